Context: an optimization exercise on an open-source flow, tuned for small area. The choices shown serve that exercise and are no tape-out recipe. Only simulation tests tie the RTL to the original design; equivalence was not proved. Runs are listed by start time; runs that overlapped did not see each other's results, and the first one shown may already differ from the original design. Not every run is shown, and edits may drop behaviour that the tests do not exercise. Power is estimated from default activity; no workload was simulated.

### config.mk
export PLATFORM = sky130hd
export DESIGN_NAME = map
export DESIGN_NICKNAME = map
export VERILOG_FILES = /design/flow/design.v
export SDC_FILE = /design/flow/constraint.sdc
export NUM_CORES = 4
export LEC_CHECK = 0
export CAP_MARGIN = 20
export CORE_MARGIN = 2
export CORE_UTILIZATION = 40
export SLEW_MARGIN = 20
### constraint.sdc
create_clock -name core_clock -period 12.0 [get_ports {CLOCK}]
set_input_delay 2.4000 -clock core_clock [delete_from_list [all_inputs] [get_ports {CLOCK}]]
set_output_delay 2.4000 -clock core_clock [all_outputs]
set_load 0.01 [all_outputs]
### design.v
`timescale 1ns / 1ps
module anode_control(input [1:0] counter, output reg [3:0] anode);
    always @ (counter) begin
        case (counter) 
            0: 
                anode = 4'b1110;
            1: 
                anode = 4'b1101;
            2: 
                anode = 4'b1011;
            default:
                anode = 4'b1111;
        endcase
    end
endmodule
`timescale 1ns / 1ps
module seg_disp( input [3:0] one, ten, hun, input [1:0] counter, output reg [3:0] digit);
    always @ (*) begin
        case (counter) 
            0: 
                digit = one;
            1: 
                digit = ten;
            2: 
                digit = hun;
            default:
                digit = 0;
        endcase
    end
endmodule
`timescale 1ns / 1ps
module refresh_counter(input CLOCK, input rst, input tick, output reg [1:0] counter);
    always @ (posedge CLOCK) begin
        if (rst) counter <= 0;
        else if (!tick) counter <= counter;
        else if (counter == 2) counter <= 0;
        else counter <= counter + 1;
    end
endmodule
`timescale 1ns / 1ps
module disp_dist( input clk50, input rst, input tick, input [13:0] distance, output reg [7:0] seg_map, output wire [3:0] an_map);
    wire [1:0] counter;
    wire [3:0] one, ten, hun, digit;
    refresh_counter fa01 (clk50, rst, tick, counter);
    anode_control fa02 (counter, an_map);
    seg_disp fa03 (one, ten, hun, counter, digit);
    assign one = distance % 10;
    assign ten = (distance/10) % 10;
    assign hun = (distance/100) % 10;
    always @ (digit) begin
        case (digit)
            0: begin
                seg_map <= 8'b11000000;
            end
            1: begin
                seg_map <= 8'b11111001;
            end
            2: begin
                seg_map <= 8'b10100100;
            end
            3: begin
                seg_map <= 8'b10110000;
            end
            4: begin
                seg_map <= 8'b10011001;
            end
            5: begin
                seg_map <= 8'b10010010;
            end
            6: begin
                seg_map <= 8'b10000010;
            end
            7: begin
                seg_map <= 8'b11111000;
            end
            8: begin;
                seg_map <= 8'b10000000;
            end
            9: begin
                seg_map <= 8'b10010000;
            end
            default: begin
                seg_map <= 8'b11000000;
            end
        endcase
    end
endmodule
`timescale 1ns / 1ps
module sqrt
    #(parameter N = 14)
    (   input Clock,   
        input rst,     
        input [6:0] set_x1, set_y1, set_x2, set_y2,
        output reg done,      
        output reg [N/2-1:0] sq_root   
    );
    reg [6:0] x, y;
    reg [N-1:0] num_in;
    reg [N-1:0] a;    
    reg [N/2+1:0] left,right;      
    reg signed [N/2+1:0] r;
    reg [N/2-1:0] q;     
    integer i;    
    always @(posedge Clock) 
    begin
        if (rst || !(set_x1 && set_y1 && set_x2 && set_y2)) begin    
            done <= 0;
            sq_root <= 0;
            i = 0;
            a = 0;
            left = 0;
            right = 0;
            r = 0;
            q = 0;
        end    
        else begin
            x = (set_x1 > set_x2) ? set_x1 - set_x2 : set_x2 - set_x1;
            y = (set_y1 > set_y2) ? set_y1 - set_y2 : set_y2 - set_y1;
            num_in = x*x + y*y;
            if(i == 0) begin  
                a = num_in;
                done <= 0;     
                i = i+1;    
            end
            else if(i < N/2) begin  
                i = i+1;  
            end
            right = {q,r[N/2+1],1'b1};
            left = {r[N/2-1:0], a[N-1:N-2]};
            a = {a[N-3:0], 2'b0};   
            if ( r[N/2+1] == 1)     
                r = left + right;
            else
                r = left - right;
            q = {q[N/2-2:0], ~r[N/2+1]};
            if(i == N/2) begin     
                done <= 1;     
                i = 0;  
                sq_root <= q;    
                left = 0;
                right = 0;
                r = 0;
                q = 0;
            end
        end    
    end
endmodule
`timescale 1ns / 1ps
module boundary_r( input clk50, input rst, input tick, input [6:0] x, y, output reg map);
    parameter [31:0] a = 4; 
    always @ (posedge clk50) begin
        if (rst) map <= 0;
        else if (tick)
        map <= (y==a && (x>= 45 && x<=53)) || (y==a+1 && (x>= 44 && x<=54)) || (y==a+2 && (x>= 41 && x<=55)) || (y==a+3 && (x>= 41 && x<=55)) || (y==a+4 && ((x>= 28 && x<=31)||(x>=39 && x<=57)))
            || (y==a+5 && ((x>= 28 && x<=31)||(x>= 39 && x<=57))) || (y==a+6 && ((x>= 25 && x<=32)||(x>= 39 && x<=58))) || (y==a+7 && ((x>= 24 && x<=32)||(x>= 37 && x<=58))) || (y==a+8 && (x>= 23 && x<=57))
            || (y==a+9 && ((x>= 21 && x<=57)||(x>=60 && x<=63))) 
            || (y==a+10 && ((x>= 19 && x<=55)||(x>= 59 && x<=63)||(x>= 72 && x<=76))) 
            || (y==a+11 && ((x>= 19 && x<=55)||(x>= 59 && x<=63)||(x==65)||(x>= 72 && x<=76))) 
            || (y==a+12 && ((x>= 19 && x<=53)||(x>= 57 && x<=65)||(x>=67 && x<=68)||(x>= 73 && x<=81)))                
            || (y==a+13 && ((x>= 19 && x<=51)||(x>= 56 && x<=65)||(x>=67 && x<=68)||(x>= 77 && x<=83))) 
            || (y==a+14 && ((x>= 18 && x<=51)||(x>= 53 && x<=69)||(x>= 78 && x<=81)))
            || (y==a+15 && ((x>= 18 && x<=49)||(x>= 53 && x<=69)||(x>= 78 && x<=81))) || (y==a+16 && (x>= 17 && x<=72)) || (y==a+17 && ((x>= 17 && x<=73)||(x>=83 && x<=85))) || (y==a+18 && ((x>= 17 && x<=73)||(x>=83 && x<=85))) 
            || (y==a+19 && ((x>= 17 && x<=75)||(x>=82 && x<=89))) || (y==a+20 && ((x>= 16 && x<=77)||(x>=80 && x<=88))) || (y==a+21 && (x>= 16 && x<=89)) || (y==a+22 && (x>= 16 && x<=89)) || (y==a+23 && (x>= 13 && x<=88)) 
            || (y==a+24 && (x>= 13 && x<=88)) || (y==a+25 && (x>= 12 && x<=89)) || (y==a+26 && (x>= 12 && x<=89)) || (y==a+27 && (x>= 11 && x<=89)) || (y==a+28 && (x>= 11 && x<=89)) || (y==a+29 && (x>= 11 && x<=89)) || (y==a+30 && (x>= 11 && x<=88)) || (y==a+31 && (x>= 10 && x<=88)) || (y==a+32 && (x>= 10 && x<=88)) || (y==a+33 && (x>= 10 && x<=87)) || (y==a+34 && (x>= 10 && x<=87)) || (y==a+35 && (x>= 10 && x<=90)) 
            || (y==a+36 && (x>= 9 && x<=91)) || (y==a+37 && ((x>= 9 && x<=10)||(x>=13 && x<=77))) || (y==a+38 && ((x>= 9 && x<=10)||(x>=16 && x<=24)||(x>=30 && x<=71))) || (y==a+39 && ((x>= 8 && x<=11)||(x>=16 && x<=18)||(x>=34 && x<=67))) || (y==a+40 && ((x>= 8 && x<=11)||(x>=16 && x<=18)||(x>=34 && x<=67))) || (y==a+41 && ((x>= 8 && x<=12)||(x>=16 && x<=18)||(x>=27 && x<=29)||(x>=37 && x<=65))) || (y==a+42 && ((x>= 8 && x<=12)||(x>=24 && x<=29)||(x>=39 && x<=63))) 
            || (y==a+43 && ((x>= 9 && x<=12)||(x>=24 && x<=30)||(x>=35 && x<=38)||(x>=40 && x<=60))) || (y==a+44 && ((x>= 9 && x<=12)||(x>=24 && x<=30)||(x>=35 && x<=38)||(x>=40 && x<=60))) || (y==a+45 && ((x>= 19 && x<=20)||(x>=23 && x<=33)||(x>=36 && x<=39)||(x>=42 && x<=59))) || (y==a+46 && ((x>= 18 && x<=21)||(x>=23 && x<=29)||(x==32)||(x>=37 && x<=39)||(x>=45 && x<=58))) || (y==a+47 && ((x>= 18 && x<=21)||(x>=23 && x<=29)||(x==32)||(x>=37 && x<=39)||(x>=45 && x<=58))) 
            || (y==a+48 && ((x>= 17 && x<=26)||(x>=28 && x<=30)||(x>=46 && x<=54))) || (y==a+49 && ((x>= 16 && x<=24)||(x>=49 && x<=50))) || (y==a+50 && ((x>= 17 && x<=22)||(x>=24 && x<=26)||(x>=47 && x<=50)||(x>=52 && x<=54))) || (y==a+51 && ((x>= 17 && x<=21)||(x>=48 && x<=55))) || (y==a+52 && ((x>= 18 && x<=20)||(x>=51 && x<=54)))
            || (y==a+53 && ((x>= 18 && x<=20)||(x>=51 && x<=54))) || (y==a+54 && ((x>= 18 && x<=20)||(x==52))) || (y==a+55 && ((x>= 18 && x<=20)||(x==52)));
    end
endmodule
`timescale 1ns / 1ps
module boundary_l( input clk50, input rst, input tick, input [6:0] x, y, output reg map);
    parameter [31:0] a = 4; 
    always @ (posedge clk50) begin
        if (rst) map <= 0;
        else if (tick)
        map <= (y==a && (x>= 45 && x<=53)) || (y==a+1 && (x>= 44 && x<=54)) || (y==a+2 && (x>= 41 && x<=55)) || (y==a+3 && (x>= 41 && x<=55)) || (y==a+4 && ((x>= 28 && x<=31)||(x>=39 && x<=57)))
            || (y==a+5 && ((x>= 28 && x<=31)||(x>= 39 && x<=57))) || (y==a+6 && ((x>= 25 && x<=32)||(x>= 39 && x<=58))) || (y==a+7 && ((x>= 24 && x<=32)||(x>= 37 && x<=58))) || (y==a+8 && (x>= 23 && x<=57))
            || (y==a+9 && ((x>= 21 && x<=57)||(x>=60 && x<=63))) 
            || (y==a+10 && ((x>= 19 && x<=55)||(x>= 59 && x<=63)||(x>= 72 && x<=76))) 
            || (y==a+11 && ((x>= 19 && x<=55)||(x>= 59 && x<=63)||(x==65)||(x>= 72 && x<=76))) 
            || (y==a+12 && ((x>= 19 && x<=53)||(x>= 57 && x<=65)||(x>=67 && x<=68)||(x>= 73 && x<=81)))                
            || (y==a+13 && ((x>= 19 && x<=51)||(x>= 56 && x<=65)||(x>=67 && x<=68)||(x>= 77 && x<=83))) 
            || (y==a+14 && ((x>= 18 && x<=51)||(x>= 53 && x<=69)||(x>= 78 && x<=81)))
            || (y==a+15 && ((x>= 18 && x<=49)||(x>= 53 && x<=69)||(x>= 78 && x<=81))) || (y==a+16 && (x>= 17 && x<=72)) || (y==a+17 && ((x>= 17 && x<=73)||(x>=83 && x<=85))) || (y==a+18 && ((x>= 17 && x<=73)||(x>=83 && x<=85))) 
            || (y==a+19 && ((x>= 17 && x<=75)||(x>=82 && x<=89))) || (y==a+20 && ((x>= 16 && x<=77)||(x>=80 && x<=88))) || (y==a+21 && (x>= 16 && x<=89)) || (y==a+22 && (x>= 16 && x<=89)) || (y==a+23 && (x>= 13 && x<=88)) 
            || (y==a+24 && (x>= 13 && x<=88)) || (y==a+25 && (x>= 12 && x<=89)) || (y==a+26 && (x>= 12 && x<=89)) || (y==a+27 && (x>= 11 && x<=89)) || (y==a+28 && (x>= 11 && x<=89)) || (y==a+29 && (x>= 11 && x<=89)) || (y==a+30 && (x>= 11 && x<=88)) || (y==a+31 && (x>= 10 && x<=88)) || (y==a+32 && (x>= 10 && x<=88)) || (y==a+33 && (x>= 10 && x<=87)) || (y==a+34 && (x>= 10 && x<=87)) || (y==a+35 && (x>= 10 && x<=90)) 
            || (y==a+36 && (x>= 9 && x<=91)) || (y==a+37 && ((x>= 9 && x<=10)||(x>=13 && x<=77))) || (y==a+38 && ((x>= 9 && x<=10)||(x>=16 && x<=24)||(x>=30 && x<=71))) || (y==a+39 && ((x>= 8 && x<=11)||(x>=16 && x<=18)||(x>=34 && x<=67))) || (y==a+40 && ((x>= 8 && x<=11)||(x>=16 && x<=18)||(x>=34 && x<=67))) || (y==a+41 && ((x>= 8 && x<=12)||(x>=16 && x<=18)||(x>=27 && x<=29)||(x>=37 && x<=65))) || (y==a+42 && ((x>= 8 && x<=12)||(x>=24 && x<=29)||(x>=39 && x<=63))) 
            || (y==a+43 && ((x>= 9 && x<=12)||(x>=24 && x<=30)||(x>=35 && x<=38)||(x>=40 && x<=60))) || (y==a+44 && ((x>= 9 && x<=12)||(x>=24 && x<=30)||(x>=35 && x<=38)||(x>=40 && x<=60))) || (y==a+45 && ((x>= 19 && x<=20)||(x>=23 && x<=33)||(x>=36 && x<=39)||(x>=42 && x<=59))) || (y==a+46 && ((x>= 18 && x<=21)||(x>=23 && x<=29)||(x==32)||(x>=37 && x<=39)||(x>=45 && x<=58))) || (y==a+47 && ((x>= 18 && x<=21)||(x>=23 && x<=29)||(x==32)||(x>=37 && x<=39)||(x>=45 && x<=58))) 
            || (y==a+48 && ((x>= 17 && x<=26)||(x>=28 && x<=30)||(x>=46 && x<=54))) || (y==a+49 && ((x>= 16 && x<=24)||(x>=49 && x<=50))) || (y==a+50 && ((x>= 17 && x<=22)||(x>=24 && x<=26)||(x>=47 && x<=50)||(x>=52 && x<=54))) || (y==a+51 && ((x>= 17 && x<=21)||(x>=48 && x<=55))) || (y==a+52 && ((x>= 18 && x<=20)||(x>=51 && x<=54)))
            || (y==a+53 && ((x>= 18 && x<=20)||(x>=51 && x<=54))) || (y==a+54 && ((x>= 18 && x<=20)||(x==52))) || (y==a+55 && ((x>= 18 && x<=20)||(x==52)));
    end
endmodule
`timescale 1ns / 1ps
module boundary_u( input clk50, input rst, input tick, input [6:0] x, y, output reg map);
    parameter [31:0] a = 4; 
    always @ (posedge clk50) begin
        if (rst) map <= 0;
        else if (tick)
        map <= (y==a && (x>= 45 && x<=53)) || (y==a+1 && (x>= 44 && x<=54)) || (y==a+2 && (x>= 41 && x<=55)) || (y==a+3 && (x>= 41 && x<=55)) || (y==a+4 && ((x>= 28 && x<=31)||(x>=39 && x<=57)))
            || (y==a+5 && ((x>= 28 && x<=31)||(x>= 39 && x<=57))) || (y==a+6 && ((x>= 25 && x<=32)||(x>= 39 && x<=58))) || (y==a+7 && ((x>= 24 && x<=32)||(x>= 37 && x<=58))) || (y==a+8 && (x>= 23 && x<=57))
            || (y==a+9 && ((x>= 21 && x<=57)||(x>=60 && x<=63))) 
            || (y==a+10 && ((x>= 19 && x<=55)||(x>= 59 && x<=63)||(x>= 72 && x<=76))) 
            || (y==a+11 && ((x>= 19 && x<=55)||(x>= 59 && x<=63)||(x==65)||(x>= 72 && x<=76))) 
            || (y==a+12 && ((x>= 19 && x<=53)||(x>= 57 && x<=65)||(x>=67 && x<=68)||(x>= 73 && x<=81)))                
            || (y==a+13 && ((x>= 19 && x<=51)||(x>= 56 && x<=65)||(x>=67 && x<=68)||(x>= 77 && x<=83))) 
            || (y==a+14 && ((x>= 18 && x<=51)||(x>= 53 && x<=69)||(x>= 78 && x<=81)))
            || (y==a+15 && ((x>= 18 && x<=49)||(x>= 53 && x<=69)||(x>= 78 && x<=81))) || (y==a+16 && (x>= 17 && x<=72)) || (y==a+17 && ((x>= 17 && x<=73)||(x>=83 && x<=85))) || (y==a+18 && ((x>= 17 && x<=73)||(x>=83 && x<=85))) 
            || (y==a+19 && ((x>= 17 && x<=75)||(x>=82 && x<=89))) || (y==a+20 && ((x>= 16 && x<=77)||(x>=80 && x<=88))) || (y==a+21 && (x>= 16 && x<=89)) || (y==a+22 && (x>= 16 && x<=89)) || (y==a+23 && (x>= 13 && x<=88)) 
            || (y==a+24 && (x>= 13 && x<=88)) || (y==a+25 && (x>= 12 && x<=89)) || (y==a+26 && (x>= 12 && x<=89)) || (y==a+27 && (x>= 11 && x<=89)) || (y==a+28 && (x>= 11 && x<=89)) || (y==a+29 && (x>= 11 && x<=89)) || (y==a+30 && (x>= 11 && x<=88)) || (y==a+31 && (x>= 10 && x<=88)) || (y==a+32 && (x>= 10 && x<=88)) || (y==a+33 && (x>= 10 && x<=87)) || (y==a+34 && (x>= 10 && x<=87)) || (y==a+35 && (x>= 10 && x<=90)) 
            || (y==a+36 && (x>= 9 && x<=91)) || (y==a+37 && ((x>= 9 && x<=10)||(x>=13 && x<=77))) || (y==a+38 && ((x>= 9 && x<=10)||(x>=16 && x<=24)||(x>=30 && x<=71))) || (y==a+39 && ((x>= 8 && x<=11)||(x>=16 && x<=18)||(x>=34 && x<=67))) || (y==a+40 && ((x>= 8 && x<=11)||(x>=16 && x<=18)||(x>=34 && x<=67))) || (y==a+41 && ((x>= 8 && x<=12)||(x>=16 && x<=18)||(x>=27 && x<=29)||(x>=37 && x<=65))) || (y==a+42 && ((x>= 8 && x<=12)||(x>=24 && x<=29)||(x>=39 && x<=63))) 
            || (y==a+43 && ((x>= 9 && x<=12)||(x>=24 && x<=30)||(x>=35 && x<=38)||(x>=40 && x<=60))) || (y==a+44 && ((x>= 9 && x<=12)||(x>=24 && x<=30)||(x>=35 && x<=38)||(x>=40 && x<=60))) || (y==a+45 && ((x>= 19 && x<=20)||(x>=23 && x<=33)||(x>=36 && x<=39)||(x>=42 && x<=59))) || (y==a+46 && ((x>= 18 && x<=21)||(x>=23 && x<=29)||(x==32)||(x>=37 && x<=39)||(x>=45 && x<=58))) || (y==a+47 && ((x>= 18 && x<=21)||(x>=23 && x<=29)||(x==32)||(x>=37 && x<=39)||(x>=45 && x<=58))) 
            || (y==a+48 && ((x>= 17 && x<=26)||(x>=28 && x<=30)||(x>=46 && x<=54))) || (y==a+49 && ((x>= 16 && x<=24)||(x>=49 && x<=50))) || (y==a+50 && ((x>= 17 && x<=22)||(x>=24 && x<=26)||(x>=47 && x<=50)||(x>=52 && x<=54))) || (y==a+51 && ((x>= 17 && x<=21)||(x>=48 && x<=55))) || (y==a+52 && ((x>= 18 && x<=20)||(x>=51 && x<=54)))
            || (y==a+53 && ((x>= 18 && x<=20)||(x>=51 && x<=54))) || (y==a+54 && ((x>= 18 && x<=20)||(x==52))) || (y==a+55 && ((x>= 18 && x<=20)||(x==52)));
    end
endmodule
`timescale 1ns / 1ps
module boundary_d( input clk50, input rst, input tick, input [6:0] x, y, output reg map);
    parameter [31:0] a = 4; 
    always @ (posedge clk50) begin
        if (rst) map <= 0;
        else if (tick)
        map <= (y==a && (x>= 45 && x<=53)) || (y==a+1 && (x>= 44 && x<=54)) || (y==a+2 && (x>= 41 && x<=55)) || (y==a+3 && (x>= 41 && x<=55)) || (y==a+4 && ((x>= 28 && x<=31)||(x>=39 && x<=57)))
            || (y==a+5 && ((x>= 28 && x<=31)||(x>= 39 && x<=57))) || (y==a+6 && ((x>= 25 && x<=32)||(x>= 39 && x<=58))) || (y==a+7 && ((x>= 24 && x<=32)||(x>= 37 && x<=58))) || (y==a+8 && (x>= 23 && x<=57))
            || (y==a+9 && ((x>= 21 && x<=57)||(x>=60 && x<=63))) 
            || (y==a+10 && ((x>= 19 && x<=55)||(x>= 59 && x<=63)||(x>= 72 && x<=76))) 
            || (y==a+11 && ((x>= 19 && x<=55)||(x>= 59 && x<=63)||(x==65)||(x>= 72 && x<=76))) 
            || (y==a+12 && ((x>= 19 && x<=53)||(x>= 57 && x<=65)||(x>=67 && x<=68)||(x>= 73 && x<=81)))                
            || (y==a+13 && ((x>= 19 && x<=51)||(x>= 56 && x<=65)||(x>=67 && x<=68)||(x>= 77 && x<=83))) 
            || (y==a+14 && ((x>= 18 && x<=51)||(x>= 53 && x<=69)||(x>= 78 && x<=81)))
            || (y==a+15 && ((x>= 18 && x<=49)||(x>= 53 && x<=69)||(x>= 78 && x<=81))) || (y==a+16 && (x>= 17 && x<=72)) || (y==a+17 && ((x>= 17 && x<=73)||(x>=83 && x<=85))) || (y==a+18 && ((x>= 17 && x<=73)||(x>=83 && x<=85))) 
            || (y==a+19 && ((x>= 17 && x<=75)||(x>=82 && x<=89))) || (y==a+20 && ((x>= 16 && x<=77)||(x>=80 && x<=88))) || (y==a+21 && (x>= 16 && x<=89)) || (y==a+22 && (x>= 16 && x<=89)) || (y==a+23 && (x>= 13 && x<=88)) 
            || (y==a+24 && (x>= 13 && x<=88)) || (y==a+25 && (x>= 12 && x<=89)) || (y==a+26 && (x>= 12 && x<=89)) || (y==a+27 && (x>= 11 && x<=89)) || (y==a+28 && (x>= 11 && x<=89)) || (y==a+29 && (x>= 11 && x<=89)) || (y==a+30 && (x>= 11 && x<=88)) || (y==a+31 && (x>= 10 && x<=88)) || (y==a+32 && (x>= 10 && x<=88)) || (y==a+33 && (x>= 10 && x<=87)) || (y==a+34 && (x>= 10 && x<=87)) || (y==a+35 && (x>= 10 && x<=90)) 
            || (y==a+36 && (x>= 9 && x<=91)) || (y==a+37 && ((x>= 9 && x<=10)||(x>=13 && x<=77))) || (y==a+38 && ((x>= 9 && x<=10)||(x>=16 && x<=24)||(x>=30 && x<=71))) || (y==a+39 && ((x>= 8 && x<=11)||(x>=16 && x<=18)||(x>=34 && x<=67))) || (y==a+40 && ((x>= 8 && x<=11)||(x>=16 && x<=18)||(x>=34 && x<=67))) || (y==a+41 && ((x>= 8 && x<=12)||(x>=16 && x<=18)||(x>=27 && x<=29)||(x>=37 && x<=65))) || (y==a+42 && ((x>= 8 && x<=12)||(x>=24 && x<=29)||(x>=39 && x<=63))) 
            || (y==a+43 && ((x>= 9 && x<=12)||(x>=24 && x<=30)||(x>=35 && x<=38)||(x>=40 && x<=60))) || (y==a+44 && ((x>= 9 && x<=12)||(x>=24 && x<=30)||(x>=35 && x<=38)||(x>=40 && x<=60))) || (y==a+45 && ((x>= 19 && x<=20)||(x>=23 && x<=33)||(x>=36 && x<=39)||(x>=42 && x<=59))) || (y==a+46 && ((x>= 18 && x<=21)||(x>=23 && x<=29)||(x==32)||(x>=37 && x<=39)||(x>=45 && x<=58))) || (y==a+47 && ((x>= 18 && x<=21)||(x>=23 && x<=29)||(x==32)||(x>=37 && x<=39)||(x>=45 && x<=58))) 
            || (y==a+48 && ((x>= 17 && x<=26)||(x>=28 && x<=30)||(x>=46 && x<=54))) || (y==a+49 && ((x>= 16 && x<=24)||(x>=49 && x<=50))) || (y==a+50 && ((x>= 17 && x<=22)||(x>=24 && x<=26)||(x>=47 && x<=50)||(x>=52 && x<=54))) || (y==a+51 && ((x>= 17 && x<=21)||(x>=48 && x<=55))) || (y==a+52 && ((x>= 18 && x<=20)||(x>=51 && x<=54)))
            || (y==a+53 && ((x>= 18 && x<=20)||(x>=51 && x<=54))) || (y==a+54 && ((x>= 18 && x<=20)||(x==52))) || (y==a+55 && ((x>= 18 && x<=20)||(x==52)));
    end
endmodule
`timescale 1ns / 1ps
module boundary_r2( input clk50, input rst, input tick, input [6:0] x, y, output reg map);
    parameter [31:0] a = 4; 
    always @ (posedge clk50) begin
        if (rst) map <= 0;
        else if (tick)
        map <= (y==a && (x>= 45 && x<=53)) || (y==a+1 && (x>= 44 && x<=54)) || (y==a+2 && (x>= 41 && x<=55)) || (y==a+3 && (x>= 41 && x<=55)) || (y==a+4 && ((x>= 28 && x<=31)||(x>=39 && x<=57)))
            || (y==a+5 && ((x>= 28 && x<=31)||(x>= 39 && x<=57))) || (y==a+6 && ((x>= 25 && x<=32)||(x>= 39 && x<=58))) || (y==a+7 && ((x>= 24 && x<=32)||(x>= 37 && x<=58))) || (y==a+8 && (x>= 23 && x<=57))
            || (y==a+9 && ((x>= 21 && x<=57)||(x>=60 && x<=63))) 
            || (y==a+10 && ((x>= 19 && x<=55)||(x>= 59 && x<=63)||(x>= 72 && x<=76))) 
            || (y==a+11 && ((x>= 19 && x<=55)||(x>= 59 && x<=63)||(x==65)||(x>= 72 && x<=76))) 
            || (y==a+12 && ((x>= 19 && x<=53)||(x>= 57 && x<=65)||(x>=67 && x<=68)||(x>= 73 && x<=81)))                
            || (y==a+13 && ((x>= 19 && x<=51)||(x>= 56 && x<=65)||(x>=67 && x<=68)||(x>= 77 && x<=83))) 
            || (y==a+14 && ((x>= 18 && x<=51)||(x>= 53 && x<=69)||(x>= 78 && x<=81)))
            || (y==a+15 && ((x>= 18 && x<=49)||(x>= 53 && x<=69)||(x>= 78 && x<=81))) || (y==a+16 && (x>= 17 && x<=72)) || (y==a+17 && ((x>= 17 && x<=73)||(x>=83 && x<=85))) || (y==a+18 && ((x>= 17 && x<=73)||(x>=83 && x<=85))) 
            || (y==a+19 && ((x>= 17 && x<=75)||(x>=82 && x<=89))) || (y==a+20 && ((x>= 16 && x<=77)||(x>=80 && x<=88))) || (y==a+21 && (x>= 16 && x<=89)) || (y==a+22 && (x>= 16 && x<=89)) || (y==a+23 && (x>= 13 && x<=88)) 
            || (y==a+24 && (x>= 13 && x<=88)) || (y==a+25 && (x>= 12 && x<=89)) || (y==a+26 && (x>= 12 && x<=89)) || (y==a+27 && (x>= 11 && x<=89)) || (y==a+28 && (x>= 11 && x<=89)) || (y==a+29 && (x>= 11 && x<=89)) || (y==a+30 && (x>= 11 && x<=88)) || (y==a+31 && (x>= 10 && x<=88)) || (y==a+32 && (x>= 10 && x<=88)) || (y==a+33 && (x>= 10 && x<=87)) || (y==a+34 && (x>= 10 && x<=87)) || (y==a+35 && (x>= 10 && x<=90)) 
            || (y==a+36 && (x>= 9 && x<=91)) || (y==a+37 && ((x>= 9 && x<=10)||(x>=13 && x<=77))) || (y==a+38 && ((x>= 9 && x<=10)||(x>=16 && x<=24)||(x>=30 && x<=71))) || (y==a+39 && ((x>= 8 && x<=11)||(x>=16 && x<=18)||(x>=34 && x<=67))) || (y==a+40 && ((x>= 8 && x<=11)||(x>=16 && x<=18)||(x>=34 && x<=67))) || (y==a+41 && ((x>= 8 && x<=12)||(x>=16 && x<=18)||(x>=27 && x<=29)||(x>=37 && x<=65))) || (y==a+42 && ((x>= 8 && x<=12)||(x>=24 && x<=29)||(x>=39 && x<=63))) 
            || (y==a+43 && ((x>= 9 && x<=12)||(x>=24 && x<=30)||(x>=35 && x<=38)||(x>=40 && x<=60))) || (y==a+44 && ((x>= 9 && x<=12)||(x>=24 && x<=30)||(x>=35 && x<=38)||(x>=40 && x<=60))) || (y==a+45 && ((x>= 19 && x<=20)||(x>=23 && x<=33)||(x>=36 && x<=39)||(x>=42 && x<=59))) || (y==a+46 && ((x>= 18 && x<=21)||(x>=23 && x<=29)||(x==32)||(x>=37 && x<=39)||(x>=45 && x<=58))) || (y==a+47 && ((x>= 18 && x<=21)||(x>=23 && x<=29)||(x==32)||(x>=37 && x<=39)||(x>=45 && x<=58))) 
            || (y==a+48 && ((x>= 17 && x<=26)||(x>=28 && x<=30)||(x>=46 && x<=54))) || (y==a+49 && ((x>= 16 && x<=24)||(x>=49 && x<=50))) || (y==a+50 && ((x>= 17 && x<=22)||(x>=24 && x<=26)||(x>=47 && x<=50)||(x>=52 && x<=54))) || (y==a+51 && ((x>= 17 && x<=21)||(x>=48 && x<=55))) || (y==a+52 && ((x>= 18 && x<=20)||(x>=51 && x<=54)))
            || (y==a+53 && ((x>= 18 && x<=20)||(x>=51 && x<=54))) || (y==a+54 && ((x>= 18 && x<=20)||(x==52))) || (y==a+55 && ((x>= 18 && x<=20)||(x==52)));
    end
endmodule
`timescale 1ns / 1ps
module boundary_l2( input clk50, input rst, input tick, input [6:0] x, y, output reg map);
    parameter [31:0] a = 4; 
    always @ (posedge clk50) begin
        if (rst) map <= 0;
        else if (tick)
        map <= (y==a && (x>= 45 && x<=53)) || (y==a+1 && (x>= 44 && x<=54)) || (y==a+2 && (x>= 41 && x<=55)) || (y==a+3 && (x>= 41 && x<=55)) || (y==a+4 && ((x>= 28 && x<=31)||(x>=39 && x<=57)))
            || (y==a+5 && ((x>= 28 && x<=31)||(x>= 39 && x<=57))) || (y==a+6 && ((x>= 25 && x<=32)||(x>= 39 && x<=58))) || (y==a+7 && ((x>= 24 && x<=32)||(x>= 37 && x<=58))) || (y==a+8 && (x>= 23 && x<=57))
            || (y==a+9 && ((x>= 21 && x<=57)||(x>=60 && x<=63))) 
            || (y==a+10 && ((x>= 19 && x<=55)||(x>= 59 && x<=63)||(x>= 72 && x<=76))) 
            || (y==a+11 && ((x>= 19 && x<=55)||(x>= 59 && x<=63)||(x==65)||(x>= 72 && x<=76))) 
            || (y==a+12 && ((x>= 19 && x<=53)||(x>= 57 && x<=65)||(x>=67 && x<=68)||(x>= 73 && x<=81)))                
            || (y==a+13 && ((x>= 19 && x<=51)||(x>= 56 && x<=65)||(x>=67 && x<=68)||(x>= 77 && x<=83))) 
            || (y==a+14 && ((x>= 18 && x<=51)||(x>= 53 && x<=69)||(x>= 78 && x<=81)))
            || (y==a+15 && ((x>= 18 && x<=49)||(x>= 53 && x<=69)||(x>= 78 && x<=81))) || (y==a+16 && (x>= 17 && x<=72)) || (y==a+17 && ((x>= 17 && x<=73)||(x>=83 && x<=85))) || (y==a+18 && ((x>= 17 && x<=73)||(x>=83 && x<=85))) 
            || (y==a+19 && ((x>= 17 && x<=75)||(x>=82 && x<=89))) || (y==a+20 && ((x>= 16 && x<=77)||(x>=80 && x<=88))) || (y==a+21 && (x>= 16 && x<=89)) || (y==a+22 && (x>= 16 && x<=89)) || (y==a+23 && (x>= 13 && x<=88)) 
            || (y==a+24 && (x>= 13 && x<=88)) || (y==a+25 && (x>= 12 && x<=89)) || (y==a+26 && (x>= 12 && x<=89)) || (y==a+27 && (x>= 11 && x<=89)) || (y==a+28 && (x>= 11 && x<=89)) || (y==a+29 && (x>= 11 && x<=89)) || (y==a+30 && (x>= 11 && x<=88)) || (y==a+31 && (x>= 10 && x<=88)) || (y==a+32 && (x>= 10 && x<=88)) || (y==a+33 && (x>= 10 && x<=87)) || (y==a+34 && (x>= 10 && x<=87)) || (y==a+35 && (x>= 10 && x<=90)) 
            || (y==a+36 && (x>= 9 && x<=91)) || (y==a+37 && ((x>= 9 && x<=10)||(x>=13 && x<=77))) || (y==a+38 && ((x>= 9 && x<=10)||(x>=16 && x<=24)||(x>=30 && x<=71))) || (y==a+39 && ((x>= 8 && x<=11)||(x>=16 && x<=18)||(x>=34 && x<=67))) || (y==a+40 && ((x>= 8 && x<=11)||(x>=16 && x<=18)||(x>=34 && x<=67))) || (y==a+41 && ((x>= 8 && x<=12)||(x>=16 && x<=18)||(x>=27 && x<=29)||(x>=37 && x<=65))) || (y==a+42 && ((x>= 8 && x<=12)||(x>=24 && x<=29)||(x>=39 && x<=63))) 
            || (y==a+43 && ((x>= 9 && x<=12)||(x>=24 && x<=30)||(x>=35 && x<=38)||(x>=40 && x<=60))) || (y==a+44 && ((x>= 9 && x<=12)||(x>=24 && x<=30)||(x>=35 && x<=38)||(x>=40 && x<=60))) || (y==a+45 && ((x>= 19 && x<=20)||(x>=23 && x<=33)||(x>=36 && x<=39)||(x>=42 && x<=59))) || (y==a+46 && ((x>= 18 && x<=21)||(x>=23 && x<=29)||(x==32)||(x>=37 && x<=39)||(x>=45 && x<=58))) || (y==a+47 && ((x>= 18 && x<=21)||(x>=23 && x<=29)||(x==32)||(x>=37 && x<=39)||(x>=45 && x<=58))) 
            || (y==a+48 && ((x>= 17 && x<=26)||(x>=28 && x<=30)||(x>=46 && x<=54))) || (y==a+49 && ((x>= 16 && x<=24)||(x>=49 && x<=50))) || (y==a+50 && ((x>= 17 && x<=22)||(x>=24 && x<=26)||(x>=47 && x<=50)||(x>=52 && x<=54))) || (y==a+51 && ((x>= 17 && x<=21)||(x>=48 && x<=55))) || (y==a+52 && ((x>= 18 && x<=20)||(x>=51 && x<=54)))
            || (y==a+53 && ((x>= 18 && x<=20)||(x>=51 && x<=54))) || (y==a+54 && ((x>= 18 && x<=20)||(x==52))) || (y==a+55 && ((x>= 18 && x<=20)||(x==52)));
    end
endmodule
`timescale 1ns / 1ps
module boundary_u2( input clk50, input rst, input tick, input [6:0] x, y, output reg map);
    parameter [31:0] a = 4; 
    always @ (posedge clk50) begin
        if (rst) map <= 0;
        else if (tick)
        map <= (y==a && (x>= 45 && x<=53)) || (y==a+1 && (x>= 44 && x<=54)) || (y==a+2 && (x>= 41 && x<=55)) || (y==a+3 && (x>= 41 && x<=55)) || (y==a+4 && ((x>= 28 && x<=31)||(x>=39 && x<=57)))
            || (y==a+5 && ((x>= 28 && x<=31)||(x>= 39 && x<=57))) || (y==a+6 && ((x>= 25 && x<=32)||(x>= 39 && x<=58))) || (y==a+7 && ((x>= 24 && x<=32)||(x>= 37 && x<=58))) || (y==a+8 && (x>= 23 && x<=57))
            || (y==a+9 && ((x>= 21 && x<=57)||(x>=60 && x<=63))) 
            || (y==a+10 && ((x>= 19 && x<=55)||(x>= 59 && x<=63)||(x>= 72 && x<=76))) 
            || (y==a+11 && ((x>= 19 && x<=55)||(x>= 59 && x<=63)||(x==65)||(x>= 72 && x<=76))) 
            || (y==a+12 && ((x>= 19 && x<=53)||(x>= 57 && x<=65)||(x>=67 && x<=68)||(x>= 73 && x<=81)))                
            || (y==a+13 && ((x>= 19 && x<=51)||(x>= 56 && x<=65)||(x>=67 && x<=68)||(x>= 77 && x<=83))) 
            || (y==a+14 && ((x>= 18 && x<=51)||(x>= 53 && x<=69)||(x>= 78 && x<=81)))
            || (y==a+15 && ((x>= 18 && x<=49)||(x>= 53 && x<=69)||(x>= 78 && x<=81))) || (y==a+16 && (x>= 17 && x<=72)) || (y==a+17 && ((x>= 17 && x<=73)||(x>=83 && x<=85))) || (y==a+18 && ((x>= 17 && x<=73)||(x>=83 && x<=85))) 
            || (y==a+19 && ((x>= 17 && x<=75)||(x>=82 && x<=89))) || (y==a+20 && ((x>= 16 && x<=77)||(x>=80 && x<=88))) || (y==a+21 && (x>= 16 && x<=89)) || (y==a+22 && (x>= 16 && x<=89)) || (y==a+23 && (x>= 13 && x<=88)) 
            || (y==a+24 && (x>= 13 && x<=88)) || (y==a+25 && (x>= 12 && x<=89)) || (y==a+26 && (x>= 12 && x<=89)) || (y==a+27 && (x>= 11 && x<=89)) || (y==a+28 && (x>= 11 && x<=89)) || (y==a+29 && (x>= 11 && x<=89)) || (y==a+30 && (x>= 11 && x<=88)) || (y==a+31 && (x>= 10 && x<=88)) || (y==a+32 && (x>= 10 && x<=88)) || (y==a+33 && (x>= 10 && x<=87)) || (y==a+34 && (x>= 10 && x<=87)) || (y==a+35 && (x>= 10 && x<=90)) 
            || (y==a+36 && (x>= 9 && x<=91)) || (y==a+37 && ((x>= 9 && x<=10)||(x>=13 && x<=77))) || (y==a+38 && ((x>= 9 && x<=10)||(x>=16 && x<=24)||(x>=30 && x<=71))) || (y==a+39 && ((x>= 8 && x<=11)||(x>=16 && x<=18)||(x>=34 && x<=67))) || (y==a+40 && ((x>= 8 && x<=11)||(x>=16 && x<=18)||(x>=34 && x<=67))) || (y==a+41 && ((x>= 8 && x<=12)||(x>=16 && x<=18)||(x>=27 && x<=29)||(x>=37 && x<=65))) || (y==a+42 && ((x>= 8 && x<=12)||(x>=24 && x<=29)||(x>=39 && x<=63))) 
            || (y==a+43 && ((x>= 9 && x<=12)||(x>=24 && x<=30)||(x>=35 && x<=38)||(x>=40 && x<=60))) || (y==a+44 && ((x>= 9 && x<=12)||(x>=24 && x<=30)||(x>=35 && x<=38)||(x>=40 && x<=60))) || (y==a+45 && ((x>= 19 && x<=20)||(x>=23 && x<=33)||(x>=36 && x<=39)||(x>=42 && x<=59))) || (y==a+46 && ((x>= 18 && x<=21)||(x>=23 && x<=29)||(x==32)||(x>=37 && x<=39)||(x>=45 && x<=58))) || (y==a+47 && ((x>= 18 && x<=21)||(x>=23 && x<=29)||(x==32)||(x>=37 && x<=39)||(x>=45 && x<=58))) 
            || (y==a+48 && ((x>= 17 && x<=26)||(x>=28 && x<=30)||(x>=46 && x<=54))) || (y==a+49 && ((x>= 16 && x<=24)||(x>=49 && x<=50))) || (y==a+50 && ((x>= 17 && x<=22)||(x>=24 && x<=26)||(x>=47 && x<=50)||(x>=52 && x<=54))) || (y==a+51 && ((x>= 17 && x<=21)||(x>=48 && x<=55))) || (y==a+52 && ((x>= 18 && x<=20)||(x>=51 && x<=54)))
            || (y==a+53 && ((x>= 18 && x<=20)||(x>=51 && x<=54))) || (y==a+54 && ((x>= 18 && x<=20)||(x==52))) || (y==a+55 && ((x>= 18 && x<=20)||(x==52)));
    end
endmodule
`timescale 1ns / 1ps
module boundary_d2( input clk50, input rst, input tick, input [6:0] x, y, output reg map);
    parameter [31:0] a = 4; 
    always @ (posedge clk50) begin
        if (rst) map <= 0;
        else if (tick)
        map <= (y==a && (x>= 45 && x<=53)) || (y==a+1 && (x>= 44 && x<=54)) || (y==a+2 && (x>= 41 && x<=55)) || (y==a+3 && (x>= 41 && x<=55)) || (y==a+4 && ((x>= 28 && x<=31)||(x>=39 && x<=57)))
            || (y==a+5 && ((x>= 28 && x<=31)||(x>= 39 && x<=57))) || (y==a+6 && ((x>= 25 && x<=32)||(x>= 39 && x<=58))) || (y==a+7 && ((x>= 24 && x<=32)||(x>= 37 && x<=58))) || (y==a+8 && (x>= 23 && x<=57))
            || (y==a+9 && ((x>= 21 && x<=57)||(x>=60 && x<=63))) 
            || (y==a+10 && ((x>= 19 && x<=55)||(x>= 59 && x<=63)||(x>= 72 && x<=76))) 
            || (y==a+11 && ((x>= 19 && x<=55)||(x>= 59 && x<=63)||(x==65)||(x>= 72 && x<=76))) 
            || (y==a+12 && ((x>= 19 && x<=53)||(x>= 57 && x<=65)||(x>=67 && x<=68)||(x>= 73 && x<=81)))                
            || (y==a+13 && ((x>= 19 && x<=51)||(x>= 56 && x<=65)||(x>=67 && x<=68)||(x>= 77 && x<=83))) 
            || (y==a+14 && ((x>= 18 && x<=51)||(x>= 53 && x<=69)||(x>= 78 && x<=81)))
            || (y==a+15 && ((x>= 18 && x<=49)||(x>= 53 && x<=69)||(x>= 78 && x<=81))) || (y==a+16 && (x>= 17 && x<=72)) || (y==a+17 && ((x>= 17 && x<=73)||(x>=83 && x<=85))) || (y==a+18 && ((x>= 17 && x<=73)||(x>=83 && x<=85))) 
            || (y==a+19 && ((x>= 17 && x<=75)||(x>=82 && x<=89))) || (y==a+20 && ((x>= 16 && x<=77)||(x>=80 && x<=88))) || (y==a+21 && (x>= 16 && x<=89)) || (y==a+22 && (x>= 16 && x<=89)) || (y==a+23 && (x>= 13 && x<=88)) 
            || (y==a+24 && (x>= 13 && x<=88)) || (y==a+25 && (x>= 12 && x<=89)) || (y==a+26 && (x>= 12 && x<=89)) || (y==a+27 && (x>= 11 && x<=89)) || (y==a+28 && (x>= 11 && x<=89)) || (y==a+29 && (x>= 11 && x<=89)) || (y==a+30 && (x>= 11 && x<=88)) || (y==a+31 && (x>= 10 && x<=88)) || (y==a+32 && (x>= 10 && x<=88)) || (y==a+33 && (x>= 10 && x<=87)) || (y==a+34 && (x>= 10 && x<=87)) || (y==a+35 && (x>= 10 && x<=90)) 
            || (y==a+36 && (x>= 9 && x<=91)) || (y==a+37 && ((x>= 9 && x<=10)||(x>=13 && x<=77))) || (y==a+38 && ((x>= 9 && x<=10)||(x>=16 && x<=24)||(x>=30 && x<=71))) || (y==a+39 && ((x>= 8 && x<=11)||(x>=16 && x<=18)||(x>=34 && x<=67))) || (y==a+40 && ((x>= 8 && x<=11)||(x>=16 && x<=18)||(x>=34 && x<=67))) || (y==a+41 && ((x>= 8 && x<=12)||(x>=16 && x<=18)||(x>=27 && x<=29)||(x>=37 && x<=65))) || (y==a+42 && ((x>= 8 && x<=12)||(x>=24 && x<=29)||(x>=39 && x<=63))) 
            || (y==a+43 && ((x>= 9 && x<=12)||(x>=24 && x<=30)||(x>=35 && x<=38)||(x>=40 && x<=60))) || (y==a+44 && ((x>= 9 && x<=12)||(x>=24 && x<=30)||(x>=35 && x<=38)||(x>=40 && x<=60))) || (y==a+45 && ((x>= 19 && x<=20)||(x>=23 && x<=33)||(x>=36 && x<=39)||(x>=42 && x<=59))) || (y==a+46 && ((x>= 18 && x<=21)||(x>=23 && x<=29)||(x==32)||(x>=37 && x<=39)||(x>=45 && x<=58))) || (y==a+47 && ((x>= 18 && x<=21)||(x>=23 && x<=29)||(x==32)||(x>=37 && x<=39)||(x>=45 && x<=58))) 
            || (y==a+48 && ((x>= 17 && x<=26)||(x>=28 && x<=30)||(x>=46 && x<=54))) || (y==a+49 && ((x>= 16 && x<=24)||(x>=49 && x<=50))) || (y==a+50 && ((x>= 17 && x<=22)||(x>=24 && x<=26)||(x>=47 && x<=50)||(x>=52 && x<=54))) || (y==a+51 && ((x>= 17 && x<=21)||(x>=48 && x<=55))) || (y==a+52 && ((x>= 18 && x<=20)||(x>=51 && x<=54)))
            || (y==a+53 && ((x>= 18 && x<=20)||(x>=51 && x<=54))) || (y==a+54 && ((x>= 18 && x<=20)||(x==52))) || (y==a+55 && ((x>= 18 && x<=20)||(x==52)));
    end
endmodule
`timescale 1ns / 1ps 
module map(input CLOCK, input rst, input tick, input pbu, pbu_ndb, pbd, pbd_ndb, pbl, pbl_ndb, pbr, pbr_ndb, pbc, SW0, SW1, SW14, input [2:0] layer, input [31:0] x, y, output reg [15:0] oled_data, output reg [7:0] seg_map, output reg [3:0] an_map); 
    parameter [6:0] b = 6;
    parameter [31:0] a = 4; 
    reg [6:0] x_ini;  
    reg [6:0] y_ini;  
    reg [6:0] x_ini2;  
    reg [6:0] y_ini2;  
    reg [6:0] set_x1;
    reg [6:0] set_y1;
    reg [6:0] set_x2;
    reg [6:0] set_y2;
    reg [2:0] cursor_state;
    reg [31:0] COUNT;
    reg [6:0] n_x_ini, n_y_ini, n_x_ini2, n_y_ini2, n_set_x1, n_set_y1, n_set_x2, n_set_y2;
    reg [2:0] n_cursor_state;
    wire sg_flag, map1, map2, cursor1, cursor2, pos1, pos2, distance_get, vert, vert2, done_sqrt, up, down, left, right, up2, down2, left2, right2;
    wire [6:0] borderx, bordery;
    wire [15:0] map [3:0];
    wire [13:0] distance;
    wire [6:0] x1, x2, y1, y2;
    wire [7:0] seg;
    wire [3:0] an;
    assign x1 = set_x1;
    assign x2 = set_x2;
    assign y1 = set_y1;
    assign y2 = set_y2;
    sqrt fa06 ( .Clock(CLOCK), .rst(rst), .set_x1(x1), .set_y1(y1), .set_x2(x2), .set_y2(y2), .done(done_sqrt), .sq_root(distance[6:0]));
    assign distance[13:7] = 7'd0;  
    boundary_r fa07 (.clk50(CLOCK), .rst(rst), .tick(tick), .x(x_ini+1), .y(y_ini), .map(right));
    boundary_l fa08 (.clk50(CLOCK), .rst(rst), .tick(tick), .x(x_ini-1), .y(y_ini), .map(left));
    boundary_u fa09 (.clk50(CLOCK), .rst(rst), .tick(tick), .x(x_ini), .y(y_ini-1), .map(up));
    boundary_d fa10 (.clk50(CLOCK), .rst(rst), .tick(tick), .x(x_ini), .y(y_ini+1), .map(down));
    boundary_r2 fa11 (.clk50(CLOCK), .rst(rst), .tick(tick), .x(x_ini2+1), .y(y_ini2), .map(right2));
    boundary_l2 fa12 (.clk50(CLOCK), .rst(rst), .tick(tick), .x(x_ini2-1), .y(y_ini2), .map(left2));
    boundary_u2 fa13 (.clk50(CLOCK), .rst(rst), .tick(tick), .x(x_ini2), .y(y_ini2-1), .map(up2));
    boundary_d2 fa14 (.clk50(CLOCK), .rst(rst), .tick(tick), .x(x_ini2), .y(y_ini2+1), .map(down2));
    disp_dist fa15 ( .clk50(CLOCK), .rst(rst), .tick(tick), .distance(distance/2), .seg_map(seg), .an_map(an));
    assign map1 = (y==a && (x>= 45 && x<=53)) || (y==a+1 && (x>= 44 && x<=54)) || (y==a+2 && (x>= 41 && x<=55)) || (y==a+3 && (x>= 41 && x<=55)) || (y==a+4 && ((x>= 28 && x<=31)||(x>=39 && x<=57)))
                || (y==a+5 && ((x>= 28 && x<=31)||(x>= 39 && x<=57))) || (y==a+6 && ((x>= 25 && x<=32)||(x>= 39 && x<=58))) || (y==a+7 && ((x>= 24 && x<=32)||(x>= 37 && x<=58))) || (y==a+8 && (x>= 23 && x<=57))
                || (y==a+9 && ((x>= 21 && x<=57)||(x>=60 && x<=63))) 
                || (y==a+10 && ((x>= 19 && x<=55)||(x>= 59 && x<=63)||(x>= 72 && x<=76))) 
                || (y==a+11 && ((x>= 19 && x<=55)||(x>= 59 && x<=63)||(x==65)||(x>= 72 && x<=76))) 
                || (y==a+12 && ((x>= 19 && x<=53)||(x>= 57 && x<=65)||(x>=67 && x<=68)||(x>= 73 && x<=81)))                
                || (y==a+13 && ((x>= 19 && x<=51)||(x>= 56 && x<=65)||(x>=67 && x<=68)||(x>= 77 && x<=83))) 
                || (y==a+14 && ((x>= 18 && x<=51)||(x>= 53 && x<=69)||(x>= 78 && x<=81)))
                || (y==a+15 && ((x>= 18 && x<=49)||(x>= 53 && x<=69)||(x>= 78 && x<=81))) || (y==a+16 && (x>= 17 && x<=72)) || (y==a+17 && ((x>= 17 && x<=73)||(x>=83 && x<=85))) || (y==a+18 && ((x>= 17 && x<=73)||(x>=83 && x<=85))) 
                || (y==a+19 && ((x>= 17 && x<=75)||(x>=82 && x<=89))) || (y==a+20 && ((x>= 16 && x<=77)||(x>=80 && x<=88))) || (y==a+21 && (x>= 16 && x<=89)) || (y==a+22 && (x>= 16 && x<=89)) || (y==a+23 && (x>= 13 && x<=88)) 
                || (y==a+24 && (x>= 13 && x<=88)) || (y==a+25 && (x>= 12 && x<=89)) || (y==a+26 && (x>= 12 && x<=89)) || (y==a+27 && (x>= 11 && x<=89));
     assign map2 = (y==a+28 && (x>= 11 && x<=89)) || (y==a+29 && (x>= 11 && x<=89)) || (y==a+30 && (x>= 11 && x<=88)) || (y==a+31 && (x>= 10 && x<=88)) || (y==a+32 && (x>= 10 && x<=88)) || (y==a+33 && (x>= 10 && x<=87)) || (y==a+34 && (x>= 10 && x<=87)) || (y==a+35 && (x>= 10 && x<=90)) 
                || (y==a+36 && (x>= 9 && x<=91)) || (y==a+37 && ((x>= 9 && x<=10)||(x>=13 && x<=77))) || (y==a+38 && ((x>= 9 && x<=10)||(x>=16 && x<=24)||(x>=30 && x<=71))) || (y==a+39 && ((x>= 8 && x<=11)||(x>=16 && x<=18)||(x>=34 && x<=67))) || (y==a+40 && ((x>= 8 && x<=11)||(x>=16 && x<=18)||(x>=34 && x<=67))) || (y==a+41 && ((x>= 8 && x<=12)||(x>=16 && x<=18)||(x>=27 && x<=29)||(x>=37 && x<=65))) || (y==a+42 && ((x>= 8 && x<=12)||(x>=24 && x<=29)||(x>=39 && x<=63))) 
                || (y==a+43 && ((x>= 9 && x<=12)||(x>=24 && x<=30)||(x>=35 && x<=38)||(x>=40 && x<=60))) || (y==a+44 && ((x>= 9 && x<=12)||(x>=24 && x<=30)||(x>=35 && x<=38)||(x>=40 && x<=60))) || (y==a+45 && ((x>= 19 && x<=20)||(x>=23 && x<=33)||(x>=36 && x<=39)||(x>=42 && x<=59))) || (y==a+46 && ((x>= 18 && x<=21)||(x>=23 && x<=29)||(x==32)||(x>=37 && x<=39)||(x>=45 && x<=58))) || (y==a+47 && ((x>= 18 && x<=21)||(x>=23 && x<=29)||(x==32)||(x>=37 && x<=39)||(x>=45 && x<=58))) 
                || (y==a+48 && ((x>= 17 && x<=26)||(x>=28 && x<=30)||(x>=46 && x<=54))) || (y==a+49 && ((x>= 16 && x<=24)||(x>=49 && x<=50))) || (y==a+50 && ((x>= 17 && x<=22)||(x>=24 && x<=26)||(x>=47 && x<=50)||(x>=52 && x<=54))) || (y==a+51 && ((x>= 17 && x<=21)||(x>=48 && x<=55))) || (y==a+52 && ((x>= 18 && x<=20)||(x>=51 && x<=54)))
                || (y==a+53 && ((x>= 18 && x<=20)||(x>=51 && x<=54))) || (y==a+54 && ((x>= 18 && x<=20)||(x==52))) || (y==a+55 && ((x>= 18 && x<=20)||(x==52)));
    assign sg_flag = (x == 27 && ( y >= 19 && y <= 22)) || (x == 28 && ( y >= 18 && y <= 23)) || (x == 29 && ( y == 17 || y == 18 || y == 23 || y == 24)) || (x == 30 && ( y == 17 || y == 24)) || (x == 31 && ( y == 17 || y == 24))
                     || (x == 32 && y == 20) || (x == 33 && y == 22) || (x == 34 && y == 18) || (x == 35 && y == 22) || (x == 36 && y == 20);
      assign vert = y >= 14 && y <= 20;
      assign vert2 = y >= 32 && y <= 38;
      assign distance_get = (x == b && vert) || (x == b+1 && ( y == 14 || y == 20)) || (x == b+2 && ( y == 14 || y == 20)) || (x == b+3 && ( y == 14 || y == 20)) || (x == b+4 && ( y >= 15 && y <= 19)) 
                            || (x == b+6 && vert) 
                            || (x == b+8 && ( y == 15 || y == 16 || y == 19)) || (x == b+9 && ( y == 14 || y == 20 || y == 17)) || (x == b+10 && ( y == 14 || y == 20 || y == 17)) || (x == b+11 && ( y == 14 || y == 20 || y == 17)) || (x == b+12 && ( y == 15 || y == 19 || y == 18)) 
                            || (x == b+14 && y == 14) || (x == b+15 && y == 14)|| (x == b+16 && vert)  || (x == b+17 && y == 14) || (x == b+18 && y == 14) 
                            || (x == b+20 && ( y >= 16 && y <= 20)) || (x == b+21 && ( y == 15 || y == 18)) || (x == b+22 && ( y == 14 || y == 18)) || (x == b+23 && ( y == 15 || y == 18)) || (x == b+24 && ( y >= 16 && y <= 20)) 
                            || (x == b+26 && vert) || (x == b+27 && y == 16) || (x == b+28 && y == 17) || (x == b+29 && y == 18) || (x == b+30 && vert)
                            || (x == b+32 && ( y >= 15 && y <= 19)) || (x == b+33 && ( y == 14 || y == 20)) || (x == b+34 && ( y == 14 || y == 20)) || (x == b+35 && ( y == 14 || y == 20)) || (x == b+36 && ( y == 15 || y == 19)) 
                            || (x == b+38 && vert) || (x == b+39 && ( y == 14 || y == 20 || y == 17)) || (x == b+40 && ( y == 14 || y == 20 || y == 17)) || (x == b+41 && ( y == 14 || y == 20)) || (x == b+42 && ( y == 14 || y == 20)) 
                            || (x == b+49 && ( y >= 16 && y <= 20)) || (x == b+50 && ( y == 15 || y == 18)) || (x == b+51 && ( y == 14 || y == 18)) || (x == b+52 && ( y == 15 || y == 18)) || (x == b+53 && ( y >= 16 && y <= 20)) 
                            || (x == b+55 && ( y >= 15 && y <= 19)) || (x == b+56 && ( y == 14 || y == 20)) || (x == b+57 && ( y == 14 || y == 20 || y == 18)) || (x == b+58 && ( y == 14 || y == 20 || y == 19)) || (x == b+59 && ( y >= 15 && y <= 19))
                            || (x == b+61 && ( y >= 14 && y <= 19)) || (x == b+62 && y == 20) || (x == b+63 && y == 20) || (x == b+64 && y == 20) || (x == b+65 && ( y >= 14 && y <= 19))
                            || (x == b+67 && vert) || (x == b+69 && vert) || (x == b+70 && ( y == 14 || y == 17)) || (x == b+71 && ( y == 14 || y == 18 || y == 17)) || (x == b+72 && ( y == 14 || y == 19 || y == 17)) || (x == b+73 && ( y == 15 || y == 20 || y == 16))
                            || (x == b+75 && vert) || (x == b+76 && ( y == 14 || y == 20 || y == 17)) || (x == b+77 && ( y == 14 || y == 20 || y == 17)) || (x == b+78 && ( y == 14 || y == 20)) || (x == b+79 && ( y == 14 || y == 20)) 
                            || (x == b+81 && vert) || (x == b+82 && ( y == 14 || y == 20)) || (x == b+83 && ( y == 14 || y == 20)) || (x == b+84 && ( y == 14 || y == 20)) || (x == b+85 && ( y >= 15 && y <= 19)) 
                            || ((x >= 6 && x <= 91) && y ==22)
                            || (x == a && y == 35) || (x == a+1 && (y >= 34 && y <= 36)) || (x == a+2 && (y >= 33 && y <= 37)) || (x == a+3 && (y >= 32 && y <= 38)) || (x == a+4 && (y >= 31 && y <= 39)) || (x == a+5 && (y >= 30 && y <= 40)) || ((x >= a+6 && x <= a+18) && (y >= 34 && y <= 36))
                            || (x == a+21 && vert2) || (x == a+22 && ( y == 32 || y == 38)) || (x == a+23 && ( y == 32 || y == 38)) || (x == a+24 && ( y == 32 || y == 38)) || (x == a+25 && ( y >= 33 && y <= 37)) 
                            || (x == a+27 && vert2) 
                            || (x== a+29 && (y ==33 || y == 34 || y ==37)) || (x==a+30 && (y ==32 || y == 35 || y ==38)) || (x==a+31 && (y ==32 || y == 35 || y ==38)) || (x==a+32 && (y ==32 || y == 35 || y ==38)) || (x==a+33 && (y ==33 || y == 36 || y ==37)) 
                            || (x==a+35 && y ==32) || (x==36 && y ==32) || (x==a+37 && vert2) || (x==38 && y ==32) || (x==a+39 && y ==32)
                            || (x == a+41 && (y >= 34 && y <= 38)) || (x== a+42 && (y ==33 || y == 36)) || (x== a+43 && (y ==32 || y == 36)) || (x== a+44 && (y ==33 || y == 36)) || (x == a+45 && (y >= 34 && y <= 38))
                            || (x == a+47 && vert2) || (x== a+48 && y ==34) || (x== a+49 && y ==35) || (x== a+50 && y ==36) || (x == a+51 && vert2)
                            || (x == a+53 && (y >= 33 && y <= 37)) || (x== a+54 && (y ==32 || y == 38)) || (x== a+55 && (y ==32 || y == 38)) || (x== a+56 && (y ==32 || y == 38)) || (x== a+57 && (y ==33 || y == 37))
                            || (x == a+59 && vert2) || (x== a+60 && (y ==32 || y == 35 || y ==38)) || (x== a+61 && (y ==32 || y == 35 || y ==38)) || (x== a+62 && (y ==32 || y ==38)) || (x== a+63 && (y ==32 || y ==38))
                            || (x == a+68 && vert2) 
                            || (x == a+70 && vert2) || (x== a+71 && y ==34) || (x== a+72 && y ==35) || (x== a+73 && y ==36) || (x == a+74 && vert2)
                            || (x == a+79 && vert2) || (x== a+80 && y ==35) || (x== a+81 && y ==35) || (x== a+82 && (y ==34 || y==36))|| (x== a+83 && (y ==32 || y==33 || y ==37 || y==38))
                            || (x == a+85 && vert2) || (x== a+86 && y ==33) || (x== a+87 && y ==34) || (x== a+88 && y ==33) || (x == a+89 && vert2);
      assign cursor1 = (x == x_ini && (y >= y_ini - 1 && y<= y_ini + 1)) || (y == y_ini && (x== x_ini - 1 || x== x_ini + 1));
      assign cursor2 = (x == x_ini2 && (y >= y_ini2 - 1 && y<= y_ini2 + 1)) || (y == y_ini2 && (x== x_ini2 - 1 || x== x_ini2 + 1));
      always @ (posedge CLOCK) begin  
        if (rst) begin
          set_x1 <= 0;
          set_y1 <= 0;
          set_x2 <= 0;
          set_y2 <= 0;
          x_ini <= 45;
          y_ini <= 30;
          x_ini2 <= 45;
          y_ini2 <= 30;
          cursor_state <= 0;
          COUNT <= 0;
          an_map <= 0;
          seg_map <= 0;
        end
        else if (tick) begin
          n_set_x1 = set_x1;
          n_set_y1 = set_y1;
          n_set_x2 = set_x2;
          n_set_y2 = set_y2;
          n_x_ini2 = x_ini2;
          n_y_ini2 = y_ini2;
          n_x_ini = x_ini;
          n_y_ini = y_ini;
          n_cursor_state = cursor_state;
        if (SW14) begin
          n_set_x1 = 0;
          n_set_y1 = 0;
          n_set_x2 = 0;
          n_set_y2 = 0;
          n_x_ini = 45; 
          n_y_ini = 30; 
          n_x_ini2 = 45; 
          n_y_ini2 = 30;
          n_cursor_state = 0;
        end
        if (SW0 && layer == 1) begin
            case (n_cursor_state)
                0: begin
                  an_map <= 4'b1111;
                  seg_map <= 8'b11111111;
                  if ( pbd_ndb && layer == 1 && down) begin  
                    COUNT <= COUNT + 1;
                    if (COUNT > 20) begin
                     n_y_ini = n_y_ini + 1;
                     n_x_ini = n_x_ini;
                     COUNT <= 0;
                  end
                  end 
                  else if (pbl_ndb && layer == 1 && left) begin  
                  COUNT <= COUNT + 1;
                  if (COUNT > 20) begin
                     n_x_ini = n_x_ini - 1;
                     n_y_ini = n_y_ini;
                     COUNT <= 0;
                   end
                  end else if (pbr_ndb && layer == 1 && right) begin  
                  COUNT <= COUNT + 1;
                  if (COUNT > 20) begin
                     n_x_ini = n_x_ini + 1;
                     n_y_ini = n_y_ini;
                     COUNT <= 0;
                  end
                  end else if (pbu_ndb && layer == 1 && up) begin  
                      COUNT <= COUNT + 1;
                      if (COUNT > 20) begin
                         n_y_ini = n_y_ini - 1;
                         n_x_ini = n_x_ini;
                         COUNT <= 0;
                      end
                  end
                  else if (pbc && layer == 1) begin     
                        n_set_y1 = n_y_ini;
                        n_set_x1 = n_x_ini;
                        n_cursor_state = 1;
                   end
                  else begin
                      n_y_ini = n_y_ini;
                      n_x_ini = n_x_ini;
                 end
             end
             1: begin 
                 if (pbd_ndb && layer == 1 && down2) begin  
                 COUNT <= COUNT + 1;
                 if (COUNT > 20) begin
                      n_y_ini2 = n_y_ini2 + 1;
                      n_x_ini2 = n_x_ini2;
                      COUNT <= 0;
                 end
                   end 
                   else if (pbl_ndb && layer == 1 && left2) begin  
                   COUNT <= COUNT + 1;
                   if (COUNT > 20) begin
                      n_x_ini2 = n_x_ini2 - 1;
                      n_y_ini2 = n_y_ini2;
                      COUNT <= 0;
                   end
                   end else if (pbr_ndb && layer == 1 && right2) begin  
                   COUNT <= COUNT + 1;
                   if (COUNT > 20) begin
                      n_x_ini2 = n_x_ini2 + 1;
                      n_y_ini2 = n_y_ini2;
                      COUNT <= 0;  
                   end
                   end else if (pbu_ndb && layer == 1 && up2) begin  
                   COUNT <= COUNT + 1;
                   if (COUNT > 20) begin
                      n_y_ini2 = n_y_ini2 - 1;
                      n_x_ini2 = n_x_ini2;
                      COUNT <= 0;
                   end
                   end
                   else if (pbc && layer == 1) begin
                       n_set_y2 = n_y_ini2;
                       n_set_x2 = n_x_ini2;
                       n_cursor_state = 2;
                   end
                   else begin
                       n_y_ini2 = n_y_ini2;
                       n_x_ini2 = n_x_ini2;
                  end
             end
             2: begin
                 if (layer == 1 && pbc) begin
                     n_cursor_state = 3;
                 end
             end
             3: begin
                 if (layer == 1 && pbc) begin
                   n_cursor_state = 0;
                   n_set_x1 = 0;
                   n_set_y1 = 0;
                   n_set_x2 = 0;
                   n_set_y2 = 0;
                   n_x_ini = 45; 
                   n_y_ini = 30; 
                   n_x_ini2 = 45; 
                   n_y_ini2 = 30;
                 end
                 else if (done_sqrt && layer == 1) begin
                    an_map <= an;
                    seg_map <= seg;
                  end
             end
            endcase
        end
        else begin 
        case (n_cursor_state)
            0: begin
              an_map <= 4'b1111;
              seg_map <= 8'b11111111;
              if (pbd && layer == 1 && down) begin  
                 n_y_ini = n_y_ini + 1;
                 n_x_ini = n_x_ini;
              end 
              else if (pbl && layer == 1 && left) begin  
                 n_x_ini = n_x_ini - 1;
                 n_y_ini = n_y_ini;
              end else if (pbr && layer == 1 && right) begin  
                 n_x_ini = n_x_ini + 1;
                 n_y_ini = n_y_ini;
              end else if (pbu && layer == 1 && up) begin  
                 n_y_ini = n_y_ini - 1;
                 n_x_ini = n_x_ini;
              end
              else if (pbc && layer == 1) begin
                    n_set_y1 = n_y_ini;
                    n_set_x1 = n_x_ini;
                    n_cursor_state = 1;
               end
              else begin
                  n_y_ini = n_y_ini;
                  n_x_ini = n_x_ini;
             end
         end
         1: begin 
             if (pbd && layer == 1 && down2) begin  
                  n_y_ini2 = n_y_ini2 + 1;
                  n_x_ini2 = n_x_ini2;
               end 
               else if (pbl && layer == 1 && left2) begin  
                  n_x_ini2 = n_x_ini2 - 1;
                  n_y_ini2 = n_y_ini2;
               end else if (pbr && layer == 1 && right2) begin  
                  n_x_ini2 = n_x_ini2 + 1;
                  n_y_ini2 = n_y_ini2;
               end else if (pbu && layer == 1 && up2) begin  
                  n_y_ini2 = n_y_ini2 - 1;
                  n_x_ini2 = n_x_ini2;
               end
               else if (pbc && layer == 1) begin
                   n_set_y2 = n_y_ini2;
                   n_set_x2 = n_x_ini2;
                   n_cursor_state = 2;
               end
               else begin
                   n_y_ini2 = n_y_ini2;
                   n_x_ini2 = n_x_ini2;
              end
         end
         2: begin
             if (layer == 1 && pbc) begin
                 n_cursor_state = 3;
             end
         end
         3: begin
             if (layer == 1 && pbc) begin
                n_cursor_state = 0;
                n_set_x1 = 0;
                n_set_y1 = 0;
                n_set_x2 = 0;
                n_set_y2 = 0;
                n_x_ini = 45; 
                n_y_ini = 30; 
                n_x_ini2 = 45; 
                n_y_ini2 = 30;
             end
             else if (done_sqrt && layer == 1) begin
                    an_map <= an;
                    seg_map <= seg;
             end
         end
        endcase
        end
          set_x1 <= n_set_x1;
          set_y1 <= n_set_y1;
          set_x2 <= n_set_x2;
          set_y2 <= n_set_y2;
          x_ini2 <= n_x_ini2;
          y_ini2 <= n_y_ini2;
          x_ini <= n_x_ini;
          y_ini <= n_y_ini;
          cursor_state <= n_cursor_state;
        end
      end
     assign pos1 = (x == set_x1 && (y >= set_y1 - 1 && y <= set_y1 + 1)) || (y == set_y1 && (x== set_x1 - 1 || x== set_x1 + 1));
     assign pos2 = (x == set_x2 && (y >= set_y2 - 1 && y<= set_y2 + 1)) || (y == set_y2 && (x== set_x2 - 1 || x== set_x2 + 1));
     assign map[0] = (map1 || map2) && ~cursor1;
     assign map[1] = (map1 || map2) && ~cursor2 && ~pos1;
     assign map[2] = (map1 || map2) && ~pos2 && ~pos1;
     assign map[3] = distance_get;  
    always @ (posedge CLOCK) begin
        if (rst) begin
            oled_data <= 0;
        end
        else if(SW1 && layer == 1) begin
           oled_data <= (map1 && ~sg_flag) ? 16'b1111100000000000 : (map2 || sg_flag) ? 16'b1111111111111111 : 0;
        end
        else if (SW14 && layer == 1) begin
            oled_data <= map[0] ? 16'b11111_000000_00000 : cursor1 ? 16'b11111_111111_00000 : 0;  
        end
        else begin
            oled_data <= map[cursor_state] ? 16'b11111_000000_00000 : (cursor_state == 0 && cursor1) ? 16'b11111_111111_00000   
            : (cursor_state == 1 && cursor2) ? 16'b11111_111111_00000 : (cursor_state == 1 && pos1) ? 16'b00000_111111_00000  
            : (cursor_state == 2 && (pos1 || pos2)) ? 16'b00000_111111_00000 : 0;  
        end
    end
endmodule
### run.sh
#!/bin/bash
# synth_recipe.tcl (not shown) runs the flow's synth.tcl, then flattens the netlist and writes it again
# the make line also repeats each setting of config.mk as NAME=value (left out here)
make -C /OpenROAD-flow-scripts/flow DESIGN_CONFIG=/design/flow/config.mk WORK_HOME=/design/flow/orfs CLKGATE_MAP_FILE= SYNTH_SCRIPT=/design/flow/synth_recipe.tcl finish
==> impl_metrics.ini, run 1 <==
[status]
run_status = complete, no violations

[yosys]
synth_most_common_cell = nor2_1
yosysWarnings = 23
synth-seq-area-share_pct = 9.77
synth.avg_cell_area_sq_um = 6.57
synthArstFlopShare_pct = 0
synth-seq-cells = 181
ys.flop_type = dfxtp_1
synth_common_cells = nor2_1, nand2_1, o21ai_0
synth_top_family_by_area = compound AO/OA/AOI/OAI gates
synth_xor_area_share_pct = 6.36
synth_compound_area_share_pct = 32.0
synthMuxAreaShare_pct = 1.53
synth_cells = 5640
synth_cell_type_count = 121
synth_area_sq_um = 37100
synth_top_area_cell = ha_1
synth_fp_nets = 6093
yosys.area_share.simple_pct = 29.6
synth_edf_count = 0
synth_area_leaders = ha_1, dfxtp_1, nor2_1, o21ai_0, a21oi_1
yosysTopAreaCellShare_pct = 10.7
synthAdderAreaFrac_pct = 13.7

[power_and_ir_drop]
powerDensity_nw_per_um2 = 50.5
p_total_mw = 2.00
ir_drop_v = 0.000122
leakagePower_nw = 15.1

[finish]
final_layout_size_suffix_gt1_share_pct = 5.66
nNetsFinal = 5931
areaGrowthSynthToFinish_pct = 7.03

[global_route]
grt_max_degree = 55
grt_pass1_wl_um = 253000
grt_overflow = 0
use_met1_pct = 47.0
use_met2_pct = 50.0
met3_usage_pct = 6.44
antenna_found_initial = 4
busiest_layer = met2
grt_pass1_vias = 41522
grt_usage_pct = 33.6

[clock_network]
numCtsBuffers = 17
cts_resized = 0
cts_tree = yes
clk_pin_slew_ns = 0.08
hold_buffers = 0
cts_setup_buffers = 0
clock-root-buffer = clkbuf_16
insertion_delay_ns = 0.51
cts.path.max_buffers = 2
ctsHtreeMaxLevel = 4
numClockSinks = 181

[placement]
post-place-ws_ns = 1.93
gp_congestion = 1.01
io_buffers = 109
dp_hpwl_um = 121000

[critical_path]
worst-endpoint-required_ns = 12.39
slowest_stage = xor2_1
worst_setup_path_start_kind = register
crit_top_cell = fa_1
cp.arrival_ns = 10.48
path_class = register to register
path_max_fanout = 11
end_kind = register
cpPeakStageDelay_ns = 0.67

[timing]
finalHoldViolCount = 0
clock_skew_ns = 0.0197
setup_tns_ns = 0
finalCritPeriodShare_pct = 84.1
finalSetupViolCount = 0
tightest_slew_ns = 1.19
fin_ws_ns = 1.91
slew_headroom_pct = 19.8
maxSlewViolCount = 0
rsz0062_at_grt = no
finalCriticalPeriod_ns = 10.09
max_freq_mhz = 99.1

[worst_hold_path]
hold_path.class = register to register

[floorplan]
start_util_pct = 40.4
core-area_sq_um = 91800
die_area_sq_um = 95100
die_height_um = 308
ios = 110
die_x_um = 308
rows = 111

[job]
maxCapViolCount = 0

[routing]
dr.pass1.iters = 9
drt_iter0_drc = 7201
post_drt_wl_per_cell_um = 24.7
vias = 45575
drc_errors = 0
wl_um = 166000
ant_nets = 0
viasPerCell = 6.76
[sequential cells by signal (all words and copies together), names as in the netlist, 8 cells and up]
signal / flops
COUNT: 32
fa06.a: 12
fa06.i: 32
fa06.r: 8
seg_map: 8
[cells by family (layout without fill, tap and decap cells)]
kind of cell	after synthesis	after routing
xor+xnor	265	265
fa+ha+maj	374	374
mux	54	54
simple gates	2293	2293
buf+inv	639	490
flops	181	181
other cells	1	4
compound gates	1833	1833
[power by group]
part / leakage [nW] / switching [mW] / internal (mW) / total (mW)
clock network: 0.292 / 0.299 / 0.302 / 0.601
registers: 1.47 / 0.0126 / 0.609 / 0.622
logic: 13.3 / 0.510 / 0.271 / 0.781
total: 15.1 / 0.821 / 1.18 / 2.00
[routing by layer]
| layer | part of all wire [%] | vias to the layer above |
|---|---|---|
| li1 | - | 20527 |
| met1 | 42 | 21138 |
| met2 | 41 | 3282 |
| met5 | 0.0078 | - |
| met4 | 4.8 | 2 |
| met3 | 12 | 626 |
[metrics by stage]
| step | instances | cell area [sq um] | util [%] | hold slack (ns) |
|---|---|---|---|---|
| after floorplan | 5640 | 37100 | - | 0.432 |
| after global placement | 6701 | 39000 | 42.5 | 0.444 |
| after detailed placement | 6702 | 39100 | 42.5 | 0.458 |
| after CTS | 6734 | 39700 | 43.2 | 0.470 |
| after global routing | 6735 | 39700 | 43.2 | 0.500 |
| final | 6737 | 39700 | 43.2 | 0.460 |
[critical path: cells and delay by family (launching register included)]
kind | cells | cell delay [ns]
multiplexers | 1 | 0.15
buffers and inverters | 2 | 0.21
adder cells (fa/ha/maj) | 9 | 3.95
flip-flops | 1 | 0.59
XOR/XNOR | 4 | 1.37
AO/OA/AOI/OAI | 13 | 2.45
AND/OR/NAND/NOR | 7 | 1.26
[layout make-up]
cell class              count  area (sq um)
flip-flops and latches    181          3630
diodes                      3          7.51
clock inverters            13           159
inverters                 214           803
well taps                1243          1560
multi-input cells        4820         31100
clock buffers              19           443
repair buffers            244          2040
fillers                  9684         52100
[cell usage in the layout, fill, tap and decap left out, drive strengths merged, types with 47 or more instances in the layout]
cell type        n
a211oi          63
a21o            80
a21oi          456
a22oi           59
a31oi          105
and3            74
buf            148
clkdlybuf4s50   96
dfxtp          181
fa              55
ha             316
inv            209
nand2          586
nand2b          63
nand3          253
nand4          117
nor2           648
nor2b           60
nor3           204
nor4            86
o211ai          61
o21ai          470
o22ai           80
or3             47
xnor2          166
xor2            98
[final timing paths]
kind         slack (ns)   endpoint  startpoint  cells past startpoint
max reg2reg        1.91  fa06.r[8]   set_y2[2]                     36
min reg2reg        0.46  fa06.a[9]   fa06.a[7]                      2
min                0.46  fa06.a[9]   fa06.a[7]                      2
max                1.91  fa06.r[8]   set_y2[2]                     36
==> run 2: changes to the inputs <==
==> design.v (replaced) <==
module map(input CLOCK, input rst, input tick, input pbu, pbu_ndb, pbd, pbd_ndb, pbl, pbl_ndb, pbr, pbr_ndb, pbc, SW0, SW1, SW14, input [2:0] layer, input [31:0] x, y, output reg [15:0] oled_data, output reg [7:0] seg_map, output reg [3:0] an_map);
    function mapf;
        input [6:0] fx;
        input [5:0] fy;
        begin
            case (fy)
            4: mapf = (fx >= 45 && fx <= 53);
            5: mapf = (fx >= 44 && fx <= 54);
            6: mapf = (fx >= 41 && fx <= 55);
            7: mapf = (fx >= 41 && fx <= 55);
            8: mapf = (fx >= 28 && fx <= 31) || (fx >= 39 && fx <= 57);
            9: mapf = (fx >= 28 && fx <= 31) || (fx >= 39 && fx <= 57);
            10: mapf = (fx >= 25 && fx <= 32) || (fx >= 39 && fx <= 58);
            11: mapf = (fx >= 24 && fx <= 32) || (fx >= 37 && fx <= 58);
            12: mapf = (fx >= 23 && fx <= 57);
            13: mapf = (fx >= 21 && fx <= 57) || (fx >= 60 && fx <= 63);
            14: mapf = (fx >= 19 && fx <= 55) || (fx >= 59 && fx <= 63) || (fx >= 72 && fx <= 76);
            15: mapf = (fx >= 19 && fx <= 55) || (fx >= 59 && fx <= 63) || fx == 65 || (fx >= 72 && fx <= 76);
            16: mapf = (fx >= 19 && fx <= 53) || (fx >= 57 && fx <= 65) || (fx >= 67 && fx <= 68) || (fx >= 73 && fx <= 81);
            17: mapf = (fx >= 19 && fx <= 51) || (fx >= 56 && fx <= 65) || (fx >= 67 && fx <= 68) || (fx >= 77 && fx <= 83);
            18: mapf = (fx >= 18 && fx <= 51) || (fx >= 53 && fx <= 69) || (fx >= 78 && fx <= 81);
            19: mapf = (fx >= 18 && fx <= 49) || (fx >= 53 && fx <= 69) || (fx >= 78 && fx <= 81);
            20: mapf = (fx >= 17 && fx <= 72);
            21: mapf = (fx >= 17 && fx <= 73) || (fx >= 83 && fx <= 85);
            22: mapf = (fx >= 17 && fx <= 73) || (fx >= 83 && fx <= 85);
            23: mapf = (fx >= 17 && fx <= 75) || (fx >= 82 && fx <= 89);
            24: mapf = (fx >= 16 && fx <= 77) || (fx >= 80 && fx <= 88);
            25: mapf = (fx >= 16 && fx <= 89);
            26: mapf = (fx >= 16 && fx <= 89);
            27: mapf = (fx >= 13 && fx <= 88);
            28: mapf = (fx >= 13 && fx <= 88);
            29: mapf = (fx >= 12 && fx <= 89);
            30: mapf = (fx >= 12 && fx <= 89);
            31: mapf = (fx >= 11 && fx <= 89);
            32: mapf = (fx >= 11 && fx <= 89);
            33: mapf = (fx >= 11 && fx <= 89);
            34: mapf = (fx >= 11 && fx <= 88);
            35: mapf = (fx >= 10 && fx <= 88);
            36: mapf = (fx >= 10 && fx <= 88);
            37: mapf = (fx >= 10 && fx <= 87);
            38: mapf = (fx >= 10 && fx <= 87);
            39: mapf = (fx >= 10 && fx <= 90);
            40: mapf = (fx >= 9 && fx <= 91);
            41: mapf = (fx >= 9 && fx <= 10) || (fx >= 13 && fx <= 77);
            42: mapf = (fx >= 9 && fx <= 10) || (fx >= 16 && fx <= 24) || (fx >= 30 && fx <= 71);
            43: mapf = (fx >= 8 && fx <= 11) || (fx >= 16 && fx <= 18) || (fx >= 34 && fx <= 67);
            44: mapf = (fx >= 8 && fx <= 11) || (fx >= 16 && fx <= 18) || (fx >= 34 && fx <= 67);
            45: mapf = (fx >= 8 && fx <= 12) || (fx >= 16 && fx <= 18) || (fx >= 27 && fx <= 29) || (fx >= 37 && fx <= 65);
            46: mapf = (fx >= 8 && fx <= 12) || (fx >= 24 && fx <= 29) || (fx >= 39 && fx <= 63);
            47: mapf = (fx >= 9 && fx <= 12) || (fx >= 24 && fx <= 30) || (fx >= 35 && fx <= 38) || (fx >= 40 && fx <= 60);
            48: mapf = (fx >= 9 && fx <= 12) || (fx >= 24 && fx <= 30) || (fx >= 35 && fx <= 38) || (fx >= 40 && fx <= 60);
            49: mapf = (fx >= 19 && fx <= 20) || (fx >= 23 && fx <= 33) || (fx >= 36 && fx <= 39) || (fx >= 42 && fx <= 59);
            50: mapf = (fx >= 18 && fx <= 21) || (fx >= 23 && fx <= 29) || fx == 32 || (fx >= 37 && fx <= 39) || (fx >= 45 && fx <= 58);
            51: mapf = (fx >= 18 && fx <= 21) || (fx >= 23 && fx <= 29) || fx == 32 || (fx >= 37 && fx <= 39) || (fx >= 45 && fx <= 58);
            52: mapf = (fx >= 17 && fx <= 26) || (fx >= 28 && fx <= 30) || (fx >= 46 && fx <= 54);
            53: mapf = (fx >= 16 && fx <= 24) || (fx >= 49 && fx <= 50);
            54: mapf = (fx >= 17 && fx <= 22) || (fx >= 24 && fx <= 26) || (fx >= 47 && fx <= 50) || (fx >= 52 && fx <= 54);
            55: mapf = (fx >= 17 && fx <= 21) || (fx >= 48 && fx <= 55);
            56: mapf = (fx >= 18 && fx <= 20) || (fx >= 51 && fx <= 54);
            57: mapf = (fx >= 18 && fx <= 20) || (fx >= 51 && fx <= 54);
            58: mapf = (fx >= 18 && fx <= 20) || fx == 52;
            59: mapf = (fx >= 18 && fx <= 20) || fx == 52;
            default: mapf = 1'b0;
            endcase
        end
    endfunction
    function sgf;
        input [6:0] fx;
        input [5:0] fy;
        begin
            case (fy)
            17: sgf = (fx >= 29 && fx <= 31);
            18: sgf = (fx >= 28 && fx <= 29) || fx == 34;
            19: sgf = (fx >= 27 && fx <= 28);
            20: sgf = (fx >= 27 && fx <= 28) || fx == 32 || fx == 36;
            21: sgf = (fx >= 27 && fx <= 28);
            22: sgf = (fx >= 27 && fx <= 28) || fx == 33 || fx == 35;
            23: sgf = (fx >= 28 && fx <= 29);
            24: sgf = (fx >= 29 && fx <= 31);
            default: sgf = 1'b0;
            endcase
        end
    endfunction
    function dgf;
        input [6:0] fx;
        input [5:0] fy;
        begin
            case (fy)
            14: dgf = (fx >= 6 && fx <= 9) || fx == 12 || (fx >= 15 && fx <= 17) || (fx >= 20 && fx <= 24) || fx == 28 || fx == 32 || fx == 36 || (fx >= 39 && fx <= 41) || (fx >= 44 && fx <= 48) || fx == 57 || (fx >= 62 && fx <= 64) || fx == 67 || fx == 71 || fx == 73 || (fx >= 75 && fx <= 78) || (fx >= 81 && fx <= 85) || (fx >= 87 && fx <= 90);
            15: dgf = fx == 6 || fx == 10 || fx == 12 || fx == 14 || fx == 18 || fx == 22 || fx == 27 || fx == 29 || fx == 32 || fx == 36 || fx == 38 || fx == 42 || fx == 44 || fx == 56 || fx == 58 || fx == 61 || fx == 65 || fx == 67 || fx == 71 || fx == 73 || fx == 75 || fx == 79 || fx == 81 || fx == 87 || fx == 91;
            16: dgf = fx == 6 || fx == 10 || fx == 12 || fx == 14 || fx == 22 || fx == 26 || fx == 30 || (fx >= 32 && fx <= 33) || fx == 36 || fx == 38 || fx == 44 || fx == 55 || fx == 59 || fx == 61 || fx == 65 || fx == 67 || fx == 71 || fx == 73 || fx == 75 || fx == 79 || fx == 81 || fx == 87 || fx == 91;
            17: dgf = fx == 6 || fx == 10 || fx == 12 || (fx >= 15 && fx <= 17) || fx == 22 || fx == 26 || fx == 30 || fx == 32 || fx == 34 || fx == 36 || fx == 38 || (fx >= 44 && fx <= 46) || fx == 55 || fx == 59 || fx == 61 || fx == 65 || fx == 67 || fx == 71 || fx == 73 || (fx >= 75 && fx <= 78) || (fx >= 81 && fx <= 83) || fx == 87 || fx == 91;
            18: dgf = fx == 6 || fx == 10 || fx == 12 || fx == 18 || fx == 22 || (fx >= 26 && fx <= 30) || fx == 32 || (fx >= 35 && fx <= 36) || fx == 38 || fx == 44 || (fx >= 55 && fx <= 59) || fx == 61 || fx == 63 || fx == 65 || fx == 67 || fx == 71 || fx == 73 || fx == 75 || fx == 77 || fx == 81 || fx == 87 || fx == 91;
            19: dgf = fx == 6 || fx == 10 || fx == 12 || fx == 14 || fx == 18 || fx == 22 || fx == 26 || fx == 30 || fx == 32 || fx == 36 || fx == 38 || fx == 42 || fx == 44 || fx == 55 || fx == 59 || fx == 61 || (fx >= 64 && fx <= 65) || fx == 67 || fx == 71 || fx == 73 || fx == 75 || fx == 78 || fx == 81 || fx == 87 || fx == 91;
            20: dgf = (fx >= 6 && fx <= 9) || fx == 12 || (fx >= 15 && fx <= 17) || fx == 22 || fx == 26 || fx == 30 || fx == 32 || fx == 36 || (fx >= 39 && fx <= 41) || (fx >= 44 && fx <= 48) || fx == 55 || fx == 59 || (fx >= 62 && fx <= 64) || (fx >= 68 && fx <= 70) || fx == 73 || fx == 75 || fx == 79 || (fx >= 81 && fx <= 85) || (fx >= 87 && fx <= 90);
            22: dgf = (fx >= 6 && fx <= 91);
            30: dgf = fx == 9;
            31: dgf = (fx >= 8 && fx <= 9);
            32: dgf = (fx >= 7 && fx <= 9) || (fx >= 25 && fx <= 28) || fx == 31 || (fx >= 34 && fx <= 36) || (fx >= 38 && fx <= 39) || fx == 41 || fx == 43 || fx == 47 || fx == 51 || fx == 55 || (fx >= 58 && fx <= 60) || (fx >= 63 && fx <= 67) || fx == 72 || fx == 74 || fx == 78 || fx == 83 || fx == 87 || fx == 89 || fx == 93;
            33: dgf = (fx >= 6 && fx <= 9) || fx == 25 || fx == 29 || fx == 31 || fx == 33 || fx == 37 || fx == 41 || fx == 46 || fx == 48 || fx == 51 || fx == 55 || fx == 57 || fx == 61 || fx == 63 || fx == 72 || fx == 74 || fx == 78 || fx == 83 || fx == 87 || (fx >= 89 && fx <= 90) || (fx >= 92 && fx <= 93);
            34: dgf = (fx >= 5 && fx <= 22) || fx == 25 || fx == 29 || fx == 31 || fx == 33 || fx == 41 || fx == 45 || fx == 49 || (fx >= 51 && fx <= 52) || fx == 55 || fx == 57 || fx == 63 || fx == 72 || (fx >= 74 && fx <= 75) || fx == 78 || fx == 83 || fx == 86 || fx == 89 || fx == 91 || fx == 93;
            35: dgf = (fx >= 4 && fx <= 22) || fx == 25 || fx == 29 || fx == 31 || (fx >= 34 && fx <= 36) || fx == 41 || fx == 45 || fx == 49 || fx == 51 || fx == 53 || fx == 55 || fx == 57 || (fx >= 63 && fx <= 65) || fx == 72 || fx == 74 || fx == 76 || fx == 78 || (fx >= 83 && fx <= 85) || fx == 89 || fx == 93;
            36: dgf = (fx >= 5 && fx <= 22) || fx == 25 || fx == 29 || fx == 31 || fx == 37 || fx == 41 || (fx >= 45 && fx <= 49) || fx == 51 || (fx >= 54 && fx <= 55) || fx == 57 || fx == 63 || fx == 72 || fx == 74 || (fx >= 77 && fx <= 78) || fx == 83 || fx == 86 || fx == 89 || fx == 93;
            37: dgf = (fx >= 6 && fx <= 9) || fx == 25 || fx == 29 || fx == 31 || fx == 33 || fx == 37 || fx == 41 || fx == 45 || fx == 49 || fx == 51 || fx == 55 || fx == 57 || fx == 61 || fx == 63 || fx == 72 || fx == 74 || fx == 78 || fx == 83 || fx == 87 || fx == 89 || fx == 93;
            38: dgf = (fx >= 7 && fx <= 9) || (fx >= 25 && fx <= 28) || fx == 31 || (fx >= 34 && fx <= 36) || fx == 41 || fx == 45 || fx == 49 || fx == 51 || fx == 55 || (fx >= 58 && fx <= 60) || (fx >= 63 && fx <= 67) || fx == 72 || fx == 74 || fx == 78 || fx == 83 || fx == 87 || fx == 89 || fx == 93;
            39: dgf = (fx >= 8 && fx <= 9);
            40: dgf = fx == 9;
            default: dgf = 1'b0;
            endcase
        end
    endfunction
    reg [6:0] x1, x2;
    reg [5:0] y1, y2;
    reg [1:0] cs;
    reg [4:0] cnt;
    reg [1:0] rc;
    reg [3:0] lk1, lk2;      
    reg [12:0] nsq;          
    wire L1 = (layer == 3'd1);
    wire [1:0] ncs = SW14 ? 2'd0 : cs;
    wire sel2 = (cs == 2'd1);
    wire [6:0] qx = sel2 ? x2 : x1;
    wire [5:0] qy = sel2 ? y2 : y1;
    wire [3:0] lk = {mapf(qx, qy + 6'd1), mapf(qx - 7'd1, qy), mapf(qx + 7'd1, qy), mapf(qx, qy - 6'd1)};
    wire home1 = (x1 == 7'd45) & (y1 == 6'd30);
    wire [3:0] lkc = ncs[0] ? lk2 : lk1;
    wire mode0 = SW0 & L1;
    wire bd = mode0 ? pbd_ndb : pbd;
    wire bl = mode0 ? pbl_ndb : pbl;
    wire br = mode0 ? pbr_ndb : pbr;
    wire bu = mode0 ? pbu_ndb : pbu;
    wire md = bd & L1 & lkc[3];
    wire ml = ~md & bl & L1 & lkc[2];
    wire mr = ~md & ~ml & br & L1 & lkc[1];
    wire mu = ~md & ~ml & ~mr & bu & L1 & lkc[0];
    wire any = md | ml | mr | mu;
    wire cen = ~any & pbc & L1;
    wire step = any & (~mode0 | (cnt > 5'd20));
    wire [6:0] dx = (step & mr) ? 7'd1 : (step & ml) ? 7'h7f : 7'd0;
    wire [5:0] dy = (step & md) ? 6'd1 : (step & mu) ? 6'h3f : 6'd0;
    wire [6:0] bx1 = SW14 ? 7'd45 : x1;
    wire [5:0] by1 = SW14 ? 6'd30 : y1;
    wire [6:0] bx2 = SW14 ? 7'd45 : x2;
    wire [5:0] by2 = SW14 ? 6'd30 : y2;
    wire [7:0] ddx = {1'b0, bx1} - {1'b0, bx2};
    wire [7:0] ddy = {2'b0, by1} - {2'b0, by2};
    wire [7:0] dd = (md | mu) ? ddy : ddx;
    wire neg = ncs[0] ^ (ml | mu);
    wire [7:0] sd = neg ? -dd : dd;
    wire [12:0] nbase = SW14 ? 13'd0 : nsq;
    wire [12:0] nmove = nbase + {{4{sd[7]}}, sd, 1'b1};
    wire act = cs[1];
    reg [2:0] ph;
    reg [6:0] r;
    reg [5:0] q;
    reg [1:0] nb;
    always @(*) begin
        case (ph)
            3'd1: nb = nsq[11:10];
            3'd2: nb = nsq[9:8];
            3'd3: nb = nsq[7:6];
            3'd4: nb = nsq[5:4];
            3'd5: nb = nsq[3:2];
            default: nb = {1'b0, nsq[12]};
        endcase
    end
    wire first = (ph == 3'd0) | (ph == 3'd7);
    wire [6:0] r0 = first ? 7'd0 : r;
    wire [5:0] q0 = first ? 6'd0 : q;
    wire [8:0] rr = {r0, nb};
    wire [8:0] tr = rr - {1'b0, q0, 2'b01};
    wire done = (ph == 3'd7);
    always @(posedge CLOCK) begin
        if (rst | ~act) ph <= 3'd0;
        else ph <= (ph == 3'd7) ? 3'd1 : ph + 3'd1;
        if (ph != 3'd6) begin
            if (~tr[8]) begin r <= tr[6:0]; q <= {q0[4:0], 1'b1}; end
            else begin r <= rr[6:0]; q <= {q0[4:0], 1'b0}; end
        end
    end
    wire [3:0] ones = q % 10;
    wire [3:0] tens = q / 10;
    wire [3:0] digit = (rc == 2'd0) ? ones : (rc == 2'd1) ? tens : 4'd0;
    reg [6:0] seg7;
    always @(*) begin
        case (digit)
            4'd1: seg7 = 7'b1111001;
            4'd2: seg7 = 7'b0100100;
            4'd3: seg7 = 7'b0110000;
            4'd4: seg7 = 7'b0011001;
            4'd5: seg7 = 7'b0010010;
            4'd6: seg7 = 7'b0000010;
            4'd7: seg7 = 7'b1111000;
            4'd8: seg7 = 7'b0000000;
            4'd9: seg7 = 7'b0010000;
            default: seg7 = 7'b1000000;
        endcase
    end
    wire [3:0] anc = (rc == 2'd0) ? 4'b1110 : (rc == 2'd1) ? 4'b1101 : (rc == 2'd2) ? 4'b1011 : 4'b1111;
    always @(posedge CLOCK) begin
        if (rst) begin
            x1 <= 7'd45; y1 <= 6'd30; x2 <= 7'd45; y2 <= 6'd30;
            lk1 <= 4'd0; lk2 <= 4'd0; nsq <= 13'd0;
            cs <= 2'd0; cnt <= 5'd0; rc <= 2'd0;
            an_map <= 4'd0; seg_map <= 8'd0;
        end else if (tick) begin
            lk1 <= sel2 ? (home1 ? 4'b1111 : lk1) : lk;
            lk2 <= sel2 ? lk : (cs == 2'd0) ? 4'b1111 : lk2;
            rc <= (rc == 2'd2) ? 2'd0 : rc + 2'd1;
            x1 <= bx1; y1 <= by1; x2 <= bx2; y2 <= by2;
            nsq <= nbase;
            cs <= ncs;
            if (mode0 & any & ~ncs[1]) cnt <= (cnt > 5'd20) ? 5'd0 : cnt + 5'd1;
            case (ncs)
                2'd0: begin
                    an_map <= 4'b1111; seg_map <= 8'hff;
                    x1 <= bx1 + dx; y1 <= by1 + dy;
                    if (step) nsq <= nmove;
                    if (cen) cs <= 2'd1;
                end
                2'd1: begin
                    x2 <= bx2 + dx; y2 <= by2 + dy;
                    if (step) nsq <= nmove;
                    if (cen) cs <= 2'd2;
                end
                2'd2: if (L1 & pbc) cs <= 2'd3;
                2'd3: begin
                    if (L1 & pbc) begin
                        cs <= 2'd0;
                        x1 <= 7'd45; y1 <= 6'd30; x2 <= 7'd45; y2 <= 6'd30;
                        nsq <= 13'd0;
                    end else if (done & L1) begin
                        an_map <= anc; seg_map <= {1'b1, seg7};
                    end
                end
            endcase
        end
    end
    wire [6:0] xx = x[6:0];
    wire [5:0] yy = y[5:0];
    wire m = mapf(xx, yy);
    wire sg = sgf(xx, yy);
    wire dg = dgf(xx, yy);
    wire [6:0] ex1 = xx - x1, ex2 = xx - x2;
    wire [5:0] ey1 = yy - y1, ey2 = yy - y2;
    wire c1 = (ex1 == 7'd0 && (ey1 == 6'd0 || ey1 == 6'd1 || ey1 == 6'h3f)) || (ey1 == 6'd0 && (ex1 == 7'd1 || ex1 == 7'h7f));
    wire c2 = (ex2 == 7'd0 && (ey2 == 6'd0 || ey2 == 6'd1 || ey2 == 6'h3f)) || (ey2 == 6'd0 && (ex2 == 7'd1 || ex2 == 7'h7f));
    wire SW1L = SW1 & L1;
    wire SW14L = SW14 & L1;
    wire wht = sg | (m & yy[5]);
    reg cr, cg;
    always @(*) begin
        if (SW1L) begin cr = m | sg; cg = wht; end
        else if (SW14L) begin cr = m | c1; cg = c1; end
        else case (cs)
            2'd0: begin cr = m | c1; cg = c1; end
            2'd1: begin cr = (m & ~c1) | c2; cg = c1 | c2; end
            2'd2: begin cr = m & ~c1 & ~c2; cg = c1 | c2; end
            default: begin cr = dg; cg = 1'b0; end
        endcase
    end
    reg oR, oG, oB;
    always @(posedge CLOCK) begin
        if (rst) begin oR <= 1'b0; oG <= 1'b0; oB <= 1'b0; end
        else begin oR <= cr; oG <= cg; oB <= SW1L & wht; end
    end
    always @(*) oled_data = {{5{oR}}, {6{oG}}, {5{oB}}};
endmodule
==> run 2 against run 1 <==
Net effect:
- register-to-register slack improved by 1.7 ns
- largest power group unchanged
- via count decreased by 44%
- synthesized cell count decreased by 48%
- fmax is 20% higher
- highest routed layer unchanged
- critical path type unchanged
- routed wire length is 39% lower
- clock power decreased by 48%
- largest cell class unchanged
- final area fell by 48%
- hold slack better by 0.034 ns
- core utilization decreased by 0.40 points
==> impl_metrics.ini, run 2 <==
[routing]
post_drt_wl_per_cell_um = 29.2
drc_errors = 0
ant_nets = 0
viasPerCell = 7.33
dr.pass1.iters = 7
vias = 25588
drt_iter0_drc = 4409
wl_um = 102000

[yosys]
synth_top_area_cell = dfxtp_1
ys.flop_type = dfxtp_1
synth_area_sq_um = 19600
synth_edf_count = 13
synth_area_leaders = dfxtp_1, ha_1, a21oi_1, nand2_1, o21ai_0
synth_most_common_cell = nand2_1
synth-seq-area-share_pct = 9.47
synth_cells = 2958
synth_cell_type_count = 110
yosysWarnings = 1
synth-seq-cells = 86
synth.avg_cell_area_sq_um = 6.61
synthArstFlopShare_pct = 0
synth_fp_nets = 3154
synth_common_cells = nand2_1, nor2_1, a21oi_1
yosysTopAreaCellShare_pct = 7.47

[critical_path]
path_class = register to register
cpPeakStageDelay_ns = 0.83
timing.rr.start = cs[1]
path_delay_family = compound AO/OA/AOI/OAI gates
path_max_fanout = 61
worst-endpoint-required_ns = 12.24
worst_setup_path_start_kind = register
end_kind = register
cp.arrival_ns = 8.63
crit_chain = inv_1 -> ha_4 -> buf_4 -> mux2i_4 -> buf_4 -> inv_2 -> ha_1 -> clkinv_1 -> o41ai_1 -> o32a_1 -> buf_4 -> nand3_1 -> o221ai_1 -> a32oi_1 -> a2111oi_0 -> nand4_1 -> nor4_1 -> o2111a_1 -> a21oi_1
critPathBufInv = 6
cp-startpoint = cs[1]
crit_top_cell = buf_4
slowest_stage = o41ai_1

[finish]
layout_common_cells = nand2_1, nor2_1, a21oi_1
nNetsFinal = 3060
largest_register = nsq
final_layout_size_suffix_gt1_share_pct = 6.97
design_area_sq_um = 20800
n_fill_cell = 5118
areaGrowthSynthToFinish_pct = 6.34
final_cells = 3492
final_common_cell = nand2_1
largest_register_ffs = 13

[clock_network]
cts_tree = yes
numClockSinks = 86
numCtsBuffers = 9
clk_pin_slew_ns = 0.06
cts_setup_buffers = 0
ctsHtreeMaxLevel = 3
insertion_delay_ns = 0.36
clock-root-buffer = clkbuf_16
cts_resized = 0
hold_buffers = 0
cts.path.max_buffers = 2

[floorplan]
start_util_pct = 40.3
rows = 81
die_x_um = 225
core-area_sq_um = 48500
die_height_um = 225
ios = 110
die_area_sq_um = 50700

[timing]
setup_tns_ns = 0
tightest_slew_ns = 1.24
rsz0062_at_grt = no
finalCriticalPeriod_ns = 8.40
whs_ns = 0.494
fin_ws_ns = 3.60
finalSetupViolCount = 0
finalCritPeriodShare_pct = 70.0
maxSlewViolCount = 0
finalHoldViolCount = 0
max_freq_mhz = 119
clock_skew_ns = 0.0127
slew_headroom_pct = 17.5

[placement]
dpl_cell_area_sq_um = 20400
gp_congestion = 1.06
io_buffers = 58
post-place-ws_ns = 4.11
dpl.cell_count = 3475
dp_hpwl_um = 75600

[worst_hold_path]
hold_start = seg_map[0]
hold_path.class = register to register

[global_route]
grt_pass1_vias = 23568
grt_max_degree = 79
antenna_found_initial = 2
grt_usage_pct = 38.5
grt_pass1_wl_um = 150000
grt_overflow = 0

[power_and_ir_drop]
leakagePower_nw = 7.81
powerDensity_nw_per_um2 = 74.5
ir_drop_v = 0.000126

[job]
maxCapViolCount = 0

[status]
run_status = complete, no violations
## run 2: logic make-up after synthesis
group / Yosys count / share of synthesized area (%)
flops: 86 / 9.47
compound gates: 1119 / 39.0
simple gates: 1153 / 29.2
buf+inv: 348 / 7.49
fa+ha+maj: 115 / 7.77
mux: 45 / 2.66
xor+xnor: 92 / 4.38
## run 2: cell type report
| class | instances | area [sq um] | area share [%] |
|---|---|---|---|
| Clock inverter | 3 | 47.5 | 0.229 |
| Inverter | 110 | 413 | 1.99 |
| Clock buffer | 13 | 282 | 1.35 |
| Timing Repair Buffer | 133 | 1100 | 5.28 |
| Multi-Input combinational cell | 2524 | 16300 | 78.5 |
| Antenna cell | 1 | 2.50 | 0.0120 |
| Sequential cell | 86 | 1850 | 8.91 |
| Tap cell | 622 | 778 | 3.74 |
## run 2: worst paths after layout
path / cells past startpoint / slack [ns] / endpoint
max reg2reg: 19 / 3.60 / lk2[1]
min reg2reg: 2 / 0.49 / seg_map[0]
min: 2 / 0.49 / seg_map[0]
max: 19 / 3.60 / lk2[1]
## run 2: layer usage
layer	GRT usage, %	part of all wire (%)	up-vias	wire (um)
met5	0	0.012	-	12
met4	15.0	4.6	2	4730
met3	11.4	14	420	14400
met2	57.3	41	2033	42000
met1	52.0	40	12120	40800
li1	-	-	11013	-
## run 2: worst register-to-register path: stages, from the launching register on
cell and delay [ns]:
dfxtp_1 0.38, inv_1 0.30, ha_4 0.67, buf_4 0.62
mux2i_4 0.11, buf_4 0.24, inv_2 0.29, ha_1 0.79
clkinv_1 0.64, o41ai_1 0.83, o32a_1 0.24, buf_4 0.27
nand3_1 0.48, o221ai_1 0.36, a32oi_1 0.10, a2111oi_0 0.83
nand4_1 0.19, nor4_1 0.29, o2111a_1 0.49, a21oi_1 0.13
## run 2: per-stage QoR
stage | util (%) | power, mW
6_report | 42.8 | 1.55
5_1_grt | 42.8 | 1.60
4_1_cts | 42.8 | 1.50
3_5_place_dp | 42.1 | 1.19
3_3_place_gp | 42.1 | 1.19
2_1_floorplan | - | 0.898
## run 2: power by group
part	switching (mW)	internal [mW]
Combinational	0.626	0.276
Clock	0.125	0.187
Sequential	0.0269	0.309
==> run 3: changes to the inputs <==
--- a/design.v
+++ b/design.v
@@ -1,4 +1,126 @@
-module map(input CLOCK, input rst, input tick, input pbu, pbu_ndb, pbd, pbd_ndb, pbl, pbl_ndb, pbr, pbr_ndb, pbc, SW0, SW1, SW14, input [2:0] layer, input [31:0] x, y, output reg [15:0] oled_data, output reg [7:0] seg_map, output reg [3:0] an_map);
+module map_pixel(input [6:0] xx, input [5:0] yy, output m, output sg, output dg);
+    function mapf;
+        input [6:0] fx;
+        input [5:0] fy;
+        begin
+            case (fy)
+            4: mapf = (fx >= 45 && fx <= 53);
+            5: mapf = (fx >= 44 && fx <= 54);
+            6: mapf = (fx >= 41 && fx <= 55);
+            7: mapf = (fx >= 41 && fx <= 55);
+            8: mapf = (fx >= 28 && fx <= 31) || (fx >= 39 && fx <= 57);
+            9: mapf = (fx >= 28 && fx <= 31) || (fx >= 39 && fx <= 57);
+            10: mapf = (fx >= 25 && fx <= 32) || (fx >= 39 && fx <= 58);
+            11: mapf = (fx >= 24 && fx <= 32) || (fx >= 37 && fx <= 58);
+            12: mapf = (fx >= 23 && fx <= 57);
+            13: mapf = (fx >= 21 && fx <= 57) || (fx >= 60 && fx <= 63);
+            14: mapf = (fx >= 19 && fx <= 55) || (fx >= 59 && fx <= 63) || (fx >= 72 && fx <= 76);
+            15: mapf = (fx >= 19 && fx <= 55) || (fx >= 59 && fx <= 63) || fx == 65 || (fx >= 72 && fx <= 76);
+            16: mapf = (fx >= 19 && fx <= 53) || (fx >= 57 && fx <= 65) || (fx >= 67 && fx <= 68) || (fx >= 73 && fx <= 81);
+            17: mapf = (fx >= 19 && fx <= 51) || (fx >= 56 && fx <= 65) || (fx >= 67 && fx <= 68) || (fx >= 77 && fx <= 83);
+            18: mapf = (fx >= 18 && fx <= 51) || (fx >= 53 && fx <= 69) || (fx >= 78 && fx <= 81);
+            19: mapf = (fx >= 18 && fx <= 49) || (fx >= 53 && fx <= 69) || (fx >= 78 && fx <= 81);
+            20: mapf = (fx >= 17 && fx <= 72);
+            21: mapf = (fx >= 17 && fx <= 73) || (fx >= 83 && fx <= 85);
+            22: mapf = (fx >= 17 && fx <= 73) || (fx >= 83 && fx <= 85);
+            23: mapf = (fx >= 17 && fx <= 75) || (fx >= 82 && fx <= 89);
+            24: mapf = (fx >= 16 && fx <= 77) || (fx >= 80 && fx <= 88);
+            25: mapf = (fx >= 16 && fx <= 89);
+            26: mapf = (fx >= 16 && fx <= 89);
+            27: mapf = (fx >= 13 && fx <= 88);
+            28: mapf = (fx >= 13 && fx <= 88);
+            29: mapf = (fx >= 12 && fx <= 89);
+            30: mapf = (fx >= 12 && fx <= 89);
+            31: mapf = (fx >= 11 && fx <= 89);
+            32: mapf = (fx >= 11 && fx <= 89);
+            33: mapf = (fx >= 11 && fx <= 89);
+            34: mapf = (fx >= 11 && fx <= 88);
+            35: mapf = (fx >= 10 && fx <= 88);
+            36: mapf = (fx >= 10 && fx <= 88);
+            37: mapf = (fx >= 10 && fx <= 87);
+            38: mapf = (fx >= 10 && fx <= 87);
+            39: mapf = (fx >= 10 && fx <= 90);
+            40: mapf = (fx >= 9 && fx <= 91);
+            41: mapf = (fx >= 9 && fx <= 10) || (fx >= 13 && fx <= 77);
+            42: mapf = (fx >= 9 && fx <= 10) || (fx >= 16 && fx <= 24) || (fx >= 30 && fx <= 71);
+            43: mapf = (fx >= 8 && fx <= 11) || (fx >= 16 && fx <= 18) || (fx >= 34 && fx <= 67);
+            44: mapf = (fx >= 8 && fx <= 11) || (fx >= 16 && fx <= 18) || (fx >= 34 && fx <= 67);
+            45: mapf = (fx >= 8 && fx <= 12) || (fx >= 16 && fx <= 18) || (fx >= 27 && fx <= 29) || (fx >= 37 && fx <= 65);
+            46: mapf = (fx >= 8 && fx <= 12) || (fx >= 24 && fx <= 29) || (fx >= 39 && fx <= 63);
+            47: mapf = (fx >= 9 && fx <= 12) || (fx >= 24 && fx <= 30) || (fx >= 35 && fx <= 38) || (fx >= 40 && fx <= 60);
+            48: mapf = (fx >= 9 && fx <= 12) || (fx >= 24 && fx <= 30) || (fx >= 35 && fx <= 38) || (fx >= 40 && fx <= 60);
+            49: mapf = (fx >= 19 && fx <= 20) || (fx >= 23 && fx <= 33) || (fx >= 36 && fx <= 39) || (fx >= 42 && fx <= 59);
+            50: mapf = (fx >= 18 && fx <= 21) || (fx >= 23 && fx <= 29) || fx == 32 || (fx >= 37 && fx <= 39) || (fx >= 45 && fx <= 58);
+            51: mapf = (fx >= 18 && fx <= 21) || (fx >= 23 && fx <= 29) || fx == 32 || (fx >= 37 && fx <= 39) || (fx >= 45 && fx <= 58);
+            52: mapf = (fx >= 17 && fx <= 26) || (fx >= 28 && fx <= 30) || (fx >= 46 && fx <= 54);
+            53: mapf = (fx >= 16 && fx <= 24) || (fx >= 49 && fx <= 50);
+            54: mapf = (fx >= 17 && fx <= 22) || (fx >= 24 && fx <= 26) || (fx >= 47 && fx <= 50) || (fx >= 52 && fx <= 54);
+            55: mapf = (fx >= 17 && fx <= 21) || (fx >= 48 && fx <= 55);
+            56: mapf = (fx >= 18 && fx <= 20) || (fx >= 51 && fx <= 54);
+            57: mapf = (fx >= 18 && fx <= 20) || (fx >= 51 && fx <= 54);
+            58: mapf = (fx >= 18 && fx <= 20) || fx == 52;
+            59: mapf = (fx >= 18 && fx <= 20) || fx == 52;
+            default: mapf = 1'b0;
+            endcase
+        end
+    endfunction
+    function sgf;
+        input [6:0] fx;
+        input [5:0] fy;
+        begin
+            case (fy)
+            17: sgf = (fx >= 29 && fx <= 31);
+            18: sgf = (fx >= 28 && fx <= 29) || fx == 34;
+            19: sgf = (fx >= 27 && fx <= 28);
+            20: sgf = (fx >= 27 && fx <= 28) || fx == 32 || fx == 36;
+            21: sgf = (fx >= 27 && fx <= 28);
+            22: sgf = (fx >= 27 && fx <= 28) || fx == 33 || fx == 35;
+            23: sgf = (fx >= 28 && fx <= 29);
+            24: sgf = (fx >= 29 && fx <= 31);
+            default: sgf = 1'b0;
+            endcase
+        end
+    endfunction
+    function dgf;
+        input [6:0] fx;
+        input [5:0] fy;
+        begin
+            case (fy)
+            14: dgf = (fx >= 6 && fx <= 9) || fx == 12 || (fx >= 15 && fx <= 17) || (fx >= 20 && fx <= 24) || fx == 28 || fx == 32 || fx == 36 || (fx >= 39 && fx <= 41) || (fx >= 44 && fx <= 48) || fx == 57 || (fx >= 62 && fx <= 64) || fx == 67 || fx == 71 || fx == 73 || (fx >= 75 && fx <= 78) || (fx >= 81 && fx <= 85) || (fx >= 87 && fx <= 90);
+            15: dgf = fx == 6 || fx == 10 || fx == 12 || fx == 14 || fx == 18 || fx == 22 || fx == 27 || fx == 29 || fx == 32 || fx == 36 || fx == 38 || fx == 42 || fx == 44 || fx == 56 || fx == 58 || fx == 61 || fx == 65 || fx == 67 || fx == 71 || fx == 73 || fx == 75 || fx == 79 || fx == 81 || fx == 87 || fx == 91;
+            16: dgf = fx == 6 || fx == 10 || fx == 12 || fx == 14 || fx == 22 || fx == 26 || fx == 30 || (fx >= 32 && fx <= 33) || fx == 36 || fx == 38 || fx == 44 || fx == 55 || fx == 59 || fx == 61 || fx == 65 || fx == 67 || fx == 71 || fx == 73 || fx == 75 || fx == 79 || fx == 81 || fx == 87 || fx == 91;
+            17: dgf = fx == 6 || fx == 10 || fx == 12 || (fx >= 15 && fx <= 17) || fx == 22 || fx == 26 || fx == 30 || fx == 32 || fx == 34 || fx == 36 || fx == 38 || (fx >= 44 && fx <= 46) || fx == 55 || fx == 59 || fx == 61 || fx == 65 || fx == 67 || fx == 71 || fx == 73 || (fx >= 75 && fx <= 78) || (fx >= 81 && fx <= 83) || fx == 87 || fx == 91;
+            18: dgf = fx == 6 || fx == 10 || fx == 12 || fx == 18 || fx == 22 || (fx >= 26 && fx <= 30) || fx == 32 || (fx >= 35 && fx <= 36) || fx == 38 || fx == 44 || (fx >= 55 && fx <= 59) || fx == 61 || fx == 63 || fx == 65 || fx == 67 || fx == 71 || fx == 73 || fx == 75 || fx == 77 || fx == 81 || fx == 87 || fx == 91;
+            19: dgf = fx == 6 || fx == 10 || fx == 12 || fx == 14 || fx == 18 || fx == 22 || fx == 26 || fx == 30 || fx == 32 || fx == 36 || fx == 38 || fx == 42 || fx == 44 || fx == 55 || fx == 59 || fx == 61 || (fx >= 64 && fx <= 65) || fx == 67 || fx == 71 || fx == 73 || fx == 75 || fx == 78 || fx == 81 || fx == 87 || fx == 91;
+            20: dgf = (fx >= 6 && fx <= 9) || fx == 12 || (fx >= 15 && fx <= 17) || fx == 22 || fx == 26 || fx == 30 || fx == 32 || fx == 36 || (fx >= 39 && fx <= 41) || (fx >= 44 && fx <= 48) || fx == 55 || fx == 59 || (fx >= 62 && fx <= 64) || (fx >= 68 && fx <= 70) || fx == 73 || fx == 75 || fx == 79 || (fx >= 81 && fx <= 85) || (fx >= 87 && fx <= 90);
+            22: dgf = (fx >= 6 && fx <= 91);
+            30: dgf = fx == 9;
+            31: dgf = (fx >= 8 && fx <= 9);
+            32: dgf = (fx >= 7 && fx <= 9) || (fx >= 25 && fx <= 28) || fx == 31 || (fx >= 34 && fx <= 36) || (fx >= 38 && fx <= 39) || fx == 41 || fx == 43 || fx == 47 || fx == 51 || fx == 55 || (fx >= 58 && fx <= 60) || (fx >= 63 && fx <= 67) || fx == 72 || fx == 74 || fx == 78 || fx == 83 || fx == 87 || fx == 89 || fx == 93;
+            33: dgf = (fx >= 6 && fx <= 9) || fx == 25 || fx == 29 || fx == 31 || fx == 33 || fx == 37 || fx == 41 || fx == 46 || fx == 48 || fx == 51 || fx == 55 || fx == 57 || fx == 61 || fx == 63 || fx == 72 || fx == 74 || fx == 78 || fx == 83 || fx == 87 || (fx >= 89 && fx <= 90) || (fx >= 92 && fx <= 93);
+            34: dgf = (fx >= 5 && fx <= 22) || fx == 25 || fx == 29 || fx == 31 || fx == 33 || fx == 41 || fx == 45 || fx == 49 || (fx >= 51 && fx <= 52) || fx == 55 || fx == 57 || fx == 63 || fx == 72 || (fx >= 74 && fx <= 75) || fx == 78 || fx == 83 || fx == 86 || fx == 89 || fx == 91 || fx == 93;
+            35: dgf = (fx >= 4 && fx <= 22) || fx == 25 || fx == 29 || fx == 31 || (fx >= 34 && fx <= 36) || fx == 41 || fx == 45 || fx == 49 || fx == 51 || fx == 53 || fx == 55 || fx == 57 || (fx >= 63 && fx <= 65) || fx == 72 || fx == 74 || fx == 76 || fx == 78 || (fx >= 83 && fx <= 85) || fx == 89 || fx == 93;
+            36: dgf = (fx >= 5 && fx <= 22) || fx == 25 || fx == 29 || fx == 31 || fx == 37 || fx == 41 || (fx >= 45 && fx <= 49) || fx == 51 || (fx >= 54 && fx <= 55) || fx == 57 || fx == 63 || fx == 72 || fx == 74 || (fx >= 77 && fx <= 78) || fx == 83 || fx == 86 || fx == 89 || fx == 93;
+            37: dgf = (fx >= 6 && fx <= 9) || fx == 25 || fx == 29 || fx == 31 || fx == 33 || fx == 37 || fx == 41 || fx == 45 || fx == 49 || fx == 51 || fx == 55 || fx == 57 || fx == 61 || fx == 63 || fx == 72 || fx == 74 || fx == 78 || fx == 83 || fx == 87 || fx == 89 || fx == 93;
+            38: dgf = (fx >= 7 && fx <= 9) || (fx >= 25 && fx <= 28) || fx == 31 || (fx >= 34 && fx <= 36) || fx == 41 || fx == 45 || fx == 49 || fx == 51 || fx == 55 || (fx >= 58 && fx <= 60) || (fx >= 63 && fx <= 67) || fx == 72 || fx == 74 || fx == 78 || fx == 83 || fx == 87 || fx == 89 || fx == 93;
+            39: dgf = (fx >= 8 && fx <= 9);
+            40: dgf = fx == 9;
+            default: dgf = 1'b0;
+            endcase
+        end
+    endfunction
+    assign m = mapf(xx, yy);
+    assign sg = sgf(xx, yy);
+    assign dg = dgf(xx, yy);
+endmodule
+module map_cross(input [6:0] xx, input [5:0] yy, input [6:0] cx, input [5:0] cy, output c);
+    wire [6:0] ex = xx - cx;
+    wire [5:0] ey = yy - cy;
+    wire ex0 = (ex == 7'd0);
+    wire ey0 = (ey == 6'd0);
+    assign c = (ex0 & (ey0 | (ey == 6'd1) | (ey == 6'h3f))) | (ey0 & ((ex == 7'd1) | (ex == 7'h7f)));
+endmodule
+module map_lookup(input [6:0] qx, input [5:0] qy, output [3:0] lk);
     function mapf;
         input [6:0] fx;
         input [5:0] fy;
@@ -109,48 +231,99 @@
             endcase
         end
     endfunction
-    reg [6:0] x1, x2;
+    assign lk = {mapf(qx, qy + 6'd1), mapf(qx - 7'd1, qy), mapf(qx + 7'd1, qy), mapf(qx, qy - 6'd1)};
+endmodule
+module map(input CLOCK, input rst, input tick, input pbu, pbu_ndb, pbd, pbd_ndb, pbl, pbl_ndb, pbr, pbr_ndb, pbc, SW0, SW1, SW14, input [2:0] layer, input [31:0] x, y, output reg [15:0] oled_data, output reg [7:0] seg_map, output reg [3:0] an_map);
+    reg [6:0] x1, x2;        
     reg [5:0] y1, y2;
-    reg [1:0] cs;
-    reg [4:0] cnt;
-    reg [1:0] rc;
+    reg [1:0] cs;            
+    reg [4:0] cnt;           
+    reg [1:0] rc;            
     reg [3:0] lk1, lk2;      
     reg [12:0] nsq;          
+    reg [2:0] dm;            
     wire L1 = (layer == 3'd1);
-    wire [1:0] ncs = SW14 ? 2'd0 : cs;
-    wire sel2 = (cs == 2'd1);
+    wire sw = SW14;
+    wire [1:0] ncs = sw ? 2'd0 : cs;
+    wire sel2 = ~cs[1] & cs[0];
     wire [6:0] qx = sel2 ? x2 : x1;
     wire [5:0] qy = sel2 ? y2 : y1;
-    wire [3:0] lk = {mapf(qx, qy + 6'd1), mapf(qx - 7'd1, qy), mapf(qx + 7'd1, qy), mapf(qx, qy - 6'd1)};
+    wire [3:0] lk;
+    map_lookup u_lk (.qx(qx), .qy(qy), .lk(lk));
     wire home1 = (x1 == 7'd45) & (y1 == 6'd30);
     wire [3:0] lkc = ncs[0] ? lk2 : lk1;
     wire mode0 = SW0 & L1;
-    wire bd = mode0 ? pbd_ndb : pbd;
-    wire bl = mode0 ? pbl_ndb : pbl;
-    wire br = mode0 ? pbr_ndb : pbr;
-    wire bu = mode0 ? pbu_ndb : pbu;
-    wire md = bd & L1 & lkc[3];
-    wire ml = ~md & bl & L1 & lkc[2];
-    wire mr = ~md & ~ml & br & L1 & lkc[1];
-    wire mu = ~md & ~ml & ~mr & bu & L1 & lkc[0];
+    wire bd = L1 & (mode0 ? pbd_ndb : pbd);
+    wire bl = L1 & (mode0 ? pbl_ndb : pbl);
+    wire br = L1 & (mode0 ? pbr_ndb : pbr);
+    wire bu = L1 & (mode0 ? pbu_ndb : pbu);
+    wire md = bd & lkc[3];
+    wire ml = ~md & bl & lkc[2];
+    wire mr = ~md & ~ml & br & lkc[1];
+    wire mu = ~md & ~ml & ~mr & bu & lkc[0];
     wire any = md | ml | mr | mu;
     wire cen = ~any & pbc & L1;
-    wire step = any & (~mode0 | (cnt > 5'd20));
-    wire [6:0] dx = (step & mr) ? 7'd1 : (step & ml) ? 7'h7f : 7'd0;
-    wire [5:0] dy = (step & md) ? 6'd1 : (step & mu) ? 6'h3f : 6'd0;
-    wire [6:0] bx1 = SW14 ? 7'd45 : x1;
-    wire [5:0] by1 = SW14 ? 6'd30 : y1;
-    wire [6:0] bx2 = SW14 ? 7'd45 : x2;
-    wire [5:0] by2 = SW14 ? 6'd30 : y2;
-    wire [7:0] ddx = {1'b0, bx1} - {1'b0, bx2};
-    wire [7:0] ddy = {2'b0, by1} - {2'b0, by2};
-    wire [7:0] dd = (md | mu) ? ddy : ddx;
-    wire neg = ncs[0] ^ (ml | mu);
-    wire [7:0] sd = neg ? -dd : dd;
-    wire [12:0] nbase = SW14 ? 13'd0 : nsq;
+    wire cfull = cnt[4] & cnt[2] & cnt[0];           
+    wire step = any & (~mode0 | cfull) & ~ncs[1];
+    wire stx = step & (ml | mr);
+    wire sty = step & (md | mu);
+    wire dn = ml | mu;                               
+    wire clr = ncs[1] & ncs[0] & L1 & pbc;           
+    wire [6:0] bx1 = sw ? 7'd45 : x1;
+    wire [5:0] by1 = sw ? 6'd30 : y1;
+    wire [6:0] bx2 = sw ? 7'd45 : x2;
+    wire [5:0] by2 = sw ? 6'd30 : y2;
+    wire [6:0] mvx = ncs[0] ? bx2 : bx1;
+    wire [5:0] mvy = ncs[0] ? by2 : by1;
+    wire [6:0] mvc = sty ? {1'b0, mvy} : mvx;
+    reg [6:0] stp;
+    reg cy;
+    integer k;
+    always @(*) begin
+        cy = 1'b1;
+        for (k = 0; k < 7; k = k + 1) begin
+            stp[k] = mvc[k] ^ cy;
+            cy = cy & (mvc[k] ^ dn);
+        end
+    end
+    wire neg = ncs[0] ^ dn;
+    wire [6:0] c1s = sty ? {1'b0, by1} : bx1;
+    wire [6:0] c2s = sty ? {1'b0, by2} : bx2;
+    wire [6:0] opa = neg ? c2s : c1s;
+    wire [6:0] opb = neg ? c1s : c2s;
+    wire [7:0] sd = {1'b0, opa} - {1'b0, opb};
+    wire [12:0] nbase = sw ? 13'd0 : nsq;
     wire [12:0] nmove = nbase + {{4{sd[7]}}, sd, 1'b1};
+    always @(posedge CLOCK) begin
+        if (rst) begin
+            x1 <= 7'd45; y1 <= 6'd30; x2 <= 7'd45; y2 <= 6'd30;
+            lk1 <= 4'd0; lk2 <= 4'd0; nsq <= 13'd0;
+            cs <= 2'd0; cnt <= 5'd0; rc <= 2'd0;
+        end else if (tick) begin
+            lk1 <= sel2 ? (home1 ? 4'b1111 : lk1) : lk;
+            lk2 <= sel2 ? lk : (cs == 2'd0) ? 4'b1111 : lk2;
+            rc <= rc[1] ? 2'd0 : {rc[0], ~rc[0]};
+            if (mode0 & any & ~ncs[1]) cnt <= cfull ? 5'd0 : cnt + 5'd1;
+            if (clr) begin
+                x1 <= 7'd45; y1 <= 6'd30; x2 <= 7'd45; y2 <= 6'd30;
+            end else begin
+                x1 <= (stx & ~ncs[0]) ? stp : bx1;
+                y1 <= (sty & ~ncs[0]) ? stp[5:0] : by1;
+                x2 <= (stx & ncs[0]) ? stp : bx2;
+                y2 <= (sty & ncs[0]) ? stp[5:0] : by2;
+            end
+            nsq <= clr ? 13'd0 : step ? nmove : nbase;
+            case (ncs)
+                2'd0: cs <= cen ? 2'd1 : 2'd0;
+                2'd1: cs <= cen ? 2'd2 : 2'd1;
+                2'd2: cs <= (L1 & pbc) ? 2'd3 : 2'd2;
+                2'd3: cs <= clr ? 2'd0 : 2'd3;
+            endcase
+        end
+    end
     wire act = cs[1];
     reg [2:0] ph;
+    reg fin;
     reg [6:0] r;
     reg [5:0] q;
     reg [1:0] nb;
@@ -164,23 +337,35 @@
             default: nb = {1'b0, nsq[12]};
         endcase
     end
-    wire first = (ph == 3'd0) | (ph == 3'd7);
+    wire first = (ph == 3'd0);
     wire [6:0] r0 = first ? 7'd0 : r;
     wire [5:0] q0 = first ? 6'd0 : q;
     wire [8:0] rr = {r0, nb};
     wire [8:0] tr = rr - {1'b0, q0, 2'b01};
     wire done = (ph == 3'd7);
     always @(posedge CLOCK) begin
-        if (rst | ~act) ph <= 3'd0;
-        else ph <= (ph == 3'd7) ? 3'd1 : ph + 3'd1;
-        if (ph != 3'd6) begin
-            if (~tr[8]) begin r <= tr[6:0]; q <= {q0[4:0], 1'b1}; end
-            else begin r <= rr[6:0]; q <= {q0[4:0], 1'b0}; end
+        if (rst | ~act) begin
+            ph <= 3'd0;
+            fin <= 1'b0;
+        end else begin
+            ph <= done ? 3'd1 : ph + 3'd1;
+            if (ph == 3'd6) fin <= 1'b1;
+        end
+        if (act & ~fin & (ph != 3'd6)) begin
+            r <= tr[8] ? rr[6:0] : tr[6:0];
+            q <= {q0[4:0], ~tr[8]};
+        end
+    end
+    always @(posedge CLOCK) begin
+        if (rst) dm <= 3'b000;
+        else if (tick) begin
+            if (ncs == 2'd0) dm <= 3'b001;
+            else if ((ncs == 2'd3) & ~clr & done & L1) dm <= {1'b1, rc};
         end
     end
     wire [3:0] ones = q % 10;
     wire [3:0] tens = q / 10;
-    wire [3:0] digit = (rc == 2'd0) ? ones : (rc == 2'd1) ? tens : 4'd0;
+    wire [3:0] digit = dm[0] ? tens : dm[1] ? 4'd0 : ones;
     reg [6:0] seg7;
     always @(*) begin
         case (digit)
@@ -195,56 +380,21 @@
             4'd9: seg7 = 7'b0010000;
             default: seg7 = 7'b1000000;
         endcase
-    end
-    wire [3:0] anc = (rc == 2'd0) ? 4'b1110 : (rc == 2'd1) ? 4'b1101 : (rc == 2'd2) ? 4'b1011 : 4'b1111;
-    always @(posedge CLOCK) begin
-        if (rst) begin
-            x1 <= 7'd45; y1 <= 6'd30; x2 <= 7'd45; y2 <= 6'd30;
-            lk1 <= 4'd0; lk2 <= 4'd0; nsq <= 13'd0;
-            cs <= 2'd0; cnt <= 5'd0; rc <= 2'd0;
-            an_map <= 4'd0; seg_map <= 8'd0;
-        end else if (tick) begin
-            lk1 <= sel2 ? (home1 ? 4'b1111 : lk1) : lk;
-            lk2 <= sel2 ? lk : (cs == 2'd0) ? 4'b1111 : lk2;
-            rc <= (rc == 2'd2) ? 2'd0 : rc + 2'd1;
-            x1 <= bx1; y1 <= by1; x2 <= bx2; y2 <= by2;
-            nsq <= nbase;
-            cs <= ncs;
-            if (mode0 & any & ~ncs[1]) cnt <= (cnt > 5'd20) ? 5'd0 : cnt + 5'd1;
-            case (ncs)
-                2'd0: begin
-                    an_map <= 4'b1111; seg_map <= 8'hff;
-                    x1 <= bx1 + dx; y1 <= by1 + dy;
-                    if (step) nsq <= nmove;
-                    if (cen) cs <= 2'd1;
-                end
-                2'd1: begin
-                    x2 <= bx2 + dx; y2 <= by2 + dy;
-                    if (step) nsq <= nmove;
-                    if (cen) cs <= 2'd2;
-                end
-                2'd2: if (L1 & pbc) cs <= 2'd3;
-                2'd3: begin
-                    if (L1 & pbc) begin
-                        cs <= 2'd0;
-                        x1 <= 7'd45; y1 <= 6'd30; x2 <= 7'd45; y2 <= 6'd30;
-                        nsq <= 13'd0;
-                    end else if (done & L1) begin
-                        an_map <= anc; seg_map <= {1'b1, seg7};
-                    end
-                end
-            endcase
+        if (dm[2]) begin
+            seg_map = {1'b1, seg7};
+            an_map = dm[1] ? 4'b1011 : dm[0] ? 4'b1101 : 4'b1110;
+        end else begin
+            seg_map = {8{dm[0]}};
+            an_map = {4{dm[0]}};
         end
     end
     wire [6:0] xx = x[6:0];
     wire [5:0] yy = y[5:0];
-    wire m = mapf(xx, yy);
-    wire sg = sgf(xx, yy);
-    wire dg = dgf(xx, yy);
-    wire [6:0] ex1 = xx - x1, ex2 = xx - x2;
-    wire [5:0] ey1 = yy - y1, ey2 = yy - y2;
-    wire c1 = (ex1 == 7'd0 && (ey1 == 6'd0 || ey1 == 6'd1 || ey1 == 6'h3f)) || (ey1 == 6'd0 && (ex1 == 7'd1 || ex1 == 7'h7f));
-    wire c2 = (ex2 == 7'd0 && (ey2 == 6'd0 || ey2 == 6'd1 || ey2 == 6'h3f)) || (ey2 == 6'd0 && (ex2 == 7'd1 || ex2 == 7'h7f));
+    wire m, sg, dg;
+    map_pixel u_px (.xx(xx), .yy(yy), .m(m), .sg(sg), .dg(dg));
+    wire c1, c2;
+    map_cross u_c1 (.xx(xx), .yy(yy), .cx(x1), .cy(y1), .c(c1));
+    map_cross u_c2 (.xx(xx), .yy(yy), .cx(x2), .cy(y2), .c(c2));
     wire SW1L = SW1 & L1;
     wire SW14L = SW14 & L1;
     wire wht = sg | (m & yy[5]);
==> flow/run.sh (new file) <==
#!/bin/bash
# Standard layout, except that synthesis maps the logic with an area-oriented
# ABC script (see my_synth.tcl). Each tool's output goes to its own log here.
set -euo pipefail
W=$(pwd)
export MY_ABC_SCRIPT=$W/flow/area.abc
sed "s#SYNTH_SCRIPT=[^ ]*#SYNTH_SCRIPT=$W/flow/my_synth.tcl#" standard.sh > standard_area.sh
bash standard_area.sh > flow_make.log 2>&1
==> flow/area.abc (new file) <==
strash
dch -f
map -a
strash
dch -f
map -a
strash
dch -f
map -a
topo
==> flow/my_synth.tcl (new file) <==
# The standard flow's synthesis script, with only the ABC mapping script replaced by an
# area-oriented one (flow/area.abc); everything else is unchanged.
proc abc {args} {
  set i [lsearch -exact $args -script]
  if {$i >= 0} { lset args [expr {$i + 1}] $::env(MY_ABC_SCRIPT) }
  yosys abc {*}$args
}
source [file join [file dirname $::env(FLOW_CONFIG)] synth_recipe.tcl]
==> standard.sh (new file) <==
#!/bin/bash
# synth_recipe.tcl (not shown) runs the flow's synth.tcl, then flattens the netlist and writes it again
# the make line also repeats each setting of config.mk as NAME=value (left out here)
make -C /OpenROAD-flow-scripts/flow DESIGN_CONFIG=/design/flow/config.mk WORK_HOME=/design/flow/orfs CLKGATE_MAP_FILE= SYNTH_SCRIPT=/design/flow/synth_recipe.tcl "${@:-finish}"
--- a/config.mk
+++ b/config.mk
@@ -5,6 +5,7 @@
 export SDC_FILE = /design/flow/constraint.sdc
 export NUM_CORES = 4
 export LEC_CHECK = 0
+export ABC_AREA = 1
 export CAP_MARGIN = 20
 export CORE_MARGIN = 2
 export CORE_UTILIZATION = 40
removed: run.sh
==> run 3 against run 2 <==
Net effect:
- still clean
- sequential power decreased by 14%
- clock skew increased by 0.0098 ns
- non-clock buffer count decreased by 46
- cell count decreased by 2.5%
- critical path type is now input pin to register
- largest power group unchanged
- highest routed layer is now met4
==> impl_metrics.ini, run 3 <==
[timing]
fin_ws_ns = 2.15
finalSetupViolCount = 0
finalCritPeriodShare_pct = 82.1
finalCriticalPeriod_ns = 9.85
clock_skew_ns = 0.0224
slew_headroom_pct = 12.2
maxSlewViolCount = 0
whs_ns = 0.463
rsz0062_at_grt = no
tightest_slew_ns = 1.28
finalHoldViolCount = 0
max_freq_mhz = 102
setup_tns_ns = 0

[global_route]
antenna_found_initial = 0
grt_overflow = 0
grt_pass1_wl_um = 118000
grt_max_degree = 43
grt_pass1_vias = 19844
grt_usage_pct = 39.3

[routing]
drt_iter0_drc = 3525
vias = 21807
drc_errors = 0
ant_nets = 0
post_drt_wl_per_cell_um = 23.1
wl_um = 78600
dr.pass1.iters = 9
viasPerCell = 6.41

[floorplan]
core-area_sq_um = 37500
die_area_sq_um = 39400
ios = 110
die_height_um = 198
die_x_um = 198
rows = 71
start_util_pct = 40.3

[clock_network]
hold_buffers = 0
numCtsBuffers = 9
clock-root-buffer = clkbuf_16
cts.path.max_buffers = 2
numClockSinks = 79
insertion_delay_ns = 0.37
clk_pin_slew_ns = 0.08
ctsHtreeMaxLevel = 3
cts_tree = yes
cts_resized = 0
cts_setup_buffers = 0

[power_and_ir_drop]
ir_drop_v = 0.000134
leakagePower_nw = 5.94
powerDensity_nw_per_um2 = 77.9

[placement]
io_buffers = 58
post-place-ws_ns = 1.85
gp_congestion = 1.12
dp_hpwl_um = 63000
dpl.cell_count = 3383

[yosys]
synth-seq-area-share_pct = 11.3
synth.avg_cell_area_sq_um = 5.40
synth_area_leaders = nor2_1, clkinv_1, a21oi_1, o21ai_0, dfxtp_1
synth_common_cells = nor2_1, clkinv_1, nand2_1
synth_area_sq_um = 15100
yosysWarnings = 3
synthArstFlopShare_pct = 0
synth_edf_count = 13
yosysTopAreaCellShare_pct = 16.6
synth_cells = 2802
synth_fp_nets = 2961
ys.flop_type = dfxtp_1
synth_most_common_cell = nor2_1
synth_cell_type_count = 51
synth_top_area_cell = nor2_1
synth-seq-cells = 79

[finish]
nNetsFinal = 3042
regArea_sq_um = 1710
areaGrowthSynthToFinish_pct = 10.9
n_fill_cell = 4147
largest_register_ffs = 13
multi_input_area_sq_um = 11400
final_common_cell = nor2_1
final_layout_size_suffix_gt1_share_pct = 2.18
layout_common_cells = nor2_1, clkinv_1, nand2_1
largest_register = nsq
final_cells = 3403
fin_util_pct = 44.7

[critical_path]
end_kind = register
path_class = input pin to register
cpPeakStageDelay_ns = 0.68
path_delay_family = compound AO/OA/AOI/OAI gates
worst_setup_path_start_kind = input pin
critPathBufInv = 9
worst-endpoint-required_ns = 12.24
cp.arrival_ns = 10.09
slowest_stage = nor2_1
path_max_fanout = 37
crit_top_cell = nand2_1

[worst_hold_path]
hold_path.class = register to register

[job]
maxCapViolCount = 0

[status]
run_status = complete, no violations
run 3: per-stage QoR:
step	instance area, sq um	power, mW
2_1_floorplan	15100	0.709
3_3_place_gp	16400	0.943
3_5_place_dp	16400	0.940
4_1_cts	16800	1.27
5_1_grt	16800	1.36
6_report	16800	1.31
run 3: power by group:
part	leakage (nW)	switching [mW]	internal, mW
combinational	5.11	0.497	0.193
sequential	0.663	0.00938	0.279
clock	0.164	0.140	0.188
run 3: worst paths after layout:
| check | from | endpoint | slack (ns) | depth (start not counted) |
|---|---|---|---|---|
| hold / removal | nsq[0] | nsq[0] | 0.46 | 2 |
| hold reg to reg | nsq[0] | nsq[0] | 0.46 | 2 |
| setup reg to reg | cs[0] | nsq[12] | 3.53 | 41 |
| setup / recovery | SW14 | nsq[12] | 2.15 | 42 |
run 3: kinds of logic (layout without fill, tap and decap cells):
logic type               Yosys count  after routing  synth area share (%)
AND/OR/NAND/NOR                 1240           1240                  33.2
AO/OA/AOI/OAI                    831            831                  32.5
buffers and inverters            526            612                  13.5
flip-flops                        79             79                  11.3
adder cells (fa/ha/maj)           77             77                  6.67
XOR/XNOR                          48             48                  2.78
multiplexers                       1              1                0.0662
other                              0              4                     0
run 3: area by class of cell:
class                      count  share of cell area [%]
multi-input combinational   2197                    67.8
clock inverter                 7                   0.649
inverter                     509                    11.4
antenna                        4                  0.0597
clock buffer                   9                    1.34
tap                          511                    3.81
timing repair buffer          87                    4.72
sequential                    79                    10.2
run 3: per-layer routing:
layer  global-route usage (%)  share of wire, %
met1                     50.8                39
met2                     57.7                40
met5                        0                 0
met4                     19.8               6.2
met3                     13.6                15
run 3: worst min-delay path, delay by kind of cell (launching register included):
kind / cells / cell delay, ns
AOI/OAI and AO/OA: 1 / 0.05
DFF: 1 / 0.31
and+or+nand+nor: 1 / 0.06
==> run 4: changes to the inputs <==
--- a/design.v
+++ b/design.v
@@ -121,117 +121,267 @@
     assign c = (ex0 & (ey0 | (ey == 6'd1) | (ey == 6'h3f))) | (ey0 & ((ex == 7'd1) | (ex == 7'h7f)));
 endmodule
 module map_lookup(input [6:0] qx, input [5:0] qy, output [3:0] lk);
-    function mapf;
+    function fD;
         input [6:0] fx;
         input [5:0] fy;
         begin
             case (fy)
-            4: mapf = (fx >= 45 && fx <= 53);
-            5: mapf = (fx >= 44 && fx <= 54);
-            6: mapf = (fx >= 41 && fx <= 55);
-            7: mapf = (fx >= 41 && fx <= 55);
-            8: mapf = (fx >= 28 && fx <= 31) || (fx >= 39 && fx <= 57);
-            9: mapf = (fx >= 28 && fx <= 31) || (fx >= 39 && fx <= 57);
-            10: mapf = (fx >= 25 && fx <= 32) || (fx >= 39 && fx <= 58);
-            11: mapf = (fx >= 24 && fx <= 32) || (fx >= 37 && fx <= 58);
-            12: mapf = (fx >= 23 && fx <= 57);
-            13: mapf = (fx >= 21 && fx <= 57) || (fx >= 60 && fx <= 63);
-            14: mapf = (fx >= 19 && fx <= 55) || (fx >= 59 && fx <= 63) || (fx >= 72 && fx <= 76);
-            15: mapf = (fx >= 19 && fx <= 55) || (fx >= 59 && fx <= 63) || fx == 65 || (fx >= 72 && fx <= 76);
-            16: mapf = (fx >= 19 && fx <= 53) || (fx >= 57 && fx <= 65) || (fx >= 67 && fx <= 68) || (fx >= 73 && fx <= 81);
-            17: mapf = (fx >= 19 && fx <= 51) || (fx >= 56 && fx <= 65) || (fx >= 67 && fx <= 68) || (fx >= 77 && fx <= 83);
-            18: mapf = (fx >= 18 && fx <= 51) || (fx >= 53 && fx <= 69) || (fx >= 78 && fx <= 81);
-            19: mapf = (fx >= 18 && fx <= 49) || (fx >= 53 && fx <= 69) || (fx >= 78 && fx <= 81);
-            20: mapf = (fx >= 17 && fx <= 72);
-            21: mapf = (fx >= 17 && fx <= 73) || (fx >= 83 && fx <= 85);
-            22: mapf = (fx >= 17 && fx <= 73) || (fx >= 83 && fx <= 85);
-            23: mapf = (fx >= 17 && fx <= 75) || (fx >= 82 && fx <= 89);
-            24: mapf = (fx >= 16 && fx <= 77) || (fx >= 80 && fx <= 88);
-            25: mapf = (fx >= 16 && fx <= 89);
-            26: mapf = (fx >= 16 && fx <= 89);
-            27: mapf = (fx >= 13 && fx <= 88);
-            28: mapf = (fx >= 13 && fx <= 88);
-            29: mapf = (fx >= 12 && fx <= 89);
-            30: mapf = (fx >= 12 && fx <= 89);
-            31: mapf = (fx >= 11 && fx <= 89);
-            32: mapf = (fx >= 11 && fx <= 89);
-            33: mapf = (fx >= 11 && fx <= 89);
-            34: mapf = (fx >= 11 && fx <= 88);
-            35: mapf = (fx >= 10 && fx <= 88);
-            36: mapf = (fx >= 10 && fx <= 88);
-            37: mapf = (fx >= 10 && fx <= 87);
-            38: mapf = (fx >= 10 && fx <= 87);
-            39: mapf = (fx >= 10 && fx <= 90);
-            40: mapf = (fx >= 9 && fx <= 91);
-            41: mapf = (fx >= 9 && fx <= 10) || (fx >= 13 && fx <= 77);
-            42: mapf = (fx >= 9 && fx <= 10) || (fx >= 16 && fx <= 24) || (fx >= 30 && fx <= 71);
-            43: mapf = (fx >= 8 && fx <= 11) || (fx >= 16 && fx <= 18) || (fx >= 34 && fx <= 67);
-            44: mapf = (fx >= 8 && fx <= 11) || (fx >= 16 && fx <= 18) || (fx >= 34 && fx <= 67);
-            45: mapf = (fx >= 8 && fx <= 12) || (fx >= 16 && fx <= 18) || (fx >= 27 && fx <= 29) || (fx >= 37 && fx <= 65);
-            46: mapf = (fx >= 8 && fx <= 12) || (fx >= 24 && fx <= 29) || (fx >= 39 && fx <= 63);
-            47: mapf = (fx >= 9 && fx <= 12) || (fx >= 24 && fx <= 30) || (fx >= 35 && fx <= 38) || (fx >= 40 && fx <= 60);
-            48: mapf = (fx >= 9 && fx <= 12) || (fx >= 24 && fx <= 30) || (fx >= 35 && fx <= 38) || (fx >= 40 && fx <= 60);
-            49: mapf = (fx >= 19 && fx <= 20) || (fx >= 23 && fx <= 33) || (fx >= 36 && fx <= 39) || (fx >= 42 && fx <= 59);
-            50: mapf = (fx >= 18 && fx <= 21) || (fx >= 23 && fx <= 29) || fx == 32 || (fx >= 37 && fx <= 39) || (fx >= 45 && fx <= 58);
-            51: mapf = (fx >= 18 && fx <= 21) || (fx >= 23 && fx <= 29) || fx == 32 || (fx >= 37 && fx <= 39) || (fx >= 45 && fx <= 58);
-            52: mapf = (fx >= 17 && fx <= 26) || (fx >= 28 && fx <= 30) || (fx >= 46 && fx <= 54);
-            53: mapf = (fx >= 16 && fx <= 24) || (fx >= 49 && fx <= 50);
-            54: mapf = (fx >= 17 && fx <= 22) || (fx >= 24 && fx <= 26) || (fx >= 47 && fx <= 50) || (fx >= 52 && fx <= 54);
-            55: mapf = (fx >= 17 && fx <= 21) || (fx >= 48 && fx <= 55);
-            56: mapf = (fx >= 18 && fx <= 20) || (fx >= 51 && fx <= 54);
-            57: mapf = (fx >= 18 && fx <= 20) || (fx >= 51 && fx <= 54);
-            58: mapf = (fx >= 18 && fx <= 20) || fx == 52;
-            59: mapf = (fx >= 18 && fx <= 20) || fx == 52;
-            default: mapf = 1'b0;
+            3: fD = (fx >= 45 && fx <= 53);
+            4: fD = (fx >= 44 && fx <= 54);
+            5: fD = (fx >= 41 && fx <= 55);
+            6: fD = (fx >= 41 && fx <= 55);
+            7: fD = (fx >= 28 && fx <= 57);
+            8: fD = (fx >= 28 && fx <= 31) || (fx >= 39 && fx <= 57);
+            9: fD = (fx >= 25 && fx <= 32) || (fx >= 39 && fx <= 58);
+            10: fD = (fx >= 24 && fx <= 32) || (fx >= 37 && fx <= 58);
+            11: fD = (fx >= 23 && fx <= 57);
+            12: fD = (fx >= 21 && fx <= 57) || (fx >= 60 && fx <= 63);
+            13: fD = (fx >= 19 && fx <= 55) || (fx >= 59 && fx <= 63);
+            14: fD = (fx >= 19 && fx <= 55) || (fx >= 59 && fx <= 63) || fx == 65;
+            15: fD = (fx >= 19 && fx <= 53) || (fx >= 57 && fx <= 65) || (fx >= 67 && fx <= 68);
+            16: fD = (fx >= 19 && fx <= 51) || (fx >= 56 && fx <= 65) || (fx >= 67 && fx <= 68);
+            17: fD = (fx >= 18 && fx <= 51) || (fx >= 53 && fx <= 69);
+            18: fD = (fx >= 18 && fx <= 49) || (fx >= 53 && fx <= 69);
+            19: fD = (fx >= 17 && fx <= 72);
+            20: fD = (fx >= 17 && fx <= 85);
+            21: fD = (fx >= 17 && fx <= 73) || (fx >= 83 && fx <= 85);
+            22: fD = (fx >= 17 && fx <= 89);
+            23: fD = (fx >= 16 && fx <= 88);
+            24: fD = (fx >= 16 && fx <= 89);
+            25: fD = (fx >= 16 && fx <= 89);
+            26: fD = (fx >= 13 && fx <= 88);
+            27: fD = (fx >= 13 && fx <= 88);
+            28: fD = (fx >= 12 && fx <= 89);
+            29: fD = (fx >= 12 && fx <= 89);
+            30: fD = (fx >= 11 && fx <= 89);
+            31: fD = (fx >= 11 && fx <= 89);
+            32: fD = (fx >= 11 && fx <= 89);
+            33: fD = (fx >= 11 && fx <= 88);
+            34: fD = (fx >= 10 && fx <= 88);
+            35: fD = (fx >= 10 && fx <= 88);
+            36: fD = (fx >= 10 && fx <= 87);
+            37: fD = (fx >= 10 && fx <= 87);
+            38: fD = (fx >= 10 && fx <= 90);
+            39: fD = (fx >= 9 && fx <= 91);
+            40: fD = (fx >= 9 && fx <= 10) || (fx >= 13 && fx <= 77);
+            41: fD = (fx >= 9 && fx <= 10) || (fx >= 16 && fx <= 24) || (fx >= 30 && fx <= 71);
+            42: fD = (fx >= 8 && fx <= 11) || (fx >= 16 && fx <= 18) || (fx >= 34 && fx <= 67);
+            43: fD = (fx >= 8 && fx <= 11) || (fx >= 16 && fx <= 18) || (fx >= 34 && fx <= 67);
+            44: fD = (fx >= 8 && fx <= 12) || (fx >= 16 && fx <= 18) || (fx >= 37 && fx <= 65);
+            45: fD = (fx >= 8 && fx <= 12) || (fx >= 39 && fx <= 63);
+            46: fD = (fx >= 9 && fx <= 12) || (fx >= 35 && fx <= 38) || (fx >= 40 && fx <= 60);
+            47: fD = (fx >= 9 && fx <= 12) || (fx >= 35 && fx <= 38) || (fx >= 40 && fx <= 60);
+            48: fD = (fx >= 36 && fx <= 39) || (fx >= 42 && fx <= 59);
+            49: fD = (fx >= 37 && fx <= 39) || (fx >= 45 && fx <= 58);
+            50: fD = (fx >= 37 && fx <= 39) || (fx >= 45 && fx <= 58);
+            51: fD = (fx >= 46 && fx <= 54);
+            52: fD = (fx >= 49 && fx <= 50);
+            53: fD = (fx >= 47 && fx <= 50) || (fx >= 52 && fx <= 54);
+            54: fD = (fx >= 48 && fx <= 55);
+            55: fD = (fx >= 51 && fx <= 54);
+            56: fD = (fx >= 51 && fx <= 54);
+            57: fD = fx == 52;
+            58: fD = fx == 52;
+            default: fD = 1'b0;
             endcase
         end
     endfunction
-    function sgf;
+    function fL;
         input [6:0] fx;
         input [5:0] fy;
         begin
             case (fy)
-            17: sgf = (fx >= 29 && fx <= 31);
-            18: sgf = (fx >= 28 && fx <= 29) || fx == 34;
-            19: sgf = (fx >= 27 && fx <= 28);
-            20: sgf = (fx >= 27 && fx <= 28) || fx == 32 || fx == 36;
-            21: sgf = (fx >= 27 && fx <= 28);
-            22: sgf = (fx >= 27 && fx <= 28) || fx == 33 || fx == 35;
-            23: sgf = (fx >= 28 && fx <= 29);
-            24: sgf = (fx >= 29 && fx <= 31);
-            default: sgf = 1'b0;
+            4: fL = (fx >= 46 && fx <= 54);
+            5: fL = (fx >= 45 && fx <= 55);
+            6: fL = (fx >= 42 && fx <= 56);
+            7: fL = (fx >= 42 && fx <= 56);
+            8: fL = (fx >= 29 && fx <= 32) || (fx >= 40 && fx <= 58);
+            9: fL = (fx >= 29 && fx <= 32) || (fx >= 40 && fx <= 58);
+            10: fL = (fx >= 26 && fx <= 33) || (fx >= 40 && fx <= 59);
+            11: fL = (fx >= 25 && fx <= 33) || (fx >= 38 && fx <= 59);
+            12: fL = (fx >= 24 && fx <= 58);
+            13: fL = (fx >= 22 && fx <= 58) || (fx >= 61 && fx <= 64);
+            14: fL = (fx >= 20 && fx <= 56) || (fx >= 60 && fx <= 64);
+            15: fL = (fx >= 20 && fx <= 56) || (fx >= 60 && fx <= 64) || fx == 66;
+            16: fL = (fx >= 20 && fx <= 54) || (fx >= 58 && fx <= 66) || (fx >= 68 && fx <= 69);
+            17: fL = (fx >= 20 && fx <= 52) || (fx >= 57 && fx <= 66) || (fx >= 68 && fx <= 69);
+            18: fL = (fx >= 19 && fx <= 52) || (fx >= 54 && fx <= 70);
+            19: fL = (fx >= 19 && fx <= 50) || (fx >= 54 && fx <= 70);
+            20: fL = (fx >= 18 && fx <= 73);
+            21: fL = (fx >= 18 && fx <= 74) || (fx >= 84 && fx <= 86);
+            22: fL = (fx >= 18 && fx <= 74) || (fx >= 84 && fx <= 86);
+            23: fL = (fx >= 18 && fx <= 76) || (fx >= 83 && fx <= 90);
+            24: fL = (fx >= 17 && fx <= 78) || (fx >= 81 && fx <= 89);
+            25: fL = (fx >= 17 && fx <= 90);
+            26: fL = (fx >= 17 && fx <= 90);
+            27: fL = (fx >= 14 && fx <= 89);
+            28: fL = (fx >= 14 && fx <= 89);
+            29: fL = (fx >= 13 && fx <= 90);
+            30: fL = (fx >= 13 && fx <= 90);
+            31: fL = (fx >= 12 && fx <= 90);
+            32: fL = (fx >= 12 && fx <= 90);
+            33: fL = (fx >= 12 && fx <= 90);
+            34: fL = (fx >= 12 && fx <= 89);
+            35: fL = (fx >= 11 && fx <= 89);
+            36: fL = (fx >= 11 && fx <= 89);
+            37: fL = (fx >= 11 && fx <= 88);
+            38: fL = (fx >= 11 && fx <= 88);
+            39: fL = (fx >= 11 && fx <= 91);
+            40: fL = (fx >= 10 && fx <= 92);
+            41: fL = (fx >= 10 && fx <= 11) || (fx >= 14 && fx <= 78);
+            42: fL = (fx >= 10 && fx <= 11) || (fx >= 17 && fx <= 25) || (fx >= 31 && fx <= 72);
+            43: fL = (fx >= 9 && fx <= 12) || (fx >= 17 && fx <= 19) || (fx >= 35 && fx <= 68);
+            44: fL = (fx >= 9 && fx <= 12) || (fx >= 17 && fx <= 19) || (fx >= 35 && fx <= 68);
+            45: fL = (fx >= 9 && fx <= 13) || (fx >= 17 && fx <= 19) || (fx >= 38 && fx <= 66);
+            46: fL = (fx >= 9 && fx <= 13) || (fx >= 40 && fx <= 64);
+            47: fL = (fx >= 10 && fx <= 13) || (fx >= 36 && fx <= 39) || (fx >= 41 && fx <= 61);
+            48: fL = (fx >= 10 && fx <= 13) || (fx >= 36 && fx <= 39) || (fx >= 41 && fx <= 61);
+            49: fL = (fx >= 37 && fx <= 40) || (fx >= 43 && fx <= 60);
+            50: fL = (fx >= 38 && fx <= 40) || (fx >= 46 && fx <= 59);
+            51: fL = (fx >= 38 && fx <= 40) || (fx >= 46 && fx <= 59);
+            52: fL = (fx >= 47 && fx <= 55);
+            53: fL = (fx >= 50 && fx <= 51);
+            54: fL = (fx >= 48 && fx <= 51) || (fx >= 53 && fx <= 55);
+            55: fL = (fx >= 49 && fx <= 56);
+            56: fL = (fx >= 52 && fx <= 55);
+            57: fL = (fx >= 52 && fx <= 55);
+            58: fL = fx == 53;
+            59: fL = fx == 53;
+            default: fL = 1'b0;
             endcase
         end
     endfunction
-    function dgf;
+    function fR;
         input [6:0] fx;
         input [5:0] fy;
         begin
             case (fy)
-            14: dgf = (fx >= 6 && fx <= 9) || fx == 12 || (fx >= 15 && fx <= 17) || (fx >= 20 && fx <= 24) || fx == 28 || fx == 32 || fx == 36 || (fx >= 39 && fx <= 41) || (fx >= 44 && fx <= 48) || fx == 57 || (fx >= 62 && fx <= 64) || fx == 67 || fx == 71 || fx == 73 || (fx >= 75 && fx <= 78) || (fx >= 81 && fx <= 85) || (fx >= 87 && fx <= 90);
-            15: dgf = fx == 6 || fx == 10 || fx == 12 || fx == 14 || fx == 18 || fx == 22 || fx == 27 || fx == 29 || fx == 32 || fx == 36 || fx == 38 || fx == 42 || fx == 44 || fx == 56 || fx == 58 || fx == 61 || fx == 65 || fx == 67 || fx == 71 || fx == 73 || fx == 75 || fx == 79 || fx == 81 || fx == 87 || fx == 91;
-            16: dgf = fx == 6 || fx == 10 || fx == 12 || fx == 14 || fx == 22 || fx == 26 || fx == 30 || (fx >= 32 && fx <= 33) || fx == 36 || fx == 38 || fx == 44 || fx == 55 || fx == 59 || fx == 61 || fx == 65 || fx == 67 || fx == 71 || fx == 73 || fx == 75 || fx == 79 || fx == 81 || fx == 87 || fx == 91;
-            17: dgf = fx == 6 || fx == 10 || fx == 12 || (fx >= 15 && fx <= 17) || fx == 22 || fx == 26 || fx == 30 || fx == 32 || fx == 34 || fx == 36 || fx == 38 || (fx >= 44 && fx <= 46) || fx == 55 || fx == 59 || fx == 61 || fx == 65 || fx == 67 || fx == 71 || fx == 73 || (fx >= 75 && fx <= 78) || (fx >= 81 && fx <= 83) || fx == 87 || fx == 91;
-            18: dgf = fx == 6 || fx == 10 || fx == 12 || fx == 18 || fx == 22 || (fx >= 26 && fx <= 30) || fx == 32 || (fx >= 35 && fx <= 36) || fx == 38 || fx == 44 || (fx >= 55 && fx <= 59) || fx == 61 || fx == 63 || fx == 65 || fx == 67 || fx == 71 || fx == 73 || fx == 75 || fx == 77 || fx == 81 || fx == 87 || fx == 91;
-            19: dgf = fx == 6 || fx == 10 || fx == 12 || fx == 14 || fx == 18 || fx == 22 || fx == 26 || fx == 30 || fx == 32 || fx == 36 || fx == 38 || fx == 42 || fx == 44 || fx == 55 || fx == 59 || fx == 61 || (fx >= 64 && fx <= 65) || fx == 67 || fx == 71 || fx == 73 || fx == 75 || fx == 78 || fx == 81 || fx == 87 || fx == 91;
-            20: dgf = (fx >= 6 && fx <= 9) || fx == 12 || (fx >= 15 && fx <= 17) || fx == 22 || fx == 26 || fx == 30 || fx == 32 || fx == 36 || (fx >= 39 && fx <= 41) || (fx >= 44 && fx <= 48) || fx == 55 || fx == 59 || (fx >= 62 && fx <= 64) || (fx >= 68 && fx <= 70) || fx == 73 || fx == 75 || fx == 79 || (fx >= 81 && fx <= 85) || (fx >= 87 && fx <= 90);
-            22: dgf = (fx >= 6 && fx <= 91);
-            30: dgf = fx == 9;
-            31: dgf = (fx >= 8 && fx <= 9);
-            32: dgf = (fx >= 7 && fx <= 9) || (fx >= 25 && fx <= 28) || fx == 31 || (fx >= 34 && fx <= 36) || (fx >= 38 && fx <= 39) || fx == 41 || fx == 43 || fx == 47 || fx == 51 || fx == 55 || (fx >= 58 && fx <= 60) || (fx >= 63 && fx <= 67) || fx == 72 || fx == 74 || fx == 78 || fx == 83 || fx == 87 || fx == 89 || fx == 93;
-            33: dgf = (fx >= 6 && fx <= 9) || fx == 25 || fx == 29 || fx == 31 || fx == 33 || fx == 37 || fx == 41 || fx == 46 || fx == 48 || fx == 51 || fx == 55 || fx == 57 || fx == 61 || fx == 63 || fx == 72 || fx == 74 || fx == 78 || fx == 83 || fx == 87 || (fx >= 89 && fx <= 90) || (fx >= 92 && fx <= 93);
-            34: dgf = (fx >= 5 && fx <= 22) || fx == 25 || fx == 29 || fx == 31 || fx == 33 || fx == 41 || fx == 45 || fx == 49 || (fx >= 51 && fx <= 52) || fx == 55 || fx == 57 || fx == 63 || fx == 72 || (fx >= 74 && fx <= 75) || fx == 78 || fx == 83 || fx == 86 || fx == 89 || fx == 91 || fx == 93;
-            35: dgf = (fx >= 4 && fx <= 22) || fx == 25 || fx == 29 || fx == 31 || (fx >= 34 && fx <= 36) || fx == 41 || fx == 45 || fx == 49 || fx == 51 || fx == 53 || fx == 55 || fx == 57 || (fx >= 63 && fx <= 65) || fx == 72 || fx == 74 || fx == 76 || fx == 78 || (fx >= 83 && fx <= 85) || fx == 89 || fx == 93;
-            36: dgf = (fx >= 5 && fx <= 22) || fx == 25 || fx == 29 || fx == 31 || fx == 37 || fx == 41 || (fx >= 45 && fx <= 49) || fx == 51 || (fx >= 54 && fx <= 55) || fx == 57 || fx == 63 || fx == 72 || fx == 74 || (fx >= 77 && fx <= 78) || fx == 83 || fx == 86 || fx == 89 || fx == 93;
-            37: dgf = (fx >= 6 && fx <= 9) || fx == 25 || fx == 29 || fx == 31 || fx == 33 || fx == 37 || fx == 41 || fx == 45 || fx == 49 || fx == 51 || fx == 55 || fx == 57 || fx == 61 || fx == 63 || fx == 72 || fx == 74 || fx == 78 || fx == 83 || fx == 87 || fx == 89 || fx == 93;
-            38: dgf = (fx >= 7 && fx <= 9) || (fx >= 25 && fx <= 28) || fx == 31 || (fx >= 34 && fx <= 36) || fx == 41 || fx == 45 || fx == 49 || fx == 51 || fx == 55 || (fx >= 58 && fx <= 60) || (fx >= 63 && fx <= 67) || fx == 72 || fx == 74 || fx == 78 || fx == 83 || fx == 87 || fx == 89 || fx == 93;
-            39: dgf = (fx >= 8 && fx <= 9);
-            40: dgf = fx == 9;
-            default: dgf = 1'b0;
+            4: fR = (fx >= 44 && fx <= 52);
+            5: fR = (fx >= 43 && fx <= 53);
+            6: fR = (fx >= 40 && fx <= 54);
+            7: fR = (fx >= 40 && fx <= 54);
+            8: fR = (fx >= 27 && fx <= 30) || (fx >= 38 && fx <= 56);
+            9: fR = (fx >= 27 && fx <= 30) || (fx >= 38 && fx <= 56);
+            10: fR = (fx >= 24 && fx <= 31) || (fx >= 38 && fx <= 57);
+            11: fR = (fx >= 23 && fx <= 31) || (fx >= 36 && fx <= 57);
+            12: fR = (fx >= 22 && fx <= 56);
+            13: fR = (fx >= 20 && fx <= 56) || (fx >= 59 && fx <= 62);
+            14: fR = (fx >= 18 && fx <= 54) || (fx >= 58 && fx <= 62);
+            15: fR = (fx >= 18 && fx <= 54) || (fx >= 58 && fx <= 62) || fx == 64;
+            16: fR = (fx >= 18 && fx <= 52) || (fx >= 56 && fx <= 64) || (fx >= 66 && fx <= 67);
+            17: fR = (fx >= 18 && fx <= 50) || (fx >= 55 && fx <= 64) || (fx >= 66 && fx <= 67);
+            18: fR = (fx >= 17 && fx <= 50) || (fx >= 52 && fx <= 68);
+            19: fR = (fx >= 17 && fx <= 48) || (fx >= 52 && fx <= 68);
+            20: fR = (fx >= 16 && fx <= 71);
+            21: fR = (fx >= 16 && fx <= 72) || (fx >= 82 && fx <= 84);
+            22: fR = (fx >= 16 && fx <= 72) || (fx >= 82 && fx <= 84);
+            23: fR = (fx >= 16 && fx <= 74) || (fx >= 81 && fx <= 88);
+            24: fR = (fx >= 15 && fx <= 76) || (fx >= 79 && fx <= 87);
+            25: fR = (fx >= 15 && fx <= 88);
+            26: fR = (fx >= 15 && fx <= 88);
+            27: fR = (fx >= 12 && fx <= 87);
+            28: fR = (fx >= 12 && fx <= 87);
+            29: fR = (fx >= 11 && fx <= 88);
+            30: fR = (fx >= 11 && fx <= 88);
+            31: fR = (fx >= 10 && fx <= 88);
+            32: fR = (fx >= 10 && fx <= 88);
+            33: fR = (fx >= 10 && fx <= 88);
+            34: fR = (fx >= 10 && fx <= 87);
+            35: fR = (fx >= 9 && fx <= 87);
+            36: fR = (fx >= 9 && fx <= 87);
+            37: fR = (fx >= 9 && fx <= 86);
+            38: fR = (fx >= 9 && fx <= 86);
+            39: fR = (fx >= 9 && fx <= 89);
+            40: fR = (fx >= 8 && fx <= 90);
+            41: fR = (fx >= 8 && fx <= 9) || (fx >= 12 && fx <= 76);
+            42: fR = (fx >= 8 && fx <= 9) || (fx >= 15 && fx <= 23) || (fx >= 29 && fx <= 70);
+            43: fR = (fx >= 7 && fx <= 10) || (fx >= 15 && fx <= 17) || (fx >= 33 && fx <= 66);
+            44: fR = (fx >= 7 && fx <= 10) || (fx >= 15 && fx <= 17) || (fx >= 33 && fx <= 66);
+            45: fR = (fx >= 7 && fx <= 11) || (fx >= 15 && fx <= 17) || (fx >= 36 && fx <= 64);
+            46: fR = (fx >= 7 && fx <= 11) || (fx >= 38 && fx <= 62);
+            47: fR = (fx >= 8 && fx <= 11) || (fx >= 34 && fx <= 37) || (fx >= 39 && fx <= 59);
+            48: fR = (fx >= 8 && fx <= 11) || (fx >= 34 && fx <= 37) || (fx >= 39 && fx <= 59);
+            49: fR = (fx >= 35 && fx <= 38) || (fx >= 41 && fx <= 58);
+            50: fR = (fx >= 36 && fx <= 38) || (fx >= 44 && fx <= 57);
+            51: fR = (fx >= 36 && fx <= 38) || (fx >= 44 && fx <= 57);
+            52: fR = (fx >= 45 && fx <= 53);
+            53: fR = (fx >= 48 && fx <= 49);
+            54: fR = (fx >= 46 && fx <= 49) || (fx >= 51 && fx <= 53);
+            55: fR = (fx >= 47 && fx <= 54);
+            56: fR = (fx >= 50 && fx <= 53);
+            57: fR = (fx >= 50 && fx <= 53);
+            58: fR = fx == 51;
+            59: fR = fx == 51;
+            default: fR = 1'b0;
             endcase
         end
     endfunction
-    assign lk = {mapf(qx, qy + 6'd1), mapf(qx - 7'd1, qy), mapf(qx + 7'd1, qy), mapf(qx, qy - 6'd1)};
+    function fU;
+        input [6:0] fx;
+        input [5:0] fy;
+        begin
+            case (fy)
+            5: fU = (fx >= 45 && fx <= 53);
+            6: fU = (fx >= 44 && fx <= 54);
+            7: fU = (fx >= 41 && fx <= 55);
+            8: fU = (fx >= 41 && fx <= 55);
+            9: fU = (fx >= 28 && fx <= 31) || (fx >= 39 && fx <= 57);
+            10: fU = (fx >= 28 && fx <= 31) || (fx >= 39 && fx <= 57);
+            11: fU = (fx >= 25 && fx <= 32) || (fx >= 39 && fx <= 58);
+            12: fU = (fx >= 24 && fx <= 32) || (fx >= 37 && fx <= 58);
+            13: fU = (fx >= 23 && fx <= 57);
+            14: fU = (fx >= 21 && fx <= 57) || (fx >= 60 && fx <= 63);
+            15: fU = (fx >= 19 && fx <= 55) || (fx >= 59 && fx <= 63);
+            16: fU = (fx >= 19 && fx <= 55) || (fx >= 59 && fx <= 63) || fx == 65;
+            17: fU = (fx >= 19 && fx <= 53) || (fx >= 57 && fx <= 65) || (fx >= 67 && fx <= 68);
+            18: fU = (fx >= 19 && fx <= 51) || (fx >= 56 && fx <= 65) || (fx >= 67 && fx <= 68);
+            19: fU = (fx >= 18 && fx <= 51) || (fx >= 53 && fx <= 69);
+            20: fU = (fx >= 18 && fx <= 49) || (fx >= 53 && fx <= 69);
+            21: fU = (fx >= 17 && fx <= 72);
+            22: fU = (fx >= 17 && fx <= 73) || (fx >= 83 && fx <= 85);
+            23: fU = (fx >= 17 && fx <= 73) || (fx >= 83 && fx <= 85);
+            24: fU = (fx >= 17 && fx <= 75) || (fx >= 82 && fx <= 89);
+            25: fU = (fx >= 16 && fx <= 77) || (fx >= 80 && fx <= 88);
+            26: fU = (fx >= 16 && fx <= 89);
+            27: fU = (fx >= 16 && fx <= 89);
+            28: fU = (fx >= 13 && fx <= 88);
+            29: fU = (fx >= 13 && fx <= 88);
+            30: fU = (fx >= 12 && fx <= 89);
+            31: fU = (fx >= 12 && fx <= 89);
+            32: fU = (fx >= 11 && fx <= 89);
+            33: fU = (fx >= 11 && fx <= 89);
+            34: fU = (fx >= 11 && fx <= 89);
+            35: fU = (fx >= 11 && fx <= 88);
+            36: fU = (fx >= 10 && fx <= 88);
+            37: fU = (fx >= 10 && fx <= 88);
+            38: fU = (fx >= 10 && fx <= 87);
+            39: fU = (fx >= 10 && fx <= 87);
+            40: fU = (fx >= 10 && fx <= 90);
+            41: fU = (fx >= 9 && fx <= 91);
+            42: fU = (fx >= 9 && fx <= 10) || (fx >= 13 && fx <= 77);
+            43: fU = (fx >= 9 && fx <= 10) || (fx >= 16 && fx <= 71);
+            44: fU = (fx >= 8 && fx <= 11) || (fx >= 16 && fx <= 18) || (fx >= 34 && fx <= 67);
+            45: fU = (fx >= 8 && fx <= 11) || (fx >= 16 && fx <= 18) || (fx >= 34 && fx <= 67);
+            46: fU = (fx >= 8 && fx <= 12) || (fx >= 16 && fx <= 18) || (fx >= 37 && fx <= 65);
+            47: fU = (fx >= 8 && fx <= 12) || (fx >= 39 && fx <= 63);
+            48: fU = (fx >= 9 && fx <= 12) || (fx >= 35 && fx <= 38) || (fx >= 40 && fx <= 60);
+            49: fU = (fx >= 9 && fx <= 38) || (fx >= 40 && fx <= 60);
+            50: fU = (fx >= 36 && fx <= 39) || (fx >= 42 && fx <= 59);
+            51: fU = (fx >= 37 && fx <= 39) || (fx >= 45 && fx <= 58);
+            52: fU = (fx >= 37 && fx <= 58);
+            53: fU = (fx >= 46 && fx <= 54);
+            54: fU = (fx >= 49 && fx <= 50);
+            55: fU = (fx >= 47 && fx <= 50) || (fx >= 52 && fx <= 54);
+            56: fU = (fx >= 48 && fx <= 55);
+            57: fU = (fx >= 51 && fx <= 54);
+            58: fU = (fx >= 51 && fx <= 54);
+            59: fU = fx == 52;
+            60: fU = fx == 52;
+            default: fU = 1'b0;
+            endcase
+        end
+    endfunction
+    assign lk = {fD(qx,qy), fL(qx,qy), fR(qx,qy), fU(qx,qy)};
 endmodule
 module map(input CLOCK, input rst, input tick, input pbu, pbu_ndb, pbd, pbd_ndb, pbl, pbl_ndb, pbr, pbr_ndb, pbc, SW0, SW1, SW14, input [2:0] layer, input [31:0] x, y, output reg [15:0] oled_data, output reg [7:0] seg_map, output reg [3:0] an_map);
     reg [6:0] x1, x2;        
==> flow/run.sh (replaced) <==
#!/bin/bash
# Standard layout, except that:
# * synthesis leaves adders to ABC and maps the logic with an area-oriented
#   ABC script (flow/area.abc,
#   see flow/my_synth.tcl); registers are mapped exactly as in the standard flow;
# * each port gets the smallest buffer (buf_1) instead of the default choice.
# Each tool's output goes to its own log in this folder.
set -euo pipefail
W=$(pwd)
export MY_ABC_SCRIPT=$W/flow/area.abc
export BUFFER_PORTS_ARGS="-buffer_cell sky130_fd_sc_hd__buf_1"
sed "s#SYNTH_SCRIPT=[^ ]*#SYNTH_SCRIPT=$W/flow/my_synth.tcl BUFFER_PORTS_ARGS='-buffer_cell sky130_fd_sc_hd__buf_1'#" standard.sh > standard_area.sh
bash standard_area.sh > flow_make.log 2>&1
==> flow/area.abc (replaced) <==
strash
&get -n
&deepsyn -T 300
&put
dch -f
map -a
strash
&get -n
&deepsyn -T 300
&put
dch -f
map -a
strash
dch -f
map -a
topo
==> flow/my_synth.tcl (replaced) <==
# The standard flow's synthesis script (synth_recipe.tcl, sourced unchanged below) with two
# changes to how the combinational logic is mapped; registers are mapped exactly
# as in the standard flow:
# * adders are left to ABC instead of being extracted into full/half-adder cells;
# * ABC runs an area-oriented script (flow/area.abc) instead of the default one.
proc extract_fa {args} { puts "extract_fa skipped: adders are left to ABC" }
proc abc {args} {
  set i [lsearch -exact $args -script]
  if {$i >= 0} { lset args [expr {$i + 1}] $::env(MY_ABC_SCRIPT) }
  yosys abc {*}$args
}
source [file join [file dirname $::env(FLOW_CONFIG)] synth_recipe.tcl]
--- a/config.mk
+++ b/config.mk
@@ -9,4 +9,5 @@
 export CAP_MARGIN = 20
 export CORE_MARGIN = 2
 export CORE_UTILIZATION = 40
+export CTS_BUF_LIST = sky130_fd_sc_hd__clkbuf_8
 export SLEW_MARGIN = 20
==> run 4 against run 3 <==
Net effect:
- clock skew fell by 0.0041 ns
- sequential share of layout area is 5.8 points higher
- fmax rose by 19%
- register-to-register slack gained 1.9 ns
- still clean on timing, DRC and antenna
==> impl_metrics.ini, run 4 <==
[finish]
regArea_sq_um = 1710
layout_common_cells = nor2_1, clkinv_1, nand2_1
areaGrowthSynthToFinish_pct = 10.1
final_common_cell = nor2_1
final_layout_size_suffix_gt1_share_pct = 3.65
largest_register_ffs = 13
n_fill_cell = 2679
final_cells = 2185
n_antenna_cell = 0
multi_input_area_sq_um = 6790
largest_register = nsq
fin_util_pct = 44.5
nNetsFinal = 1938

[critical_path]
critPathCapture = nsq[12]
worst-path-stages = 39
crit_top_cell = nor2_1
path_max_fanout = 19
path_delay_family = simple AND/OR/NAND/NOR gates
worst-endpoint-required_ns = 12.31
reg2reg_to = nsq[12]
worst_setup_path_start_kind = input pin
ff2ff_setup_slack_ns = 5.38
slowest_stage = clkinv_1
cpPeakStageDelay_ns = 0.49
cp-startpoint = SW14
path_class = input pin to register
critPathBufInv = 6
reg2regPathDepth = 37
timing.rr.start = cs[0]
cp.arrival_ns = 8.61
end_kind = register

[floorplan]
die_height_um = 160
rows = 57
core-area_sq_um = 24100
die_area_sq_um = 25600
ios = 110
die_x_um = 160
start_util_pct = 40.4

[global_route]
grt_overflow = 0
grt_usage_pct = 39.1
antenna_found_initial = 0
grt_pass1_vias = 13016
grt_max_degree = 29
grt_pass1_wl_um = 76800

[clock_network]
clock-root-buffer = clkbuf_8
ctsHtreeMaxLevel = 3
numCtsBuffers = 9
clk_pin_slew_ns = 0.08
cts_setup_buffers = 0
cts_tree = yes
cts.path.max_buffers = 2
numClockSinks = 79
insertion_delay_ns = 0.39
cts_resized = 0
hold_buffers = 0

[yosys]
synth_most_common_cell = nor2_1
synth.avg_cell_area_sq_um = 5.52
synth_fp_nets = 1845
synth_cells = 1763
synthArstFlopShare_pct = 0
synth_edf_count = 13
yosysTopAreaCellShare_pct = 14.6
synth_cell_type_count = 45
ys.flop_type = dfxtp_1
yosysWarnings = 3
synth_top_area_cell = nor2_1
synth_common_cells = nor2_1, clkinv_1, nand2_1
synth-seq-cells = 79
synth_area_leaders = nor2_1, dfxtp_1, clkinv_1, nand2_1, o21ai_0
synth-seq-area-share_pct = 17.6
synth_area_sq_um = 9740

[timing]
finalSetupViolCount = 0
slew_headroom_pct = 24.2
max_freq_mhz = 121
rsz0062_at_grt = no
tightest_slew_ns = 1.13
finalCritPeriodShare_pct = 69.1
clock_skew_ns = 0.0183
finalHoldViolCount = 0
setup_tns_ns = 0
maxSlewViolCount = 0
finalCriticalPeriod_ns = 8.30

[status]
run_status = complete, no violations

[placement]
gp_congestion = 1.05
dp_hpwl_um = 39400
io_buffers = 58
dpl.cell_count = 2168

[routing]
wl_um = 51400
post_drt_wl_per_cell_um = 23.5
vias = 14105
viasPerCell = 6.46
drc_errors = 0
ant_nets = 0
dr.pass1.iters = 9
drt_iter0_drc = 1891

[job]
maxCapViolCount = 0

[power_and_ir_drop]
ir_drop_v = 0.0000619
p_total_uw = 685
powerDensity_nw_per_um2 = 63.9
leakagePower_nw = 3.74

[worst_hold_path]
hold_path.class = register to register
## run 4: routing by layer
| layer | up-vias | global-route usage (%) | part of all wire [%] |
|---|---|---|---|
| met5 | - | 0 | 0 |
| met4 | 0 | 26.1 | 8.3 |
| met3 | 342 | 9.22 | 13 |
| met2 | 1219 | 62.1 | 43 |
| met1 | 6253 | 47.1 | 36 |
| li1 | 6291 | - | - |
## run 4: kinds of logic (layout without fill, tap and decap cells)
family / count (synthesis) / count (layout) / share of synthesized area [%]
AO/OA/AOI/OAI: 522 / 522 / 32.2
XOR/XNOR: 35 / 35 / 3.15
buffers and inverters: 313 / 411 / 12.7
flip-flops: 79 / 79 / 17.6
multiplexers: 1 / 1 / 0.103
AND/OR/NAND/NOR: 813 / 813 / 34.2
## run 4: final cells by class
| cell class | instances | area share (%) |
|---|---|---|
| Multi-Input combinational cell | 1371 | 63.3 |
| Tap cell | 324 | 3.78 |
| Sequential cell | 79 | 16.0 |
| Clock inverter | 6 | 0.350 |
| Timing Repair Buffer | 99 | 4.90 |
| Clock buffer | 10 | 1.28 |
| Inverter | 296 | 10.4 |
## run 4: stage by stage
stage                     setup WS, ns  hold WS [ns]  instance area [sq um]
after detailed placement          3.47         0.441                  10500
final                             3.70         0.450                  10700
after floorplan                   4.20         0.416                   9740
after global placement            3.66         0.436                  10500
after CTS                         3.85         0.450                  10700
after global routing              2.76         0.481                  10700
## run 4: where the power goes
part,total [mW],switching [mW],internal (mW)
Combinational,0.221,0.162,0.0596
Sequential,0.276,0.00382,0.272
Clock,0.188,0.108,0.0797
## run 4: how the worst min path moves through the flow
stage / startpoint / end / cells after the start
after global placement: nsq[12] / nsq[12] / 1
final: nsq[12] / nsq[12] / 1
after detailed placement: nsq[12] / nsq[12] / 1
after floorplan: nsq[12] / nsq[12] / 1
after CTS: nsq[12] / nsq[12] / 1
after global routing: nsq[5] / nsq[5] / 1
## run 4: worst register-to-register path: cells and delay by family (launching register included)
kind                   cells  cell delay [ns]
AOI/OAI and AO/OA          9             2.08
buffers and inverters      6             1.12
DFF                        1             0.39
and+or+nand+nor           22             2.96
==> run 5: changes to the inputs <==
--- a/config.mk
+++ b/config.mk
@@ -9,5 +9,4 @@
 export CAP_MARGIN = 20
 export CORE_MARGIN = 2
 export CORE_UTILIZATION = 40
-export CTS_BUF_LIST = sky130_fd_sc_hd__clkbuf_8
 export SLEW_MARGIN = 20
==> run 5 against run 4 <==
Net effect:
- global-route usage grew 0.079 points
- die area unchanged
- sequential power is essentially flat
- fmax is 0.66% lower
- clock power up 38%
- total power grew 11%
- still clean
- routed wire length is 0.18% lower
- sequential cell count is the same
==> impl_metrics.ini, run 5 <==
[status]
run_status = complete, no violations

[timing]
finalSetupViolCount = 0
slew_headroom_pct = 27.2
tightest_slew_ns = 1.09
max_freq_mhz = 120
finalCriticalPeriod_ns = 8.35
setup_tns_ns = 0
clock_skew_ns = 0.0119
rsz0062_at_grt = no
finalHoldViolCount = 0
finalCritPeriodShare_pct = 69.6
maxSlewViolCount = 0

[clock_network]
cts_tree = yes
ctsHtreeMaxLevel = 3
insertion_delay_ns = 0.35
clock-root-buffer = clkbuf_16
hold_buffers = 0
cts.path.max_buffers = 2
cts_setup_buffers = 0
clk_pin_slew_ns = 0.06
numClockSinks = 79
cts_resized = 0
numCtsBuffers = 9

[finish]
areaGrowthSynthToFinish_pct = 11.0
final_layout_size_suffix_gt1_share_pct = 3.60
fin_util_pct = 44.9
nNetsFinal = 1937
multi_input_area_sq_um = 6790
largest_register_ffs = 13
n_antenna_cell = 0
layout_common_cells = nor2_1, clkinv_1, nand2_1
regArea_sq_um = 1710
largest_register = nsq
final_common_cell = nor2_1
n_fill_cell = 2659

[yosys]
synth_edf_count = 13
synth_xor_area_share_pct = 3.15
synth_common_cells = nor2_1, clkinv_1, nand2_1
synth_area_leaders = nor2_1, dfxtp_1, clkinv_1, nand2_1, o21ai_0
synth.avg_cell_area_sq_um = 5.52
ys.flop_type = dfxtp_1
synthArstFlopShare_pct = 0
yosysTopAreaCellShare_pct = 14.6
synth_area_sq_um = 9740
synth_cells = 1763
synth_fp_nets = 1845
yosysWarnings = 3
synth_compound_area_share_pct = 32.2
synth-seq-area-share_pct = 17.6
synth_most_common_cell = nor2_1
synth_cell_type_count = 45
synth_top_family_by_area = simple AND/OR/NAND/NOR gates
synth-seq-cells = 79
synthAdderAreaFrac_pct = 0
synth_top_area_cell = nor2_1
yosys.area_share.simple_pct = 34.2
synthMuxAreaShare_pct = 0.103

[critical_path]
path_class = input pin to register
path_max_fanout = 19
path_delay_family = simple AND/OR/NAND/NOR gates
end_kind = register
slowest_stage = clkinv_1
critPathBufInv = 7
worst-path-stages = 39
reg2regPathDepth = 38
worst_setup_path_start_kind = input pin
worst-endpoint-required_ns = 12.28
cpPeakStageDelay_ns = 0.50
cp.arrival_ns = 8.63

[job]
maxCapViolCount = 0

[floorplan]
die_x_um = 160
core-area_sq_um = 24100
ios = 110
start_util_pct = 40.4
rows = 57
die_area_sq_um = 25600
die_height_um = 160

[power_and_ir_drop]
powerDensity_nw_per_um2 = 70.0
ir_drop_v = 0.0000575
leakagePower_nw = 3.78

[global_route]
grt_usage_pct = 39.2
grt_pass1_wl_um = 77000
grt_pass1_vias = 13072
antenna_found_initial = 0
grt_overflow = 0
grt_max_degree = 29

[worst_hold_path]
whs_path_depth = 1
hold_path.class = register to register

[routing]
wl_um = 51300
vias = 14042
drc_errors = 0
viasPerCell = 6.43
drt_iter0_drc = 1847
ant_nets = 0
post_drt_wl_per_cell_um = 23.5
dr.pass1.iters = 6

[placement]
gp_congestion = 1.05
dp_hpwl_um = 39400
io_buffers = 58
## run 5: cell types whose count changed in the layout (fill, tap and decap cells not counted), sizes merged
| cell | before | now |
|---|---|---|
| clkbuf | 10 | 11 |
| buf | 99 | 98 |
| inv | 1 | 0 |
## run 5: worst register-to-register path, delay by kind of cell (launching register included)
family	cells	cell delay [ns]
AND/OR/NAND/NOR	20	2.96
AO/OA/AOI/OAI	10	1.70
buffers and inverters	7	1.34
flip-flops	1	0.37
XOR/XNOR	1	0.18
## run 5: area by class of cell
type	count	area share, %
inverter	296	10.3
tap	324	3.75
timing repair buffer	98	4.79
multi-input combinational	1371	62.8
sequential	79	15.8
clock inverter	5	0.312
clock buffer	11	2.25
## run 5: kinds of logic after synthesis
kind of cell / Yosys count
xor+xnor: 35
mux: 1
compound gates: 522
simple gates: 813
buf+inv: 313
flops: 79
## run 5: through the flow
step / cells / area (sq um) / setup WS [ns] / hold WS [ns] / total power, mW
after floorplan: 1763 / 9740 / 4.20 / 0.416 / 0.410
after global placement: 2168 / 10500 / 3.66 / 0.436 / 0.493
after detailed placement: 2168 / 10500 / 3.47 / 0.441 / 0.488
after CTS: 2184 / 10800 / 3.79 / 0.446 / 0.744
after global routing: 2184 / 10800 / 2.71 / 0.477 / 0.782
final: 2184 / 10800 / 3.65 / 0.446 / 0.757
## run 5: power by group
group	total (mW)	leakage (nW)	internal [mW]	switching [mW]
Combinational	0.221	2.99	0.0596	0.161
Clock	0.260	0.132	0.145	0.115
Sequential	0.276	0.653	0.272	0.00380
## run 5: final timing paths
| path | from | endpoint | slack, ns |
|---|---|---|---|
| max | SW14 | nsq[12] | 3.65 |
| min | nsq[12] | nsq[12] | 0.45 |
| max reg2reg | cs[0] | nsq[12] | 5.36 |
| min reg2reg | nsq[12] | nsq[12] | 0.45 |
## run 5: layer usage
layer / up-vias / global-route usage (%) / routed length, um
met5: - / 0 / 0
met3: 345 / 9.32 / 6850
met2: 1230 / 62.6 / 22200
li1: 6303 / - / -
met4: 0 / 25.3 / 4150
met1: 6164 / 47.2 / 18100
==> run 6: changes to the inputs <==
==> design.v (replaced) <==
module map_pixel(input [6:0] xx, input [5:0] yy, output m, output sg, output dg);
    wire new_n100;
    wire new_n101;
    wire new_n102;
    wire new_n103;
    wire new_n104;
    wire new_n105;
    wire new_n106;
    wire new_n107;
    wire new_n108;
    wire new_n109;
    wire new_n110;
    wire new_n111;
    wire new_n112;
    wire new_n113;
    wire new_n114;
    wire new_n115;
    wire new_n116;
    wire new_n117;
    wire new_n118;
    wire new_n119;
    wire new_n120;
    wire new_n121;
    wire new_n122;
    wire new_n123;
    wire new_n124;
    wire new_n125;
    wire new_n126;
    wire new_n127;
    wire new_n128;
    wire new_n129;
    wire new_n130;
    wire new_n131;
    wire new_n132;
    wire new_n133;
    wire new_n134;
    wire new_n135;
    wire new_n136;
    wire new_n137;
    wire new_n138;
    wire new_n139;
    wire new_n140;
    wire new_n141;
    wire new_n142;
    wire new_n143;
    wire new_n144;
    wire new_n145;
    wire new_n146;
    wire new_n147;
    wire new_n148;
    wire new_n149;
    wire new_n150;
    wire new_n151;
    wire new_n152;
    wire new_n153;
    wire new_n154;
    wire new_n155;
    wire new_n156;
    wire new_n157;
    wire new_n158;
    wire new_n159;
    wire new_n160;
    wire new_n161;
    wire new_n162;
    wire new_n163;
    wire new_n164;
    wire new_n165;
    wire new_n166;
    wire new_n167;
    wire new_n168;
    wire new_n169;
    wire new_n17;
    wire new_n170;
    wire new_n171;
    wire new_n172;
    wire new_n173;
    wire new_n174;
    wire new_n175;
    wire new_n176;
    wire new_n177;
    wire new_n178;
    wire new_n179;
    wire new_n18;
    wire new_n180;
    wire new_n181;
    wire new_n182;
    wire new_n183;
    wire new_n184;
    wire new_n185;
    wire new_n186;
    wire new_n187;
    wire new_n188;
    wire new_n189;
    wire new_n19;
    wire new_n190;
    wire new_n191;
    wire new_n192;
    wire new_n193;
    wire new_n194;
    wire new_n195;
    wire new_n196;
    wire new_n197;
    wire new_n198;
    wire new_n199;
    wire new_n20;
    wire new_n200;
    wire new_n201;
    wire new_n202;
    wire new_n203;
    wire new_n204;
    wire new_n205;
    wire new_n206;
    wire new_n207;
    wire new_n208;
    wire new_n209;
    wire new_n21;
    wire new_n210;
    wire new_n211;
    wire new_n212;
    wire new_n213;
    wire new_n214;
    wire new_n215;
    wire new_n216;
    wire new_n217;
    wire new_n218;
    wire new_n219;
    wire new_n22;
    wire new_n220;
    wire new_n221;
    wire new_n222;
    wire new_n223;
    wire new_n224;
    wire new_n225;
    wire new_n226;
    wire new_n227;
    wire new_n228;
    wire new_n229;
    wire new_n23;
    wire new_n230;
    wire new_n231;
    wire new_n232;
    wire new_n233;
    wire new_n234;
    wire new_n235;
    wire new_n236;
    wire new_n237;
    wire new_n238;
    wire new_n239;
    wire new_n24;
    wire new_n240;
    wire new_n241;
    wire new_n242;
    wire new_n243;
    wire new_n244;
    wire new_n245;
    wire new_n246;
    wire new_n247;
    wire new_n248;
    wire new_n249;
    wire new_n25;
    wire new_n250;
    wire new_n251;
    wire new_n252;
    wire new_n253;
    wire new_n254;
    wire new_n255;
    wire new_n256;
    wire new_n257;
    wire new_n258;
    wire new_n259;
    wire new_n26;
    wire new_n260;
    wire new_n261;
    wire new_n262;
    wire new_n263;
    wire new_n264;
    wire new_n265;
    wire new_n266;
    wire new_n267;
    wire new_n268;
    wire new_n269;
    wire new_n27;
    wire new_n270;
    wire new_n271;
    wire new_n272;
    wire new_n273;
    wire new_n274;
    wire new_n276;
    wire new_n277;
    wire new_n278;
    wire new_n279;
    wire new_n28;
    wire new_n280;
    wire new_n281;
    wire new_n282;
    wire new_n283;
    wire new_n285;
    wire new_n286;
    wire new_n287;
    wire new_n288;
    wire new_n289;
    wire new_n29;
    wire new_n290;
    wire new_n291;
    wire new_n292;
    wire new_n293;
    wire new_n294;
    wire new_n295;
    wire new_n296;
    wire new_n297;
    wire new_n298;
    wire new_n299;
    wire new_n30;
    wire new_n300;
    wire new_n301;
    wire new_n302;
    wire new_n303;
    wire new_n304;
    wire new_n305;
    wire new_n306;
    wire new_n307;
    wire new_n308;
    wire new_n309;
    wire new_n31;
    wire new_n310;
    wire new_n311;
    wire new_n312;
    wire new_n313;
    wire new_n314;
    wire new_n315;
    wire new_n316;
    wire new_n317;
    wire new_n318;
    wire new_n319;
    wire new_n32;
    wire new_n320;
    wire new_n321;
    wire new_n322;
    wire new_n323;
    wire new_n324;
    wire new_n325;
    wire new_n326;
    wire new_n327;
    wire new_n328;
    wire new_n329;
    wire new_n33;
    wire new_n330;
    wire new_n331;
    wire new_n332;
    wire new_n333;
    wire new_n334;
    wire new_n335;
    wire new_n336;
    wire new_n337;
    wire new_n338;
    wire new_n339;
    wire new_n34;
    wire new_n340;
    wire new_n341;
    wire new_n342;
    wire new_n343;
    wire new_n344;
    wire new_n345;
    wire new_n346;
    wire new_n347;
    wire new_n348;
    wire new_n349;
    wire new_n35;
    wire new_n350;
    wire new_n351;
    wire new_n352;
    wire new_n353;
    wire new_n354;
    wire new_n355;
    wire new_n356;
    wire new_n357;
    wire new_n358;
    wire new_n359;
    wire new_n36;
    wire new_n360;
    wire new_n361;
    wire new_n362;
    wire new_n363;
    wire new_n364;
    wire new_n365;
    wire new_n366;
    wire new_n367;
    wire new_n368;
    wire new_n369;
    wire new_n37;
    wire new_n370;
    wire new_n371;
    wire new_n372;
    wire new_n373;
    wire new_n374;
    wire new_n375;
    wire new_n376;
    wire new_n377;
    wire new_n378;
    wire new_n379;
    wire new_n38;
    wire new_n380;
    wire new_n381;
    wire new_n382;
    wire new_n383;
    wire new_n384;
    wire new_n385;
    wire new_n39;
    wire new_n40;
    wire new_n41;
    wire new_n42;
    wire new_n43;
    wire new_n44;
    wire new_n45;
    wire new_n46;
    wire new_n47;
    wire new_n48;
    wire new_n49;
    wire new_n50;
    wire new_n51;
    wire new_n52;
    wire new_n53;
    wire new_n54;
    wire new_n55;
    wire new_n56;
    wire new_n57;
    wire new_n58;
    wire new_n59;
    wire new_n60;
    wire new_n61;
    wire new_n62;
    wire new_n63;
    wire new_n64;
    wire new_n65;
    wire new_n66;
    wire new_n67;
    wire new_n68;
    wire new_n69;
    wire new_n70;
    wire new_n71;
    wire new_n72;
    wire new_n73;
    wire new_n74;
    wire new_n75;
    wire new_n76;
    wire new_n77;
    wire new_n78;
    wire new_n79;
    wire new_n80;
    wire new_n81;
    wire new_n82;
    wire new_n83;
    wire new_n84;
    wire new_n85;
    wire new_n86;
    wire new_n87;
    wire new_n88;
    wire new_n89;
    wire new_n90;
    wire new_n91;
    wire new_n92;
    wire new_n93;
    wire new_n94;
    wire new_n95;
    wire new_n96;
    wire new_n97;
    wire new_n98;
    wire new_n99;
    assign new_n17 = (~yy[2]);
    assign new_n18 = (~yy[0]&~new_n17);
    assign new_n19 = (~xx[0]&~xx[1]);
    assign new_n20 = (~new_n19);
    assign new_n21 = (~new_n20) | (~yy[1]);
    assign new_n22 = (~yy[3]);
    assign new_n23 = (~new_n22) | (~xx[1]);
    assign new_n24 = (~xx[3]);
    assign new_n25 = (~xx[4]);
    assign new_n26 = (~new_n24&~new_n25);
    assign new_n27 = (~new_n26) | (~xx[6]);
    assign new_n28 = (~new_n21&~new_n27) | (~new_n23&~new_n27);
    assign new_n29 = (~yy[0]&~yy[1]);
    assign new_n30 = (~new_n29);
    assign new_n31 = (~yy[2]&~new_n30) | (~yy[3]);
    assign new_n32 = (~yy[4]);
    assign new_n33 = (~yy[1]);
    assign new_n34 = (~new_n33&~new_n22);
    assign new_n35 = (~yy[5]&~new_n17&~new_n32);
    assign new_n36 = (~new_n31&~new_n34) | (~new_n31&~new_n35) | (~new_n32&~new_n34) | (~yy[5]&~new_n34) | (~new_n32&~new_n35) | (~yy[5]&~new_n35);
    assign new_n37 = (~xx[4]&~xx[5]);
    assign new_n38 = (~new_n37);
    assign new_n39 = (~xx[6]&~new_n38);
    assign new_n40 = (~new_n39);
    assign new_n41 = (~xx[0]);
    assign new_n42 = (~xx[1]);
    assign new_n43 = (~new_n41&~new_n42);
    assign new_n44 = (~xx[2]&~new_n43);
    assign new_n45 = (~new_n44);
    assign new_n46 = (~new_n40&~new_n45) | (~new_n17&~new_n45);
    assign new_n47 = (~new_n18&~new_n28&~new_n36&~new_n46);
    assign new_n48 = (~xx[2]&~new_n20);
    assign new_n49 = (~xx[6]&~new_n24);
    assign new_n50 = (~new_n49);
    assign new_n51 = (~xx[3]&~xx[5]);
    assign new_n52 = (~new_n51);
    assign new_n53 = (~xx[6]);
    assign new_n54 = (~xx[1]&~xx[2]);
    assign new_n55 = (~xx[2]);
    assign new_n56 = (~new_n55&~new_n19);
    assign new_n57 = (~new_n43);
    assign new_n58 = (~new_n55&~new_n57);
    assign new_n59 = (~new_n58);
    assign new_n60 = (~xx[3]&~xx[4]);
    assign new_n61 = (~new_n60);
    assign new_n62 = (~new_n59&~new_n61) | (~new_n45&~new_n61);
    assign new_n63 = (~new_n37&~new_n62) | (~new_n56&~new_n62);
    assign new_n64 = (~new_n54&~new_n63);
    assign new_n65 = (~new_n53&~new_n64) | (~new_n44&~new_n64);
    assign new_n66 = (~xx[2]&~new_n24);
    assign new_n67 = (~new_n42&~new_n55);
    assign new_n68 = (~xx[6]&~new_n67);
    assign new_n69 = (~new_n54);
    assign new_n70 = (~new_n69) | (~xx[4]);
    assign new_n71 = (~yy[2]&~yy[3]&~new_n30&~new_n26);
    assign new_n72 = (~new_n68&~new_n70) | (~new_n71);
    assign new_n73 = (~yy[0]);
    assign new_n74 = (~yy[1]&~yy[2]);
    assign new_n75 = (~new_n74);
    assign new_n76 = (~new_n73&~new_n75);
    assign new_n77 = (~xx[2]&~xx[3]);
    assign new_n78 = (~new_n77);
    assign new_n79 = (~new_n61) | (~new_n78);
    assign new_n80 = (~xx[5]&~xx[6]);
    assign new_n81 = (~new_n76&~new_n80) | (~new_n79&~new_n80);
    assign new_n82 = (~xx[6]&~new_n72) | (~xx[6]&~new_n81) | (~new_n19&~new_n72) | (~new_n66&~new_n72) | (~new_n19&~new_n81) | (~new_n66&~new_n81);
    assign new_n83 = (~new_n26);
    assign new_n84 = (~xx[5]);
    assign new_n85 = (~new_n55&~new_n84);
    assign new_n86 = (~new_n85);
    assign new_n87 = (~new_n83&~new_n86) | (~new_n76);
    assign new_n88 = (~new_n87&~new_n65);
    assign new_n89 = (~new_n82&~new_n88) | (~new_n52&~new_n65);
    assign new_n90 = (~new_n48&~new_n50) | (~new_n89);
    assign new_n91 = (~new_n90) | (~new_n40);
    assign new_n92 = (~yy[2]&~new_n33);
    assign new_n93 = (~new_n92);
    assign new_n94 = (~xx[4]&~xx[6]);
    assign new_n95 = (~new_n94);
    assign new_n96 = (~new_n56);
    assign new_n97 = (~new_n67);
    assign new_n98 = (~xx[3]&~new_n97);
    assign new_n99 = (~new_n54&~new_n67);
    assign new_n100 = (~xx[6]&~new_n25);
    assign new_n101 = (~new_n100);
    assign new_n102 = (~xx[3]&~new_n101);
    assign new_n103 = (~new_n102);
    assign new_n104 = (~new_n95&~new_n96&~new_n98) | (~new_n99&~new_n103);
    assign new_n105 = (~xx[5]&~new_n43);
    assign new_n106 = (~new_n37&~new_n105);
    assign new_n107 = (~new_n57) | (~xx[3]);
    assign new_n108 = (~new_n25&~new_n106) | (~new_n25&~new_n107) | (~new_n105&~new_n106) | (~new_n105&~new_n107);
    assign new_n109 = (new_n104&new_n108);
    assign new_n110 = (~new_n109);
    assign new_n111 = (~new_n25&~new_n84);
    assign new_n112 = (~new_n48) | (~new_n24);
    assign new_n113 = (~xx[6]&~new_n84);
    assign new_n114 = (~new_n113);
    assign new_n115 = (~new_n112&~new_n114) | (~new_n96&~new_n114);
    assign new_n116 = (~new_n26&~new_n115) | (~new_n68&~new_n115);
    assign new_n117 = (~new_n45&~new_n116) | (~new_n111&~new_n116);
    assign new_n118 = (~new_n110&~new_n117) | (~new_n102&~new_n117);
    assign new_n119 = (~new_n93&~new_n118);
    assign new_n120 = (~xx[3]&~new_n19);
    assign new_n121 = (~new_n84&~new_n120) | (~new_n19&~new_n120);
    assign new_n122 = (~yy[0]&~new_n121) | (~new_n52&~new_n121);
    assign new_n123 = (~new_n24&~new_n67);
    assign new_n124 = (~new_n123&~new_n98);
    assign new_n125 = (~new_n53&~new_n124);
    assign new_n126 = (~new_n116);
    assign new_n127 = (~new_n70&~new_n126);
    assign new_n128 = (~new_n69) | (~new_n24);
    assign new_n129 = (~new_n54) | (~xx[3]);
    assign new_n130 = (~new_n128) | (~new_n129);
    assign new_n131 = (~yy[0]) | (~yy[2]);
    assign new_n132 = (~new_n131&~new_n33);
    assign new_n133 = (~new_n130) | (~new_n132);
    assign new_n134 = (~yy[1]&~new_n73);
    assign new_n135 = (~yy[0]&~new_n33);
    assign new_n136 = (~new_n134&~new_n135);
    assign new_n137 = (~xx[1]&~new_n136) | (~new_n20);
    assign new_n138 = (~new_n83&~new_n137) | (~yy[3]);
    assign new_n139 = (~new_n73&~new_n33);
    assign new_n140 = (~yy[2]&~new_n139);
    assign new_n141 = (~new_n96&~new_n140);
    assign new_n142 = (~new_n24&~new_n97);
    assign new_n143 = (~new_n17&~new_n136);
    assign new_n144 = (~new_n143);
    assign new_n145 = (~new_n55&~new_n144) | (~new_n49&~new_n142);
    assign new_n146 = (~new_n141&~new_n145) | (new_n133&new_n138);
    assign new_n147 = (~new_n80&~new_n93&~new_n125&~new_n127) | (~new_n146);
    assign new_n148 = (~new_n119&~new_n147) | (~new_n122&~new_n147);
    assign new_n149 = (~new_n91&~new_n32&~yy[5]) | (~new_n148&~new_n32&~yy[5]);
    assign new_n150 = (~new_n55&~new_n83);
    assign new_n151 = (~xx[5]&~new_n150);
    assign new_n152 = (~new_n52&~new_n95);
    assign new_n153 = (~new_n152);
    assign new_n154 = (~new_n53&~new_n151) | (~new_n153);
    assign new_n155 = (~new_n154);
    assign new_n156 = (~new_n47&~new_n149) | (~new_n155);
    assign new_n157 = (~new_n24&~new_n95);
    assign new_n158 = (~new_n20&~new_n30) | (~xx[5]) | (~new_n157);
    assign new_n159 = (~new_n55&~new_n158) | (~new_n21&~new_n158);
    assign new_n160 = (~new_n41&~new_n97) | (~yy[0]&~new_n97);
    assign new_n161 = (~xx[3]&~new_n25);
    assign new_n162 = (~new_n113) | (~new_n161);
    assign new_n163 = (~new_n160&~new_n162) | (~new_n33&~new_n162);
    assign new_n164 = (~new_n159&~new_n163) | (~yy[2]);
    assign new_n165 = (~yy[5]);
    assign new_n166 = (~new_n164) | (~new_n165);
    assign new_n167 = (~new_n122);
    assign new_n168 = (~new_n119) | (~new_n167);
    assign new_n169 = (~new_n53&~new_n38);
    assign new_n170 = (~new_n169);
    assign new_n171 = (~xx[1]&~new_n41);
    assign new_n172 = (~new_n171);
    assign new_n173 = (~xx[2]&~new_n172);
    assign new_n174 = (~xx[3]&~new_n173) | (~xx[3]&~yy[0]) | (~new_n96&~new_n173) | (~new_n96&~yy[0]);
    assign new_n175 = (~new_n170&~new_n174) | (~new_n44&~new_n101);
    assign new_n176 = (~new_n84&~yy[2]) | (~new_n150);
    assign new_n177 = (~new_n33&~new_n17);
    assign new_n178 = (~new_n177);
    assign new_n179 = (~new_n18&~new_n176) | (~new_n178);
    assign new_n180 = (~new_n175) | (~new_n179);
    assign new_n181 = (~new_n59&~new_n114) | (~new_n60&~new_n114);
    assign new_n182 = (~yy[1]&~new_n69) | (~new_n26);
    assign new_n183 = (~new_n181) | (~new_n182);
    assign new_n184 = (~yy[0]&~new_n43) | (~new_n56);
    assign new_n185 = (~new_n184) | (~new_n51);
    assign new_n186 = (~xx[6]&~new_n37);
    assign new_n187 = (~new_n17&~new_n111);
    assign new_n188 = (~new_n185) | (~new_n186) | (~new_n187);
    assign new_n189 = (~new_n168&~new_n22) | (~new_n180&~new_n22) | (~new_n183&~new_n22) | (~new_n188&~new_n22);
    assign new_n190 = (~yy[4]&~new_n22);
    assign new_n191 = (~new_n190);
    assign new_n192 = (~new_n140);
    assign new_n193 = (~new_n25&~new_n171&~new_n99);
    assign new_n194 = (~new_n24&~new_n33&~new_n193);
    assign new_n195 = (~new_n142);
    assign new_n196 = (~new_n195&~new_n186) | (~new_n169&~new_n186);
    assign new_n197 = (~new_n192) | (~new_n178);
    assign new_n198 = (~new_n57) | (~new_n20);
    assign new_n199 = (~new_n197&~xx[2]) | (~new_n198&~xx[2]);
    assign new_n200 = (~new_n135&~new_n132) | (~new_n17&~new_n132);
    assign new_n201 = (~new_n200) | (~new_n56);
    assign new_n202 = (~new_n144&~new_n141) | (~new_n201&~new_n141);
    assign new_n203 = (~new_n199&~new_n202) | (~new_n157);
    assign new_n204 = (new_n192&new_n203) | (new_n194&new_n203) | (new_n196&new_n203);
    assign new_n205 = (~new_n204);
    assign new_n206 = (~xx[2]&~new_n42);
    assign new_n207 = (~yy[1]&~new_n43&~new_n86);
    assign new_n208 = (~new_n41&~yy[1]) | (~new_n206);
    assign new_n209 = (~new_n208);
    assign new_n210 = (~new_n96) | (~new_n69);
    assign new_n211 = (~new_n209&~new_n210);
    assign new_n212 = (~new_n84&~new_n207&~new_n211) | (~new_n206&~new_n207&~new_n211);
    assign new_n213 = (~yy[2]&~new_n103&~new_n212);
    assign new_n214 = (~yy[3]) | (~yy[4]);
    assign new_n215 = (~xx[6]&~new_n51&~new_n37);
    assign new_n216 = (~new_n84) | (~xx[0]);
    assign new_n217 = (~new_n216&~new_n101) | (~new_n54&~new_n101);
    assign new_n218 = (~new_n215&~new_n217);
    assign new_n219 = (~new_n161&~new_n57) | (~new_n55&~new_n33);
    assign new_n220 = (~new_n57&~new_n211) | (~new_n161);
    assign new_n221 = (xx[5]&new_n220) | (new_n219&new_n220);
    assign new_n222 = (~xx[0]&~new_n33);
    assign new_n223 = (~xx[4]&~new_n222);
    assign new_n224 = (~new_n142) | (~new_n223);
    assign new_n225 = (~new_n221) | (~new_n224);
    assign new_n226 = (~new_n54&~xx[1]) | (~new_n54&~new_n77) | (~xx[3]&~xx[1]) | (~xx[3]&~new_n77);
    assign new_n227 = (~new_n52&~new_n198) | (~xx[4]&~new_n226);
    assign new_n228 = (~new_n87&~new_n227);
    assign new_n229 = (~new_n225&~new_n228) | (~new_n18&~new_n228);
    assign new_n230 = (~new_n99) | (~new_n161);
    assign new_n231 = (~new_n44) | (~new_n26);
    assign new_n232 = (~xx[5]&~new_n53);
    assign new_n233 = (~new_n232);
    assign new_n234 = (~new_n230&~new_n233) | (~new_n231&~new_n233);
    assign new_n235 = (~new_n234);
    assign new_n236 = (~new_n19&~new_n27) | (~new_n155);
    assign new_n237 = (~new_n140&~new_n236) | (~new_n178&~new_n235);
    assign new_n238 = (~new_n27&~new_n136);
    assign new_n239 = (~new_n69&~new_n40);
    assign new_n240 = (~yy[4]&~new_n238&~new_n239);
    assign new_n241 = (~new_n237&~yy[3]) | (~new_n240&~yy[3]);
    assign new_n242 = (~new_n50&~new_n48);
    assign new_n243 = (~new_n42&~xx[5]) | (~xx[2]&~xx[5]);
    assign new_n244 = (~new_n173);
    assign new_n245 = (~new_n33&~new_n243) | (~new_n244);
    assign new_n246 = (~new_n84&~new_n245&~new_n209) | (~new_n84&~new_n24&~new_n209) | (~new_n33&~new_n245&~new_n209) | (~new_n33&~new_n24&~new_n209);
    assign new_n247 = (~new_n242&~new_n131&~new_n101&~new_n246);
    assign new_n248 = (~new_n247&~new_n119);
    assign new_n249 = (~new_n218&~new_n229) | (~new_n241) | (~new_n248);
    assign new_n250 = (~new_n213&~new_n214) | (~new_n191&~new_n205) | (~new_n249);
    assign new_n251 = (~new_n178&~new_n181);
    assign new_n252 = (~new_n33&~new_n131&~new_n54) | (~xx[4]&~new_n131&~new_n54);
    assign new_n253 = (~new_n24&~new_n114) | (~new_n54&~new_n114);
    assign new_n254 = (~new_n45&~new_n103) | (~new_n78&~new_n170);
    assign new_n255 = (~new_n253&~new_n254);
    assign new_n256 = (~new_n45&~new_n251) | (~new_n45&~new_n26) | (~new_n134&~new_n251) | (~new_n134&~new_n26);
    assign new_n257 = (~new_n251&~new_n252&~new_n255) | (~new_n116&~new_n256);
    assign new_n258 = (~new_n257) | (~new_n32);
    assign new_n259 = (~new_n29&~new_n34);
    assign new_n260 = (~new_n83&~new_n96&~new_n105);
    assign new_n261 = (~new_n259&~new_n260);
    assign new_n262 = (~yy[3]&~new_n32);
    assign new_n263 = (~new_n262&~new_n132);
    assign new_n264 = (~new_n191&~new_n263) | (~yy[2]&~new_n263);
    assign new_n265 = (~new_n242&~new_n215) | (~new_n261) | (~new_n264) | (~new_n63);
    assign new_n266 = (~new_n250) | (~yy[5]) | (~new_n258) | (~new_n265);
    assign new_n267 = (~new_n166&~new_n189) | (~new_n266);
    assign new_n268 = (~xx[5]&~new_n44);
    assign new_n269 = (~new_n268) | (~new_n161) | (~new_n99);
    assign new_n270 = (~new_n55&~new_n24) | (~new_n169);
    assign new_n271 = (~new_n29&~new_n269) | (~new_n270);
    assign new_n272 = (~new_n24&~new_n139&~new_n137) | (~new_n271);
    assign new_n273 = (~new_n272) | (~new_n218);
    assign new_n274 = (~new_n273) | (~new_n35);
    assign m = (~new_n156) | (~new_n267) | (~new_n274);
    assign new_n276 = (~yy[3]&~new_n76) | (~new_n56);
    assign new_n277 = (~new_n201) | (~new_n75);
    assign new_n278 = (~new_n19&~new_n177);
    assign new_n279 = (~new_n42&~yy[2]&~new_n45) | (~new_n222&~new_n278);
    assign new_n280 = (~yy[0]&~new_n61);
    assign new_n281 = (~new_n279) | (~new_n280);
    assign new_n282 = (~new_n42&~new_n200) | (~new_n268);
    assign new_n283 = (~new_n31) | (~yy[4]) | (~new_n165) | (~new_n215);
    assign sg = (~new_n276&~new_n281&~new_n283) | (~new_n276&~new_n282&~new_n283) | (~new_n277&~new_n281&~new_n283) | (~new_n277&~new_n282&~new_n283);
    assign new_n285 = (~new_n42&~new_n25) | (~new_n24&~new_n25);
    assign new_n286 = (~xx[2]&~new_n41);
    assign new_n287 = (~new_n286);
    assign new_n288 = (~new_n285&~new_n233&~new_n287);
    assign new_n289 = (~xx[2]&~new_n139) | (~new_n24&~new_n139);
    assign new_n290 = (~new_n41) | (~xx[3]);
    assign new_n291 = (~new_n61&~new_n56) | (~new_n25&~new_n290) | (~new_n53);
    assign new_n292 = (~new_n124) | (~new_n22) | (~new_n128) | (~new_n169);
    assign new_n293 = (~new_n42&~new_n291) | (~new_n292);
    assign new_n294 = (~new_n84&~new_n66) | (~new_n293);
    assign new_n295 = (~xx[1]&~new_n114) | (~new_n33&~new_n114);
    assign new_n296 = (~new_n33&~new_n43) | (~new_n55) | (~new_n280) | (~new_n295);
    assign new_n297 = (~xx[0]&~xx[5]) | (xx[0]&xx[5]);
    assign new_n298 = (~new_n297) | (~xx[1]) | (~new_n100);
    assign new_n299 = (~yy[3]&~new_n298&~new_n260);
    assign new_n300 = (~new_n195&~new_n261);
    assign new_n301 = (~new_n61&~new_n114);
    assign new_n302 = (~new_n24&~new_n40);
    assign new_n303 = (~new_n301&~new_n302) | (~new_n41);
    assign new_n304 = (~new_n233&~new_n57);
    assign new_n305 = (~new_n304);
    assign new_n306 = (~new_n172&~new_n83) | (~xx[4]&~new_n20);
    assign new_n307 = (~new_n306) | (~new_n113);
    assign new_n308 = (~new_n303) | (~new_n305) | (~new_n307);
    assign new_n309 = (~new_n308);
    assign new_n310 = (~new_n300&~new_n309);
    assign new_n311 = (~new_n299&~new_n310) | (~new_n226);
    assign new_n312 = (~xx[0]&~new_n289&~new_n294) | (~new_n296) | (~new_n311);
    assign new_n313 = (~new_n288&~new_n312);
    assign new_n314 = (~new_n22&~new_n297);
    assign new_n315 = (~new_n221) | (~new_n86) | (~new_n126);
    assign new_n316 = (~new_n286&~new_n298);
    assign new_n317 = (~new_n60&~new_n43);
    assign new_n318 = (~new_n317);
    assign new_n319 = (~new_n41&~new_n55&~new_n170&~new_n318);
    assign new_n320 = (~new_n316&~new_n319) | (~new_n73);
    assign new_n321 = (~new_n315) | (~new_n320);
    assign new_n322 = (~new_n135&~new_n314) | (~new_n321);
    assign new_n323 = (~xx[2]&~new_n304) | (~xx[2]&~new_n24) | (~new_n169&~new_n304) | (~new_n317&~new_n304) | (~new_n169&~new_n24) | (~new_n317&~new_n24);
    assign new_n324 = (~new_n110) | (~new_n323);
    assign new_n325 = (~new_n309&~new_n78) | (~new_n235&~new_n78);
    assign new_n326 = (~new_n324&~new_n325) | (~new_n134);
    assign new_n327 = (~new_n313) | (~new_n322) | (~new_n326);
    assign new_n328 = (~new_n114&~new_n195);
    assign new_n329 = (~new_n61&~new_n234&~new_n328&~new_n109) | (~new_n288&~new_n234&~new_n328&~new_n109);
    assign new_n330 = (~new_n55&~xx[6]&~new_n52);
    assign new_n331 = (~new_n80&~new_n330) | (~new_n19&~new_n330);
    assign new_n332 = (~new_n32&~new_n154) | (~new_n331&~new_n154);
    assign new_n333 = (~new_n50&~new_n244);
    assign new_n334 = (~new_n333) | (~xx[5]);
    assign new_n335 = (~new_n334) | (~new_n323);
    assign new_n336 = (~new_n77&~new_n298) | (~new_n33);
    assign new_n337 = (~new_n55&~new_n53&~new_n317&~new_n62);
    assign new_n338 = (~new_n336&~new_n337) | (~new_n332&~new_n335);
    assign new_n339 = (~new_n254&~new_n308) | (~new_n19);
    assign new_n340 = (~new_n95&~new_n77&~new_n99);
    assign new_n341 = (~new_n309) | (~new_n340);
    assign new_n342 = (~new_n177&~new_n18) | (~new_n177&~new_n262) | (~new_n190&~new_n18) | (~new_n73&~new_n18) | (~new_n190&~new_n262) | (~new_n73&~new_n262);
    assign new_n343 = (~new_n329&~new_n342) | (~new_n338&~new_n342) | (~new_n339&~new_n342) | (~new_n341&~new_n342);
    assign new_n344 = (~new_n327&~new_n343) | (~new_n264&~new_n343);
    assign new_n345 = (~yy[3]&~new_n132);
    assign new_n346 = (~xx[0]&~new_n333) | (~xx[2]&~new_n333) | (~new_n53&~new_n333) | (~new_n26&~new_n333);
    assign new_n347 = (~new_n61&~new_n114&~new_n210) | (~new_n306&~new_n346);
    assign new_n348 = (~new_n75&~new_n347) | (~new_n178&~new_n347);
    assign new_n349 = (~new_n318) | (~xx[1]) | (~new_n17) | (~new_n113);
    assign new_n350 = (~new_n78&~new_n170);
    assign new_n351 = (~xx[3]&~new_n350) | (~new_n96&~new_n350) | (~new_n217&~new_n350);
    assign new_n352 = (~new_n348) | (~new_n73) | (~new_n349) | (~new_n351);
    assign new_n353 = (~new_n301) | (~new_n171);
    assign new_n354 = (~new_n346) | (~new_n134) | (~new_n353);
    assign new_n355 = (~new_n161);
    assign new_n356 = (~new_n290&~new_n38);
    assign new_n357 = (~new_n356);
    assign new_n358 = (~new_n53&~new_n357) | (~new_n153);
    assign new_n359 = (~new_n41&~new_n162);
    assign new_n360 = (~new_n358&~new_n359) | (~new_n185&~new_n359);
    assign new_n361 = (~new_n42&~new_n360) | (~new_n355&~new_n305);
    assign new_n362 = (~new_n352&~new_n361) | (~new_n354&~new_n361);
    assign new_n363 = (~new_n17&~new_n319) | (~new_n353);
    assign new_n364 = (~new_n66&~new_n363) | (~new_n304&~new_n363);
    assign new_n365 = (~new_n104&~new_n364);
    assign new_n366 = (~xx[0]&~new_n55);
    assign new_n367 = (~new_n286&~new_n366) | (~xx[4]) | (~new_n51);
    assign new_n368 = (~new_n346&~new_n42) | (~new_n357&~new_n42) | (~new_n367&~new_n42);
    assign new_n369 = (~new_n365&~yy[0]&~new_n213&~new_n368) | (~yy[1]&~yy[0]&~new_n213&~new_n368);
    assign new_n370 = (~yy[1]&~new_n365) | (~new_n369);
    assign new_n371 = (~xx[6]&~new_n52);
    assign new_n372 = (~new_n139&~new_n371) | (~new_n360);
    assign new_n373 = (~new_n372&~new_n347);
    assign new_n374 = (~new_n330&~new_n350) | (~new_n42);
    assign new_n375 = (~new_n373) | (~new_n269) | (~new_n374);
    assign new_n376 = (~new_n361);
    assign new_n377 = (~new_n376&~new_n291) | (~new_n106&~new_n291) | (~new_n244&~new_n291);
    assign new_n378 = (~new_n370&~new_n377) | (~new_n375&~new_n377);
    assign new_n379 = (~new_n172&~new_n205) | (~xx[0]&~new_n87);
    assign new_n380 = (~new_n128&~new_n97) | (~new_n128&~new_n232) | (~new_n113&~new_n97) | (~new_n113&~new_n232);
    assign new_n381 = (~new_n104&~new_n236);
    assign new_n382 = (~new_n380&~new_n381);
    assign new_n383 = (~new_n22&~new_n379) | (~new_n22&~new_n382) | (~new_n54&~new_n379) | (~new_n356&~new_n379) | (~new_n54&~new_n382) | (~new_n356&~new_n382);
    assign new_n384 = (~new_n362&~new_n378) | (~new_n383);
    assign new_n385 = (~new_n239&~new_n345) | (~new_n384);
    assign dg = (~new_n36&~new_n385) | (~yy[5]&~new_n344);
endmodule
module map_cross(input [6:0] xx, input [5:0] yy, input [6:0] cx, input [5:0] cy, output c);
    wire new_n100;
    wire new_n101;
    wire new_n102;
    wire new_n103;
    wire new_n104;
    wire new_n105;
    wire new_n106;
    wire new_n28;
    wire new_n29;
    wire new_n30;
    wire new_n31;
    wire new_n32;
    wire new_n33;
    wire new_n34;
    wire new_n35;
    wire new_n36;
    wire new_n37;
    wire new_n38;
    wire new_n39;
    wire new_n40;
    wire new_n41;
    wire new_n42;
    wire new_n43;
    wire new_n44;
    wire new_n45;
    wire new_n46;
    wire new_n47;
    wire new_n48;
    wire new_n49;
    wire new_n50;
    wire new_n51;
    wire new_n52;
    wire new_n53;
    wire new_n54;
    wire new_n55;
    wire new_n56;
    wire new_n57;
    wire new_n58;
    wire new_n59;
    wire new_n60;
    wire new_n61;
    wire new_n62;
    wire new_n63;
    wire new_n64;
    wire new_n65;
    wire new_n66;
    wire new_n67;
    wire new_n68;
    wire new_n69;
    wire new_n70;
    wire new_n71;
    wire new_n72;
    wire new_n73;
    wire new_n74;
    wire new_n75;
    wire new_n76;
    wire new_n77;
    wire new_n78;
    wire new_n79;
    wire new_n80;
    wire new_n81;
    wire new_n82;
    wire new_n83;
    wire new_n84;
    wire new_n85;
    wire new_n86;
    wire new_n87;
    wire new_n88;
    wire new_n89;
    wire new_n90;
    wire new_n91;
    wire new_n92;
    wire new_n93;
    wire new_n94;
    wire new_n95;
    wire new_n96;
    wire new_n97;
    wire new_n98;
    wire new_n99;
    assign new_n28 = (~cx[1]);
    assign new_n29 = (~xx[1]&~new_n28);
    assign new_n30 = (~xx[1]);
    assign new_n31 = (~cx[1]&~new_n30);
    assign new_n32 = (~new_n29&~new_n31);
    assign new_n33 = (~new_n32);
    assign new_n34 = (~cx[0]);
    assign new_n35 = (~new_n34) | (~xx[0]);
    assign new_n36 = (~new_n35);
    assign new_n37 = (~xx[0]&~new_n34&~new_n33);
    assign new_n38 = (~new_n33&~new_n37) | (~new_n36&~new_n37);
    assign new_n39 = (xx[6]&~cx[6]) | (~xx[6]&cx[6]);
    assign new_n40 = (xx[5]&~cx[5]) | (~xx[5]&cx[5]);
    assign new_n41 = (~xx[4]);
    assign new_n42 = (xx[4]&~cx[4]) | (~xx[4]&cx[4]);
    assign new_n43 = (~xx[3]);
    assign new_n44 = (xx[3]&~cx[3]) | (~xx[3]&cx[3]);
    assign new_n45 = (~xx[2]);
    assign new_n46 = (~xx[2]&~cx[2]) | (xx[2]&cx[2]);
    assign new_n47 = (~new_n46);
    assign new_n48 = (~new_n29&~new_n37);
    assign new_n49 = (~new_n47&~new_n48);
    assign new_n50 = (~new_n45&~new_n49) | (~cx[2]&~new_n49);
    assign new_n51 = (~new_n44&~new_n50);
    assign new_n52 = (~new_n43&~new_n51) | (~cx[3]&~new_n51);
    assign new_n53 = (~new_n42&~new_n52);
    assign new_n54 = (~new_n41&~new_n53) | (~cx[4]&~new_n53);
    assign new_n55 = (~xx[5]);
    assign new_n56 = (~new_n55) | (~cx[5]);
    assign new_n57 = (~new_n40&~new_n54) | (~new_n56);
    assign new_n58 = (~new_n39&~new_n57) | (new_n39&new_n57);
    assign new_n59 = (new_n40&~new_n54) | (~new_n40&new_n54);
    assign new_n60 = (new_n44&~new_n50) | (~new_n44&new_n50);
    assign new_n61 = (~new_n60);
    assign new_n62 = (~new_n29&~new_n46&~new_n37);
    assign new_n63 = (~new_n62&~new_n49);
    assign new_n64 = (~new_n63);
    assign new_n65 = (new_n42&~new_n52) | (~new_n42&new_n52);
    assign new_n66 = (~new_n65);
    assign new_n67 = (~new_n61&~new_n64&~new_n66);
    assign new_n68 = (~new_n58) | (~new_n59) | (~new_n67);
    assign new_n69 = (~xx[0]&~new_n34);
    assign new_n70 = (yy[0]&~cy[0]) | (~yy[0]&cy[0]);
    assign new_n71 = (~new_n69&~new_n36) | (~new_n70);
    assign new_n72 = (~yy[4]&~cy[4]) | (yy[4]&cy[4]);
    assign new_n73 = (~cy[3]);
    assign new_n74 = (~cy[0]);
    assign new_n75 = (~yy[0]&~new_n74);
    assign new_n76 = (~cy[1]);
    assign new_n77 = (~new_n76) | (~yy[1]);
    assign new_n78 = (~yy[1]&~new_n76);
    assign new_n79 = (~new_n75&~new_n78) | (~new_n77&~new_n78);
    assign new_n80 = (~new_n79);
    assign new_n81 = (~new_n80) | (~cy[2]);
    assign new_n82 = (~cy[2]&~new_n80);
    assign new_n83 = (~new_n81&~new_n82) | (~yy[2]&~new_n82);
    assign new_n84 = (~yy[3]&~cy[3]) | (yy[3]&cy[3]);
    assign new_n85 = (~new_n83) | (~new_n84);
    assign new_n86 = (~yy[3]&~new_n73) | (~new_n85);
    assign new_n87 = (new_n72&~new_n86) | (~new_n72&new_n86);
    assign new_n88 = (new_n84&~new_n83) | (~new_n84&new_n83);
    assign new_n89 = (~yy[2]&~new_n81) | (~new_n83);
    assign new_n90 = (~new_n82) | (~yy[2]);
    assign new_n91 = (~new_n89) | (~new_n90);
    assign new_n92 = (~new_n78);
    assign new_n93 = (~new_n92) | (~new_n77);
    assign new_n94 = (new_n75&~new_n93) | (~new_n75&new_n93);
    assign new_n95 = (~new_n91) | (~new_n70) | (~new_n94);
    assign new_n96 = (~yy[5]&~cy[5]) | (yy[5]&cy[5]);
    assign new_n97 = (~yy[4]);
    assign new_n98 = (new_n97&new_n86) | (new_n97&cy[4]) | (new_n86&cy[4]);
    assign new_n99 = (new_n96&~new_n98) | (~new_n96&new_n98);
    assign new_n100 = (~new_n94&~new_n91);
    assign new_n101 = (~new_n99) | (~new_n87) | (~new_n88) | (~new_n100);
    assign new_n102 = (~new_n87&~new_n88&~new_n95&~new_n99) | (~new_n101);
    assign new_n103 = (~new_n69&~new_n32&~new_n36) | (~new_n71) | (~new_n102);
    assign new_n104 = (~new_n66) | (~new_n61) | (~new_n64);
    assign new_n105 = (~new_n59&~new_n104&~new_n58);
    assign new_n106 = (~new_n38&~new_n105);
    assign c = (~new_n38&~new_n103&~new_n106) | (~new_n68&~new_n103&~new_n106);
endmodule
module map_lookup(input [6:0] qx, input [5:0] qy, output [3:0] lk);
    wire new_n100;
    wire new_n101;
    wire new_n102;
    wire new_n103;
    wire new_n104;
    wire new_n105;
    wire new_n106;
    wire new_n107;
    wire new_n108;
    wire new_n109;
    wire new_n110;
    wire new_n111;
    wire new_n112;
    wire new_n113;
    wire new_n114;
    wire new_n115;
    wire new_n116;
    wire new_n117;
    wire new_n118;
    wire new_n119;
    wire new_n120;
    wire new_n121;
    wire new_n122;
    wire new_n123;
    wire new_n124;
    wire new_n125;
    wire new_n126;
    wire new_n127;
    wire new_n128;
    wire new_n129;
    wire new_n130;
    wire new_n131;
    wire new_n132;
    wire new_n133;
    wire new_n134;
    wire new_n135;
    wire new_n136;
    wire new_n137;
    wire new_n138;
    wire new_n139;
    wire new_n140;
    wire new_n141;
    wire new_n142;
    wire new_n143;
    wire new_n144;
    wire new_n145;
    wire new_n146;
    wire new_n147;
    wire new_n148;
    wire new_n149;
    wire new_n150;
    wire new_n151;
    wire new_n152;
    wire new_n153;
    wire new_n154;
    wire new_n155;
    wire new_n156;
    wire new_n157;
    wire new_n158;
    wire new_n159;
    wire new_n160;
    wire new_n161;
    wire new_n162;
    wire new_n163;
    wire new_n164;
    wire new_n165;
    wire new_n166;
    wire new_n167;
    wire new_n168;
    wire new_n169;
    wire new_n170;
    wire new_n171;
    wire new_n172;
    wire new_n173;
    wire new_n174;
    wire new_n175;
    wire new_n176;
    wire new_n177;
    wire new_n178;
    wire new_n179;
    wire new_n18;
    wire new_n180;
    wire new_n181;
    wire new_n182;
    wire new_n183;
    wire new_n184;
    wire new_n185;
    wire new_n186;
    wire new_n187;
    wire new_n188;
    wire new_n189;
    wire new_n19;
    wire new_n190;
    wire new_n191;
    wire new_n192;
    wire new_n193;
    wire new_n194;
    wire new_n195;
    wire new_n196;
    wire new_n197;
    wire new_n198;
    wire new_n199;
    wire new_n20;
    wire new_n200;
    wire new_n201;
    wire new_n202;
    wire new_n203;
    wire new_n204;
    wire new_n205;
    wire new_n206;
    wire new_n207;
    wire new_n208;
    wire new_n209;
    wire new_n21;
    wire new_n210;
    wire new_n211;
    wire new_n212;
    wire new_n213;
    wire new_n214;
    wire new_n215;
    wire new_n216;
    wire new_n217;
    wire new_n218;
    wire new_n219;
    wire new_n22;
    wire new_n220;
    wire new_n221;
    wire new_n222;
    wire new_n223;
    wire new_n224;
    wire new_n225;
    wire new_n226;
    wire new_n227;
    wire new_n228;
    wire new_n229;
    wire new_n23;
    wire new_n230;
    wire new_n231;
    wire new_n232;
    wire new_n233;
    wire new_n234;
    wire new_n235;
    wire new_n236;
    wire new_n237;
    wire new_n238;
    wire new_n239;
    wire new_n24;
    wire new_n240;
    wire new_n241;
    wire new_n242;
    wire new_n243;
    wire new_n244;
    wire new_n245;
    wire new_n246;
    wire new_n247;
    wire new_n248;
    wire new_n249;
    wire new_n25;
    wire new_n250;
    wire new_n251;
    wire new_n252;
    wire new_n253;
    wire new_n254;
    wire new_n255;
    wire new_n256;
    wire new_n257;
    wire new_n258;
    wire new_n259;
    wire new_n26;
    wire new_n260;
    wire new_n261;
    wire new_n262;
    wire new_n263;
    wire new_n264;
    wire new_n265;
    wire new_n266;
    wire new_n267;
    wire new_n268;
    wire new_n269;
    wire new_n27;
    wire new_n270;
    wire new_n271;
    wire new_n272;
    wire new_n273;
    wire new_n274;
    wire new_n275;
    wire new_n276;
    wire new_n277;
    wire new_n278;
    wire new_n279;
    wire new_n28;
    wire new_n280;
    wire new_n281;
    wire new_n282;
    wire new_n283;
    wire new_n284;
    wire new_n285;
    wire new_n286;
    wire new_n287;
    wire new_n288;
    wire new_n289;
    wire new_n29;
    wire new_n290;
    wire new_n291;
    wire new_n292;
    wire new_n293;
    wire new_n294;
    wire new_n295;
    wire new_n296;
    wire new_n297;
    wire new_n298;
    wire new_n299;
    wire new_n30;
    wire new_n300;
    wire new_n301;
    wire new_n302;
    wire new_n303;
    wire new_n304;
    wire new_n305;
    wire new_n307;
    wire new_n308;
    wire new_n309;
    wire new_n31;
    wire new_n310;
    wire new_n311;
    wire new_n312;
    wire new_n313;
    wire new_n314;
    wire new_n315;
    wire new_n316;
    wire new_n317;
    wire new_n318;
    wire new_n319;
    wire new_n32;
    wire new_n320;
    wire new_n321;
    wire new_n322;
    wire new_n323;
    wire new_n324;
    wire new_n325;
    wire new_n326;
    wire new_n327;
    wire new_n328;
    wire new_n329;
    wire new_n33;
    wire new_n330;
    wire new_n331;
    wire new_n332;
    wire new_n333;
    wire new_n334;
    wire new_n335;
    wire new_n336;
    wire new_n337;
    wire new_n338;
    wire new_n339;
    wire new_n34;
    wire new_n340;
    wire new_n341;
    wire new_n342;
    wire new_n343;
    wire new_n344;
    wire new_n345;
    wire new_n346;
    wire new_n347;
    wire new_n348;
    wire new_n349;
    wire new_n35;
    wire new_n350;
    wire new_n351;
    wire new_n352;
    wire new_n353;
    wire new_n354;
    wire new_n355;
    wire new_n356;
    wire new_n357;
    wire new_n358;
    wire new_n359;
    wire new_n36;
    wire new_n360;
    wire new_n361;
    wire new_n362;
    wire new_n363;
    wire new_n364;
    wire new_n365;
    wire new_n366;
    wire new_n367;
    wire new_n368;
    wire new_n369;
    wire new_n37;
    wire new_n370;
    wire new_n371;
    wire new_n372;
    wire new_n373;
    wire new_n374;
    wire new_n375;
    wire new_n376;
    wire new_n377;
    wire new_n378;
    wire new_n379;
    wire new_n38;
    wire new_n380;
    wire new_n381;
    wire new_n382;
    wire new_n383;
    wire new_n384;
    wire new_n385;
    wire new_n386;
    wire new_n387;
    wire new_n388;
    wire new_n389;
    wire new_n39;
    wire new_n390;
    wire new_n391;
    wire new_n392;
    wire new_n393;
    wire new_n394;
    wire new_n395;
    wire new_n396;
    wire new_n397;
    wire new_n399;
    wire new_n40;
    wire new_n400;
    wire new_n401;
    wire new_n402;
    wire new_n403;
    wire new_n404;
    wire new_n405;
    wire new_n406;
    wire new_n407;
    wire new_n408;
    wire new_n409;
    wire new_n41;
    wire new_n410;
    wire new_n411;
    wire new_n412;
    wire new_n413;
    wire new_n414;
    wire new_n415;
    wire new_n416;
    wire new_n417;
    wire new_n418;
    wire new_n419;
    wire new_n42;
    wire new_n420;
    wire new_n421;
    wire new_n422;
    wire new_n423;
    wire new_n424;
    wire new_n425;
    wire new_n426;
    wire new_n427;
    wire new_n428;
    wire new_n429;
    wire new_n43;
    wire new_n430;
    wire new_n431;
    wire new_n432;
    wire new_n433;
    wire new_n434;
    wire new_n435;
    wire new_n436;
    wire new_n437;
    wire new_n438;
    wire new_n439;
    wire new_n44;
    wire new_n440;
    wire new_n441;
    wire new_n442;
    wire new_n443;
    wire new_n444;
    wire new_n445;
    wire new_n446;
    wire new_n447;
    wire new_n448;
    wire new_n449;
    wire new_n45;
    wire new_n450;
    wire new_n451;
    wire new_n452;
    wire new_n453;
    wire new_n454;
    wire new_n455;
    wire new_n456;
    wire new_n457;
    wire new_n458;
    wire new_n459;
    wire new_n46;
    wire new_n460;
    wire new_n461;
    wire new_n462;
    wire new_n463;
    wire new_n464;
    wire new_n465;
    wire new_n466;
    wire new_n467;
    wire new_n468;
    wire new_n47;
    wire new_n470;
    wire new_n471;
    wire new_n472;
    wire new_n473;
    wire new_n474;
    wire new_n475;
    wire new_n476;
    wire new_n477;
    wire new_n478;
    wire new_n479;
    wire new_n48;
    wire new_n480;
    wire new_n481;
    wire new_n482;
    wire new_n483;
    wire new_n484;
    wire new_n485;
    wire new_n486;
    wire new_n487;
    wire new_n488;
    wire new_n489;
    wire new_n49;
    wire new_n490;
    wire new_n491;
    wire new_n492;
    wire new_n493;
    wire new_n494;
    wire new_n495;
    wire new_n50;
    wire new_n51;
    wire new_n52;
    wire new_n53;
    wire new_n54;
    wire new_n55;
    wire new_n56;
    wire new_n57;
    wire new_n58;
    wire new_n59;
    wire new_n60;
    wire new_n61;
    wire new_n62;
    wire new_n63;
    wire new_n64;
    wire new_n65;
    wire new_n66;
    wire new_n67;
    wire new_n68;
    wire new_n69;
    wire new_n70;
    wire new_n71;
    wire new_n72;
    wire new_n73;
    wire new_n74;
    wire new_n75;
    wire new_n76;
    wire new_n77;
    wire new_n78;
    wire new_n79;
    wire new_n80;
    wire new_n81;
    wire new_n82;
    wire new_n83;
    wire new_n84;
    wire new_n85;
    wire new_n86;
    wire new_n87;
    wire new_n88;
    wire new_n89;
    wire new_n90;
    wire new_n91;
    wire new_n92;
    wire new_n93;
    wire new_n94;
    wire new_n95;
    wire new_n96;
    wire new_n97;
    wire new_n98;
    wire new_n99;
    assign new_n18 = (~qy[3]);
    assign new_n19 = (~qy[5]);
    assign new_n20 = (~qy[4]&~new_n19);
    assign new_n21 = (~new_n20);
    assign new_n22 = (~new_n18&~new_n21);
    assign new_n23 = (~new_n22);
    assign new_n24 = (~qx[1]&~qx[2]);
    assign new_n25 = (~qx[1]);
    assign new_n26 = (~qx[2]);
    assign new_n27 = (~new_n25&~new_n26);
    assign new_n28 = (~new_n24&~new_n27);
    assign new_n29 = (~qx[3]);
    assign new_n30 = (~qx[5]);
    assign new_n31 = (~qx[6]&~new_n30);
    assign new_n32 = (~qx[4]&~qx[6]);
    assign new_n33 = (~new_n32);
    assign new_n34 = (~qx[2]&~new_n29);
    assign new_n35 = (~new_n34);
    assign new_n36 = (~new_n33&~new_n35);
    assign new_n37 = (~new_n28&~new_n36) | (~new_n29&~new_n36) | (~new_n31&~new_n36);
    assign new_n38 = (~qx[2]&~qx[3]);
    assign new_n39 = (~new_n38);
    assign new_n40 = (~qx[6]);
    assign new_n41 = (~qx[4]&~qx[5]);
    assign new_n42 = (~new_n41);
    assign new_n43 = (~new_n40&~new_n42);
    assign new_n44 = (~new_n43);
    assign new_n45 = (~new_n39&~new_n44);
    assign new_n46 = (~new_n45);
    assign new_n47 = (~qx[0]);
    assign new_n48 = (~new_n47&~new_n25);
    assign new_n49 = (~new_n39&~new_n48);
    assign new_n50 = (~qx[4]);
    assign new_n51 = (~qx[6]&~new_n50);
    assign new_n52 = (~new_n49) | (~new_n51);
    assign new_n53 = (~new_n31);
    assign new_n54 = (~new_n53&~new_n49);
    assign new_n55 = (~new_n54);
    assign new_n56 = (~new_n46&~new_n23) | (~new_n52&~new_n23) | (~new_n55&~new_n23);
    assign new_n57 = (~new_n56);
    assign new_n58 = (~new_n50&~new_n30);
    assign new_n59 = (~qx[2]&~new_n48);
    assign new_n60 = (~new_n29&~new_n59);
    assign new_n61 = (~new_n41&~new_n58) | (~new_n60);
    assign new_n62 = (~qx[3]&~qx[5]);
    assign new_n63 = (~new_n62);
    assign new_n64 = (~qx[0]&~qx[1]);
    assign new_n65 = (~new_n26&~new_n64);
    assign new_n66 = (~new_n64);
    assign new_n67 = (~qx[2]&~new_n66);
    assign new_n68 = (~new_n65&~new_n67);
    assign new_n69 = (~new_n68);
    assign new_n70 = (~new_n61&~qy[0]) | (~new_n61&~new_n69) | (~new_n63&~qy[0]) | (~new_n63&~new_n69);
    assign new_n71 = (~qx[6]&~new_n41);
    assign new_n72 = (~qx[1]&~new_n63) | (~new_n71);
    assign new_n73 = (~new_n46) | (~new_n72);
    assign new_n74 = (~qy[5]&~new_n18);
    assign new_n75 = (~new_n73) | (~new_n74);
    assign new_n76 = (~new_n70&~new_n75);
    assign new_n77 = (~qx[3]&~new_n69);
    assign new_n78 = (~qy[0]&~new_n77);
    assign new_n79 = (~new_n76) | (~new_n78);
    assign new_n80 = (~new_n26&~new_n29);
    assign new_n81 = (~new_n33&~new_n80);
    assign new_n82 = (~new_n29&~new_n33);
    assign new_n83 = (~new_n82);
    assign new_n84 = (~new_n65&~new_n83);
    assign new_n85 = (~new_n81&~new_n84);
    assign new_n86 = (~qy[4]);
    assign new_n87 = (~qy[5]&~new_n86);
    assign new_n88 = (~new_n87);
    assign new_n89 = (~new_n18&~new_n88);
    assign new_n90 = (~new_n89);
    assign new_n91 = (~new_n29&~new_n50);
    assign new_n92 = (~new_n91);
    assign new_n93 = (~new_n92&~new_n67);
    assign new_n94 = (~qx[5]&~new_n93);
    assign new_n95 = (~new_n94);
    assign new_n96 = (~new_n90&~new_n95);
    assign new_n97 = (~new_n25&~new_n29);
    assign new_n98 = (~new_n81);
    assign new_n99 = (~qx[5]&~new_n98);
    assign new_n100 = (~new_n99);
    assign new_n101 = (~new_n97&~new_n100);
    assign new_n102 = (~new_n95&~new_n101);
    assign new_n103 = (~qy[3]&~new_n19);
    assign new_n104 = (~new_n103);
    assign new_n105 = (~qy[4]&~new_n104);
    assign new_n106 = (~new_n71&~new_n102) | (~new_n105);
    assign new_n107 = (~new_n106);
    assign new_n108 = (~new_n85&~new_n107) | (~new_n96&~new_n107);
    assign new_n109 = (~new_n23&~new_n37) | (~new_n57) | (~new_n79) | (~new_n108);
    assign new_n110 = (~new_n65);
    assign new_n111 = (~new_n92&~new_n59);
    assign new_n112 = (~new_n50&~new_n111) | (~new_n110&~new_n111);
    assign new_n113 = (~new_n112) | (~new_n31) | (~new_n103);
    assign new_n114 = (~qy[2]);
    assign new_n115 = (~qy[1]&~new_n114);
    assign new_n116 = (~new_n113) | (~new_n115);
    assign new_n117 = (~new_n80&~new_n33) | (~qy[2]&~new_n33);
    assign new_n118 = (~new_n29&~new_n24);
    assign new_n119 = (~qx[5]&~new_n118);
    assign new_n120 = (~new_n40&~new_n41&~new_n119);
    assign new_n121 = (~new_n18&~new_n117&~new_n120);
    assign new_n122 = (~qx[2]&~new_n47);
    assign new_n123 = (~new_n122);
    assign new_n124 = (~qx[3]&~new_n44);
    assign new_n125 = (~new_n124);
    assign new_n126 = (~new_n66&~new_n125) | (~new_n123&~new_n125);
    assign new_n127 = (~new_n59);
    assign new_n128 = (~new_n71);
    assign new_n129 = (~new_n30&~new_n92);
    assign new_n130 = (~new_n26&~new_n128&~new_n129) | (~new_n62&~new_n128&~new_n129);
    assign new_n131 = (~new_n51&~new_n130) | (~new_n127&~new_n130);
    assign new_n132 = (~new_n131) | (~new_n53);
    assign new_n133 = (~new_n126&~new_n132);
    assign new_n134 = (~qx[2]&~new_n133) | (~new_n29&~new_n133) | (~new_n58&~new_n133);
    assign new_n135 = (~new_n121&~new_n134) | (~new_n87);
    assign new_n136 = (~new_n48);
    assign new_n137 = (~qy[3]&~new_n114);
    assign new_n138 = (~new_n137);
    assign new_n139 = (~qx[3]&~qx[4]);
    assign new_n140 = (~new_n30&~new_n139);
    assign new_n141 = (~new_n140);
    assign new_n142 = (~new_n118&~new_n128) | (~new_n58&~new_n128);
    assign new_n143 = (~new_n142);
    assign new_n144 = (~new_n141&~new_n143);
    assign new_n145 = (~new_n144);
    assign new_n146 = (~new_n138&~new_n145);
    assign new_n147 = (~new_n29&~new_n67);
    assign new_n148 = (~new_n147);
    assign new_n149 = (~new_n39&~new_n66);
    assign new_n150 = (~new_n149);
    assign new_n151 = (~new_n148&~new_n43) | (~new_n51&~new_n43) | (~new_n150&~new_n43);
    assign new_n152 = (~new_n39&~new_n151);
    assign new_n153 = (~new_n28);
    assign new_n154 = (~qx[2]&~qx[4]);
    assign new_n155 = (~new_n47&~new_n154) | (~new_n50&~new_n154);
    assign new_n156 = (~new_n153&~new_n155) | (~new_n56);
    assign new_n157 = (~qy[2]&~new_n53&~new_n104);
    assign new_n158 = (~new_n97);
    assign new_n159 = (~qx[4]&~new_n158) | (~qx[4]&~new_n154) | (~new_n80&~new_n158) | (~new_n80&~new_n154);
    assign new_n160 = (~new_n27);
    assign new_n161 = (~new_n160&~new_n40) | (~new_n41&~new_n40);
    assign new_n162 = (~new_n22) | (~new_n114);
    assign new_n163 = (~new_n161&~new_n162);
    assign new_n164 = (~new_n157&~new_n85) | (~new_n157&~new_n163) | (~new_n159&~new_n85) | (~new_n159&~new_n163);
    assign new_n165 = (~new_n156) | (~new_n164);
    assign new_n166 = (~qy[0]);
    assign new_n167 = (~new_n136&~new_n165) | (~new_n136&~new_n166) | (~new_n146&~new_n165) | (~new_n152&~new_n165) | (~new_n146&~new_n166) | (~new_n152&~new_n166);
    assign new_n168 = (~new_n135) | (~new_n167);
    assign new_n169 = (~new_n114&~new_n18);
    assign new_n170 = (~new_n169);
    assign new_n171 = (~new_n21&~new_n170);
    assign new_n172 = (~new_n171);
    assign new_n173 = (~new_n26&~new_n136);
    assign new_n174 = (~new_n173);
    assign new_n175 = (~new_n174&~new_n53) | (~new_n139&~new_n53);
    assign new_n176 = (~new_n84&~new_n175);
    assign new_n177 = (~new_n74);
    assign new_n178 = (~qy[2]&~new_n177);
    assign new_n179 = (~new_n178);
    assign new_n180 = (~qx[3]&~new_n48);
    assign new_n181 = (~new_n38&~new_n80&~new_n180);
    assign new_n182 = (~new_n60);
    assign new_n183 = (~new_n49);
    assign new_n184 = (~new_n44&~new_n183) | (~new_n53&~new_n149);
    assign new_n185 = (~new_n184);
    assign new_n186 = (~new_n181&~new_n185) | (~new_n150&~new_n185) | (~new_n182&~new_n185);
    assign new_n187 = (~qx[6]&~new_n94&~new_n179&~new_n186);
    assign new_n188 = (~new_n80);
    assign new_n189 = (~new_n136&~new_n188);
    assign new_n190 = (~new_n180&~new_n189);
    assign new_n191 = (~new_n146);
    assign new_n192 = (~new_n190&~new_n191);
    assign new_n193 = (~new_n187&~new_n192) | (~qy[0]);
    assign new_n194 = (new_n172&new_n193) | (new_n176&new_n193);
    assign new_n195 = (~qy[1]);
    assign new_n196 = (~qy[2]&~new_n113);
    assign new_n197 = (new_n37) | (~new_n66) | (~new_n136);
    assign new_n198 = (~new_n71&~new_n124);
    assign new_n199 = (~new_n197&~new_n162) | (~new_n198&~new_n162);
    assign new_n200 = (~new_n195&~new_n196&~new_n199);
    assign new_n201 = (~new_n194) | (~new_n200);
    assign new_n202 = (~new_n60&~new_n100);
    assign new_n203 = (~new_n120&~new_n202);
    assign new_n204 = (~new_n30&~new_n203) | (~new_n66&~new_n203) | (~new_n34&~new_n203);
    assign new_n205 = (~new_n204);
    assign new_n206 = (~new_n180) | (~qx[2]);
    assign new_n207 = (~new_n69&~new_n55) | (~new_n69&~new_n83) | (~new_n206&~new_n55) | (~new_n206&~new_n83);
    assign new_n208 = (~new_n144&~new_n207);
    assign new_n209 = (~new_n208);
    assign new_n210 = (~new_n86&~new_n104);
    assign new_n211 = (~new_n205&~new_n209) | (~new_n205&~new_n210) | (~qy[0]&~new_n209) | (~new_n22&~new_n209) | (~qy[0]&~new_n210) | (~new_n22&~new_n210);
    assign new_n212 = (~qy[1]&~qy[2]);
    assign new_n213 = (~new_n211) | (~new_n212);
    assign new_n214 = (~new_n168&~new_n201) | (~new_n109&~new_n116) | (~new_n213);
    assign new_n215 = (~new_n149&~new_n151);
    assign new_n216 = (~new_n51) | (~qx[0]);
    assign new_n217 = (~new_n26) | (~qx[1]);
    assign new_n218 = (~new_n217&~new_n83) | (~new_n28&~new_n216) | (~new_n53);
    assign new_n219 = (~new_n215&~new_n218) | (~new_n148&~new_n218);
    assign new_n220 = (~qx[3]&~new_n59);
    assign new_n221 = (~new_n220);
    assign new_n222 = (~new_n50&~new_n27);
    assign new_n223 = (~new_n222) | (~new_n30);
    assign new_n224 = (~new_n118&~new_n151) | (~new_n221&~new_n223);
    assign new_n225 = (~new_n224) | (~new_n87);
    assign new_n226 = (~qy[0]&~qy[1]);
    assign new_n227 = (~new_n114&~new_n226);
    assign new_n228 = (~new_n227);
    assign new_n229 = (~new_n219&~new_n225&~new_n228) | (~new_n195&~new_n225&~new_n228);
    assign new_n230 = (~new_n29&~new_n160);
    assign new_n231 = (~new_n32&~new_n230);
    assign new_n232 = (~new_n166&~new_n195);
    assign new_n233 = (~new_n232);
    assign new_n234 = (~new_n114&~new_n233);
    assign new_n235 = (~new_n234&~new_n178) | (~new_n18&~new_n178) | (~new_n19&~new_n178);
    assign new_n236 = (~new_n80&~new_n175);
    assign new_n237 = (~new_n143&~new_n235&~new_n236);
    assign new_n238 = (~new_n96&~new_n237) | (~new_n231&~new_n237);
    assign new_n239 = (~new_n59&~new_n173);
    assign new_n240 = (~new_n239);
    assign new_n241 = (~new_n50&~new_n240);
    assign new_n242 = (~new_n139);
    assign new_n243 = (~new_n242&~new_n67);
    assign new_n244 = (~qy[2]&~new_n243&~new_n111);
    assign new_n245 = (~new_n241) | (~new_n244);
    assign new_n246 = (~qy[5]&~new_n114);
    assign new_n247 = (~new_n246);
    assign new_n248 = (~new_n245) | (~new_n247);
    assign new_n249 = (~new_n63&~new_n173) | (~qy[3]) | (~new_n142) | (~new_n248);
    assign new_n250 = (~new_n226&~new_n232);
    assign new_n251 = (~new_n250);
    assign new_n252 = (~new_n238&~new_n251) | (~new_n249&~new_n251);
    assign new_n253 = (~new_n114&~new_n106) | (~new_n202&~new_n106);
    assign new_n254 = (~new_n40&~new_n114&~new_n92) | (~new_n253);
    assign new_n255 = (~new_n50&~qy[1]&~new_n222) | (~new_n65&~qy[1]&~new_n222);
    assign new_n256 = (~new_n166&~new_n247&~new_n255);
    assign new_n257 = (~new_n226);
    assign new_n258 = (~qy[2]&~new_n257);
    assign new_n259 = (~qx[2]&~new_n258) | (~new_n64&~new_n258);
    assign new_n260 = (~new_n50&~new_n18&~new_n259);
    assign new_n261 = (~new_n66&~new_n35);
    assign new_n262 = (~new_n91&~new_n261&~new_n145);
    assign new_n263 = (~new_n74&~new_n256&~new_n260) | (~new_n262);
    assign new_n264 = (~qx[1]&~new_n125);
    assign new_n265 = (~new_n264);
    assign new_n266 = (~new_n123&~new_n265) | (~new_n131);
    assign new_n267 = (~new_n97) | (~qx[5]);
    assign new_n268 = (~new_n267&~new_n65) | (~new_n63&~new_n65);
    assign new_n269 = (~new_n50&~new_n166) | (~new_n268);
    assign new_n270 = (~new_n195&~new_n114);
    assign new_n271 = (~new_n270);
    assign new_n272 = (~new_n177&~new_n271);
    assign new_n273 = (~qy[2]&~new_n232);
    assign new_n274 = (~new_n273);
    assign new_n275 = (~new_n105);
    assign new_n276 = (~new_n234);
    assign new_n277 = (~new_n90&~new_n276) | (~new_n274&~new_n275);
    assign new_n278 = (~new_n277) | (~new_n100);
    assign new_n279 = (~new_n120&~new_n278);
    assign new_n280 = (~new_n266&~new_n279) | (~new_n269&~new_n279) | (~new_n272&~new_n279);
    assign new_n281 = (~new_n247&~new_n181&~new_n145);
    assign new_n282 = (~new_n258);
    assign new_n283 = (~new_n282&~new_n23&~new_n101);
    assign new_n284 = (~qx[5]&~new_n111) | (~qx[6]);
    assign new_n285 = (~new_n281&~new_n283) | (~new_n281&~new_n284) | (~qy[1]&~new_n283) | (~qy[1]&~new_n284);
    assign new_n286 = (~new_n254) | (~new_n263) | (~new_n280) | (~new_n285);
    assign new_n287 = (~new_n229&~new_n252&~new_n286);
    assign new_n288 = (~new_n58);
    assign new_n289 = (~new_n29&~new_n288&~new_n147) | (~new_n160&~new_n288&~new_n147);
    assign new_n290 = (~new_n166&~new_n274&~new_n289&~new_n133);
    assign new_n291 = (~new_n32&~new_n120);
    assign new_n292 = (~new_n24);
    assign new_n293 = (~qx[3]&~new_n292);
    assign new_n294 = (~new_n18&~new_n80);
    assign new_n295 = (~new_n294);
    assign new_n296 = (~new_n151&~new_n295) | (~new_n293&~new_n295);
    assign new_n297 = (~new_n291&~new_n266) | (~new_n296&~new_n266);
    assign new_n298 = (~new_n71&~new_n73) | (~new_n292&~new_n73);
    assign new_n299 = (~new_n77) | (~qx[4]) | (~new_n292);
    assign new_n300 = (~new_n64) | (~new_n154) | (~qx[6]);
    assign new_n301 = (~new_n299&~new_n30) | (~new_n300&~new_n30);
    assign new_n302 = (~new_n298&~new_n301) | (~new_n265);
    assign new_n303 = (~new_n302);
    assign new_n304 = (~new_n273&~new_n303) | (~new_n282&~new_n297);
    assign new_n305 = (~new_n290&~new_n304) | (~new_n87);
    assign lk[0] = (~new_n214) | (~new_n287) | (~new_n305);
    assign new_n307 = (~new_n299) | (~new_n300);
    assign new_n308 = (~new_n307) | (~new_n30) | (~new_n250);
    assign new_n309 = (~new_n308) | (~new_n198);
    assign new_n310 = (~new_n288&~new_n123) | (~new_n42&~new_n123);
    assign new_n311 = (~qx[2]) | (~qy[0]);
    assign new_n312 = (~new_n160) | (~new_n62) | (~new_n311);
    assign new_n313 = (~new_n312) | (~new_n115);
    assign new_n314 = (~new_n241);
    assign new_n315 = (~qy[2]&~new_n195);
    assign new_n316 = (~new_n315);
    assign new_n317 = (~new_n29&~new_n316) | (~new_n311&~new_n316);
    assign new_n318 = (~new_n314) | (~new_n317);
    assign new_n319 = (~new_n310&~new_n313) | (~new_n318);
    assign new_n320 = (~new_n157&~new_n319) | (~new_n157&~new_n74) | (~new_n98&~new_n319) | (~new_n98&~new_n74);
    assign new_n321 = (~new_n143&~new_n320) | (~new_n114&~new_n88);
    assign new_n322 = (~new_n195&~new_n88);
    assign new_n323 = (~qy[0]&~new_n48);
    assign new_n324 = (~new_n323&~new_n133);
    assign new_n325 = (~new_n324) | (~new_n152);
    assign new_n326 = (~new_n126&~new_n132&~new_n152) | (~new_n322) | (~new_n325);
    assign new_n327 = (~new_n275&~new_n204);
    assign new_n328 = (~new_n50&~new_n40&~new_n180&~new_n234);
    assign new_n329 = (~qx[3]&~new_n227) | (~new_n328);
    assign new_n330 = (~new_n212&~new_n120);
    assign new_n331 = (~new_n327) | (~new_n329) | (~new_n330);
    assign new_n332 = (~new_n29&~new_n65);
    assign new_n333 = (~new_n42&~new_n173);
    assign new_n334 = (~new_n333);
    assign new_n335 = (~new_n41&~new_n332) | (~new_n334);
    assign new_n336 = (~qy[0]&~new_n335);
    assign new_n337 = (~new_n255) | (~new_n43);
    assign new_n338 = (~new_n323) | (~qx[2]);
    assign new_n339 = (~new_n338) | (~new_n82) | (~new_n217);
    assign new_n340 = (~new_n198&~new_n336) | (~new_n273) | (~new_n337) | (~new_n339);
    assign new_n341 = (new_n48&new_n32) | (new_n51&new_n293) | (new_n36);
    assign new_n342 = (~new_n341) | (~new_n240);
    assign new_n343 = (~new_n342) | (~new_n274) | (~new_n185);
    assign new_n344 = (~new_n227&~new_n23);
    assign new_n345 = (~new_n340) | (~new_n343) | (~new_n344);
    assign new_n346 = (~new_n326) | (~new_n331) | (~new_n285) | (~new_n345);
    assign new_n347 = (~new_n25&~qy[1]&~new_n88) | (~qx[6]&~qy[1]&~new_n88);
    assign new_n348 = (~qy[0]&~new_n299);
    assign new_n349 = (~new_n166&~new_n241);
    assign new_n350 = (~new_n288&~new_n221&~new_n348&~new_n349);
    assign new_n351 = (~new_n281&~new_n347) | (new_n350);
    assign new_n352 = (~new_n40&~new_n66) | (~new_n273) | (~new_n136) | (~new_n295);
    assign new_n353 = (~new_n352) | (~new_n30) | (~new_n87) | (~new_n98);
    assign new_n354 = (~new_n351&~new_n298) | (~new_n353&~new_n298);
    assign new_n355 = (~new_n341&~new_n31) | (~new_n171&~new_n31);
    assign new_n356 = (~new_n188&~new_n195) | (~new_n39&~new_n195);
    assign new_n357 = (~new_n21&~new_n251&~new_n356) | (~new_n93&~new_n179);
    assign new_n358 = (~new_n226&~new_n247&~new_n59);
    assign new_n359 = (~new_n226&~new_n358) | (~new_n155&~new_n358) | (~new_n103&~new_n358);
    assign new_n360 = (new_n91) | (new_n359);
    assign new_n361 = (~new_n220) | (~new_n166) | (~new_n103);
    assign new_n362 = (~new_n360&~new_n27) | (~new_n361&~new_n27);
    assign new_n363 = (~new_n357&~new_n362) | (~new_n27&~new_n242);
    assign new_n364 = (~new_n166&~qy[1]&~qy[4]&~new_n170);
    assign new_n365 = (~new_n50&~new_n364) | (~new_n103&~new_n364) | (~new_n315&~new_n364);
    assign new_n366 = (~new_n53&~new_n154&~new_n365);
    assign new_n367 = (~new_n366&~new_n187) | (~new_n239);
    assign new_n368 = (~new_n50&~new_n18&~new_n37);
    assign new_n369 = (~new_n368&~new_n107) | (~new_n212&~new_n122);
    assign new_n370 = (~new_n40&~new_n88&~new_n276);
    assign new_n371 = (~new_n233&~qy[2]) | (~qx[6]&~qy[2]);
    assign new_n372 = (~new_n226&~new_n371&~new_n90);
    assign new_n373 = (new_n370&new_n150&new_n182) | (new_n372);
    assign new_n374 = (~new_n26&~new_n92) | (~new_n175);
    assign new_n375 = (~new_n210) | (~new_n258);
    assign new_n376 = (~new_n233&~new_n172) | (~new_n375);
    assign new_n377 = (~new_n376);
    assign new_n378 = (~new_n374&~new_n377) | (~new_n37&~new_n377);
    assign new_n379 = (~new_n18&~new_n91&~new_n353);
    assign new_n380 = (~new_n230&~new_n189&~new_n293) | (~new_n230&~qy[1]&~new_n293) | (~new_n166&~new_n189&~new_n293) | (~new_n166&~qy[1]&~new_n293);
    assign new_n381 = (~new_n380&~new_n191);
    assign new_n382 = (~new_n102&~new_n378&~new_n379&~new_n381) | (~new_n373&~new_n378&~new_n379&~new_n381);
    assign new_n383 = (~new_n355&~new_n363) | (~new_n367) | (~new_n369) | (~new_n382);
    assign new_n384 = (~new_n309&~new_n346&~new_n354&~new_n383) | (~new_n321&~new_n346&~new_n354&~new_n383);
    assign new_n385 = (~qy[1]&~new_n168);
    assign new_n386 = (~new_n314) | (~new_n157) | (~new_n207);
    assign new_n387 = (~new_n66&~new_n57) | (~new_n386);
    assign new_n388 = (~new_n385) | (~new_n387);
    assign new_n389 = (~new_n71&~new_n76) | (~new_n71&~new_n288) | (~new_n292&~new_n76) | (~new_n292&~new_n288);
    assign new_n390 = (~new_n177&~new_n271&~new_n389);
    assign new_n391 = (~qx[4]&~new_n19) | (~qy[0]&~new_n19);
    assign new_n392 = (~new_n195&~new_n391&~new_n191);
    assign new_n393 = (~new_n392) | (~new_n92);
    assign new_n394 = (~new_n250) | (~new_n20) | (~new_n140);
    assign new_n395 = (~new_n329) | (~new_n330);
    assign new_n396 = (~new_n393&~new_n395) | (~new_n394&~new_n395);
    assign new_n397 = (~new_n390&~new_n396) | (~new_n288&~new_n174);
    assign lk[1] = (~new_n384) | (~new_n388) | (~new_n397);
    assign new_n399 = (~new_n126) | (~new_n292);
    assign new_n400 = (~new_n399) | (~new_n208);
    assign new_n401 = (~new_n273&~new_n175&~new_n400);
    assign new_n402 = (~new_n273&~new_n401) | (~new_n219&~new_n401);
    assign new_n403 = (~qx[6]&~new_n138&~new_n202) | (~new_n233&~new_n138&~new_n202) | (~new_n95&~new_n138&~new_n202);
    assign new_n404 = (~qx[4]&~new_n160);
    assign new_n405 = (~new_n261&~new_n404);
    assign new_n406 = (~new_n405) | (~new_n169) | (~new_n250);
    assign new_n407 = (~new_n300&~new_n406) | (~new_n83&~new_n406);
    assign new_n408 = (~new_n403&~new_n407) | (~new_n205);
    assign new_n409 = (~new_n334) | (~qx[6]);
    assign new_n410 = (~new_n62&~new_n160) | (~new_n32);
    assign new_n411 = (~new_n30) | (~qy[2]);
    assign new_n412 = (~new_n195&~new_n152) | (~new_n409) | (~new_n410) | (~new_n411);
    assign new_n413 = (~new_n399) | (~new_n195) | (~new_n152);
    assign new_n414 = (~new_n408&~new_n21) | (~new_n412&~new_n21) | (~new_n413&~new_n21);
    assign new_n415 = (~new_n195&~new_n404&~new_n187) | (~new_n76);
    assign new_n416 = (~new_n28&~new_n90) | (~new_n275);
    assign new_n417 = (~new_n203) | (~new_n416);
    assign new_n418 = (~new_n115&~new_n232);
    assign new_n419 = (~new_n415&~new_n418) | (~new_n417&~new_n418);
    assign new_n420 = (~new_n33&~new_n377) | (new_n392);
    assign new_n421 = (~new_n29&~new_n24) | (~new_n151);
    assign new_n422 = (~new_n47&~new_n29&~new_n166);
    assign new_n423 = (~new_n166&~new_n136) | (~new_n97&~new_n422);
    assign new_n424 = (~new_n423&~new_n360) | (~qy[1]&~new_n88);
    assign new_n425 = (~new_n422&~new_n145) | (~new_n184);
    assign new_n426 = (~new_n110&~new_n288&~new_n323) | (~new_n130);
    assign new_n427 = (~new_n425) | (~new_n265) | (~new_n426);
    assign new_n428 = (~new_n420&~new_n424) | (~new_n420&~new_n427) | (~new_n160&~new_n424) | (~new_n421&~new_n424) | (~new_n160&~new_n427) | (~new_n421&~new_n427);
    assign new_n429 = (~new_n158&~new_n250);
    assign new_n430 = (~new_n88&~new_n44&~new_n60&~new_n429) | (~new_n298);
    assign new_n431 = (~new_n50&~new_n217) | (~new_n272);
    assign new_n432 = (~new_n310&~new_n431) | (~new_n114&~new_n88);
    assign new_n433 = (~new_n18&~new_n189) | (~new_n228&~new_n206);
    assign new_n434 = (~new_n291) | (~new_n433) | (~new_n87);
    assign new_n435 = (~qx[5]&~new_n65);
    assign new_n436 = (~new_n94&~new_n435) | (~new_n283);
    assign new_n437 = (~new_n149&~new_n434) | (~new_n436);
    assign new_n438 = (~new_n430&~new_n437) | (~new_n432&~new_n437);
    assign new_n439 = (~new_n332&~new_n220) | (~new_n370);
    assign new_n440 = (~new_n372) | (~new_n85);
    assign new_n441 = (~new_n439) | (~new_n278) | (~new_n440);
    assign new_n442 = (~new_n188) | (~qx[4]);
    assign new_n443 = (~new_n257&~new_n281) | (~new_n157&~new_n281);
    assign new_n444 = (~new_n405&~new_n443) | (~new_n442&~new_n443);
    assign new_n445 = (~new_n284&~new_n444) | (~new_n441&~new_n444);
    assign new_n446 = (~new_n428) | (~new_n438) | (~new_n445);
    assign new_n447 = (~new_n344&~new_n414&~new_n419&~new_n446) | (~new_n402&~new_n414&~new_n419&~new_n446);
    assign new_n448 = (~new_n173&~new_n125);
    assign new_n449 = (~new_n420) | (~qx[2]);
    assign new_n450 = (~new_n47&~new_n230) | (~new_n50&~new_n230);
    assign new_n451 = (~new_n375&~new_n141) | (~new_n21&~new_n141);
    assign new_n452 = (~qx[2]) | (~qy[3]);
    assign new_n453 = (~qx[1]&~new_n418) | (~new_n26&~new_n418);
    assign new_n454 = (~new_n138&~new_n453) | (~qx[1]&~new_n452);
    assign new_n455 = (~new_n26&~new_n66) | (~new_n454);
    assign new_n456 = (~new_n58) | (~new_n29);
    assign new_n457 = (~new_n455&~new_n456) | (~new_n359&~new_n456);
    assign new_n458 = (~new_n451&~new_n457) | (~new_n377&~new_n450);
    assign new_n459 = (~new_n350) | (~new_n28);
    assign new_n460 = (~new_n35&~new_n316) | (~new_n292&~new_n316);
    assign new_n461 = (~new_n30&~new_n460&~new_n244);
    assign new_n462 = (~new_n195&~new_n119&~new_n177&~new_n461) | (~new_n435&~new_n119&~new_n177&~new_n461);
    assign new_n463 = (~new_n459&~new_n462) | (~new_n322&~new_n462);
    assign new_n464 = (~new_n449) | (~new_n458) | (~new_n463);
    assign new_n465 = (~new_n452&~new_n456);
    assign new_n466 = (~new_n110&~new_n211) | (~new_n182&~new_n211);
    assign new_n467 = (new_n465&new_n212) | (new_n466&new_n212);
    assign new_n468 = (~new_n464&~new_n467) | (~new_n132&~new_n448);
    assign lk[2] = (~new_n447) | (~new_n468);
    assign new_n470 = (~new_n166&~new_n94) | (~new_n291);
    assign new_n471 = (~qx[6]&~qy[0]&~new_n95);
    assign new_n472 = (~new_n271&~new_n470&~new_n471);
    assign new_n473 = (~new_n302&~new_n472) | (~new_n257&~new_n472);
    assign new_n474 = (~new_n268&~new_n144) | (~new_n251);
    assign new_n475 = (~new_n226&~new_n266) | (~new_n226&~new_n474) | (~new_n144&~new_n266) | (~new_n144&~new_n474);
    assign new_n476 = (~new_n177&~new_n475) | (~new_n225);
    assign new_n477 = (~new_n476) | (~new_n274);
    assign new_n478 = (~new_n222&~new_n404);
    assign new_n479 = (~qy[2]&~new_n478) | (~new_n349);
    assign new_n480 = (~new_n50&~new_n271) | (~new_n233);
    assign new_n481 = (~new_n479) | (~new_n480);
    assign new_n482 = (~new_n481) | (~qy[4]);
    assign new_n483 = (new_n114&new_n239&new_n260) | (new_n482);
    assign new_n484 = (~new_n482) | (~qy[3]);
    assign new_n485 = (~new_n196) | (~new_n250);
    assign new_n486 = (~new_n251&~new_n237) | (~new_n279&~new_n237);
    assign new_n487 = (~new_n254) | (~new_n485) | (~new_n486);
    assign new_n488 = (~new_n483&~new_n487) | (~new_n262&~new_n487) | (~new_n484&~new_n487);
    assign new_n489 = (~new_n166&~new_n289&~new_n177&~new_n133);
    assign new_n490 = (~new_n203&~new_n271) | (~new_n89&~new_n271);
    assign new_n491 = (~qy[0]&~new_n112) | (~new_n327);
    assign new_n492 = (~new_n23&~new_n208) | (~new_n490) | (~new_n491);
    assign new_n493 = (~new_n148&~new_n223) | (~new_n199);
    assign new_n494 = (~new_n385) | (~new_n194) | (~new_n493);
    assign new_n495 = (~new_n489&~new_n492) | (~new_n109&~new_n316) | (~new_n494);
    assign lk[3] = (~new_n88&~new_n473) | (~new_n477) | (~new_n488) | (~new_n495);
endmodule
module map(input CLOCK, input rst, input tick, input pbu, pbu_ndb, pbd, pbd_ndb, pbl, pbl_ndb, pbr, pbr_ndb, pbc, SW0, SW1, SW14, input [2:0] layer, input [31:0] x, y, output reg [15:0] oled_data, output reg [7:0] seg_map, output reg [3:0] an_map);
    reg [6:0] x1, x2;        
    reg [5:0] y1, y2;
    reg [1:0] cs;            
    reg [4:0] cnt;           
    reg [1:0] rc;            
    reg [3:0] lk1, lk2;      
    reg [12:0] nsq;          
    reg [2:0] dm;            
    wire L1 = (layer == 3'd1);
    wire sw = SW14;
    wire [1:0] ncs = sw ? 2'd0 : cs;
    wire sel2 = ~cs[1] & cs[0];
    wire [6:0] qx = sel2 ? x2 : x1;
    wire [5:0] qy = sel2 ? y2 : y1;
    wire [3:0] lk;
    map_lookup u_lk (.qx(qx), .qy(qy), .lk(lk));
    wire home1 = (x1 == 7'd45) & (y1 == 6'd30);
    wire [3:0] lkc = ncs[0] ? lk2 : lk1;
    wire mode0 = SW0 & L1;
    wire bd = L1 & (mode0 ? pbd_ndb : pbd);
    wire bl = L1 & (mode0 ? pbl_ndb : pbl);
    wire br = L1 & (mode0 ? pbr_ndb : pbr);
    wire bu = L1 & (mode0 ? pbu_ndb : pbu);
    wire md = bd & lkc[3];
    wire ml = ~md & bl & lkc[2];
    wire mr = ~md & ~ml & br & lkc[1];
    wire mu = ~md & ~ml & ~mr & bu & lkc[0];
    wire any = md | ml | mr | mu;
    wire cen = ~any & pbc & L1;
    wire cfull = cnt[4] & cnt[2] & cnt[0];           
    wire step = any & (~mode0 | cfull) & ~ncs[1];
    wire stx = step & (ml | mr);
    wire sty = step & (md | mu);
    wire dn = ml | mu;                               
    wire clr = ncs[1] & ncs[0] & L1 & pbc;           
    wire [6:0] bx1 = sw ? 7'd45 : x1;
    wire [5:0] by1 = sw ? 6'd30 : y1;
    wire [6:0] bx2 = sw ? 7'd45 : x2;
    wire [5:0] by2 = sw ? 6'd30 : y2;
    wire [6:0] mvx = ncs[0] ? bx2 : bx1;
    wire [5:0] mvy = ncs[0] ? by2 : by1;
    wire [6:0] mvc = sty ? {1'b0, mvy} : mvx;
    reg [6:0] stp;
    reg cy;
    integer k;
    always @(*) begin
        cy = 1'b1;
        for (k = 0; k < 7; k = k + 1) begin
            stp[k] = mvc[k] ^ cy;
            cy = cy & (mvc[k] ^ dn);
        end
    end
    wire neg = ncs[0] ^ dn;
    wire [6:0] c1s = sty ? {1'b0, by1} : bx1;
    wire [6:0] c2s = sty ? {1'b0, by2} : bx2;
    wire [6:0] opa = neg ? c2s : c1s;
    wire [6:0] opb = neg ? c1s : c2s;
    wire [7:0] sd = {1'b0, opa} - {1'b0, opb};
    wire [12:0] nbase = sw ? 13'd0 : nsq;
    wire [12:0] nmove = nbase + {{4{sd[7]}}, sd, 1'b1};
    always @(posedge CLOCK) begin
        if (rst) begin
            x1 <= 7'd45; y1 <= 6'd30; x2 <= 7'd45; y2 <= 6'd30;
            lk1 <= 4'd0; lk2 <= 4'd0; nsq <= 13'd0;
            cs <= 2'd0; cnt <= 5'd0; rc <= 2'd0;
        end else if (tick) begin
            lk1 <= sel2 ? (home1 ? 4'b1111 : lk1) : lk;
            lk2 <= sel2 ? lk : (cs == 2'd0) ? 4'b1111 : lk2;
            rc <= rc[1] ? 2'd0 : {rc[0], ~rc[0]};
            if (mode0 & any & ~ncs[1]) cnt <= cfull ? 5'd0 : cnt + 5'd1;
            if (clr) begin
                x1 <= 7'd45; y1 <= 6'd30; x2 <= 7'd45; y2 <= 6'd30;
            end else begin
                x1 <= (stx & ~ncs[0]) ? stp : bx1;
                y1 <= (sty & ~ncs[0]) ? stp[5:0] : by1;
                x2 <= (stx & ncs[0]) ? stp : bx2;
                y2 <= (sty & ncs[0]) ? stp[5:0] : by2;
            end
            nsq <= clr ? 13'd0 : step ? nmove : nbase;
            case (ncs)
                2'd0: cs <= cen ? 2'd1 : 2'd0;
                2'd1: cs <= cen ? 2'd2 : 2'd1;
                2'd2: cs <= (L1 & pbc) ? 2'd3 : 2'd2;
                2'd3: cs <= clr ? 2'd0 : 2'd3;
            endcase
        end
    end
    wire act = cs[1];
    reg [2:0] ph;
    reg fin;
    reg [6:0] r;
    reg [5:0] q;
    reg [1:0] nb;
    always @(*) begin
        case (ph)
            3'd1: nb = nsq[11:10];
            3'd2: nb = nsq[9:8];
            3'd3: nb = nsq[7:6];
            3'd4: nb = nsq[5:4];
            3'd5: nb = nsq[3:2];
            default: nb = {1'b0, nsq[12]};
        endcase
    end
    wire first = (ph == 3'd0);
    wire [6:0] r0 = first ? 7'd0 : r;
    wire [5:0] q0 = first ? 6'd0 : q;
    wire [8:0] rr = {r0, nb};
    wire [8:0] tr = rr - {1'b0, q0, 2'b01};
    wire done = (ph == 3'd7);
    always @(posedge CLOCK) begin
        if (rst | ~act) begin
            ph <= 3'd0;
            fin <= 1'b0;
        end else begin
            ph <= done ? 3'd1 : ph + 3'd1;
            if (ph == 3'd6) fin <= 1'b1;
        end
        if (act & ~fin & (ph != 3'd6)) begin
            r <= tr[8] ? rr[6:0] : tr[6:0];
            q <= {q0[4:0], ~tr[8]};
        end
    end
    always @(posedge CLOCK) begin
        if (rst) dm <= 3'b000;
        else if (tick) begin
            if (ncs == 2'd0) dm <= 3'b001;
            else if ((ncs == 2'd3) & ~clr & done & L1) dm <= {1'b1, rc};
        end
    end
    wire [3:0] ones = q % 10;
    wire [3:0] tens = q / 10;
    wire [3:0] digit = dm[0] ? tens : dm[1] ? 4'd0 : ones;
    reg [6:0] seg7;
    always @(*) begin
        case (digit)
            4'd1: seg7 = 7'b1111001;
            4'd2: seg7 = 7'b0100100;
            4'd3: seg7 = 7'b0110000;
            4'd4: seg7 = 7'b0011001;
            4'd5: seg7 = 7'b0010010;
            4'd6: seg7 = 7'b0000010;
            4'd7: seg7 = 7'b1111000;
            4'd8: seg7 = 7'b0000000;
            4'd9: seg7 = 7'b0010000;
            default: seg7 = 7'b1000000;
        endcase
        if (dm[2]) begin
            seg_map = {1'b1, seg7};
            an_map = dm[1] ? 4'b1011 : dm[0] ? 4'b1101 : 4'b1110;
        end else begin
            seg_map = {8{dm[0]}};
            an_map = {4{dm[0]}};
        end
    end
    wire [6:0] xx = x[6:0];
    wire [5:0] yy = y[5:0];
    wire m, sg, dg;
    map_pixel u_px (.xx(xx), .yy(yy), .m(m), .sg(sg), .dg(dg));
    wire c1, c2;
    map_cross u_c1 (.xx(xx), .yy(yy), .cx(x1), .cy(y1), .c(c1));
    map_cross u_c2 (.xx(xx), .yy(yy), .cx(x2), .cy(y2), .c(c2));
    wire SW1L = SW1 & L1;
    wire SW14L = SW14 & L1;
    wire wht = sg | (m & yy[5]);
    reg cr, cg;
    always @(*) begin
        if (SW1L) begin cr = m | sg; cg = wht; end
        else if (SW14L) begin cr = m | c1; cg = c1; end
        else case (cs)
            2'd0: begin cr = m | c1; cg = c1; end
            2'd1: begin cr = (m & ~c1) | c2; cg = c1 | c2; end
            2'd2: begin cr = m & ~c1 & ~c2; cg = c1 | c2; end
            default: begin cr = dg; cg = 1'b0; end
        endcase
    end
    reg oR, oG, oB;
    always @(posedge CLOCK) begin
        if (rst) begin oR <= 1'b0; oG <= 1'b0; oB <= 1'b0; end
        else begin oR <= cr; oG <= cg; oB <= SW1L & wht; end
    end
    always @(*) oled_data = {{5{oR}}, {6{oG}}, {5{oB}}};
endmodule
==> flow/area.abc (replaced) <==
strash
&get -n
&deepsyn -T 400
&put
dch -f
amap -F 16 -A 16
topo
==> flow/my_synth.tcl (replaced) <==
# The standard flow's synthesis script (synth_recipe.tcl, sourced unchanged below) with
# changes only to how the combinational logic is mapped; registers are mapped
# exactly as in the standard flow:
# * adders are left to ABC instead of being extracted into full/half-adder cells;
# * ABC runs an area-oriented script (flow/area.abc) instead of the default one;
# * wires that feed several outputs get the smallest buffer (buf_1).
proc extract_fa {args} { puts "extract_fa skipped: adders are left to ABC" }
proc abc {args} {
  set i [lsearch -exact $args -script]
  if {$i >= 0} { lset args [expr {$i + 1}] $::env(MY_ABC_SCRIPT) }
  yosys abc {*}$args
}
set ::env(MIN_BUF_CELL_AND_PORTS) "sky130_fd_sc_hd__buf_1 A X"
source [file join [file dirname $::env(FLOW_CONFIG)] synth_recipe.tcl]
--- a/config.mk
+++ b/config.mk
@@ -9,4 +9,5 @@
 export CAP_MARGIN = 20
 export CORE_MARGIN = 2
 export CORE_UTILIZATION = 40
+export CTS_BUF_LIST = sky130_fd_sc_hd__clkbuf_8
 export SLEW_MARGIN = 20
==> run 6 against run 5 <==
Net effect:
- critical path depth shrank 7
- sequential share of layout area increased by 0.95 points
- total power down 4.8%
- clock power down 6%
- still clean
- highest routed layer unchanged
- routed wire length is 7.8% lower
- largest cell class unchanged
- fmax down 12%
- clock skew down 0.00076 ns
- hold slack better by 0.014 ns
==> impl_metrics.ini, run 6 <==
[routing]
post_drt_wl_per_cell_um = 25.0
ant_nets = 0
drt_iter0_drc = 1973
wl_um = 47300
viasPerCell = 7.00
vias = 13214
dr.pass1.iters = 8
drc_errors = 0

[power_and_ir_drop]
powerDensity_nw_per_um2 = 70.6
swShare_pct = 33.8
pwr-share-comb_pct = 27.8
p_seq_share_pct = 38.2
p_int_uw = 477
p_sw_uw = 243
ir_drop_v = 0.0000572
leakagePower_nw = 3.15
clockPowerShare_pct = 34.0

[finish]
n_antenna_cell = 0
largest_register_ffs = 13
n_fill_cell = 2442
final_common_cell = nor2_1
regArea_sq_um = 1710
areaGrowthSynthToFinish_pct = 11.4
layout_common_cells = nor2_1, clkinv_1, o21ai_0
multi_input_area_sq_um = 6610
final_layout_size_suffix_gt1_share_pct = 3.30
final_cells = 1889
nNetsFinal = 1681
fin_util_pct = 45.2
largest_register = nsq

[timing]
finalHoldViolCount = 0
tightest_slew_ns = 1.19
setup_tns_ns = 0
max_freq_mhz = 105
finalCritPeriodShare_pct = 79.5
rsz0062_at_grt = no
finalCriticalPeriod_ns = 9.54
clock_skew_ns = 0.0111
slew_headroom_pct = 19.4
maxSlewViolCount = 0
finalSetupViolCount = 0

[clock_network]
ctsHtreeMaxLevel = 3
cts.path.max_buffers = 2
numCtsBuffers = 9
clk_pin_slew_ns = 0.08
hold_buffers = 0
insertion_delay_ns = 0.36
clock-root-buffer = clkbuf_8
cts_setup_buffers = 0
numClockSinks = 79
cts_tree = yes
cts_resized = 0

[job]
maxCapViolCount = 0

[floorplan]
die_x_um = 155
die_area_sq_um = 24100
die_height_um = 155
start_util_pct = 40.6
core-area_sq_um = 22600
rows = 55
ios = 110

[critical_path]
crit_top_cell = nor2_1
cp.arrival_ns = 9.83
timing.rr.start = cs[0]
path_class = input pin to register
reg2regPathDepth = 31
cpPeakStageDelay_ns = 0.80
slowest_stage = nor2_1
reg2reg_to = nsq[12]
path_max_fanout = 13
worst_setup_path_start_kind = input pin
end_kind = register
worst-endpoint-required_ns = 12.29
ff2ff_setup_slack_ns = 4.28

[yosys]
synth_area_sq_um = 9160
ys.flop_type = dfxtp_1
yosysWarnings = 1
synth.avg_cell_area_sq_um = 6.06
synthArstFlopShare_pct = 0
synth_cell_type_count = 58
synth_area_leaders = nor2_1, dfxtp_1, clkinv_1, o21ai_0, a21oi_1
synth_edf_count = 13
synth-seq-area-share_pct = 18.7
synth_most_common_cell = nor2_1
synth_common_cells = nor2_1, clkinv_1, o21ai_0
synth_cells = 1511
synth_top_area_cell = nor2_1
synth_fp_nets = 1593
yosysTopAreaCellShare_pct = 14.7
synth-seq-cells = 79

[worst_hold_path]
hold_start = cnt[3]
min_to = cnt[3]
whs_path_depth = 1
hold_path.class = register to register

[global_route]
grt_pass1_vias = 12041
grt_usage_pct = 38.2
antenna_found_initial = 0
grt_overflow = 0
grt_max_degree = 26
grt_pass1_wl_um = 71600

[placement]
gp_congestion = 1.10
dp_hpwl_um = 35100
io_buffers = 58
dpl.cell_count = 1873

[status]
run_status = complete, no violations
run 6: layout make-up:
type | instances | area share (%)
multi-input cells | 1205 | 64.8
repair buffers | 94 | 4.78
clock inverters | 5 | 0.957
inverters | 210 | 7.73
well taps | 285 | 3.50
flip-flops and latches | 79 | 16.8
clock buffers | 11 | 1.48
run 6: worst max path at each step:
stage / end / cells past startpoint / from / slack [ns]
CTS: nsq[12] / 33 / layer[1] / 2.72
detailed placement: nsq[12] / 32 / layer[1] / 2.40
finish: nsq[12] / 32 / layer[1] / 2.46
floorplan: nsq[12] / 32 / layer[1] / 4.04
global route: nsq[12] / 33 / layer[1] / 1.91
global placement: nsq[12] / 33 / layer[1] / 2.67
run 6: logic make-up after synthesis:
| kind of cell | share of synthesized area, % |
|---|---|
| AO/OA/AOI/OAI | 44.2 |
| XOR/XNOR | 0.191 |
| buffers and inverters | 9.31 |
| flip-flops | 18.7 |
| AND/OR/NAND/NOR | 27.6 |
run 6: power by group through the flow:
| stage | logic (mW) | clock network, mW | registers [mW] |
|---|---|---|---|
| 2_1_floorplan | 0.114 | 0 | 0.280 |
| 3_3_place_gp | 0.192 | 0 | 0.281 |
| 3_5_place_dp | 0.187 | 0 | 0.281 |
| 4_1_cts | 0.188 | 0.248 | 0.275 |
| 5_1_grt | 0.212 | 0.256 | 0.276 |
| 6_report | 0.200 | 0.245 | 0.275 |
run 6: layer usage:
layer,GRT usage [%],vias up,share of wire [%]
met5,0,-,0
met4,19.6,0,6.7
met3,9.36,274,13
met2,59.1,1156,42
met1,49.5,5961,38
li1,-,5823,-
run 6: per-stage QoR:
stage / power, mW / hold WS, ns / cell area [sq um] / worst slack, ns
after floorplan: 0.395 / 0.430 / 9160 / 4.04
after global placement: 0.473 / 0.444 / 9950 / 2.67
after detailed placement: 0.469 / 0.449 / 9950 / 2.40
after CTS: 0.711 / 0.462 / 10200 / 2.72
after global routing: 0.744 / 0.483 / 10200 / 1.91
final: 0.720 / 0.460 / 10200 / 2.46
run 6: worst max-delay path, delay by kind of cell:
| kind | cells | cell delay [ns] |
|---|---|---|
| AND/OR/NAND/NOR | 13 | 3.25 |
| AO/OA/AOI/OAI | 16 | 3.33 |
| buffers and inverters | 3 | 0.87 |
==> run 7: changes to the inputs <==
--- a/config.mk
+++ b/config.mk
@@ -8,6 +8,7 @@
 export ABC_AREA = 1
 export CAP_MARGIN = 20
 export CORE_MARGIN = 2
-export CORE_UTILIZATION = 40
+export CORE_UTILIZATION = 55
 export CTS_BUF_LIST = sky130_fd_sc_hd__clkbuf_8
+export GPL_TIMING_DRIVEN = 0
 export SLEW_MARGIN = 20
==> run 7 against run 6 <==
Net effect:
- still clean on timing, DRC and antenna
- global-route usage is 8.3 points higher
- critical path depth stayed put
- via count is 2.7% higher
- die area is 27% lower
- setup slack worse by 0.043 ns
- cell count is 4.2% lower
- fmax is 0.45% lower
- final area is 2.3% lower
- sequential share of layout area is 0.40 points higher
- synthesized cell count stayed put
- non-clock buffer count is 15 lower
- largest cell class unchanged
- highest routed layer unchanged
==> impl_metrics.ini, run 7 <==
[floorplan]
core-area_sq_um = 16400
die_height_um = 133
die_x_um = 133
die_area_sq_um = 17700
rows = 47
ios = 110
start_util_pct = 55.8

[yosys]
synth_cell_type_count = 58
synth_area_leaders = nor2_1, dfxtp_1, clkinv_1, o21ai_0, a21oi_1
synth_common_cells = nor2_1, clkinv_1, o21ai_0
synth.avg_cell_area_sq_um = 6.06
synth-seq-cells = 79
synth_fp_nets = 1593
synth-seq-area-share_pct = 18.7
synth_most_common_cell = nor2_1
synth_top_area_cell = nor2_1
synth_edf_count = 13
yosysWarnings = 1
ys.flop_type = dfxtp_1
synth_cells = 1511
synthArstFlopShare_pct = 0
yosysTopAreaCellShare_pct = 14.7
synth_area_sq_um = 9160

[timing]
finalCriticalPeriod_ns = 9.58
maxSlewViolCount = 0
tightest_slew_ns = 1.37
rsz0062_at_grt = no
finalSetupViolCount = 0
max_freq_mhz = 104
setup_tns_ns = 0
slew_headroom_pct = 8.46
clock_skew_ns = 0.00870
finalCritPeriodShare_pct = 79.8
finalHoldViolCount = 0

[placement]
io_buffers = 58
gp_congestion = 1.31
dp_hpwl_um = 31100

[critical_path]
cp-startpoint = layer[1]
worst_setup_path_start_kind = input pin
slowest_stage = nor2_1
path_class = input pin to register
cp.arrival_ns = 9.87
reg2reg_to = lk2[2]
timing.rr.start = cs[0]
cpPeakStageDelay_ns = 0.72
ff2ff_setup_slack_ns = 3.42
critPathCapture = nsq[12]
worst-endpoint-required_ns = 12.29
path_max_fanout = 13
end_kind = register
crit_top_cell = nor2_1
reg2regPathDepth = 16

[routing]
drt_iter0_drc = 3648
post_drt_wl_per_cell_um = 23.6
dr.pass1.iters = 14
vias = 13571
drc_errors = 0
viasPerCell = 7.50
wl_um = 42700
ant_nets = 0

[power_and_ir_drop]
ir_drop_v = 0.0000781
leakagePower_nw = 3.01
p_total_uw = 692
powerDensity_nw_per_um2 = 69.4

[status]
run_status = complete, no violations

[clock_network]
hold_buffers = 0
clk_pin_slew_ns = 0.09
cts.path.max_buffers = 2
clock-root-buffer = clkbuf_8
numClockSinks = 79
insertion_delay_ns = 0.37
numCtsBuffers = 9
ctsHtreeMaxLevel = 3
cts_setup_buffers = 0
cts_tree = yes
cts_resized = 0

[finish]
final_common_cell = nor2_1
regArea_sq_um = 1710
nNetsFinal = 1666
largest_register = nsq
final_layout_size_suffix_gt1_share_pct = 1.83
n_antenna_cell = 0
largest_register_ffs = 13
n_fill_cell = 1581
layout_common_cells = nor2_1, clkinv_1, o21ai_0
areaGrowthSynthToFinish_pct = 8.83
multi_input_area_sq_um = 6640

[global_route]
grt_max_degree = 26
grt_pass1_wl_um = 64900
grt_overflow = 0
grt_usage_pct = 46.5
grt_pass1_vias = 12000
antenna_found_initial = 1

[job]
maxCapViolCount = 0

[worst_hold_path]
hold_path.class = register to register
## run 7: cell count changes in the layout (fill, tap and decap cells not counted), sizes merged
cell / change
buf: -17
clkinv: +2
bufinv: -1
clkinvlp: +1
## run 7: per-stage QoR
step	hold WS, ns	worst slack (ns)	utilization (%)	instances	cell area [sq um]
2_1_floorplan	0.430	4.04	-	1511	9160
3_3_place_gp	0.444	2.93	58.8	1789	9650
3_5_place_dp	0.449	2.53	59.3	1792	9720
4_1_cts	0.461	2.70	60.6	1808	9940
5_1_grt	0.479	1.74	60.7	1809	9960
6_report	0.464	2.42	60.7	1809	9960
## run 7: worst max-delay path, delay by kind of cell
family | cells | cell delay (ns)
buffers and inverters | 3 | 0.81
and+or+nand+nor | 13 | 3.22
AOI/OAI and AO/OA | 16 | 3.43
## run 7: where the power goes
part / internal [mW] / switching, mW / leakage [nW]
clock network: 0.118 / 0.105 / 0.111
registers: 0.272 / 0.00364 / 0.627
logic: 0.0540 / 0.139 / 2.27
## run 7: kinds of logic (layout without fill, tap and decap cells)
family | Yosys count | after routing | share of synthesized area [%]
compound gates | 610 | 610 | 44.2
simple gates | 593 | 593 | 27.6
buf+inv | 227 | 305 | 9.31
flops | 79 | 79 | 18.7
xor+xnor | 2 | 2 | 0.191
## run 7: layout make-up
type	count	share of cell area (%)
buffer	17	0.640
timing repair buffer	62	2.70
sequential	79	17.2
clock inverter	7	0.979
tap	220	2.76
inverter	210	7.91
multi-input combinational	1205	66.6
clock buffer	9	1.24
## run 7: worst min path at each step
| stage | start | to | slack (ns) | cells after the start |
|---|---|---|---|---|
| 2_1_floorplan | nsq[12] | nsq[12] | 0.43 | 1 |
| 3_3_place_gp | cnt[3] | cnt[3] | 0.44 | 1 |
| 3_5_place_dp | cnt[3] | cnt[3] | 0.45 | 1 |
| 4_1_cts | cnt[3] | cnt[3] | 0.46 | 1 |
| 5_1_grt | cnt[3] | cnt[3] | 0.48 | 1 |
| 6_report | cnt[3] | cnt[3] | 0.46 | 1 |
## run 7: layer usage
layer	global-route usage [%]	up-vias	routed length, um
met5	0	-	0
met4	26.9	0	3830
met3	17.8	456	7340
met2	67.6	1450	16800
met1	58.6	5862	14700
li1	-	5803	-
==> run 8: changes to the inputs <==
--- a/design.v
+++ b/design.v
@@ -745,6 +745,11 @@
     wire new_n104;
     wire new_n105;
     wire new_n106;
+    wire new_n107;
+    wire new_n108;
+    wire new_n109;
+    wire new_n110;
+    wire new_n111;
     wire new_n28;
     wire new_n29;
     wire new_n30;
@@ -817,86 +822,91 @@
     wire new_n97;
     wire new_n98;
     wire new_n99;
-    assign new_n28 = (~cx[1]);
-    assign new_n29 = (~xx[1]&~new_n28);
-    assign new_n30 = (~xx[1]);
-    assign new_n31 = (~cx[1]&~new_n30);
-    assign new_n32 = (~new_n29&~new_n31);
-    assign new_n33 = (~new_n32);
-    assign new_n34 = (~cx[0]);
-    assign new_n35 = (~new_n34) | (~xx[0]);
-    assign new_n36 = (~new_n35);
-    assign new_n37 = (~xx[0]&~new_n34&~new_n33);
-    assign new_n38 = (~new_n33&~new_n37) | (~new_n36&~new_n37);
-    assign new_n39 = (xx[6]&~cx[6]) | (~xx[6]&cx[6]);
-    assign new_n40 = (xx[5]&~cx[5]) | (~xx[5]&cx[5]);
-    assign new_n41 = (~xx[4]);
-    assign new_n42 = (xx[4]&~cx[4]) | (~xx[4]&cx[4]);
-    assign new_n43 = (~xx[3]);
-    assign new_n44 = (xx[3]&~cx[3]) | (~xx[3]&cx[3]);
-    assign new_n45 = (~xx[2]);
-    assign new_n46 = (~xx[2]&~cx[2]) | (xx[2]&cx[2]);
-    assign new_n47 = (~new_n46);
-    assign new_n48 = (~new_n29&~new_n37);
-    assign new_n49 = (~new_n47&~new_n48);
-    assign new_n50 = (~new_n45&~new_n49) | (~cx[2]&~new_n49);
-    assign new_n51 = (~new_n44&~new_n50);
-    assign new_n52 = (~new_n43&~new_n51) | (~cx[3]&~new_n51);
-    assign new_n53 = (~new_n42&~new_n52);
-    assign new_n54 = (~new_n41&~new_n53) | (~cx[4]&~new_n53);
-    assign new_n55 = (~xx[5]);
-    assign new_n56 = (~new_n55) | (~cx[5]);
-    assign new_n57 = (~new_n40&~new_n54) | (~new_n56);
-    assign new_n58 = (~new_n39&~new_n57) | (new_n39&new_n57);
-    assign new_n59 = (new_n40&~new_n54) | (~new_n40&new_n54);
-    assign new_n60 = (new_n44&~new_n50) | (~new_n44&new_n50);
-    assign new_n61 = (~new_n60);
-    assign new_n62 = (~new_n29&~new_n46&~new_n37);
-    assign new_n63 = (~new_n62&~new_n49);
-    assign new_n64 = (~new_n63);
-    assign new_n65 = (new_n42&~new_n52) | (~new_n42&new_n52);
-    assign new_n66 = (~new_n65);
-    assign new_n67 = (~new_n61&~new_n64&~new_n66);
-    assign new_n68 = (~new_n58) | (~new_n59) | (~new_n67);
-    assign new_n69 = (~xx[0]&~new_n34);
-    assign new_n70 = (yy[0]&~cy[0]) | (~yy[0]&cy[0]);
-    assign new_n71 = (~new_n69&~new_n36) | (~new_n70);
-    assign new_n72 = (~yy[4]&~cy[4]) | (yy[4]&cy[4]);
-    assign new_n73 = (~cy[3]);
-    assign new_n74 = (~cy[0]);
-    assign new_n75 = (~yy[0]&~new_n74);
-    assign new_n76 = (~cy[1]);
-    assign new_n77 = (~new_n76) | (~yy[1]);
-    assign new_n78 = (~yy[1]&~new_n76);
-    assign new_n79 = (~new_n75&~new_n78) | (~new_n77&~new_n78);
-    assign new_n80 = (~new_n79);
-    assign new_n81 = (~new_n80) | (~cy[2]);
-    assign new_n82 = (~cy[2]&~new_n80);
-    assign new_n83 = (~new_n81&~new_n82) | (~yy[2]&~new_n82);
-    assign new_n84 = (~yy[3]&~cy[3]) | (yy[3]&cy[3]);
-    assign new_n85 = (~new_n83) | (~new_n84);
-    assign new_n86 = (~yy[3]&~new_n73) | (~new_n85);
-    assign new_n87 = (new_n72&~new_n86) | (~new_n72&new_n86);
-    assign new_n88 = (new_n84&~new_n83) | (~new_n84&new_n83);
-    assign new_n89 = (~yy[2]&~new_n81) | (~new_n83);
-    assign new_n90 = (~new_n82) | (~yy[2]);
-    assign new_n91 = (~new_n89) | (~new_n90);
-    assign new_n92 = (~new_n78);
-    assign new_n93 = (~new_n92) | (~new_n77);
-    assign new_n94 = (new_n75&~new_n93) | (~new_n75&new_n93);
-    assign new_n95 = (~new_n91) | (~new_n70) | (~new_n94);
-    assign new_n96 = (~yy[5]&~cy[5]) | (yy[5]&cy[5]);
-    assign new_n97 = (~yy[4]);
-    assign new_n98 = (new_n97&new_n86) | (new_n97&cy[4]) | (new_n86&cy[4]);
-    assign new_n99 = (new_n96&~new_n98) | (~new_n96&new_n98);
-    assign new_n100 = (~new_n94&~new_n91);
-    assign new_n101 = (~new_n99) | (~new_n87) | (~new_n88) | (~new_n100);
-    assign new_n102 = (~new_n87&~new_n88&~new_n95&~new_n99) | (~new_n101);
-    assign new_n103 = (~new_n69&~new_n32&~new_n36) | (~new_n71) | (~new_n102);
-    assign new_n104 = (~new_n66) | (~new_n61) | (~new_n64);
-    assign new_n105 = (~new_n59&~new_n104&~new_n58);
-    assign new_n106 = (~new_n38&~new_n105);
-    assign c = (~new_n38&~new_n103&~new_n106) | (~new_n68&~new_n103&~new_n106);
+    assign new_n28 = (~cx[2]);
+    assign new_n29 = (~xx[2]&~new_n28);
+    assign new_n30 = (~new_n29);
+    assign new_n31 = (~xx[4]);
+    assign new_n32 = (~cx[4]&~new_n31);
+    assign new_n33 = (~new_n31) | (~cx[4]);
+    assign new_n34 = (~new_n33);
+    assign new_n35 = (~xx[5]);
+    assign new_n36 = (~cx[5]&~new_n35);
+    assign new_n37 = (~new_n36);
+    assign new_n38 = (~new_n35) | (~cx[5]);
+    assign new_n39 = (~new_n37) | (~new_n38);
+    assign new_n40 = (~new_n32&~new_n34&~new_n39);
+    assign new_n41 = (~xx[1]&new_n40) | (~new_n30&new_n40);
+    assign new_n42 = (~new_n39);
+    assign new_n43 = (~cx[4]&~new_n42);
+    assign new_n44 = (~xx[3]);
+    assign new_n45 = (~cx[3]&~new_n44);
+    assign new_n46 = (~new_n34&~new_n43) | (~new_n45);
+    assign new_n47 = (~new_n44) | (~cx[3]);
+    assign new_n48 = (~new_n47);
+    assign new_n49 = (~new_n40) | (~new_n48);
+    assign new_n50 = (~new_n46&~cx[2]) | (~new_n49&~cx[2]);
+    assign new_n51 = (~xx[6]&~cx[6]) | (xx[6]&cx[6]);
+    assign new_n52 = (new_n36&~new_n51) | (~new_n36&new_n51);
+    assign new_n53 = (~new_n45&~new_n48);
+    assign new_n54 = (~new_n28) | (~xx[2]);
+    assign new_n55 = (~new_n53) | (~new_n30) | (~new_n54);
+    assign new_n56 = (~cx[1]);
+    assign new_n57 = (~new_n56) | (~xx[1]);
+    assign new_n58 = (~xx[0]);
+    assign new_n59 = (~cx[0]&~new_n58);
+    assign new_n60 = (~xx[2]&~new_n53) | (~new_n59);
+    assign new_n61 = (~xx[4]&~new_n42);
+    assign new_n62 = (~new_n55&~new_n60&~new_n61) | (~new_n57&~new_n60&~new_n61);
+    assign new_n63 = (~new_n41&~new_n50) | (~new_n52) | (~new_n62);
+    assign new_n64 = (~xx[1]&~new_n56);
+    assign new_n65 = (~new_n64);
+    assign new_n66 = (~new_n58) | (~cx[0]);
+    assign new_n67 = (~new_n66);
+    assign new_n68 = (~new_n65&~new_n67) | (~new_n57&~new_n67);
+    assign new_n69 = (~new_n51&~new_n39);
+    assign new_n70 = (~new_n68&~new_n69&~new_n43);
+    assign new_n71 = (~new_n55&~new_n52) | (~new_n55&~new_n39) | (~new_n65&~new_n52) | (~new_n65&~new_n39);
+    assign new_n72 = (~new_n32&~new_n45&~new_n61);
+    assign new_n73 = (~new_n53&~new_n65) | (~xx[2]&~new_n65) | (~new_n28&~new_n65);
+    assign new_n74 = (~new_n30&~new_n72) | (~new_n73);
+    assign new_n75 = (~new_n40&~new_n48) | (~new_n70) | (~new_n71) | (~new_n74);
+    assign new_n76 = (~yy[3]);
+    assign new_n77 = (~cy[3]&~new_n76);
+    assign new_n78 = (~new_n76) | (~cy[3]);
+    assign new_n79 = (~new_n78);
+    assign new_n80 = (~new_n77&~new_n79);
+    assign new_n81 = (~yy[2]);
+    assign new_n82 = (~cy[2]&~new_n81);
+    assign new_n83 = (~new_n81) | (~cy[2]);
+    assign new_n84 = (~new_n80) | (~new_n83);
+    assign new_n85 = (~new_n80&~new_n82) | (~new_n84);
+    assign new_n86 = (~new_n59&~new_n67);
+    assign new_n87 = (~yy[4]);
+    assign new_n88 = (~cy[4]&~new_n87);
+    assign new_n89 = (~new_n88);
+    assign new_n90 = (~yy[5]&~cy[5]) | (yy[5]&cy[5]);
+    assign new_n91 = (~new_n87&~new_n90) | (~cy[4]&~new_n90);
+    assign new_n92 = (~new_n87) | (~cy[4]);
+    assign new_n93 = (~new_n89&~new_n79) | (~new_n92&~new_n79);
+    assign new_n94 = (~new_n79&~new_n91&~new_n93) | (~new_n89&~new_n91&~new_n93) | (~new_n90&~new_n91&~new_n93);
+    assign new_n95 = (~new_n82);
+    assign new_n96 = (~cy[1]);
+    assign new_n97 = (~yy[0]);
+    assign new_n98 = (~new_n97) | (~cy[0]);
+    assign new_n99 = (~new_n95&~yy[1]&~new_n96&~new_n98) | (~new_n83&~yy[1]&~new_n96&~new_n98);
+    assign new_n100 = (~new_n89&~new_n77) | (~new_n92&~new_n77);
+    assign new_n101 = (cy[0]) | (new_n97);
+    assign new_n102 = (~new_n101&~new_n86) | (~new_n98&~new_n86);
+    assign new_n103 = (~new_n90) | (~new_n77) | (~new_n92);
+    assign new_n104 = (~new_n96) | (~yy[1]);
+    assign new_n105 = (~new_n101) | (~cy[1]);
+    assign new_n106 = (~new_n98&~new_n82) | (~yy[1]&~new_n82) | (~new_n96&~new_n82);
+    assign new_n107 = (~yy[1]&~new_n105) | (~new_n106);
+    assign new_n108 = (~new_n101&~new_n104&~new_n85) | (~new_n84&~new_n107);
+    assign new_n109 = (~new_n88&~new_n90) | (~new_n103) | (~new_n108);
+    assign new_n110 = (~new_n100&~new_n102&~new_n109);
+    assign new_n111 = (~new_n85&~new_n110) | (~new_n86&~new_n110) | (~new_n94&~new_n110) | (~new_n99&~new_n110);
+    assign c = (~new_n63&~new_n111) | (~new_n75&~new_n111);
 endmodule
 module map_lookup(input [6:0] qx, input [5:0] qy, output [3:0] lk);
     wire new_n100;
==> flow/run.sh (replaced) <==
#!/bin/bash
# Standard layout (standard.sh), except that:
# * synthesis leaves adders to ABC and maps the logic with an area-oriented ABC
#   script (flow/area.abc, used by flow/my_synth.tcl); registers are mapped
#   exactly as in the standard synthesis;
# * each port gets the smallest buffer (buf_1) instead of the default choice.
# Each tool's output goes to its own log in this folder (flow_make.log, and
# ORFS's own logs under orfs/logs).
set -euo pipefail
W=$(pwd)
export MY_ABC_SCRIPT=$W/flow/area.abc
export BUFFER_PORTS_ARGS="-buffer_cell sky130_fd_sc_hd__buf_1"
sed "s#SYNTH_SCRIPT=[^ ]*#SYNTH_SCRIPT=$W/flow/my_synth.tcl BUFFER_PORTS_ARGS='-buffer_cell sky130_fd_sc_hd__buf_1'#" standard.sh > standard_area.sh
bash standard_area.sh > flow_make.log 2>&1
==> flow/area.abc (replaced) <==
strash
&get -n
&deepsyn -T 300 -S 2
&put
dch -f
amap -F 16 -A 16
topo
--- a/config.mk
+++ b/config.mk
@@ -8,7 +8,6 @@
 export ABC_AREA = 1
 export CAP_MARGIN = 20
 export CORE_MARGIN = 2
-export CORE_UTILIZATION = 55
+export CORE_UTILIZATION = 40
 export CTS_BUF_LIST = sky130_fd_sc_hd__clkbuf_8
-export GPL_TIMING_DRIVEN = 0
 export SLEW_MARGIN = 20
==> run 8 against run 7 <==
Net effect:
- via count decreased by 4.9%
- still clean on timing, DRC and antenna
- largest power group unchanged
- synthesized area is 0.92% lower
- global-route usage shrank 9.3 points
- first-iteration DRC count is 44% lower
==> impl_metrics.ini, run 8 <==
[status]
run_status = complete, no violations

[critical_path]
cpPeakStageDelay_ns = 0.51
worst_setup_path_start_kind = input pin
path_delay_family = simple AND/OR/NAND/NOR gates
path_max_fanout = 11
critPathBufInv = 6
crit_top_cell = nor2_1
end_kind = register
slowest_stage = nor2_1
cp.arrival_ns = 8.99
path_class = input pin to register
worst-endpoint-required_ns = 12.30

[placement]
gp_congestion = 1.13
dpl.cell_count = 1876
dp_hpwl_um = 34300
io_buffers = 58

[yosys]
synth_most_common_cell = nor2_1
synth_area_leaders = nor2_1, dfxtp_1, o21ai_0, clkinv_1, a21oi_1
synth_common_cells = nor2_1, clkinv_1, o21ai_0
yosysTopAreaCellShare_pct = 15.2
synth_top_area_cell = nor2_1
synth_cells = 1517
synth_area_sq_um = 9070
synth_fp_nets = 1599
synth_cell_type_count = 55
synth_edf_count = 13
synth-seq-cells = 79
ys.flop_type = dfxtp_1
yosysWarnings = 1
synthArstFlopShare_pct = 0
synth-seq-area-share_pct = 18.9
synth.avg_cell_area_sq_um = 5.98

[routing]
post_drt_wl_per_cell_um = 24.2
ant_nets = 0
top_layer = met4
dr.pass1.iters = 7
wl_met2_um = 19400
wl_met1_um = 17700
vias = 12903
wl_um = 45700
drc_errors = 0
drt_iter0_drc = 2055
viasPerCell = 6.82
met3WireLength_um = 6070

[timing]
clock_skew_ns = 0.0222
tightest_slew_ns = 1.12
setup_tns_ns = 0
max_freq_mhz = 115
finalHoldViolCount = 0
finalCriticalPeriod_ns = 8.69
slew_headroom_pct = 24.7
finalSetupViolCount = 0
maxSlewViolCount = 0
finalCritPeriodShare_pct = 72.4
rsz0062_at_grt = no

[floorplan]
die_area_sq_um = 23900
die_height_um = 155
start_util_pct = 40.4
core-area_sq_um = 22400
rows = 55
die_x_um = 155
ios = 110

[clock_network]
hold_buffers = 0
cts_tree = yes
numClockSinks = 79
cts_setup_buffers = 0
cts.path.max_buffers = 2
clk_pin_slew_ns = 0.09
clock-root-buffer = clkbuf_8
cts_resized = 0
numCtsBuffers = 9
insertion_delay_ns = 0.39
ctsHtreeMaxLevel = 3

[finish]
final_common_cell = nor2_1
nNetsFinal = 1684
n_antenna_cell = 0
final_layout_size_suffix_gt1_share_pct = 3.05
largest_register_ffs = 13
layout_common_cells = nor2_1, clkinv_1, o21ai_0
largest_register = nsq
areaGrowthSynthToFinish_pct = 10.6
final_cells = 1892
fin_util_pct = 44.7

[global_route]
grt_pass1_wl_um = 69200
grt_overflow = 0
grt_pass1_vias = 11793
grt_usage_pct = 37.2
grt_max_degree = 23
antenna_found_initial = 0

[worst_hold_path]
hold_path.class = register to register

[power_and_ir_drop]
p_total_uw = 695
powerDensity_nw_per_um2 = 69.3
leakagePower_nw = 3.11
ir_drop_v = 0.0000596

[job]
maxCapViolCount = 0
## run 8: final cells by class
class	count	area (sq um)
inverter	207	777
fill	2485	12400
clock buffer	10	138
clock inverter	6	60.1
timing repair buffer	91	465
multi-input combinational	1214	6530
tap	285	357
sequential	79	1710
## run 8: cell families after synthesis
family          share of synthesized area [%]
compound gates                           43.8
flops                                    18.9
xor+xnor                               0.0966
simple gates                             28.0
buf+inv                                  9.27
## run 8: metal layers
layer / vias to the layer above / GRT usage [%]
li1: 5827 / -
met1: 5800 / 48.5
met2: 1040 / 57.6
met3: 236 / 9.53
met4: 0 / 17.8
met5: - / 0
## run 8: power breakdown
| part | switching [mW] | internal [mW] | leakage, nW |
|---|---|---|---|
| sequential | 0.00354 | 0.272 | 0.654 |
| clock | 0.120 | 0.102 | 0.110 |
| combinational | 0.141 | 0.0561 | 2.35 |
| total | 0.265 | 0.430 | 3.11 |
## run 8: per-stage QoR
stage	hold WS, ns	setup WS [ns]	cell area (sq um)
final	0.463	3.31	10000
after global routing	0.480	2.67	10000
after CTS	0.461	3.41	10000
after detailed placement	0.448	3.03	9840
after global placement	0.443	3.26	9840
after floorplan	0.424	4.60	9070
## run 8: path summary, 6_finish.rpt
| kind | depth (start not counted) | slack (ns) | start | end |
|---|---|---|---|---|
| max reg2reg | 20 | 4.74 | cs[0] | lk1[3] |
| min reg2reg | 1 | 0.46 | cnt[3] | cnt[3] |
| max | 32 | 3.31 | SW14 | nsq[12] |
| min | 1 | 0.46 | cnt[3] | cnt[3] |
==> run 9: changes to the inputs <==
--- a/config.mk
+++ b/config.mk
@@ -8,6 +8,7 @@
 export ABC_AREA = 1
 export CAP_MARGIN = 20
 export CORE_MARGIN = 2
-export CORE_UTILIZATION = 40
+export CORE_UTILIZATION = 50
 export CTS_BUF_LIST = sky130_fd_sc_hd__clkbuf_8
+export GPL_TIMING_DRIVEN = 0
 export SLEW_MARGIN = 20
==> run 9 against run 8 <==
Net effect:
- register-to-register slack got worse by 0.93 ns
- fmax fell by 5.6%
- critical path type unchanged
- largest power group unchanged
- critical endpoint unchanged
- critical path depth is 1 higher
- hold slack worse by 0.0027 ns
==> impl_metrics.ini, run 9 <==
[status]
run_status = complete, no violations

[finish]
n_fill_cell = 1752
final_common_cell = nor2_1
regArea_sq_um = 1710
multi_input_area_sq_um = 6590
layout_common_cells = nor2_1, clkinv_1, o21ai_0
design_area_sq_um = 9920
fin_util_pct = 55.4
largest_register = nsq
areaGrowthSynthToFinish_pct = 9.35
n_antenna_cell = 0
largest_register_ffs = 13
nNetsFinal = 1674
final_cells = 1826
final_layout_size_suffix_gt1_share_pct = 2.13

[global_route]
grt_max_degree = 23
antenna_found_initial = 0
grt_overflow = 0
grt_pass1_wl_um = 70100
grt_usage_pct = 46.0
grt_pass1_vias = 12401

[yosys]
synth-seq-area-share_pct = 18.9
yosysWarnings = 1
synth_area_leaders = nor2_1, dfxtp_1, o21ai_0, clkinv_1, a21oi_1
synth_fp_nets = 1599
synth_cells = 1517
synth_most_common_cell = nor2_1
yosysTopAreaCellShare_pct = 15.2
synth_edf_count = 13
synth-seq-cells = 79
synth.avg_cell_area_sq_um = 5.98
synth_area_sq_um = 9070
synth_common_cells = nor2_1, clkinv_1, o21ai_0
synthArstFlopShare_pct = 0
synth_cell_type_count = 55
synth_top_area_cell = nor2_1
ys.flop_type = dfxtp_1

[placement]
post-place-ws_ns = 2.84
dp_hpwl_um = 34000
dpl_cell_area_sq_um = 9690
io_buffers = 58
gp_congestion = 1.13
dpl.cell_count = 1810

[timing]
setup_tns_ns = 0
maxSlewViolCount = 0
clock_skew_ns = 0.0247
max_freq_mhz = 109
rsz0062_at_grt = no
finalHoldViolCount = 0
tightest_slew_ns = 1.23
finalCriticalPeriod_ns = 9.20
whs_ns = 0.461
finalCritPeriodShare_pct = 76.7
slew_headroom_pct = 18.0
finalSetupViolCount = 0
fin_ws_ns = 2.80

[floorplan]
die_height_um = 139
rows = 49
start_util_pct = 50.7
die_area_sq_um = 19200
ios = 110
die_x_um = 139
core-area_sq_um = 17900

[job]
maxCapViolCount = 0

[critical_path]
worst-endpoint-required_ns = 12.30
path_max_fanout = 11
worst_setup_path_start_kind = input pin
end_kind = register
crit_top_cell = nor2_1
ff2ff_setup_slack_ns = 3.81
cpPeakStageDelay_ns = 0.51
path_class = input pin to register
slowest_stage = nor2_1
cp.arrival_ns = 9.49

[worst_hold_path]
hold_path.class = register to register

[routing]
ant_nets = 0
post_drt_wl_per_cell_um = 25.5
wl_um = 46600
dr.pass1.iters = 10
viasPerCell = 7.48
vias = 13658
drt_iter0_drc = 2862
drc_errors = 0

[clock_network]
clock-root-buffer = clkbuf_8
cts_setup_buffers = 0
cts.path.max_buffers = 2
cts_resized = 0
cts_tree = yes
clk_pin_slew_ns = 0.09
ctsHtreeMaxLevel = 3
hold_buffers = 0
insertion_delay_ns = 0.39
numCtsBuffers = 9
numClockSinks = 79

[power_and_ir_drop]
powerDensity_nw_per_um2 = 70.5
leakagePower_nw = 3.02
p_total_uw = 700
ir_drop_v = 0.000111
run 9: power breakdown:
| part | total [mW] | switching [mW] | internal [mW] |
|---|---|---|---|
| sequential | 0.276 | 0.00393 | 0.272 |
| clock | 0.226 | 0.122 | 0.103 |
| combinational | 0.198 | 0.145 | 0.0537 |
| total | 0.700 | 0.271 | 0.429 |
run 9: final cells by class:
cell class,instances,share of cell area [%]
plain buffers,17,0.643
clock buffers,10,1.39
clock inverters,6,0.656
inverters,207,7.83
multi-input cells,1214,66.5
flip-flops and latches,79,17.3
well taps,229,2.89
repair buffers,64,2.88
run 9: logic make-up after synthesis:
kind of cell	count (synthesis)	share of synthesized area, %
AOI/OAI and AO/OA	609	43.8
and+or+nand+nor	604	28.0
buffers and inverters	224	9.27
DFF	79	18.9
xor gates and xnor gates	1	0.0966
run 9: per-layer routing:
layer	part of all wire [%]	track usage, %	vias to the layer above	routed length [um]
li1	-	-	5826	-
met1	36	58.1	5981	16800
met2	40	67.6	1429	18600
met3	16	17.5	422	7540
met4	7.8	25.3	0	3640
met5	0	0	-	0
run 9: critical path, delay by kind of cell:
| kind | cells | cell delay (ns) |
|---|---|---|
| AO/OA/AOI/OAI | 14 | 2.84 |
| buffers and inverters | 6 | 1.46 |
| AND/OR/NAND/NOR | 13 | 2.79 |
run 9: worst paths after layout:
path               start      end  cells past startpoint
setup / recovery    SW14  nsq[12]                     33
hold reg to reg   nsq[1]   nsq[1]                      1
setup reg to reg   cs[0]   lk2[1]                     18
hold / removal    nsq[1]   nsq[1]                      1

-- port drivers added, routing unchanged --
No port has a modelled driver above. Below, the same layouts with a new extraction and two added sets of constraints. Step 1 (the two cells are an assumption about what drives the block):
set clk [get_ports {CLOCK}]
set_driving_cell -lib_cell sky130_fd_sc_hd__clkbuf_16 $clk
set_driving_cell -lib_cell sky130_fd_sc_hd__buf_2 [delete_from_list [all_inputs] $clk]
Step 2, shift: input delay + t, output delay - t, t = (earliest + latest rising clock arrival at the registers) / 2. This alone moves slack from input paths to output paths. Three values: no drivers, after step 1, after step 2; two values: the first two.
run	t, ns	setup WS [ns]	latest minus earliest clock arrival (ns)	worst register clock-pin slew, ns	cell pins on the clock port's net
run 1	0.560	1.910 / 1.910 / 1.910	0.020 / 0.020	0.09 / 0.09	1
run 2	0.396	3.602 / 3.602 / 3.602	0.013 / 0.014	0.07 / 0.07	1
run 3	0.417	2.148 / 2.135 / 1.717	0.025 / 0.025	0.09 / 0.09	1
run 4	0.411	3.705 / 3.713 / 3.302	0.018 / 0.018	0.10 / 0.10	1
run 5	0.384	3.649 / 3.663 / 3.279	0.012 / 0.012	0.07 / 0.07	1
run 6	0.382	2.462 / 2.473 / 2.092	0.011 / 0.011	0.08 / 0.08	1
run 7	0.399	2.419 / 2.433 / 2.035	0.009 / 0.009	0.09 / 0.09	1
run 8	0.423	3.314 / 3.323 / 2.900	0.023 / 0.024	0.11 / 0.11	1
run 9	0.421	2.801 / 2.806 / 2.385	0.025 / 0.025	0.11 / 0.11	1
After both steps every run listed still meets setup and hold. For run 3, which loses most, drivers alone change the setup slack by -0.013 ns; drivers and shift together by -0.431 ns.
